This design comes from an exercise in tuning for small area on the open sky130 flow, not from production work.
RTL that was checked went through simulation tests only; none was proved equivalent to the original.
Runs are listed by start time; runs that overlapped did not see each other's results, and the first one shown may already differ from the original design.
The series may have gaps, and a smaller design here may also do less where the tests do not look.
The RTL of runs 2 to 7, 9, 10, 14, 15, 18 to 20, 22, 23, 25, 26, 34, 36 to 39, 41 and 43 was laid out without a check of its function.
Power and IR drop assume default switching activity.

<file path="design/flow/config.mk">
export PLATFORM = sky130hd
export DESIGN_NAME = sqrt
export DESIGN_NICKNAME = sqrt
export VERILOG_FILES = /design/flow/design.v
export SDC_FILE = /design/flow/constraint.sdc
export NUM_CORES = 4
export LEC_CHECK = 0
export CAP_MARGIN = 20
export CORE_MARGIN = 2
export CORE_UTILIZATION = 40
export SLEW_MARGIN = 20
</file>
<file path="design/flow/constraint.sdc">
create_clock -name core_clock -period 5.0 [get_ports {clk}]
set_input_delay 1.0000 -clock core_clock [delete_from_list [all_inputs] [get_ports {clk}]]
set_output_delay 1.0000 -clock core_clock [all_outputs]
set_load 0.01 [all_outputs]
</file>
<file path="design/flow/design.v">
`timescale 1ps / 1ps
module sqrt
#(
    parameter integer D_W = 32
)
(
    input  wire                clk,
    input  wire                rst,
    input  wire                enable,
    input  wire                in_valid,
    input  wire [D_W-1:0]      qin,
    output wire                out_valid,
    output wire [(D_W>>1)-1:0] qout
);
localparam integer P = D_W >> 1;     
localparam integer W = D_W >> 1;     
integer p;
reg         [P-1:0]   in_v_r;
reg                   out_v_r;
reg         [W-1:0]   qout_r;
reg         [W-1:0]   root_r [P-1:0];
reg         [D_W+1:0] acc_r  [P-1:0];
reg         [D_W-1:0] x_r    [P-1:0];
reg  signed [D_W+1:0] test   [P-1:0];
assign out_valid = out_v_r;
assign qout      = qout_r;
always @(*) begin
    for (p = 0; p < P; p = p + 1) begin
        test[p] = acc_r[p] - {root_r[p], 2'b01};
    end
end
always @(posedge clk) begin
    if (rst) begin
        for (p = 0; p < P; p = p + 1) begin
            in_v_r[p] <= 0;
            acc_r[p]  <= 0;
            x_r[p]    <= 0;
            root_r[p] <= 0;
        end
        out_v_r <= 0;
        qout_r  <= 0;
    end else if (enable) begin
        in_v_r[0]          <= in_valid;
        {acc_r[0], x_r[0]} <= {{D_W{1'b0}}, qin, 2'b00};
        root_r[0]          <= 0;
        for (p = 1; p < P; p = p + 1) begin
            in_v_r[p]         <= in_v_r[p-1];
            acc_r[p][D_W+1:2] <= test[p-1][D_W+1] ? acc_r[p-1][D_W-1:0] : test[p-1][D_W-1:0];
            acc_r[p][1:0]     <= x_r[p-1][D_W-1:D_W-2];
            x_r[p]            <= x_r[p-1] << 2;
            root_r[p]         <= {root_r[p-1][W-2:0], ~test[p-1][D_W+1]};
        end
        out_v_r <= in_v_r[P-1];
        qout_r  <= {root_r[P-1][W-2:0], ~test[P-1][D_W+1]};
    end
end
endmodule
</file>
<file path="design/flow/run.sh">
#!/bin/bash
# synth_recipe.tcl (not shown) runs the flow's synth.tcl, then flattens the netlist and writes it again
# the make line also repeats each setting of config.mk as NAME=value (left out here)
make -C /OpenROAD-flow-scripts/flow DESIGN_CONFIG=/design/flow/config.mk WORK_HOME=/design/flow/orfs CLKGATE_MAP_FILE= SYNTH_SCRIPT=/design/flow/synth_recipe.tcl finish
</file>
==> results of run 1 <==
-- sequential cells by signal (all words and copies together), names as in the netlist --
name     flops
acc_r      455
root_r     120
out_v_r      1
qout_r      16
x_r        240
in_v_r      16
-- where the power goes --
group	switching (mW)	internal, mW
Clock	2.85	4.03
Sequential	0.436	7.18
Combinational	2.20	1.69
-- synthesized netlist by cell type (9+ instances only) --
library cell  instances
or2_2                20
nor4_1               65
a211oi_1            269
a21oi_1             127
buf_1                40
mux2i_1             483
nand2b_1             37
buf_2                10
xnor2_1             191
nand3_1              57
nand4_1              39
xor2_1              146
o21ai_0             139
nor2_1              906
a31oi_1               9
clkbuf_1            219
dfxtp_1             848
and2_1               13
nor2b_1              40
or3_1                65
o211ai_1             17
a21boi_0             10
a21o_1               27
nand3b_1             15
ha_1                135
or4_1                34
a311oi_1             42
nor3_1              108
nand4b_1             14
nand2_1             275
o21a_1               31
nor3b_1              11
inv_1               181
and3_1               16
-- final cells by class --
class                           count  area, µm²  area share
Clock inverter                     40      391.6    0.008451
Tap cell                         1380       1727     0.03726
Timing Repair Buffer               95      991.0     0.02138
Inverter                          181      679.4     0.01466
Multi-Input combinational cell   3471      22840      0.4929
Clock buffer                      132       2736     0.05905
Sequential cell                   848      16980      0.3663
-- logic make-up after synthesis --
kind of cell / Yosys count / share of synthesized area
multiplexers: 484 / 0.1168
XOR/XNOR: 340 / 0.07258
AO/OA/AOI/OAI: 764 / 0.1262
buffers and inverters: 452 / 0.04146
adder cells (fa/ha/maj): 135 / 0.04071
flip-flops: 848 / 0.4091
AND/OR/NAND/NOR: 1748 / 0.1932
-- worst min-delay path by stage --
| stage | from | end | slack (ps) | cells past startpoint |
|---|---|---|---|---|
| 3_3_place_gp | acc_r[14][32]$_SDFFE_PP0P_ | acc_r[14][32]$_SDFFE_PP0P_ | 440 | 2 |
| 4_1_cts | acc_r[11][32]$_SDFFE_PP0P_ | acc_r[11][32]$_SDFFE_PP0P_ | 460 | 2 |
| 2_1_floorplan | acc_r[15][28]$_SDFFE_PP0P_ | acc_r[15][28]$_SDFFE_PP0P_ | 430 | 2 |
| 6_report | qout_r[0]$_SDFFE_PP0P_ | qout_r[0]$_SDFFE_PP0P_ | 450 | 2 |
| 5_1_grt | acc_r[11][32]$_SDFFE_PP0P_ | acc_r[11][32]$_SDFFE_PP0P_ | 480 | 2 |
| 3_5_place_dp | acc_r[11][32]$_SDFFE_PP0P_ | acc_r[11][32]$_SDFFE_PP0P_ | 450 | 2 |
-- critical path: cells and delay by family, from the launching register on --
family          cells  cell delay, ps
xor+xnor            2             310
compound gates      1             210
flops               1             360
simple gates        6            2770
-- metrics by stage --
stage	worst slack, ps	cell area [µm²]	hold WS (ps)	utilization
after global routing	956.9	46340	476.6	0.4490
after detailed placement	1297	43210	445.3	0.4187
after CTS	1277	46340	460.3	0.4490
final	1272	46340	453.5	0.4490
after global placement	1355	43210	437.4	0.4187
after floorplan	1643	41490	425.9	-
-- metal layers --
layer  routed length [µm]  track usage
met1                43880       0.2197
met2                40950       0.2715
met3                 2532      0.02296
met4                 2383      0.05420
met5                    0            0
==> run_summary.xml, run 1 <==
<?xml version="1.0" encoding="UTF-8"?>
<metrics>
  <group name="run_status">
    <metric name="status" unit="">no timing/DRC/antenna violations</metric>
  </group>
  <group name="global_route">
    <metric name="grt_pass1_wl" unit="µm">149600</metric>
    <metric name="overflow" unit="">0</metric>
    <metric name="first_global_vias" unit="">29438</metric>
    <metric name="grt_antenna_before_repair" unit="">0</metric>
    <metric name="grt_start_max_net_pins" unit="">200</metric>
    <metric name="grt.total_usage" unit="">0.1642</metric>
  </group>
  <group name="route">
    <metric name="drt_pass1_iterations" unit="">5</metric>
    <metric name="detail_route.iter0.violations" unit="">1722</metric>
    <metric name="wl" unit="µm">89740</metric>
    <metric name="wire_per_inst" unit="µm">14.60</metric>
    <metric name="avg_vias_per_cell" unit="">5.120</metric>
    <metric name="drtAntennaViolNets" unit="">0</metric>
    <metric name="remaining_drc_errors" unit="">0</metric>
    <metric name="dr_total_vias" unit="">31475</metric>
  </group>
  <group name="synthesis">
    <metric name="synth_seq_area_share" unit="">0.4091</metric>
    <metric name="synth_enable_flop_cells" unit="">0</metric>
    <metric name="synth.top_cell.area_share" unit="">0.4091</metric>
    <metric name="ys_warn_count" unit="">5</metric>
    <metric name="synth_largest_area_cell" unit="">dfxtp_1</metric>
    <metric name="mappedNetlistNets" unit="">4942</metric>
    <metric name="synth.distinct_cells" unit="">86</metric>
    <metric name="post_synth_instance_area" unit="µm²">41490</metric>
    <metric name="synth_flop_cell" unit="">dfxtp_1</metric>
    <metric name="synth_area_per_cell" unit="µm²">8.697</metric>
    <metric name="postSynthRegisterBits" unit="">848</metric>
    <metric name="syn-instance-count" unit="">4771</metric>
    <metric name="async_reset_ff_frac" unit="">0</metric>
    <metric name="most_area_consuming_cells_after_synthesis" unit="">dfxtp_1 (41%), mux2i_1 (12%), nor2_1 (8.2%)</metric>
  </group>
  <group name="worst_setup_path">
    <metric name="timing.critical_path.arrival" unit="ps">4310</metric>
    <metric name="timing_worst_setup_path_type" unit="">reg2reg</metric>
    <metric name="critical-path-top-cell-by-count" unit="">or4_1</metric>
    <metric name="timing.critical_path.from" unit="">acc_r[4][13]$_SDFFE_PP0P_</metric>
    <metric name="worst_reg_to_reg_setup_slack" unit="ps">1270</metric>
    <metric name="startpoint_type" unit="">flop</metric>
    <metric name="worstPathCellList" unit="">or4_1 -&gt; nor4_2 -&gt; nand3b_1 -&gt; nor4_1 -&gt; xor2_1 -&gt; or4_1 -&gt; or4_1 -&gt; xor2_1 -&gt; a211oi_1</metric>
    <metric name="worstSetupEndpointType" unit="">flop</metric>
    <metric name="slowest_delay" unit="ps">690</metric>
    <metric name="worst_r2r_startpoint" unit="">acc_r[4][13]$_SDFFE_PP0P_</metric>
    <metric name="r2r_end" unit="">acc_r[5][31]$_SDFFE_PP0P_</metric>
    <metric name="r2r_cells" unit="">9</metric>
    <metric name="crit_slowest_cell" unit="">nor4_1</metric>
    <metric name="timing.critical_path.to" unit="">acc_r[5][31]$_SDFFE_PP0P_</metric>
    <metric name="critPathMaxFanout" unit="">6</metric>
    <metric name="timing.critical_path.required" unit="ps">5580</metric>
  </group>
  <group name="sta">
    <metric name="rsz0062_at_grt" unit="">false</metric>
    <metric name="hold_violations" unit="">0</metric>
    <metric name="period_minus_slack" unit="ps">3728</metric>
    <metric name="timing.clock.skew" unit="ps">21.03</metric>
    <metric name="setup_tns" unit="ps">0</metric>
    <metric name="post_route_clock_period_utilization" unit="">0.7455</metric>
    <metric name="maxSlewViolCount" unit="">0</metric>
    <metric name="max_slew.worst_pin.slew" unit="ps">1048</metric>
    <metric name="max_slew_margin" unit="">0.2831</metric>
    <metric name="setup_viol" unit="">0</metric>
    <metric name="fmaxAchievable" unit="GHz">0.2683</metric>
  </group>
  <group name="die">
    <metric name="fp.coreArea" unit="µm²">103200</metric>
    <metric name="top_level_ports" unit="">53</metric>
    <metric name="die_h" unit="µm">326.1</metric>
    <metric name="floorplan.die_area" unit="µm²">106300</metric>
    <metric name="start_util" unit="">0.4021</metric>
    <metric name="die_width" unit="µm">326.1</metric>
    <metric name="rows" unit="">118</metric>
  </group>
  <group name="cells_and_area">
    <metric name="antenna_cells" unit="">0</metric>
    <metric name="layout.filler_cells" unit="">10141</metric>
    <metric name="final_cell_mix" unit="">nor2_1 (904), dfxtp_1 (848), mux2i_1 (483), nand2_1 (275), a211oi_1 (269)</metric>
    <metric name="drive_gt1_frac" unit="">0.05265</metric>
    <metric name="final_non_filler_cell_total" unit="">6147</metric>
    <metric name="area.growth.synth_to_final" unit="%">11.68</metric>
    <metric name="most_common_cell_after_layout_fill_and_taps_aside" unit="">nor2_1</metric>
    <metric name="nNetsFinal" unit="">4861</metric>
  </group>
  <group name="cts">
    <metric name="cts-buffers-inserted" unit="">93</metric>
    <metric name="clock-sinks" unit="">848</metric>
    <metric name="post_cts_resized" unit="">0</metric>
    <metric name="tritoncts" unit="">built</metric>
    <metric name="path_clk_slew" unit="ps">60</metric>
    <metric name="post-cts-setup-buffer-count" unit="">0</metric>
    <metric name="cts_max_level" unit="">3</metric>
    <metric name="cts-hold-fix-buffers" unit="">0</metric>
    <metric name="clk_root_buffer_cell" unit="">clkbuf_16</metric>
    <metric name="worst_skew_late_latency" unit="ps">670</metric>
    <metric name="clock_tree.buffer_depth" unit="">3</metric>
  </group>
  <group name="placed_design">
    <metric name="gp_routability_congestion" unit="">0.8781</metric>
    <metric name="post-place-cells" unit="">5975</metric>
    <metric name="io_buffers" unit="">52</metric>
    <metric name="post-dp-hpwl" unit="µm">60650</metric>
  </group>
  <group name="power_and_ir_drop">
    <metric name="fin_total_pwr" unit="mW">18.39</metric>
    <metric name="total_leakage_power" unit="nW">18.37</metric>
    <metric name="ir_drop" unit="µV">305.8</metric>
    <metric name="power.density_cell_area" unit="nW/µm²">396.8</metric>
  </group>
  <group name="run">
    <metric name="max_cap_viol_count" unit="">0</metric>
  </group>
  <group name="worst_hold_path">
    <metric name="hold_path.class" unit="">reg2reg</metric>
  </group>
</metrics>
--- run 2: outline of the changes from run 1 ---
design/flow/design.v: 57 -> 214 lines; modules unchanged: 0
  sqrt: edited, 56 -> 213 lines, shown in part
==> module sqrt, changes in run 2, first 35 of 244 lines <==
@@ -13,44 +13,201 @@
 );
-localparam integer P = D_W >> 1;     
-localparam integer W = D_W >> 1;     
-integer p;
-reg         [P-1:0]   in_v_r;
-reg                   out_v_r;
-reg         [W-1:0]   qout_r;
-reg         [W-1:0]   root_r [P-1:0];
-reg         [D_W+1:0] acc_r  [P-1:0];
-reg         [D_W-1:0] x_r    [P-1:0];
-reg  signed [D_W+1:0] test   [P-1:0];
-assign out_valid = out_v_r;
-assign qout      = qout_r;
-always @(*) begin
-    for (p = 0; p < P; p = p + 1) begin
-        test[p] = acc_r[p] - {root_r[p], 2'b01};
-    end
-end
-always @(posedge clk) begin
-    if (rst) begin
-        for (p = 0; p < P; p = p + 1) begin
-            in_v_r[p] <= 0;
-            acc_r[p]  <= 0;
-            x_r[p]    <= 0;
-            root_r[p] <= 0;
-        end
-        out_v_r <= 0;
-        qout_r  <= 0;
-    end else if (enable) begin
-        in_v_r[0]          <= in_valid;
-        {acc_r[0], x_r[0]} <= {{D_W{1'b0}}, qin, 2'b00};
-        root_r[0]          <= 0;
-        for (p = 1; p < P; p = p + 1) begin
-            in_v_r[p]         <= in_v_r[p-1];
==> run 2 against run 1 <==
Compared with the run above:
- the layout now fails its checks (setup timing)
- clock skew is 8.3 ps lower
- largest cell class unchanged
- wire length is 70% lower
- register-to-register slack worse by 1100 ps
- cell count is 70% lower
- critical path type is now reg2out
- maximum frequency is 29% lower
- worst setup slack worse by 1600 ps
- design area is 67% lower
- clock-buffer cell count is 115 lower
- die area is 70% lower
- sequential cell count is 678 lower
==> run_summary.xml, run 2 <==
<?xml version="1.0" encoding="UTF-8"?>
<metrics>
  <group name="synthesis">
    <metric name="syn-instance-count" unit="">1217</metric>
    <metric name="yosys.area_share.xor_xnor" unit="">0.06764</metric>
    <metric name="synth_top_family_by_area" unit="">compound AO/OA/AOI/OAI gates</metric>
    <metric name="most_area_consuming_cells_after_synthesis" unit="">edfxtp_1 (40%), ha_1 (13%), a21oi_1 (4.6%)</metric>
    <metric name="synth.top_cell.area_share" unit="">0.4028</metric>
    <metric name="adder_cell_share_of_the_synthesized_area" unit="">0.1343</metric>
    <metric name="postSynthRegisterBits" unit="">170</metric>
    <metric name="post-synth-top-count-cell" unit="">edfxtp_1</metric>
    <metric name="post_synth_instance_area" unit="µm²">12300</metric>
    <metric name="ys_warn_count" unit="">1</metric>
    <metric name="post_synth_most_frequent_cells" unit="">edfxtp_1 (165), ha_1 (132), a21oi_1 (112), inv_1 (108), nor2_1 (94)</metric>
    <metric name="synth_area_per_cell" unit="µm²">10.11</metric>
    <metric name="synth.distinct_cells" unit="">86</metric>
    <metric name="mappedNetlistNets" unit="">1385</metric>
    <metric name="async_reset_ff_frac" unit="">0</metric>
    <metric name="synth_compound_gate_area_share" unit="">0.1798</metric>
    <metric name="synth_largest_area_cell" unit="">edfxtp_1</metric>
    <metric name="synth_flop_cell" unit="">edfxtp_1</metric>
    <metric name="yosys-mux-area-fraction" unit="">0.03814</metric>
    <metric name="synth_seq_area_share" unit="">0.4109</metric>
    <metric name="synth_enable_flop_cells" unit="">165</metric>
    <metric name="synth-simple-area-share" unit="">0.1264</metric>
  </group>
  <group name="worst_hold_path">
    <metric name="hold_path.class" unit="">reg2reg</metric>
  </group>
  <group name="die">
    <metric name="fp.coreArea" unit="µm²">30430</metric>
    <metric name="rows" unit="">64</metric>
    <metric name="start_util" unit="">0.4042</metric>
    <metric name="die_h" unit="µm">179.4</metric>
    <metric name="top_level_ports" unit="">53</metric>
    <metric name="floorplan.die_area" unit="µm²">32170</metric>
    <metric name="die_width" unit="µm">179.4</metric>
  </group>
  <group name="route">
    <metric name="drt_pass1_iterations" unit="">5</metric>
    <metric name="met2WireLength" unit="µm">13760</metric>
    <metric name="detail_route.iter0.violations" unit="">450</metric>
    <metric name="remaining_drc_errors" unit="">0</metric>
    <metric name="top_sig_layer" unit="">met4</metric>
    <metric name="routed_length_on_met1" unit="µm">12300</metric>
    <metric name="avg_vias_per_cell" unit="">5.156</metric>
    <metric name="met3_wirelength" unit="µm">616</metric>
    <metric name="dr_total_vias" unit="">9466</metric>
    <metric name="wl" unit="µm">27280</metric>
    <metric name="drtAntennaViolNets" unit="">0</metric>
    <metric name="wire_per_inst" unit="µm">14.86</metric>
  </group>
  <group name="sta">
    <metric name="maxSlewViolCount" unit="">0</metric>
    <metric name="fmaxAchievable" unit="GHz">0.1892</metric>
    <metric name="max_slew.worst_pin.slew" unit="ps">844.1</metric>
    <metric name="timing.clock.skew" unit="ps">12.69</metric>
    <metric name="hold_violations" unit="">0</metric>
    <metric name="setup_viol" unit="">1</metric>
    <metric name="post_route_clock_period_utilization" unit="">1.057</metric>
    <metric name="max_slew_margin" unit="">0.4373</metric>
    <metric name="finalWorstSetupSlack" unit="ps">-284.5</metric>
    <metric name="rsz0062_at_grt" unit="">true</metric>
    <metric name="period_minus_slack" unit="ps">5285</metric>
  </group>
  <group name="cells_and_area">
    <metric name="antenna_cells" unit="">0</metric>
    <metric name="area.growth.synth_to_final" unit="%">24.99</metric>
    <metric name="registers.top_by_ff_count" unit="">x_s0</metric>
    <metric name="most_common_cell_after_layout_fill_and_taps_aside" unit="">edfxtp_1</metric>
    <metric name="largest_registers" unit="">x_s0: 24 flops, x_s1: 18 flops, r_s4: 15 flops</metric>
    <metric name="largest_register_ff_count" unit="">24</metric>
    <metric name="final_non_filler_cell_total" unit="">1836</metric>
    <metric name="drive_gt1_frac" unit="">0.2194</metric>
    <metric name="nNetsFinal" unit="">1596</metric>
    <metric name="final_cell_mix" unit="">edfxtp_1 (165), buf_4 (156), ha_1 (123), inv_1 (100), a21oi_1 (97)</metric>
  </group>
  <group name="cts">
    <metric name="clk_root_buffer_cell" unit="">clkbuf_16</metric>
    <metric name="cts-hold-fix-buffers" unit="">0</metric>
    <metric name="cts-buffers-inserted" unit="">17</metric>
    <metric name="tritoncts" unit="">built</metric>
    <metric name="clock_tree.buffer_depth" unit="">2</metric>
    <metric name="worst_skew_late_latency" unit="ps">440</metric>
    <metric name="cts_max_level" unit="">4</metric>
    <metric name="path_clk_slew" unit="ps">70</metric>
    <metric name="clock-sinks" unit="">170</metric>
  </group>
  <group name="worst_setup_path">
    <metric name="crit_slowest_cell" unit="">edfxtp_1</metric>
    <metric name="timing.critical_path.arrival" unit="ps">4280</metric>
    <metric name="startpoint_type" unit="">flop</metric>
    <metric name="slowest_delay" unit="ps">410</metric>
    <metric name="worstPathCellList" unit="">inv_2 -&gt; ha_4 -&gt; o21a_1 -&gt; o21a_1 -&gt; o2111ai_2 -&gt; a21o_1 -&gt; nand3_1 -&gt; a31o_2 -&gt; a41oi_4 -&gt; a21oi_4 -&gt; buf_6 -&gt; nor2_4 -&gt; a21oi_2 -&gt; ha_1 -&gt; a21o_1 -&gt; a21o_1 -&gt; a21oi_1 -&gt; nor2b_1 -&gt; o21ai_1 -&gt; nand2b_1 -&gt; a221oi_2 -&gt; o211ai_1 -&gt; buf_2</metric>
    <metric name="timing.critical_path.required" unit="ps">4000</metric>
    <metric name="critPathTopFamily" unit="">compound AO/OA/AOI/OAI gates</metric>
    <metric name="critical-path-top-cell-by-count" unit="">a21o_1</metric>
    <metric name="timing_worst_setup_path_type" unit="">reg2out</metric>
    <metric name="critPathMaxFanout" unit="">6</metric>
    <metric name="worstSetupEndpointType" unit="">primary output</metric>
    <metric name="critPathBufInv" unit="">3</metric>
  </group>
  <group name="placed_design">
    <metric name="post-place-cells" unit="">1789</metric>
    <metric name="post-dp-hpwl" unit="µm">21680</metric>
    <metric name="io_buffers" unit="">52</metric>
    <metric name="gp_routability_congestion" unit="">0.8704</metric>
  </group>
  <group name="run_status">
    <metric name="checkFailReasons" unit="">setup timing</metric>
    <metric name="status" unit="">failed layout checks</metric>
  </group>
  <group name="global_route">
    <metric name="grt_antenna_before_repair" unit="">0</metric>
    <metric name="grt.total_usage" unit="">0.1739</metric>
    <metric name="first_global_vias" unit="">9172</metric>
    <metric name="grt_pass1_wl" unit="µm">44060</metric>
    <metric name="grt_start_max_net_pins" unit="">92</metric>
    <metric name="overflow" unit="">0</metric>
  </group>
  <group name="run">
    <metric name="max_cap_viol_count" unit="">0</metric>
  </group>
</metrics>
## run 2: path summary, 6_finish.rpt
| path | from | endpoint | slack [ps] | cells after the start |
|---|---|---|---|---|
| setup / recovery | q_s4[0]$_DFFE_PP_ | qout[0] | -280 | 23 |
| hold / removal | x_s0[2]$_DFFE_PP_ | x_s1[2]$_DFFE_PP_ | 420 | 0 |
| setup reg to reg | r_s0[0]$_DFFE_PP_ | r_s1[3]$_DFFE_PP_ | 210 | 21 |
| hold reg to reg | x_s0[2]$_DFFE_PP_ | x_s1[2]$_DFFE_PP_ | 420 | 0 |
## run 2: area by class of cell
cell class / instances / area (µm²)
inverter: 113 / 432.9
clock inverter: 14 / 132.6
clock buffer: 17 / 425.4
multi-input combinational: 913 / 7072
timing repair buffer: 213 / 1762
tap: 396 / 495.5
sequential: 170 / 5055
fill: 2795 / 15050
## run 2: timing repair
item,in CTS,in global routing
pin swaps,11,12
resized for setup,22,36
setup endpoints to repair,12,36
endpoints found under the hold margin,0,0
setup buffers,7,9
## run 2: logic make-up after synthesis
family                     count (synthesis)
AOI/OAI and AO/OA                        330
and+or+nand+nor                          316
DFF                                      170
buffers and inverters                    134
adders and majority gates                132
xor gates and xnor gates                  95
muxes                                     40
## run 2: stage by stage
stage	util	setup TNS [ps]	hold WS (ps)	instance area [µm²]	setup slack, ps
6_report	0.5053	-284.5	417.4	15370	-284.5
5_1_grt	0.5053	-846.1	425.0	15370	-654.9
3_5_place_dp	0.4755	-1405	404.5	14470	-542.9
4_1_cts	0.4978	-407.8	416.9	15150	-407.8
3_3_place_gp	0.4755	-1183	401.0	14470	-373.8
2_1_floorplan	-	0	400.3	12500	3.023
## run 2: routing by layer
metal | global-route usage | vias up
li1 | - | 4886
met1 | 0.2136 | 4415
met2 | 0.3111 | 128
met3 | 0.02236 | 37
met4 | 0.06452 | 0
met5 | 0 | -
Power of run 2 is not shown: default switching activity piles up to over one toggle a cycle in this logic, so the estimate is an artifact.
==> inputs of run 3 (changes only) <==
--- a/design/flow/design.v
+++ b/design/flow/design.v
@@ -93,14 +93,4 @@
 wire [17:0] xn6 = xn5[17:0];
-reg [6:0] q_s1;
-reg [7:0] r_s1;
-reg [17:0] x_s1;
-always @(posedge clk) begin
-    if (enable) begin
-        q_s1 <= qn6;
-        r_s1 <= rn6;
-        x_s1 <= xn6;
-    end
-end
-wire [9:0] rp7 = {r_s1, x_s1[17:16]};
-wire [9:0] m7 = {1'd0, q_s1, 2'b01};
+wire [9:0] rp7 = {rn6, xn6[17:16]};
+wire [9:0] m7 = {1'd0, qn6, 2'b01};
 wire [10:0] t7;
@@ -110,6 +100,16 @@
 wire [8:0] rn7 = ge7 ? d7[8:0] : rp7[8:0];
-wire [7:0] qn7 = {q_s1, ge7};
-wire [15:0] xn7 = x_s1[15:0];
-wire [10:0] rp8 = {rn7, xn7[15:14]};
-wire [10:0] m8 = {1'd0, qn7, 2'b01};
+wire [7:0] qn7 = {qn6, ge7};
+wire [15:0] xn7 = xn6[15:0];
+reg [7:0] q_s1;
+reg [8:0] r_s1;
+reg [15:0] x_s1;
+always @(posedge clk) begin
+    if (enable) begin
+        q_s1 <= qn7;
+        r_s1 <= rn7;
+        x_s1 <= xn7;
+    end
+end
+wire [10:0] rp8 = {r_s1, x_s1[15:14]};
+wire [10:0] m8 = {1'd0, q_s1, 2'b01};
 wire [11:0] t8;
@@ -119,4 +119,4 @@
 wire [9:0] rn8 = ge8 ? d8[9:0] : rp8[9:0];
-wire [8:0] qn8 = {qn7, ge8};
-wire [13:0] xn8 = xn7[13:0];
+wire [8:0] qn8 = {q_s1, ge8};
+wire [13:0] xn8 = x_s1[13:0];
 wire [11:0] rp9 = {rn8, xn8[13:12]};
@@ -130,14 +130,4 @@
 wire [11:0] xn9 = xn8[11:0];
-reg [9:0] q_s2;
-reg [10:0] r_s2;
-reg [11:0] x_s2;
-always @(posedge clk) begin
-    if (enable) begin
-        q_s2 <= qn9;
-        r_s2 <= rn9;
-        x_s2 <= xn9;
-    end
-end
-wire [12:0] rp10 = {r_s2, x_s2[11:10]};
-wire [12:0] m10 = {1'd0, q_s2, 2'b01};
+wire [12:0] rp10 = {rn9, xn9[11:10]};
+wire [12:0] m10 = {1'd0, qn9, 2'b01};
 wire [13:0] t10;
@@ -147,6 +137,16 @@
 wire [11:0] rn10 = ge10 ? d10[11:0] : rp10[11:0];
-wire [10:0] qn10 = {q_s2, ge10};
-wire [9:0] xn10 = x_s2[9:0];
-wire [13:0] rp11 = {rn10, xn10[9:8]};
-wire [13:0] m11 = {1'd0, qn10, 2'b01};
+wire [10:0] qn10 = {qn9, ge10};
+wire [9:0] xn10 = xn9[9:0];
+reg [10:0] q_s2;
+reg [11:0] r_s2;
+reg [9:0] x_s2;
+always @(posedge clk) begin
+    if (enable) begin
+        q_s2 <= qn10;
+        r_s2 <= rn10;
+        x_s2 <= xn10;
+    end
+end
+wire [13:0] rp11 = {r_s2, x_s2[9:8]};
+wire [13:0] m11 = {1'd0, q_s2, 2'b01};
 wire [14:0] t11;
@@ -156,16 +156,6 @@
 wire [12:0] rn11 = ge11 ? d11[12:0] : rp11[12:0];
-wire [11:0] qn11 = {qn10, ge11};
-wire [7:0] xn11 = xn10[7:0];
-reg [11:0] q_s3;
-reg [12:0] r_s3;
-reg [7:0] x_s3;
-always @(posedge clk) begin
-    if (enable) begin
-        q_s3 <= qn11;
-        r_s3 <= rn11;
-        x_s3 <= xn11;
-    end
-end
-wire [14:0] rp12 = {r_s3, x_s3[7:6]};
-wire [14:0] m12 = {1'd0, q_s3, 2'b01};
+wire [11:0] qn11 = {q_s2, ge11};
+wire [7:0] xn11 = x_s2[7:0];
+wire [14:0] rp12 = {rn11, xn11[7:6]};
+wire [14:0] m12 = {1'd0, qn11, 2'b01};
 wire [15:0] t12;
@@ -175,6 +165,16 @@
 wire [13:0] rn12 = ge12 ? d12[13:0] : rp12[13:0];
-wire [12:0] qn12 = {q_s3, ge12};
-wire [5:0] xn12 = x_s3[5:0];
-wire [15:0] rp13 = {rn12, xn12[5:4]};
-wire [15:0] m13 = {1'd0, qn12, 2'b01};
+wire [12:0] qn12 = {qn11, ge12};
+wire [5:0] xn12 = xn11[5:0];
+reg [12:0] q_s3;
+reg [13:0] r_s3;
+reg [5:0] x_s3;
+always @(posedge clk) begin
+    if (enable) begin
+        q_s3 <= qn12;
+        r_s3 <= rn12;
+        x_s3 <= xn12;
+    end
+end
+wire [15:0] rp13 = {r_s3, x_s3[5:4]};
+wire [15:0] m13 = {1'd0, q_s3, 2'b01};
 wire [16:0] t13;
@@ -184,16 +184,6 @@
 wire [14:0] rn13 = ge13 ? d13[14:0] : rp13[14:0];
-wire [13:0] qn13 = {qn12, ge13};
-wire [3:0] xn13 = xn12[3:0];
-reg [13:0] q_s4;
-reg [14:0] r_s4;
-reg [3:0] x_s4;
-always @(posedge clk) begin
-    if (enable) begin
-        q_s4 <= qn13;
-        r_s4 <= rn13;
-        x_s4 <= xn13;
-    end
-end
-wire [16:0] rp14 = {r_s4, x_s4[3:2]};
-wire [16:0] m14 = {1'd0, q_s4, 2'b01};
+wire [13:0] qn13 = {q_s3, ge13};
+wire [3:0] xn13 = x_s3[3:0];
+wire [16:0] rp14 = {rn13, xn13[3:2]};
+wire [16:0] m14 = {1'd0, qn13, 2'b01};
 wire [17:0] t14;
@@ -203,6 +193,16 @@
 wire [15:0] rn14 = ge14 ? d14[15:0] : rp14[15:0];
-wire [14:0] qn14 = {q_s4, ge14};
-wire [1:0] xn14 = x_s4[1:0];
-wire [17:0] rp15 = {rn14, xn14[1:0]};
-wire [17:0] m15 = {1'd0, qn14, 2'b01};
+wire [14:0] qn14 = {qn13, ge14};
+wire [1:0] xn14 = xn13[1:0];
+reg [14:0] q_s4;
+reg [15:0] r_s4;
+reg [1:0] x_s4;
+always @(posedge clk) begin
+    if (enable) begin
+        q_s4 <= qn14;
+        r_s4 <= rn14;
+        x_s4 <= xn14;
+    end
+end
+wire [17:0] rp15 = {r_s4, x_s4[1:0]};
+wire [17:0] m15 = {1'd0, q_s4, 2'b01};
 wire [18:0] t15;
@@ -211,3 +211,3 @@
 wire [17:0] d15 = t15[17:0];
-wire [15:0] qn15 = {qn14, ge15};
+wire [15:0] qn15 = {q_s4, ge15};
 assign qout = qn15;
==> run 3 against run 2 <==
Compared with the run above:
- sequential share of layout area down 3.2 points
- critical endpoint is now r_s1[7]$_DFFE_PP_
- highest routed layer unchanged
- worst setup slack lost 680 ps
- die area shrank 0.44%
- the layout still fails its checks (setup timing)
==> run_summary.xml, run 3 <==
<?xml version="1.0" encoding="UTF-8"?>
<metrics>
  <group name="run_status">
    <metric name="status" unit="">failed layout checks</metric>
    <metric name="checkFailReasons" unit="">setup timing</metric>
  </group>
  <group name="cts">
    <metric name="worst_skew_late_latency" unit="ps">450</metric>
    <metric name="path_clk_slew" unit="ps">70</metric>
    <metric name="cts_max_level" unit="">4</metric>
    <metric name="clock-sinks" unit="">170</metric>
    <metric name="clk_root_buffer_cell" unit="">clkbuf_16</metric>
    <metric name="cts-hold-fix-buffers" unit="">0</metric>
    <metric name="tritoncts" unit="">built</metric>
    <metric name="clock_tree.buffer_depth" unit="">2</metric>
    <metric name="cts-buffers-inserted" unit="">17</metric>
  </group>
  <group name="die">
    <metric name="rows" unit="">64</metric>
    <metric name="die_width" unit="µm">179.0</metric>
    <metric name="floorplan.die_area" unit="µm²">32030</metric>
    <metric name="top_level_ports" unit="">53</metric>
    <metric name="die_h" unit="µm">179.0</metric>
    <metric name="fp.coreArea" unit="µm²">30350</metric>
    <metric name="start_util" unit="">0.4035</metric>
  </group>
  <group name="cells_and_area">
    <metric name="registers.top_by_ff_count" unit="">x_s0</metric>
    <metric name="largest_register_ff_count" unit="">24</metric>
    <metric name="antenna_cells" unit="">0</metric>
    <metric name="layout.filler_cells" unit="">2580</metric>
    <metric name="largest_registers" unit="">x_s0: 24 flops, r_s4: 16 flops, x_s1: 16 flops</metric>
    <metric name="drive_gt1_frac" unit="">0.3226</metric>
    <metric name="most_common_cell_after_layout_fill_and_taps_aside" unit="">buf_4</metric>
    <metric name="area.growth.synth_to_final" unit="%">39.27</metric>
    <metric name="finish.utilization" unit="">0.5619</metric>
    <metric name="final_cell_mix" unit="">buf_4 (266), edfxtp_1 (165), inv_1 (113), ha_1 (108), nor2_1 (86)</metric>
    <metric name="nNetsFinal" unit="">1739</metric>
  </group>
  <group name="worst_hold_path">
    <metric name="hold_path.class" unit="">reg2reg</metric>
    <metric name="hold-path-cell-count" unit="">0</metric>
  </group>
  <group name="synthesis">
    <metric name="post_synth_most_frequent_cells" unit="">edfxtp_1 (165), ha_1 (132), inv_1 (122), nor2_1 (101), a21oi_1 (99)</metric>
    <metric name="async_reset_ff_frac" unit="">0</metric>
    <metric name="synth.distinct_cells" unit="">85</metric>
    <metric name="synth_seq_area_share" unit="">0.4128</metric>
    <metric name="most_area_consuming_cells_after_synthesis" unit="">edfxtp_1 (40%), ha_1 (13%), xnor2_1 (4.5%)</metric>
    <metric name="yosys-mux-area-fraction" unit="">0.03454</metric>
    <metric name="synth_top_family_by_area" unit="">compound AO/OA/AOI/OAI gates</metric>
    <metric name="ys_warn_count" unit="">1</metric>
    <metric name="post-synth-top-count-cell" unit="">edfxtp_1</metric>
    <metric name="adder_cell_share_of_the_synthesized_area" unit="">0.1349</metric>
    <metric name="synth_enable_flop_cells" unit="">165</metric>
    <metric name="synth_compound_gate_area_share" unit="">0.1816</metric>
    <metric name="yosys.area_share.xor_xnor" unit="">0.06795</metric>
    <metric name="postSynthRegisterBits" unit="">170</metric>
    <metric name="syn-instance-count" unit="">1228</metric>
    <metric name="mappedNetlistNets" unit="">1396</metric>
    <metric name="synth.top_cell.area_share" unit="">0.4046</metric>
    <metric name="post_synth_instance_area" unit="µm²">12250</metric>
    <metric name="synth_largest_area_cell" unit="">edfxtp_1</metric>
    <metric name="synth_flop_cell" unit="">edfxtp_1</metric>
    <metric name="synth_area_per_cell" unit="µm²">9.972</metric>
    <metric name="synth-simple-area-share" unit="">0.1240</metric>
  </group>
  <group name="worst_setup_path">
    <metric name="worst-path-stages" unit="">32</metric>
    <metric name="r2r_cells" unit="">32</metric>
    <metric name="crit_slowest_cell" unit="">edfxtp_1</metric>
    <metric name="critPathMaxFanout" unit="">7</metric>
    <metric name="slowest_delay" unit="ps">410</metric>
    <metric name="critPathTopFamily" unit="">compound AO/OA/AOI/OAI gates</metric>
    <metric name="startpoint_type" unit="">flop</metric>
    <metric name="worstSetupEndpointType" unit="">flop</metric>
    <metric name="timing.critical_path.arrival" unit="ps">6160</metric>
    <metric name="timing_worst_setup_path_type" unit="">reg2reg</metric>
    <metric name="critPathBufInv" unit="">6</metric>
    <metric name="timing.critical_path.required" unit="ps">5200</metric>
  </group>
  <group name="sta">
    <metric name="max_slew_margin" unit="">0.4278</metric>
    <metric name="maxSlewViolCount" unit="">0</metric>
    <metric name="fmaxAchievable" unit="GHz">0.1676</metric>
    <metric name="period_minus_slack" unit="ps">5967</metric>
    <metric name="rsz0062_at_grt" unit="">true</metric>
    <metric name="hold_violations" unit="">0</metric>
    <metric name="setup_viol" unit="">23</metric>
    <metric name="whs" unit="ps">415.1</metric>
    <metric name="max_slew.worst_pin.slew" unit="ps">836.6</metric>
    <metric name="finalWorstSetupSlack" unit="ps">-967.4</metric>
    <metric name="post_route_clock_period_utilization" unit="">1.193</metric>
    <metric name="timing.clock.skew" unit="ps">11.54</metric>
  </group>
  <group name="route">
    <metric name="drtAntennaViolNets" unit="">0</metric>
    <metric name="wire_per_inst" unit="µm">15.67</metric>
    <metric name="drt_pass1_iterations" unit="">5</metric>
    <metric name="dr_total_vias" unit="">10265</metric>
    <metric name="avg_vias_per_cell" unit="">5.184</metric>
    <metric name="detail_route.iter0.violations" unit="">509</metric>
    <metric name="wl" unit="µm">31020</metric>
    <metric name="remaining_drc_errors" unit="">0</metric>
  </group>
  <group name="global_route">
    <metric name="grt_antenna_before_repair" unit="">0</metric>
    <metric name="first_global_vias" unit="">10375</metric>
    <metric name="grt_start_max_net_pins" unit="">87</metric>
    <metric name="grt_pass1_wl" unit="µm">49930</metric>
    <metric name="overflow" unit="">0</metric>
    <metric name="grt.total_usage" unit="">0.1985</metric>
  </group>
  <group name="placed_design">
    <metric name="dp_worst_setup_slack" unit="ps">-1121</metric>
    <metric name="post-dp-hpwl" unit="µm">23140</metric>
    <metric name="io_buffers" unit="">52</metric>
    <metric name="gp_routability_congestion" unit="">0.8556</metric>
  </group>
  <group name="run">
    <metric name="max_cap_viol_count" unit="">0</metric>
  </group>
</metrics>
run 3: worst paths after layout:
path | slack, ps | end | start
worst min-delay path | 420 | x_s1[4]$_DFFE_PP_ | x_s0[4]$_DFFE_PP_
worst min register to register | 420 | x_s1[4]$_DFFE_PP_ | x_s0[4]$_DFFE_PP_
worst max-delay path | -970 | r_s1[7]$_DFFE_PP_ | q_s0[2]$_DFFE_PP_
worst max register to register | -970 | r_s1[7]$_DFFE_PP_ | q_s0[2]$_DFFE_PP_
run 3: cell type report:
cell class / count / area [µm²] / area share
sequential: 170 / 5055 / 0.2964
timing repair buffer: 341 / 2853 / 0.1673
inverter: 125 / 488.0 / 0.02861
clock inverter: 14 / 141.4 / 0.008291
clock buffer: 18 / 429.2 / 0.02517
multi-input combinational: 916 / 7592 / 0.4452
tap: 396 / 495.5 / 0.02905
run 3: cells by family after synthesis:
family                   count (synthesis)
AND/OR/NAND/NOR                        324
XOR/XNOR                                95
buffers and inverters                  142
flip-flops                             170
multiplexers                            37
AO/OA/AOI/OAI                          328
adder cells (fa/ha/maj)                132
run 3: metrics by stage:
stage / setup TNS (ps) / cell area [µm²] / std cells
after floorplan: -12140 / 12480 / 1228
after global placement: -17930 / 15170 / 1892
after detailed placement: -20210 / 15170 / 1892
after CTS: -14320 / 16560 / 1959
after global routing: -23640 / 17050 / 1980
final: -17070 / 17050 / 1980
run 3: repair_timing:
item | in CTS | in global routing
buffers inserted | 35 | 23
pin swaps | 50 | 46
resized for setup | 114 | 65
endpoints found under the setup margin | 31 | 40
gates cloned | 1 | 0
run 3: metal layers:
metal	GRT usage	vias up	wire length, µm
met2	0.3567	163	15740
li1	-	5187	-
met1	0.2446	4878	13920
met5	0	-	0
met3	0.02714	37	833
met4	0.06301	0	529
Power of run 3 is left out for the same reason.
--- run 4: outline of the changes from run 3 ---
design/flow/design.v: 214 -> 224 lines; modules unchanged: 0
  sqrt: edited, 213 -> 223 lines, shown in part
==> module sqrt, changes in run 4, first 46 of 197 lines <==
@@ -13,8 +13,8 @@
 );
-reg [4:0] v;
-always @(posedge clk) begin
-    if (rst) v <= 5'd0;
-    else if (enable) v <= {v[3:0], in_valid};
-end
-assign out_valid = v[4];
+reg [5:0] v;
+always @(posedge clk) begin
+    if (rst) v <= 6'd0;
+    else if (enable) v <= {v[4:0], in_valid};
+end
+assign out_valid = v[5];
 wire [1:0] rp0 = qin[31:30];
@@ -92,4 +92,14 @@
 wire [17:0] xn6 = xn5[17:0];
-wire [9:0] rp7 = {rn6, xn6[17:16]};
-wire [9:0] m7 = {1'd0, qn6, 2'b01};
+reg [6:0] q_s1;
+reg [7:0] r_s1;
+reg [17:0] x_s1;
+always @(posedge clk) begin
+    if (enable) begin
+        q_s1 <= qn6;
+        r_s1 <= rn6;
+        x_s1 <= xn6;
+    end
+end
+wire [9:0] rp7 = {r_s1, x_s1[17:16]};
+wire [9:0] m7 = {1'd0, q_s1, 2'b01};
 wire [10:0] t7;
@@ -99,16 +109,6 @@
 wire [8:0] rn7 = ge7 ? d7[8:0] : rp7[8:0];
-wire [7:0] qn7 = {qn6, ge7};
-wire [15:0] xn7 = xn6[15:0];
-reg [7:0] q_s1;
-reg [8:0] r_s1;
-reg [15:0] x_s1;
-always @(posedge clk) begin
-    if (enable) begin
-        q_s1 <= qn7;
-        r_s1 <= rn7;
-        x_s1 <= xn7;
-    end
-end
==> run 4 against run 3 <==
Compared with the run above:
- still fails the layout checks on setup timing
- design area is 2.6% lower
- sequential cell count is 34 higher
- area after synthesis is 8.4% higher
- critical path type unchanged
- register-to-register slack better by 210 ps
- critical path depth is 7 lower
==> run_summary.xml, run 4 <==
<?xml version="1.0" encoding="UTF-8"?>
<metrics>
  <group name="cells_and_area">
    <metric name="largest_register_ff_count" unit="">24</metric>
    <metric name="post_layout_instance_area" unit="µm²">16610</metric>
    <metric name="drive_gt1_frac" unit="">0.1915</metric>
    <metric name="final_cell_mix" unit="">edfxtp_1 (198), buf_4 (167), ha_1 (128), inv_1 (126), nor2_1 (111)</metric>
    <metric name="registers.top_by_ff_count" unit="">x_s0</metric>
    <metric name="largest_registers" unit="">x_s0: 24 flops, x_s1: 18 flops, r_s5: 16 flops</metric>
    <metric name="area.growth.synth_to_final" unit="%">25.13</metric>
    <metric name="nNetsFinal" unit="">1675</metric>
    <metric name="most_common_cell_after_layout_fill_and_taps_aside" unit="">edfxtp_1</metric>
    <metric name="antenna_cells" unit="">0</metric>
  </group>
  <group name="cts">
    <metric name="tritoncts" unit="">built</metric>
    <metric name="path_clk_slew" unit="ps">60</metric>
    <metric name="cts-buffers-inserted" unit="">24</metric>
    <metric name="clock-sinks" unit="">204</metric>
    <metric name="cts_max_level" unit="">1</metric>
    <metric name="cts-hold-fix-buffers" unit="">0</metric>
    <metric name="clk_root_buffer_cell" unit="">clkbuf_16</metric>
    <metric name="clock_tree.buffer_depth" unit="">3</metric>
    <metric name="worst_skew_late_latency" unit="ps">530</metric>
  </group>
  <group name="synthesis">
    <metric name="post_synth_most_frequent_cells" unit="">edfxtp_1 (198), ha_1 (132), inv_1 (129), nor2_1 (114), a21oi_1 (112)</metric>
    <metric name="syn-instance-count" unit="">1277</metric>
    <metric name="ys_warn_count" unit="">1</metric>
    <metric name="synth_enable_flop_cells" unit="">198</metric>
    <metric name="post_synth_instance_area" unit="µm²">13280</metric>
    <metric name="synth-simple-area-share" unit="">0.1130</metric>
    <metric name="post-synth-top-count-cell" unit="">edfxtp_1</metric>
    <metric name="synth_area_per_cell" unit="µm²">10.40</metric>
    <metric name="synth.top_cell.area_share" unit="">0.4478</metric>
    <metric name="yosys.area_share.xor_xnor" unit="">0.06333</metric>
    <metric name="most_area_consuming_cells_after_synthesis" unit="">edfxtp_1 (45%), ha_1 (12%), xnor2_1 (4.4%)</metric>
    <metric name="adder_cell_share_of_the_synthesized_area" unit="">0.1244</metric>
    <metric name="synth.distinct_cells" unit="">82</metric>
    <metric name="async_reset_ff_frac" unit="">0</metric>
    <metric name="yosys-mux-area-fraction" unit="">0.03280</metric>
    <metric name="mappedNetlistNets" unit="">1445</metric>
    <metric name="synth_seq_area_share" unit="">0.4569</metric>
    <metric name="synth_compound_gate_area_share" unit="">0.1650</metric>
    <metric name="synth_top_family_by_area" unit="">compound AO/OA/AOI/OAI gates</metric>
    <metric name="synth_largest_area_cell" unit="">edfxtp_1</metric>
    <metric name="synth_flop_cell" unit="">edfxtp_1</metric>
    <metric name="postSynthRegisterBits" unit="">204</metric>
  </group>
  <group name="route">
    <metric name="wire_per_inst" unit="µm">14.14</metric>
    <metric name="wl" unit="µm">27820</metric>
    <metric name="drt_pass1_iterations" unit="">5</metric>
    <metric name="avg_vias_per_cell" unit="">5.062</metric>
    <metric name="detail_route.iter0.violations" unit="">379</metric>
    <metric name="drtAntennaViolNets" unit="">0</metric>
    <metric name="dr_total_vias" unit="">9957</metric>
    <metric name="remaining_drc_errors" unit="">0</metric>
  </group>
  <group name="worst_setup_path">
    <metric name="critical-path-top-cell-by-count" unit="">ha_4</metric>
    <metric name="timing.critical_path.arrival" unit="ps">6020</metric>
    <metric name="critPathMaxFanout" unit="">7</metric>
    <metric name="timing.critical_path.required" unit="ps">5260</metric>
    <metric name="slowest_delay" unit="ps">430</metric>
    <metric name="crit_slowest_cell" unit="">edfxtp_1</metric>
    <metric name="startpoint_type" unit="">flop</metric>
    <metric name="timing_worst_setup_path_type" unit="">reg2reg</metric>
    <metric name="worstSetupEndpointType" unit="">flop</metric>
    <metric name="worst_reg_to_reg_setup_slack" unit="ps">-760</metric>
  </group>
  <group name="global_route">
    <metric name="first_global_vias" unit="">9628</metric>
    <metric name="grt.total_usage" unit="">0.1603</metric>
    <metric name="grt_antenna_before_repair" unit="">0</metric>
    <metric name="overflow" unit="">0</metric>
    <metric name="grt_pass1_wl" unit="µm">45150</metric>
    <metric name="grt_start_max_net_pins" unit="">124</metric>
  </group>
  <group name="sta">
    <metric name="fmaxAchievable" unit="GHz">0.1736</metric>
    <metric name="period_minus_slack" unit="ps">5760</metric>
    <metric name="post_route_clock_period_utilization" unit="">1.152</metric>
    <metric name="finalWorstSetupSlack" unit="ps">-760.3</metric>
    <metric name="max_slew_margin" unit="">0.3295</metric>
    <metric name="rsz0062_at_grt" unit="">true</metric>
    <metric name="max_slew.worst_pin.slew" unit="ps">1006</metric>
    <metric name="setup_tns" unit="ps">-8547</metric>
    <metric name="timing.clock.skew" unit="ps">27.13</metric>
    <metric name="setup_viol" unit="">12</metric>
    <metric name="maxSlewViolCount" unit="">0</metric>
    <metric name="hold_violations" unit="">0</metric>
  </group>
  <group name="placed_design">
    <metric name="dp_area" unit="µm²">15500</metric>
    <metric name="post-dp-hpwl" unit="µm">21820</metric>
    <metric name="io_buffers" unit="">52</metric>
    <metric name="gp_routability_congestion" unit="">0.8752</metric>
  </group>
  <group name="die">
    <metric name="top_level_ports" unit="">53</metric>
    <metric name="die_width" unit="µm">186.2</metric>
    <metric name="fp.coreArea" unit="µm²">32620</metric>
    <metric name="die_h" unit="µm">186.2</metric>
    <metric name="floorplan.die_area" unit="µm²">34660</metric>
    <metric name="start_util" unit="">0.4070</metric>
    <metric name="rows" unit="">66</metric>
  </group>
  <group name="run_status">
    <metric name="status" unit="">failed layout checks</metric>
    <metric name="checkFailReasons" unit="">setup timing</metric>
  </group>
  <group name="worst_hold_path">
    <metric name="hold_path.class" unit="">reg2reg</metric>
  </group>
  <group name="run">
    <metric name="max_cap_viol_count" unit="">0</metric>
  </group>
</metrics>
run 4: changes by cell type after synthesis, moves of 7 or more:
cell | before | now
o21ai_0 | 56 | 46
edfxtp_1 | 165 | 198
mux2_2 | 26 | 14
inv_1 | 122 | 129
o21ai_1 | 11 | 18
nand2_1 | 95 | 79
a21oi_1 | 99 | 112
nor2_1 | 101 | 114
run 4: layout make-up:
| type | instances | area, µm² |
|---|---|---|
| fillers | 2937 | 16010 |
| multi-input cells | 918 | 6819 |
| flip-flops and latches | 204 | 6066 |
| repair buffers | 223 | 1832 |
| clock buffers | 25 | 604.3 |
| well taps | 442 | 553.0 |
| inverters | 136 | 515.5 |
| clock inverters | 19 | 222.7 |
run 4: cells by family (layout without fill, tap and decap cells):
family,after synthesis,in the layout
buf+inv,155,403
flops,204,204
simple gates,319,319
xor+xnor,96,96
fa+ha+maj,132,132
compound gates,333,333
mux,38,38
run 4: path summary, 6_finish.rpt:
check	start	to	cells after the start
setup / recovery	r_s1[0]$_DFFE_PP_	r_s2[4]$_DFFE_PP_	25
setup reg to reg	r_s1[0]$_DFFE_PP_	r_s2[4]$_DFFE_PP_	25
hold / removal	x_s0[3]$_DFFE_PP_	x_s1[3]$_DFFE_PP_	0
hold reg to reg	x_s0[3]$_DFFE_PP_	x_s1[3]$_DFFE_PP_	0
run 4: routing by layer:
metal | routed length, µm | track usage | vias to the layer above
met5 | 0 | 0 | -
met4 | 1029 | 0.05701 | 0
met3 | 805 | 0.02044 | 50
met2 | 13710 | 0.2904 | 134
met1 | 12280 | 0.1956 | 4644
li1 | - | - | 5129
run 4: stage by stage:
stage,cells,util,hold slack [ps],setup slack (ps)
6_report,1967,0.5093,412.1,-760.3
5_1_grt,1967,0.5093,421.1,-1054
4_1_cts,1961,0.5054,416.2,-872.6
3_5_place_dp,1906,0.4753,404.5,-918.2
3_3_place_gp,1906,0.4753,401.3,-759.1
2_1_floorplan,1277,-,400.3,-841.7
run 4: worst max-delay path: cells and delay by family, from the launching register on:
kind	cells	cell delay, ps
flip-flops	1	430
buffers and inverters	1	70
multiplexers	2	660
AO/OA/AOI/OAI	11	2100
AND/OR/NAND/NOR	7	1290
adder cells (fa/ha/maj)	3	760
XOR/XNOR	1	200
run 4: timing repair:
| action | in CTS | in global routing |
|---|---|---|
| setup buffers | 11 | 6 |
| gates resized for setup | 17 | 17 |
| pin swaps | 21 | 10 |
| endpoints found under the setup margin | 14 | 21 |
Power of run 4 is left out for the same reason.
==> inputs of run 5 (changes only) <==
--- a/design/flow/design.v
+++ b/design/flow/design.v
@@ -14,8 +14,8 @@
 );
-reg [5:0] v;
-always @(posedge clk) begin
-    if (rst) v <= 6'd0;
-    else if (enable) v <= {v[4:0], in_valid};
-end
-assign out_valid = v[5];
+reg [4:0] v;
+always @(posedge clk) begin
+    if (rst) v <= 5'd0;
+    else if (enable) v <= {v[3:0], in_valid};
+end
+assign out_valid = v[4];
 wire [1:0] rp0 = qin[31:30];
@@ -158,14 +158,4 @@
 wire [7:0] xn11 = xn10[7:0];
-reg [11:0] q_s3;
-reg [12:0] r_s3;
-reg [7:0] x_s3;
-always @(posedge clk) begin
-    if (enable) begin
-        q_s3 <= qn11;
-        r_s3 <= rn11;
-        x_s3 <= xn11;
-    end
-end
-wire [14:0] rp12 = {r_s3, x_s3[7:6]};
-wire [14:0] m12 = {1'd0, q_s3, 2'b01};
+wire [14:0] rp12 = {rn11, xn11[7:6]};
+wire [14:0] m12 = {1'd0, qn11, 2'b01};
 wire [15:0] t12;
@@ -175,6 +165,16 @@
 wire [13:0] rn12 = ge12 ? d12[13:0] : rp12[13:0];
-wire [12:0] qn12 = {q_s3, ge12};
-wire [5:0] xn12 = x_s3[5:0];
-wire [15:0] rp13 = {rn12, xn12[5:4]};
-wire [15:0] m13 = {1'd0, qn12, 2'b01};
+wire [12:0] qn12 = {qn11, ge12};
+wire [5:0] xn12 = xn11[5:0];
+reg [12:0] q_s3;
+reg [13:0] r_s3;
+reg [5:0] x_s3;
+always @(posedge clk) begin
+    if (enable) begin
+        q_s3 <= qn12;
+        r_s3 <= rn12;
+        x_s3 <= xn12;
+    end
+end
+wire [15:0] rp13 = {r_s3, x_s3[5:4]};
+wire [15:0] m13 = {1'd0, q_s3, 2'b01};
 wire [16:0] t13;
@@ -184,16 +184,6 @@
 wire [14:0] rn13 = ge13 ? d13[14:0] : rp13[14:0];
-wire [13:0] qn13 = {qn12, ge13};
-wire [3:0] xn13 = xn12[3:0];
-reg [13:0] q_s4;
-reg [14:0] r_s4;
-reg [3:0] x_s4;
-always @(posedge clk) begin
-    if (enable) begin
-        q_s4 <= qn13;
-        r_s4 <= rn13;
-        x_s4 <= xn13;
-    end
-end
-wire [16:0] rp14 = {r_s4, x_s4[3:2]};
-wire [16:0] m14 = {1'd0, q_s4, 2'b01};
+wire [13:0] qn13 = {q_s3, ge13};
+wire [3:0] xn13 = x_s3[3:0];
+wire [16:0] rp14 = {rn13, xn13[3:2]};
+wire [16:0] m14 = {1'd0, qn13, 2'b01};
 wire [17:0] t14;
@@ -203,16 +193,16 @@
 wire [15:0] rn14 = ge14 ? d14[15:0] : rp14[15:0];
-wire [14:0] qn14 = {q_s4, ge14};
-wire [1:0] xn14 = x_s4[1:0];
-reg [14:0] q_s5;
-reg [15:0] r_s5;
-reg [1:0] x_s5;
-always @(posedge clk) begin
-    if (enable) begin
-        q_s5 <= qn14;
-        r_s5 <= rn14;
-        x_s5 <= xn14;
-    end
-end
-wire [17:0] rp15 = {r_s5, x_s5[1:0]};
-wire [17:0] m15 = {1'd0, q_s5, 2'b01};
+wire [14:0] qn14 = {qn13, ge14};
+wire [1:0] xn14 = xn13[1:0];
+reg [14:0] q_s4;
+reg [15:0] r_s4;
+reg [1:0] x_s4;
+always @(posedge clk) begin
+    if (enable) begin
+        q_s4 <= qn14;
+        r_s4 <= rn14;
+        x_s4 <= xn14;
+    end
+end
+wire [17:0] rp15 = {r_s4, x_s4[1:0]};
+wire [17:0] m15 = {1'd0, q_s4, 2'b01};
 wire [18:0] t15;
@@ -221,3 +211,3 @@
 wire [17:0] d15 = t15[17:0];
-wire [15:0] qn15 = {q_s5, ge15};
+wire [15:0] qn15 = {q_s4, ge15};
 assign qout = qn15;
==> run 5 against run 4 <==
Compared with the run above:
- the layout still fails its checks (setup timing)
- sequential cell count down 34
- cell count grew 5.1%
- sequential share of layout area fell by 7.8 points
- clock skew is 14 ps lower
==> run_summary.xml, run 5 <==
<?xml version="1.0" encoding="UTF-8"?>
<metrics>
  <group name="die">
    <metric name="start_util" unit="">0.4036</metric>
    <metric name="floorplan.die_area" unit="µm²">32120</metric>
    <metric name="rows" unit="">64</metric>
    <metric name="die_h" unit="µm">179.2</metric>
    <metric name="top_level_ports" unit="">53</metric>
    <metric name="die_width" unit="µm">179.2</metric>
    <metric name="fp.coreArea" unit="µm²">30430</metric>
  </group>
  <group name="sta">
    <metric name="rsz0062_at_grt" unit="">true</metric>
    <metric name="hold_violations" unit="">0</metric>
    <metric name="finalWorstSetupSlack" unit="ps">-834.4</metric>
    <metric name="setup_viol" unit="">24</metric>
    <metric name="fmaxAchievable" unit="GHz">0.1714</metric>
    <metric name="post_route_clock_period_utilization" unit="">1.167</metric>
    <metric name="timing.clock.skew" unit="ps">12.85</metric>
    <metric name="period_minus_slack" unit="ps">5834</metric>
    <metric name="max_slew_margin" unit="">0.4507</metric>
    <metric name="maxSlewViolCount" unit="">0</metric>
    <metric name="max_slew.worst_pin.slew" unit="ps">824.0</metric>
  </group>
  <group name="synthesis">
    <metric name="syn-instance-count" unit="">1233</metric>
    <metric name="post_synth_most_frequent_cells" unit="">edfxtp_1 (165), ha_1 (132), inv_1 (114), nor2_1 (99), a21oi_1 (97)</metric>
    <metric name="synth_seq_area_share" unit="">0.4116</metric>
    <metric name="synth_largest_area_cell" unit="">edfxtp_1</metric>
    <metric name="synth.top_cell.area_share" unit="">0.4034</metric>
    <metric name="mappedNetlistNets" unit="">1401</metric>
    <metric name="post_synth_instance_area" unit="µm²">12280</metric>
    <metric name="postSynthRegisterBits" unit="">170</metric>
    <metric name="ys_warn_count" unit="">1</metric>
    <metric name="synth.distinct_cells" unit="">78</metric>
    <metric name="synth_area_per_cell" unit="µm²">9.961</metric>
    <metric name="async_reset_ff_frac" unit="">0</metric>
    <metric name="synth_enable_flop_cells" unit="">165</metric>
    <metric name="post-synth-top-count-cell" unit="">edfxtp_1</metric>
    <metric name="most_area_consuming_cells_after_synthesis" unit="">edfxtp_1 (40%), ha_1 (13%), xnor2_1 (4.1%)</metric>
    <metric name="synth_flop_cell" unit="">edfxtp_1</metric>
  </group>
  <group name="cts">
    <metric name="tritoncts" unit="">built</metric>
    <metric name="clock-sinks" unit="">170</metric>
    <metric name="worst_skew_late_latency" unit="ps">450</metric>
    <metric name="path_clk_slew" unit="ps">80</metric>
    <metric name="clk_root_buffer_cell" unit="">clkbuf_16</metric>
    <metric name="cts-buffers-inserted" unit="">17</metric>
    <metric name="cts_max_level" unit="">4</metric>
    <metric name="clock_tree.buffer_depth" unit="">2</metric>
  </group>
  <group name="route">
    <metric name="drtAntennaViolNets" unit="">0</metric>
    <metric name="drt_pass1_iterations" unit="">5</metric>
    <metric name="dr_total_vias" unit="">10779</metric>
    <metric name="avg_vias_per_cell" unit="">5.215</metric>
    <metric name="wl" unit="µm">31950</metric>
    <metric name="wire_per_inst" unit="µm">15.46</metric>
    <metric name="remaining_drc_errors" unit="">0</metric>
    <metric name="detail_route.iter0.violations" unit="">584</metric>
  </group>
  <group name="cells_and_area">
    <metric name="final_cell_mix" unit="">buf_4 (360), edfxtp_1 (165), ha_1 (106), inv_1 (104), nor2_1 (92)</metric>
    <metric name="most_common_cell_after_layout_fill_and_taps_aside" unit="">buf_4</metric>
    <metric name="layout.filler_cells" unit="">2564</metric>
    <metric name="nNetsFinal" unit="">1826</metric>
    <metric name="registers.top_by_ff_count" unit="">x_s0</metric>
    <metric name="antenna_cells" unit="">0</metric>
    <metric name="largest_registers" unit="">x_s0: 24 flops, x_s1: 18 flops, r_s4: 16 flops</metric>
    <metric name="largest_register_ff_count" unit="">24</metric>
    <metric name="drive_gt1_frac" unit="">0.3591</metric>
    <metric name="area.growth.synth_to_final" unit="%">43.56</metric>
  </group>
  <group name="global_route">
    <metric name="grt.total_usage" unit="">0.1995</metric>
    <metric name="grt_antenna_before_repair" unit="">0</metric>
    <metric name="overflow" unit="">0</metric>
    <metric name="first_global_vias" unit="">10638</metric>
    <metric name="grt_pass1_wl" unit="µm">50630</metric>
    <metric name="grt_start_max_net_pins" unit="">89</metric>
  </group>
  <group name="worst_setup_path">
    <metric name="slowest_delay" unit="ps">410</metric>
    <metric name="critical-path-top-cell-by-count" unit="">ha_4</metric>
    <metric name="timing_worst_setup_path_type" unit="">reg2reg</metric>
    <metric name="worst_r2r_startpoint" unit="">q_s2[6]$_DFFE_PP_</metric>
    <metric name="critPathMaxFanout" unit="">7</metric>
    <metric name="timing.critical_path.arrival" unit="ps">6040</metric>
    <metric name="crit_slowest_cell" unit="">a221o_1</metric>
    <metric name="worst_reg_to_reg_setup_slack" unit="ps">-830</metric>
    <metric name="worstSetupEndpointType" unit="">flop</metric>
    <metric name="r2r_cells" unit="">28</metric>
    <metric name="startpoint_type" unit="">flop</metric>
    <metric name="r2r_end" unit="">r_s3[3]$_DFFE_PP_</metric>
    <metric name="timing.critical_path.required" unit="ps">5200</metric>
  </group>
  <group name="worst_hold_path">
    <metric name="hold_path_end" unit="">x_s1[9]$_DFFE_PP_</metric>
    <metric name="min-delay-start" unit="">x_s0[9]$_DFFE_PP_</metric>
    <metric name="hold-path-cell-count" unit="">0</metric>
    <metric name="hold_path.class" unit="">reg2reg</metric>
  </group>
  <group name="run_status">
    <metric name="checkFailReasons" unit="">setup timing</metric>
    <metric name="status" unit="">failed layout checks</metric>
  </group>
  <group name="placed_design">
    <metric name="gp_routability_congestion" unit="">0.8982</metric>
    <metric name="dp_worst_setup_slack" unit="ps">-883.6</metric>
    <metric name="post-dp-hpwl" unit="µm">23860</metric>
    <metric name="io_buffers" unit="">52</metric>
  </group>
  <group name="run">
    <metric name="max_cap_viol_count" unit="">0</metric>
  </group>
</metrics>
run 5: changes by cell type in the layout (fill, tap and decap cells not counted), sizes merged, moves of 8 or more:
cell / previous run / this run
nor2: 115 / 99
xnor2: 67 / 57
inv: 135 / 125
and3: 2 / 11
o21a: 21 / 31
buf: 171 / 376
nand3: 16 / 24
clkbuf: 26 / 17
edfxtp: 198 / 165
a21oi: 113 / 98
run 5: area by class of cell:
type / count / area [µm²] / share of cell area
clock buffers: 17 / 425.4 / 0.02413
inverters: 118 / 460.4 / 0.02611
clock inverters: 15 / 193.9 / 0.01100
flip-flops and latches: 170 / 5055 / 0.2867
multi-input cells: 924 / 7602 / 0.4312
repair buffers: 427 / 3400 / 0.1928
well taps: 396 / 495.5 / 0.02810
run 5: worst max-delay path by stage:
stage,from,to,slack (ps)
after floorplan,q_s2[6]$_DFFE_PP_,r_s3[3]$_DFFE_PP_,-960
after global placement,q_s2[6]$_DFFE_PP_,r_s3[3]$_DFFE_PP_,-810
after detailed placement,q_s2[6]$_DFFE_PP_,r_s3[3]$_DFFE_PP_,-880
after CTS,q_s2[6]$_DFFE_PP_,r_s3[3]$_DFFE_PP_,-790
after global routing,r_s2[2]$_DFFE_PP_,r_s3[3]$_DFFE_PP_,-1090
final,q_s2[6]$_DFFE_PP_,r_s3[3]$_DFFE_PP_,-830
run 5: worst max-delay path, delay by kind of cell (launching register included):
kind | cells | cell delay (ps)
adder cells (fa/ha/maj) | 3 | 640
AND/OR/NAND/NOR | 6 | 940
multiplexers | 1 | 290
flip-flops | 1 | 400
AO/OA/AOI/OAI | 14 | 2760
buffers and inverters | 4 | 560
run 5: cells by family after synthesis:
group,synth area share
buffers and inverters,0.04442
muxes,0.03240
DFF,0.4116
AOI/OAI and AO/OA,0.1818
and+or+nand+nor,0.1297
xor gates and xnor gates,0.06561
adders and majority gates,0.1345
run 5: what timing repair did:
| action | CTS | global route |
|---|---|---|
| pin swaps | 49 | 73 |
| endpoints found under the setup margin | 39 | 53 |
| hold buffers | 0 | 0 |
| setup buffers | 54 | 22 |
| resized for setup | 73 | 105 |
| cloned | 0 | 1 |
run 5: metrics by stage:
| step | instance area, µm² | util | hold slack (ps) | std cells | TNS (ps) |
|---|---|---|---|---|---|
| 6_report | 17630 | 0.5794 | 414.2 | 2067 | -12420 |
| 5_1_grt | 17630 | 0.5794 | 422.2 | 2067 | -19610 |
| 4_1_cts | 16980 | 0.5580 | 411.1 | 2046 | -10580 |
| 3_5_place_dp | 15640 | 0.5140 | 404.5 | 1961 | -16080 |
| 3_3_place_gp | 15640 | 0.5140 | 402.1 | 1961 | -14270 |
| 2_1_floorplan | 12510 | - | 400.3 | 1233 | -12710 |
run 5: per-layer routing:
metal	part of all wire	wire length, µm	vias up	global-route usage
li1	-	-	5388	-
met1	0.44	14130	5144	0.2471
met2	0.50	16080	180	0.3500
met3	0.023	729	67	0.02545
met4	0.032	1013	0	0.08199
met5	0	0	-	0
Power of run 5 is left out for the same reason.
==> inputs of run 6 (changes only) <==
--- a/design/flow/design.v
+++ b/design/flow/design.v
@@ -158,4 +158,14 @@
 wire [7:0] xn11 = xn10[7:0];
-wire [14:0] rp12 = {rn11, xn11[7:6]};
-wire [14:0] m12 = {1'd0, qn11, 2'b01};
+reg [11:0] q_s3;
+reg [12:0] r_s3;
+reg [7:0] x_s3;
+always @(posedge clk) begin
+    if (enable) begin
+        q_s3 <= qn11;
+        r_s3 <= rn11;
+        x_s3 <= xn11;
+    end
+end
+wire [14:0] rp12 = {r_s3, x_s3[7:6]};
+wire [14:0] m12 = {1'd0, q_s3, 2'b01};
 wire [15:0] t12;
@@ -165,16 +175,6 @@
 wire [13:0] rn12 = ge12 ? d12[13:0] : rp12[13:0];
-wire [12:0] qn12 = {qn11, ge12};
-wire [5:0] xn12 = xn11[5:0];
-reg [12:0] q_s3;
-reg [13:0] r_s3;
-reg [5:0] x_s3;
-always @(posedge clk) begin
-    if (enable) begin
-        q_s3 <= qn12;
-        r_s3 <= rn12;
-        x_s3 <= xn12;
-    end
-end
-wire [15:0] rp13 = {r_s3, x_s3[5:4]};
-wire [15:0] m13 = {1'd0, q_s3, 2'b01};
+wire [12:0] qn12 = {q_s3, ge12};
+wire [5:0] xn12 = x_s3[5:0];
+wire [15:0] rp13 = {rn12, xn12[5:4]};
+wire [15:0] m13 = {1'd0, qn12, 2'b01};
 wire [16:0] t13;
@@ -184,6 +184,16 @@
 wire [14:0] rn13 = ge13 ? d13[14:0] : rp13[14:0];
-wire [13:0] qn13 = {q_s3, ge13};
-wire [3:0] xn13 = x_s3[3:0];
-wire [16:0] rp14 = {rn13, xn13[3:2]};
-wire [16:0] m14 = {1'd0, qn13, 2'b01};
+wire [13:0] qn13 = {qn12, ge13};
+wire [3:0] xn13 = xn12[3:0];
+reg [13:0] q_s4;
+reg [14:0] r_s4;
+reg [3:0] x_s4;
+always @(posedge clk) begin
+    if (enable) begin
+        q_s4 <= qn13;
+        r_s4 <= rn13;
+        x_s4 <= xn13;
+    end
+end
+wire [16:0] rp14 = {r_s4, x_s4[3:2]};
+wire [16:0] m14 = {1'd0, q_s4, 2'b01};
 wire [17:0] t14;
@@ -193,16 +203,6 @@
 wire [15:0] rn14 = ge14 ? d14[15:0] : rp14[15:0];
-wire [14:0] qn14 = {qn13, ge14};
-wire [1:0] xn14 = xn13[1:0];
-reg [14:0] q_s4;
-reg [15:0] r_s4;
-reg [1:0] x_s4;
-always @(posedge clk) begin
-    if (enable) begin
-        q_s4 <= qn14;
-        r_s4 <= rn14;
-        x_s4 <= xn14;
-    end
-end
-wire [17:0] rp15 = {r_s4, x_s4[1:0]};
-wire [17:0] m15 = {1'd0, q_s4, 2'b01};
+wire [14:0] qn14 = {q_s4, ge14};
+wire [1:0] xn14 = x_s4[1:0];
+wire [17:0] rp15 = {rn14, xn14[1:0]};
+wire [17:0] m15 = {1'd0, qn14, 2'b01};
 wire [18:0] t15;
@@ -211,3 +211,3 @@
 wire [17:0] d15 = t15[17:0];
-wire [15:0] qn15 = {q_s4, ge15};
+wire [15:0] qn15 = {qn14, ge15};
 assign qout = qn15;
--- a/design/flow/config.mk
+++ b/design/flow/config.mk
@@ -7,2 +7,3 @@
 export LEC_CHECK = 0
+export ABC_CLOCK_PERIOD_IN_PS = 4000
 export CAP_MARGIN = 20
==> run 6 against run 5 <==
Compared with the run above:
- the layout still fails its checks (setup timing)
- sequential cell count did not move
- hold slack improved by 3.2 ps
- core utilization fell by 7.4 points
- area after synthesis rose by 0.15%
- wire length fell by 15%
- highest routed layer unchanged
- die area rose by 0.15%
- design area fell by 13%
- critical path depth fell by 5
- synthesized cell count fell by 1.3%
==> run_summary.xml, run 6 <==
<?xml version="1.0" encoding="UTF-8"?>
<metrics>
  <group name="run_status">
    <metric name="status" unit="">failed layout checks</metric>
    <metric name="checkFailReasons" unit="">setup timing</metric>
  </group>
  <group name="placed_design">
    <metric name="post-place-cells" unit="">1789</metric>
    <metric name="dp_worst_setup_slack" unit="ps">-542.9</metric>
    <metric name="io_buffers" unit="">52</metric>
    <metric name="gp_routability_congestion" unit="">0.8704</metric>
    <metric name="post-dp-hpwl" unit="µm">21680</metric>
  </group>
  <group name="worst_setup_path">
    <metric name="critical-path-top-cell-by-count" unit="">a21o_1</metric>
    <metric name="slowest_delay" unit="ps">410</metric>
    <metric name="timing.critical_path.required" unit="ps">4000</metric>
    <metric name="worstPathCellList" unit="">inv_2 -&gt; ha_4 -&gt; o21a_1 -&gt; o21a_1 -&gt; o2111ai_2 -&gt; a21o_1 -&gt; nand3_1 -&gt; a31o_2 -&gt; a41oi_4 -&gt; a21oi_4 -&gt; buf_6 -&gt; nor2_4 -&gt; a21oi_2 -&gt; ha_1 -&gt; a21o_1 -&gt; a21o_1 -&gt; a21oi_1 -&gt; nor2b_1 -&gt; o21ai_1 -&gt; nand2b_1 -&gt; a221oi_2 -&gt; o211ai_1 -&gt; buf_2</metric>
    <metric name="startpoint_type" unit="">flop</metric>
    <metric name="critPathMaxFanout" unit="">6</metric>
    <metric name="r2r_end" unit="">r_s1[3]$_DFFE_PP_</metric>
    <metric name="worst_r2r_startpoint" unit="">r_s0[0]$_DFFE_PP_</metric>
    <metric name="critPathTopFamily" unit="">compound AO/OA/AOI/OAI gates</metric>
    <metric name="worstSetupEndpointType" unit="">primary output</metric>
    <metric name="crit_slowest_cell" unit="">edfxtp_1</metric>
    <metric name="timing.critical_path.arrival" unit="ps">4280</metric>
    <metric name="timing_worst_setup_path_type" unit="">reg2out</metric>
    <metric name="worst_reg_to_reg_setup_slack" unit="ps">210</metric>
    <metric name="critPathBufInv" unit="">3</metric>
    <metric name="r2r_cells" unit="">21</metric>
  </group>
  <group name="sta">
    <metric name="fmaxAchievable" unit="GHz">0.1892</metric>
    <metric name="post_route_clock_period_utilization" unit="">1.057</metric>
    <metric name="finalWorstSetupSlack" unit="ps">-284.5</metric>
    <metric name="max_slew.worst_pin.slew" unit="ps">844.1</metric>
    <metric name="setup_viol" unit="">1</metric>
    <metric name="maxSlewViolCount" unit="">0</metric>
    <metric name="rsz0062_at_grt" unit="">true</metric>
    <metric name="max_slew_margin" unit="">0.4373</metric>
    <metric name="period_minus_slack" unit="ps">5285</metric>
    <metric name="hold_violations" unit="">0</metric>
    <metric name="timing.clock.skew" unit="ps">12.69</metric>
  </group>
  <group name="synthesis">
    <metric name="mappedNetlistNets" unit="">1385</metric>
    <metric name="synth_enable_flop_cells" unit="">165</metric>
    <metric name="synth_flop_cell" unit="">edfxtp_1</metric>
    <metric name="postSynthRegisterBits" unit="">170</metric>
    <metric name="ys_warn_count" unit="">1</metric>
    <metric name="most_area_consuming_cells_after_synthesis" unit="">edfxtp_1 (40%), ha_1 (13%), a21oi_1 (4.6%)</metric>
    <metric name="async_reset_ff_frac" unit="">0</metric>
    <metric name="synth.top_cell.area_share" unit="">0.4028</metric>
    <metric name="post_synth_instance_area" unit="µm²">12300</metric>
    <metric name="synth_seq_area_share" unit="">0.4109</metric>
    <metric name="post-synth-top-count-cell" unit="">edfxtp_1</metric>
    <metric name="post_synth_most_frequent_cells" unit="">edfxtp_1 (165), ha_1 (132), a21oi_1 (112), inv_1 (108), nor2_1 (94)</metric>
    <metric name="syn-instance-count" unit="">1217</metric>
    <metric name="synth_largest_area_cell" unit="">edfxtp_1</metric>
    <metric name="synth.distinct_cells" unit="">86</metric>
    <metric name="synth_area_per_cell" unit="µm²">10.11</metric>
  </group>
  <group name="run">
    <metric name="max_cap_viol_count" unit="">0</metric>
  </group>
  <group name="worst_hold_path">
    <metric name="min-delay-start" unit="">x_s0[2]$_DFFE_PP_</metric>
    <metric name="hold_path.class" unit="">reg2reg</metric>
    <metric name="hold-path-cell-count" unit="">0</metric>
    <metric name="hold_path_end" unit="">x_s1[2]$_DFFE_PP_</metric>
  </group>
  <group name="global_route">
    <metric name="grt_start_max_net_pins" unit="">92</metric>
    <metric name="overflow" unit="">0</metric>
    <metric name="grt.total_usage" unit="">0.1739</metric>
    <metric name="first_global_vias" unit="">9172</metric>
    <metric name="grt_antenna_before_repair" unit="">0</metric>
    <metric name="grt_pass1_wl" unit="µm">44060</metric>
  </group>
  <group name="cells_and_area">
    <metric name="layout.filler_cells" unit="">2795</metric>
    <metric name="drive_gt1_frac" unit="">0.2194</metric>
    <metric name="largest_registers" unit="">x_s0: 24 flops, x_s1: 18 flops, r_s4: 15 flops</metric>
    <metric name="antenna_cells" unit="">0</metric>
    <metric name="registers.top_by_ff_count" unit="">x_s0</metric>
    <metric name="most_common_cell_after_layout_fill_and_taps_aside" unit="">edfxtp_1</metric>
    <metric name="area.growth.synth_to_final" unit="%">24.99</metric>
    <metric name="final_non_filler_cell_total" unit="">1836</metric>
    <metric name="largest_register_ff_count" unit="">24</metric>
    <metric name="final_cell_mix" unit="">edfxtp_1 (165), buf_4 (156), ha_1 (123), inv_1 (100), a21oi_1 (97)</metric>
    <metric name="nNetsFinal" unit="">1596</metric>
  </group>
  <group name="die">
    <metric name="die_h" unit="µm">179.4</metric>
    <metric name="die_width" unit="µm">179.4</metric>
    <metric name="top_level_ports" unit="">53</metric>
    <metric name="floorplan.die_area" unit="µm²">32170</metric>
    <metric name="rows" unit="">64</metric>
    <metric name="fp.coreArea" unit="µm²">30430</metric>
    <metric name="start_util" unit="">0.4042</metric>
  </group>
  <group name="cts">
    <metric name="clock-sinks" unit="">170</metric>
    <metric name="clock_tree.buffer_depth" unit="">2</metric>
    <metric name="tritoncts" unit="">built</metric>
    <metric name="clk_root_buffer_cell" unit="">clkbuf_16</metric>
    <metric name="cts-buffers-inserted" unit="">17</metric>
    <metric name="cts-hold-fix-buffers" unit="">0</metric>
    <metric name="path_clk_slew" unit="ps">70</metric>
    <metric name="cts_max_level" unit="">4</metric>
    <metric name="worst_skew_late_latency" unit="ps">440</metric>
  </group>
  <group name="route">
    <metric name="wl" unit="µm">27280</metric>
    <metric name="remaining_drc_errors" unit="">0</metric>
    <metric name="detail_route.iter0.violations" unit="">450</metric>
    <metric name="drt_pass1_iterations" unit="">5</metric>
    <metric name="drtAntennaViolNets" unit="">0</metric>
    <metric name="wire_per_inst" unit="µm">14.86</metric>
    <metric name="dr_total_vias" unit="">9466</metric>
    <metric name="avg_vias_per_cell" unit="">5.156</metric>
  </group>
</metrics>
[run 6: layer usage]
metal / global-route usage / part of all wire / vias up / wire [µm]
met4: 0.06452 / 0.022 / 0 / 604
met2: 0.3111 / 0.50 / 128 / 13760
li1: - / - / 4886 / -
met3: 0.02236 / 0.023 / 37 / 616
met1: 0.2136 / 0.45 / 4415 / 12300
met5: 0 / 0 / - / 0
[run 6: metrics by stage]
step	TNS, ps	hold WS [ps]	instance area (µm²)	utilization
after global placement	-1183	401.0	14470	0.4755
final	-284.5	417.4	15370	0.5053
after floorplan	0	400.3	12500	-
after global routing	-846.1	425.0	15370	0.5053
after detailed placement	-1405	404.5	14470	0.4755
after CTS	-407.8	416.9	15150	0.4978
[run 6: worst max path at each step]
stage,endpoint,from,cells past startpoint
finish,qout[0],q_s4[0]$_DFFE_PP_,23
global route,qout[0],q_s4[0]$_DFFE_PP_,23
CTS,qout[0],r_s4[0]$_DFFE_PP_,20
detailed placement,qout[0],q_s4[0]$_DFFE_PP_,23
global placement,qout[0],q_s4[0]$_DFFE_PP_,23
floorplan,r_s2[3]$_DFFE_PP_,q_s1[5]$_DFFE_PP_,28
[run 6: timing repair]
action / 4_1_cts / 5_1_grt
pin swaps: 11 / 12
resized for setup: 22 / 36
endpoints found under the setup margin: 12 / 36
buffers inserted: 7 / 9
[run 6: area by class of cell]
class / count / area [µm²] / area share
Multi-Input combinational cell: 913 / 7072 / 0.4600
Timing Repair Buffer: 213 / 1762 / 0.1146
Sequential cell: 170 / 5055 / 0.3288
Tap cell: 396 / 495.5 / 0.03223
Clock buffer: 17 / 425.4 / 0.02767
Clock inverter: 14 / 132.6 / 0.008626
Inverter: 113 / 432.9 / 0.02816
[run 6: cells by family after synthesis]
family | count (synthesis) | share of synthesized area
adder cells (fa/ha/maj) | 132 | 0.1343
AND/OR/NAND/NOR | 316 | 0.1264
flip-flops | 170 | 0.4109
multiplexers | 40 | 0.03814
XOR/XNOR | 95 | 0.06764
AO/OA/AOI/OAI | 330 | 0.1798
buffers and inverters | 134 | 0.04272
Power of run 6 is left out for the same reason.
==> inputs of run 7 (changes only) <==
--- a/design/flow/design.v
+++ b/design/flow/design.v
@@ -14,8 +14,8 @@
 );
-reg [4:0] v;
-always @(posedge clk) begin
-    if (rst) v <= 5'd0;
-    else if (enable) v <= {v[3:0], in_valid};
-end
-assign out_valid = v[4];
+reg [5:0] v;
+always @(posedge clk) begin
+    if (rst) v <= 6'd0;
+    else if (enable) v <= {v[4:0], in_valid};
+end
+assign out_valid = v[5];
 wire [1:0] rp0 = qin[31:30];
@@ -205,4 +205,14 @@
 wire [1:0] xn14 = x_s4[1:0];
-wire [17:0] rp15 = {rn14, xn14[1:0]};
-wire [17:0] m15 = {1'd0, qn14, 2'b01};
+reg [14:0] q_s5;
+reg [15:0] r_s5;
+reg [1:0] x_s5;
+always @(posedge clk) begin
+    if (enable) begin
+        q_s5 <= qn14;
+        r_s5 <= rn14;
+        x_s5 <= xn14;
+    end
+end
+wire [17:0] rp15 = {r_s5, x_s5[1:0]};
+wire [17:0] m15 = {1'd0, q_s5, 2'b01};
 wire [18:0] t15;
@@ -211,3 +221,3 @@
 wire [17:0] d15 = t15[17:0];
-wire [15:0] qn15 = {qn14, ge15};
+wire [15:0] qn15 = {q_s5, ge15};
 assign qout = qn15;
==> run 7 against run 6 <==
Compared with the run above:
- the layout still fails its checks (setup timing)
- maximum frequency is 8.3% lower
- global-route usage is 1.4 points lower
- cell count is 7.1% higher
- non-clock buffer count is 10 higher
- wire length is 2.0% higher
==> run_summary.xml, run 7 <==
<?xml version="1.0" encoding="UTF-8"?>
<metrics>
  <group name="run_status">
    <metric name="status" unit="">failed layout checks</metric>
    <metric name="checkFailReasons" unit="">setup timing</metric>
  </group>
  <group name="sta">
    <metric name="hold_violations" unit="">0</metric>
    <metric name="setup_viol" unit="">12</metric>
    <metric name="finalWorstSetupSlack" unit="ps">-760.3</metric>
    <metric name="fmaxAchievable" unit="GHz">0.1736</metric>
    <metric name="timing.clock.skew" unit="ps">27.13</metric>
    <metric name="post_route_clock_period_utilization" unit="">1.152</metric>
    <metric name="maxSlewViolCount" unit="">0</metric>
    <metric name="rsz0062_at_grt" unit="">true</metric>
    <metric name="max_slew.worst_pin.slew" unit="ps">1006</metric>
    <metric name="whs" unit="ps">412.1</metric>
    <metric name="period_minus_slack" unit="ps">5760</metric>
    <metric name="max_slew_margin" unit="">0.3295</metric>
  </group>
  <group name="worst_setup_path">
    <metric name="worstSetupEndpointType" unit="">flop</metric>
    <metric name="timing_worst_setup_path_type" unit="">reg2reg</metric>
    <metric name="worst_r2r_startpoint" unit="">r_s1[0]$_DFFE_PP_</metric>
    <metric name="startpoint_type" unit="">flop</metric>
    <metric name="timing.critical_path.arrival" unit="ps">6020</metric>
    <metric name="crit_slowest_cell" unit="">edfxtp_1</metric>
    <metric name="worst_reg_to_reg_setup_slack" unit="ps">-760</metric>
    <metric name="r2r_cells" unit="">25</metric>
    <metric name="timing.critical_path.required" unit="ps">5260</metric>
    <metric name="r2r_end" unit="">r_s2[4]$_DFFE_PP_</metric>
    <metric name="slowest_delay" unit="ps">430</metric>
    <metric name="critPathMaxFanout" unit="">7</metric>
    <metric name="critical-path-top-cell-by-count" unit="">ha_4</metric>
  </group>
  <group name="cts">
    <metric name="cts-buffers-inserted" unit="">24</metric>
    <metric name="worst_skew_late_latency" unit="ps">530</metric>
    <metric name="path_clk_slew" unit="ps">60</metric>
    <metric name="clk_root_buffer_cell" unit="">clkbuf_16</metric>
    <metric name="clock_tree.buffer_depth" unit="">3</metric>
    <metric name="clock-sinks" unit="">204</metric>
    <metric name="cts_max_level" unit="">1</metric>
    <metric name="tritoncts" unit="">built</metric>
  </group>
  <group name="synthesis">
    <metric name="yosys-mux-area-fraction" unit="">0.03280</metric>
    <metric name="post_synth_instance_area" unit="µm²">13280</metric>
    <metric name="post-synth-top-count-cell" unit="">edfxtp_1</metric>
    <metric name="synth_compound_gate_area_share" unit="">0.1650</metric>
    <metric name="synth.top_cell.area_share" unit="">0.4478</metric>
    <metric name="synth_largest_area_cell" unit="">edfxtp_1</metric>
    <metric name="ys_warn_count" unit="">1</metric>
    <metric name="synth_seq_area_share" unit="">0.4569</metric>
    <metric name="synth_top_family_by_area" unit="">compound AO/OA/AOI/OAI gates</metric>
    <metric name="synth_enable_flop_cells" unit="">198</metric>
    <metric name="postSynthRegisterBits" unit="">204</metric>
    <metric name="yosys.area_share.xor_xnor" unit="">0.06333</metric>
    <metric name="async_reset_ff_frac" unit="">0</metric>
    <metric name="synth-simple-area-share" unit="">0.1130</metric>
    <metric name="synth_flop_cell" unit="">edfxtp_1</metric>
    <metric name="mappedNetlistNets" unit="">1445</metric>
    <metric name="syn-instance-count" unit="">1277</metric>
    <metric name="synth_area_per_cell" unit="µm²">10.40</metric>
    <metric name="post_synth_most_frequent_cells" unit="">edfxtp_1 (198), ha_1 (132), inv_1 (129), nor2_1 (114), a21oi_1 (112)</metric>
    <metric name="synth.distinct_cells" unit="">82</metric>
    <metric name="adder_cell_share_of_the_synthesized_area" unit="">0.1244</metric>
    <metric name="most_area_consuming_cells_after_synthesis" unit="">edfxtp_1 (45%), ha_1 (12%), xnor2_1 (4.4%)</metric>
  </group>
  <group name="worst_hold_path">
    <metric name="hold_path.class" unit="">reg2reg</metric>
    <metric name="hold-path-cell-count" unit="">0</metric>
    <metric name="hold_path_end" unit="">x_s1[3]$_DFFE_PP_</metric>
    <metric name="min-delay-start" unit="">x_s0[3]$_DFFE_PP_</metric>
  </group>
  <group name="cells_and_area">
    <metric name="largest_register_ff_count" unit="">24</metric>
    <metric name="largest_registers" unit="">x_s0: 24 flops, x_s1: 18 flops, r_s5: 16 flops</metric>
    <metric name="drive_gt1_frac" unit="">0.1915</metric>
    <metric name="antenna_cells" unit="">0</metric>
    <metric name="layout.filler_cells" unit="">2937</metric>
    <metric name="nNetsFinal" unit="">1675</metric>
    <metric name="area.growth.synth_to_final" unit="%">25.13</metric>
    <metric name="final_cell_mix" unit="">edfxtp_1 (198), buf_4 (167), ha_1 (128), inv_1 (126), nor2_1 (111)</metric>
    <metric name="post_layout_instance_area" unit="µm²">16610</metric>
    <metric name="registers.top_by_ff_count" unit="">x_s0</metric>
    <metric name="most_common_cell_after_layout_fill_and_taps_aside" unit="">edfxtp_1</metric>
  </group>
  <group name="route">
    <metric name="top_sig_layer" unit="">met4</metric>
    <metric name="wl" unit="µm">27820</metric>
    <metric name="drtAntennaViolNets" unit="">0</metric>
    <metric name="met3_wirelength" unit="µm">805</metric>
    <metric name="dr_total_vias" unit="">9957</metric>
    <metric name="met2WireLength" unit="µm">13710</metric>
    <metric name="drt_pass1_iterations" unit="">5</metric>
    <metric name="detail_route.iter0.violations" unit="">379</metric>
    <metric name="wire_per_inst" unit="µm">14.14</metric>
    <metric name="avg_vias_per_cell" unit="">5.062</metric>
    <metric name="remaining_drc_errors" unit="">0</metric>
    <metric name="routed_length_on_met1" unit="µm">12280</metric>
  </group>
  <group name="global_route">
    <metric name="overflow" unit="">0</metric>
    <metric name="grt_antenna_before_repair" unit="">0</metric>
    <metric name="first_global_vias" unit="">9628</metric>
    <metric name="grt.total_usage" unit="">0.1603</metric>
    <metric name="grt_start_max_net_pins" unit="">124</metric>
    <metric name="grt_pass1_wl" unit="µm">45150</metric>
  </group>
  <group name="die">
    <metric name="top_level_ports" unit="">53</metric>
    <metric name="start_util" unit="">0.4070</metric>
    <metric name="rows" unit="">66</metric>
    <metric name="die_width" unit="µm">186.2</metric>
    <metric name="fp.coreArea" unit="µm²">32620</metric>
    <metric name="die_h" unit="µm">186.2</metric>
    <metric name="floorplan.die_area" unit="µm²">34660</metric>
  </group>
  <group name="placed_design">
    <metric name="gp_routability_congestion" unit="">0.8752</metric>
    <metric name="dp_area" unit="µm²">15500</metric>
    <metric name="post-dp-hpwl" unit="µm">21820</metric>
    <metric name="io_buffers" unit="">52</metric>
    <metric name="dp_worst_setup_slack" unit="ps">-918.2</metric>
  </group>
  <group name="run">
    <metric name="max_cap_viol_count" unit="">0</metric>
  </group>
</metrics>
-- run 7: cell types whose count changed after synthesis, moves of 8 or more --
cell,previous run,this run
xnor2_1,59,67
o21ai_1,10,18
nor2_1,94,114
edfxtp_1,165,198
a21o_1,40,29
inv_1,108,129
o21ai_0,57,46
-- run 7: timing repair --
action | CTS | global route
pin swaps | 21 | 10
endpoints found under the setup margin | 14 | 21
hold buffers | 0 | 0
setup buffers | 11 | 6
gates resized for setup | 17 | 17
-- run 7: logic make-up (layout without fill, tap and decap cells) --
kind of cell | after synthesis | in the layout
compound gates | 333 | 333
simple gates | 319 | 319
flops | 204 | 204
buf+inv | 155 | 403
fa+ha+maj | 132 | 132
xor+xnor | 96 | 96
mux | 38 | 38
-- run 7: per-stage QoR --
step	setup TNS, ps	std cells	util
6_report	-8547	1967	0.5093
5_1_grt	-11930	1967	0.5093
4_1_cts	-9788	1961	0.5054
3_5_place_dp	-10270	1906	0.4753
3_3_place_gp	-8489	1906	0.4753
2_1_floorplan	-8629	1277	-
-- run 7: final cells by class --
class	instances	area (µm²)	share of cell area
clock buffer	25	604.3	0.03638
clock inverter	19	222.7	0.01341
inverter	136	515.5	0.03103
multi-input combinational	918	6819	0.4105
sequential	204	6066	0.3651
tap	442	553.0	0.03329
timing repair buffer	223	1832	0.1103
-- run 7: worst max-delay path by stage --
stage	to	start	cells past startpoint
after CTS	r_s2[4]$_DFFE_PP_	r_s1[0]$_DFFE_PP_	24
after floorplan	r_s2[3]$_DFFE_PP_	q_s1[0]$_DFFE_PP_	27
after detailed placement	r_s2[4]$_DFFE_PP_	q_s1[0]$_DFFE_PP_	26
after global placement	r_s2[6]$_DFFE_PP_	q_s1[0]$_DFFE_PP_	26
after global routing	r_s2[4]$_DFFE_PP_	q_s1[0]$_DFFE_PP_	26
final	r_s2[4]$_DFFE_PP_	r_s1[0]$_DFFE_PP_	25
-- run 7: layer usage --
| metal | track usage | vias to the layer above |
|---|---|---|
| li1 | - | 5129 |
| met1 | 0.1956 | 4644 |
| met2 | 0.2904 | 134 |
| met3 | 0.02044 | 50 |
| met4 | 0.05701 | 0 |
| met5 | 0 | - |
-- run 7: critical path: cells and delay by family, from the launching register on --
family	cells	cell delay [ps]
adders and majority gates	3	760
DFF	1	430
AOI/OAI and AO/OA	11	2100
muxes	2	660
xor gates and xnor gates	1	200
buffers and inverters	1	70
and+or+nand+nor	7	1290
Power of run 7 is left out for the same reason.
==> inputs of run 8 (changes only) <==
--- a/design/flow/design.v
+++ b/design/flow/design.v
@@ -121,4 +121,14 @@
 wire [13:0] xn8 = xn7[13:0];
-wire [11:0] rp9 = {rn8, xn8[13:12]};
-wire [11:0] m9 = {1'd0, qn8, 2'b01};
+reg [8:0] q_s2;
+reg [9:0] r_s2;
+reg [13:0] x_s2;
+always @(posedge clk) begin
+    if (enable) begin
+        q_s2 <= qn8;
+        r_s2 <= rn8;
+        x_s2 <= xn8;
+    end
+end
+wire [11:0] rp9 = {r_s2, x_s2[13:12]};
+wire [11:0] m9 = {1'd0, q_s2, 2'b01};
 wire [12:0] t9;
@@ -128,16 +138,6 @@
 wire [10:0] rn9 = ge9 ? d9[10:0] : rp9[10:0];
-wire [9:0] qn9 = {qn8, ge9};
-wire [11:0] xn9 = xn8[11:0];
-reg [9:0] q_s2;
-reg [10:0] r_s2;
-reg [11:0] x_s2;
-always @(posedge clk) begin
-    if (enable) begin
-        q_s2 <= qn9;
-        r_s2 <= rn9;
-        x_s2 <= xn9;
-    end
-end
-wire [12:0] rp10 = {r_s2, x_s2[11:10]};
-wire [12:0] m10 = {1'd0, q_s2, 2'b01};
+wire [9:0] qn9 = {q_s2, ge9};
+wire [11:0] xn9 = x_s2[11:0];
+wire [12:0] rp10 = {rn9, xn9[11:10]};
+wire [12:0] m10 = {1'd0, qn9, 2'b01};
 wire [13:0] t10;
@@ -147,6 +147,16 @@
 wire [11:0] rn10 = ge10 ? d10[11:0] : rp10[11:0];
-wire [10:0] qn10 = {q_s2, ge10};
-wire [9:0] xn10 = x_s2[9:0];
-wire [13:0] rp11 = {rn10, xn10[9:8]};
-wire [13:0] m11 = {1'd0, qn10, 2'b01};
+wire [10:0] qn10 = {qn9, ge10};
+wire [9:0] xn10 = xn9[9:0];
+reg [10:0] q_s3;
+reg [11:0] r_s3;
+reg [9:0] x_s3;
+always @(posedge clk) begin
+    if (enable) begin
+        q_s3 <= qn10;
+        r_s3 <= rn10;
+        x_s3 <= xn10;
+    end
+end
+wire [13:0] rp11 = {r_s3, x_s3[9:8]};
+wire [13:0] m11 = {1'd0, q_s3, 2'b01};
 wire [14:0] t11;
@@ -156,16 +166,6 @@
 wire [12:0] rn11 = ge11 ? d11[12:0] : rp11[12:0];
-wire [11:0] qn11 = {qn10, ge11};
-wire [7:0] xn11 = xn10[7:0];
-reg [11:0] q_s3;
-reg [12:0] r_s3;
-reg [7:0] x_s3;
-always @(posedge clk) begin
-    if (enable) begin
-        q_s3 <= qn11;
-        r_s3 <= rn11;
-        x_s3 <= xn11;
-    end
-end
-wire [14:0] rp12 = {r_s3, x_s3[7:6]};
-wire [14:0] m12 = {1'd0, q_s3, 2'b01};
+wire [11:0] qn11 = {q_s3, ge11};
+wire [7:0] xn11 = x_s3[7:0];
+wire [14:0] rp12 = {rn11, xn11[7:6]};
+wire [14:0] m12 = {1'd0, qn11, 2'b01};
 wire [15:0] t12;
@@ -175,6 +175,16 @@
 wire [13:0] rn12 = ge12 ? d12[13:0] : rp12[13:0];
-wire [12:0] qn12 = {q_s3, ge12};
-wire [5:0] xn12 = x_s3[5:0];
-wire [15:0] rp13 = {rn12, xn12[5:4]};
-wire [15:0] m13 = {1'd0, qn12, 2'b01};
+wire [12:0] qn12 = {qn11, ge12};
+wire [5:0] xn12 = xn11[5:0];
+reg [12:0] q_s4;
+reg [13:0] r_s4;
+reg [5:0] x_s4;
+always @(posedge clk) begin
+    if (enable) begin
+        q_s4 <= qn12;
+        r_s4 <= rn12;
+        x_s4 <= xn12;
+    end
+end
+wire [15:0] rp13 = {r_s4, x_s4[5:4]};
+wire [15:0] m13 = {1'd0, q_s4, 2'b01};
 wire [16:0] t13;
@@ -184,16 +194,6 @@
 wire [14:0] rn13 = ge13 ? d13[14:0] : rp13[14:0];
-wire [13:0] qn13 = {qn12, ge13};
-wire [3:0] xn13 = xn12[3:0];
-reg [13:0] q_s4;
-reg [14:0] r_s4;
-reg [3:0] x_s4;
-always @(posedge clk) begin
-    if (enable) begin
-        q_s4 <= qn13;
-        r_s4 <= rn13;
-        x_s4 <= xn13;
-    end
-end
-wire [16:0] rp14 = {r_s4, x_s4[3:2]};
-wire [16:0] m14 = {1'd0, q_s4, 2'b01};
+wire [13:0] qn13 = {q_s4, ge13};
+wire [3:0] xn13 = x_s4[3:0];
+wire [16:0] rp14 = {rn13, xn13[3:2]};
+wire [16:0] m14 = {1'd0, qn13, 2'b01};
 wire [17:0] t14;
@@ -203,4 +203,4 @@
 wire [15:0] rn14 = ge14 ? d14[15:0] : rp14[15:0];
-wire [14:0] qn14 = {q_s4, ge14};
-wire [1:0] xn14 = x_s4[1:0];
+wire [14:0] qn14 = {qn13, ge14};
+wire [1:0] xn14 = xn13[1:0];
 reg [14:0] q_s5;
--- a/design/flow/config.mk
+++ b/design/flow/config.mk
@@ -7,3 +7,2 @@
 export LEC_CHECK = 0
-export ABC_CLOCK_PERIOD_IN_PS = 4000
 export CAP_MARGIN = 20
==> run 8 against run 7 <==
Compared with the run above:
- now clean on timing, DRC and antenna
- critical endpoint is now r_s1[6]$_DFFE_PP_
- clock-buffer cell count is the same
- largest cell class unchanged
- via count is 4.5% lower
- synthesized cell count down 0.16%
- register-to-register slack improved by 1100 ps
- first-iteration DRC count grew 46%
==> run_summary.xml, run 8 <==
<?xml version="1.0" encoding="UTF-8"?>
<metrics>
  <group name="run_status">
    <metric name="status" unit="">no timing/DRC/antenna violations</metric>
  </group>
  <group name="synthesis">
    <metric name="async_reset_ff_frac" unit="">0</metric>
    <metric name="synth_largest_area_cell" unit="">edfxtp_1</metric>
    <metric name="post_synth_instance_area" unit="µm²">13440</metric>
    <metric name="ys_warn_count" unit="">1</metric>
    <metric name="synth.top_cell.area_share" unit="">0.4423</metric>
    <metric name="post-synth-top-count-cell" unit="">edfxtp_1</metric>
    <metric name="most_area_consuming_cells_after_synthesis" unit="">edfxtp_1 (44%), ha_1 (12%), xnor2_1 (3.6%)</metric>
    <metric name="synth.distinct_cells" unit="">88</metric>
    <metric name="synth_enable_flop_cells" unit="">198</metric>
    <metric name="postSynthRegisterBits" unit="">204</metric>
    <metric name="synth_flop_cell" unit="">edfxtp_1</metric>
    <metric name="post_synth_most_frequent_cells" unit="">edfxtp_1 (198), ha_1 (132), inv_1 (123), nor2_1 (99), a21oi_1 (94)</metric>
    <metric name="syn-instance-count" unit="">1275</metric>
    <metric name="mappedNetlistNets" unit="">1443</metric>
    <metric name="synth_area_per_cell" unit="µm²">10.54</metric>
    <metric name="synth_seq_area_share" unit="">0.4513</metric>
  </group>
  <group name="route">
    <metric name="detail_route.iter0.violations" unit="">552</metric>
    <metric name="dr_total_vias" unit="">9506</metric>
    <metric name="drt_pass1_iterations" unit="">5</metric>
    <metric name="drtAntennaViolNets" unit="">0</metric>
    <metric name="wl" unit="µm">27730</metric>
    <metric name="remaining_drc_errors" unit="">0</metric>
    <metric name="wire_per_inst" unit="µm">15.25</metric>
    <metric name="avg_vias_per_cell" unit="">5.226</metric>
  </group>
  <group name="cells_and_area">
    <metric name="largest_register_ff_count" unit="">24</metric>
    <metric name="final_cell_mix" unit="">edfxtp_1 (198), ha_1 (130), inv_1 (123), nor2_1 (99), a21oi_1 (93)</metric>
    <metric name="antenna_cells" unit="">0</metric>
    <metric name="most_common_cell_after_layout_fill_and_taps_aside" unit="">edfxtp_1</metric>
    <metric name="largest_registers" unit="">x_s0: 24 flops, x_s1: 18 flops, r_s5: 16 flops</metric>
    <metric name="finish.utilization" unit="">0.4664</metric>
    <metric name="nNetsFinal" unit="">1521</metric>
    <metric name="drive_gt1_frac" unit="">0.1007</metric>
    <metric name="area.growth.synth_to_final" unit="%">15.47</metric>
    <metric name="registers.top_by_ff_count" unit="">x_s0</metric>
  </group>
  <group name="placed_design">
    <metric name="dp_worst_setup_slack" unit="ps">-20.21</metric>
    <metric name="post-dp-hpwl" unit="µm">21580</metric>
    <metric name="gp_routability_congestion" unit="">0.8958</metric>
    <metric name="io_buffers" unit="">52</metric>
  </group>
  <group name="worst_setup_path">
    <metric name="r2r_cells" unit="">19</metric>
    <metric name="critPathMaxFanout" unit="">9</metric>
    <metric name="timing.critical_path.arrival" unit="ps">4980</metric>
    <metric name="worst_reg_to_reg_setup_slack" unit="ps">290</metric>
    <metric name="timing_worst_setup_path_type" unit="">reg2reg</metric>
    <metric name="worstSetupEndpointType" unit="">flop</metric>
    <metric name="startpoint_type" unit="">flop</metric>
    <metric name="worst_r2r_startpoint" unit="">q_s0[0]$_DFFE_PP_</metric>
    <metric name="timing.critical_path.required" unit="ps">5270</metric>
    <metric name="r2r_end" unit="">r_s1[6]$_DFFE_PP_</metric>
  </group>
  <group name="die">
    <metric name="floorplan.die_area" unit="µm²">35090</metric>
    <metric name="fp.coreArea" unit="µm²">33280</metric>
    <metric name="die_h" unit="µm">187.3</metric>
    <metric name="rows" unit="">67</metric>
    <metric name="die_width" unit="µm">187.3</metric>
    <metric name="top_level_ports" unit="">53</metric>
    <metric name="start_util" unit="">0.4039</metric>
  </group>
  <group name="worst_hold_path">
    <metric name="hold-path-cell-count" unit="">0</metric>
    <metric name="hold_path.class" unit="">reg2reg</metric>
    <metric name="min-delay-start" unit="">x_s3[5]$_DFFE_PP_</metric>
    <metric name="hold_path_end" unit="">x_s4[5]$_DFFE_PP_</metric>
  </group>
  <group name="sta">
    <metric name="period_minus_slack" unit="ps">4709</metric>
    <metric name="hold_violations" unit="">0</metric>
    <metric name="setup_viol" unit="">0</metric>
    <metric name="fmaxAchievable" unit="GHz">0.2123</metric>
    <metric name="finalWorstSetupSlack" unit="ps">290.7</metric>
    <metric name="post_route_clock_period_utilization" unit="">0.9419</metric>
    <metric name="max_slew_margin" unit="">0.3475</metric>
    <metric name="max_slew.worst_pin.slew" unit="ps">978.8</metric>
    <metric name="whs" unit="ps">414.7</metric>
    <metric name="timing.clock.skew" unit="ps">14.55</metric>
    <metric name="maxSlewViolCount" unit="">0</metric>
  </group>
  <group name="cts">
    <metric name="tritoncts" unit="">built</metric>
    <metric name="clk_root_buffer_cell" unit="">clkbuf_16</metric>
    <metric name="cts-buffers-inserted" unit="">24</metric>
    <metric name="cts-hold-fix-buffers" unit="">0</metric>
    <metric name="path_clk_slew" unit="ps">60</metric>
    <metric name="worst_skew_late_latency" unit="ps">520</metric>
    <metric name="clock_tree.buffer_depth" unit="">3</metric>
    <metric name="clock-sinks" unit="">204</metric>
    <metric name="cts_max_level" unit="">1</metric>
  </group>
  <group name="global_route">
    <metric name="overflow" unit="">0</metric>
    <metric name="grt_antenna_before_repair" unit="">0</metric>
    <metric name="grt.total_usage" unit="">0.1571</metric>
    <metric name="grt_pass1_wl" unit="µm">45660</metric>
    <metric name="grt_start_max_net_pins" unit="">122</metric>
    <metric name="first_global_vias" unit="">9434</metric>
  </group>
  <group name="run">
    <metric name="max_cap_viol_count" unit="">0</metric>
  </group>
</metrics>
-- run 8: cell types whose count changed after synthesis, sizes merged, moves of 10 or more --
cell and delta:
a21oi -15, a21o -10, a31oi +10, xnor2 -12, o21ai +11, nor2 -16
-- run 8: how the worst max path moves through the flow --
stage / to / from / slack, ps
floorplan: r_s1[3]$_DFFE_PP_ / q_s0[0]$_DFFE_PP_ / 290
global placement: r_s1[6]$_DFFE_PP_ / q_s0[0]$_DFFE_PP_ / 100
detailed placement: r_s1[4]$_DFFE_PP_ / q_s0[0]$_DFFE_PP_ / -20
CTS: r_s1[6]$_DFFE_PP_ / q_s0[0]$_DFFE_PP_ / 10
global route: r_s1[4]$_DFFE_PP_ / q_s0[2]$_DFFE_PP_ / -4
finish: r_s1[6]$_DFFE_PP_ / q_s0[0]$_DFFE_PP_ / 290
-- run 8: layout make-up --
type                            instances  area, µm²
Fill cell                            3114      17760
Multi-Input combinational cell        923       6820
Sequential cell                       204       6066
Timing Repair Buffer                   73      694.4
Clock buffer                           25      625.6
Tap cell                              448      560.5
Inverter                              127      491.7
Clock inverter                         19      262.8
-- run 8: what timing repair did --
item | CTS | global route
buffers inserted | 0 | 1
resized for setup | 1 | 10
endpoints found under the setup margin | 4 | 9
hold endpoints to repair | 0 | 0
pin swaps | 0 | 2
-- run 8: layer usage --
layer,up-vias,track usage,part of all wire
met4,0,0.03877,0.023
met5,-,0,0
met3,38,0.01820,0.028
li1,4866,-,-
met2,127,0.2912,0.50
met1,4475,0.1936,0.45
-- run 8: worst max-delay path, cell delays in order, from the launching register on --
cell      delay [ps]
edfxtp_1         390
inv_1            170
ha_2             340
o21ai_2          190
o21ai_2          110
nand2_2          170
o21ai_0          160
ha_1             400
nand2_1           70
a211o_1          290
a31oi_1          240
or2_4            200
nand2_1           80
xor2_2           160
ha_2             390
nand3_1           80
a211o_1          260
a31o_1           250
nand2_4          130
mux2_2           350
-- run 8: cells by family (layout without fill, tap and decap cells) --
family | Yosys count | count (layout) | share of synthesized area
muxes | 40 | 40 | 0.03649
buffers and inverters | 148 | 244 | 0.04468
xor gates and xnor gates | 89 | 89 | 0.05799
adders and majority gates | 132 | 132 | 0.1229
DFF | 204 | 204 | 0.4513
AOI/OAI and AO/OA | 334 | 334 | 0.1683
and+or+nand+nor | 328 | 328 | 0.1184
-- run 8: stage by stage --
stage | std cells | TNS, ps | cell area [µm²]
finish | 1819 | 0 | 15520
global route | 1819 | -6.043 | 15520
CTS | 1818 | 0 | 15470
detailed placement | 1774 | -44.91 | 14580
global placement | 1774 | 0 | 14580
floorplan | 1275 | 0 | 13440
Power of run 8 is left out for the same reason.
--- run 9: outline of the changes from run 8 ---
design/flow/design.v: 224 -> 141 lines; modules unchanged: 0
  sqrt: edited, 223 -> 140 lines, not shown
==> run 9 against run 8 <==
Compared with the run above:
- the layout now fails its checks (setup timing)
- global-route usage is 3.7 points higher
- worst setup slack worse by 310 ps
- register-to-register slack worse by 310 ps
- highest routed layer unchanged
==> run_summary.xml, run 9 <==
<?xml version="1.0" encoding="UTF-8"?>
<metrics>
  <group name="run_status">
    <metric name="status" unit="">failed layout checks</metric>
    <metric name="checkFailReasons" unit="">setup timing</metric>
  </group>
  <group name="global_route">
    <metric name="grt.total_usage" unit="">0.1944</metric>
    <metric name="grt_pass1_wl" unit="µm">56860</metric>
    <metric name="grt_start_max_net_pins" unit="">73</metric>
    <metric name="overflow" unit="">0</metric>
    <metric name="first_global_vias" unit="">11608</metric>
    <metric name="grt_antenna_before_repair" unit="">0</metric>
  </group>
  <group name="die">
    <metric name="rows" unit="">68</metric>
    <metric name="start_util" unit="">0.4074</metric>
    <metric name="fp.coreArea" unit="µm²">34630</metric>
    <metric name="die_width" unit="µm">191.8</metric>
    <metric name="top_level_ports" unit="">53</metric>
    <metric name="die_h" unit="µm">191.8</metric>
    <metric name="floorplan.die_area" unit="µm²">36790</metric>
  </group>
  <group name="worst_setup_path">
    <metric name="critPathMaxFanout" unit="">6</metric>
    <metric name="worst_reg_to_reg_setup_slack" unit="ps">-20</metric>
    <metric name="r2r_cells" unit="">21</metric>
    <metric name="timing.critical_path.arrival" unit="ps">5190</metric>
    <metric name="timing.critical_path.required" unit="ps">5180</metric>
    <metric name="timing.critical_path.from" unit="">q_s1[1]$_DFFE_PP_</metric>
    <metric name="worst_r2r_startpoint" unit="">q_s1[1]$_DFFE_PP_</metric>
    <metric name="timing_worst_setup_path_type" unit="">reg2reg</metric>
    <metric name="timing.critical_path.to" unit="">r_s2[4]$_DFFE_PP_</metric>
    <metric name="startpoint_type" unit="">flop</metric>
    <metric name="r2r_end" unit="">r_s2[4]$_DFFE_PP_</metric>
    <metric name="worstSetupEndpointType" unit="">flop</metric>
  </group>
  <group name="sta">
    <metric name="max_slew_margin" unit="">0.3096</metric>
    <metric name="finalWorstSetupSlack" unit="ps">-16.50</metric>
    <metric name="rsz0062_at_grt" unit="">true</metric>
    <metric name="period_minus_slack" unit="ps">5017</metric>
    <metric name="max_slew.worst_pin.slew" unit="ps">1026</metric>
    <metric name="hold_violations" unit="">0</metric>
    <metric name="maxSlewViolCount" unit="">0</metric>
    <metric name="fmaxAchievable" unit="GHz">0.1993</metric>
    <metric name="setup_viol" unit="">3</metric>
    <metric name="timing.clock.skew" unit="ps">12.72</metric>
    <metric name="post_route_clock_period_utilization" unit="">1.003</metric>
  </group>
  <group name="cts">
    <metric name="cts-buffers-inserted" unit="">17</metric>
    <metric name="clock_tree.buffer_depth" unit="">2</metric>
    <metric name="tritoncts" unit="">built</metric>
    <metric name="clk_root_buffer_cell" unit="">clkbuf_16</metric>
    <metric name="worst_skew_late_latency" unit="ps">440</metric>
    <metric name="clock-sinks" unit="">136</metric>
    <metric name="path_clk_slew" unit="ps">70</metric>
    <metric name="cts_max_level" unit="">4</metric>
  </group>
  <group name="route">
    <metric name="wl" unit="µm">35520</metric>
    <metric name="wire_per_inst" unit="µm">16.29</metric>
    <metric name="drtAntennaViolNets" unit="">0</metric>
    <metric name="remaining_drc_errors" unit="">0</metric>
    <metric name="detail_route.iter0.violations" unit="">531</metric>
    <metric name="dr_total_vias" unit="">11648</metric>
    <metric name="drt_pass1_iterations" unit="">5</metric>
    <metric name="avg_vias_per_cell" unit="">5.341</metric>
  </group>
  <group name="cells_and_area">
    <metric name="antenna_cells" unit="">0</metric>
    <metric name="registers.top_by_ff_count" unit="">x_s0</metric>
    <metric name="final_non_filler_cell_total" unit="">2181</metric>
    <metric name="most_common_cell_after_layout_fill_and_taps_aside" unit="">buf_4</metric>
    <metric name="drive_gt1_frac" unit="">0.2213</metric>
    <metric name="largest_registers" unit="">x_s0: 24 flops, x_s1: 16 flops, r_s3: 15 flops</metric>
    <metric name="area.growth.synth_to_final" unit="%">27.86</metric>
    <metric name="largest_register_ff_count" unit="">24</metric>
    <metric name="layout.filler_cells" unit="">3082</metric>
    <metric name="nNetsFinal" unit="">2007</metric>
    <metric name="final_cell_mix" unit="">buf_4 (199), ha_1 (195), inv_1 (150), edfxtp_1 (132), xnor2_1 (88)</metric>
  </group>
  <group name="synthesis">
    <metric name="synth_enable_flop_cells" unit="">132</metric>
    <metric name="synth_area_per_cell" unit="µm²">9.736</metric>
    <metric name="async_reset_ff_frac" unit="">0</metric>
    <metric name="post_synth_instance_area" unit="µm²">14110</metric>
    <metric name="synth.distinct_cells" unit="">93</metric>
    <metric name="postSynthRegisterBits" unit="">136</metric>
    <metric name="most_area_consuming_cells_after_synthesis" unit="">edfxtp_1 (28%), ha_1 (19%), fa_1 (6.8%)</metric>
    <metric name="synth_seq_area_share" unit="">0.2867</metric>
    <metric name="synth_largest_area_cell" unit="">edfxtp_1</metric>
    <metric name="mappedNetlistNets" unit="">1743</metric>
    <metric name="syn-instance-count" unit="">1449</metric>
    <metric name="synth.top_cell.area_share" unit="">0.2810</metric>
    <metric name="post-synth-top-count-cell" unit="">ha_1</metric>
    <metric name="synth_flop_cell" unit="">edfxtp_1</metric>
    <metric name="post_synth_most_frequent_cells" unit="">ha_1 (210), inv_1 (160), edfxtp_1 (132), a21oi_1 (105), xnor2_1 (88)</metric>
    <metric name="ys_warn_count" unit="">1</metric>
  </group>
  <group name="placed_design">
    <metric name="post-place-cells" unit="">2120</metric>
    <metric name="io_buffers" unit="">52</metric>
    <metric name="gp_routability_congestion" unit="">0.9449</metric>
    <metric name="post-dp-hpwl" unit="µm">27900</metric>
  </group>
  <group name="worst_hold_path">
    <metric name="hold_path.class" unit="">reg2reg</metric>
  </group>
  <group name="run">
    <metric name="max_cap_viol_count" unit="">0</metric>
  </group>
</metrics>
-- run 9: per-layer routing --
layer,share of wire,wire length [µm],GRT usage,vias to the layer above
met5,0,0,0,-
met4,0.027,965,0.06450,0
met3,0.027,966,0.02485,49
met2,0.50,17900,0.3516,187
met1,0.44,15690,0.2377,5591
li1,-,-,-,5821
-- run 9: worst min-delay path by stage --
stage / from / endpoint / slack [ps] / cells after the start
2_1_floorplan: x_s0[0]$_DFFE_PP_ / x_s1[0]$_DFFE_PP_ / 400 / 0
3_3_place_gp: x_s1[2]$_DFFE_PP_ / x_s2[2]$_DFFE_PP_ / 400 / 0
3_5_place_dp: x_s2[3]$_DFFE_PP_ / x_s3[3]$_DFFE_PP_ / 410 / 0
4_1_cts: x_s2[3]$_DFFE_PP_ / x_s3[3]$_DFFE_PP_ / 420 / 0
5_1_grt: x_s2[3]$_DFFE_PP_ / x_s3[3]$_DFFE_PP_ / 420 / 0
6_report: x_s2[3]$_DFFE_PP_ / x_s3[3]$_DFFE_PP_ / 420 / 0
-- run 9: critical path, stage by stage (launching register included) --
cell and delay (ps):
edfxtp_1 400, inv_2 140, fa_1 470, ha_4 270, o21ai_4 180, a21oi_4 60, o311ai_4 340, a21o_2 270
nand2b_4 90, mux2i_4 230, buf_4 170, ha_4 190, or2_4 240, a21oi_4 200, o31ai_4 100, a21o_1 190
a21o_1 190, and3_4 200, and4bb_4 430, buf_6 130, mux2i_1 170, o21ai_1 110
-- run 9: timing repair --
item	in CTS	in global routing
cloned	1	2
buffers inserted	7	21
pin swaps	20	46
setup endpoints to repair	13	24
resized for setup	32	102
endpoints found under the hold margin	0	0
hold buffers	0	0
-- run 9: final cells by class --
cell class / count / area, µm² / share of cell area
clock buffer: 17 / 425.4 / 0.02358
clock inverter: 15 / 220.2 / 0.01221
inverter: 165 / 619.3 / 0.03434
multi-input combinational: 1127 / 9963 / 0.5524
sequential: 136 / 4044 / 0.2242
tap: 455 / 569.3 / 0.03156
timing repair buffer: 266 / 2196 / 0.1217
-- run 9: cells by family after synthesis --
logic type,after synthesis,synth area share
simple gates,317,0.1127
flops,136,0.2867
buf+inv,187,0.05188
xor+xnor,115,0.07140
mux,39,0.02803
compound gates,397,0.1949
fa+ha+maj,258,0.2544
-- run 9: metrics by stage --
stage          hold slack, ps  TNS [ps]  setup WS, ps  cell area (µm²)    util
6_report                416.4    -33.67        -16.50            18040  0.5209
5_1_grt                 420.8     -2149        -164.1            18040  0.5209
4_1_cts                 419.6         0         4.049            17370  0.5015
3_5_place_dp            405.4     -2144        -252.7            16500  0.4764
3_3_place_gp            400.8    -968.6        -154.8            16500  0.4764
2_1_floorplan           400.3         0         7.849            14120       -
Power of run 9 is left out for the same reason.
--- run 10: outline of the changes from run 9 ---
design/flow/design.v: 141 -> 151 lines; modules unchanged: 0
  sqrt: edited, 140 -> 150 lines, not shown
==> run 10 against run 9 <==
Compared with the run above:
- now clean on timing, DRC and antenna
- critical path depth fell by 4
- non-clock buffer count fell by 171
- core utilization fell by 5.8 points
- critical path type unchanged
- register-to-register slack improved by 190 ps
- cell count fell by 11%
- area after synthesis rose by 1.6%
- clock-buffer cell count did not move
- global-route usage fell by 3.1 points
- die area rose by 1.5%
- wire length fell by 15%
- maximum frequency rose by 4.0%
- first-iteration DRC count fell by 24%
==> run_summary.xml, run 10 <==
<?xml version="1.0" encoding="UTF-8"?>
<metrics>
  <group name="synthesis">
    <metric name="mappedNetlistNets" unit="">1634</metric>
    <metric name="synth_seq_area_share" unit="">0.3528</metric>
    <metric name="postSynthRegisterBits" unit="">170</metric>
    <metric name="post_synth_instance_area" unit="µm²">14330</metric>
    <metric name="synth_flop_cell" unit="">edfxtp_1</metric>
    <metric name="most_area_consuming_cells_after_synthesis" unit="">edfxtp_1 (35%), ha_1 (17%), fa_1 (5.9%)</metric>
    <metric name="synth_largest_area_cell" unit="">edfxtp_1</metric>
    <metric name="synth_area_per_cell" unit="µm²">10.50</metric>
    <metric name="synth.distinct_cells" unit="">84</metric>
    <metric name="adder_cell_share_of_the_synthesized_area" unit="">0.2264</metric>
    <metric name="synth-simple-area-share" unit="">0.1025</metric>
    <metric name="post_synth_most_frequent_cells" unit="">ha_1 (192), edfxtp_1 (165), inv_1 (114), a21oi_1 (100), nor2_1 (77)</metric>
    <metric name="synth_enable_flop_cells" unit="">165</metric>
    <metric name="post-synth-top-count-cell" unit="">ha_1</metric>
    <metric name="syn-instance-count" unit="">1364</metric>
    <metric name="ys_warn_count" unit="">1</metric>
    <metric name="yosys.area_share.xor_xnor" unit="">0.06786</metric>
    <metric name="synth_top_family_by_area" unit="">adder cells</metric>
    <metric name="yosys-mux-area-fraction" unit="">0.04079</metric>
    <metric name="synth.top_cell.area_share" unit="">0.3459</metric>
    <metric name="synth_compound_gate_area_share" unit="">0.1716</metric>
    <metric name="async_reset_ff_frac" unit="">0</metric>
  </group>
  <group name="sta">
    <metric name="fmaxAchievable" unit="GHz">0.2073</metric>
    <metric name="max_slew_margin" unit="">0.4044</metric>
    <metric name="post_route_clock_period_utilization" unit="">0.9646</metric>
    <metric name="finalWorstSetupSlack" unit="ps">176.9</metric>
    <metric name="hold_violations" unit="">0</metric>
    <metric name="setup_viol" unit="">0</metric>
    <metric name="setup_tns" unit="ps">0</metric>
    <metric name="timing.clock.skew" unit="ps">17.35</metric>
    <metric name="period_minus_slack" unit="ps">4823</metric>
    <metric name="rsz0062_at_grt" unit="">false</metric>
    <metric name="max_slew.worst_pin.slew" unit="ps">890.5</metric>
    <metric name="maxSlewViolCount" unit="">0</metric>
  </group>
  <group name="route">
    <metric name="remaining_drc_errors" unit="">0</metric>
    <metric name="wl" unit="µm">30340</metric>
    <metric name="drt_pass1_iterations" unit="">5</metric>
    <metric name="avg_vias_per_cell" unit="">5.347</metric>
    <metric name="detail_route.iter0.violations" unit="">405</metric>
    <metric name="wire_per_inst" unit="µm">15.71</metric>
    <metric name="drtAntennaViolNets" unit="">0</metric>
    <metric name="dr_total_vias" unit="">10326</metric>
  </group>
  <group name="die">
    <metric name="die_width" unit="µm">193.3</metric>
    <metric name="top_level_ports" unit="">53</metric>
    <metric name="fp.coreArea" unit="µm²">35400</metric>
    <metric name="floorplan.die_area" unit="µm²">37350</metric>
    <metric name="die_h" unit="µm">193.3</metric>
    <metric name="start_util" unit="">0.4047</metric>
    <metric name="rows" unit="">69</metric>
  </group>
  <group name="worst_setup_path">
    <metric name="worst_reg_to_reg_setup_slack" unit="ps">180</metric>
    <metric name="worst_r2r_startpoint" unit="">r_s1[0]$_DFFE_PP_</metric>
    <metric name="timing.critical_path.to" unit="">r_s2[2]$_DFFE_PP_</metric>
    <metric name="r2r_end" unit="">r_s2[2]$_DFFE_PP_</metric>
    <metric name="timing_worst_setup_path_type" unit="">reg2reg</metric>
    <metric name="timing.critical_path.from" unit="">r_s1[0]$_DFFE_PP_</metric>
    <metric name="worstSetupEndpointType" unit="">flop</metric>
    <metric name="startpoint_type" unit="">flop</metric>
    <metric name="critPathMaxFanout" unit="">7</metric>
    <metric name="r2r_cells" unit="">17</metric>
    <metric name="timing.critical_path.arrival" unit="ps">5000</metric>
    <metric name="timing.critical_path.required" unit="ps">5180</metric>
  </group>
  <group name="cells_and_area">
    <metric name="drive_gt1_frac" unit="">0.1068</metric>
    <metric name="final_cell_mix" unit="">ha_1 (188), edfxtp_1 (165), inv_1 (110), a21oi_1 (99), nor2_1 (77)</metric>
    <metric name="largest_registers" unit="">x_s0: 24 flops, x_s1: 18 flops, r_s4: 15 flops</metric>
    <metric name="area.growth.synth_to_final" unit="%">14.31</metric>
    <metric name="nNetsFinal" unit="">1727</metric>
    <metric name="registers.top_by_ff_count" unit="">x_s0</metric>
    <metric name="antenna_cells" unit="">0</metric>
    <metric name="largest_register_ff_count" unit="">24</metric>
    <metric name="most_common_cell_after_layout_fill_and_taps_aside" unit="">ha_1</metric>
    <metric name="post_layout_instance_area" unit="µm²">16380</metric>
  </group>
  <group name="worst_hold_path">
    <metric name="hold_path.class" unit="">reg2reg</metric>
    <metric name="hold-path-cell-count" unit="">0</metric>
  </group>
  <group name="global_route">
    <metric name="grt_start_max_net_pins" unit="">89</metric>
    <metric name="first_global_vias" unit="">10380</metric>
    <metric name="grt_pass1_wl" unit="µm">50600</metric>
    <metric name="grt_antenna_before_repair" unit="">0</metric>
    <metric name="overflow" unit="">0</metric>
    <metric name="grt.total_usage" unit="">0.1631</metric>
  </group>
  <group name="cts">
    <metric name="clock-sinks" unit="">170</metric>
    <metric name="worst_skew_late_latency" unit="ps">440</metric>
    <metric name="cts-buffers-inserted" unit="">17</metric>
    <metric name="clk_root_buffer_cell" unit="">clkbuf_16</metric>
    <metric name="tritoncts" unit="">built</metric>
    <metric name="path_clk_slew" unit="ps">80</metric>
    <metric name="clock_tree.buffer_depth" unit="">2</metric>
    <metric name="cts_max_level" unit="">4</metric>
  </group>
  <group name="run">
    <metric name="max_cap_viol_count" unit="">0</metric>
  </group>
  <group name="placed_design">
    <metric name="gp_routability_congestion" unit="">0.8758</metric>
    <metric name="dp_worst_setup_slack" unit="ps">-88.40</metric>
    <metric name="post-dp-hpwl" unit="µm">24370</metric>
    <metric name="io_buffers" unit="">52</metric>
    <metric name="dp_area" unit="µm²">15530</metric>
  </group>
  <group name="run_status">
    <metric name="status" unit="">no timing/DRC/antenna violations</metric>
  </group>
</metrics>
==> run 10: area by class of cell <==
type / instances / area, µm²
repair buffers: 95 / 864.6
clock buffers: 17 / 425.4
multi-input cells: 1059 / 8820
fillers: 3326 / 19020
clock inverters: 15 / 206.4
flip-flops and latches: 170 / 5055
well taps: 461 / 576.8
inverters: 114 / 427.9
==> run 10: critical path: stages, from the launching register on <==
cell and delay [ps]:
edfxtp_1 470, fa_1 560, ha_4 310, nand3_1 110, o211ai_2 240, nor2b_1 100
o31ai_4 420, o21ai_0 160, xnor2_1 230, ha_1 300, o21ai_0 160, a21oi_1 90
o41ai_2 240, buf_4 180, o21ai_1 110, a221oi_2 350, buf_6 190, mux2_2 340
==> run 10: cells by family after synthesis <==
family	count (synthesis)
AOI/OAI and AO/OA	367
xor gates and xnor gates	111
adders and majority gates	234
buffers and inverters	135
DFF	170
muxes	53
and+or+nand+nor	294
==> run 10: worst min path at each step <==
stage | slack, ps | endpoint | from
floorplan | 400 | x_s1[0]$_DFFE_PP_ | x_s0[0]$_DFFE_PP_
finish | 410 | x_s1[10]$_DFFE_PP_ | x_s0[10]$_DFFE_PP_
detailed placement | 410 | x_s2[2]$_DFFE_PP_ | x_s1[2]$_DFFE_PP_
global placement | 400 | x_s4[2]$_DFFE_PP_ | x_s3[2]$_DFFE_PP_
CTS | 410 | x_s1[10]$_DFFE_PP_ | x_s0[10]$_DFFE_PP_
global route | 430 | x_s3[7]$_DFFE_PP_ | x_s2[7]$_DFFE_PP_
==> run 10: timing repair <==
action,CTS,global route
endpoints found under the setup margin,9,18
hold buffers,0,0
buffers inserted,2,14
resized for setup,0,22
pin swaps,1,10
gates cloned,0,1
==> run 10: metrics by stage <==
| stage | instances | utilization | hold slack, ps |
|---|---|---|---|
| detailed placement | 1882 | 0.4388 | 405.2 |
| finish | 1931 | 0.4626 | 414.7 |
| CTS | 1916 | 0.4571 | 413.2 |
| floorplan | 1364 | - | 400.3 |
| global route | 1931 | 0.4626 | 426.9 |
| global placement | 1882 | 0.4388 | 401.7 |
==> run 10: per-layer routing <==
metal	share of wire	track usage
met5	0	0
met2	0.52	0.3050
met4	0.016	0.04128
met1	0.44	0.1951
met3	0.027	0.02336
Power of run 10 is left out for the same reason.
==> inputs of run 11 (changes only) <==
==> design/flow/design.v: back to that of run 8 <==
--- a/design/flow/config.mk
+++ b/design/flow/config.mk
@@ -10,2 +10,3 @@
 export CORE_UTILIZATION = 40
+export CTS_BUF_LIST = sky130_fd_sc_hd__clkbuf_4
 export SLEW_MARGIN = 20
==> run 11 against run 10 <==
Compared with the run above:
- sequential cell count rose by 34
- global-route usage barely moved
- worst setup slack improved by 90 ps
- critical path type unchanged
- largest cell class unchanged
==> run_summary.xml, run 11 <==
<?xml version="1.0" encoding="UTF-8"?>
<metrics>
  <group name="run_status">
    <metric name="status" unit="">no timing/DRC/antenna violations</metric>
  </group>
  <group name="route">
    <metric name="drtAntennaViolNets" unit="">0</metric>
    <metric name="drt_pass1_iterations" unit="">5</metric>
    <metric name="wl" unit="µm">28170</metric>
    <metric name="remaining_drc_errors" unit="">0</metric>
    <metric name="avg_vias_per_cell" unit="">5.160</metric>
    <metric name="detail_route.iter0.violations" unit="">478</metric>
    <metric name="wire_per_inst" unit="µm">15.01</metric>
    <metric name="dr_total_vias" unit="">9686</metric>
  </group>
  <group name="synthesis">
    <metric name="synth.top_cell.area_share" unit="">0.4423</metric>
    <metric name="ys_warn_count" unit="">1</metric>
    <metric name="async_reset_ff_frac" unit="">0</metric>
    <metric name="synth.distinct_cells" unit="">88</metric>
    <metric name="post-synth-top-count-cell" unit="">edfxtp_1</metric>
    <metric name="synth_largest_area_cell" unit="">edfxtp_1</metric>
    <metric name="postSynthRegisterBits" unit="">204</metric>
    <metric name="synth_enable_flop_cells" unit="">198</metric>
    <metric name="mappedNetlistNets" unit="">1443</metric>
    <metric name="synth_seq_area_share" unit="">0.4513</metric>
    <metric name="synth_flop_cell" unit="">edfxtp_1</metric>
    <metric name="syn-instance-count" unit="">1275</metric>
    <metric name="post_synth_most_frequent_cells" unit="">edfxtp_1 (198), ha_1 (132), inv_1 (123), nor2_1 (99), a21oi_1 (94)</metric>
    <metric name="synth_area_per_cell" unit="µm²">10.54</metric>
    <metric name="most_area_consuming_cells_after_synthesis" unit="">edfxtp_1 (44%), ha_1 (12%), xnor2_1 (3.6%)</metric>
    <metric name="post_synth_instance_area" unit="µm²">13440</metric>
  </group>
  <group name="worst_setup_path">
    <metric name="critPathTopFamily" unit="">compound AO/OA/AOI/OAI gates</metric>
    <metric name="slowest_delay" unit="ps">400</metric>
    <metric name="worstSetupEndpointType" unit="">flop</metric>
    <metric name="startpoint_type" unit="">flop</metric>
    <metric name="critPathMaxFanout" unit="">9</metric>
    <metric name="timing_worst_setup_path_type" unit="">reg2reg</metric>
    <metric name="timing.critical_path.from" unit="">q_s0[0]$_DFFE_PP_</metric>
    <metric name="timing.critical_path.arrival" unit="ps">5200</metric>
    <metric name="worst_r2r_startpoint" unit="">q_s0[0]$_DFFE_PP_</metric>
    <metric name="worst_reg_to_reg_setup_slack" unit="ps">270</metric>
    <metric name="crit_slowest_cell" unit="">ha_1</metric>
    <metric name="critPathBufInv" unit="">1</metric>
    <metric name="timing.critical_path.required" unit="ps">5470</metric>
    <metric name="worstPathCellList" unit="">inv_1 -&gt; ha_2 -&gt; o21ai_2 -&gt; o21ai_2 -&gt; nand2_2 -&gt; o21ai_0 -&gt; ha_1 -&gt; nand2_1 -&gt; a211o_1 -&gt; a31oi_1 -&gt; or2_4 -&gt; nand2_1 -&gt; xor2_2 -&gt; ha_2 -&gt; nand3_1 -&gt; a211o_1 -&gt; a31o_1 -&gt; nand2_4 -&gt; mux2_2</metric>
  </group>
  <group name="sta">
    <metric name="setup_viol" unit="">0</metric>
    <metric name="max_slew_margin" unit="">0.3583</metric>
    <metric name="max_slew.worst_pin.slew" unit="ps">962.6</metric>
    <metric name="maxSlewViolCount" unit="">0</metric>
    <metric name="whs" unit="ps">407.3</metric>
    <metric name="timing.clock.skew" unit="ps">60.78</metric>
    <metric name="period_minus_slack" unit="ps">4733</metric>
    <metric name="post_route_clock_period_utilization" unit="">0.9467</metric>
    <metric name="fmaxAchievable" unit="GHz">0.2113</metric>
    <metric name="hold_violations" unit="">0</metric>
    <metric name="finalWorstSetupSlack" unit="ps">266.7</metric>
  </group>
  <group name="die">
    <metric name="top_level_ports" unit="">53</metric>
    <metric name="die_width" unit="µm">187.3</metric>
    <metric name="rows" unit="">67</metric>
    <metric name="die_h" unit="µm">187.3</metric>
    <metric name="start_util" unit="">0.4039</metric>
    <metric name="fp.coreArea" unit="µm²">33280</metric>
    <metric name="floorplan.die_area" unit="µm²">35090</metric>
  </group>
  <group name="cells_and_area">
    <metric name="most_common_cell_after_layout_fill_and_taps_aside" unit="">edfxtp_1</metric>
    <metric name="area.growth.synth_to_final" unit="%">14.38</metric>
    <metric name="nNetsFinal" unit="">1552</metric>
    <metric name="largest_register_ff_count" unit="">24</metric>
    <metric name="final_non_filler_cell_total" unit="">1877</metric>
    <metric name="drive_gt1_frac" unit="">0.1276</metric>
    <metric name="registers.top_by_ff_count" unit="">x_s0</metric>
    <metric name="final_cell_mix" unit="">edfxtp_1 (198), ha_1 (130), inv_1 (123), nor2_1 (99), a21oi_1 (93)</metric>
    <metric name="largest_registers" unit="">x_s0: 24 flops, x_s1: 18 flops, r_s5: 16 flops</metric>
    <metric name="finish.utilization" unit="">0.4620</metric>
  </group>
  <group name="global_route">
    <metric name="grt_pass1_wl" unit="µm">46350</metric>
    <metric name="overflow" unit="">0</metric>
    <metric name="grt.total_usage" unit="">0.1628</metric>
    <metric name="grt_antenna_before_repair" unit="">2</metric>
    <metric name="grt_start_max_net_pins" unit="">122</metric>
    <metric name="first_global_vias" unit="">9682</metric>
  </group>
  <group name="cts">
    <metric name="cts-hold-fix-buffers" unit="">0</metric>
    <metric name="worst_skew_late_latency" unit="ps">750</metric>
    <metric name="path_clk_slew" unit="ps">70</metric>
    <metric name="tritoncts" unit="">built</metric>
    <metric name="clk_root_buffer_cell" unit="">clkbuf_4</metric>
    <metric name="clock-sinks" unit="">204</metric>
    <metric name="clock_tree.buffer_depth" unit="">3</metric>
    <metric name="cts-buffers-inserted" unit="">55</metric>
    <metric name="cts_max_level" unit="">2</metric>
  </group>
  <group name="worst_hold_path">
    <metric name="hold_path.class" unit="">reg2reg</metric>
    <metric name="min-delay-start" unit="">x_s0[1]$_DFFE_PP_</metric>
  </group>
  <group name="placed_design">
    <metric name="post-dp-hpwl" unit="µm">21580</metric>
    <metric name="gp_routability_congestion" unit="">0.8958</metric>
    <metric name="post-place-cells" unit="">1774</metric>
    <metric name="dp_worst_setup_slack" unit="ps">-20.21</metric>
    <metric name="io_buffers" unit="">52</metric>
  </group>
  <group name="run">
    <metric name="max_cap_viol_count" unit="">0</metric>
  </group>
</metrics>
[run 11: worst register-to-register path, stage by stage, from the launching register on]
cell and delay [ps]:
edfxtp_1 390, inv_1 170, ha_2 340, o21ai_2 200, o21ai_2 110, nand2_2 180, o21ai_0 160, ha_1 400
nand2_1 70, a211o_1 290, a31oi_1 250, or2_4 200, nand2_1 90, xor2_2 160, ha_2 390, nand3_1 80
a211o_1 260, a31o_1 260, nand2_4 140, mux2_2 360
[run 11: final cells by class]
type / instances / area (µm²)
Antenna cell: 3 / 7.507
Fill cell: 3164 / 17910
Sequential cell: 204 / 6066
Tap cell: 448 / 560.5
Clock buffer: 80 / 600.6
Timing Repair Buffer: 73 / 694.4
Inverter: 127 / 491.7
Clock inverter: 19 / 132.6
Multi-Input combinational cell: 923 / 6822
[run 11: final timing paths]
path	to	cells after the start
max	r_s1[6]$_DFFE_PP_	19
min	x_s1[1]$_DFFE_PP_	0
max reg2reg	r_s1[6]$_DFFE_PP_	19
min reg2reg	x_s1[1]$_DFFE_PP_	0
[run 11: repair_timing]
action                                  in CTS  in global routing
setup buffers                                0                  1
gates cloned                                 0                  0
endpoints found under the setup margin       4                 10
resized for setup                            1                 11
pin swaps                                    0                  2
[run 11: routing by layer]
metal / wire [µm] / up-vias / share of wire / track usage
met3: 1037 / 42 / 0.037 / 0.03621
met5: 0 / - / 0 / 0
met4: 629 / 0 / 0.022 / 0.05464
li1: - / 4973 / - / -
met1: 12460 / 4528 / 0.44 / 0.1912
met2: 14050 / 143 / 0.50 / 0.2930
[run 11: kinds of logic after synthesis]
| logic type | count (synthesis) | synth area share |
|---|---|---|
| muxes | 40 | 0.03649 |
| buffers and inverters | 148 | 0.04468 |
| AOI/OAI and AO/OA | 334 | 0.1683 |
| adders and majority gates | 132 | 0.1229 |
| and+or+nand+nor | 328 | 0.1184 |
| DFF | 204 | 0.4513 |
| xor gates and xnor gates | 89 | 0.05799 |
[run 11: per-stage QoR]
stage / area [µm²] / TNS (ps)
finish: 15370 / 0
global route: 15370 / -69.57
CTS: 15320 / 0
detailed placement: 14580 / -44.91
global placement: 14580 / 0
floorplan: 13440 / 0
Power of run 11 is left out for the same reason.
==> inputs of run 12 (changes only) <==
--- a/design/flow/config.mk
+++ b/design/flow/config.mk
@@ -7,2 +7,3 @@
 export LEC_CHECK = 0
+export ABC_AREA = 1
 export CAP_MARGIN = 20
==> run 12 against run 11 <==
Compared with the run above:
- clock skew increased by 5.5 ps
- maximum frequency increased by 4.5%
- hold slack got worse by 13 ps
- critical path type unchanged
- design area about the same
- global-route usage increased by 0.49 points
==> run_summary.xml, run 12 <==
<?xml version="1.0" encoding="UTF-8"?>
<metrics>
  <group name="cells_and_area">
    <metric name="nNetsFinal" unit="">1789</metric>
    <metric name="final_non_filler_cell_total" unit="">2117</metric>
    <metric name="final_cell_mix" unit="">nand2_1 (358), edfxtp_1 (198), inv_1 (195), ha_1 (132), a21oi_1 (104)</metric>
    <metric name="finish.utilization" unit="">0.4588</metric>
    <metric name="area.growth.synth_to_final" unit="%">13.23</metric>
    <metric name="most_common_cell_after_layout_fill_and_taps_aside" unit="">nand2_1</metric>
    <metric name="registers.top_by_ff_count" unit="">x_s0</metric>
    <metric name="drive_gt1_frac" unit="">0.1110</metric>
    <metric name="largest_register_ff_count" unit="">24</metric>
    <metric name="largest_registers" unit="">x_s0: 24 flops, x_s1: 18 flops, r_s5: 16 flops</metric>
  </group>
  <group name="synthesis">
    <metric name="synth_enable_flop_cells" unit="">198</metric>
    <metric name="synth_flop_cell" unit="">edfxtp_1</metric>
    <metric name="mappedNetlistNets" unit="">1685</metric>
    <metric name="async_reset_ff_frac" unit="">0</metric>
    <metric name="syn-instance-count" unit="">1517</metric>
    <metric name="synth_seq_area_share" unit="">0.4464</metric>
    <metric name="synth.distinct_cells" unit="">50</metric>
    <metric name="synth_area_per_cell" unit="µm²">8.956</metric>
    <metric name="most_area_consuming_cells_after_synthesis" unit="">edfxtp_1 (44%), ha_1 (12%), nand2_1 (9.9%)</metric>
    <metric name="post_synth_instance_area" unit="µm²">13590</metric>
    <metric name="post_synth_most_frequent_cells" unit="">nand2_1 (358), edfxtp_1 (198), inv_1 (195), ha_1 (132), a21oi_1 (104)</metric>
    <metric name="postSynthRegisterBits" unit="">204</metric>
    <metric name="ys_warn_count" unit="">1</metric>
    <metric name="synth_largest_area_cell" unit="">edfxtp_1</metric>
    <metric name="synth.top_cell.area_share" unit="">0.4376</metric>
    <metric name="post-synth-top-count-cell" unit="">nand2_1</metric>
  </group>
  <group name="worst_setup_path">
    <metric name="worstSetupEndpointType" unit="">flop</metric>
    <metric name="timing.critical_path.required" unit="ps">5470</metric>
    <metric name="startpoint_type" unit="">flop</metric>
    <metric name="timing_worst_setup_path_type" unit="">reg2reg</metric>
    <metric name="critPathMaxFanout" unit="">11</metric>
    <metric name="critical-path-top-cell-by-count" unit="">nand2_1</metric>
    <metric name="worst_reg_to_reg_setup_slack" unit="ps">470</metric>
    <metric name="timing.critical_path.arrival" unit="ps">5000</metric>
    <metric name="crit_slowest_cell" unit="">and3_1</metric>
    <metric name="slowest_delay" unit="ps">450</metric>
  </group>
  <group name="sta">
    <metric name="setup_viol" unit="">0</metric>
    <metric name="timing.clock.skew" unit="ps">66.25</metric>
    <metric name="whs" unit="ps">393.9</metric>
    <metric name="post_route_clock_period_utilization" unit="">0.9063</metric>
    <metric name="setup_tns" unit="ps">0</metric>
    <metric name="fmaxAchievable" unit="GHz">0.2207</metric>
    <metric name="max_slew_margin" unit="">0.3983</metric>
    <metric name="max_slew.worst_pin.slew" unit="ps">902.5</metric>
    <metric name="hold_violations" unit="">0</metric>
    <metric name="maxSlewViolCount" unit="">0</metric>
    <metric name="period_minus_slack" unit="ps">4531</metric>
    <metric name="rsz0062_at_grt" unit="">false</metric>
  </group>
  <group name="cts">
    <metric name="path_clk_slew" unit="ps">70</metric>
    <metric name="cts-hold-fix-buffers" unit="">0</metric>
    <metric name="cts_max_level" unit="">2</metric>
    <metric name="clock_tree.buffer_depth" unit="">3</metric>
    <metric name="clock-sinks" unit="">204</metric>
    <metric name="cts-buffers-inserted" unit="">56</metric>
    <metric name="tritoncts" unit="">built</metric>
    <metric name="worst_skew_late_latency" unit="ps">760</metric>
    <metric name="clk_root_buffer_cell" unit="">clkbuf_4</metric>
    <metric name="post-cts-setup-buffer-count" unit="">0</metric>
    <metric name="post_cts_resized" unit="">0</metric>
  </group>
  <group name="route">
    <metric name="drt_pass1_iterations" unit="">5</metric>
    <metric name="drtAntennaViolNets" unit="">0</metric>
    <metric name="dr_total_vias" unit="">10436</metric>
    <metric name="avg_vias_per_cell" unit="">4.930</metric>
    <metric name="detail_route.iter0.violations" unit="">543</metric>
    <metric name="wire_per_inst" unit="µm">13.79</metric>
    <metric name="remaining_drc_errors" unit="">0</metric>
    <metric name="wl" unit="µm">29200</metric>
  </group>
  <group name="die">
    <metric name="rows" unit="">67</metric>
    <metric name="die_width" unit="µm">188.3</metric>
    <metric name="start_util" unit="">0.4052</metric>
    <metric name="fp.coreArea" unit="µm²">33530</metric>
    <metric name="die_h" unit="µm">188.3</metric>
    <metric name="top_level_ports" unit="">53</metric>
    <metric name="floorplan.die_area" unit="µm²">35460</metric>
  </group>
  <group name="run">
    <metric name="max_cap_viol_count" unit="">0</metric>
  </group>
  <group name="placed_design">
    <metric name="post-dp-hpwl" unit="µm">22790</metric>
    <metric name="gp_routability_congestion" unit="">0.8840</metric>
    <metric name="post-place-cells" unit="">2011</metric>
    <metric name="io_buffers" unit="">52</metric>
  </group>
  <group name="global_route">
    <metric name="overflow" unit="">0</metric>
    <metric name="grt_antenna_before_repair" unit="">2</metric>
    <metric name="grt_start_max_net_pins" unit="">116</metric>
    <metric name="grt_pass1_wl" unit="µm">48410</metric>
    <metric name="grt.total_usage" unit="">0.1676</metric>
    <metric name="first_global_vias" unit="">10061</metric>
  </group>
  <group name="run_status">
    <metric name="status" unit="">no timing/DRC/antenna violations</metric>
  </group>
  <group name="worst_hold_path">
    <metric name="hold_path.class" unit="">reg2reg</metric>
  </group>
</metrics>
-- run 12: cell count changes after synthesis, moves of 14 or more --
cell      before  now
o21ai_0       66   95
nand2b_1      21    0
nand3_1       25   77
nand2_2        3   28
nor2_1        99   85
o21a_1        23    2
nand3b_1       3   17
mux2_4        15    0
nand2_1       76  358
inv_1        123  195
xnor2_1       55   30
a31oi_1       20    3
nor3_1        32   12
-- run 12: metal layers --
layer  wire length [µm]  global-route usage  vias up
met4                647             0.05138        0
met1              12960              0.2105     4783
met5                  0                   0        -
met3               1269             0.03744       44
met2              14320              0.2880      173
li1                   -                   -     5436
-- run 12: worst max-delay path: cells and delay by family, from the launching register on --
family,cells,cell delay (ps)
AO/OA/AOI/OAI,5,840
adder cells (fa/ha/maj),3,1010
buffers and inverters,6,470
flip-flops,1,360
AND/OR/NAND/NOR,14,1620
-- run 12: through the flow --
| stage | setup WS [ps] | area (µm²) |
|---|---|---|
| floorplan | 1158 | 13590 |
| global placement | 401.3 | 14620 |
| detailed placement | 306.7 | 14620 |
| CTS | 475.1 | 15380 |
| global route | 70.69 | 15380 |
| finish | 468.5 | 15380 |
-- run 12: path summary, 6_finish.rpt --
check                         start                end  cells past startpoint
setup / recovery  q_s0[1]$_DFFE_PP_  r_s1[6]$_DFFE_PP_                     28
hold / removal    x_s2[4]$_DFFE_PP_  x_s3[4]$_DFFE_PP_                      0
setup reg to reg  q_s0[1]$_DFFE_PP_  r_s1[6]$_DFFE_PP_                     28
hold reg to reg   x_s2[4]$_DFFE_PP_  x_s3[4]$_DFFE_PP_                      0
-- run 12: cells by family after synthesis --
| kind of cell | after synthesis | synth area share |
|---|---|---|
| buf+inv | 220 | 0.06658 |
| xor+xnor | 71 | 0.04632 |
| compound gates | 273 | 0.1153 |
| flops | 204 | 0.4465 |
| simple gates | 617 | 0.2038 |
| fa+ha+maj | 132 | 0.1216 |
-- run 12: final cells by class --
cell class	count	area [µm²]
antenna	2	5.005
clock buffer	90	675.6
fill	3303	18150
multi-input combinational	1093	6616
tap	448	560.5
inverter	205	784.5
sequential	204	6066
timing repair buffer	61	591.8
clock inverter	14	85.08
Power of run 12 is left out for the same reason.
==> inputs of run 13 (changes only) <==
==> design/flow/design.v (replaced) <==
`timescale 1ps / 1ps
module sqrt
#(
    parameter integer D_W = 32
)
(
    input  wire                clk,
    input  wire                rst,
    input  wire                enable,
    input  wire                in_valid,
    input  wire [D_W-1:0]      qin,
    output wire                out_valid,
    output wire [(D_W>>1)-1:0] qout
);
reg [4:0] v;
always @(posedge clk) begin
    if (rst) v <= 5'd0;
    else if (enable) v <= {v[3:0], in_valid};
end
assign out_valid = v[4];
wire [1:0] a0 = qin[31:30];
wire [1:0] t0 = a0 - 2'd1;
wire ge0 = a0 != 2'd0;
wire [0:0] q1 = ge0;
wire [1:0] r1 = ge0 ? t0[1:0] : a0[1:0];
wire [3:0] a1 = {r1, qin[29:28]};
wire [4:0] t1 = {1'b0, a1} - {2'b00, q1, 2'b01};
wire ge1 = ~t1[4];
wire [1:0] q2 = {q1, ge1};
wire [2:0] r2 = ge1 ? t1[2:0] : a1[2:0];
wire [4:0] a2 = {r2, qin[27:26]};
wire [5:0] t2 = {1'b0, a2} - {2'b00, q2, 2'b01};
wire ge2 = ~t2[5];
wire [2:0] q3 = {q2, ge2};
wire [3:0] r3 = ge2 ? t2[3:0] : a2[3:0];
wire [5:0] a3 = {r3, qin[25:24]};
wire [6:0] t3 = {1'b0, a3} - {2'b00, q3, 2'b01};
wire ge3 = ~t3[6];
wire [3:0] q4 = {q3, ge3};
wire [4:0] r4 = ge3 ? t3[4:0] : a3[4:0];
reg [3:0] q_s0;
reg [4:0] r_s0;
reg [23:0] x_s0;
always @(posedge clk) begin
    if (enable) begin
        q_s0 <= q4;
        r_s0 <= r4;
        x_s0 <= qin[23:0];
    end
end
wire [6:0] a4 = {r_s0, x_s0[23:22]};
wire [7:0] t4 = {1'b0, a4} - {2'b00, q_s0, 2'b01};
wire ge4 = ~t4[7];
wire [4:0] q5 = {q_s0, ge4};
wire [5:0] r5 = ge4 ? t4[5:0] : a4[5:0];
wire [7:0] a5 = {r5, x_s0[21:20]};
wire [8:0] t5 = {1'b0, a5} - {2'b00, q5, 2'b01};
wire ge5 = ~t5[8];
wire [5:0] q6 = {q5, ge5};
wire [6:0] r6 = ge5 ? t5[6:0] : a5[6:0];
wire [8:0] a6 = {r6, x_s0[19:18]};
wire [9:0] t6 = {1'b0, a6} - {2'b00, q6, 2'b01};
wire ge6 = ~t6[9];
wire [6:0] q7 = {q6, ge6};
wire [7:0] r7 = ge6 ? t6[7:0] : a6[7:0];
reg [6:0] q_s1;
reg [7:0] r_s1;
reg [17:0] x_s1;
always @(posedge clk) begin
    if (enable) begin
        q_s1 <= q7;
        r_s1 <= r7;
        x_s1 <= x_s0[17:0];
    end
end
wire [9:0] a7 = {r_s1, x_s1[17:16]};
wire [10:0] t7 = {1'b0, a7} - {2'b00, q_s1, 2'b01};
wire ge7 = ~t7[10];
wire [7:0] q8 = {q_s1, ge7};
wire [8:0] r8 = ge7 ? t7[8:0] : a7[8:0];
wire [10:0] a8 = {r8, x_s1[15:14]};
wire [11:0] t8 = {1'b0, a8} - {2'b00, q8, 2'b01};
wire ge8 = ~t8[11];
wire [8:0] q9 = {q8, ge8};
wire [9:0] r9 = ge8 ? t8[9:0] : a8[9:0];
wire [11:0] a9 = {r9, x_s1[13:12]};
wire [12:0] t9 = {1'b0, a9} - {2'b00, q9, 2'b01};
wire ge9 = ~t9[12];
wire [9:0] q10 = {q9, ge9};
wire [10:0] r10 = ge9 ? t9[10:0] : a9[10:0];
reg [9:0] q_s2;
reg [10:0] r_s2;
reg [11:0] x_s2;
always @(posedge clk) begin
    if (enable) begin
        q_s2 <= q10;
        r_s2 <= r10;
        x_s2 <= x_s1[11:0];
    end
end
wire [12:0] a10 = {r_s2, x_s2[11:10]};
wire [13:0] t10 = {1'b0, a10} - {2'b00, q_s2, 2'b01};
wire ge10 = ~t10[13];
wire [10:0] q11 = {q_s2, ge10};
wire [11:0] r11 = ge10 ? t10[11:0] : a10[11:0];
wire [13:0] a11 = {r11, x_s2[9:8]};
wire [14:0] t11 = {1'b0, a11} - {2'b00, q11, 2'b01};
wire ge11 = ~t11[14];
wire [11:0] q12 = {q11, ge11};
wire [12:0] r12 = ge11 ? t11[12:0] : a11[12:0];
reg [11:0] q_s3;
reg [12:0] r_s3;
reg [7:0] x_s3;
always @(posedge clk) begin
    if (enable) begin
        q_s3 <= q12;
        r_s3 <= r12;
        x_s3 <= x_s2[7:0];
    end
end
wire [14:0] a12 = {r_s3, x_s3[7:6]};
wire [15:0] t12 = {1'b0, a12} - {2'b00, q_s3, 2'b01};
wire ge12 = ~t12[15];
wire [12:0] q13 = {q_s3, ge12};
wire [13:0] r13 = ge12 ? t12[13:0] : a12[13:0];
wire [15:0] a13 = {r13, x_s3[5:4]};
wire [16:0] t13 = {1'b0, a13} - {2'b00, q13, 2'b01};
wire ge13 = ~t13[16];
wire [13:0] q14 = {q13, ge13};
wire [14:0] r14 = ge13 ? t13[14:0] : a13[14:0];
reg [13:0] q_s4;
reg [14:0] r_s4;
reg [3:0] x_s4;
always @(posedge clk) begin
    if (enable) begin
        q_s4 <= q14;
        r_s4 <= r14;
        x_s4 <= x_s3[3:0];
    end
end
wire [18:0] a14 = {r_s4, x_s4[3:0]};
wire [19:0] u14_1 = {1'b0, a14} - {2'b00, q_s4, 3'b001};
wire [19:0] u14_2 = {1'b0, a14} - {1'b0, q_s4, 4'b0100};
wire [19:0] u14_3 = {1'b0, a14} - {1'b0, q_s4, 4'b1001} - {2'b00, q_s4, 3'b000};
wire c14_1 = ~u14_1[19];
wire c14_2 = ~u14_2[19];
wire c14_3 = ~u14_3[19];
wire [1:0] d14 = {c14_2, c14_3 | (c14_1 & ~c14_2)};
wire [15:0] q16 = {q_s4, d14};
assign qout = q16;
endmodule
--- a/design/flow/config.mk
+++ b/design/flow/config.mk
@@ -7,3 +7,2 @@
 export LEC_CHECK = 0
-export ABC_AREA = 1
 export CAP_MARGIN = 20
@@ -11,3 +10,2 @@
 export CORE_UTILIZATION = 40
-export CTS_BUF_LIST = sky130_fd_sc_hd__clkbuf_4
 export SLEW_MARGIN = 20
==> run 13 against run 12 <==
Compared with the run above:
- now fails the layout checks on setup timing
- via count is 7.1% lower
- non-clock buffer count is 174 higher
- sequential cell count is 34 lower
- register-to-register slack worse by 670 ps
- synthesized cell count is 21% lower
- clock-buffer cell count is 73 lower
- maximum frequency is 13% lower
- sequential share of layout area is 7.6 points lower
- cell count is 13% lower
- hold slack better by 27 ps
- clock skew is 48 ps lower
- critical path type unchanged
- largest cell class unchanged
==> run_summary.xml, run 13 <==
<?xml version="1.0" encoding="UTF-8"?>
<metrics>
  <group name="run_status">
    <metric name="status" unit="">failed layout checks</metric>
    <metric name="checkFailReasons" unit="">setup timing</metric>
  </group>
  <group name="synthesis">
    <metric name="synth_area_per_cell" unit="µm²">10.44</metric>
    <metric name="post_synth_instance_area" unit="µm²">12510</metric>
    <metric name="synth_largest_area_cell" unit="">edfxtp_1</metric>
    <metric name="synth.top_cell.area_share" unit="">0.3961</metric>
    <metric name="synth.distinct_cells" unit="">94</metric>
    <metric name="synth_flop_cell" unit="">edfxtp_1</metric>
    <metric name="mappedNetlistNets" unit="">1393</metric>
    <metric name="postSynthRegisterBits" unit="">170</metric>
    <metric name="post_synth_most_frequent_cells" unit="">edfxtp_1 (165), ha_1 (146), inv_1 (108), nor2_1 (97), a21oi_1 (93)</metric>
    <metric name="syn-instance-count" unit="">1198</metric>
    <metric name="synth_seq_area_share" unit="">0.4041</metric>
    <metric name="ys_warn_count" unit="">1</metric>
    <metric name="most_area_consuming_cells_after_synthesis" unit="">edfxtp_1 (40%), ha_1 (15%), a21oi_1 (3.7%)</metric>
    <metric name="synth_enable_flop_cells" unit="">165</metric>
    <metric name="post-synth-top-count-cell" unit="">edfxtp_1</metric>
    <metric name="async_reset_ff_frac" unit="">0</metric>
  </group>
  <group name="route">
    <metric name="remaining_drc_errors" unit="">0</metric>
    <metric name="drt_pass1_iterations" unit="">4</metric>
    <metric name="wl" unit="µm">28300</metric>
    <metric name="wire_per_inst" unit="µm">15.34</metric>
    <metric name="detail_route.iter0.violations" unit="">436</metric>
    <metric name="dr_total_vias" unit="">9694</metric>
    <metric name="avg_vias_per_cell" unit="">5.254</metric>
    <metric name="drtAntennaViolNets" unit="">0</metric>
  </group>
  <group name="cells_and_area">
    <metric name="registers.top_by_ff_count" unit="">x_s0</metric>
    <metric name="final_cell_mix" unit="">buf_4 (175), edfxtp_1 (165), ha_1 (135), inv_1 (104), nor2_1 (90)</metric>
    <metric name="layout.filler_cells" unit="">2740</metric>
    <metric name="area.growth.synth_to_final" unit="%">27.06</metric>
    <metric name="largest_register_ff_count" unit="">24</metric>
    <metric name="largest_registers" unit="">x_s0: 24 flops, x_s1: 18 flops, r_s4: 15 flops</metric>
    <metric name="most_common_cell_after_layout_fill_and_taps_aside" unit="">buf_4</metric>
    <metric name="antenna_cells" unit="">0</metric>
    <metric name="nNetsFinal" unit="">1631</metric>
    <metric name="drive_gt1_frac" unit="">0.2374</metric>
  </group>
  <group name="sta">
    <metric name="setup_tns" unit="ps">-1777</metric>
    <metric name="fmaxAchievable" unit="GHz">0.1924</metric>
    <metric name="period_minus_slack" unit="ps">5198</metric>
    <metric name="finalWorstSetupSlack" unit="ps">-198.5</metric>
    <metric name="max_slew_margin" unit="">0.4219</metric>
    <metric name="maxSlewViolCount" unit="">0</metric>
    <metric name="timing.clock.skew" unit="ps">18.66</metric>
    <metric name="setup_viol" unit="">12</metric>
    <metric name="rsz0062_at_grt" unit="">true</metric>
    <metric name="max_slew.worst_pin.slew" unit="ps">845.3</metric>
    <metric name="hold_violations" unit="">0</metric>
    <metric name="post_route_clock_period_utilization" unit="">1.040</metric>
  </group>
  <group name="global_route">
    <metric name="grt_antenna_before_repair" unit="">0</metric>
    <metric name="first_global_vias" unit="">9467</metric>
    <metric name="overflow" unit="">0</metric>
    <metric name="grt.total_usage" unit="">0.1740</metric>
    <metric name="grt_pass1_wl" unit="µm">46340</metric>
    <metric name="grt_start_max_net_pins" unit="">119</metric>
  </group>
  <group name="cts">
    <metric name="path_clk_slew" unit="ps">80</metric>
    <metric name="cts-hold-fix-buffers" unit="">0</metric>
    <metric name="clk_root_buffer_cell" unit="">clkbuf_16</metric>
    <metric name="clock-sinks" unit="">170</metric>
    <metric name="tritoncts" unit="">built</metric>
    <metric name="cts_max_level" unit="">4</metric>
    <metric name="worst_skew_late_latency" unit="ps">440</metric>
    <metric name="cts-buffers-inserted" unit="">17</metric>
    <metric name="clock_tree.buffer_depth" unit="">2</metric>
  </group>
  <group name="placed_design">
    <metric name="io_buffers" unit="">52</metric>
    <metric name="gp_routability_congestion" unit="">0.8926</metric>
    <metric name="dp_worst_setup_slack" unit="ps">-401.1</metric>
    <metric name="post-dp-hpwl" unit="µm">22670</metric>
  </group>
  <group name="run">
    <metric name="max_cap_viol_count" unit="">0</metric>
  </group>
  <group name="die">
    <metric name="top_level_ports" unit="">53</metric>
    <metric name="rows" unit="">64</metric>
    <metric name="die_width" unit="µm">180.8</metric>
    <metric name="start_util" unit="">0.4078</metric>
    <metric name="die_h" unit="µm">180.8</metric>
    <metric name="floorplan.die_area" unit="µm²">32700</metric>
    <metric name="fp.coreArea" unit="µm²">30670</metric>
  </group>
  <group name="worst_hold_path">
    <metric name="hold_path.class" unit="">reg2reg</metric>
  </group>
  <group name="worst_setup_path">
    <metric name="timing.critical_path.arrival" unit="ps">5380</metric>
    <metric name="critPathMaxFanout" unit="">8</metric>
    <metric name="timing.critical_path.required" unit="ps">5190</metric>
    <metric name="timing_worst_setup_path_type" unit="">reg2reg</metric>
    <metric name="startpoint_type" unit="">flop</metric>
    <metric name="worstSetupEndpointType" unit="">flop</metric>
  </group>
</metrics>
-- run 13: changes by cell type after synthesis, sizes merged, moves of 14 or more --
cell / delta
inv: -95
nand2: -309
or3: +14
ha: +14
nand2b: +14
a21oi: -16
mux2: +23
edfxtp: -33
nand3: -63
o21ai: -64
nand3b: -14
o21a: +27
nor2: +14
-- run 13: timing repair --
action / in CTS / in global routing
pin swaps: 14 / 17
buffers inserted: 15 / 16
endpoints found under the hold margin: 0 / 0
setup endpoints to repair: 12 / 35
gates resized for setup: 25 / 45
-- run 13: cells by family after synthesis --
logic type / Yosys count / share of synthesized area
AO/OA/AOI/OAI: 318 / 0.1799
AND/OR/NAND/NOR: 315 / 0.1226
flip-flops: 170 / 0.4041
adder cells (fa/ha/maj): 159 / 0.1668
buffers and inverters: 128 / 0.04061
XOR/XNOR: 76 / 0.05382
multiplexers: 32 / 0.03211
-- run 13: path summary, 6_finish.rpt --
kind                      start  slack (ps)                  to  cells after the start
max           q_s1[3]$_DFFE_PP_        -200   r_s2[5]$_DFFE_PP_                     25
min          x_s1[10]$_DFFE_PP_         420  x_s2[10]$_DFFE_PP_                      0
max reg2reg   q_s1[3]$_DFFE_PP_        -200   r_s2[5]$_DFFE_PP_                     25
min reg2reg  x_s1[10]$_DFFE_PP_         420  x_s2[10]$_DFFE_PP_                      0
-- run 13: stage by stage --
stage	cells	utilization	area (µm²)	hold WS, ps
final	1845	0.5182	15890	420.6
after global routing	1845	0.5182	15890	430.9
after CTS	1829	0.5069	15540	421.9
after detailed placement	1783	0.4791	14690	404.5
after global placement	1783	0.4791	14690	400.7
after floorplan	1198	-	12590	400.3
-- run 13: critical path, stage by stage, from the launching register on --
cell and delay [ps]:
edfxtp_1 400, inv_2 90, ha_4 200, a21o_1 160, or3_4 330, o211ai_1 240, nand2_2 200, buf_6 180
mux2_2 300, ha_4 280, o21ai_0 80, nand2b_1 100, and3_4 210, nand3_4 80, nand2_4 130, mux2_4 330
ha_4 280, o211ai_1 110, nand2_1 90, a21oi_2 60, nor2b_2 180, nor2_4 70, nor4_4 330, nor2_4 60
buf_12 150, mux2_4 300
-- run 13: metal layers --
| layer | GRT usage | up-vias | share of wire |
|---|---|---|---|
| li1 | - | 4935 | - |
| met1 | 0.2040 | 4569 | 0.43 |
| met2 | 0.3211 | 139 | 0.51 |
| met3 | 0.02439 | 51 | 0.021 |
| met4 | 0.06387 | 0 | 0.031 |
| met5 | 0 | - | 0 |
-- run 13: area by class of cell --
type | count | area (µm²) | share of cell area
Multi-Input combinational cell | 900 | 7308 | 0.4599
Sequential cell | 170 | 5055 | 0.3181
Timing Repair Buffer | 235 | 1977 | 0.1244
Tap cell | 396 | 495.5 | 0.03118
Clock buffer | 17 | 425.4 | 0.02677
Inverter | 112 | 425.4 | 0.02677
Clock inverter | 15 | 206.4 | 0.01299
Power of run 13 is left out for the same reason.
==> inputs of run 14 (changes only) <==
--- a/design/flow/design.v
+++ b/design/flow/design.v
@@ -26,3 +26,20 @@
 wire [3:0] a1 = {r1, qin[29:28]};
-wire [4:0] t1 = {1'b0, a1} - {2'b00, q1, 2'b01};
+wire [3:0] t1_y = {1'b0, q1, 2'b01};
+wire [3:0] t1_h = a1 ^ t1_y;
+wire [3:0] t1_g = ~a1 & t1_y;
+wire [3:0] t1_p = ~t1_h;
+wire t1_n1_G = t1_g[1] | (t1_p[1] & t1_g[0]);
+wire t1_n1_P = t1_p[1] & t1_p[0];
+wire t1_n2_G = t1_g[3] | (t1_p[3] & t1_g[2]);
+wire t1_n2_P = t1_p[3] & t1_p[2];
+wire t1_n3_G = t1_n2_G | (t1_n2_P & t1_n1_G);
+wire t1_n3_P = t1_n2_P & t1_n1_P;
+wire t1_n4_G = t1_g[2] | (t1_p[2] & t1_n1_G);
+wire t1_n4_P = t1_p[2] & t1_n1_P;
+wire [4:0] t1;
+assign t1[0] = t1_h[0];
+assign t1[1] = t1_h[1] ^ t1_g[0];
+assign t1[2] = t1_h[2] ^ t1_n1_G;
+assign t1[3] = t1_h[3] ^ t1_n4_G;
+assign t1[4] = t1_n3_G;
 wire ge1 = ~t1[4];
@@ -31,3 +48,23 @@
 wire [4:0] a2 = {r2, qin[27:26]};
-wire [5:0] t2 = {1'b0, a2} - {2'b00, q2, 2'b01};
+wire [4:0] t2_y = {1'b0, q2, 2'b01};
+wire [4:0] t2_h = a2 ^ t2_y;
+wire [4:0] t2_g = ~a2 & t2_y;
+wire [4:0] t2_p = ~t2_h;
+wire t2_n1_G = t2_g[1] | (t2_p[1] & t2_g[0]);
+wire t2_n1_P = t2_p[1] & t2_p[0];
+wire t2_n2_G = t2_g[3] | (t2_p[3] & t2_g[2]);
+wire t2_n2_P = t2_p[3] & t2_p[2];
+wire t2_n3_G = t2_n2_G | (t2_n2_P & t2_n1_G);
+wire t2_n3_P = t2_n2_P & t2_n1_P;
+wire t2_n4_G = t2_g[2] | (t2_p[2] & t2_n1_G);
+wire t2_n4_P = t2_p[2] & t2_n1_P;
+wire t2_n5_G = t2_g[4] | (t2_p[4] & t2_n3_G);
+wire t2_n5_P = t2_p[4] & t2_n3_P;
+wire [5:0] t2;
+assign t2[0] = t2_h[0];
+assign t2[1] = t2_h[1] ^ t2_g[0];
+assign t2[2] = t2_h[2] ^ t2_n1_G;
+assign t2[3] = t2_h[3] ^ t2_n4_G;
+assign t2[4] = t2_h[4] ^ t2_n3_G;
+assign t2[5] = t2_n5_G;
 wire ge2 = ~t2[5];
@@ -36,3 +73,28 @@
 wire [5:0] a3 = {r3, qin[25:24]};
-wire [6:0] t3 = {1'b0, a3} - {2'b00, q3, 2'b01};
+wire [5:0] t3_y = {1'b0, q3, 2'b01};
+wire [5:0] t3_h = a3 ^ t3_y;
+wire [5:0] t3_g = ~a3 & t3_y;
+wire [5:0] t3_p = ~t3_h;
+wire t3_n1_G = t3_g[1] | (t3_p[1] & t3_g[0]);
+wire t3_n1_P = t3_p[1] & t3_p[0];
+wire t3_n2_G = t3_g[3] | (t3_p[3] & t3_g[2]);
+wire t3_n2_P = t3_p[3] & t3_p[2];
+wire t3_n3_G = t3_g[5] | (t3_p[5] & t3_g[4]);
+wire t3_n3_P = t3_p[5] & t3_p[4];
+wire t3_n4_G = t3_n2_G | (t3_n2_P & t3_n1_G);
+wire t3_n4_P = t3_n2_P & t3_n1_P;
+wire t3_n5_G = t3_n3_G | (t3_n3_P & t3_n4_G);
+wire t3_n5_P = t3_n3_P & t3_n4_P;
+wire t3_n6_G = t3_g[2] | (t3_p[2] & t3_n1_G);
+wire t3_n6_P = t3_p[2] & t3_n1_P;
+wire t3_n7_G = t3_g[4] | (t3_p[4] & t3_n4_G);
+wire t3_n7_P = t3_p[4] & t3_n4_P;
+wire [6:0] t3;
+assign t3[0] = t3_h[0];
+assign t3[1] = t3_h[1] ^ t3_g[0];
+assign t3[2] = t3_h[2] ^ t3_n1_G;
+assign t3[3] = t3_h[3] ^ t3_n6_G;
+assign t3[4] = t3_h[4] ^ t3_n4_G;
+assign t3[5] = t3_h[5] ^ t3_n7_G;
+assign t3[6] = t3_n5_G;
 wire ge3 = ~t3[6];
@@ -51,3 +113,31 @@
 wire [6:0] a4 = {r_s0, x_s0[23:22]};
-wire [7:0] t4 = {1'b0, a4} - {2'b00, q_s0, 2'b01};
+wire [6:0] t4_y = {1'b0, q_s0, 2'b01};
+wire [6:0] t4_h = a4 ^ t4_y;
+wire [6:0] t4_g = ~a4 & t4_y;
+wire [6:0] t4_p = ~t4_h;
+wire t4_n1_G = t4_g[1] | (t4_p[1] & t4_g[0]);
+wire t4_n1_P = t4_p[1] & t4_p[0];
+wire t4_n2_G = t4_g[3] | (t4_p[3] & t4_g[2]);
+wire t4_n2_P = t4_p[3] & t4_p[2];
+wire t4_n3_G = t4_g[5] | (t4_p[5] & t4_g[4]);
+wire t4_n3_P = t4_p[5] & t4_p[4];
+wire t4_n4_G = t4_n2_G | (t4_n2_P & t4_n1_G);
+wire t4_n4_P = t4_n2_P & t4_n1_P;
+wire t4_n5_G = t4_n3_G | (t4_n3_P & t4_n4_G);
+wire t4_n5_P = t4_n3_P & t4_n4_P;
+wire t4_n6_G = t4_g[2] | (t4_p[2] & t4_n1_G);
+wire t4_n6_P = t4_p[2] & t4_n1_P;
+wire t4_n7_G = t4_g[4] | (t4_p[4] & t4_n4_G);
+wire t4_n7_P = t4_p[4] & t4_n4_P;
+wire t4_n8_G = t4_g[6] | (t4_p[6] & t4_n5_G);
+wire t4_n8_P = t4_p[6] & t4_n5_P;
+wire [7:0] t4;
+assign t4[0] = t4_h[0];
+assign t4[1] = t4_h[1] ^ t4_g[0];
+assign t4[2] = t4_h[2] ^ t4_n1_G;
+assign t4[3] = t4_h[3] ^ t4_n6_G;
+assign t4[4] = t4_h[4] ^ t4_n4_G;
+assign t4[5] = t4_h[5] ^ t4_n7_G;
+assign t4[6] = t4_h[6] ^ t4_n5_G;
+assign t4[7] = t4_n8_G;
 wire ge4 = ~t4[7];
@@ -56,3 +146,38 @@
 wire [7:0] a5 = {r5, x_s0[21:20]};
-wire [8:0] t5 = {1'b0, a5} - {2'b00, q5, 2'b01};
+wire [7:0] t5_y = {1'b0, q5, 2'b01};
+wire [7:0] t5_h = a5 ^ t5_y;
+wire [7:0] t5_g = ~a5 & t5_y;
+wire [7:0] t5_p = ~t5_h;
+wire t5_n1_G = t5_g[1] | (t5_p[1] & t5_g[0]);
+wire t5_n1_P = t5_p[1] & t5_p[0];
+wire t5_n2_G = t5_g[3] | (t5_p[3] & t5_g[2]);
+wire t5_n2_P = t5_p[3] & t5_p[2];
+wire t5_n3_G = t5_g[5] | (t5_p[5] & t5_g[4]);
+wire t5_n3_P = t5_p[5] & t5_p[4];
+wire t5_n4_G = t5_g[7] | (t5_p[7] & t5_g[6]);
+wire t5_n4_P = t5_p[7] & t5_p[6];
+wire t5_n5_G = t5_n2_G | (t5_n2_P & t5_n1_G);
+wire t5_n5_P = t5_n2_P & t5_n1_P;
+wire t5_n6_G = t5_n4_G | (t5_n4_P & t5_n3_G);
+wire t5_n6_P = t5_n4_P & t5_n3_P;
+wire t5_n7_G = t5_n6_G | (t5_n6_P & t5_n5_G);
+wire t5_n7_P = t5_n6_P & t5_n5_P;
+wire t5_n8_G = t5_n3_G | (t5_n3_P & t5_n5_G);
+wire t5_n8_P = t5_n3_P & t5_n5_P;
+wire t5_n9_G = t5_g[2] | (t5_p[2] & t5_n1_G);
+wire t5_n9_P = t5_p[2] & t5_n1_P;
+wire t5_n10_G = t5_g[4] | (t5_p[4] & t5_n5_G);
+wire t5_n10_P = t5_p[4] & t5_n5_P;
+wire t5_n11_G = t5_g[6] | (t5_p[6] & t5_n8_G);
+wire t5_n11_P = t5_p[6] & t5_n8_P;
+wire [8:0] t5;
+assign t5[0] = t5_h[0];
+assign t5[1] = t5_h[1] ^ t5_g[0];
+assign t5[2] = t5_h[2] ^ t5_n1_G;
+assign t5[3] = t5_h[3] ^ t5_n9_G;
+assign t5[4] = t5_h[4] ^ t5_n5_G;
+assign t5[5] = t5_h[5] ^ t5_n10_G;
+assign t5[6] = t5_h[6] ^ t5_n8_G;
+assign t5[7] = t5_h[7] ^ t5_n11_G;
+assign t5[8] = t5_n7_G;
 wire ge5 = ~t5[8];
@@ -61,3 +186,41 @@
 wire [8:0] a6 = {r6, x_s0[19:18]};
-wire [9:0] t6 = {1'b0, a6} - {2'b00, q6, 2'b01};
+wire [8:0] t6_y = {1'b0, q6, 2'b01};
+wire [8:0] t6_h = a6 ^ t6_y;
+wire [8:0] t6_g = ~a6 & t6_y;
+wire [8:0] t6_p = ~t6_h;
+wire t6_n1_G = t6_g[1] | (t6_p[1] & t6_g[0]);
+wire t6_n1_P = t6_p[1] & t6_p[0];
+wire t6_n2_G = t6_g[3] | (t6_p[3] & t6_g[2]);
+wire t6_n2_P = t6_p[3] & t6_p[2];
+wire t6_n3_G = t6_g[5] | (t6_p[5] & t6_g[4]);
+wire t6_n3_P = t6_p[5] & t6_p[4];
+wire t6_n4_G = t6_g[7] | (t6_p[7] & t6_g[6]);
+wire t6_n4_P = t6_p[7] & t6_p[6];
+wire t6_n5_G = t6_n2_G | (t6_n2_P & t6_n1_G);
+wire t6_n5_P = t6_n2_P & t6_n1_P;
+wire t6_n6_G = t6_n4_G | (t6_n4_P & t6_n3_G);
+wire t6_n6_P = t6_n4_P & t6_n3_P;
+wire t6_n7_G = t6_n6_G | (t6_n6_P & t6_n5_G);
+wire t6_n7_P = t6_n6_P & t6_n5_P;
+wire t6_n8_G = t6_n3_G | (t6_n3_P & t6_n5_G);
+wire t6_n8_P = t6_n3_P & t6_n5_P;
+wire t6_n9_G = t6_g[2] | (t6_p[2] & t6_n1_G);
+wire t6_n9_P = t6_p[2] & t6_n1_P;
+wire t6_n10_G = t6_g[4] | (t6_p[4] & t6_n5_G);
+wire t6_n10_P = t6_p[4] & t6_n5_P;
+wire t6_n11_G = t6_g[6] | (t6_p[6] & t6_n8_G);
+wire t6_n11_P = t6_p[6] & t6_n8_P;
+wire t6_n12_G = t6_g[8] | (t6_p[8] & t6_n7_G);
+wire t6_n12_P = t6_p[8] & t6_n7_P;
+wire [9:0] t6;
+assign t6[0] = t6_h[0];
+assign t6[1] = t6_h[1] ^ t6_g[0];
+assign t6[2] = t6_h[2] ^ t6_n1_G;
+assign t6[3] = t6_h[3] ^ t6_n9_G;
+assign t6[4] = t6_h[4] ^ t6_n5_G;
+assign t6[5] = t6_h[5] ^ t6_n10_G;
+assign t6[6] = t6_h[6] ^ t6_n8_G;
+assign t6[7] = t6_h[7] ^ t6_n11_G;
+assign t6[8] = t6_h[8] ^ t6_n7_G;
+assign t6[9] = t6_n12_G;
 wire ge6 = ~t6[9];
@@ -76,3 +239,46 @@
 wire [9:0] a7 = {r_s1, x_s1[17:16]};
-wire [10:0] t7 = {1'b0, a7} - {2'b00, q_s1, 2'b01};
+wire [9:0] t7_y = {1'b0, q_s1, 2'b01};
+wire [9:0] t7_h = a7 ^ t7_y;
+wire [9:0] t7_g = ~a7 & t7_y;
+wire [9:0] t7_p = ~t7_h;
+wire t7_n1_G = t7_g[1] | (t7_p[1] & t7_g[0]);
+wire t7_n1_P = t7_p[1] & t7_p[0];
+wire t7_n2_G = t7_g[3] | (t7_p[3] & t7_g[2]);
+wire t7_n2_P = t7_p[3] & t7_p[2];
+wire t7_n3_G = t7_g[5] | (t7_p[5] & t7_g[4]);
+wire t7_n3_P = t7_p[5] & t7_p[4];
+wire t7_n4_G = t7_g[7] | (t7_p[7] & t7_g[6]);
+wire t7_n4_P = t7_p[7] & t7_p[6];
+wire t7_n5_G = t7_g[9] | (t7_p[9] & t7_g[8]);
+wire t7_n5_P = t7_p[9] & t7_p[8];
+wire t7_n6_G = t7_n2_G | (t7_n2_P & t7_n1_G);
+wire t7_n6_P = t7_n2_P & t7_n1_P;
+wire t7_n7_G = t7_n4_G | (t7_n4_P & t7_n3_G);
+wire t7_n7_P = t7_n4_P & t7_n3_P;
+wire t7_n8_G = t7_n7_G | (t7_n7_P & t7_n6_G);
+wire t7_n8_P = t7_n7_P & t7_n6_P;
+wire t7_n9_G = t7_n3_G | (t7_n3_P & t7_n6_G);
+wire t7_n9_P = t7_n3_P & t7_n6_P;
+wire t7_n10_G = t7_n5_G | (t7_n5_P & t7_n8_G);
+wire t7_n10_P = t7_n5_P & t7_n8_P;
+wire t7_n11_G = t7_g[2] | (t7_p[2] & t7_n1_G);
+wire t7_n11_P = t7_p[2] & t7_n1_P;
+wire t7_n12_G = t7_g[4] | (t7_p[4] & t7_n6_G);
+wire t7_n12_P = t7_p[4] & t7_n6_P;
+wire t7_n13_G = t7_g[6] | (t7_p[6] & t7_n9_G);
+wire t7_n13_P = t7_p[6] & t7_n9_P;
+wire t7_n14_G = t7_g[8] | (t7_p[8] & t7_n8_G);
+wire t7_n14_P = t7_p[8] & t7_n8_P;
+wire [10:0] t7;
+assign t7[0] = t7_h[0];
+assign t7[1] = t7_h[1] ^ t7_g[0];
+assign t7[2] = t7_h[2] ^ t7_n1_G;
+assign t7[3] = t7_h[3] ^ t7_n11_G;
+assign t7[4] = t7_h[4] ^ t7_n6_G;
+assign t7[5] = t7_h[5] ^ t7_n12_G;
+assign t7[6] = t7_h[6] ^ t7_n9_G;
+assign t7[7] = t7_h[7] ^ t7_n13_G;
+assign t7[8] = t7_h[8] ^ t7_n8_G;
+assign t7[9] = t7_h[9] ^ t7_n14_G;
+assign t7[10] = t7_n10_G;
 wire ge7 = ~t7[10];
@@ -81,3 +287,49 @@
 wire [10:0] a8 = {r8, x_s1[15:14]};
-wire [11:0] t8 = {1'b0, a8} - {2'b00, q8, 2'b01};
+wire [10:0] t8_y = {1'b0, q8, 2'b01};
+wire [10:0] t8_h = a8 ^ t8_y;
+wire [10:0] t8_g = ~a8 & t8_y;
+wire [10:0] t8_p = ~t8_h;
+wire t8_n1_G = t8_g[1] | (t8_p[1] & t8_g[0]);
+wire t8_n1_P = t8_p[1] & t8_p[0];
+wire t8_n2_G = t8_g[3] | (t8_p[3] & t8_g[2]);
+wire t8_n2_P = t8_p[3] & t8_p[2];
+wire t8_n3_G = t8_g[5] | (t8_p[5] & t8_g[4]);
+wire t8_n3_P = t8_p[5] & t8_p[4];
+wire t8_n4_G = t8_g[7] | (t8_p[7] & t8_g[6]);
+wire t8_n4_P = t8_p[7] & t8_p[6];
+wire t8_n5_G = t8_g[9] | (t8_p[9] & t8_g[8]);
+wire t8_n5_P = t8_p[9] & t8_p[8];
+wire t8_n6_G = t8_n2_G | (t8_n2_P & t8_n1_G);
+wire t8_n6_P = t8_n2_P & t8_n1_P;
+wire t8_n7_G = t8_n4_G | (t8_n4_P & t8_n3_G);
+wire t8_n7_P = t8_n4_P & t8_n3_P;
+wire t8_n8_G = t8_n7_G | (t8_n7_P & t8_n6_G);
+wire t8_n8_P = t8_n7_P & t8_n6_P;
+wire t8_n9_G = t8_n3_G | (t8_n3_P & t8_n6_G);
+wire t8_n9_P = t8_n3_P & t8_n6_P;
+wire t8_n10_G = t8_n5_G | (t8_n5_P & t8_n8_G);
+wire t8_n10_P = t8_n5_P & t8_n8_P;
+wire t8_n11_G = t8_g[2] | (t8_p[2] & t8_n1_G);
+wire t8_n11_P = t8_p[2] & t8_n1_P;
+wire t8_n12_G = t8_g[4] | (t8_p[4] & t8_n6_G);
+wire t8_n12_P = t8_p[4] & t8_n6_P;
+wire t8_n13_G = t8_g[6] | (t8_p[6] & t8_n9_G);
+wire t8_n13_P = t8_p[6] & t8_n9_P;
+wire t8_n14_G = t8_g[8] | (t8_p[8] & t8_n8_G);
+wire t8_n14_P = t8_p[8] & t8_n8_P;
+wire t8_n15_G = t8_g[10] | (t8_p[10] & t8_n10_G);
+wire t8_n15_P = t8_p[10] & t8_n10_P;
+wire [11:0] t8;
+assign t8[0] = t8_h[0];
+assign t8[1] = t8_h[1] ^ t8_g[0];
+assign t8[2] = t8_h[2] ^ t8_n1_G;
+assign t8[3] = t8_h[3] ^ t8_n11_G;
+assign t8[4] = t8_h[4] ^ t8_n6_G;
+assign t8[5] = t8_h[5] ^ t8_n12_G;
+assign t8[6] = t8_h[6] ^ t8_n9_G;
+assign t8[7] = t8_h[7] ^ t8_n13_G;
+assign t8[8] = t8_h[8] ^ t8_n8_G;
+assign t8[9] = t8_h[9] ^ t8_n14_G;
+assign t8[10] = t8_h[10] ^ t8_n10_G;
+assign t8[11] = t8_n15_G;
 wire ge8 = ~t8[11];
@@ -86,3 +338,56 @@
 wire [11:0] a9 = {r9, x_s1[13:12]};
-wire [12:0] t9 = {1'b0, a9} - {2'b00, q9, 2'b01};
+wire [11:0] t9_y = {1'b0, q9, 2'b01};
+wire [11:0] t9_h = a9 ^ t9_y;
+wire [11:0] t9_g = ~a9 & t9_y;
+wire [11:0] t9_p = ~t9_h;
+wire t9_n1_G = t9_g[1] | (t9_p[1] & t9_g[0]);
+wire t9_n1_P = t9_p[1] & t9_p[0];
+wire t9_n2_G = t9_g[3] | (t9_p[3] & t9_g[2]);
+wire t9_n2_P = t9_p[3] & t9_p[2];
+wire t9_n3_G = t9_g[5] | (t9_p[5] & t9_g[4]);
+wire t9_n3_P = t9_p[5] & t9_p[4];
+wire t9_n4_G = t9_g[7] | (t9_p[7] & t9_g[6]);
+wire t9_n4_P = t9_p[7] & t9_p[6];
+wire t9_n5_G = t9_g[9] | (t9_p[9] & t9_g[8]);
+wire t9_n5_P = t9_p[9] & t9_p[8];
+wire t9_n6_G = t9_g[11] | (t9_p[11] & t9_g[10]);
+wire t9_n6_P = t9_p[11] & t9_p[10];
+wire t9_n7_G = t9_n2_G | (t9_n2_P & t9_n1_G);
+wire t9_n7_P = t9_n2_P & t9_n1_P;
+wire t9_n8_G = t9_n4_G | (t9_n4_P & t9_n3_G);
+wire t9_n8_P = t9_n4_P & t9_n3_P;
+wire t9_n9_G = t9_n6_G | (t9_n6_P & t9_n5_G);
+wire t9_n9_P = t9_n6_P & t9_n5_P;
+wire t9_n10_G = t9_n8_G | (t9_n8_P & t9_n7_G);
+wire t9_n10_P = t9_n8_P & t9_n7_P;
+wire t9_n11_G = t9_n9_G | (t9_n9_P & t9_n10_G);
+wire t9_n11_P = t9_n9_P & t9_n10_P;
+wire t9_n12_G = t9_n3_G | (t9_n3_P & t9_n7_G);
+wire t9_n12_P = t9_n3_P & t9_n7_P;
+wire t9_n13_G = t9_n5_G | (t9_n5_P & t9_n10_G);
+wire t9_n13_P = t9_n5_P & t9_n10_P;
+wire t9_n14_G = t9_g[2] | (t9_p[2] & t9_n1_G);
+wire t9_n14_P = t9_p[2] & t9_n1_P;
+wire t9_n15_G = t9_g[4] | (t9_p[4] & t9_n7_G);
+wire t9_n15_P = t9_p[4] & t9_n7_P;
+wire t9_n16_G = t9_g[6] | (t9_p[6] & t9_n12_G);
+wire t9_n16_P = t9_p[6] & t9_n12_P;
+wire t9_n17_G = t9_g[8] | (t9_p[8] & t9_n10_G);
+wire t9_n17_P = t9_p[8] & t9_n10_P;
+wire t9_n18_G = t9_g[10] | (t9_p[10] & t9_n13_G);
+wire t9_n18_P = t9_p[10] & t9_n13_P;
+wire [12:0] t9;
+assign t9[0] = t9_h[0];
+assign t9[1] = t9_h[1] ^ t9_g[0];
+assign t9[2] = t9_h[2] ^ t9_n1_G;
+assign t9[3] = t9_h[3] ^ t9_n14_G;
+assign t9[4] = t9_h[4] ^ t9_n7_G;
+assign t9[5] = t9_h[5] ^ t9_n15_G;
+assign t9[6] = t9_h[6] ^ t9_n12_G;
+assign t9[7] = t9_h[7] ^ t9_n16_G;
+assign t9[8] = t9_h[8] ^ t9_n10_G;
+assign t9[9] = t9_h[9] ^ t9_n17_G;
+assign t9[10] = t9_h[10] ^ t9_n13_G;
+assign t9[11] = t9_h[11] ^ t9_n18_G;
+assign t9[12] = t9_n11_G;
 wire ge9 = ~t9[12];
@@ -101,3 +406,59 @@
 wire [12:0] a10 = {r_s2, x_s2[11:10]};
-wire [13:0] t10 = {1'b0, a10} - {2'b00, q_s2, 2'b01};
+wire [12:0] t10_y = {1'b0, q_s2, 2'b01};
+wire [12:0] t10_h = a10 ^ t10_y;
+wire [12:0] t10_g = ~a10 & t10_y;
+wire [12:0] t10_p = ~t10_h;
+wire t10_n1_G = t10_g[1] | (t10_p[1] & t10_g[0]);
+wire t10_n1_P = t10_p[1] & t10_p[0];
+wire t10_n2_G = t10_g[3] | (t10_p[3] & t10_g[2]);
+wire t10_n2_P = t10_p[3] & t10_p[2];
+wire t10_n3_G = t10_g[5] | (t10_p[5] & t10_g[4]);
+wire t10_n3_P = t10_p[5] & t10_p[4];
+wire t10_n4_G = t10_g[7] | (t10_p[7] & t10_g[6]);
+wire t10_n4_P = t10_p[7] & t10_p[6];
+wire t10_n5_G = t10_g[9] | (t10_p[9] & t10_g[8]);
+wire t10_n5_P = t10_p[9] & t10_p[8];
+wire t10_n6_G = t10_g[11] | (t10_p[11] & t10_g[10]);
+wire t10_n6_P = t10_p[11] & t10_p[10];
+wire t10_n7_G = t10_n2_G | (t10_n2_P & t10_n1_G);
+wire t10_n7_P = t10_n2_P & t10_n1_P;
+wire t10_n8_G = t10_n4_G | (t10_n4_P & t10_n3_G);
+wire t10_n8_P = t10_n4_P & t10_n3_P;
+wire t10_n9_G = t10_n6_G | (t10_n6_P & t10_n5_G);
+wire t10_n9_P = t10_n6_P & t10_n5_P;
+wire t10_n10_G = t10_n8_G | (t10_n8_P & t10_n7_G);
+wire t10_n10_P = t10_n8_P & t10_n7_P;
+wire t10_n11_G = t10_n9_G | (t10_n9_P & t10_n10_G);
+wire t10_n11_P = t10_n9_P & t10_n10_P;
+wire t10_n12_G = t10_n3_G | (t10_n3_P & t10_n7_G);
+wire t10_n12_P = t10_n3_P & t10_n7_P;
+wire t10_n13_G = t10_n5_G | (t10_n5_P & t10_n10_G);
+wire t10_n13_P = t10_n5_P & t10_n10_P;
+wire t10_n14_G = t10_g[2] | (t10_p[2] & t10_n1_G);
+wire t10_n14_P = t10_p[2] & t10_n1_P;
+wire t10_n15_G = t10_g[4] | (t10_p[4] & t10_n7_G);
+wire t10_n15_P = t10_p[4] & t10_n7_P;
+wire t10_n16_G = t10_g[6] | (t10_p[6] & t10_n12_G);
+wire t10_n16_P = t10_p[6] & t10_n12_P;
+wire t10_n17_G = t10_g[8] | (t10_p[8] & t10_n10_G);
+wire t10_n17_P = t10_p[8] & t10_n10_P;
+wire t10_n18_G = t10_g[10] | (t10_p[10] & t10_n13_G);
+wire t10_n18_P = t10_p[10] & t10_n13_P;
+wire t10_n19_G = t10_g[12] | (t10_p[12] & t10_n11_G);
+wire t10_n19_P = t10_p[12] & t10_n11_P;
+wire [13:0] t10;
+assign t10[0] = t10_h[0];
+assign t10[1] = t10_h[1] ^ t10_g[0];
+assign t10[2] = t10_h[2] ^ t10_n1_G;
+assign t10[3] = t10_h[3] ^ t10_n14_G;
+assign t10[4] = t10_h[4] ^ t10_n7_G;
+assign t10[5] = t10_h[5] ^ t10_n15_G;
+assign t10[6] = t10_h[6] ^ t10_n12_G;
+assign t10[7] = t10_h[7] ^ t10_n16_G;
+assign t10[8] = t10_h[8] ^ t10_n10_G;
+assign t10[9] = t10_h[9] ^ t10_n17_G;
+assign t10[10] = t10_h[10] ^ t10_n13_G;
+assign t10[11] = t10_h[11] ^ t10_n18_G;
+assign t10[12] = t10_h[12] ^ t10_n11_G;
+assign t10[13] = t10_n19_G;
 wire ge10 = ~t10[13];
@@ -106,3 +467,64 @@
 wire [13:0] a11 = {r11, x_s2[9:8]};
-wire [14:0] t11 = {1'b0, a11} - {2'b00, q11, 2'b01};
+wire [13:0] t11_y = {1'b0, q11, 2'b01};
+wire [13:0] t11_h = a11 ^ t11_y;
+wire [13:0] t11_g = ~a11 & t11_y;
+wire [13:0] t11_p = ~t11_h;
+wire t11_n1_G = t11_g[1] | (t11_p[1] & t11_g[0]);
+wire t11_n1_P = t11_p[1] & t11_p[0];
+wire t11_n2_G = t11_g[3] | (t11_p[3] & t11_g[2]);
+wire t11_n2_P = t11_p[3] & t11_p[2];
+wire t11_n3_G = t11_g[5] | (t11_p[5] & t11_g[4]);
+wire t11_n3_P = t11_p[5] & t11_p[4];
+wire t11_n4_G = t11_g[7] | (t11_p[7] & t11_g[6]);
+wire t11_n4_P = t11_p[7] & t11_p[6];
+wire t11_n5_G = t11_g[9] | (t11_p[9] & t11_g[8]);
+wire t11_n5_P = t11_p[9] & t11_p[8];
+wire t11_n6_G = t11_g[11] | (t11_p[11] & t11_g[10]);
+wire t11_n6_P = t11_p[11] & t11_p[10];
+wire t11_n7_G = t11_g[13] | (t11_p[13] & t11_g[12]);
+wire t11_n7_P = t11_p[13] & t11_p[12];
+wire t11_n8_G = t11_n2_G | (t11_n2_P & t11_n1_G);
+wire t11_n8_P = t11_n2_P & t11_n1_P;
+wire t11_n9_G = t11_n4_G | (t11_n4_P & t11_n3_G);
+wire t11_n9_P = t11_n4_P & t11_n3_P;
+wire t11_n10_G = t11_n6_G | (t11_n6_P & t11_n5_G);
+wire t11_n10_P = t11_n6_P & t11_n5_P;
+wire t11_n11_G = t11_n9_G | (t11_n9_P & t11_n8_G);
+wire t11_n11_P = t11_n9_P & t11_n8_P;
+wire t11_n12_G = t11_n10_G | (t11_n10_P & t11_n11_G);
+wire t11_n12_P = t11_n10_P & t11_n11_P;
+wire t11_n13_G = t11_n3_G | (t11_n3_P & t11_n8_G);
+wire t11_n13_P = t11_n3_P & t11_n8_P;
+wire t11_n14_G = t11_n5_G | (t11_n5_P & t11_n11_G);
+wire t11_n14_P = t11_n5_P & t11_n11_P;
+wire t11_n15_G = t11_n7_G | (t11_n7_P & t11_n12_G);
+wire t11_n15_P = t11_n7_P & t11_n12_P;
+wire t11_n16_G = t11_g[2] | (t11_p[2] & t11_n1_G);
+wire t11_n16_P = t11_p[2] & t11_n1_P;
+wire t11_n17_G = t11_g[4] | (t11_p[4] & t11_n8_G);
+wire t11_n17_P = t11_p[4] & t11_n8_P;
+wire t11_n18_G = t11_g[6] | (t11_p[6] & t11_n13_G);
+wire t11_n18_P = t11_p[6] & t11_n13_P;
+wire t11_n19_G = t11_g[8] | (t11_p[8] & t11_n11_G);
+wire t11_n19_P = t11_p[8] & t11_n11_P;
+wire t11_n20_G = t11_g[10] | (t11_p[10] & t11_n14_G);
+wire t11_n20_P = t11_p[10] & t11_n14_P;
+wire t11_n21_G = t11_g[12] | (t11_p[12] & t11_n12_G);
+wire t11_n21_P = t11_p[12] & t11_n12_P;
+wire [14:0] t11;
+assign t11[0] = t11_h[0];
+assign t11[1] = t11_h[1] ^ t11_g[0];
+assign t11[2] = t11_h[2] ^ t11_n1_G;
+assign t11[3] = t11_h[3] ^ t11_n16_G;
+assign t11[4] = t11_h[4] ^ t11_n8_G;
+assign t11[5] = t11_h[5] ^ t11_n17_G;
+assign t11[6] = t11_h[6] ^ t11_n13_G;
+assign t11[7] = t11_h[7] ^ t11_n18_G;
+assign t11[8] = t11_h[8] ^ t11_n11_G;
+assign t11[9] = t11_h[9] ^ t11_n19_G;
+assign t11[10] = t11_h[10] ^ t11_n14_G;
+assign t11[11] = t11_h[11] ^ t11_n20_G;
+assign t11[12] = t11_h[12] ^ t11_n12_G;
+assign t11[13] = t11_h[13] ^ t11_n21_G;
+assign t11[14] = t11_n15_G;
 wire ge11 = ~t11[14];
@@ -121,3 +543,67 @@
 wire [14:0] a12 = {r_s3, x_s3[7:6]};
-wire [15:0] t12 = {1'b0, a12} - {2'b00, q_s3, 2'b01};
+wire [14:0] t12_y = {1'b0, q_s3, 2'b01};
+wire [14:0] t12_h = a12 ^ t12_y;
+wire [14:0] t12_g = ~a12 & t12_y;
+wire [14:0] t12_p = ~t12_h;
+wire t12_n1_G = t12_g[1] | (t12_p[1] & t12_g[0]);
+wire t12_n1_P = t12_p[1] & t12_p[0];
+wire t12_n2_G = t12_g[3] | (t12_p[3] & t12_g[2]);
+wire t12_n2_P = t12_p[3] & t12_p[2];
+wire t12_n3_G = t12_g[5] | (t12_p[5] & t12_g[4]);
+wire t12_n3_P = t12_p[5] & t12_p[4];
+wire t12_n4_G = t12_g[7] | (t12_p[7] & t12_g[6]);
+wire t12_n4_P = t12_p[7] & t12_p[6];
+wire t12_n5_G = t12_g[9] | (t12_p[9] & t12_g[8]);
+wire t12_n5_P = t12_p[9] & t12_p[8];
+wire t12_n6_G = t12_g[11] | (t12_p[11] & t12_g[10]);
+wire t12_n6_P = t12_p[11] & t12_p[10];
+wire t12_n7_G = t12_g[13] | (t12_p[13] & t12_g[12]);
+wire t12_n7_P = t12_p[13] & t12_p[12];
+wire t12_n8_G = t12_n2_G | (t12_n2_P & t12_n1_G);
+wire t12_n8_P = t12_n2_P & t12_n1_P;
+wire t12_n9_G = t12_n4_G | (t12_n4_P & t12_n3_G);
+wire t12_n9_P = t12_n4_P & t12_n3_P;
+wire t12_n10_G = t12_n6_G | (t12_n6_P & t12_n5_G);
+wire t12_n10_P = t12_n6_P & t12_n5_P;
+wire t12_n11_G = t12_n9_G | (t12_n9_P & t12_n8_G);
+wire t12_n11_P = t12_n9_P & t12_n8_P;
+wire t12_n12_G = t12_n10_G | (t12_n10_P & t12_n11_G);
+wire t12_n12_P = t12_n10_P & t12_n11_P;
+wire t12_n13_G = t12_n3_G | (t12_n3_P & t12_n8_G);
+wire t12_n13_P = t12_n3_P & t12_n8_P;
+wire t12_n14_G = t12_n5_G | (t12_n5_P & t12_n11_G);
+wire t12_n14_P = t12_n5_P & t12_n11_P;
+wire t12_n15_G = t12_n7_G | (t12_n7_P & t12_n12_G);
+wire t12_n15_P = t12_n7_P & t12_n12_P;
+wire t12_n16_G = t12_g[2] | (t12_p[2] & t12_n1_G);
+wire t12_n16_P = t12_p[2] & t12_n1_P;
+wire t12_n17_G = t12_g[4] | (t12_p[4] & t12_n8_G);
+wire t12_n17_P = t12_p[4] & t12_n8_P;
+wire t12_n18_G = t12_g[6] | (t12_p[6] & t12_n13_G);
+wire t12_n18_P = t12_p[6] & t12_n13_P;
+wire t12_n19_G = t12_g[8] | (t12_p[8] & t12_n11_G);
+wire t12_n19_P = t12_p[8] & t12_n11_P;
+wire t12_n20_G = t12_g[10] | (t12_p[10] & t12_n14_G);
+wire t12_n20_P = t12_p[10] & t12_n14_P;
+wire t12_n21_G = t12_g[12] | (t12_p[12] & t12_n12_G);
+wire t12_n21_P = t12_p[12] & t12_n12_P;
+wire t12_n22_G = t12_g[14] | (t12_p[14] & t12_n15_G);
+wire t12_n22_P = t12_p[14] & t12_n15_P;
+wire [15:0] t12;
+assign t12[0] = t12_h[0];
+assign t12[1] = t12_h[1] ^ t12_g[0];
+assign t12[2] = t12_h[2] ^ t12_n1_G;
+assign t12[3] = t12_h[3] ^ t12_n16_G;
+assign t12[4] = t12_h[4] ^ t12_n8_G;
+assign t12[5] = t12_h[5] ^ t12_n17_G;
+assign t12[6] = t12_h[6] ^ t12_n13_G;
+assign t12[7] = t12_h[7] ^ t12_n18_G;
+assign t12[8] = t12_h[8] ^ t12_n11_G;
+assign t12[9] = t12_h[9] ^ t12_n19_G;
+assign t12[10] = t12_h[10] ^ t12_n14_G;
+assign t12[11] = t12_h[11] ^ t12_n20_G;
+assign t12[12] = t12_h[12] ^ t12_n12_G;
+assign t12[13] = t12_h[13] ^ t12_n21_G;
+assign t12[14] = t12_h[14] ^ t12_n15_G;
+assign t12[15] = t12_n22_G;
 wire ge12 = ~t12[15];
@@ -126,3 +612,76 @@
 wire [15:0] a13 = {r13, x_s3[5:4]};
-wire [16:0] t13 = {1'b0, a13} - {2'b00, q13, 2'b01};
+wire [15:0] t13_y = {1'b0, q13, 2'b01};
+wire [15:0] t13_h = a13 ^ t13_y;
+wire [15:0] t13_g = ~a13 & t13_y;
+wire [15:0] t13_p = ~t13_h;
+wire t13_n1_G = t13_g[1] | (t13_p[1] & t13_g[0]);
+wire t13_n1_P = t13_p[1] & t13_p[0];
+wire t13_n2_G = t13_g[3] | (t13_p[3] & t13_g[2]);
+wire t13_n2_P = t13_p[3] & t13_p[2];
+wire t13_n3_G = t13_g[5] | (t13_p[5] & t13_g[4]);
+wire t13_n3_P = t13_p[5] & t13_p[4];
+wire t13_n4_G = t13_g[7] | (t13_p[7] & t13_g[6]);
+wire t13_n4_P = t13_p[7] & t13_p[6];
+wire t13_n5_G = t13_g[9] | (t13_p[9] & t13_g[8]);
+wire t13_n5_P = t13_p[9] & t13_p[8];
+wire t13_n6_G = t13_g[11] | (t13_p[11] & t13_g[10]);
+wire t13_n6_P = t13_p[11] & t13_p[10];
+wire t13_n7_G = t13_g[13] | (t13_p[13] & t13_g[12]);
+wire t13_n7_P = t13_p[13] & t13_p[12];
+wire t13_n8_G = t13_g[15] | (t13_p[15] & t13_g[14]);
+wire t13_n8_P = t13_p[15] & t13_p[14];
+wire t13_n9_G = t13_n2_G | (t13_n2_P & t13_n1_G);
+wire t13_n9_P = t13_n2_P & t13_n1_P;
+wire t13_n10_G = t13_n4_G | (t13_n4_P & t13_n3_G);
+wire t13_n10_P = t13_n4_P & t13_n3_P;
+wire t13_n11_G = t13_n6_G | (t13_n6_P & t13_n5_G);
+wire t13_n11_P = t13_n6_P & t13_n5_P;
+wire t13_n12_G = t13_n8_G | (t13_n8_P & t13_n7_G);
+wire t13_n12_P = t13_n8_P & t13_n7_P;
+wire t13_n13_G = t13_n10_G | (t13_n10_P & t13_n9_G);
+wire t13_n13_P = t13_n10_P & t13_n9_P;
+wire t13_n14_G = t13_n12_G | (t13_n12_P & t13_n11_G);
+wire t13_n14_P = t13_n12_P & t13_n11_P;
+wire t13_n15_G = t13_n14_G | (t13_n14_P & t13_n13_G);
+wire t13_n15_P = t13_n14_P & t13_n13_P;
+wire t13_n16_G = t13_n11_G | (t13_n11_P & t13_n13_G);
+wire t13_n16_P = t13_n11_P & t13_n13_P;
+wire t13_n17_G = t13_n3_G | (t13_n3_P & t13_n9_G);
+wire t13_n17_P = t13_n3_P & t13_n9_P;
+wire t13_n18_G = t13_n5_G | (t13_n5_P & t13_n13_G);
+wire t13_n18_P = t13_n5_P & t13_n13_P;
+wire t13_n19_G = t13_n7_G | (t13_n7_P & t13_n16_G);
+wire t13_n19_P = t13_n7_P & t13_n16_P;
+wire t13_n20_G = t13_g[2] | (t13_p[2] & t13_n1_G);
+wire t13_n20_P = t13_p[2] & t13_n1_P;
+wire t13_n21_G = t13_g[4] | (t13_p[4] & t13_n9_G);
+wire t13_n21_P = t13_p[4] & t13_n9_P;
+wire t13_n22_G = t13_g[6] | (t13_p[6] & t13_n17_G);
+wire t13_n22_P = t13_p[6] & t13_n17_P;
+wire t13_n23_G = t13_g[8] | (t13_p[8] & t13_n13_G);
+wire t13_n23_P = t13_p[8] & t13_n13_P;
+wire t13_n24_G = t13_g[10] | (t13_p[10] & t13_n18_G);
+wire t13_n24_P = t13_p[10] & t13_n18_P;
+wire t13_n25_G = t13_g[12] | (t13_p[12] & t13_n16_G);
+wire t13_n25_P = t13_p[12] & t13_n16_P;
+wire t13_n26_G = t13_g[14] | (t13_p[14] & t13_n19_G);
+wire t13_n26_P = t13_p[14] & t13_n19_P;
+wire [16:0] t13;
+assign t13[0] = t13_h[0];
+assign t13[1] = t13_h[1] ^ t13_g[0];
+assign t13[2] = t13_h[2] ^ t13_n1_G;
+assign t13[3] = t13_h[3] ^ t13_n20_G;
+assign t13[4] = t13_h[4] ^ t13_n9_G;
+assign t13[5] = t13_h[5] ^ t13_n21_G;
+assign t13[6] = t13_h[6] ^ t13_n17_G;
+assign t13[7] = t13_h[7] ^ t13_n22_G;
+assign t13[8] = t13_h[8] ^ t13_n13_G;
+assign t13[9] = t13_h[9] ^ t13_n23_G;
+assign t13[10] = t13_h[10] ^ t13_n18_G;
+assign t13[11] = t13_h[11] ^ t13_n24_G;
+assign t13[12] = t13_h[12] ^ t13_n16_G;
+assign t13[13] = t13_h[13] ^ t13_n25_G;
+assign t13[14] = t13_h[14] ^ t13_n19_G;
+assign t13[15] = t13_h[15] ^ t13_n26_G;
+assign t13[16] = t13_n15_G;
 wire ge13 = ~t13[16];
==> run 14 against run 13 <==
Compared with the run above:
- the layout still fails its checks (setup timing)
- register-to-register slack worse by 800 ps
- core utilization up 0.41 points
- clock skew down 6.7 ps
- cell count down 8.3%
- sequential share of layout area up 0.85 points
- critical endpoint is now r_s2[8]$_DFFE_PP_
- largest cell class unchanged
- wire length down 15%
- worst setup slack worse by 800 ps
- sequential cell count unchanged
- non-clock buffer count down 16
- synthesized cell count down 11%
- first-iteration DRC count down 21%
==> run_summary.xml, run 14 <==
<?xml version="1.0" encoding="UTF-8"?>
<metrics>
  <group name="sta">
    <metric name="finalWorstSetupSlack" unit="ps">-999.9</metric>
    <metric name="maxSlewViolCount" unit="">0</metric>
    <metric name="whs" unit="ps">416.6</metric>
    <metric name="post_route_clock_period_utilization" unit="">1.200</metric>
    <metric name="setup_viol" unit="">12</metric>
    <metric name="timing.clock.skew" unit="ps">11.96</metric>
    <metric name="max_slew.worst_pin.slew" unit="ps">1047</metric>
    <metric name="hold_violations" unit="">0</metric>
    <metric name="rsz0062_at_grt" unit="">true</metric>
    <metric name="max_slew_margin" unit="">0.3021</metric>
    <metric name="fmaxAchievable" unit="GHz">0.1667</metric>
    <metric name="period_minus_slack" unit="ps">6000</metric>
    <metric name="setup_tns" unit="ps">-10320</metric>
  </group>
  <group name="global_route">
    <metric name="grt.total_usage" unit="">0.1562</metric>
    <metric name="grt_pass1_wl" unit="µm">39610</metric>
    <metric name="overflow" unit="">0</metric>
    <metric name="grt_antenna_before_repair" unit="">0</metric>
    <metric name="grt_start_max_net_pins" unit="">114</metric>
    <metric name="first_global_vias" unit="">8609</metric>
  </group>
  <group name="cts">
    <metric name="clock_tree.buffer_depth" unit="">2</metric>
    <metric name="tritoncts" unit="">built</metric>
    <metric name="path_clk_slew" unit="ps">80</metric>
    <metric name="clk_root_buffer_cell" unit="">clkbuf_16</metric>
    <metric name="clock-sinks" unit="">170</metric>
    <metric name="cts_max_level" unit="">4</metric>
    <metric name="cts-buffers-inserted" unit="">17</metric>
    <metric name="worst_skew_late_latency" unit="ps">440</metric>
  </group>
  <group name="synthesis">
    <metric name="synth_enable_flop_cells" unit="">165</metric>
    <metric name="synth.distinct_cells" unit="">79</metric>
    <metric name="synth_seq_area_share" unit="">0.4209</metric>
    <metric name="syn-instance-count" unit="">1067</metric>
    <metric name="post_synth_instance_area" unit="µm²">12010</metric>
    <metric name="synth.top_cell.area_share" unit="">0.4126</metric>
    <metric name="ys_warn_count" unit="">1</metric>
    <metric name="synth_largest_area_cell" unit="">edfxtp_1</metric>
    <metric name="post-synth-top-count-cell" unit="">edfxtp_1</metric>
    <metric name="postSynthRegisterBits" unit="">170</metric>
    <metric name="most_area_consuming_cells_after_synthesis" unit="">edfxtp_1 (41%), ha_1 (15%), fa_1 (7.5%)</metric>
    <metric name="synth_area_per_cell" unit="µm²">11.25</metric>
    <metric name="post_synth_most_frequent_cells" unit="">edfxtp_1 (165), ha_1 (146), inv_1 (129), a21oi_1 (72), o21ai_0 (63)</metric>
    <metric name="mappedNetlistNets" unit="">1294</metric>
    <metric name="async_reset_ff_frac" unit="">0</metric>
    <metric name="synth_flop_cell" unit="">edfxtp_1</metric>
  </group>
  <group name="die">
    <metric name="die_h" unit="µm">177.3</metric>
    <metric name="floorplan.die_area" unit="µm²">31420</metric>
    <metric name="rows" unit="">63</metric>
    <metric name="start_util" unit="">0.4052</metric>
    <metric name="die_width" unit="µm">177.3</metric>
    <metric name="fp.coreArea" unit="µm²">29640</metric>
    <metric name="top_level_ports" unit="">53</metric>
  </group>
  <group name="run_status">
    <metric name="checkFailReasons" unit="">setup timing</metric>
    <metric name="status" unit="">failed layout checks</metric>
  </group>
  <group name="worst_setup_path">
    <metric name="timing.critical_path.required" unit="ps">5180</metric>
    <metric name="startpoint_type" unit="">flop</metric>
    <metric name="critPathMaxFanout" unit="">5</metric>
    <metric name="timing_worst_setup_path_type" unit="">reg2reg</metric>
    <metric name="timing.critical_path.arrival" unit="ps">6180</metric>
    <metric name="worstSetupEndpointType" unit="">flop</metric>
  </group>
  <group name="route">
    <metric name="wl" unit="µm">24180</metric>
    <metric name="wire_per_inst" unit="µm">14.29</metric>
    <metric name="drtAntennaViolNets" unit="">0</metric>
    <metric name="dr_total_vias" unit="">8566</metric>
    <metric name="detail_route.iter0.violations" unit="">346</metric>
    <metric name="remaining_drc_errors" unit="">0</metric>
    <metric name="drt_pass1_iterations" unit="">4</metric>
    <metric name="avg_vias_per_cell" unit="">5.063</metric>
  </group>
  <group name="cells_and_area">
    <metric name="multi_input_area" unit="µm²">7002</metric>
    <metric name="drive_gt1_frac" unit="">0.2465</metric>
    <metric name="ff_latch_area" unit="µm²">5055</metric>
    <metric name="most_common_cell_after_layout_fill_and_taps_aside" unit="">edfxtp_1</metric>
    <metric name="largest_register_ff_count" unit="">24</metric>
    <metric name="antenna_cells" unit="">0</metric>
    <metric name="area.growth.synth_to_final" unit="%">28.91</metric>
    <metric name="final_cell_mix" unit="">edfxtp_1 (165), buf_4 (160), ha_1 (129), inv_1 (123), a21oi_1 (54)</metric>
    <metric name="layout.filler_cells" unit="">2585</metric>
    <metric name="nNetsFinal" unit="">1516</metric>
    <metric name="registers.top_by_ff_count" unit="">x_s0</metric>
    <metric name="final_non_filler_cell_total" unit="">1692</metric>
    <metric name="largest_registers" unit="">x_s0: 24 flops, x_s1: 18 flops, r_s4: 15 flops</metric>
  </group>
  <group name="run">
    <metric name="max_cap_viol_count" unit="">0</metric>
  </group>
  <group name="placed_design">
    <metric name="gp_routability_congestion" unit="">0.8570</metric>
    <metric name="io_buffers" unit="">52</metric>
    <metric name="post-place-cells" unit="">1631</metric>
    <metric name="post-dp-hpwl" unit="µm">18670</metric>
    <metric name="dp_worst_setup_slack" unit="ps">-1076</metric>
  </group>
  <group name="worst_hold_path">
    <metric name="hold_path.class" unit="">reg2reg</metric>
  </group>
</metrics>
run 14: cell count changes in the layout (fill, tap and decap cells not counted), moves of 10 or more:
cell,delta
nor2_1,-40
fa_1,+32
a21oi_1,-26
nand2_1,-25
inv_1,+19
mux2i_1,+19
buf_4,-15
o21ai_0,+12
xor2_1,-11
mux2_4,-10
nand3_1,-10
nor3_1,-10
run 14: logic make-up after synthesis:
group / Yosys count / synth area share
XOR/XNOR: 64 / 0.04668
buffers and inverters: 149 / 0.04782
flip-flops: 170 / 0.4209
multiplexers: 41 / 0.03542
adder cells (fa/ha/maj): 193 / 0.2289
AO/OA/AOI/OAI: 264 / 0.1462
AND/OR/NAND/NOR: 186 / 0.07408
run 14: final timing paths:
kind | from | to | slack (ps) | cells after the start
min reg2reg | x_s0[7]$_DFFE_PP_ | x_s1[7]$_DFFE_PP_ | 420 | 0
max | q_s1[5]$_DFFE_PP_ | r_s2[8]$_DFFE_PP_ | -1000 | 26
max reg2reg | q_s1[5]$_DFFE_PP_ | r_s2[8]$_DFFE_PP_ | -1000 | 26
min | x_s0[7]$_DFFE_PP_ | x_s1[7]$_DFFE_PP_ | 420 | 0
run 14: area by class of cell:
class / count / area share
multi-input combinational: 749 / 0.4523
clock buffer: 17 / 0.02748
tap: 390 / 0.03152
inverter: 132 / 0.03225
sequential: 170 / 0.3265
timing repair buffer: 219 / 0.1163
clock inverter: 15 / 0.01366
run 14: what timing repair did:
| action | CTS | global route |
|---|---|---|
| pin swaps | 25 | 51 |
| cloned | 0 | 1 |
| setup endpoints to repair | 30 | 44 |
| hold endpoints to repair | 0 | 0 |
| hold buffers | 0 | 0 |
| gates resized for setup | 32 | 63 |
| buffers inserted | 7 | 22 |
run 14: routing by layer:
metal | part of all wire | track usage
met3 | 0.017 | 0.01933
met4 | 0.024 | 0.05772
met1 | 0.43 | 0.1819
met5 | 0 | 0
met2 | 0.53 | 0.2920
run 14: stage by stage:
stage,cell area [µm²],util
after floorplan,12270,-
after global placement,14180,0.4783
after detailed placement,14180,0.4783
after CTS,15000,0.5062
after global routing,15480,0.5223
final,15480,0.5223
run 14: critical path: stages, from the launching register on:
cell      delay [ps]
edfxtp_1         440
ha_4             330
a21oi_4           70
a21boi_2         220
a21oi_4           90
nor2_4           170
inv_4             50
ha_4             280
nor4bb_2          40
a311o_1          360
o31ai_2          250
o211ai_2         140
a211oi_2         250
nor2_2            90
mux2_4           320
ha_4             240
nand2_2           60
nor2_2            40
and4_1           180
a211o_1          230
a211o_1          250
maj3_2           310
a21o_1           180
maj3_2           300
a21oi_2          150
fa_1             430
mux2_4           270
Power of run 14 is left out for the same reason.
## Run 15: large edit since run 14, in outline
design/flow/design.v: 710 -> 877 lines; modules unchanged: 0
  sqrt: edited, 709 -> 876 lines, not shown
==> run 15 against run 14 <==
Compared with the run above:
- global-route usage shrank 0.44 points
- synthesized cell count grew 19%
- critical path depth shrank 4
- clock-buffer cell count grew 13
- via count grew 15%
- cell count grew 14%
- the run now finishes clean
- register-to-register slack gained 1200 ps
- largest cell class unchanged
- sequential cell count grew 34
==> run_summary.xml, run 15 <==
<?xml version="1.0" encoding="UTF-8"?>
<metrics>
  <group name="synthesis">
    <metric name="post_synth_instance_area" unit="µm²">13790</metric>
    <metric name="synth_largest_area_cell" unit="">edfxtp_1</metric>
    <metric name="async_reset_ff_frac" unit="">0</metric>
    <metric name="post-synth-top-count-cell" unit="">edfxtp_1</metric>
    <metric name="mappedNetlistNets" unit="">1482</metric>
    <metric name="postSynthRegisterBits" unit="">204</metric>
    <metric name="syn-instance-count" unit="">1273</metric>
    <metric name="most_area_consuming_cells_after_synthesis" unit="">edfxtp_1 (43%), ha_1 (12%), fa_1 (5.8%)</metric>
    <metric name="synth.top_cell.area_share" unit="">0.4311</metric>
    <metric name="synth_enable_flop_cells" unit="">198</metric>
    <metric name="synth_flop_cell" unit="">edfxtp_1</metric>
    <metric name="post_synth_most_frequent_cells" unit="">edfxtp_1 (198), inv_1 (159), ha_1 (133), a21oi_1 (87), nor2_1 (78)</metric>
    <metric name="ys_warn_count" unit="">1</metric>
    <metric name="synth.distinct_cells" unit="">75</metric>
    <metric name="synth_area_per_cell" unit="µm²">10.83</metric>
    <metric name="synth_seq_area_share" unit="">0.4398</metric>
  </group>
  <group name="route">
    <metric name="wire_per_inst" unit="µm">13.99</metric>
    <metric name="detail_route.iter0.violations" unit="">305</metric>
    <metric name="drtAntennaViolNets" unit="">0</metric>
    <metric name="remaining_drc_errors" unit="">0</metric>
    <metric name="wl" unit="µm">27000</metric>
    <metric name="dr_total_vias" unit="">9879</metric>
    <metric name="drt_pass1_iterations" unit="">4</metric>
    <metric name="avg_vias_per_cell" unit="">5.119</metric>
  </group>
  <group name="die">
    <metric name="start_util" unit="">0.4022</metric>
    <metric name="fp.coreArea" unit="µm²">34290</metric>
    <metric name="die_h" unit="µm">189.7</metric>
    <metric name="rows" unit="">68</metric>
    <metric name="die_width" unit="µm">189.7</metric>
    <metric name="floorplan.die_area" unit="µm²">35980</metric>
    <metric name="top_level_ports" unit="">53</metric>
  </group>
  <group name="cts">
    <metric name="worst_skew_late_latency" unit="ps">520</metric>
    <metric name="clock_tree.buffer_depth" unit="">3</metric>
    <metric name="tritoncts" unit="">built</metric>
    <metric name="cts_max_level" unit="">1</metric>
    <metric name="path_clk_slew" unit="ps">60</metric>
    <metric name="clk_root_buffer_cell" unit="">clkbuf_16</metric>
    <metric name="cts-hold-fix-buffers" unit="">0</metric>
    <metric name="cts-buffers-inserted" unit="">25</metric>
    <metric name="clock-sinks" unit="">204</metric>
  </group>
  <group name="worst_setup_path">
    <metric name="timing.critical_path.required" unit="ps">5270</metric>
    <metric name="worst_reg_to_reg_setup_slack" unit="ps">150</metric>
    <metric name="critPathMaxFanout" unit="">7</metric>
    <metric name="r2r_end" unit="">r_s1[7]$_DFFE_PP_</metric>
    <metric name="worstPathCellList" unit="">inv_1 -&gt; ha_2 -&gt; buf_4 -&gt; a211o_1 -&gt; o21ai_2 -&gt; fa_1 -&gt; xor2_1 -&gt; or3_1 -&gt; a211o_1 -&gt; a31o_4 -&gt; buf_4 -&gt; nor2_2 -&gt; a21oi_2 -&gt; ha_1 -&gt; o211a_1 -&gt; a21oi_2 -&gt; fa_2 -&gt; buf_4 -&gt; nand2b_1 -&gt; a2bb2oi_1 -&gt; a2111oi_2 -&gt; nand3_1</metric>
    <metric name="timing.critical_path.to" unit="">r_s1[7]$_DFFE_PP_</metric>
    <metric name="timing.critical_path.from" unit="">x_s0[22]$_DFFE_PP_</metric>
    <metric name="r2r_cells" unit="">22</metric>
    <metric name="startpoint_type" unit="">flop</metric>
    <metric name="critical-path-top-cell-by-count" unit="">buf_4</metric>
    <metric name="timing_worst_setup_path_type" unit="">reg2reg</metric>
    <metric name="worstSetupEndpointType" unit="">flop</metric>
    <metric name="slowest_delay" unit="ps">430</metric>
    <metric name="timing.critical_path.arrival" unit="ps">5120</metric>
    <metric name="crit_slowest_cell" unit="">fa_1</metric>
    <metric name="worst_r2r_startpoint" unit="">x_s0[22]$_DFFE_PP_</metric>
  </group>
  <group name="sta">
    <metric name="max_slew_margin" unit="">0.2891</metric>
    <metric name="hold_violations" unit="">0</metric>
    <metric name="rsz0062_at_grt" unit="">true</metric>
    <metric name="setup_viol" unit="">0</metric>
    <metric name="timing.clock.skew" unit="ps">12.06</metric>
    <metric name="period_minus_slack" unit="ps">4850</metric>
    <metric name="maxSlewViolCount" unit="">0</metric>
    <metric name="post_route_clock_period_utilization" unit="">0.9699</metric>
    <metric name="max_slew.worst_pin.slew" unit="ps">1066</metric>
    <metric name="fmaxAchievable" unit="GHz">0.2062</metric>
  </group>
  <group name="cells_and_area">
    <metric name="layout.filler_cells" unit="">3126</metric>
    <metric name="most_common_cell_after_layout_fill_and_taps_aside" unit="">edfxtp_1</metric>
    <metric name="nNetsFinal" unit="">1666</metric>
    <metric name="final_cell_mix" unit="">edfxtp_1 (198), inv_1 (156), buf_4 (135), ha_1 (125), a21oi_1 (81)</metric>
    <metric name="antenna_cells" unit="">0</metric>
    <metric name="largest_register_ff_count" unit="">24</metric>
    <metric name="multi_input_area" unit="µm²">7266</metric>
    <metric name="registers.top_by_ff_count" unit="">x_s0</metric>
    <metric name="post_layout_instance_area" unit="µm²">16870</metric>
    <metric name="ff_latch_area" unit="µm²">6066</metric>
    <metric name="largest_registers" unit="">x_s0: 24 flops, x_s1: 18 flops, r_s5: 16 flops</metric>
    <metric name="area.growth.synth_to_final" unit="%">22.32</metric>
    <metric name="drive_gt1_frac" unit="">0.1715</metric>
  </group>
  <group name="placed_design">
    <metric name="gp_routability_congestion" unit="">0.8652</metric>
    <metric name="post-dp-hpwl" unit="µm">21230</metric>
    <metric name="io_buffers" unit="">52</metric>
    <metric name="dp_area" unit="µm²">15910</metric>
  </group>
  <group name="global_route">
    <metric name="grt_pass1_wl" unit="µm">44870</metric>
    <metric name="grt.total_usage" unit="">0.1519</metric>
    <metric name="overflow" unit="">0</metric>
    <metric name="grt_start_max_net_pins" unit="">128</metric>
    <metric name="first_global_vias" unit="">9959</metric>
    <metric name="grt_antenna_before_repair" unit="">0</metric>
  </group>
  <group name="worst_hold_path">
    <metric name="hold_path.class" unit="">reg2reg</metric>
  </group>
  <group name="run_status">
    <metric name="status" unit="">no timing/DRC/antenna violations</metric>
  </group>
  <group name="run">
    <metric name="max_cap_viol_count" unit="">0</metric>
  </group>
</metrics>
==> run 15: kinds of logic after synthesis <==
family / share of synthesized area
compound gates: 0.1372
xor+xnor: 0.04509
fa+ha+maj: 0.1787
buf+inv: 0.05416
flops: 0.4398
mux: 0.03348
simple gates: 0.1116
==> run 15: critical path: cells and delay by family (launching register included) <==
kind	cells	cell delay (ps)
buffers and inverters	4	520
adder cells (fa/ha/maj)	4	1340
AO/OA/AOI/OAI	9	1480
flip-flops	1	400
AND/OR/NAND/NOR	4	680
XOR/XNOR	1	160
==> run 15: what timing repair did <==
item,in CTS,in global routing
setup endpoints to repair,4,27
gates resized for setup,10,26
pin swaps,1,20
buffers inserted,0,6
==> run 15: cell type report <==
| class | instances | area share |
|---|---|---|
| Clock buffer | 30 | 0.03820 |
| Clock inverter | 15 | 0.007046 |
| Inverter | 159 | 0.03538 |
| Multi-Input combinational cell | 876 | 0.4307 |
| Sequential cell | 204 | 0.3596 |
| Tap cell | 455 | 0.03375 |
| Timing Repair Buffer | 191 | 0.09538 |
==> run 15: worst min-delay path by stage <==
stage / end / slack, ps / cells after the start / start
detailed placement: x_s4[2]$_DFFE_PP_ / 400 / 0 / x_s3[2]$_DFFE_PP_
CTS: x_s1[6]$_DFFE_PP_ / 410 / 0 / x_s0[6]$_DFFE_PP_
global route: x_s1[7]$_DFFE_PP_ / 420 / 0 / x_s0[7]$_DFFE_PP_
floorplan: x_s1[0]$_DFFE_PP_ / 400 / 0 / x_s0[0]$_DFFE_PP_
finish: x_s1[7]$_DFFE_PP_ / 410 / 0 / x_s0[7]$_DFFE_PP_
global placement: x_s1[12]$_DFFE_PP_ / 400 / 0 / x_s0[12]$_DFFE_PP_
==> run 15: through the flow <==
stage | hold slack [ps] | util | std cells | TNS (ps) | worst slack (ps)
global route | 418.2 | 0.4920 | 1930 | -162.8 | -98.52
detailed placement | 404.5 | 0.4640 | 1879 | -1069 | -228.2
CTS | 413.2 | 0.4878 | 1924 | 0 | 3.067
finish | 413.8 | 0.4920 | 1930 | 0 | 150.3
global placement | 400.4 | 0.4640 | 1879 | -140.1 | -34.04
floorplan | 400.3 | - | 1273 | -648.2 | -393.7
==> run 15: routing by layer <==
metal  track usage  part of all wire
met5             0                 0
met1        0.1615              0.40
met2        0.2975              0.54
met3       0.02269             0.030
met4       0.06112             0.035
Power of run 15 is left out for the same reason.
==> inputs of run 16 (changes only) <==
==> design/flow/design.v: back to that of run 8 <==
--- a/design/flow/config.mk
+++ b/design/flow/config.mk
@@ -10,2 +10,3 @@
 export CORE_UTILIZATION = 40
+export GPL_TIMING_DRIVEN = 0
 export SLEW_MARGIN = 20
==> run 16 against run 15 <==
Compared with the run above:
- still clean on timing, DRC and antenna
- critical path depth is 2 lower
- register-to-register slack better by 60 ps
- clock skew hardly changed
- critical path type unchanged
==> run_summary.xml, run 16 <==
<?xml version="1.0" encoding="UTF-8"?>
<metrics>
  <group name="synthesis">
    <metric name="synth.top_cell.area_share" unit="">0.4423</metric>
    <metric name="synth_seq_area_share" unit="">0.4513</metric>
    <metric name="mappedNetlistNets" unit="">1443</metric>
    <metric name="postSynthRegisterBits" unit="">204</metric>
    <metric name="syn-instance-count" unit="">1275</metric>
    <metric name="post_synth_most_frequent_cells" unit="">edfxtp_1 (198), ha_1 (132), inv_1 (123), nor2_1 (99), a21oi_1 (94)</metric>
    <metric name="most_area_consuming_cells_after_synthesis" unit="">edfxtp_1 (44%), ha_1 (12%), xnor2_1 (3.6%)</metric>
    <metric name="synth_flop_cell" unit="">edfxtp_1</metric>
    <metric name="synth_largest_area_cell" unit="">edfxtp_1</metric>
    <metric name="synth_enable_flop_cells" unit="">198</metric>
    <metric name="synth_area_per_cell" unit="µm²">10.54</metric>
    <metric name="synth.distinct_cells" unit="">88</metric>
    <metric name="post_synth_instance_area" unit="µm²">13440</metric>
    <metric name="async_reset_ff_frac" unit="">0</metric>
    <metric name="ys_warn_count" unit="">1</metric>
    <metric name="post-synth-top-count-cell" unit="">edfxtp_1</metric>
  </group>
  <group name="sta">
    <metric name="max_slew.worst_pin.slew" unit="ps">733.7</metric>
    <metric name="maxSlewViolCount" unit="">0</metric>
    <metric name="post_route_clock_period_utilization" unit="">0.9577</metric>
    <metric name="timing.clock.skew" unit="ps">11.70</metric>
    <metric name="setup_tns" unit="ps">0</metric>
    <metric name="period_minus_slack" unit="ps">4788</metric>
    <metric name="hold_violations" unit="">0</metric>
    <metric name="max_slew_margin" unit="">0.5109</metric>
    <metric name="setup_viol" unit="">0</metric>
    <metric name="fmaxAchievable" unit="GHz">0.2088</metric>
  </group>
  <group name="route">
    <metric name="wire_per_inst" unit="µm">15.39</metric>
    <metric name="drt_pass1_iterations" unit="">5</metric>
    <metric name="detail_route.iter0.violations" unit="">517</metric>
    <metric name="drtAntennaViolNets" unit="">0</metric>
    <metric name="remaining_drc_errors" unit="">0</metric>
    <metric name="avg_vias_per_cell" unit="">5.227</metric>
    <metric name="dr_total_vias" unit="">9575</metric>
    <metric name="wl" unit="µm">28190</metric>
  </group>
  <group name="cts">
    <metric name="path_clk_slew" unit="ps">60</metric>
    <metric name="cts_max_level" unit="">1</metric>
    <metric name="clock_tree.buffer_depth" unit="">3</metric>
    <metric name="tritoncts" unit="">built</metric>
    <metric name="cts-buffers-inserted" unit="">24</metric>
    <metric name="worst_skew_late_latency" unit="ps">520</metric>
    <metric name="clk_root_buffer_cell" unit="">clkbuf_16</metric>
    <metric name="clock-sinks" unit="">204</metric>
    <metric name="cts-hold-fix-buffers" unit="">0</metric>
  </group>
  <group name="die">
    <metric name="rows" unit="">67</metric>
    <metric name="fp.coreArea" unit="µm²">33280</metric>
    <metric name="start_util" unit="">0.4039</metric>
    <metric name="floorplan.die_area" unit="µm²">35090</metric>
    <metric name="die_h" unit="µm">187.3</metric>
    <metric name="top_level_ports" unit="">53</metric>
    <metric name="die_width" unit="µm">187.3</metric>
  </group>
  <group name="worst_setup_path">
    <metric name="critical-path-top-cell-by-count" unit="">nor2_1</metric>
    <metric name="critPathMaxFanout" unit="">10</metric>
    <metric name="timing.critical_path.required" unit="ps">5260</metric>
    <metric name="slowest_delay" unit="ps">430</metric>
    <metric name="timing.critical_path.arrival" unit="ps">5050</metric>
    <metric name="timing_worst_setup_path_type" unit="">reg2reg</metric>
    <metric name="startpoint_type" unit="">flop</metric>
    <metric name="worstSetupEndpointType" unit="">flop</metric>
    <metric name="timing.critical_path.from" unit="">q_s4[3]$_DFFE_PP_</metric>
    <metric name="worstPathCellList" unit="">inv_1 -&gt; ha_1 -&gt; a21o_1 -&gt; or3_1 -&gt; o21a_2 -&gt; a21o_4 -&gt; inv_2 -&gt; clkbuf_1 -&gt; nor2_1 -&gt; nor2_1 -&gt; ha_1 -&gt; nor2_1 -&gt; nor2_1 -&gt; o2111ai_1 -&gt; a31oi_4 -&gt; o211ai_4 -&gt; and2_4 -&gt; buf_6 -&gt; inv_8 -&gt; mux2_4</metric>
    <metric name="worst_r2r_startpoint" unit="">q_s4[3]$_DFFE_PP_</metric>
    <metric name="crit_slowest_cell" unit="">edfxtp_1</metric>
  </group>
  <group name="cells_and_area">
    <metric name="largest_registers" unit="">x_s0: 24 flops, x_s1: 18 flops, r_s5: 16 flops</metric>
    <metric name="final_non_filler_cell_total" unit="">1832</metric>
    <metric name="antenna_cells" unit="">0</metric>
    <metric name="registers.top_by_ff_count" unit="">x_s0</metric>
    <metric name="layout.filler_cells" unit="">3098</metric>
    <metric name="most_common_cell_after_layout_fill_and_taps_aside" unit="">edfxtp_1</metric>
    <metric name="final_cell_mix" unit="">edfxtp_1 (198), ha_1 (123), inv_1 (119), nor2_1 (99), a21oi_1 (88)</metric>
    <metric name="largest_register_ff_count" unit="">24</metric>
    <metric name="finish.utilization" unit="">0.4703</metric>
    <metric name="area.growth.synth_to_final" unit="%">16.45</metric>
    <metric name="drive_gt1_frac" unit="">0.1156</metric>
    <metric name="nNetsFinal" unit="">1535</metric>
  </group>
  <group name="global_route">
    <metric name="use_met2" unit="">0.2901</metric>
    <metric name="grt.met3_usage" unit="">0.01932</metric>
    <metric name="grt.total_usage" unit="">0.1595</metric>
    <metric name="busiest_metal_layer_after_global_routing" unit="">met2</metric>
    <metric name="global_route.usage.met1" unit="">0.1948</metric>
    <metric name="first_global_vias" unit="">9525</metric>
    <metric name="grt_start_max_net_pins" unit="">105</metric>
    <metric name="grt_pass1_wl" unit="µm">46180</metric>
    <metric name="grt_antenna_before_repair" unit="">0</metric>
    <metric name="overflow" unit="">0</metric>
  </group>
  <group name="placed_design">
    <metric name="io_buffers" unit="">52</metric>
    <metric name="gp_routability_congestion" unit="">0.8838</metric>
    <metric name="post-dp-hpwl" unit="µm">21580</metric>
    <metric name="post-place-cells" unit="">1776</metric>
  </group>
  <group name="run_status">
    <metric name="status" unit="">no timing/DRC/antenna violations</metric>
  </group>
  <group name="worst_hold_path">
    <metric name="min-delay-start" unit="">x_s2[4]$_DFFE_PP_</metric>
    <metric name="hold_path.class" unit="">reg2reg</metric>
  </group>
  <group name="run">
    <metric name="max_cap_viol_count" unit="">0</metric>
  </group>
</metrics>
## run 16: worst paths after layout
kind                        endpoint  slack (ps)  depth (start not counted)
setup / recovery  r_s5[10]$_DFFE_PP_         210                         20
hold / removal     x_s3[4]$_DFFE_PP_         420                          0
setup reg to reg  r_s5[10]$_DFFE_PP_         210                         20
hold reg to reg    x_s3[4]$_DFFE_PP_         420                          0
## run 16: metrics by stage
step	setup slack, ps	hold slack, ps	area (µm²)
floorplan	292.9	400.3	13440
global placement	-3587	400.4	14520
detailed placement	-569.6	405.4	14560
CTS	4.739	419.3	15440
global route	-26.65	420.7	15650
finish	211.6	417.1	15650
## run 16: critical path: cells and delay by family, from the launching register on
family | cells | cell delay (ps)
buffers and inverters | 5 | 800
adders and majority gates | 2 | 600
and+or+nand+nor | 6 | 1010
DFF | 1 | 430
AOI/OAI and AO/OA | 6 | 1390
muxes | 1 | 290
## run 16: timing repair
action | CTS | global route
gates resized for setup | 24 | 36
pin swaps | 6 | 12
setup endpoints to repair | 28 | 52
buffers inserted | 4 | 13
## run 16: logic make-up (layout without fill, tap and decap cells)
family                   Yosys count  in the layout  share of synthesized area
AO/OA/AOI/OAI                    334            334                     0.1683
AND/OR/NAND/NOR                  328            328                     0.1184
flip-flops                       204            204                     0.4513
buffers and inverters            148            257                    0.04468
adder cells (fa/ha/maj)          132            132                     0.1229
XOR/XNOR                          89             89                    0.05799
multiplexers                      40             40                    0.03649
## run 16: final cells by class
cell class / instances / area [µm²] / area share
multi-input cells: 923 / 6963 / 0.4448
flip-flops and latches: 204 / 6066 / 0.3875
repair buffers: 70 / 680.7 / 0.04349
clock buffers: 30 / 644.4 / 0.04117
well taps: 448 / 560.5 / 0.03581
inverters: 127 / 495.5 / 0.03165
plain buffers: 17 / 122.6 / 0.007834
clock inverters: 13 / 120.1 / 0.007674
## run 16: per-layer routing
metal	vias to the layer above	part of all wire
met1	4488	0.44
met3	42	0.028
li1	4899	-
met4	0	0.027
met2	146	0.50
met5	-	0
Power of run 16 is left out for the same reason.
==> inputs of run 17 (changes only) <==
==> design/flow/design.v: back to that of run 13 <==
==> run 17 against run 16 <==
Compared with the run above:
- critical endpoint is now r_s2[8]$_DFFE_PP_
- synthesized cell count fell by 6.0%
- first-iteration DRC count fell by 7.9%
- core utilization rose by 3.0 points
- the layout now fails its checks (setup timing)
- global-route usage rose by 1.1 points
- register-to-register slack got worse by 880 ps
- sequential cell count fell by 34
- maximum frequency fell by 16%
==> run_summary.xml, run 17 <==
<?xml version="1.0" encoding="UTF-8"?>
<metrics>
  <group name="global_route">
    <metric name="first_global_vias" unit="">9405</metric>
    <metric name="grt.total_usage" unit="">0.1702</metric>
    <metric name="grt_start_max_net_pins" unit="">61</metric>
    <metric name="overflow" unit="">0</metric>
    <metric name="grt_pass1_wl" unit="µm">45260</metric>
    <metric name="grt_antenna_before_repair" unit="">0</metric>
  </group>
  <group name="route">
    <metric name="dr_total_vias" unit="">9421</metric>
    <metric name="drt_pass1_iterations" unit="">4</metric>
    <metric name="avg_vias_per_cell" unit="">5.380</metric>
    <metric name="wire_per_inst" unit="µm">15.93</metric>
    <metric name="detail_route.iter0.violations" unit="">476</metric>
    <metric name="drtAntennaViolNets" unit="">0</metric>
    <metric name="wl" unit="µm">27890</metric>
    <metric name="remaining_drc_errors" unit="">0</metric>
  </group>
  <group name="worst_setup_path">
    <metric name="critPathMaxFanout" unit="">8</metric>
    <metric name="crit_slowest_cell" unit="">edfxtp_1</metric>
    <metric name="slowest_delay" unit="ps">480</metric>
    <metric name="timing.critical_path.arrival" unit="ps">5860</metric>
    <metric name="timing.critical_path.required" unit="ps">5190</metric>
    <metric name="timing_worst_setup_path_type" unit="">reg2reg</metric>
    <metric name="startpoint_type" unit="">flop</metric>
    <metric name="worstSetupEndpointType" unit="">flop</metric>
  </group>
  <group name="cts">
    <metric name="clock_tree.buffer_depth" unit="">2</metric>
    <metric name="tritoncts" unit="">built</metric>
    <metric name="clk_root_buffer_cell" unit="">clkbuf_16</metric>
    <metric name="worst_skew_late_latency" unit="ps">440</metric>
    <metric name="path_clk_slew" unit="ps">80</metric>
    <metric name="clock-sinks" unit="">170</metric>
    <metric name="cts_max_level" unit="">4</metric>
    <metric name="cts-buffers-inserted" unit="">17</metric>
  </group>
  <group name="synthesis">
    <metric name="syn-instance-count" unit="">1198</metric>
    <metric name="async_reset_ff_frac" unit="">0</metric>
    <metric name="post_synth_instance_area" unit="µm²">12510</metric>
    <metric name="synth_seq_area_share" unit="">0.4041</metric>
    <metric name="synth_top_family_by_area" unit="">compound AO/OA/AOI/OAI gates</metric>
    <metric name="post-synth-top-count-cell" unit="">edfxtp_1</metric>
    <metric name="yosys-mux-area-fraction" unit="">0.03211</metric>
    <metric name="ys_warn_count" unit="">1</metric>
    <metric name="synth_flop_cell" unit="">edfxtp_1</metric>
    <metric name="most_area_consuming_cells_after_synthesis" unit="">edfxtp_1 (40%), ha_1 (15%), a21oi_1 (3.7%)</metric>
    <metric name="synth.top_cell.area_share" unit="">0.3961</metric>
    <metric name="post_synth_most_frequent_cells" unit="">edfxtp_1 (165), ha_1 (146), inv_1 (108), nor2_1 (97), a21oi_1 (93)</metric>
    <metric name="synth_compound_gate_area_share" unit="">0.1799</metric>
    <metric name="synth_enable_flop_cells" unit="">165</metric>
    <metric name="synth_area_per_cell" unit="µm²">10.44</metric>
    <metric name="synth.distinct_cells" unit="">94</metric>
    <metric name="postSynthRegisterBits" unit="">170</metric>
    <metric name="synth_largest_area_cell" unit="">edfxtp_1</metric>
    <metric name="adder_cell_share_of_the_synthesized_area" unit="">0.1669</metric>
    <metric name="synth-simple-area-share" unit="">0.1226</metric>
    <metric name="yosys.area_share.xor_xnor" unit="">0.05382</metric>
    <metric name="mappedNetlistNets" unit="">1393</metric>
  </group>
  <group name="die">
    <metric name="die_width" unit="µm">180.8</metric>
    <metric name="fp.coreArea" unit="µm²">30670</metric>
    <metric name="top_level_ports" unit="">53</metric>
    <metric name="die_h" unit="µm">180.8</metric>
    <metric name="floorplan.die_area" unit="µm²">32700</metric>
    <metric name="rows" unit="">64</metric>
    <metric name="start_util" unit="">0.4078</metric>
  </group>
  <group name="cells_and_area">
    <metric name="nNetsFinal" unit="">1537</metric>
    <metric name="antenna_cells" unit="">0</metric>
    <metric name="ff_latch_area" unit="µm²">5055</metric>
    <metric name="area.growth.synth_to_final" unit="%">22.56</metric>
    <metric name="most_common_cell_after_layout_fill_and_taps_aside" unit="">edfxtp_1</metric>
    <metric name="drive_gt1_frac" unit="">0.1934</metric>
    <metric name="post_layout_instance_area" unit="µm²">15330</metric>
    <metric name="largest_registers" unit="">x_s0: 24 flops, x_s1: 18 flops, r_s4: 15 flops</metric>
    <metric name="registers.top_by_ff_count" unit="">x_s0</metric>
    <metric name="layout.filler_cells" unit="">2750</metric>
    <metric name="multi_input_area" unit="µm²">7420</metric>
    <metric name="largest_register_ff_count" unit="">24</metric>
    <metric name="final_cell_mix" unit="">edfxtp_1 (165), ha_1 (129), inv_1 (100), nor2_1 (90), a21oi_1 (78)</metric>
  </group>
  <group name="placed_design">
    <metric name="post-dp-hpwl" unit="µm">21010</metric>
    <metric name="gp_routability_congestion" unit="">0.8922</metric>
    <metric name="dp_area" unit="µm²">13670</metric>
    <metric name="io_buffers" unit="">52</metric>
  </group>
  <group name="sta">
    <metric name="period_minus_slack" unit="ps">5673</metric>
    <metric name="setup_viol" unit="">12</metric>
    <metric name="fmaxAchievable" unit="GHz">0.1763</metric>
    <metric name="post_route_clock_period_utilization" unit="">1.135</metric>
    <metric name="rsz0062_at_grt" unit="">true</metric>
    <metric name="max_slew_margin" unit="">0.4440</metric>
    <metric name="setup_tns" unit="ps">-7505</metric>
    <metric name="hold_violations" unit="">0</metric>
    <metric name="max_slew.worst_pin.slew" unit="ps">829.0</metric>
    <metric name="timing.clock.skew" unit="ps">12.17</metric>
    <metric name="maxSlewViolCount" unit="">0</metric>
    <metric name="finalWorstSetupSlack" unit="ps">-673.2</metric>
  </group>
  <group name="run_status">
    <metric name="checkFailReasons" unit="">setup timing</metric>
    <metric name="status" unit="">failed layout checks</metric>
  </group>
  <group name="run">
    <metric name="max_cap_viol_count" unit="">0</metric>
  </group>
  <group name="worst_hold_path">
    <metric name="hold_path.class" unit="">reg2reg</metric>
  </group>
</metrics>
[run 17: cell types whose count changed after synthesis, moves of 7 or more]
| cell | previous run | this run |
|---|---|---|
| a31oi_1 | 20 | 6 |
| edfxtp_1 | 198 | 165 |
| fa_1 | 0 | 13 |
| ha_1 | 132 | 146 |
| inv_1 | 123 | 108 |
| nand2b_1 | 21 | 14 |
| nor3_1 | 32 | 20 |
| o21ai_0 | 66 | 45 |
| xnor2_1 | 55 | 42 |
[run 17: final cells by class]
class                   count  share of cell area
clock buffers              17             0.02775
flip-flops and latches    170              0.3297
multi-input cells         901              0.4840
plain buffers              13            0.007183
well taps                 396             0.03232
repair buffers            127             0.07648
clock inverters            15             0.01379
inverters                 112             0.02873
[run 17: stage by stage]
step	setup WS, ps	instances	hold slack [ps]	utilization
after CTS	-616.9	1726	421.1	0.4879
after floorplan	-375.7	1198	400.3	-
after global placement	-2396	1646	402.5	0.4437
final	-673.2	1751	417.3	0.4998
after detailed placement	-1624	1648	404.5	0.4457
after global routing	-893.1	1751	423.9	0.4998
[run 17: what timing repair did]
item	in CTS	in global routing
endpoints found under the hold margin	0	0
endpoints found under the setup margin	51	47
gates resized for setup	65	43
hold buffers	0	0
setup buffers	49	24
cloned	1	1
pin swaps	29	29
[run 17: kinds of logic (layout without fill, tap and decap cells)]
| family | Yosys count | in the layout |
|---|---|---|
| and+or+nand+nor | 315 | 316 |
| DFF | 170 | 170 |
| muxes | 32 | 32 |
| AOI/OAI and AO/OA | 318 | 318 |
| adders and majority gates | 159 | 159 |
| buffers and inverters | 128 | 284 |
| xor gates and xnor gates | 76 | 76 |
[run 17: layer usage]
| layer | part of all wire | GRT usage | vias up | wire length, µm |
|---|---|---|---|---|
| li1 | - | - | 4747 | - |
| met1 | 0.43 | 0.1971 | 4479 | 11990 |
| met2 | 0.52 | 0.3156 | 145 | 14410 |
| met3 | 0.023 | 0.02036 | 50 | 630 |
| met4 | 0.031 | 0.07097 | 0 | 865 |
| met5 | 0 | 0 | - | 0 |
[run 17: critical path: cells and delay by family (launching register included)]
| kind | cells | cell delay [ps] |
|---|---|---|
| buffers and inverters | 5 | 690 |
| and+or+nand+nor | 11 | 1700 |
| AOI/OAI and AO/OA | 6 | 1020 |
| DFF | 1 | 480 |
| adders and majority gates | 3 | 800 |
| muxes | 2 | 610 |
| xor gates and xnor gates | 1 | 100 |
[run 17: worst paths after layout]
kind / from / to / slack (ps) / cells after the start
worst min register to register: x_s0[7]$_DFFE_PP_ / x_s1[7]$_DFFE_PP_ / 420 / 0
worst max-delay path: q_s1[3]$_DFFE_PP_ / r_s2[8]$_DFFE_PP_ / -670 / 28
worst max register to register: q_s1[3]$_DFFE_PP_ / r_s2[8]$_DFFE_PP_ / -670 / 28
worst min-delay path: x_s0[7]$_DFFE_PP_ / x_s1[7]$_DFFE_PP_ / 420 / 0
Power of run 17 is left out for the same reason.
==> inputs of run 18 (changes only) <==
==> design/flow/design.v (replaced) <==
`timescale 1ps / 1ps
module sqrt
#(
    parameter integer D_W = 32
)
(
    input  wire                clk,
    input  wire                rst,
    input  wire                enable,
    input  wire                in_valid,
    input  wire [D_W-1:0]      qin,
    output wire                out_valid,
    output wire [(D_W>>1)-1:0] qout
);
reg [5:0] v;
always @(posedge clk) begin
    if (rst) v <= 6'd0;
    else if (enable) v <= {v[4:0], in_valid};
end
assign out_valid = v[5];
wire [2:0] t0 = {1'b0, qin[31:30]} - 3'd1;
wire [0:0] q1 = ~t0[2];
wire [2:0] r1 = t0[2:0];
wire [4:0] a1 = {r1, qin[29:28]};
wire p1 = ~r1[2];
wire [4:0] t1 = a1 + {{2{p1}}, q1 ^ {1{p1}}, 2'b11};
wire [1:0] q2 = {q1, ~t1[4]};
wire [3:0] r2 = t1[3:0];
wire [5:0] a2 = {r2, qin[27:26]};
wire p2 = ~r2[3];
wire [5:0] t2 = a2 + {{2{p2}}, q2 ^ {2{p2}}, 2'b11};
wire [2:0] q3 = {q2, ~t2[5]};
wire [4:0] r3 = t2[4:0];
wire [6:0] a3 = {r3, qin[25:24]};
wire p3 = ~r3[4];
wire [6:0] t3 = a3 + {{2{p3}}, q3 ^ {3{p3}}, 2'b11};
wire [3:0] q4 = {q3, ~t3[6]};
wire [5:0] r4 = t3[5:0];
reg [3:0] q_s0;
reg [5:0] r_s0;
reg [23:0] x_s0;
always @(posedge clk) begin
    if (enable) begin
        q_s0 <= q4;
        r_s0 <= r4;
        x_s0 <= qin[23:0];
    end
end
wire [7:0] a4 = {r_s0, x_s0[23:22]};
wire p4 = ~r_s0[5];
wire [7:0] t4 = a4 + {{2{p4}}, q_s0 ^ {4{p4}}, 2'b11};
wire [4:0] q5 = {q_s0, ~t4[7]};
wire [6:0] r5 = t4[6:0];
wire [8:0] a5 = {r5, x_s0[21:20]};
wire p5 = ~r5[6];
wire [8:0] t5 = a5 + {{2{p5}}, q5 ^ {5{p5}}, 2'b11};
wire [5:0] q6 = {q5, ~t5[8]};
wire [7:0] r6 = t5[7:0];
wire [9:0] a6 = {r6, x_s0[19:18]};
wire p6 = ~r6[7];
wire [9:0] t6 = a6 + {{2{p6}}, q6 ^ {6{p6}}, 2'b11};
wire [6:0] q7 = {q6, ~t6[9]};
wire [8:0] r7 = t6[8:0];
reg [6:0] q_s1;
reg [8:0] r_s1;
reg [17:0] x_s1;
always @(posedge clk) begin
    if (enable) begin
        q_s1 <= q7;
        r_s1 <= r7;
        x_s1 <= x_s0[17:0];
    end
end
wire [10:0] a7 = {r_s1, x_s1[17:16]};
wire p7 = ~r_s1[8];
wire [10:0] t7 = a7 + {{2{p7}}, q_s1 ^ {7{p7}}, 2'b11};
wire [7:0] q8 = {q_s1, ~t7[10]};
wire [9:0] r8 = t7[9:0];
wire [11:0] a8 = {r8, x_s1[15:14]};
wire p8 = ~r8[9];
wire [11:0] t8 = a8 + {{2{p8}}, q8 ^ {8{p8}}, 2'b11};
wire [8:0] q9 = {q8, ~t8[11]};
wire [10:0] r9 = t8[10:0];
reg [8:0] q_s2;
reg [10:0] r_s2;
reg [13:0] x_s2;
always @(posedge clk) begin
    if (enable) begin
        q_s2 <= q9;
        r_s2 <= r9;
        x_s2 <= x_s1[13:0];
    end
end
wire [12:0] a9 = {r_s2, x_s2[13:12]};
wire p9 = ~r_s2[10];
wire [12:0] t9 = a9 + {{2{p9}}, q_s2 ^ {9{p9}}, 2'b11};
wire [9:0] q10 = {q_s2, ~t9[12]};
wire [11:0] r10 = t9[11:0];
wire [13:0] a10 = {r10, x_s2[11:10]};
wire p10 = ~r10[11];
wire [13:0] t10 = a10 + {{2{p10}}, q10 ^ {10{p10}}, 2'b11};
wire [10:0] q11 = {q10, ~t10[13]};
wire [12:0] r11 = t10[12:0];
reg [10:0] q_s3;
reg [12:0] r_s3;
reg [9:0] x_s3;
always @(posedge clk) begin
    if (enable) begin
        q_s3 <= q11;
        r_s3 <= r11;
        x_s3 <= x_s2[9:0];
    end
end
wire [14:0] a11 = {r_s3, x_s3[9:8]};
wire p11 = ~r_s3[12];
wire [14:0] t11 = a11 + {{2{p11}}, q_s3 ^ {11{p11}}, 2'b11};
wire [11:0] q12 = {q_s3, ~t11[14]};
wire [13:0] r12 = t11[13:0];
wire [15:0] a12 = {r12, x_s3[7:6]};
wire p12 = ~r12[13];
wire [15:0] t12 = a12 + {{2{p12}}, q12 ^ {12{p12}}, 2'b11};
wire [12:0] q13 = {q12, ~t12[15]};
wire [14:0] r13 = t12[14:0];
reg [12:0] q_s4;
reg [14:0] r_s4;
reg [5:0] x_s4;
always @(posedge clk) begin
    if (enable) begin
        q_s4 <= q13;
        r_s4 <= r13;
        x_s4 <= x_s3[5:0];
    end
end
wire [16:0] a13 = {r_s4, x_s4[5:4]};
wire p13 = ~r_s4[14];
wire [16:0] t13 = a13 + {{2{p13}}, q_s4 ^ {13{p13}}, 2'b11};
wire [13:0] q14 = {q_s4, ~t13[16]};
wire [15:0] r14 = t13[15:0];
wire [17:0] a14 = {r14, x_s4[3:2]};
wire p14 = ~r14[15];
wire [17:0] t14 = a14 + {{2{p14}}, q14 ^ {14{p14}}, 2'b11};
wire [14:0] q15 = {q14, ~t14[17]};
wire [16:0] r15 = t14[16:0];
reg [14:0] q_s5;
reg [16:0] r_s5;
reg [1:0] x_s5;
always @(posedge clk) begin
    if (enable) begin
        q_s5 <= q15;
        r_s5 <= r15;
        x_s5 <= x_s4[1:0];
    end
end
wire [18:0] a15 = {r_s5, x_s5[1:0]};
wire p15 = ~r_s5[16];
wire [18:0] t15 = a15 + {{2{p15}}, q_s5 ^ {15{p15}}, 2'b11};
wire [15:0] q16 = {q_s5, ~t15[18]};
assign qout = q16;
endmodule
--- a/design/flow/config.mk
+++ b/design/flow/config.mk
@@ -10,3 +10,2 @@
 export CORE_UTILIZATION = 40
-export GPL_TIMING_DRIVEN = 0
 export SLEW_MARGIN = 20
==> run 18 against run 17 <==
Compared with the run above:
- now clean on timing, DRC and antenna
- critical path depth shrank 3
- hold slack worse by 4.1 ps
- maximum frequency increased by 17%
- clock skew shrank 1.0 ps
- sequential cell count rose by 40
- critical endpoint is now r_s1[7]$_DFFE_PP_
==> run_summary.xml, run 18 <==
<?xml version="1.0" encoding="UTF-8"?>
<metrics>
  <group name="cts">
    <metric name="cts-hold-fix-buffers" unit="">0</metric>
    <metric name="worst_skew_late_latency" unit="ps">530</metric>
    <metric name="clock_tree.buffer_depth" unit="">3</metric>
    <metric name="clk_root_buffer_cell" unit="">clkbuf_16</metric>
    <metric name="cts-buffers-inserted" unit="">25</metric>
    <metric name="tritoncts" unit="">built</metric>
    <metric name="cts_max_level" unit="">1</metric>
    <metric name="clock-sinks" unit="">210</metric>
    <metric name="path_clk_slew" unit="ps">60</metric>
  </group>
  <group name="worst_hold_path">
    <metric name="min-delay-start" unit="">x_s2[2]$_DFFE_PP_</metric>
    <metric name="hold_path_end" unit="">x_s3[2]$_DFFE_PP_</metric>
    <metric name="hold-path-cell-count" unit="">0</metric>
    <metric name="hold_path.class" unit="">reg2reg</metric>
  </group>
  <group name="route">
    <metric name="wire_per_inst" unit="µm">13.72</metric>
    <metric name="dr_total_vias" unit="">8468</metric>
    <metric name="drtAntennaViolNets" unit="">0</metric>
    <metric name="drt_pass1_iterations" unit="">4</metric>
    <metric name="detail_route.iter0.violations" unit="">314</metric>
    <metric name="wl" unit="µm">23630</metric>
    <metric name="remaining_drc_errors" unit="">0</metric>
    <metric name="avg_vias_per_cell" unit="">4.918</metric>
  </group>
  <group name="die">
    <metric name="rows" unit="">66</metric>
    <metric name="fp.coreArea" unit="µm²">32540</metric>
    <metric name="floorplan.die_area" unit="µm²">34450</metric>
    <metric name="start_util" unit="">0.4055</metric>
    <metric name="top_level_ports" unit="">53</metric>
    <metric name="die_h" unit="µm">185.6</metric>
    <metric name="die_width" unit="µm">185.6</metric>
  </group>
  <group name="synthesis">
    <metric name="post-synth-top-count-cell" unit="">edfxtp_1</metric>
    <metric name="synth_enable_flop_cells" unit="">204</metric>
    <metric name="postSynthRegisterBits" unit="">210</metric>
    <metric name="synth_flop_cell" unit="">edfxtp_1</metric>
    <metric name="syn-instance-count" unit="">1152</metric>
    <metric name="mappedNetlistNets" unit="">1335</metric>
    <metric name="synth_largest_area_cell" unit="">edfxtp_1</metric>
    <metric name="synth_seq_area_share" unit="">0.4734</metric>
    <metric name="synth_area_per_cell" unit="µm²">11.45</metric>
    <metric name="post_synth_most_frequent_cells" unit="">edfxtp_1 (204), xnor2_1 (156), ha_1 (147), inv_1 (86), nor2_1 (78)</metric>
    <metric name="synth.distinct_cells" unit="">66</metric>
    <metric name="synth.top_cell.area_share" unit="">0.4643</metric>
    <metric name="async_reset_ff_frac" unit="">0</metric>
    <metric name="post_synth_instance_area" unit="µm²">13190</metric>
    <metric name="ys_warn_count" unit="">1</metric>
    <metric name="most_area_consuming_cells_after_synthesis" unit="">edfxtp_1 (46%), ha_1 (14%), xnor2_1 (10%)</metric>
  </group>
  <group name="worst_setup_path">
    <metric name="critPathMaxFanout" unit="">3</metric>
    <metric name="worst_r2r_startpoint" unit="">q_s0[0]$_DFFE_PP_</metric>
    <metric name="r2r_cells" unit="">25</metric>
    <metric name="startpoint_type" unit="">flop</metric>
    <metric name="r2r_end" unit="">r_s1[7]$_DFFE_PP_</metric>
    <metric name="crit_slowest_cell" unit="">edfxtp_1</metric>
    <metric name="timing.critical_path.arrival" unit="ps">5140</metric>
    <metric name="worstSetupEndpointType" unit="">flop</metric>
    <metric name="slowest_delay" unit="ps">400</metric>
    <metric name="timing.critical_path.required" unit="ps">5280</metric>
    <metric name="worst_reg_to_reg_setup_slack" unit="ps">140</metric>
    <metric name="critPathBufInv" unit="">0</metric>
    <metric name="critical-path-top-cell-by-count" unit="">o21a_1</metric>
    <metric name="timing_worst_setup_path_type" unit="">reg2reg</metric>
    <metric name="critPathTopFamily" unit="">compound AO/OA/AOI/OAI gates</metric>
  </group>
  <group name="sta">
    <metric name="finalWorstSetupSlack" unit="ps">143.0</metric>
    <metric name="maxSlewViolCount" unit="">0</metric>
    <metric name="whs" unit="ps">413.3</metric>
    <metric name="timing.clock.skew" unit="ps">11.14</metric>
    <metric name="period_minus_slack" unit="ps">4857</metric>
    <metric name="rsz0062_at_grt" unit="">true</metric>
    <metric name="post_route_clock_period_utilization" unit="">0.9714</metric>
    <metric name="setup_viol" unit="">0</metric>
    <metric name="setup_tns" unit="ps">0</metric>
    <metric name="hold_violations" unit="">0</metric>
    <metric name="fmaxAchievable" unit="GHz">0.2059</metric>
    <metric name="max_slew_margin" unit="">0.4599</metric>
    <metric name="max_slew.worst_pin.slew" unit="ps">810.1</metric>
  </group>
  <group name="global_route">
    <metric name="overflow" unit="">0</metric>
    <metric name="grt.total_usage" unit="">0.1390</metric>
    <metric name="first_global_vias" unit="">8309</metric>
    <metric name="grt_antenna_before_repair" unit="">0</metric>
    <metric name="grt_pass1_wl" unit="µm">38720</metric>
    <metric name="grt_start_max_net_pins" unit="">100</metric>
  </group>
  <group name="cells_and_area">
    <metric name="ff_latch_area" unit="µm²">6246</metric>
    <metric name="nNetsFinal" unit="">1444</metric>
    <metric name="final_non_filler_cell_total" unit="">1722</metric>
    <metric name="final_cell_mix" unit="">edfxtp_1 (204), xnor2_1 (154), ha_1 (147), inv_1 (86), nor2_1 (78)</metric>
    <metric name="largest_registers" unit="">x_s0: 24 flops, x_s1: 18 flops, r_s5: 17 flops</metric>
    <metric name="area.growth.synth_to_final" unit="%">16.90</metric>
    <metric name="multi_input_area" unit="µm²">6616</metric>
    <metric name="most_common_cell_after_layout_fill_and_taps_aside" unit="">edfxtp_1</metric>
    <metric name="largest_register_ff_count" unit="">24</metric>
    <metric name="layout.filler_cells" unit="">3039</metric>
    <metric name="registers.top_by_ff_count" unit="">x_s0</metric>
    <metric name="drive_gt1_frac" unit="">0.08281</metric>
    <metric name="antenna_cells" unit="">0</metric>
  </group>
  <group name="placed_design">
    <metric name="post-dp-hpwl" unit="µm">18230</metric>
    <metric name="io_buffers" unit="">52</metric>
    <metric name="post-place-cells" unit="">1669</metric>
    <metric name="gp_routability_congestion" unit="">0.8490</metric>
    <metric name="dp_worst_setup_slack" unit="ps">-25.20</metric>
  </group>
  <group name="run_status">
    <metric name="status" unit="">no timing/DRC/antenna violations</metric>
  </group>
  <group name="run">
    <metric name="max_cap_viol_count" unit="">0</metric>
  </group>
</metrics>
run 18: kinds of logic after synthesis:
logic type	Yosys count	synth area share
AOI/OAI and AO/OA	254	0.1281
xor gates and xnor gates	211	0.1406
adders and majority gates	147	0.1394
buffers and inverters	99	0.02987
DFF	210	0.4734
muxes	7	0.005311
and+or+nand+nor	224	0.08326
run 18: worst max-delay path by stage:
stage | startpoint | end | slack [ps] | depth (start not counted)
6_report | q_s0[0]$_DFFE_PP_ | r_s1[7]$_DFFE_PP_ | 140 | 25
2_1_floorplan | r_s0[5]$_DFFE_PP_ | q_s1[0]$_DFFE_PP_ | 3 | 26
3_5_place_dp | r_s0[5]$_DFFE_PP_ | q_s1[0]$_DFFE_PP_ | -30 | 25
4_1_cts | r_s0[5]$_DFFE_PP_ | q_s1[0]$_DFFE_PP_ | 10 | 25
5_1_grt | r_s0[5]$_DFFE_PP_ | r_s1[7]$_DFFE_PP_ | -170 | 25
3_3_place_gp | r_s0[5]$_DFFE_PP_ | q_s1[0]$_DFFE_PP_ | 60 | 25
run 18: worst register-to-register path: stages, from the launching register on:
cell and delay [ps]:
edfxtp_1 400, xnor2_1 150, ha_1 330, o21a_1 130, o21a_1 180, o21ai_1 120
nand2b_1 80, a21o_1 180, a21o_1 190, xnor2_1 130, ha_1 320, o21a_1 160
o21a_1 160, o21ai_2 70, a21boi_2 190, mux2i_1 230, o2111ai_2 160, xnor2_1 160
ha_1 330, o21a_1 130, o21a_1 180, o21ai_1 110, nand2b_1 90, a21o_1 180
a21oi_2 160, xnor2_1 90
run 18: layout make-up:
type,instances,area share
inverter,86,0.02093
clock inverter,12,0.01030
sequential,210,0.4050
clock buffer,34,0.04275
timing repair buffer,95,0.05622
multi-input combinational,843,0.4290
tap,442,0.03586
run 18: per-layer routing:
layer  GRT usage  part of all wire  vias up
li1            -                 -     4389
met1      0.1588              0.43     3930
met2      0.2651              0.51      107
met3     0.02172             0.026       42
met4     0.04157             0.027        0
met5           0                 0        -
run 18: repair_timing:
action	in CTS	in global routing
endpoints found under the setup margin	1	11
pin swaps	0	22
resized for setup	2	17
buffers inserted	0	7
endpoints found under the hold margin	0	0
run 18: metrics by stage:
step | cell area [µm²] | util
2_1_floorplan | 13210 | -
3_3_place_gp | 14500 | 0.4458
3_5_place_dp | 14500 | 0.4458
4_1_cts | 15330 | 0.4710
5_1_grt | 15420 | 0.4740
6_report | 15420 | 0.4740
Power of run 18 is left out for the same reason.
==> inputs of run 19 (changes only) <==
==> design/flow/design.v (replaced) <==
`timescale 1ps / 1ps
module sqrt
#(
    parameter integer D_W = 32
)
(
    input  wire                clk,
    input  wire                rst,
    input  wire                enable,
    input  wire                in_valid,
    input  wire [D_W-1:0]      qin,
    output wire                out_valid,
    output wire [(D_W>>1)-1:0] qout
);
reg [4:0] v;
always @(posedge clk) begin
    if (rst) v <= 5'd0;
    else if (enable) v <= {v[3:0], in_valid};
end
assign out_valid = v[4];
wire [2:0] t0 = {1'b0, qin[31:30]} - 3'd1;
wire [0:0] q1 = ~t0[2];
wire [2:0] r1 = t0[2:0];
wire [4:0] a1 = {r1, qin[29:28]};
wire p1 = ~r1[2];
wire [4:0] t1 = a1 + {{2{p1}}, q1 ^ {1{p1}}, 2'b11};
wire [1:0] q2 = {q1, ~t1[4]};
wire [3:0] r2 = t1[3:0];
wire [5:0] a2 = {r2, qin[27:26]};
wire p2 = ~r2[3];
wire [5:0] t2 = a2 + {{2{p2}}, q2 ^ {2{p2}}, 2'b11};
wire [2:0] q3 = {q2, ~t2[5]};
wire [4:0] r3 = t2[4:0];
wire [6:0] a3 = {r3, qin[25:24]};
wire p3 = ~r3[4];
wire [6:0] t3 = a3 + {{2{p3}}, q3 ^ {3{p3}}, 2'b11};
wire [3:0] q4 = {q3, ~t3[6]};
wire [5:0] r4 = t3[5:0];
reg [3:0] q_s0;
reg [5:0] r_s0;
reg [23:0] x_s0;
always @(posedge clk) begin
    if (enable) begin
        q_s0 <= q4;
        r_s0 <= r4;
        x_s0 <= qin[23:0];
    end
end
wire [7:0] a4 = {r_s0, x_s0[23:22]};
wire p4 = ~r_s0[5];
wire [7:0] t4 = a4 + {{2{p4}}, q_s0 ^ {4{p4}}, 2'b11};
wire [4:0] q5 = {q_s0, ~t4[7]};
wire [6:0] r5 = t4[6:0];
wire [8:0] a5 = {r5, x_s0[21:20]};
wire p5 = ~r5[6];
wire [8:0] t5 = a5 + {{2{p5}}, q5 ^ {5{p5}}, 2'b11};
wire [5:0] q6 = {q5, ~t5[8]};
wire [7:0] r6 = t5[7:0];
wire [9:0] a6 = {r6, x_s0[19:18]};
wire p6 = ~r6[7];
wire [9:0] t6 = a6 + {{2{p6}}, q6 ^ {6{p6}}, 2'b11};
wire [6:0] q7 = {q6, ~t6[9]};
wire [8:0] r7 = t6[8:0];
reg [6:0] q_s1;
reg [8:0] r_s1;
reg [17:0] x_s1;
always @(posedge clk) begin
    if (enable) begin
        q_s1 <= q7;
        r_s1 <= r7;
        x_s1 <= x_s0[17:0];
    end
end
wire [10:0] a7 = {r_s1, x_s1[17:16]};
wire p7 = ~r_s1[8];
wire [10:0] t7 = a7 + {{2{p7}}, q_s1 ^ {7{p7}}, 2'b11};
wire [7:0] q8 = {q_s1, ~t7[10]};
wire [9:0] r8 = t7[9:0];
wire [11:0] a8 = {r8, x_s1[15:14]};
wire p8 = ~r8[9];
wire [11:0] t8 = a8 + {{2{p8}}, q8 ^ {8{p8}}, 2'b11};
wire [8:0] q9 = {q8, ~t8[11]};
wire [10:0] r9 = t8[10:0];
wire [12:0] a9 = {r9, x_s1[13:12]};
wire p9 = ~r9[10];
wire [12:0] t9 = a9 + {{2{p9}}, q9 ^ {9{p9}}, 2'b11};
wire [9:0] q10 = {q9, ~t9[12]};
wire [11:0] r10 = t9[11:0];
reg [9:0] q_s2;
reg [11:0] r_s2;
reg [11:0] x_s2;
always @(posedge clk) begin
    if (enable) begin
        q_s2 <= q10;
        r_s2 <= r10;
        x_s2 <= x_s1[11:0];
    end
end
wire [13:0] a10 = {r_s2, x_s2[11:10]};
wire p10 = ~r_s2[11];
wire [13:0] t10 = a10 + {{2{p10}}, q_s2 ^ {10{p10}}, 2'b11};
wire [10:0] q11 = {q_s2, ~t10[13]};
wire [12:0] r11 = t10[12:0];
wire [14:0] a11 = {r11, x_s2[9:8]};
wire p11 = ~r11[12];
wire [14:0] t11 = a11 + {{2{p11}}, q11 ^ {11{p11}}, 2'b11};
wire [11:0] q12 = {q11, ~t11[14]};
wire [13:0] r12 = t11[13:0];
reg [11:0] q_s3;
reg [13:0] r_s3;
reg [7:0] x_s3;
always @(posedge clk) begin
    if (enable) begin
        q_s3 <= q12;
        r_s3 <= r12;
        x_s3 <= x_s2[7:0];
    end
end
wire [15:0] a12 = {r_s3, x_s3[7:6]};
wire p12 = ~r_s3[13];
wire [15:0] t12 = a12 + {{2{p12}}, q_s3 ^ {12{p12}}, 2'b11};
wire [12:0] q13 = {q_s3, ~t12[15]};
wire [14:0] r13 = t12[14:0];
wire [16:0] a13 = {r13, x_s3[5:4]};
wire p13 = ~r13[14];
wire [16:0] t13 = a13 + {{2{p13}}, q13 ^ {13{p13}}, 2'b11};
wire [13:0] q14 = {q13, ~t13[16]};
wire [15:0] r14 = t13[15:0];
reg [13:0] q_s4;
reg [15:0] r_s4;
reg [3:0] x_s4;
always @(posedge clk) begin
    if (enable) begin
        q_s4 <= q14;
        r_s4 <= r14;
        x_s4 <= x_s3[3:0];
    end
end
wire [17:0] a14 = {r_s4, x_s4[3:2]};
wire p14 = ~r_s4[15];
wire [17:0] t14 = a14 + {{2{p14}}, q_s4 ^ {14{p14}}, 2'b11};
wire [14:0] q15 = {q_s4, ~t14[17]};
wire [16:0] r15 = t14[16:0];
wire [18:0] a15 = {r15, x_s4[1:0]};
wire p15 = ~r15[16];
wire [18:0] t15 = a15 + {{2{p15}}, q15 ^ {15{p15}}, 2'b11};
wire [15:0] q16 = {q15, ~t15[18]};
assign qout = q16;
endmodule
==> run 19 against run 18 <==
Compared with the run above:
- the layout now fails its checks (setup timing)
- sequential share of layout area down 8.0 points
- clock-buffer cell count down 17
- sequential cell count down 35
- global-route usage up 1.9 points
- design area up 3.7%
- wire length up 6.1%
- cell count up 3.6%
==> run_summary.xml, run 19 <==
<?xml version="1.0" encoding="UTF-8"?>
<metrics>
  <group name="synthesis">
    <metric name="postSynthRegisterBits" unit="">175</metric>
    <metric name="post_synth_most_frequent_cells" unit="">xnor2_1 (201), edfxtp_1 (170), ha_1 (148), inv_1 (81), nor2_1 (74)</metric>
    <metric name="post-synth-top-count-cell" unit="">xnor2_1</metric>
    <metric name="synth_enable_flop_cells" unit="">170</metric>
    <metric name="synth.distinct_cells" unit="">67</metric>
    <metric name="mappedNetlistNets" unit="">1314</metric>
    <metric name="async_reset_ff_frac" unit="">0</metric>
    <metric name="synth.top_cell.area_share" unit="">0.4153</metric>
    <metric name="post_synth_instance_area" unit="µm²">12290</metric>
    <metric name="synth_top_family_by_area" unit="">XOR/XNOR gates</metric>
    <metric name="synth_area_per_cell" unit="µm²">10.88</metric>
    <metric name="synth_compound_gate_area_share" unit="">0.1410</metric>
    <metric name="ys_warn_count" unit="">1</metric>
    <metric name="syn-instance-count" unit="">1130</metric>
    <metric name="yosys-mux-area-fraction" unit="">0.004885</metric>
    <metric name="synth_largest_area_cell" unit="">edfxtp_1</metric>
    <metric name="adder_cell_share_of_the_synthesized_area" unit="">0.1506</metric>
    <metric name="most_area_consuming_cells_after_synthesis" unit="">edfxtp_1 (42%), ha_1 (15%), xnor2_1 (14%)</metric>
    <metric name="synth_flop_cell" unit="">edfxtp_1</metric>
    <metric name="synth-simple-area-share" unit="">0.08427</metric>
    <metric name="synth_seq_area_share" unit="">0.4234</metric>
    <metric name="yosys.area_share.xor_xnor" unit="">0.1632</metric>
  </group>
  <group name="cells_and_area">
    <metric name="registers.top_by_ff_count" unit="">x_s0</metric>
    <metric name="post_layout_instance_area" unit="µm²">16000</metric>
    <metric name="area.growth.synth_to_final" unit="%">30.13</metric>
    <metric name="antenna_cells" unit="">0</metric>
    <metric name="most_common_cell_after_layout_fill_and_taps_aside" unit="">xnor2_1</metric>
    <metric name="final_non_filler_cell_total" unit="">1784</metric>
    <metric name="largest_register_ff_count" unit="">24</metric>
    <metric name="final_cell_mix" unit="">xnor2_1 (183), buf_4 (174), edfxtp_1 (170), ha_1 (138), inv_1 (81)</metric>
    <metric name="nNetsFinal" unit="">1559</metric>
    <metric name="drive_gt1_frac" unit="">0.2298</metric>
    <metric name="largest_registers" unit="">x_s0: 24 flops, x_s1: 18 flops, r_s4: 16 flops</metric>
  </group>
  <group name="worst_hold_path">
    <metric name="hold_path_end" unit="">x_s2[7]$_DFFE_PP_</metric>
    <metric name="min-delay-start" unit="">x_s1[7]$_DFFE_PP_</metric>
    <metric name="hold_path.class" unit="">reg2reg</metric>
    <metric name="hold-path-cell-count" unit="">0</metric>
  </group>
  <group name="worst_setup_path">
    <metric name="critical-path-top-cell-by-count" unit="">buf_4</metric>
    <metric name="r2r_end" unit="">r_s2[11]$_DFFE_PP_</metric>
    <metric name="worst_reg_to_reg_setup_slack" unit="ps">-260</metric>
    <metric name="timing.critical_path.arrival" unit="ps">5440</metric>
    <metric name="slowest_delay" unit="ps">560</metric>
    <metric name="worst_r2r_startpoint" unit="">r_s1[8]$_DFFE_PP_</metric>
    <metric name="timing.critical_path.required" unit="ps">5180</metric>
    <metric name="startpoint_type" unit="">flop</metric>
    <metric name="r2r_cells" unit="">28</metric>
    <metric name="critPathMaxFanout" unit="">7</metric>
    <metric name="critPathBufInv" unit="">8</metric>
    <metric name="worstSetupEndpointType" unit="">flop</metric>
    <metric name="crit_slowest_cell" unit="">edfxtp_1</metric>
    <metric name="timing_worst_setup_path_type" unit="">reg2reg</metric>
    <metric name="critPathTopFamily" unit="">compound AO/OA/AOI/OAI gates</metric>
  </group>
  <group name="cts">
    <metric name="cts-buffers-inserted" unit="">17</metric>
    <metric name="cts-hold-fix-buffers" unit="">0</metric>
    <metric name="path_clk_slew" unit="ps">80</metric>
    <metric name="worst_skew_late_latency" unit="ps">440</metric>
    <metric name="clock_tree.buffer_depth" unit="">2</metric>
    <metric name="cts_max_level" unit="">4</metric>
    <metric name="clk_root_buffer_cell" unit="">clkbuf_16</metric>
    <metric name="clock-sinks" unit="">175</metric>
    <metric name="tritoncts" unit="">built</metric>
  </group>
  <group name="sta">
    <metric name="setup_tns" unit="ps">-1141</metric>
    <metric name="hold_violations" unit="">0</metric>
    <metric name="rsz0062_at_grt" unit="">true</metric>
    <metric name="finalWorstSetupSlack" unit="ps">-259.5</metric>
    <metric name="fmaxAchievable" unit="GHz">0.1901</metric>
    <metric name="setup_viol" unit="">8</metric>
    <metric name="post_route_clock_period_utilization" unit="">1.052</metric>
    <metric name="max_slew_margin" unit="">0.4440</metric>
    <metric name="timing.clock.skew" unit="ps">12.48</metric>
    <metric name="maxSlewViolCount" unit="">0</metric>
    <metric name="max_slew.worst_pin.slew" unit="ps">834.0</metric>
    <metric name="period_minus_slack" unit="ps">5259</metric>
  </group>
  <group name="run">
    <metric name="max_cap_viol_count" unit="">0</metric>
  </group>
  <group name="global_route">
    <metric name="grt.total_usage" unit="">0.1577</metric>
    <metric name="grt_antenna_before_repair" unit="">0</metric>
    <metric name="overflow" unit="">0</metric>
    <metric name="grt_pass1_wl" unit="µm">40410</metric>
    <metric name="grt.met3_usage" unit="">0.02566</metric>
    <metric name="use_met2" unit="">0.2893</metric>
    <metric name="grt_start_max_net_pins" unit="">91</metric>
    <metric name="global_route.usage.met1" unit="">0.1871</metric>
    <metric name="busiest_metal_layer_after_global_routing" unit="">met2</metric>
    <metric name="first_global_vias" unit="">8819</metric>
  </group>
  <group name="placed_design">
    <metric name="post-dp-hpwl" unit="µm">18890</metric>
    <metric name="io_buffers" unit="">52</metric>
    <metric name="dp_worst_setup_slack" unit="ps">-517.8</metric>
    <metric name="dp_area" unit="µm²">14370</metric>
    <metric name="post-place-cells" unit="">1701</metric>
    <metric name="gp_routability_congestion" unit="">0.8390</metric>
  </group>
  <group name="route">
    <metric name="detail_route.iter0.violations" unit="">368</metric>
    <metric name="remaining_drc_errors" unit="">0</metric>
    <metric name="drt_pass1_iterations" unit="">4</metric>
    <metric name="drtAntennaViolNets" unit="">0</metric>
    <metric name="dr_total_vias" unit="">8849</metric>
    <metric name="wire_per_inst" unit="µm">14.06</metric>
    <metric name="avg_vias_per_cell" unit="">4.960</metric>
    <metric name="wl" unit="µm">25080</metric>
  </group>
  <group name="die">
    <metric name="rows" unit="">64</metric>
    <metric name="fp.coreArea" unit="µm²">30430</metric>
    <metric name="top_level_ports" unit="">53</metric>
    <metric name="die_h" unit="µm">179.3</metric>
    <metric name="start_util" unit="">0.4040</metric>
    <metric name="die_width" unit="µm">179.3</metric>
    <metric name="floorplan.die_area" unit="µm²">32150</metric>
  </group>
  <group name="run_status">
    <metric name="checkFailReasons" unit="">setup timing</metric>
    <metric name="status" unit="">failed layout checks</metric>
  </group>
</metrics>
[run 19: changes by cell type after synthesis, sizes merged, moves of 9 or more]
cell and delta:
a21oi +10, edfxtp -34, xnor2 +45, nand3 +9, xor2 -30, nand2 -15
[run 19: how the worst max path moves through the flow]
stage,start,endpoint,cells past startpoint
2_1_floorplan,r_s1[8]$_DFFE_PP_,r_s2[9]$_DFFE_PP_,27
3_3_place_gp,r_s1[8]$_DFFE_PP_,r_s2[11]$_DFFE_PP_,25
3_5_place_dp,r_s1[8]$_DFFE_PP_,r_s2[11]$_DFFE_PP_,25
4_1_cts,r_s4[15]$_DFFE_PP_,qout[0],20
5_1_grt,r_s1[8]$_DFFE_PP_,r_s2[11]$_DFFE_PP_,26
6_report,r_s1[8]$_DFFE_PP_,r_s2[11]$_DFFE_PP_,28
[run 19: routing by layer]
| metal | part of all wire | wire length, µm | up-vias |
|---|---|---|---|
| met3 | 0.019 | 466 | 29 |
| met4 | 0.019 | 469 | 0 |
| met1 | 0.44 | 11090 | 4161 |
| met2 | 0.52 | 13060 | 86 |
| li1 | - | - | 4573 |
| met5 | 0 | 0 | - |
[run 19: logic make-up after synthesis]
| family | Yosys count |
|---|---|
| simple gates | 212 |
| mux | 6 |
| flops | 175 |
| buf+inv | 99 |
| xor+xnor | 226 |
| fa+ha+maj | 148 |
| compound gates | 264 |
[run 19: cell type report]
cell class / count / area (µm²)
timing repair buffer: 244 / 2056
sequential: 175 / 5205
tap: 396 / 495.5
fill: 2654 / 14430
clock inverter: 15 / 216.5
multi-input combinational: 856 / 7295
inverter: 81 / 304.0
clock buffer: 17 / 425.4
[run 19: per-stage QoR]
step                utilization  hold WS [ps]
global route             0.5257         429.0
CTS                      0.5059         419.2
detailed placement       0.4723         405.2
global placement         0.4723         403.0
finish                   0.5257         414.2
floorplan                     -         400.3
[run 19: what timing repair did]
item | in CTS | in global routing
setup buffers | 31 | 22
endpoints found under the setup margin | 13 | 16
pin swaps | 56 | 75
resized for setup | 49 | 79
Power of run 19 is left out for the same reason.
==> inputs of run 20 (changes only) <==
==> design/flow/design.v (replaced) <==
`timescale 1ps / 1ps
module sqrt
#(
    parameter integer D_W = 32
)
(
    input  wire                clk,
    input  wire                rst,
    input  wire                enable,
    input  wire                in_valid,
    input  wire [D_W-1:0]      qin,
    output wire                out_valid,
    output wire [(D_W>>1)-1:0] qout
);
reg [4:0] v;
always @(posedge clk) begin
    if (rst) v <= 5'd0;
    else if (enable) v <= {v[3:0], in_valid};
end
assign out_valid = v[4];
wire [1:0] a0 = qin[31:30];
wire [1:0] t0 = a0 - 2'd1;
wire ge0 = a0 != 2'd0;
wire [0:0] q1 = ge0;
wire [1:0] r1 = ge0 ? t0[1:0] : a0[1:0];
wire [3:0] a1 = {r1, qin[29:28]};
wire [4:0] t1 = {1'b0, a1} - {2'b00, q1, 2'b01};
wire ge1 = ~t1[4];
wire [1:0] q2 = {q1, ge1};
wire [2:0] r2 = ge1 ? t1[2:0] : a1[2:0];
wire [4:0] a2 = {r2, qin[27:26]};
wire [5:0] t2 = {1'b0, a2} - {2'b00, q2, 2'b01};
wire ge2 = ~t2[5];
wire [2:0] q3 = {q2, ge2};
wire [3:0] r3 = ge2 ? t2[3:0] : a2[3:0];
wire [5:0] a3 = {r3, qin[25:24]};
wire [6:0] t3 = {1'b0, a3} - {2'b00, q3, 2'b01};
wire ge3 = ~t3[6];
wire [3:0] q4 = {q3, ge3};
wire [4:0] r4 = ge3 ? t3[4:0] : a3[4:0];
reg [3:0] q_s0;
reg [4:0] r_s0;
reg [23:0] x_s0;
always @(posedge clk) begin
    if (enable) begin
        q_s0 <= q4;
        r_s0 <= r4;
        x_s0 <= qin[23:0];
    end
end
wire [6:0] a4 = {r_s0, x_s0[23:22]};
wire [7:0] t4 = {1'b0, a4} - {2'b00, q_s0, 2'b01};
wire ge4 = ~t4[7];
wire [4:0] q5 = {q_s0, ge4};
wire [5:0] r5 = ge4 ? t4[5:0] : a4[5:0];
wire [7:0] a5 = {r5, x_s0[21:20]};
wire [8:0] t5 = {1'b0, a5} - {2'b00, q5, 2'b01};
wire ge5 = ~t5[8];
wire [5:0] q6 = {q5, ge5};
wire [6:0] r6 = ge5 ? t5[6:0] : a5[6:0];
wire [8:0] a6 = {r6, x_s0[19:18]};
wire [9:0] t6 = {1'b0, a6} - {2'b00, q6, 2'b01};
wire ge6 = ~t6[9];
wire [6:0] q7 = {q6, ge6};
wire [7:0] r7 = ge6 ? t6[7:0] : a6[7:0];
reg [6:0] q_s1;
reg [7:0] r_s1;
reg [17:0] x_s1;
always @(posedge clk) begin
    if (enable) begin
        q_s1 <= q7;
        r_s1 <= r7;
        x_s1 <= x_s0[17:0];
    end
end
wire [11:0] a7 = {r_s1, x_s1[17:14]};
wire [12:0] u7_1 = {1'b0, a7} - {2'b00, q_s1, 3'b001};
wire [12:0] u7_2 = {1'b0, a7} - {1'b0, q_s1, 4'b0100};
wire [12:0] u7_3 = {1'b0, a7} - {1'b0, q_s1, 4'b1001} - {2'b00, q_s1, 3'b000};
wire c7_1 = ~u7_1[12];
wire c7_2 = ~u7_2[12];
wire c7_3 = ~u7_3[12];
wire [1:0] d7 = {c7_2, c7_3 | (c7_1 & ~c7_2)};
wire [8:0] q9 = {q_s1, d7};
wire [9:0] r9 = c7_3 ? u7_3[9:0] : c7_2 ? u7_2[9:0] : c7_1 ? u7_1[9:0] : a7[9:0];
wire [11:0] a9 = {r9, x_s1[13:12]};
wire [12:0] t9 = {1'b0, a9} - {2'b00, q9, 2'b01};
wire ge9 = ~t9[12];
wire [9:0] q10 = {q9, ge9};
wire [10:0] r10 = ge9 ? t9[10:0] : a9[10:0];
reg [9:0] q_s2;
reg [10:0] r_s2;
reg [11:0] x_s2;
always @(posedge clk) begin
    if (enable) begin
        q_s2 <= q10;
        r_s2 <= r10;
        x_s2 <= x_s1[11:0];
    end
end
wire [12:0] a10 = {r_s2, x_s2[11:10]};
wire [13:0] t10 = {1'b0, a10} - {2'b00, q_s2, 2'b01};
wire ge10 = ~t10[13];
wire [10:0] q11 = {q_s2, ge10};
wire [11:0] r11 = ge10 ? t10[11:0] : a10[11:0];
wire [13:0] a11 = {r11, x_s2[9:8]};
wire [14:0] t11 = {1'b0, a11} - {2'b00, q11, 2'b01};
wire ge11 = ~t11[14];
wire [11:0] q12 = {q11, ge11};
wire [12:0] r12 = ge11 ? t11[12:0] : a11[12:0];
reg [11:0] q_s3;
reg [12:0] r_s3;
reg [7:0] x_s3;
always @(posedge clk) begin
    if (enable) begin
        q_s3 <= q12;
        r_s3 <= r12;
        x_s3 <= x_s2[7:0];
    end
end
wire [14:0] a12 = {r_s3, x_s3[7:6]};
wire [15:0] t12 = {1'b0, a12} - {2'b00, q_s3, 2'b01};
wire ge12 = ~t12[15];
wire [12:0] q13 = {q_s3, ge12};
wire [13:0] r13 = ge12 ? t12[13:0] : a12[13:0];
wire [15:0] a13 = {r13, x_s3[5:4]};
wire [16:0] t13 = {1'b0, a13} - {2'b00, q13, 2'b01};
wire ge13 = ~t13[16];
wire [13:0] q14 = {q13, ge13};
wire [14:0] r14 = ge13 ? t13[14:0] : a13[14:0];
reg [13:0] q_s4;
reg [14:0] r_s4;
reg [3:0] x_s4;
always @(posedge clk) begin
    if (enable) begin
        q_s4 <= q14;
        r_s4 <= r14;
        x_s4 <= x_s3[3:0];
    end
end
wire [18:0] a14 = {r_s4, x_s4[3:0]};
wire [19:0] u14_1 = {1'b0, a14} - {2'b00, q_s4, 3'b001};
wire [19:0] u14_2 = {1'b0, a14} - {1'b0, q_s4, 4'b0100};
wire [19:0] u14_3 = {1'b0, a14} - {1'b0, q_s4, 4'b1001} - {2'b00, q_s4, 3'b000};
wire c14_1 = ~u14_1[19];
wire c14_2 = ~u14_2[19];
wire c14_3 = ~u14_3[19];
wire [1:0] d14 = {c14_2, c14_3 | (c14_1 & ~c14_2)};
wire [15:0] q16 = {q_s4, d14};
assign qout = q16;
endmodule
==> run 20 against run 19 <==
Compared with the run above:
- maximum frequency is 11% higher
- critical endpoint is now r_s1[7]$_DFFE_PP_
- critical path depth down 7
- die area increased by 2.8%
- clock skew decreased by 1.1 ps
- clock-buffer cell count did not move
- worst setup slack better by 530 ps
- sequential share of layout area grew 2.0 points
- via count is 1.5% higher
- core utilization shrank 5.8 points
- now clean on timing, DRC and antenna
- critical path type unchanged
==> run_summary.xml, run 20 <==
<?xml version="1.0" encoding="UTF-8"?>
<metrics>
  <group name="sta">
    <metric name="period_minus_slack" unit="ps">4732</metric>
    <metric name="post_route_clock_period_utilization" unit="">0.9464</metric>
    <metric name="max_slew.worst_pin.slew" unit="ps">772.5</metric>
    <metric name="fmaxAchievable" unit="GHz">0.2113</metric>
    <metric name="max_slew_margin" unit="">0.4785</metric>
    <metric name="setup_viol" unit="">0</metric>
    <metric name="timing.clock.skew" unit="ps">11.35</metric>
    <metric name="hold_violations" unit="">0</metric>
    <metric name="maxSlewViolCount" unit="">0</metric>
  </group>
  <group name="synthesis">
    <metric name="adder_cell_share_of_the_synthesized_area" unit="">0.1845</metric>
    <metric name="synth_largest_area_cell" unit="">edfxtp_1</metric>
    <metric name="most_area_consuming_cells_after_synthesis" unit="">edfxtp_1 (39%), ha_1 (15%), xnor2_1 (4.5%)</metric>
    <metric name="yosys.area_share.xor_xnor" unit="">0.06166</metric>
    <metric name="synth_flop_cell" unit="">edfxtp_1</metric>
    <metric name="async_reset_ff_frac" unit="">0</metric>
    <metric name="synth.top_cell.area_share" unit="">0.3919</metric>
    <metric name="yosys-mux-area-fraction" unit="">0.03899</metric>
    <metric name="synth_top_family_by_area" unit="">adder cells</metric>
    <metric name="post_synth_instance_area" unit="µm²">12640</metric>
    <metric name="mappedNetlistNets" unit="">1403</metric>
    <metric name="synth_compound_gate_area_share" unit="">0.1709</metric>
    <metric name="synth_enable_flop_cells" unit="">165</metric>
    <metric name="synth.distinct_cells" unit="">79</metric>
    <metric name="post_synth_most_frequent_cells" unit="">edfxtp_1 (165), ha_1 (156), inv_1 (114), a21oi_1 (77), nor2_1 (71)</metric>
    <metric name="postSynthRegisterBits" unit="">170</metric>
    <metric name="ys_warn_count" unit="">1</metric>
    <metric name="synth-simple-area-share" unit="">0.1024</metric>
    <metric name="synth_seq_area_share" unit="">0.3998</metric>
    <metric name="syn-instance-count" unit="">1192</metric>
    <metric name="post-synth-top-count-cell" unit="">edfxtp_1</metric>
    <metric name="synth_area_per_cell" unit="µm²">10.61</metric>
  </group>
  <group name="worst_setup_path">
    <metric name="startpoint_type" unit="">flop</metric>
    <metric name="slowest_delay" unit="ps">400</metric>
    <metric name="worstPathCellList" unit="">inv_1 -&gt; ha_4 -&gt; o21a_1 -&gt; nor4_2 -&gt; o41ai_2 -&gt; buf_4 -&gt; inv_1 -&gt; ha_2 -&gt; or4_1 -&gt; o2111ai_1 -&gt; a311oi_2 -&gt; a211oi_2 -&gt; o21ai_4 -&gt; nand2_1 -&gt; xor2_1 -&gt; ha_1 -&gt; nor3_1 -&gt; nor2_1 -&gt; a31oi_1 -&gt; nor2b_1 -&gt; a211oi_2</metric>
    <metric name="worstSetupEndpointType" unit="">flop</metric>
    <metric name="timing_worst_setup_path_type" unit="">reg2reg</metric>
    <metric name="crit_slowest_cell" unit="">or4_1</metric>
    <metric name="critPathBufInv" unit="">3</metric>
    <metric name="timing.critical_path.required" unit="ps">5240</metric>
    <metric name="critPathTopFamily" unit="">compound AO/OA/AOI/OAI gates</metric>
    <metric name="critPathMaxFanout" unit="">8</metric>
    <metric name="timing.critical_path.arrival" unit="ps">4980</metric>
  </group>
  <group name="cells_and_area">
    <metric name="multi_input_area" unit="µm²">7164</metric>
    <metric name="layout.filler_cells" unit="">2889</metric>
    <metric name="antenna_cells" unit="">0</metric>
    <metric name="largest_registers" unit="">x_s0: 24 flops, x_s1: 18 flops, r_s4: 15 flops</metric>
    <metric name="registers.top_by_ff_count" unit="">x_s0</metric>
    <metric name="area.growth.synth_to_final" unit="%">15.92</metric>
    <metric name="largest_register_ff_count" unit="">24</metric>
    <metric name="ff_latch_area" unit="µm²">5055</metric>
    <metric name="final_cell_mix" unit="">edfxtp_1 (165), ha_1 (151), inv_1 (111), a21oi_1 (77), nor2_1 (71)</metric>
    <metric name="drive_gt1_frac" unit="">0.1176</metric>
    <metric name="nNetsFinal" unit="">1509</metric>
    <metric name="final_non_filler_cell_total" unit="">1712</metric>
    <metric name="most_common_cell_after_layout_fill_and_taps_aside" unit="">edfxtp_1</metric>
  </group>
  <group name="placed_design">
    <metric name="io_buffers" unit="">52</metric>
    <metric name="post-dp-hpwl" unit="µm">20860</metric>
    <metric name="gp_routability_congestion" unit="">0.8703</metric>
    <metric name="post-place-cells" unit="">1667</metric>
  </group>
  <group name="cts">
    <metric name="tritoncts" unit="">built</metric>
    <metric name="path_clk_slew" unit="ps">70</metric>
    <metric name="cts_max_level" unit="">4</metric>
    <metric name="clock-sinks" unit="">170</metric>
    <metric name="cts-buffers-inserted" unit="">17</metric>
    <metric name="clock_tree.buffer_depth" unit="">2</metric>
    <metric name="cts-hold-fix-buffers" unit="">0</metric>
    <metric name="worst_skew_late_latency" unit="ps">430</metric>
    <metric name="clk_root_buffer_cell" unit="">clkbuf_16</metric>
  </group>
  <group name="die">
    <metric name="die_width" unit="µm">181.8</metric>
    <metric name="start_util" unit="">0.4038</metric>
    <metric name="floorplan.die_area" unit="µm²">33040</metric>
    <metric name="top_level_ports" unit="">53</metric>
    <metric name="die_h" unit="µm">181.8</metric>
    <metric name="rows" unit="">65</metric>
    <metric name="fp.coreArea" unit="µm²">31310</metric>
  </group>
  <group name="route">
    <metric name="avg_vias_per_cell" unit="">5.248</metric>
    <metric name="wl" unit="µm">26750</metric>
    <metric name="drtAntennaViolNets" unit="">0</metric>
    <metric name="wire_per_inst" unit="µm">15.62</metric>
    <metric name="remaining_drc_errors" unit="">0</metric>
    <metric name="detail_route.iter0.violations" unit="">406</metric>
    <metric name="dr_total_vias" unit="">8984</metric>
    <metric name="drt_pass1_iterations" unit="">5</metric>
  </group>
  <group name="run_status">
    <metric name="status" unit="">no timing/DRC/antenna violations</metric>
  </group>
  <group name="global_route">
    <metric name="grt.total_usage" unit="">0.1662</metric>
    <metric name="grt_antenna_before_repair" unit="">0</metric>
    <metric name="grt_start_max_net_pins" unit="">76</metric>
    <metric name="overflow" unit="">0</metric>
    <metric name="first_global_vias" unit="">8963</metric>
    <metric name="grt_pass1_wl" unit="µm">44420</metric>
  </group>
  <group name="run">
    <metric name="max_cap_viol_count" unit="">0</metric>
  </group>
  <group name="worst_hold_path">
    <metric name="hold_path.class" unit="">reg2reg</metric>
  </group>
</metrics>
-- run 20: cell families after synthesis --
group | count (synthesis)
AOI/OAI and AO/OA | 316
and+or+nand+nor | 264
adders and majority gates | 175
DFF | 170
buffers and inverters | 134
xor gates and xnor gates | 89
muxes | 44
-- run 20: timing repair --
item / CTS / global route
resized for setup: 4 / 20
cloned: 0 / 1
pin swaps: 1 / 8
setup buffers: 2 / 11
endpoints found under the setup margin: 12 / 25
-- run 20: metrics by stage --
step	hold WS [ps]	area [µm²]	setup slack (ps)	setup TNS, ps	utilization
finish	419.8	14660	267.8	0	0.4681
CTS	417.2	14480	19.51	0	0.4625
floorplan	400.3	12640	56.09	0	-
global route	426.5	14660	-19.96	-168.8	0.4681
global placement	402.9	13870	34.96	0	0.4429
detailed placement	404.5	13870	-55.22	-377.0	0.4429
-- run 20: per-layer routing --
metal / GRT usage / vias to the layer above / part of all wire
li1: - / 4614 / -
met2: 0.2878 / 117 / 0.48
met4: 0.03967 / 0 / 0.014
met5: 0 / - / 0
met1: 0.2180 / 4234 / 0.48
met3: 0.02647 / 19 / 0.024
-- run 20: worst paths after layout --
kind | startpoint | end | slack [ps] | depth (start not counted)
worst max register to register | q_s0[0]$_DFFE_PP_ | r_s1[7]$_DFFE_PP_ | 270 | 21
worst min register to register | x_s1[8]$_DFFE_PP_ | x_s2[8]$_DFFE_PP_ | 420 | 0
worst min-delay path | x_s1[8]$_DFFE_PP_ | x_s2[8]$_DFFE_PP_ | 420 | 0
worst max-delay path | q_s0[0]$_DFFE_PP_ | r_s1[7]$_DFFE_PP_ | 270 | 21
-- run 20: worst reg2reg max path: cells and delay by family (launching register included) --
kind / cells / cell delay (ps)
DFF: 1 / 360
xor gates and xnor gates: 1 / 190
buffers and inverters: 3 / 350
AOI/OAI and AO/OA: 8 / 1720
adders and majority gates: 3 / 940
and+or+nand+nor: 6 / 970
-- run 20: final cells by class --
cell class	count	share of cell area
Sequential cell	170	0.3449
Timing Repair Buffer	102	0.06147
Multi-Input combinational cell	888	0.4889
Clock buffer	17	0.02903
Inverter	119	0.03065
Clock inverter	14	0.01076
Tap cell	402	0.03432
Power of run 20 is left out for the same reason.
==> inputs of run 21 (changes only) <==
--- a/design/flow/design.v
+++ b/design/flow/design.v
@@ -50,12 +50,12 @@
 end
-wire [6:0] a4 = {r_s0, x_s0[23:22]};
-wire [7:0] t4 = {1'b0, a4} - {2'b00, q_s0, 2'b01};
-wire ge4 = ~t4[7];
-wire [4:0] q5 = {q_s0, ge4};
-wire [5:0] r5 = ge4 ? t4[5:0] : a4[5:0];
-wire [7:0] a5 = {r5, x_s0[21:20]};
-wire [8:0] t5 = {1'b0, a5} - {2'b00, q5, 2'b01};
-wire ge5 = ~t5[8];
-wire [5:0] q6 = {q5, ge5};
-wire [6:0] r6 = ge5 ? t5[6:0] : a5[6:0];
+wire [8:0] a4 = {r_s0, x_s0[23:20]};
+wire [9:0] u4_1 = {1'b0, a4} - {2'b00, q_s0, 3'b001};
+wire [9:0] u4_2 = {1'b0, a4} - {1'b0, q_s0, 4'b0100};
+wire [9:0] u4_3 = {1'b0, a4} - {1'b0, q_s0, 4'b1001} - {2'b00, q_s0, 3'b000};
+wire c4_1 = ~u4_1[9];
+wire c4_2 = ~u4_2[9];
+wire c4_3 = ~u4_3[9];
+wire [1:0] d4 = {c4_2, c4_3 | (c4_1 & ~c4_2)};
+wire [5:0] q6 = {q_s0, d4};
+wire [6:0] r6 = c4_3 ? u4_3[6:0] : c4_2 ? u4_2[6:0] : c4_1 ? u4_1[6:0] : a4[6:0];
 wire [8:0] a6 = {r6, x_s0[19:18]};
==> run 21 against run 20 <==
Compared with the run above:
- sequential cell count stayed put
- sequential share of layout area is 0.31 points higher
- design area is 0.88% lower
- core utilization is 0.53 points lower
==> run_summary.xml, run 21 <==
<?xml version="1.0" encoding="UTF-8"?>
<metrics>
  <group name="synthesis">
    <metric name="synth.distinct_cells" unit="">71</metric>
    <metric name="async_reset_ff_frac" unit="">0</metric>
    <metric name="synth_largest_area_cell" unit="">edfxtp_1</metric>
    <metric name="syn-instance-count" unit="">1215</metric>
    <metric name="post-synth-top-count-cell" unit="">edfxtp_1</metric>
    <metric name="synth.top_cell.area_share" unit="">0.3914</metric>
    <metric name="synth_seq_area_share" unit="">0.3993</metric>
    <metric name="synth_enable_flop_cells" unit="">165</metric>
    <metric name="most_area_consuming_cells_after_synthesis" unit="">edfxtp_1 (39%), ha_1 (16%), a21oi_1 (3.6%)</metric>
    <metric name="synth_area_per_cell" unit="µm²">10.42</metric>
    <metric name="post_synth_most_frequent_cells" unit="">edfxtp_1 (165), ha_1 (163), inv_1 (112), a21oi_1 (91), nor2_1 (74)</metric>
    <metric name="mappedNetlistNets" unit="">1436</metric>
    <metric name="postSynthRegisterBits" unit="">170</metric>
    <metric name="synth_flop_cell" unit="">edfxtp_1</metric>
    <metric name="post_synth_instance_area" unit="µm²">12660</metric>
    <metric name="ys_warn_count" unit="">1</metric>
  </group>
  <group name="cells_and_area">
    <metric name="multi_input_area" unit="µm²">7091</metric>
    <metric name="drive_gt1_frac" unit="">0.07669</metric>
    <metric name="nNetsFinal" unit="">1525</metric>
    <metric name="final_non_filler_cell_total" unit="">1719</metric>
    <metric name="ff_latch_area" unit="µm²">5055</metric>
    <metric name="antenna_cells" unit="">0</metric>
    <metric name="area.growth.synth_to_final" unit="%">14.76</metric>
    <metric name="registers.top_by_ff_count" unit="">x_s0</metric>
    <metric name="final_cell_mix" unit="">edfxtp_1 (165), ha_1 (163), inv_1 (111), a21oi_1 (88), nor2_1 (73)</metric>
    <metric name="largest_register_ff_count" unit="">24</metric>
    <metric name="most_common_cell_after_layout_fill_and_taps_aside" unit="">edfxtp_1</metric>
    <metric name="largest_registers" unit="">x_s0: 24 flops, x_s1: 18 flops, r_s4: 15 flops</metric>
    <metric name="layout.filler_cells" unit="">2935</metric>
    <metric name="finish.utilization" unit="">0.4627</metric>
  </group>
  <group name="die">
    <metric name="die_width" unit="µm">181.9</metric>
    <metric name="top_level_ports" unit="">53</metric>
    <metric name="die_h" unit="µm">181.9</metric>
    <metric name="start_util" unit="">0.4032</metric>
    <metric name="fp.coreArea" unit="µm²">31390</metric>
    <metric name="rows" unit="">65</metric>
    <metric name="floorplan.die_area" unit="µm²">33090</metric>
  </group>
  <group name="sta">
    <metric name="maxSlewViolCount" unit="">0</metric>
    <metric name="timing.clock.skew" unit="ps">11.66</metric>
    <metric name="max_slew.worst_pin.slew" unit="ps">971.7</metric>
    <metric name="max_slew_margin" unit="">0.3522</metric>
    <metric name="hold_violations" unit="">0</metric>
    <metric name="setup_viol" unit="">0</metric>
    <metric name="period_minus_slack" unit="ps">4806</metric>
    <metric name="fmaxAchievable" unit="GHz">0.2081</metric>
    <metric name="post_route_clock_period_utilization" unit="">0.9611</metric>
    <metric name="setup_tns" unit="ps">0</metric>
  </group>
  <group name="global_route">
    <metric name="overflow" unit="">0</metric>
    <metric name="grt.total_usage" unit="">0.1615</metric>
    <metric name="grt_pass1_wl" unit="µm">43080</metric>
    <metric name="first_global_vias" unit="">8858</metric>
    <metric name="grt_start_max_net_pins" unit="">108</metric>
    <metric name="grt_antenna_before_repair" unit="">0</metric>
  </group>
  <group name="cts">
    <metric name="cts_max_level" unit="">4</metric>
    <metric name="clk_root_buffer_cell" unit="">clkbuf_16</metric>
    <metric name="path_clk_slew" unit="ps">70</metric>
    <metric name="tritoncts" unit="">built</metric>
    <metric name="cts-buffers-inserted" unit="">17</metric>
    <metric name="cts-hold-fix-buffers" unit="">0</metric>
    <metric name="worst_skew_late_latency" unit="ps">440</metric>
    <metric name="clock-sinks" unit="">170</metric>
    <metric name="clock_tree.buffer_depth" unit="">2</metric>
  </group>
  <group name="route">
    <metric name="avg_vias_per_cell" unit="">5.263</metric>
    <metric name="detail_route.iter0.violations" unit="">380</metric>
    <metric name="drt_pass1_iterations" unit="">4</metric>
    <metric name="wl" unit="µm">26050</metric>
    <metric name="dr_total_vias" unit="">9047</metric>
    <metric name="remaining_drc_errors" unit="">0</metric>
    <metric name="drtAntennaViolNets" unit="">0</metric>
    <metric name="wire_per_inst" unit="µm">15.15</metric>
  </group>
  <group name="worst_setup_path">
    <metric name="worstSetupEndpointType" unit="">flop</metric>
    <metric name="timing.critical_path.required" unit="ps">5180</metric>
    <metric name="r2r_cells" unit="">20</metric>
    <metric name="timing.critical_path.arrival" unit="ps">4990</metric>
    <metric name="critPathMaxFanout" unit="">5</metric>
    <metric name="startpoint_type" unit="">flop</metric>
    <metric name="timing_worst_setup_path_type" unit="">reg2reg</metric>
  </group>
  <group name="placed_design">
    <metric name="io_buffers" unit="">52</metric>
    <metric name="gp_routability_congestion" unit="">0.8928</metric>
    <metric name="post-place-cells" unit="">1680</metric>
    <metric name="post-dp-hpwl" unit="µm">20530</metric>
  </group>
  <group name="worst_hold_path">
    <metric name="hold-path-cell-count" unit="">0</metric>
    <metric name="hold_path.class" unit="">reg2reg</metric>
  </group>
  <group name="run">
    <metric name="max_cap_viol_count" unit="">0</metric>
  </group>
  <group name="run_status">
    <metric name="status" unit="">no timing/DRC/antenna violations</metric>
  </group>
</metrics>
-- run 21: cell count changes after synthesis, moves of 10 or more --
cell,previous run,this run
mux2_2,25,5
xor2_1,24,38
o21ai_1,4,35
a21oi_1,77,91
o21ai_0,61,43
xnor2_1,65,49
nor3_1,22,35
mux2_1,1,16
nor2b_1,20,10
-- run 21: cells by family after synthesis --
kind of cell | Yosys count | synth area share
xor+xnor | 87 | 0.06020
fa+ha+maj | 185 | 0.1959
mux | 37 | 0.03331
flops | 170 | 0.3993
simple gates | 284 | 0.1096
buf+inv | 135 | 0.04260
compound gates | 317 | 0.1590
-- run 21: worst paths after layout --
kind / startpoint / to / slack (ps)
worst max register to register: r_s1[3]$_DFFE_PP_ / r_s2[10]$_DFFE_PP_ / 190
worst min register to register: x_s2[6]$_DFFE_PP_ / x_s3[6]$_DFFE_PP_ / 420
worst min-delay path: x_s2[6]$_DFFE_PP_ / x_s3[6]$_DFFE_PP_ / 420
worst max-delay path: r_s1[3]$_DFFE_PP_ / r_s2[10]$_DFFE_PP_ / 190
-- run 21: per-layer routing --
layer | wire length [µm] | part of all wire | up-vias | global-route usage
met4 | 558 | 0.021 | 0 | 0.05290
met1 | 12400 | 0.48 | 4224 | 0.2109
met5 | 0 | 0 | - | 0
met3 | 756 | 0.029 | 34 | 0.02387
met2 | 12340 | 0.47 | 145 | 0.2759
li1 | - | - | 4644 | -
-- run 21: timing repair --
action                     in CTS  in global routing
setup endpoints to repair       0                 21
hold endpoints to repair        0                  0
buffers inserted                0                  6
gates resized for setup         0                 13
-- run 21: layout make-up --
cell class / instances / area share
Clock inverter: 13 / 0.01249
Clock buffer: 19 / 0.02980
Timing Repair Buffer: 89 / 0.05702
Inverter: 116 / 0.02997
Sequential cell: 170 / 0.3480
Multi-Input combinational cell: 910 / 0.4881
Tap cell: 402 / 0.03463
-- run 21: worst max-delay path: stages (launching register included) --
cell and delay (ps):
edfxtp_1 460, fa_1 520, ha_1 330, or2_1 240, a21oi_2 150, nand4b_1 170
o21a_1 160, o21ai_1 110, nor3_1 160, a21oi_1 90, ha_1 310, nor2b_1 130
o21ai_1 210, a21boi_1 140, o21ai_2 190, a21oi_2 90, nor2_2 130, o21ai_1 120
a311oi_2 290, buf_4 220, mux2_1 320
-- run 21: metrics by stage --
step | hold WS (ps) | instance area (µm²) | setup slack (ps)
3_5_place_dp | 404.5 | 13830 | 52.59
4_1_cts | 417.6 | 14440 | 35.94
2_1_floorplan | 400.3 | 12660 | 111.9
5_1_grt | 424.1 | 14530 | -129.5
6_report | 416.1 | 14530 | 194.4
3_3_place_gp | 400.7 | 13830 | 91.59
Power of run 21 is left out for the same reason.
==> inputs of run 22 (changes only) <==
==> design/flow/design.v (replaced) <==
`timescale 1ps / 1ps
module sqrt
#(
    parameter integer D_W = 32
)
(
    input  wire                clk,
    input  wire                rst,
    input  wire                enable,
    input  wire                in_valid,
    input  wire [D_W-1:0]      qin,
    output wire                out_valid,
    output wire [(D_W>>1)-1:0] qout
);
reg [3:0] v;
always @(posedge clk) begin
    if (rst) v <= 4'd0;
    else if (enable) v <= {v[2:0], in_valid};
end
assign out_valid = v[3];
wire [3:0] a0 = qin[31:28];
wire [4:0] u0_1 = {1'b0, a0} - 5'd1;
wire [4:0] u0_2 = {1'b0, a0} - 5'd4;
wire [4:0] u0_3 = {1'b0, a0} - 5'd9;
wire c0_1 = ~u0_1[4];
wire c0_2 = ~u0_2[4];
wire c0_3 = ~u0_3[4];
wire [1:0] d0 = {c0_2, c0_3 | (c0_1 & ~c0_2)};
wire [1:0] q2 = d0;
wire [2:0] r2 = c0_3 ? u0_3[2:0] : c0_2 ? u0_2[2:0] : c0_1 ? u0_1[2:0] : a0[2:0];
wire [6:0] a2 = {r2, qin[27:24]};
wire [7:0] u2_1 = {1'b0, a2} - {2'b00, q2, 3'b001};
wire [7:0] u2_2 = {1'b0, a2} - {1'b0, q2, 4'b0100};
wire [7:0] u2_3 = {1'b0, a2} - {1'b0, q2, 4'b1001} - {2'b00, q2, 3'b000};
wire c2_1 = ~u2_1[7];
wire c2_2 = ~u2_2[7];
wire c2_3 = ~u2_3[7];
wire [1:0] d2 = {c2_2, c2_3 | (c2_1 & ~c2_2)};
wire [3:0] q4 = {q2, d2};
wire [4:0] r4 = c2_3 ? u2_3[4:0] : c2_2 ? u2_2[4:0] : c2_1 ? u2_1[4:0] : a2[4:0];
wire [6:0] a4 = {r4, qin[23:22]};
wire [7:0] t4 = {1'b0, a4} - {2'b00, q4, 2'b01};
wire ge4 = ~t4[7];
wire [4:0] q5 = {q4, ge4};
wire [5:0] r5 = ge4 ? t4[5:0] : a4[5:0];
reg [4:0] q_s0;
reg [5:0] r_s0;
reg [21:0] x_s0;
always @(posedge clk) begin
    if (enable) begin
        q_s0 <= q5;
        r_s0 <= r5;
        x_s0 <= qin[21:0];
    end
end
wire [9:0] a5 = {r_s0, x_s0[21:18]};
wire [10:0] u5_1 = {1'b0, a5} - {2'b00, q_s0, 3'b001};
wire [10:0] u5_2 = {1'b0, a5} - {1'b0, q_s0, 4'b0100};
wire [10:0] u5_3 = {1'b0, a5} - {1'b0, q_s0, 4'b1001} - {2'b00, q_s0, 3'b000};
wire c5_1 = ~u5_1[10];
wire c5_2 = ~u5_2[10];
wire c5_3 = ~u5_3[10];
wire [1:0] d5 = {c5_2, c5_3 | (c5_1 & ~c5_2)};
wire [6:0] q7 = {q_s0, d5};
wire [7:0] r7 = c5_3 ? u5_3[7:0] : c5_2 ? u5_2[7:0] : c5_1 ? u5_1[7:0] : a5[7:0];
wire [9:0] a7 = {r7, x_s0[17:16]};
wire [10:0] t7 = {1'b0, a7} - {2'b00, q7, 2'b01};
wire ge7 = ~t7[10];
wire [7:0] q8 = {q7, ge7};
wire [8:0] r8 = ge7 ? t7[8:0] : a7[8:0];
reg [7:0] q_s1;
reg [8:0] r_s1;
reg [15:0] x_s1;
always @(posedge clk) begin
    if (enable) begin
        q_s1 <= q8;
        r_s1 <= r8;
        x_s1 <= x_s0[15:0];
    end
end
wire [12:0] a8 = {r_s1, x_s1[15:12]};
wire [13:0] u8_1 = {1'b0, a8} - {2'b00, q_s1, 3'b001};
wire [13:0] u8_2 = {1'b0, a8} - {1'b0, q_s1, 4'b0100};
wire [13:0] u8_3 = {1'b0, a8} - {1'b0, q_s1, 4'b1001} - {2'b00, q_s1, 3'b000};
wire c8_1 = ~u8_1[13];
wire c8_2 = ~u8_2[13];
wire c8_3 = ~u8_3[13];
wire [1:0] d8 = {c8_2, c8_3 | (c8_1 & ~c8_2)};
wire [9:0] q10 = {q_s1, d8};
wire [10:0] r10 = c8_3 ? u8_3[10:0] : c8_2 ? u8_2[10:0] : c8_1 ? u8_1[10:0] : a8[10:0];
wire [12:0] a10 = {r10, x_s1[11:10]};
wire [13:0] t10 = {1'b0, a10} - {2'b00, q10, 2'b01};
wire ge10 = ~t10[13];
wire [10:0] q11 = {q10, ge10};
wire [11:0] r11 = ge10 ? t10[11:0] : a10[11:0];
reg [10:0] q_s2;
reg [11:0] r_s2;
reg [9:0] x_s2;
always @(posedge clk) begin
    if (enable) begin
        q_s2 <= q11;
        r_s2 <= r11;
        x_s2 <= x_s1[9:0];
    end
end
wire [15:0] a11 = {r_s2, x_s2[9:6]};
wire [16:0] u11_1 = {1'b0, a11} - {2'b00, q_s2, 3'b001};
wire [16:0] u11_2 = {1'b0, a11} - {1'b0, q_s2, 4'b0100};
wire [16:0] u11_3 = {1'b0, a11} - {1'b0, q_s2, 4'b1001} - {2'b00, q_s2, 3'b000};
wire c11_1 = ~u11_1[16];
wire c11_2 = ~u11_2[16];
wire c11_3 = ~u11_3[16];
wire [1:0] d11 = {c11_2, c11_3 | (c11_1 & ~c11_2)};
wire [12:0] q13 = {q_s2, d11};
wire [13:0] r13 = c11_3 ? u11_3[13:0] : c11_2 ? u11_2[13:0] : c11_1 ? u11_1[13:0] : a11[13:0];
wire [15:0] a13 = {r13, x_s2[5:4]};
wire [16:0] t13 = {1'b0, a13} - {2'b00, q13, 2'b01};
wire ge13 = ~t13[16];
wire [13:0] q14 = {q13, ge13};
wire [14:0] r14 = ge13 ? t13[14:0] : a13[14:0];
reg [13:0] q_s3;
reg [14:0] r_s3;
reg [3:0] x_s3;
always @(posedge clk) begin
    if (enable) begin
        q_s3 <= q14;
        r_s3 <= r14;
        x_s3 <= x_s2[3:0];
    end
end
wire [18:0] a14 = {r_s3, x_s3[3:0]};
wire [19:0] u14_1 = {1'b0, a14} - {2'b00, q_s3, 3'b001};
wire [19:0] u14_2 = {1'b0, a14} - {1'b0, q_s3, 4'b0100};
wire [19:0] u14_3 = {1'b0, a14} - {1'b0, q_s3, 4'b1001} - {2'b00, q_s3, 3'b000};
wire c14_1 = ~u14_1[19];
wire c14_2 = ~u14_2[19];
wire c14_3 = ~u14_3[19];
wire [1:0] d14 = {c14_2, c14_3 | (c14_1 & ~c14_2)};
wire [15:0] q16 = {q_s3, d14};
assign qout = q16;
endmodule
==> run 22 against run 21 <==
Compared with the run above:
- the layout now fails its checks (setup timing)
- critical endpoint is now r_s3[8]$_DFFE_PP_
- critical path depth is 1 higher
- design area is 19% higher
- worst setup slack worse by 310 ps
- first-iteration DRC count up 29%
- global-route usage up 3.5 points
- non-clock buffer count grew 259
- core utilization rose by 8.2 points
- sequential cell count shrank 34
- maximum frequency is 6.0% lower
- hold slack better by 1.9 ps
==> run_summary.xml, run 22 <==
<?xml version="1.0" encoding="UTF-8"?>
<metrics>
  <group name="route">
    <metric name="detail_route.iter0.violations" unit="">489</metric>
    <metric name="drt_pass1_iterations" unit="">7</metric>
    <metric name="wire_per_inst" unit="µm">16.16</metric>
    <metric name="top_sig_layer" unit="">met4</metric>
    <metric name="met3_wirelength" unit="µm">963</metric>
    <metric name="remaining_drc_errors" unit="">0</metric>
    <metric name="dr_total_vias" unit="">10790</metric>
    <metric name="routed_length_on_met1" unit="µm">15100</metric>
    <metric name="met2WireLength" unit="µm">16440</metric>
    <metric name="avg_vias_per_cell" unit="">5.294</metric>
    <metric name="drtAntennaViolNets" unit="">0</metric>
    <metric name="wl" unit="µm">32940</metric>
  </group>
  <group name="cells_and_area">
    <metric name="largest_register_ff_count" unit="">22</metric>
    <metric name="final_cell_mix" unit="">buf_4 (286), ha_1 (169), edfxtp_1 (132), inv_1 (97), nor2_1 (74)</metric>
    <metric name="largest_registers" unit="">x_s0: 22 flops, x_s1: 16 flops, r_s3: 15 flops</metric>
    <metric name="most_common_cell_after_layout_fill_and_taps_aside" unit="">buf_4</metric>
    <metric name="antenna_cells" unit="">0</metric>
    <metric name="area.growth.synth_to_final" unit="%">33.42</metric>
    <metric name="final_non_filler_cell_total" unit="">2038</metric>
    <metric name="registers.top_by_ff_count" unit="">x_s0</metric>
    <metric name="nNetsFinal" unit="">1880</metric>
    <metric name="drive_gt1_frac" unit="">0.2903</metric>
  </group>
  <group name="sta">
    <metric name="max_slew_margin" unit="">0.3176</metric>
    <metric name="setup_viol" unit="">8</metric>
    <metric name="setup_tns" unit="ps">-566.3</metric>
    <metric name="rsz0062_at_grt" unit="">true</metric>
    <metric name="finalWorstSetupSlack" unit="ps">-113.1</metric>
    <metric name="period_minus_slack" unit="ps">5113</metric>
    <metric name="max_slew.worst_pin.slew" unit="ps">1024</metric>
    <metric name="post_route_clock_period_utilization" unit="">1.023</metric>
    <metric name="hold_violations" unit="">0</metric>
    <metric name="fmaxAchievable" unit="GHz">0.1956</metric>
    <metric name="maxSlewViolCount" unit="">0</metric>
    <metric name="timing.clock.skew" unit="ps">12.50</metric>
  </group>
  <group name="synthesis">
    <metric name="synth_area_per_cell" unit="µm²">10.09</metric>
    <metric name="synth-simple-area-share" unit="">0.1116</metric>
    <metric name="mappedNetlistNets" unit="">1540</metric>
    <metric name="postSynthRegisterBits" unit="">136</metric>
    <metric name="post_synth_instance_area" unit="µm²">12950</metric>
    <metric name="most_area_consuming_cells_after_synthesis" unit="">edfxtp_1 (31%), ha_1 (18%), fa_1 (5.3%)</metric>
    <metric name="post-synth-top-count-cell" unit="">ha_1</metric>
    <metric name="synth_largest_area_cell" unit="">edfxtp_1</metric>
    <metric name="async_reset_ff_frac" unit="">0</metric>
    <metric name="adder_cell_share_of_the_synthesized_area" unit="">0.2322</metric>
    <metric name="synth_seq_area_share" unit="">0.3121</metric>
    <metric name="synth_top_family_by_area" unit="">adder cells</metric>
    <metric name="synth_compound_gate_area_share" unit="">0.1754</metric>
    <metric name="syn-instance-count" unit="">1284</metric>
    <metric name="yosys-mux-area-fraction" unit="">0.05264</metric>
    <metric name="ys_warn_count" unit="">1</metric>
    <metric name="post_synth_most_frequent_cells" unit="">ha_1 (186), edfxtp_1 (132), inv_1 (117), a21oi_1 (81), nor2_1 (78)</metric>
    <metric name="synth_flop_cell" unit="">edfxtp_1</metric>
    <metric name="yosys.area_share.xor_xnor" unit="">0.07166</metric>
    <metric name="synth.top_cell.area_share" unit="">0.3060</metric>
    <metric name="synth.distinct_cells" unit="">82</metric>
    <metric name="synth_enable_flop_cells" unit="">132</metric>
  </group>
  <group name="run_status">
    <metric name="status" unit="">failed layout checks</metric>
    <metric name="checkFailReasons" unit="">setup timing</metric>
  </group>
  <group name="placed_design">
    <metric name="dp_worst_setup_slack" unit="ps">-493.8</metric>
    <metric name="post-place-cells" unit="">1962</metric>
    <metric name="gp_routability_congestion" unit="">0.9304</metric>
    <metric name="io_buffers" unit="">52</metric>
    <metric name="post-dp-hpwl" unit="µm">26200</metric>
  </group>
  <group name="global_route">
    <metric name="grt.total_usage" unit="">0.1967</metric>
    <metric name="overflow" unit="">0</metric>
    <metric name="grt_pass1_wl" unit="µm">53230</metric>
    <metric name="grt_antenna_before_repair" unit="">0</metric>
    <metric name="first_global_vias" unit="">10736</metric>
    <metric name="grt_start_max_net_pins" unit="">112</metric>
  </group>
  <group name="cts">
    <metric name="cts-buffers-inserted" unit="">17</metric>
    <metric name="cts_max_level" unit="">4</metric>
    <metric name="clock_tree.buffer_depth" unit="">2</metric>
    <metric name="clock-sinks" unit="">136</metric>
    <metric name="cts-hold-fix-buffers" unit="">0</metric>
    <metric name="clk_root_buffer_cell" unit="">clkbuf_16</metric>
    <metric name="path_clk_slew" unit="ps">60</metric>
    <metric name="worst_skew_late_latency" unit="ps">430</metric>
    <metric name="tritoncts" unit="">built</metric>
  </group>
  <group name="worst_setup_path">
    <metric name="critPathMaxFanout" unit="">7</metric>
    <metric name="startpoint_type" unit="">flop</metric>
    <metric name="timing.critical_path.required" unit="ps">5170</metric>
    <metric name="worstSetupEndpointType" unit="">flop</metric>
    <metric name="timing_worst_setup_path_type" unit="">reg2reg</metric>
    <metric name="timing.critical_path.arrival" unit="ps">5280</metric>
  </group>
  <group name="die">
    <metric name="fp.coreArea" unit="µm²">31720</metric>
    <metric name="die_width" unit="µm">184.0</metric>
    <metric name="floorplan.die_area" unit="µm²">33840</metric>
    <metric name="start_util" unit="">0.4084</metric>
    <metric name="die_h" unit="µm">184.0</metric>
    <metric name="top_level_ports" unit="">53</metric>
    <metric name="rows" unit="">65</metric>
  </group>
  <group name="run">
    <metric name="max_cap_viol_count" unit="">0</metric>
  </group>
  <group name="worst_hold_path">
    <metric name="hold_path.class" unit="">reg2reg</metric>
  </group>
</metrics>
[run 22: area by class of cell]
type                       instances  area, µm²
fill                            2774      14430
sequential                       136       4044
multi-input combinational       1004       8894
tap                              402      503.0
timing repair buffer             348       2818
inverter                         117      441.7
clock buffer                      19      432.9
clock inverter                    12      151.4
[run 22: repair_timing]
action                     in CTS  in global routing
pin swaps                      18                 31
setup endpoints to repair      32                 44
cloned                          1                  0
gates resized for setup        35                101
buffers inserted               15                 30
[run 22: routing by layer]
metal / global-route usage / vias up
li1: - / 5456
met1: 0.2559 / 5129
met2: 0.3503 / 179
met3: 0.02239 / 26
met4: 0.04352 / 0
met5: 0 / -
[run 22: critical path, cell delays in order, from the launching register on]
cell and delay [ps]:
edfxtp_1 470, inv_2 150, fa_1 440, ha_1 320, a21oi_1 230, o21ai_2 140
a31oi_4 180, o21a_4 190, a21boi_4 200, inv_2 70, mux2i_4 210, ha_4 230
or2_4 230, o311a_4 140, o21ai_4 170, a21oi_2 80, o21a_1 200, a41o_1 230
nor4b_4 340, buf_4 180, clkbuf_16 160, mux2_4 290
[run 22: path summary, 6_finish.rpt]
check	start	end	slack, ps	depth (start not counted)
worst min register to register	x_s2[2]$_DFFE_PP_	x_s3[2]$_DFFE_PP_	420	0
worst max register to register	q_s2[5]$_DFFE_PP_	r_s3[8]$_DFFE_PP_	-110	21
worst min-delay path	x_s2[2]$_DFFE_PP_	x_s3[2]$_DFFE_PP_	420	0
worst max-delay path	q_s2[5]$_DFFE_PP_	r_s3[8]$_DFFE_PP_	-110	21
[run 22: cells by family (layout without fill, tap and decap cells)]
family                   Yosys count  count (layout)
flip-flops                       136             136
adder cells (fa/ha/maj)          220             220
AND/OR/NAND/NOR                  281             281
multiplexers                      60              60
AO/OA/AOI/OAI                    337             337
XOR/XNOR                         106             106
buffers and inverters            144             496
[run 22: through the flow]
step | hold slack, ps | cell area [µm²] | util
finish | 418.0 | 17280 | 0.5449
global route | 421.1 | 17280 | 0.5449
CTS | 418.4 | 16640 | 0.5246
detailed placement | 404.5 | 15800 | 0.4982
global placement | 400.4 | 15800 | 0.4982
floorplan | 400.3 | 13020 | -
Power of run 22 is left out for the same reason.
==> inputs of run 23 (changes only) <==
--- a/design/flow/design.v
+++ b/design/flow/design.v
@@ -30,12 +30,12 @@
 wire [2:0] r2 = c0_3 ? u0_3[2:0] : c0_2 ? u0_2[2:0] : c0_1 ? u0_1[2:0] : a0[2:0];
-wire [6:0] a2 = {r2, qin[27:24]};
-wire [7:0] u2_1 = {1'b0, a2} - {2'b00, q2, 3'b001};
-wire [7:0] u2_2 = {1'b0, a2} - {1'b0, q2, 4'b0100};
-wire [7:0] u2_3 = {1'b0, a2} - {1'b0, q2, 4'b1001} - {2'b00, q2, 3'b000};
-wire c2_1 = ~u2_1[7];
-wire c2_2 = ~u2_2[7];
-wire c2_3 = ~u2_3[7];
-wire [1:0] d2 = {c2_2, c2_3 | (c2_1 & ~c2_2)};
-wire [3:0] q4 = {q2, d2};
-wire [4:0] r4 = c2_3 ? u2_3[4:0] : c2_2 ? u2_2[4:0] : c2_1 ? u2_1[4:0] : a2[4:0];
+wire [4:0] a2 = {r2, qin[27:26]};
+wire [5:0] t2 = {1'b0, a2} - {2'b00, q2, 2'b01};
+wire ge2 = ~t2[5];
+wire [2:0] q3 = {q2, ge2};
+wire [3:0] r3 = ge2 ? t2[3:0] : a2[3:0];
+wire [5:0] a3 = {r3, qin[25:24]};
+wire [6:0] t3 = {1'b0, a3} - {2'b00, q3, 2'b01};
+wire ge3 = ~t3[6];
+wire [3:0] q4 = {q3, ge3};
+wire [4:0] r4 = ge3 ? t3[4:0] : a3[4:0];
 wire [6:0] a4 = {r4, qin[23:22]};
==> run 23 against run 22 <==
Compared with the run above:
- still fails the layout checks on setup timing
- die area shrank 3.2%
- core utilization increased by 1.3 points
- maximum frequency down 2.9%
- via count down 2.2%
- cell count about the same
- clock skew down 1.5 ps
- sequential cell count unchanged
- worst setup slack lost 150 ps
- global-route usage shrank 0.66 points
- clock-buffer cell count decreased by 2
- non-clock buffer count up 37
==> run_summary.xml, run 23 <==
<?xml version="1.0" encoding="UTF-8"?>
<metrics>
  <group name="run_status">
    <metric name="status" unit="">failed layout checks</metric>
    <metric name="checkFailReasons" unit="">setup timing</metric>
  </group>
  <group name="sta">
    <metric name="period_minus_slack" unit="ps">5266</metric>
    <metric name="setup_viol" unit="">16</metric>
    <metric name="max_slew.worst_pin.slew" unit="ps">723.5</metric>
    <metric name="finalWorstSetupSlack" unit="ps">-266.4</metric>
    <metric name="max_slew_margin" unit="">0.5177</metric>
    <metric name="post_route_clock_period_utilization" unit="">1.053</metric>
    <metric name="rsz0062_at_grt" unit="">true</metric>
    <metric name="hold_violations" unit="">0</metric>
    <metric name="timing.clock.skew" unit="ps">11.03</metric>
    <metric name="setup_tns" unit="ps">-3937</metric>
    <metric name="maxSlewViolCount" unit="">0</metric>
    <metric name="fmaxAchievable" unit="GHz">0.1899</metric>
  </group>
  <group name="cells_and_area">
    <metric name="nNetsFinal" unit="">1881</metric>
    <metric name="largest_register_ff_count" unit="">22</metric>
    <metric name="antenna_cells" unit="">0</metric>
    <metric name="final_cell_mix" unit="">buf_4 (322), ha_1 (169), edfxtp_1 (132), inv_1 (91), nor2_1 (82)</metric>
    <metric name="ff_latch_area" unit="µm²">4044</metric>
    <metric name="layout.filler_cells" unit="">2699</metric>
    <metric name="registers.top_by_ff_count" unit="">x_s0</metric>
    <metric name="drive_gt1_frac" unit="">0.3108</metric>
    <metric name="multi_input_area" unit="µm²">8501</metric>
    <metric name="largest_registers" unit="">x_s0: 22 flops, x_s1: 16 flops, r_s3: 15 flops</metric>
    <metric name="area.growth.synth_to_final" unit="%">36.92</metric>
    <metric name="most_common_cell_after_layout_fill_and_taps_aside" unit="">buf_4</metric>
  </group>
  <group name="worst_setup_path">
    <metric name="startpoint_type" unit="">flop</metric>
    <metric name="worst_reg_to_reg_setup_slack" unit="ps">-270</metric>
    <metric name="timing_worst_setup_path_type" unit="">reg2reg</metric>
    <metric name="r2r_cells" unit="">23</metric>
    <metric name="crit_slowest_cell" unit="">fa_1</metric>
    <metric name="worstPathCellList" unit="">inv_2 -&gt; fa_1 -&gt; ha_4 -&gt; and3_4 -&gt; a221oi_4 -&gt; a21oi_2 -&gt; a41oi_2 -&gt; a31oi_4 -&gt; buf_6 -&gt; nor2_4 -&gt; a21oi_4 -&gt; xnor2_2 -&gt; ha_4 -&gt; or3_4 -&gt; o211ai_1 -&gt; buf_4 -&gt; a311oi_2 -&gt; o21ai_1 -&gt; nand2b_1 -&gt; a211oi_2 -&gt; o311ai_4 -&gt; clkbuf_16 -&gt; mux2_2</metric>
    <metric name="critPathBufInv" unit="">4</metric>
    <metric name="worstSetupEndpointType" unit="">flop</metric>
    <metric name="worst_r2r_startpoint" unit="">q_s2[3]$_DFFE_PP_</metric>
    <metric name="critPathMaxFanout" unit="">7</metric>
    <metric name="critPathTopFamily" unit="">compound AO/OA/AOI/OAI gates</metric>
    <metric name="critical-path-top-cell-by-count" unit="">ha_4</metric>
    <metric name="timing.critical_path.arrival" unit="ps">5440</metric>
    <metric name="timing.critical_path.required" unit="ps">5180</metric>
    <metric name="slowest_delay" unit="ps">590</metric>
    <metric name="r2r_end" unit="">r_s3[3]$_DFFE_PP_</metric>
  </group>
  <group name="synthesis">
    <metric name="post-synth-top-count-cell" unit="">ha_1</metric>
    <metric name="synth.distinct_cells" unit="">75</metric>
    <metric name="async_reset_ff_frac" unit="">0</metric>
    <metric name="postSynthRegisterBits" unit="">136</metric>
    <metric name="adder_cell_share_of_the_synthesized_area" unit="">0.2340</metric>
    <metric name="ys_warn_count" unit="">1</metric>
    <metric name="synth_seq_area_share" unit="">0.3226</metric>
    <metric name="yosys-mux-area-fraction" unit="">0.04093</metric>
    <metric name="synth_area_per_cell" unit="µm²">10.04</metric>
    <metric name="synth.top_cell.area_share" unit="">0.3162</metric>
    <metric name="post_synth_instance_area" unit="µm²">12530</metric>
    <metric name="most_area_consuming_cells_after_synthesis" unit="">edfxtp_1 (32%), ha_1 (18%), fa_1 (5.4%)</metric>
    <metric name="synth_top_family_by_area" unit="">adder cells</metric>
    <metric name="syn-instance-count" unit="">1249</metric>
    <metric name="synth_compound_gate_area_share" unit="">0.1792</metric>
    <metric name="synth_flop_cell" unit="">edfxtp_1</metric>
    <metric name="synth_largest_area_cell" unit="">edfxtp_1</metric>
    <metric name="synth-simple-area-share" unit="">0.1109</metric>
    <metric name="post_synth_most_frequent_cells" unit="">ha_1 (180), edfxtp_1 (132), inv_1 (106), a21oi_1 (86), nor2_1 (86)</metric>
    <metric name="synth_enable_flop_cells" unit="">132</metric>
    <metric name="yosys.area_share.xor_xnor" unit="">0.07057</metric>
    <metric name="mappedNetlistNets" unit="">1499</metric>
  </group>
  <group name="die">
    <metric name="top_level_ports" unit="">53</metric>
    <metric name="die_h" unit="µm">181.0</metric>
    <metric name="start_util" unit="">0.4076</metric>
    <metric name="rows" unit="">64</metric>
    <metric name="die_width" unit="µm">181.0</metric>
    <metric name="floorplan.die_area" unit="µm²">32770</metric>
    <metric name="fp.coreArea" unit="µm²">30750</metric>
  </group>
  <group name="worst_hold_path">
    <metric name="hold_path.class" unit="">reg2reg</metric>
    <metric name="hold-path-cell-count" unit="">0</metric>
    <metric name="min-delay-start" unit="">x_s0[3]$_DFFE_PP_</metric>
    <metric name="hold_path_end" unit="">x_s1[3]$_DFFE_PP_</metric>
  </group>
  <group name="global_route">
    <metric name="grt_antenna_before_repair" unit="">0</metric>
    <metric name="overflow" unit="">0</metric>
    <metric name="first_global_vias" unit="">10548</metric>
    <metric name="grt.total_usage" unit="">0.1901</metric>
    <metric name="grt_pass1_wl" unit="µm">50560</metric>
    <metric name="grt_start_max_net_pins" unit="">76</metric>
  </group>
  <group name="cts">
    <metric name="clock_tree.buffer_depth" unit="">2</metric>
    <metric name="worst_skew_late_latency" unit="ps">430</metric>
    <metric name="cts-buffers-inserted" unit="">17</metric>
    <metric name="clock-sinks" unit="">136</metric>
    <metric name="cts-hold-fix-buffers" unit="">0</metric>
    <metric name="cts_max_level" unit="">4</metric>
    <metric name="tritoncts" unit="">built</metric>
    <metric name="clk_root_buffer_cell" unit="">clkbuf_16</metric>
    <metric name="path_clk_slew" unit="ps">60</metric>
  </group>
  <group name="placed_design">
    <metric name="post-dp-hpwl" unit="µm">24810</metric>
    <metric name="gp_routability_congestion" unit="">0.9098</metric>
    <metric name="io_buffers" unit="">52</metric>
  </group>
  <group name="route">
    <metric name="remaining_drc_errors" unit="">0</metric>
    <metric name="dr_total_vias" unit="">10557</metric>
    <metric name="drt_pass1_iterations" unit="">4</metric>
    <metric name="avg_vias_per_cell" unit="">5.175</metric>
    <metric name="drtAntennaViolNets" unit="">0</metric>
    <metric name="wl" unit="µm">31240</metric>
    <metric name="wire_per_inst" unit="µm">15.31</metric>
    <metric name="detail_route.iter0.violations" unit="">413</metric>
  </group>
  <group name="run">
    <metric name="max_cap_viol_count" unit="">0</metric>
  </group>
</metrics>
==> run 23: logic make-up (layout without fill, tap and decap cells) <==
kind of cell    count (synthesis)  count (layout)
compound gates                335             335
xor+xnor                      101             101
fa+ha+maj                     214             214
buf+inv                       131             525
flops                         136             136
mux                            45              45
simple gates                  287             288
==> run 23: layer usage <==
layer / vias to the layer above / wire length, µm / part of all wire / track usage
met5: - / 0 / 0 / 0
met4: 0 / 745 / 0.024 / 0.06634
met3: 40 / 729 / 0.023 / 0.02499
met2: 150 / 15630 / 0.50 / 0.3354
met1: 4981 / 14140 / 0.45 / 0.2391
li1: 5386 / - / - / -
==> run 23: per-stage QoR <==
stage	hold slack (ps)	instance area, µm²	setup WS, ps	util	cells
after floorplan	400.3	12680	-18.72	-	1249
after global placement	400.9	15820	-531.6	0.5144	1974
after detailed placement	404.5	15820	-735.2	0.5144	1974
after CTS	417.7	16750	-394.7	0.5448	2020
after global routing	424.0	17160	-527.4	0.5581	2040
final	418.0	17160	-266.4	0.5581	2040
==> run 23: timing repair <==
item	CTS	global route
setup endpoints to repair	44	46
setup buffers	13	18
cloned	1	2
pin swaps	24	40
gates resized for setup	50	66
==> run 23: final cells by class <==
type                       instances  area share
clock buffer                      17     0.02479
timing repair buffer             385      0.1797
multi-input combinational        983      0.4953
clock inverter                    15     0.01108
tap                              396     0.02887
sequential                       136      0.2356
inverter                         108     0.02464
==> run 23: how the worst max path moves through the flow <==
| stage | start | end | depth (start not counted) |
|---|---|---|---|
| after floorplan | qin[29] | r_s0[2]$_DFFE_PP_ | 25 |
| after global placement | qin[29] | r_s0[2]$_DFFE_PP_ | 25 |
| after detailed placement | qin[29] | r_s0[3]$_DFFE_PP_ | 24 |
| after CTS | q_s2[2]$_DFFE_PP_ | r_s3[10]$_DFFE_PP_ | 24 |
| after global routing | r_s2[1]$_DFFE_PP_ | r_s3[3]$_DFFE_PP_ | 25 |
| final | q_s2[3]$_DFFE_PP_ | r_s3[3]$_DFFE_PP_ | 23 |
Power of run 23 is left out for the same reason.
==> inputs of run 24 (changes only) <==
==> design/flow/design.v: back to that of run 21 <==
--- a/design/flow/config.mk
+++ b/design/flow/config.mk
@@ -9,3 +9,3 @@
 export CORE_MARGIN = 2
-export CORE_UTILIZATION = 40
+export CORE_UTILIZATION = 60
 export SLEW_MARGIN = 20
==> run 24 against run 23 <==
Compared with the run above:
- clock skew up 6.5 ps
- design area is 15% lower
- the run now finishes clean
- highest routed layer unchanged
- sequential share of layout area is 11 points higher
- core utilization increased by 14 points
- wire length down 16%
- via count is 13% lower
- largest cell class unchanged
- clock-buffer cell count stayed put
- cell count down 21%
- critical path type unchanged
==> run_summary.xml, run 24 <==
<?xml version="1.0" encoding="UTF-8"?>
<metrics>
  <group name="synthesis">
    <metric name="post-synth-top-count-cell" unit="">edfxtp_1</metric>
    <metric name="ys_warn_count" unit="">1</metric>
    <metric name="synth.top_cell.area_share" unit="">0.3914</metric>
    <metric name="syn-instance-count" unit="">1215</metric>
    <metric name="async_reset_ff_frac" unit="">0</metric>
    <metric name="post_synth_most_frequent_cells" unit="">edfxtp_1 (165), ha_1 (163), inv_1 (112), a21oi_1 (91), nor2_1 (74)</metric>
    <metric name="synth_seq_area_share" unit="">0.3993</metric>
    <metric name="mappedNetlistNets" unit="">1436</metric>
    <metric name="synth.distinct_cells" unit="">71</metric>
    <metric name="postSynthRegisterBits" unit="">170</metric>
    <metric name="synth_area_per_cell" unit="µm²">10.42</metric>
    <metric name="synth_flop_cell" unit="">edfxtp_1</metric>
    <metric name="post_synth_instance_area" unit="µm²">12660</metric>
    <metric name="most_area_consuming_cells_after_synthesis" unit="">edfxtp_1 (39%), ha_1 (16%), a21oi_1 (3.6%)</metric>
    <metric name="synth_enable_flop_cells" unit="">165</metric>
    <metric name="synth_largest_area_cell" unit="">edfxtp_1</metric>
  </group>
  <group name="global_route">
    <metric name="grt_start_max_net_pins" unit="">88</metric>
    <metric name="first_global_vias" unit="">8914</metric>
    <metric name="overflow" unit="">0</metric>
    <metric name="grt_pass1_wl" unit="µm">42490</metric>
    <metric name="grt_antenna_before_repair" unit="">0</metric>
    <metric name="grt.total_usage" unit="">0.2420</metric>
  </group>
  <group name="route">
    <metric name="wl" unit="µm">26380</metric>
    <metric name="drtAntennaViolNets" unit="">0</metric>
    <metric name="avg_vias_per_cell" unit="">5.683</metric>
    <metric name="wire_per_inst" unit="µm">16.38</metric>
    <metric name="remaining_drc_errors" unit="">0</metric>
    <metric name="dr_total_vias" unit="">9155</metric>
    <metric name="detail_route.iter0.violations" unit="">409</metric>
    <metric name="drt_pass1_iterations" unit="">5</metric>
  </group>
  <group name="placed_design">
    <metric name="dp_area" unit="µm²">13840</metric>
    <metric name="post-dp-hpwl" unit="µm">20840</metric>
    <metric name="gp_routability_congestion" unit="">0.8658</metric>
    <metric name="io_buffers" unit="">52</metric>
    <metric name="dp_worst_setup_slack" unit="ps">80.72</metric>
  </group>
  <group name="cts">
    <metric name="cts_max_level" unit="">4</metric>
    <metric name="tritoncts" unit="">built</metric>
    <metric name="worst_skew_late_latency" unit="ps">440</metric>
    <metric name="clock_tree.buffer_depth" unit="">2</metric>
    <metric name="cts-hold-fix-buffers" unit="">0</metric>
    <metric name="clock-sinks" unit="">170</metric>
    <metric name="clk_root_buffer_cell" unit="">clkbuf_16</metric>
    <metric name="path_clk_slew" unit="ps">80</metric>
    <metric name="cts-buffers-inserted" unit="">17</metric>
  </group>
  <group name="die">
    <metric name="die_h" unit="µm">149.3</metric>
    <metric name="rows" unit="">53</metric>
    <metric name="fp.coreArea" unit="µm²">20890</metric>
    <metric name="die_width" unit="µm">149.3</metric>
    <metric name="start_util" unit="">0.6060</metric>
    <metric name="top_level_ports" unit="">53</metric>
    <metric name="floorplan.die_area" unit="µm²">22280</metric>
  </group>
  <group name="cells_and_area">
    <metric name="ff_latch_area" unit="µm²">5055</metric>
    <metric name="post_layout_instance_area" unit="µm²">14520</metric>
    <metric name="multi_input_area" unit="µm²">7098</metric>
    <metric name="registers.top_by_ff_count" unit="">x_s0</metric>
    <metric name="most_common_cell_after_layout_fill_and_taps_aside" unit="">edfxtp_1</metric>
    <metric name="area.growth.synth_to_final" unit="%">14.70</metric>
    <metric name="nNetsFinal" unit="">1544</metric>
    <metric name="largest_registers" unit="">x_s0: 24 flops, x_s1: 18 flops, r_s4: 15 flops</metric>
    <metric name="drive_gt1_frac" unit="">0.09281</metric>
    <metric name="final_cell_mix" unit="">edfxtp_1 (165), ha_1 (163), inv_1 (111), a21oi_1 (88), nor2_1 (73)</metric>
    <metric name="layout.filler_cells" unit="">1638</metric>
    <metric name="largest_register_ff_count" unit="">24</metric>
    <metric name="antenna_cells" unit="">0</metric>
  </group>
  <group name="worst_hold_path">
    <metric name="hold_path.class" unit="">reg2reg</metric>
  </group>
  <group name="worst_setup_path">
    <metric name="worstSetupEndpointType" unit="">flop</metric>
    <metric name="critical-path-top-cell-by-count" unit="">a21oi_2</metric>
    <metric name="timing.critical_path.required" unit="ps">5190</metric>
    <metric name="worstPathCellList" unit="">inv_1 -&gt; fa_1 -&gt; ha_1 -&gt; or2_1 -&gt; a21oi_2 -&gt; nand4b_1 -&gt; o21a_1 -&gt; o21a_1 -&gt; buf_4 -&gt; a21boi_1 -&gt; a21oi_2 -&gt; xnor2_2 -&gt; ha_1 -&gt; a21boi_1 -&gt; o21ai_1 -&gt; a21oi_2 -&gt; nor2_2 -&gt; o21ai_2 -&gt; a311oi_2 -&gt; buf_4 -&gt; mux2_1</metric>
    <metric name="slowest_delay" unit="ps">440</metric>
    <metric name="critPathMaxFanout" unit="">6</metric>
    <metric name="timing.critical_path.arrival" unit="ps">5010</metric>
    <metric name="crit_slowest_cell" unit="">fa_1</metric>
    <metric name="critPathTopFamily" unit="">compound AO/OA/AOI/OAI gates</metric>
    <metric name="startpoint_type" unit="">flop</metric>
    <metric name="timing_worst_setup_path_type" unit="">reg2reg</metric>
    <metric name="critPathBufInv" unit="">3</metric>
  </group>
  <group name="sta">
    <metric name="timing.clock.skew" unit="ps">17.56</metric>
    <metric name="setup_viol" unit="">0</metric>
    <metric name="maxSlewViolCount" unit="">0</metric>
    <metric name="period_minus_slack" unit="ps">4825</metric>
    <metric name="max_slew_margin" unit="">0.4363</metric>
    <metric name="max_slew.worst_pin.slew" unit="ps">845.6</metric>
    <metric name="finalWorstSetupSlack" unit="ps">174.7</metric>
    <metric name="fmaxAchievable" unit="GHz">0.2072</metric>
    <metric name="hold_violations" unit="">0</metric>
    <metric name="post_route_clock_period_utilization" unit="">0.9651</metric>
  </group>
  <group name="run">
    <metric name="max_cap_viol_count" unit="">0</metric>
  </group>
  <group name="run_status">
    <metric name="status" unit="">no timing/DRC/antenna violations</metric>
  </group>
</metrics>
-- run 24: changes by cell type in the layout (fill, tap and decap cells not counted), moves of 12 or more --
cell,before,now
buf_4,322,53
edfxtp_1,132,165
inv_1,91,111
o21ai_1,17,35
mux2_2,22,5
mux2_1,0,16
a21oi_1,73,88
xnor2_1,62,48
fa_1,34,22
-- run 24: through the flow --
stage | instances | utilization | setup TNS [ps] | hold WS, ps
2_1_floorplan | 1215 | - | 0 | 400.3
3_5_place_dp | 1575 | 0.6624 | 0 | 404.5
3_3_place_gp | 1575 | 0.6624 | 0 | 400.3
6_report | 1611 | 0.6951 | 0 | 410.6
5_1_grt | 1611 | 0.6951 | -350.6 | 423.6
4_1_cts | 1607 | 0.6918 | 0 | 411.1
-- run 24: what timing repair did --
item	4_1_cts	5_1_grt
resized for setup	0	14
endpoints found under the setup margin	0	21
setup buffers	0	3
-- run 24: worst paths after layout --
check                          from                  to  slack, ps  cells after the start
hold / removal    x_s1[4]$_DFFE_PP_   x_s2[4]$_DFFE_PP_        410                      0
setup / recovery  q_s1[2]$_DFFE_PP_  r_s2[10]$_DFFE_PP_        170                     21
hold reg to reg   x_s1[4]$_DFFE_PP_   x_s2[4]$_DFFE_PP_        410                      0
setup reg to reg  q_s1[2]$_DFFE_PP_  r_s2[10]$_DFFE_PP_        170                     21
-- run 24: logic make-up (layout without fill, tap and decap cells) --
logic type | after synthesis | after routing | share of synthesized area
fa+ha+maj | 185 | 185 | 0.1959
simple gates | 284 | 284 | 0.1096
xor+xnor | 87 | 87 | 0.06020
mux | 37 | 37 | 0.03331
buf+inv | 135 | 256 | 0.04260
compound gates | 317 | 317 | 0.1590
flops | 170 | 170 | 0.3993
-- run 24: cell type report --
type,count,share of cell area
inverter,116,0.02999
sequential,170,0.3482
clock inverter,15,0.01310
clock buffer,17,0.02930
tap,275,0.02370
multi-input combinational,910,0.4889
timing repair buffer,108,0.06687
-- run 24: worst register-to-register path, cell delays in order (launching register included) --
cell,delay (ps)
edfxtp_1,360
inv_1,160
fa_1,450
ha_1,310
or2_1,240
a21oi_2,160
nand4b_1,150
o21a_1,150
o21a_1,140
buf_4,150
a21boi_1,90
a21oi_2,160
xnor2_2,140
ha_1,280
a21boi_1,150
o21ai_1,210
a21oi_2,100
nor2_2,130
o21ai_2,90
a311oi_2,380
buf_4,230
mux2_1,330
-- run 24: per-layer routing --
layer	vias to the layer above	part of all wire	GRT usage	wire (µm)
met3	29	0.028	0.03609	726
met4	0	0.020	0.07143	536
met1	4315	0.42	0.2871	11150
met5	-	0	0	0
li1	4668	-	-	-
met2	143	0.53	0.4521	13970
Power of run 24 is left out for the same reason.
==> inputs of run 25 (changes only) <==
--- a/design/flow/design.v
+++ b/design/flow/design.v
@@ -100,46 +100,36 @@
 end
-wire [12:0] a10 = {r_s2, x_s2[11:10]};
-wire [13:0] t10 = {1'b0, a10} - {2'b00, q_s2, 2'b01};
-wire ge10 = ~t10[13];
-wire [10:0] q11 = {q_s2, ge10};
-wire [11:0] r11 = ge10 ? t10[11:0] : a10[11:0];
-wire [13:0] a11 = {r11, x_s2[9:8]};
-wire [14:0] t11 = {1'b0, a11} - {2'b00, q11, 2'b01};
-wire ge11 = ~t11[14];
-wire [11:0] q12 = {q11, ge11};
-wire [12:0] r12 = ge11 ? t11[12:0] : a11[12:0];
-reg [11:0] q_s3;
-reg [12:0] r_s3;
-reg [7:0] x_s3;
+wire [14:0] a10 = {r_s2, x_s2[11:8]};
+wire [15:0] u10_1 = {1'b0, a10} - {2'b00, q_s2, 3'b001};
+wire [15:0] u10_2 = {1'b0, a10} - {1'b0, q_s2, 4'b0100};
+wire [15:0] u10_3 = {1'b0, a10} - {1'b0, q_s2, 4'b1001} - {2'b00, q_s2, 3'b000};
+wire c10_1 = ~u10_1[15];
+wire c10_2 = ~u10_2[15];
+wire c10_3 = ~u10_3[15];
+wire [1:0] d10 = {c10_2, c10_3 | (c10_1 & ~c10_2)};
+wire [11:0] q12 = {q_s2, d10};
+wire [12:0] r12 = c10_3 ? u10_3[12:0] : c10_2 ? u10_2[12:0] : c10_1 ? u10_1[12:0] : a10[12:0];
+wire [14:0] a12 = {r12, x_s2[7:6]};
+wire [15:0] t12 = {1'b0, a12} - {2'b00, q12, 2'b01};
+wire ge12 = ~t12[15];
+wire [12:0] q13 = {q12, ge12};
+wire [13:0] r13 = ge12 ? t12[13:0] : a12[13:0];
+reg [12:0] q_s3;
+reg [13:0] r_s3;
+reg [5:0] x_s3;
 always @(posedge clk) begin
     if (enable) begin
-        q_s3 <= q12;
-        r_s3 <= r12;
-        x_s3 <= x_s2[7:0];
+        q_s3 <= q13;
+        r_s3 <= r13;
+        x_s3 <= x_s2[5:0];
     end
 end
-wire [14:0] a12 = {r_s3, x_s3[7:6]};
-wire [15:0] t12 = {1'b0, a12} - {2'b00, q_s3, 2'b01};
-wire ge12 = ~t12[15];
-wire [12:0] q13 = {q_s3, ge12};
-wire [13:0] r13 = ge12 ? t12[13:0] : a12[13:0];
-wire [15:0] a13 = {r13, x_s3[5:4]};
-wire [16:0] t13 = {1'b0, a13} - {2'b00, q13, 2'b01};
+wire [15:0] a13 = {r_s3, x_s3[5:4]};
+wire [16:0] t13 = {1'b0, a13} - {2'b00, q_s3, 2'b01};
 wire ge13 = ~t13[16];
-wire [13:0] q14 = {q13, ge13};
+wire [13:0] q14 = {q_s3, ge13};
 wire [14:0] r14 = ge13 ? t13[14:0] : a13[14:0];
-reg [13:0] q_s4;
-reg [14:0] r_s4;
-reg [3:0] x_s4;
-always @(posedge clk) begin
-    if (enable) begin
-        q_s4 <= q14;
-        r_s4 <= r14;
-        x_s4 <= x_s3[3:0];
-    end
-end
-wire [18:0] a14 = {r_s4, x_s4[3:0]};
-wire [19:0] u14_1 = {1'b0, a14} - {2'b00, q_s4, 3'b001};
-wire [19:0] u14_2 = {1'b0, a14} - {1'b0, q_s4, 4'b0100};
-wire [19:0] u14_3 = {1'b0, a14} - {1'b0, q_s4, 4'b1001} - {2'b00, q_s4, 3'b000};
+wire [18:0] a14 = {r14, x_s3[3:0]};
+wire [19:0] u14_1 = {1'b0, a14} - {2'b00, q14, 3'b001};
+wire [19:0] u14_2 = {1'b0, a14} - {1'b0, q14, 4'b0100};
+wire [19:0] u14_3 = {1'b0, a14} - {1'b0, q14, 4'b1001} - {2'b00, q14, 3'b000};
 wire c14_1 = ~u14_1[19];
@@ -148,4 +138,10 @@
 wire [1:0] d14 = {c14_2, c14_3 | (c14_1 & ~c14_2)};
-wire [15:0] q16 = {q_s4, d14};
-assign qout = q16;
+wire [15:0] q16 = {q14, d14};
+reg [15:0] q_s4;
+always @(posedge clk) begin
+    if (enable) begin
+        q_s4 <= q16;
+    end
+end
+assign qout = q_s4;
 endmodule
--- a/design/flow/config.mk
+++ b/design/flow/config.mk
@@ -9,3 +9,3 @@
 export CORE_MARGIN = 2
-export CORE_UTILIZATION = 60
+export CORE_UTILIZATION = 40
 export SLEW_MARGIN = 20
==> run 25 against run 24 <==
Compared with the run above:
- critical path depth is 1 lower
- clock skew shrank 6.5 ps
- sequential share of layout area shrank 6.5 points
- via count rose by 9.1%
- core utilization fell by 20 points
- design area grew 11%
- global-route usage is 6.0 points lower
==> run_summary.xml, run 25 <==
<?xml version="1.0" encoding="UTF-8"?>
<metrics>
  <group name="sta">
    <metric name="rsz0062_at_grt" unit="">true</metric>
    <metric name="maxSlewViolCount" unit="">0</metric>
    <metric name="max_slew_margin" unit="">0.4124</metric>
    <metric name="max_slew.worst_pin.slew" unit="ps">881.4</metric>
    <metric name="hold_violations" unit="">0</metric>
    <metric name="post_route_clock_period_utilization" unit="">0.9772</metric>
    <metric name="fmaxAchievable" unit="GHz">0.2047</metric>
    <metric name="timing.clock.skew" unit="ps">11.10</metric>
    <metric name="period_minus_slack" unit="ps">4886</metric>
    <metric name="setup_tns" unit="ps">0</metric>
    <metric name="setup_viol" unit="">0</metric>
  </group>
  <group name="worst_setup_path">
    <metric name="worst_reg_to_reg_setup_slack" unit="ps">110</metric>
    <metric name="worst_r2r_startpoint" unit="">r_s2[0]$_DFFE_PP_</metric>
    <metric name="worstSetupEndpointType" unit="">flop</metric>
    <metric name="crit_slowest_cell" unit="">fa_1</metric>
    <metric name="critPathMaxFanout" unit="">7</metric>
    <metric name="startpoint_type" unit="">flop</metric>
    <metric name="r2r_end" unit="">r_s3[5]$_DFFE_PP_</metric>
    <metric name="timing_worst_setup_path_type" unit="">reg2reg</metric>
    <metric name="timing.critical_path.arrival" unit="ps">5080</metric>
    <metric name="slowest_delay" unit="ps">510</metric>
    <metric name="r2r_cells" unit="">20</metric>
    <metric name="timing.critical_path.required" unit="ps">5190</metric>
    <metric name="worstPathCellList" unit="">fa_1 -&gt; ha_2 -&gt; o21a_1 -&gt; nor2_1 -&gt; or3_4 -&gt; and3_4 -&gt; buf_4 -&gt; o211ai_1 -&gt; a21boi_2 -&gt; xnor2_1 -&gt; ha_2 -&gt; nand3_1 -&gt; a21o_1 -&gt; a31oi_2 -&gt; nand4_1 -&gt; a21boi_2 -&gt; o21ai_2 -&gt; buf_4 -&gt; o211ai_4 -&gt; mux2_2</metric>
  </group>
  <group name="route">
    <metric name="remaining_drc_errors" unit="">0</metric>
    <metric name="met2WireLength" unit="µm">15010</metric>
    <metric name="wl" unit="µm">30530</metric>
    <metric name="top_sig_layer" unit="">met4</metric>
    <metric name="detail_route.iter0.violations" unit="">554</metric>
    <metric name="drt_pass1_iterations" unit="">5</metric>
    <metric name="dr_total_vias" unit="">9986</metric>
    <metric name="drtAntennaViolNets" unit="">0</metric>
    <metric name="wire_per_inst" unit="µm">15.83</metric>
    <metric name="routed_length_on_met1" unit="µm">13950</metric>
    <metric name="met3_wirelength" unit="µm">858</metric>
    <metric name="avg_vias_per_cell" unit="">5.179</metric>
  </group>
  <group name="synthesis">
    <metric name="post_synth_most_frequent_cells" unit="">ha_1 (175), edfxtp_1 (148), inv_1 (132), a21oi_1 (84), nor2_1 (80)</metric>
    <metric name="synth_seq_area_share" unit="">0.3463</metric>
    <metric name="synth.top_cell.area_share" unit="">0.3387</metric>
    <metric name="syn-instance-count" unit="">1270</metric>
    <metric name="most_area_consuming_cells_after_synthesis" unit="">edfxtp_1 (34%), ha_1 (17%), xnor2_1 (5.0%)</metric>
    <metric name="synth_flop_cell" unit="">edfxtp_1</metric>
    <metric name="post-synth-top-count-cell" unit="">ha_1</metric>
    <metric name="synth.distinct_cells" unit="">79</metric>
    <metric name="mappedNetlistNets" unit="">1511</metric>
    <metric name="async_reset_ff_frac" unit="">0</metric>
    <metric name="synth_area_per_cell" unit="µm²">10.33</metric>
    <metric name="postSynthRegisterBits" unit="">153</metric>
    <metric name="synth_enable_flop_cells" unit="">148</metric>
    <metric name="post_synth_instance_area" unit="µm²">13120</metric>
    <metric name="ys_warn_count" unit="">1</metric>
    <metric name="synth_largest_area_cell" unit="">edfxtp_1</metric>
  </group>
  <group name="cts">
    <metric name="cts-hold-fix-buffers" unit="">0</metric>
    <metric name="clock-sinks" unit="">153</metric>
    <metric name="cts_max_level" unit="">4</metric>
    <metric name="clk_root_buffer_cell" unit="">clkbuf_16</metric>
    <metric name="cts-buffers-inserted" unit="">17</metric>
    <metric name="path_clk_slew" unit="ps">70</metric>
    <metric name="clock_tree.buffer_depth" unit="">2</metric>
    <metric name="worst_skew_late_latency" unit="ps">450</metric>
    <metric name="tritoncts" unit="">built</metric>
  </group>
  <group name="cells_and_area">
    <metric name="registers.top_by_ff_count" unit="">x_s0</metric>
    <metric name="final_cell_mix" unit="">ha_1 (171), buf_4 (149), edfxtp_1 (148), inv_1 (123), a21oi_1 (83)</metric>
    <metric name="antenna_cells" unit="">0</metric>
    <metric name="largest_register_ff_count" unit="">24</metric>
    <metric name="final_non_filler_cell_total" unit="">1928</metric>
    <metric name="post_layout_instance_area" unit="µm²">16050</metric>
    <metric name="finish.utilization" unit="">0.4945</metric>
    <metric name="nNetsFinal" unit="">1714</metric>
    <metric name="drive_gt1_frac" unit="">0.1938</metric>
    <metric name="layout.filler_cells" unit="">2959</metric>
    <metric name="most_common_cell_after_layout_fill_and_taps_aside" unit="">ha_1</metric>
    <metric name="largest_registers" unit="">x_s0: 24 flops, x_s1: 18 flops, q_s4: 16 flops</metric>
    <metric name="area.growth.synth_to_final" unit="%">22.30</metric>
  </group>
  <group name="placed_design">
    <metric name="dp_area" unit="µm²">15100</metric>
    <metric name="gp_routability_congestion" unit="">0.8968</metric>
    <metric name="post-place-cells" unit="">1881</metric>
    <metric name="io_buffers" unit="">52</metric>
    <metric name="post-dp-hpwl" unit="µm">24250</metric>
  </group>
  <group name="die">
    <metric name="top_level_ports" unit="">53</metric>
    <metric name="rows" unit="">66</metric>
    <metric name="fp.coreArea" unit="µm²">32450</metric>
    <metric name="die_h" unit="µm">185.1</metric>
    <metric name="die_width" unit="µm">185.1</metric>
    <metric name="floorplan.die_area" unit="µm²">34270</metric>
    <metric name="start_util" unit="">0.4043</metric>
  </group>
  <group name="global_route">
    <metric name="first_global_vias" unit="">9888</metric>
    <metric name="overflow" unit="">0</metric>
    <metric name="grt.total_usage" unit="">0.1817</metric>
    <metric name="grt_start_max_net_pins" unit="">94</metric>
    <metric name="grt_antenna_before_repair" unit="">1</metric>
    <metric name="grt_pass1_wl" unit="µm">48770</metric>
  </group>
  <group name="worst_hold_path">
    <metric name="hold_path_end" unit="">x_s3[5]$_DFFE_PP_</metric>
    <metric name="min-delay-start" unit="">x_s2[5]$_DFFE_PP_</metric>
    <metric name="hold-path-cell-count" unit="">0</metric>
    <metric name="hold_path.class" unit="">reg2reg</metric>
  </group>
  <group name="run_status">
    <metric name="status" unit="">no timing/DRC/antenna violations</metric>
  </group>
  <group name="run">
    <metric name="max_cap_viol_count" unit="">0</metric>
  </group>
</metrics>
==> run 25: changes by cell type in the layout (fill, tap and decap cells not counted), moves of 10 or more <==
cell      before  now
buf_4         53  149
o21ai_1       35    8
xnor2_1       48   74
mux2_2         5   27
mux2i_1       11   30
edfxtp_1     165  148
o21ai_0       41   57
inv_1        111  123
mux2_1        16    4
nor3_1        35   24
xor2_1        38   28
==> run 25: worst max-delay path, delay by kind of cell (launching register included) <==
kind | cells | cell delay [ps]
compound gates | 8 | 1280
fa+ha+maj | 3 | 1190
simple gates | 5 | 850
flops | 1 | 490
mux | 1 | 390
buf+inv | 2 | 290
xor+xnor | 1 | 160
==> run 25: timing repair <==
item                       4_1_cts  5_1_grt
buffers inserted                 1       12
pin swaps                        2       12
gates cloned                     1        1
setup endpoints to repair       14       28
gates resized for setup         13       49
==> run 25: per-stage QoR <==
| step | hold slack (ps) | setup WS [ps] |
|---|---|---|
| final | 412.1 | 114.1 |
| after global routing | 414.2 | -59.15 |
| after CTS | 415.1 | 9.348 |
| after detailed placement | 404.5 | -132.3 |
| after global placement | 400.9 | -63.32 |
| after floorplan | 400.3 | 120.3 |
==> run 25: cell families after synthesis <==
| family | Yosys count | share of synthesized area |
|---|---|---|
| AND/OR/NAND/NOR | 269 | 0.1016 |
| flip-flops | 153 | 0.3463 |
| multiplexers | 73 | 0.06160 |
| buffers and inverters | 152 | 0.04692 |
| AO/OA/AOI/OAI | 315 | 0.1622 |
| XOR/XNOR | 103 | 0.06875 |
| adder cells (fa/ha/maj) | 205 | 0.2126 |
==> run 25: area by class of cell <==
type	count	area, µm²	share of cell area
tap	442	553.0	0.03446
multi-input combinational	967	8209	0.5115
clock buffer	17	425.4	0.02651
inverter	133	501.7	0.03126
timing repair buffer	201	1640	0.1022
sequential	153	4544	0.2832
clock inverter	15	173.9	0.01084
==> run 25: worst max path at each step <==
stage	startpoint	endpoint	slack, ps	cells past startpoint
2_1_floorplan	q_s2[1]$_DFFE_PP_	r_s3[10]$_DFFE_PP_	120	22
3_3_place_gp	q_s2[0]$_DFFE_PP_	r_s3[3]$_DFFE_PP_	-60	20
3_5_place_dp	q_s2[0]$_DFFE_PP_	r_s3[12]$_DFFE_PP_	-130	19
4_1_cts	q_s2[6]$_DFFE_PP_	r_s3[12]$_DFFE_PP_	9	17
5_1_grt	q_s3[3]$_DFFE_PP_	q_s4[0]$_DFFE_PP_	-60	21
6_report	r_s2[0]$_DFFE_PP_	r_s3[5]$_DFFE_PP_	110	20
==> run 25: metal layers <==
layer  vias up  global-route usage
li1       5062                   -
met5         -                   0
met3        35             0.03048
met4         0             0.05905
met1      4727              0.2306
met2       162              0.3146
Power of run 25 is left out for the same reason.
==> inputs of run 26 (changes only) <==
--- a/design/flow/config.mk
+++ b/design/flow/config.mk
@@ -10,2 +10,3 @@
 export CORE_UTILIZATION = 40
+export CTS_BUF_LIST = sky130_fd_sc_hd__clkbuf_8
 export SLEW_MARGIN = 20
==> run 26 against run 25 <==
Compared with the run above:
- synthesized cell count did not move
- non-clock buffer count fell by 1
- via count is 0.19% lower
- cell count about the same
- clock-buffer cell count is the same
- largest cell class unchanged
==> run_summary.xml, run 26 <==
<?xml version="1.0" encoding="UTF-8"?>
<metrics>
  <group name="worst_setup_path">
    <metric name="timing.critical_path.required" unit="ps">5240</metric>
    <metric name="worstSetupEndpointType" unit="">flop</metric>
    <metric name="startpoint_type" unit="">flop</metric>
    <metric name="timing.critical_path.arrival" unit="ps">5110</metric>
    <metric name="timing_worst_setup_path_type" unit="">reg2reg</metric>
    <metric name="slowest_delay" unit="ps">500</metric>
    <metric name="critical-path-top-cell-by-count" unit="">buf_4</metric>
    <metric name="crit_slowest_cell" unit="">edfxtp_1</metric>
    <metric name="worstPathCellList" unit="">fa_1 -&gt; ha_2 -&gt; o21a_1 -&gt; nor2_1 -&gt; or3_4 -&gt; and3_4 -&gt; buf_4 -&gt; o21a_2 -&gt; o21ai_0 -&gt; a2bb2oi_2 -&gt; ha_4 -&gt; nand3_1 -&gt; a21o_1 -&gt; a31oi_2 -&gt; nand4_1 -&gt; a21boi_2 -&gt; o21ai_2 -&gt; buf_4 -&gt; o211ai_4 -&gt; mux2_4</metric>
    <metric name="critPathMaxFanout" unit="">7</metric>
  </group>
  <group name="synthesis">
    <metric name="async_reset_ff_frac" unit="">0</metric>
    <metric name="mappedNetlistNets" unit="">1511</metric>
    <metric name="post_synth_instance_area" unit="µm²">13120</metric>
    <metric name="post_synth_most_frequent_cells" unit="">ha_1 (175), edfxtp_1 (148), inv_1 (132), a21oi_1 (84), nor2_1 (80)</metric>
    <metric name="synth_seq_area_share" unit="">0.3463</metric>
    <metric name="syn-instance-count" unit="">1270</metric>
    <metric name="synth_area_per_cell" unit="µm²">10.33</metric>
    <metric name="synth_flop_cell" unit="">edfxtp_1</metric>
    <metric name="synth.top_cell.area_share" unit="">0.3387</metric>
    <metric name="synth_largest_area_cell" unit="">edfxtp_1</metric>
    <metric name="postSynthRegisterBits" unit="">153</metric>
    <metric name="synth_enable_flop_cells" unit="">148</metric>
    <metric name="ys_warn_count" unit="">1</metric>
    <metric name="synth.distinct_cells" unit="">79</metric>
    <metric name="most_area_consuming_cells_after_synthesis" unit="">edfxtp_1 (34%), ha_1 (17%), xnor2_1 (5.0%)</metric>
    <metric name="post-synth-top-count-cell" unit="">ha_1</metric>
  </group>
  <group name="global_route">
    <metric name="grt.total_usage" unit="">0.1808</metric>
    <metric name="grt_antenna_before_repair" unit="">1</metric>
    <metric name="overflow" unit="">0</metric>
    <metric name="first_global_vias" unit="">9875</metric>
    <metric name="grt_start_max_net_pins" unit="">94</metric>
    <metric name="grt_pass1_wl" unit="µm">48620</metric>
  </group>
  <group name="sta">
    <metric name="hold_violations" unit="">0</metric>
    <metric name="max_slew_margin" unit="">0.4127</metric>
    <metric name="max_slew.worst_pin.slew" unit="ps">880.9</metric>
    <metric name="fmaxAchievable" unit="GHz">0.2051</metric>
    <metric name="maxSlewViolCount" unit="">0</metric>
    <metric name="period_minus_slack" unit="ps">4875</metric>
    <metric name="post_route_clock_period_utilization" unit="">0.9749</metric>
    <metric name="rsz0062_at_grt" unit="">true</metric>
    <metric name="setup_viol" unit="">0</metric>
    <metric name="whs" unit="ps">413.9</metric>
    <metric name="timing.clock.skew" unit="ps">15.36</metric>
  </group>
  <group name="die">
    <metric name="floorplan.die_area" unit="µm²">34270</metric>
    <metric name="rows" unit="">66</metric>
    <metric name="die_width" unit="µm">185.1</metric>
    <metric name="top_level_ports" unit="">53</metric>
    <metric name="start_util" unit="">0.4043</metric>
    <metric name="fp.coreArea" unit="µm²">32450</metric>
    <metric name="die_h" unit="µm">185.1</metric>
  </group>
  <group name="run_status">
    <metric name="status" unit="">no timing/DRC/antenna violations</metric>
  </group>
  <group name="cts">
    <metric name="clk_root_buffer_cell" unit="">clkbuf_8</metric>
    <metric name="cts-buffers-inserted" unit="">17</metric>
    <metric name="clock_tree.buffer_depth" unit="">2</metric>
    <metric name="cts-hold-fix-buffers" unit="">0</metric>
    <metric name="cts_max_level" unit="">4</metric>
    <metric name="tritoncts" unit="">built</metric>
    <metric name="clock-sinks" unit="">153</metric>
    <metric name="path_clk_slew" unit="ps">100</metric>
    <metric name="worst_skew_late_latency" unit="ps">490</metric>
  </group>
  <group name="route">
    <metric name="dr_total_vias" unit="">9967</metric>
    <metric name="drt_pass1_iterations" unit="">5</metric>
    <metric name="wl" unit="µm">30600</metric>
    <metric name="wire_per_inst" unit="µm">15.88</metric>
    <metric name="remaining_drc_errors" unit="">0</metric>
    <metric name="avg_vias_per_cell" unit="">5.172</metric>
    <metric name="detail_route.iter0.violations" unit="">568</metric>
    <metric name="drtAntennaViolNets" unit="">0</metric>
  </group>
  <group name="placed_design">
    <metric name="post-dp-hpwl" unit="µm">24250</metric>
    <metric name="gp_routability_congestion" unit="">0.8968</metric>
    <metric name="io_buffers" unit="">52</metric>
  </group>
  <group name="cells_and_area">
    <metric name="layout.filler_cells" unit="">2966</metric>
    <metric name="largest_register_ff_count" unit="">24</metric>
    <metric name="registers.top_by_ff_count" unit="">x_s0</metric>
    <metric name="drive_gt1_frac" unit="">0.1933</metric>
    <metric name="final_cell_mix" unit="">ha_1 (170), buf_4 (148), edfxtp_1 (148), inv_1 (123), a21oi_1 (84)</metric>
    <metric name="ff_latch_area" unit="µm²">4544</metric>
    <metric name="area.growth.synth_to_final" unit="%">21.10</metric>
    <metric name="most_common_cell_after_layout_fill_and_taps_aside" unit="">ha_1</metric>
    <metric name="nNetsFinal" unit="">1713</metric>
    <metric name="largest_registers" unit="">x_s0: 24 flops, x_s1: 18 flops, q_s4: 16 flops</metric>
    <metric name="antenna_cells" unit="">0</metric>
    <metric name="multi_input_area" unit="µm²">8243</metric>
  </group>
  <group name="worst_hold_path">
    <metric name="hold_path.class" unit="">reg2reg</metric>
  </group>
  <group name="run">
    <metric name="max_cap_viol_count" unit="">0</metric>
  </group>
</metrics>
-- run 26: area by class of cell --
cell class                 instances  share of cell area
tap                              442             0.03480
clock inverter                    15             0.01094
sequential                       153              0.2860
inverter                         133             0.03205
multi-input combinational        967              0.5187
timing repair buffer             200              0.1028
clock buffer                      17             0.01472
-- run 26: kinds of logic after synthesis --
family | Yosys count | share of synthesized area
adders and majority gates | 205 | 0.2126
and+or+nand+nor | 269 | 0.1016
muxes | 73 | 0.06160
xor gates and xnor gates | 103 | 0.06875
AOI/OAI and AO/OA | 315 | 0.1622
buffers and inverters | 152 | 0.04692
DFF | 153 | 0.3463
-- run 26: worst paths after layout --
check	start	to	slack [ps]	depth (start not counted)
setup reg to reg	r_s2[0]$_DFFE_PP_	r_s3[2]$_DFFE_PP_	130	20
hold reg to reg	x_s0[6]$_DFFE_PP_	x_s1[6]$_DFFE_PP_	410	0
hold / removal	x_s0[6]$_DFFE_PP_	x_s1[6]$_DFFE_PP_	410	0
setup / recovery	r_s2[0]$_DFFE_PP_	r_s3[2]$_DFFE_PP_	130	20
-- run 26: layer usage --
metal	routed length (µm)	GRT usage
met2	15130	0.3131
met5	0	0
met4	818	0.06571
met1	13900	0.2303
met3	759	0.02438
-- run 26: worst max-delay path: cells and delay by family, from the launching register on --
kind	cells	cell delay, ps
AO/OA/AOI/OAI	9	1620
adder cells (fa/ha/maj)	3	1020
buffers and inverters	2	290
flip-flops	1	500
multiplexers	1	340
AND/OR/NAND/NOR	5	850
-- run 26: repair_timing --
item                                    4_1_cts  5_1_grt
cloned                                        1        1
pin swaps                                     2       14
setup buffers                                 1       11
endpoints found under the setup margin       14       28
resized for setup                            13       60
-- run 26: per-stage QoR --
| step | setup TNS, ps | instances | util | worst slack, ps | area (µm²) |
|---|---|---|---|---|---|
| detailed placement | -1272 | 1881 | 0.4653 | -132.3 | 15100 |
| global placement | -616.7 | 1881 | 0.4653 | -63.32 | 15100 |
| CTS | 0 | 1915 | 0.4793 | 4.780 | 15550 |
| global route | -276.1 | 1927 | 0.4896 | -47.49 | 15890 |
| finish | 0 | 1927 | 0.4896 | 125.3 | 15890 |
| floorplan | 0 | 1270 | - | 120.3 | 13120 |
Power of run 26 is left out for the same reason.
==> inputs of run 27 (changes only) <==
==> design/flow/design.v: back to that of run 21 <==
==> run 27 against run 26 <==
Compared with the run above:
- still clean
- via count down 9.8%
- register-to-register slack gained 100 ps
- hold slack improved by 3.6 ps
- cell count down 11%
- area after synthesis fell by 3.5%
- critical endpoint is now r_s2[10]$_DFFE_PP_
==> run_summary.xml, run 27 <==
<?xml version="1.0" encoding="UTF-8"?>
<metrics>
  <group name="run_status">
    <metric name="status" unit="">no timing/DRC/antenna violations</metric>
  </group>
  <group name="sta">
    <metric name="max_slew_margin" unit="">0.3517</metric>
    <metric name="maxSlewViolCount" unit="">0</metric>
    <metric name="max_slew.worst_pin.slew" unit="ps">972.5</metric>
    <metric name="post_route_clock_period_utilization" unit="">0.9542</metric>
    <metric name="setup_viol" unit="">0</metric>
    <metric name="timing.clock.skew" unit="ps">16.53</metric>
    <metric name="period_minus_slack" unit="ps">4771</metric>
    <metric name="finalWorstSetupSlack" unit="ps">229.1</metric>
    <metric name="hold_violations" unit="">0</metric>
    <metric name="fmaxAchievable" unit="GHz">0.2096</metric>
  </group>
  <group name="cts">
    <metric name="clock-sinks" unit="">170</metric>
    <metric name="clock_tree.buffer_depth" unit="">2</metric>
    <metric name="cts-buffers-inserted" unit="">17</metric>
    <metric name="cts-hold-fix-buffers" unit="">0</metric>
    <metric name="tritoncts" unit="">built</metric>
    <metric name="cts_max_level" unit="">4</metric>
    <metric name="worst_skew_late_latency" unit="ps">480</metric>
    <metric name="clk_root_buffer_cell" unit="">clkbuf_8</metric>
    <metric name="path_clk_slew" unit="ps">90</metric>
  </group>
  <group name="synthesis">
    <metric name="synth.distinct_cells" unit="">71</metric>
    <metric name="synth.top_cell.area_share" unit="">0.3914</metric>
    <metric name="synth_seq_area_share" unit="">0.3993</metric>
    <metric name="synth_area_per_cell" unit="µm²">10.42</metric>
    <metric name="ys_warn_count" unit="">1</metric>
    <metric name="postSynthRegisterBits" unit="">170</metric>
    <metric name="synth_largest_area_cell" unit="">edfxtp_1</metric>
    <metric name="synth_flop_cell" unit="">edfxtp_1</metric>
    <metric name="mappedNetlistNets" unit="">1436</metric>
    <metric name="most_area_consuming_cells_after_synthesis" unit="">edfxtp_1 (39%), ha_1 (16%), a21oi_1 (3.6%)</metric>
    <metric name="post_synth_instance_area" unit="µm²">12660</metric>
    <metric name="syn-instance-count" unit="">1215</metric>
    <metric name="synth_enable_flop_cells" unit="">165</metric>
    <metric name="post-synth-top-count-cell" unit="">edfxtp_1</metric>
    <metric name="async_reset_ff_frac" unit="">0</metric>
    <metric name="post_synth_most_frequent_cells" unit="">edfxtp_1 (165), ha_1 (163), inv_1 (112), a21oi_1 (91), nor2_1 (74)</metric>
  </group>
  <group name="cells_and_area">
    <metric name="nNetsFinal" unit="">1525</metric>
    <metric name="largest_register_ff_count" unit="">24</metric>
    <metric name="final_cell_mix" unit="">edfxtp_1 (165), ha_1 (163), inv_1 (112), a21oi_1 (89), nor2_1 (74)</metric>
    <metric name="finish.utilization" unit="">0.4566</metric>
    <metric name="final_non_filler_cell_total" unit="">1719</metric>
    <metric name="area.growth.synth_to_final" unit="%">13.25</metric>
    <metric name="most_common_cell_after_layout_fill_and_taps_aside" unit="">edfxtp_1</metric>
    <metric name="registers.top_by_ff_count" unit="">x_s0</metric>
    <metric name="largest_registers" unit="">x_s0: 24 flops, x_s1: 18 flops, r_s4: 15 flops</metric>
    <metric name="drive_gt1_frac" unit="">0.07745</metric>
    <metric name="antenna_cells" unit="">0</metric>
  </group>
  <group name="global_route">
    <metric name="grt_start_max_net_pins" unit="">108</metric>
    <metric name="first_global_vias" unit="">8870</metric>
    <metric name="grt_antenna_before_repair" unit="">0</metric>
    <metric name="grt_pass1_wl" unit="µm">43230</metric>
    <metric name="overflow" unit="">0</metric>
    <metric name="grt.total_usage" unit="">0.1620</metric>
  </group>
  <group name="worst_hold_path">
    <metric name="hold-path-cell-count" unit="">0</metric>
    <metric name="hold_path.class" unit="">reg2reg</metric>
    <metric name="hold_path_end" unit="">x_s3[6]$_DFFE_PP_</metric>
    <metric name="min-delay-start" unit="">x_s2[6]$_DFFE_PP_</metric>
  </group>
  <group name="placed_design">
    <metric name="post-dp-hpwl" unit="µm">20530</metric>
    <metric name="io_buffers" unit="">52</metric>
    <metric name="dp_worst_setup_slack" unit="ps">52.59</metric>
    <metric name="gp_routability_congestion" unit="">0.8928</metric>
    <metric name="post-place-cells" unit="">1680</metric>
  </group>
  <group name="worst_setup_path">
    <metric name="startpoint_type" unit="">flop</metric>
    <metric name="r2r_cells" unit="">20</metric>
    <metric name="slowest_delay" unit="ps">520</metric>
    <metric name="critPathMaxFanout" unit="">5</metric>
    <metric name="worstSetupEndpointType" unit="">flop</metric>
    <metric name="crit_slowest_cell" unit="">fa_1</metric>
    <metric name="critPathTopFamily" unit="">compound AO/OA/AOI/OAI gates</metric>
    <metric name="r2r_end" unit="">r_s2[10]$_DFFE_PP_</metric>
    <metric name="critPathBufInv" unit="">1</metric>
    <metric name="timing.critical_path.arrival" unit="ps">5000</metric>
    <metric name="worst_reg_to_reg_setup_slack" unit="ps">230</metric>
    <metric name="worstPathCellList" unit="">fa_1 -&gt; ha_1 -&gt; or2_1 -&gt; a21oi_2 -&gt; nand4b_1 -&gt; o21a_1 -&gt; o21ai_1 -&gt; nor3_1 -&gt; a21oi_1 -&gt; ha_1 -&gt; nor2b_1 -&gt; o21ai_2 -&gt; a21boi_1 -&gt; o21ai_2 -&gt; a21oi_2 -&gt; nor2_1 -&gt; o21ai_1 -&gt; a311oi_2 -&gt; buf_4 -&gt; mux2_1</metric>
    <metric name="timing.critical_path.required" unit="ps">5230</metric>
    <metric name="worst_r2r_startpoint" unit="">r_s1[3]$_DFFE_PP_</metric>
    <metric name="timing_worst_setup_path_type" unit="">reg2reg</metric>
    <metric name="timing.critical_path.from" unit="">r_s1[3]$_DFFE_PP_</metric>
  </group>
  <group name="die">
    <metric name="start_util" unit="">0.4032</metric>
    <metric name="floorplan.die_area" unit="µm²">33090</metric>
    <metric name="die_h" unit="µm">181.9</metric>
    <metric name="rows" unit="">65</metric>
    <metric name="die_width" unit="µm">181.9</metric>
    <metric name="fp.coreArea" unit="µm²">31390</metric>
    <metric name="top_level_ports" unit="">53</metric>
  </group>
  <group name="route">
    <metric name="drt_pass1_iterations" unit="">5</metric>
    <metric name="wire_per_inst" unit="µm">15.15</metric>
    <metric name="dr_total_vias" unit="">8986</metric>
    <metric name="avg_vias_per_cell" unit="">5.227</metric>
    <metric name="remaining_drc_errors" unit="">0</metric>
    <metric name="wl" unit="µm">26050</metric>
    <metric name="detail_route.iter0.violations" unit="">377</metric>
    <metric name="drtAntennaViolNets" unit="">0</metric>
  </group>
  <group name="run">
    <metric name="max_cap_viol_count" unit="">0</metric>
  </group>
</metrics>
-- run 27: cell types whose count changed after synthesis, moves of 7 or more --
| cell | before | now |
|---|---|---|
| a21oi_1 | 84 | 91 |
| mux2i_1 | 32 | 11 |
| mux2_1 | 7 | 16 |
| inv_1 | 132 | 112 |
| ha_1 | 175 | 163 |
| mux2_2 | 27 | 5 |
| fa_1 | 30 | 22 |
| o21ai_1 | 3 | 35 |
| nor3_1 | 25 | 35 |
| xnor2_1 | 75 | 49 |
| o21ai_0 | 66 | 43 |
| edfxtp_1 | 148 | 165 |
| xor2_1 | 28 | 38 |
-- run 27: timing repair --
| action | in CTS | in global routing |
|---|---|---|
| setup endpoints to repair | 6 | 17 |
| gates resized for setup | 1 | 13 |
| setup buffers | 0 | 6 |
| gates cloned | 0 | 1 |
| pin swaps | 0 | 6 |
-- run 27: stage by stage --
step,TNS [ps],instance area (µm²),hold WS [ps]
CTS,0,14250,422.3
floorplan,0,12660,400.3
global route,-80.41,14340,429.4
global placement,0,13830,400.7
detailed placement,0,13830,404.5
finish,0,14340,417.5
-- run 27: cell type report --
type / instances / area [µm²]
clock buffer: 17 / 234.0
sequential: 170 / 5055
timing repair buffer: 89 / 828.3
tap: 402 / 503.0
clock inverter: 15 / 188.9
inverter: 116 / 435.4
fill: 2960 / 17060
multi-input combinational: 910 / 7091
-- run 27: worst max-delay path by stage --
stage | end | cells after the start
finish | r_s2[10]$_DFFE_PP_ | 20
CTS | r_s2[5]$_DFFE_PP_ | 19
detailed placement | r_s2[5]$_DFFE_PP_ | 20
global route | r_s2[10]$_DFFE_PP_ | 20
global placement | r_s0[3]$_DFFE_PP_ | 18
floorplan | r_s2[3]$_DFFE_PP_ | 22
-- run 27: worst reg2reg max path: stages, from the launching register on --
cell and delay (ps):
edfxtp_1 480, fa_1 520, ha_1 330, or2_1 240, a21oi_2 150, nand4b_1 170
o21a_1 160, o21ai_1 110, nor3_1 160, a21oi_1 80, ha_1 310, nor2b_1 140
o21ai_2 160, a21boi_1 130, o21ai_2 180, a21oi_2 80, nor2_1 160, o21ai_1 130
a311oi_2 280, buf_4 220, mux2_1 330
-- run 27: per-layer routing --
metal,track usage,up-vias,part of all wire
met5,0,-,0
met4,0.05323,0,0.019
met3,0.02306,26,0.030
met2,0.2771,144,0.48
met1,0.2117,4181,0.47
li1,-,4635,-
-- run 27: cell families after synthesis --
family / after synthesis / synth area share
adder cells (fa/ha/maj): 185 / 0.1959
multiplexers: 37 / 0.03331
AO/OA/AOI/OAI: 317 / 0.1590
flip-flops: 170 / 0.3993
AND/OR/NAND/NOR: 284 / 0.1096
buffers and inverters: 135 / 0.04260
XOR/XNOR: 87 / 0.06020
Power of run 27 is left out for the same reason.
==> inputs of run 28 (changes only) <==
==> design/flow/flow/run.sh (new file) <==
#!/bin/bash
# Own layout flow: the standard ORFS flow (standard synthesis unchanged),
# with the port buffers made of the smallest buffer cell (buf_1) instead of
# the cell buffer_ports picks by default.  Every tool's output goes to
# run.log here; ORFS's per-step logs stay under orfs/logs/.
set -euo pipefail
cd "$(dirname "$0")/.."
bash standard.sh BUFFER_PORTS_ARGS="-buffer_cell sky130_fd_sc_hd__buf_1" finish > run.log 2>&1
==> design/flow/standard.sh (new file) <==
#!/bin/bash
# synth_recipe.tcl (not shown) runs the flow's synth.tcl, then flattens the netlist and writes it again
# the make line also repeats each setting of config.mk as NAME=value (left out here)
make -C /OpenROAD-flow-scripts/flow DESIGN_CONFIG=/design/flow/config.mk WORK_HOME=/design/flow/orfs CLKGATE_MAP_FILE= SYNTH_SCRIPT=/design/flow/synth_recipe.tcl "${@:-finish}"
removed: design/flow/run.sh
==> run 28 against run 27 <==
Compared with the run above:
- still clean on timing, DRC and antenna
- critical path depth up 3
- hold slack worse by 4.9 ps
- core utilization down 0.85 points
- worst setup slack worse by 59 ps
- synthesized cell count unchanged
- global-route usage up 0.13 points
- register-to-register slack worse by 60 ps
- maximum frequency down 1.2%
- non-clock buffer count up 6
- highest routed layer unchanged
==> run_summary.xml, run 28 <==
<?xml version="1.0" encoding="UTF-8"?>
<metrics>
  <group name="cts">
    <metric name="tritoncts" unit="">built</metric>
    <metric name="clock_tree.buffer_depth" unit="">2</metric>
    <metric name="cts-buffers-inserted" unit="">17</metric>
    <metric name="path_clk_slew" unit="ps">100</metric>
    <metric name="clock-sinks" unit="">170</metric>
    <metric name="clk_root_buffer_cell" unit="">clkbuf_8</metric>
    <metric name="worst_skew_late_latency" unit="ps">480</metric>
    <metric name="cts-hold-fix-buffers" unit="">0</metric>
    <metric name="cts_max_level" unit="">4</metric>
  </group>
  <group name="route">
    <metric name="wire_per_inst" unit="µm">15.43</metric>
    <metric name="met2WireLength" unit="µm">12630</metric>
    <metric name="drt_pass1_iterations" unit="">5</metric>
    <metric name="wl" unit="µm">26610</metric>
    <metric name="met3_wirelength" unit="µm">871</metric>
    <metric name="drtAntennaViolNets" unit="">0</metric>
    <metric name="dr_total_vias" unit="">9111</metric>
    <metric name="detail_route.iter0.violations" unit="">448</metric>
    <metric name="avg_vias_per_cell" unit="">5.285</metric>
    <metric name="routed_length_on_met1" unit="µm">12490</metric>
    <metric name="remaining_drc_errors" unit="">0</metric>
    <metric name="top_sig_layer" unit="">met4</metric>
  </group>
  <group name="synthesis">
    <metric name="yosys.area_share.xor_xnor" unit="">0.06020</metric>
    <metric name="post_synth_instance_area" unit="µm²">12660</metric>
    <metric name="synth_compound_gate_area_share" unit="">0.1590</metric>
    <metric name="synth_area_per_cell" unit="µm²">10.42</metric>
    <metric name="post-synth-top-count-cell" unit="">edfxtp_1</metric>
    <metric name="synth_largest_area_cell" unit="">edfxtp_1</metric>
    <metric name="synth.distinct_cells" unit="">71</metric>
    <metric name="synth_enable_flop_cells" unit="">165</metric>
    <metric name="yosys-mux-area-fraction" unit="">0.03331</metric>
    <metric name="synth_seq_area_share" unit="">0.3993</metric>
    <metric name="mappedNetlistNets" unit="">1436</metric>
    <metric name="synth_flop_cell" unit="">edfxtp_1</metric>
    <metric name="syn-instance-count" unit="">1215</metric>
    <metric name="synth-simple-area-share" unit="">0.1096</metric>
    <metric name="most_area_consuming_cells_after_synthesis" unit="">edfxtp_1 (39%), ha_1 (16%), a21oi_1 (3.6%)</metric>
    <metric name="ys_warn_count" unit="">1</metric>
    <metric name="post_synth_most_frequent_cells" unit="">edfxtp_1 (165), ha_1 (163), inv_1 (112), a21oi_1 (91), nor2_1 (74)</metric>
    <metric name="adder_cell_share_of_the_synthesized_area" unit="">0.1959</metric>
    <metric name="async_reset_ff_frac" unit="">0</metric>
    <metric name="synth.top_cell.area_share" unit="">0.3914</metric>
    <metric name="synth_top_family_by_area" unit="">adder cells</metric>
    <metric name="postSynthRegisterBits" unit="">170</metric>
  </group>
  <group name="worst_setup_path">
    <metric name="startpoint_type" unit="">flop</metric>
    <metric name="critPathBufInv" unit="">4</metric>
    <metric name="critPathTopFamily" unit="">compound AO/OA/AOI/OAI gates</metric>
    <metric name="critical-path-top-cell-by-count" unit="">o21ai_2</metric>
    <metric name="timing_worst_setup_path_type" unit="">reg2reg</metric>
    <metric name="worstPathCellList" unit="">inv_2 -&gt; buf_4 -&gt; fa_1 -&gt; ha_1 -&gt; or2_1 -&gt; a21oi_2 -&gt; nand4b_1 -&gt; o21a_1 -&gt; o21ai_2 -&gt; nor3_1 -&gt; a21oi_1 -&gt; ha_1 -&gt; nor2b_1 -&gt; o21ai_1 -&gt; a21boi_2 -&gt; o21ai_2 -&gt; a21oi_2 -&gt; nor2_2 -&gt; o21ai_2 -&gt; a311oi_2 -&gt; clkbuf_16 -&gt; clkbuf_4 -&gt; mux2_1</metric>
    <metric name="timing.critical_path.required" unit="ps">5220</metric>
    <metric name="timing.critical_path.arrival" unit="ps">5050</metric>
    <metric name="worstSetupEndpointType" unit="">flop</metric>
    <metric name="critPathMaxFanout" unit="">5</metric>
    <metric name="crit_slowest_cell" unit="">edfxtp_1</metric>
    <metric name="slowest_delay" unit="ps">370</metric>
  </group>
  <group name="sta">
    <metric name="period_minus_slack" unit="ps">4830</metric>
    <metric name="max_slew.worst_pin.slew" unit="ps">832.7</metric>
    <metric name="max_slew_margin" unit="">0.4449</metric>
    <metric name="post_route_clock_period_utilization" unit="">0.9660</metric>
    <metric name="fmaxAchievable" unit="GHz">0.2070</metric>
    <metric name="timing.clock.skew" unit="ps">14.06</metric>
    <metric name="setup_viol" unit="">0</metric>
    <metric name="hold_violations" unit="">0</metric>
    <metric name="finalWorstSetupSlack" unit="ps">170.1</metric>
    <metric name="maxSlewViolCount" unit="">0</metric>
  </group>
  <group name="placed_design">
    <metric name="gp_routability_congestion" unit="">0.9174</metric>
    <metric name="post-dp-hpwl" unit="µm">21020</metric>
    <metric name="dp_worst_setup_slack" unit="ps">70.73</metric>
    <metric name="io_buffers" unit="">52</metric>
  </group>
  <group name="die">
    <metric name="top_level_ports" unit="">53</metric>
    <metric name="rows" unit="">65</metric>
    <metric name="start_util" unit="">0.4032</metric>
    <metric name="die_width" unit="µm">181.9</metric>
    <metric name="fp.coreArea" unit="µm²">31390</metric>
    <metric name="floorplan.die_area" unit="µm²">33090</metric>
    <metric name="die_h" unit="µm">181.9</metric>
  </group>
  <group name="cells_and_area">
    <metric name="final_cell_mix" unit="">edfxtp_1 (165), ha_1 (163), inv_1 (109), a21oi_1 (86), nor2_1 (73)</metric>
    <metric name="largest_register_ff_count" unit="">24</metric>
    <metric name="registers.top_by_ff_count" unit="">x_s0</metric>
    <metric name="most_common_cell_after_layout_fill_and_taps_aside" unit="">edfxtp_1</metric>
    <metric name="nNetsFinal" unit="">1531</metric>
    <metric name="drive_gt1_frac" unit="">0.09077</metric>
    <metric name="antenna_cells" unit="">0</metric>
    <metric name="area.growth.synth_to_final" unit="%">11.14</metric>
    <metric name="largest_registers" unit="">x_s0: 24 flops, x_s1: 18 flops, r_s4: 15 flops</metric>
  </group>
  <group name="global_route">
    <metric name="grt_pass1_wl" unit="µm">43350</metric>
    <metric name="grt_start_max_net_pins" unit="">88</metric>
    <metric name="grt_antenna_before_repair" unit="">0</metric>
    <metric name="grt.total_usage" unit="">0.1632</metric>
    <metric name="overflow" unit="">0</metric>
    <metric name="first_global_vias" unit="">8780</metric>
  </group>
  <group name="run_status">
    <metric name="status" unit="">no timing/DRC/antenna violations</metric>
  </group>
  <group name="worst_hold_path">
    <metric name="hold_path.class" unit="">reg2reg</metric>
  </group>
  <group name="run">
    <metric name="max_cap_viol_count" unit="">0</metric>
  </group>
</metrics>
-- run 28: cell counts after synthesis --
No cell type changed its count.
-- run 28: kinds of logic (layout without fill, tap and decap cells) --
kind of cell	count (synthesis)	after routing
AO/OA/AOI/OAI	317	317
AND/OR/NAND/NOR	284	284
adder cells (fa/ha/maj)	185	185
flip-flops	170	170
buffers and inverters	135	242
XOR/XNOR	87	87
multiplexers	37	37
-- run 28: worst reg2reg max path, delay by kind of cell, from the launching register on --
| kind | cells | cell delay, ps |
|---|---|---|
| AOI/OAI and AO/OA | 10 | 1440 |
| adders and majority gates | 3 | 990 |
| and+or+nand+nor | 5 | 920 |
| buffers and inverters | 4 | 570 |
| DFF | 1 | 370 |
| muxes | 1 | 330 |
-- run 28: path summary, 6_finish.rpt --
path | startpoint | end | slack (ps) | cells past startpoint
worst max register to register | q_s1[3]$_DFFE_PP_ | r_s2[3]$_DFFE_PP_ | 170 | 23
worst min register to register | x_s2[7]$_DFFE_PP_ | x_s3[7]$_DFFE_PP_ | 410 | 0
worst min-delay path | x_s2[7]$_DFFE_PP_ | x_s3[7]$_DFFE_PP_ | 410 | 0
worst max-delay path | q_s1[3]$_DFFE_PP_ | r_s2[3]$_DFFE_PP_ | 170 | 23
-- run 28: final cells by class --
| type | count | area, µm² |
|---|---|---|
| Clock buffer | 17 | 234.0 |
| Clock inverter | 14 | 141.4 |
| Fill cell | 2984 | 17320 |
| Inverter | 116 | 435.4 |
| Multi-Input combinational cell | 910 | 7136 |
| Sequential cell | 170 | 5055 |
| Tap cell | 402 | 503.0 |
| Timing Repair Buffer | 95 | 564.3 |
-- run 28: per-stage QoR --
step / setup TNS [ps] / hold slack (ps) / instance area, µm² / std cells / util
after floorplan: 0 / 400.3 / 12660 / 1215 / -
after CTS: 0 / 414.3 / 13920 / 1715 / 0.4436
after global routing: -620.5 / 421.5 / 14070 / 1724 / 0.4481
after detailed placement: 0 / 404.5 / 13550 / 1684 / 0.4316
final: 0 / 412.6 / 14070 / 1724 / 0.4481
after global placement: 0 / 400.3 / 13550 / 1684 / 0.4316
-- run 28: repair_timing --
action                                  in CTS  in global routing
setup buffers                                0                  9
endpoints found under the setup margin       0                 26
resized for setup                            0                 27
-- run 28: layer usage --
metal / vias to the layer above / global-route usage
met4: 0 / 0.05968
met2: 151 / 0.2752
met5: - / 0
met3: 33 / 0.02647
li1: 4641 / -
met1: 4286 / 0.2122
Power of run 28 is left out for the same reason.
==> inputs of run 29 (changes only) <==
--- a/design/flow/flow/run.sh
+++ b/design/flow/flow/run.sh
@@ -7,2 +7,2 @@
 cd "$(dirname "$0")/.."
-bash standard.sh BUFFER_PORTS_ARGS="-buffer_cell sky130_fd_sc_hd__buf_1" finish > run.log 2>&1
+bash standard.sh BUFFER_PORTS_ARGS="-buffer_cell sky130_fd_sc_hd__buf_1" RECOVER_POWER=100 finish > run.log 2>&1
==> run 29 against run 28 <==
Compared with the run above:
- still clean on timing, DRC and antenna
- area after synthesis is the same
- first-iteration DRC count is the same
- design area is the same
- core utilization is the same
- cell count is the same
- clock-buffer cell count is the same
- sequential share of layout area is the same
- maximum frequency is the same
- worst setup slack is the same
- global-route usage is the same
- register-to-register slack is essentially flat
- critical endpoint unchanged
- largest cell class unchanged
==> run_summary.xml, run 29 <==
<?xml version="1.0" encoding="UTF-8"?>
<metrics>
  <group name="worst_setup_path">
    <metric name="timing.critical_path.required" unit="ps">5220</metric>
    <metric name="slowest_delay" unit="ps">370</metric>
    <metric name="worstPathCellList" unit="">inv_2 -&gt; buf_4 -&gt; fa_1 -&gt; ha_1 -&gt; or2_1 -&gt; a21oi_2 -&gt; nand4b_1 -&gt; o21a_1 -&gt; o21ai_2 -&gt; nor3_1 -&gt; a21oi_1 -&gt; ha_1 -&gt; nor2b_1 -&gt; o21ai_1 -&gt; a21boi_2 -&gt; o21ai_2 -&gt; a21oi_2 -&gt; nor2_2 -&gt; o21ai_2 -&gt; a311oi_2 -&gt; clkbuf_16 -&gt; clkbuf_4 -&gt; mux2_1</metric>
    <metric name="worstSetupEndpointType" unit="">flop</metric>
    <metric name="crit_slowest_cell" unit="">edfxtp_1</metric>
    <metric name="critPathBufInv" unit="">4</metric>
    <metric name="startpoint_type" unit="">flop</metric>
    <metric name="critPathMaxFanout" unit="">5</metric>
    <metric name="critical-path-top-cell-by-count" unit="">o21ai_2</metric>
    <metric name="critPathTopFamily" unit="">compound AO/OA/AOI/OAI gates</metric>
    <metric name="timing.critical_path.arrival" unit="ps">5050</metric>
    <metric name="timing_worst_setup_path_type" unit="">reg2reg</metric>
  </group>
  <group name="cells_and_area">
    <metric name="most_common_cell_after_layout_fill_and_taps_aside" unit="">edfxtp_1</metric>
    <metric name="antenna_cells" unit="">0</metric>
    <metric name="drive_gt1_frac" unit="">0.09077</metric>
    <metric name="ff_latch_area" unit="µm²">5055</metric>
    <metric name="registers.top_by_ff_count" unit="">x_s0</metric>
    <metric name="nNetsFinal" unit="">1531</metric>
    <metric name="multi_input_area" unit="µm²">7136</metric>
    <metric name="area.growth.synth_to_final" unit="%">11.14</metric>
    <metric name="largest_register_ff_count" unit="">24</metric>
    <metric name="largest_registers" unit="">x_s0: 24 flops, x_s1: 18 flops, r_s4: 15 flops</metric>
    <metric name="layout.filler_cells" unit="">2984</metric>
    <metric name="post_layout_instance_area" unit="µm²">14070</metric>
    <metric name="final_cell_mix" unit="">edfxtp_1 (165), ha_1 (163), inv_1 (109), a21oi_1 (86), nor2_1 (73)</metric>
  </group>
  <group name="synthesis">
    <metric name="syn-instance-count" unit="">1215</metric>
    <metric name="postSynthRegisterBits" unit="">170</metric>
    <metric name="async_reset_ff_frac" unit="">0</metric>
    <metric name="synth_seq_area_share" unit="">0.3993</metric>
    <metric name="synth_largest_area_cell" unit="">edfxtp_1</metric>
    <metric name="synth_flop_cell" unit="">edfxtp_1</metric>
    <metric name="post-synth-top-count-cell" unit="">edfxtp_1</metric>
    <metric name="synth.top_cell.area_share" unit="">0.3914</metric>
    <metric name="synth.distinct_cells" unit="">71</metric>
    <metric name="mappedNetlistNets" unit="">1436</metric>
    <metric name="post_synth_most_frequent_cells" unit="">edfxtp_1 (165), ha_1 (163), inv_1 (112), a21oi_1 (91), nor2_1 (74)</metric>
    <metric name="synth_enable_flop_cells" unit="">165</metric>
    <metric name="ys_warn_count" unit="">1</metric>
    <metric name="most_area_consuming_cells_after_synthesis" unit="">edfxtp_1 (39%), ha_1 (16%), a21oi_1 (3.6%)</metric>
    <metric name="synth_area_per_cell" unit="µm²">10.42</metric>
    <metric name="post_synth_instance_area" unit="µm²">12660</metric>
  </group>
  <group name="sta">
    <metric name="maxSlewViolCount" unit="">0</metric>
    <metric name="max_slew_margin" unit="">0.4449</metric>
    <metric name="post_route_clock_period_utilization" unit="">0.9660</metric>
    <metric name="timing.clock.skew" unit="ps">14.06</metric>
    <metric name="fmaxAchievable" unit="GHz">0.2070</metric>
    <metric name="setup_viol" unit="">0</metric>
    <metric name="period_minus_slack" unit="ps">4830</metric>
    <metric name="max_slew.worst_pin.slew" unit="ps">832.7</metric>
    <metric name="hold_violations" unit="">0</metric>
  </group>
  <group name="run_status">
    <metric name="status" unit="">no timing/DRC/antenna violations</metric>
  </group>
  <group name="route">
    <metric name="wl" unit="µm">26610</metric>
    <metric name="dr_total_vias" unit="">9111</metric>
    <metric name="detail_route.iter0.violations" unit="">448</metric>
    <metric name="avg_vias_per_cell" unit="">5.285</metric>
    <metric name="remaining_drc_errors" unit="">0</metric>
    <metric name="wire_per_inst" unit="µm">15.43</metric>
    <metric name="drt_pass1_iterations" unit="">5</metric>
    <metric name="drtAntennaViolNets" unit="">0</metric>
  </group>
  <group name="global_route">
    <metric name="grt_start_max_net_pins" unit="">88</metric>
    <metric name="grt_pass1_wl" unit="µm">43350</metric>
    <metric name="grt.total_usage" unit="">0.1632</metric>
    <metric name="grt_antenna_before_repair" unit="">0</metric>
    <metric name="first_global_vias" unit="">8780</metric>
    <metric name="overflow" unit="">0</metric>
  </group>
  <group name="placed_design">
    <metric name="gp_routability_congestion" unit="">0.9174</metric>
    <metric name="io_buffers" unit="">52</metric>
    <metric name="dp_area" unit="µm²">13550</metric>
    <metric name="post-dp-hpwl" unit="µm">21020</metric>
  </group>
  <group name="cts">
    <metric name="clock-sinks" unit="">170</metric>
    <metric name="cts-buffers-inserted" unit="">17</metric>
    <metric name="cts_max_level" unit="">4</metric>
    <metric name="path_clk_slew" unit="ps">100</metric>
    <metric name="clk_root_buffer_cell" unit="">clkbuf_8</metric>
    <metric name="tritoncts" unit="">built</metric>
    <metric name="clock_tree.buffer_depth" unit="">2</metric>
    <metric name="worst_skew_late_latency" unit="ps">480</metric>
    <metric name="cts-hold-fix-buffers" unit="">0</metric>
  </group>
  <group name="die">
    <metric name="die_h" unit="µm">181.9</metric>
    <metric name="die_width" unit="µm">181.9</metric>
    <metric name="start_util" unit="">0.4032</metric>
    <metric name="fp.coreArea" unit="µm²">31390</metric>
    <metric name="rows" unit="">65</metric>
    <metric name="top_level_ports" unit="">53</metric>
    <metric name="floorplan.die_area" unit="µm²">33090</metric>
  </group>
  <group name="worst_hold_path">
    <metric name="hold_path.class" unit="">reg2reg</metric>
  </group>
  <group name="run">
    <metric name="max_cap_viol_count" unit="">0</metric>
  </group>
</metrics>
## run 29: area by class of cell
cell class / count / area share
Tap cell: 402 / 0.03575
Sequential cell: 170 / 0.3593
Inverter: 116 / 0.03095
Clock inverter: 14 / 0.01005
Multi-Input combinational cell: 910 / 0.5072
Clock buffer: 17 / 0.01663
Timing Repair Buffer: 95 / 0.04011
## run 29: kinds of logic (layout without fill, tap and decap cells)
logic type	after synthesis	in the layout	synth area share
AOI/OAI and AO/OA	317	317	0.1590
and+or+nand+nor	284	284	0.1096
adders and majority gates	185	185	0.1959
DFF	170	170	0.3993
buffers and inverters	135	242	0.04260
xor gates and xnor gates	87	87	0.06020
muxes	37	37	0.03331
## run 29: layer usage
layer  share of wire  up-vias  global-route usage
met4           0.023        0             0.05968
li1                -     4641                   -
met2            0.47      151              0.2752
met5               0        -                   0
met3           0.033       33             0.02647
met1            0.47     4286              0.2122
## run 29: per-stage QoR
stage	worst slack, ps	hold WS [ps]	cells	TNS, ps	util
2_1_floorplan	111.9	400.3	1215	0	-
3_3_place_gp	250.5	400.3	1684	0	0.4316
3_5_place_dp	70.73	404.5	1684	0	0.4316
4_1_cts	54.77	414.3	1715	0	0.4436
5_1_grt	-100.4	421.5	1724	-620.5	0.4481
6_report	170.1	412.6	1724	0	0.4481
## run 29: what timing repair did
| item | in CTS | in global routing |
|---|---|---|
| setup endpoints to repair | 0 | 26 |
| buffers inserted | 0 | 9 |
| gates resized for setup | 0 | 27 |
## run 29: worst paths after layout
kind	start	end	slack (ps)	cells after the start
max	q_s1[3]$_DFFE_PP_	r_s2[3]$_DFFE_PP_	170	23
min	x_s2[7]$_DFFE_PP_	x_s3[7]$_DFFE_PP_	410	0
min reg2reg	x_s2[7]$_DFFE_PP_	x_s3[7]$_DFFE_PP_	410	0
max reg2reg	q_s1[3]$_DFFE_PP_	r_s2[3]$_DFFE_PP_	170	23
Power of run 29 is left out for the same reason.
==> inputs of run 30 (changes only) <==
--- a/design/flow/flow/run.sh
+++ b/design/flow/flow/run.sh
@@ -7,2 +7,2 @@
 cd "$(dirname "$0")/.."
-bash standard.sh BUFFER_PORTS_ARGS="-buffer_cell sky130_fd_sc_hd__buf_1" RECOVER_POWER=100 finish > run.log 2>&1
+bash standard.sh BUFFER_PORTS_ARGS="-buffer_cell sky130_fd_sc_hd__buf_1" finish > run.log 2>&1
--- a/design/flow/config.mk
+++ b/design/flow/config.mk
@@ -11,2 +11,3 @@
 export CTS_BUF_LIST = sky130_fd_sc_hd__clkbuf_8
+export CTS_CLUSTER_SIZE = 30
 export SLEW_MARGIN = 20
==> run 30 against run 29 <==
Compared with the run above:
- sequential share of layout area unchanged
- critical path type unchanged
- global-route usage unchanged
- non-clock buffer count did not move
- first-iteration DRC count stayed put
- worst setup slack is the same
- design area unchanged
- clock-buffer cell count is the same
- hold slack is the same
- core utilization unchanged
==> run_summary.xml, run 30 <==
<?xml version="1.0" encoding="UTF-8"?>
<metrics>
  <group name="worst_setup_path">
    <metric name="worst-path-stages" unit="">23</metric>
    <metric name="worstPathCellList" unit="">inv_2 -&gt; buf_4 -&gt; fa_1 -&gt; ha_1 -&gt; or2_1 -&gt; a21oi_2 -&gt; nand4b_1 -&gt; o21a_1 -&gt; o21ai_2 -&gt; nor3_1 -&gt; a21oi_1 -&gt; ha_1 -&gt; nor2b_1 -&gt; o21ai_1 -&gt; a21boi_2 -&gt; o21ai_2 -&gt; a21oi_2 -&gt; nor2_2 -&gt; o21ai_2 -&gt; a311oi_2 -&gt; clkbuf_16 -&gt; clkbuf_4 -&gt; mux2_1</metric>
    <metric name="timing.critical_path.from" unit="">q_s1[3]$_DFFE_PP_</metric>
    <metric name="timing.critical_path.arrival" unit="ps">5050</metric>
    <metric name="critPathMaxFanout" unit="">5</metric>
    <metric name="timing.critical_path.required" unit="ps">5220</metric>
    <metric name="r2r_cells" unit="">23</metric>
    <metric name="worst_reg_to_reg_setup_slack" unit="ps">170</metric>
    <metric name="startpoint_type" unit="">flop</metric>
    <metric name="crit_slowest_cell" unit="">edfxtp_1</metric>
    <metric name="critPathBufInv" unit="">4</metric>
    <metric name="slowest_delay" unit="ps">370</metric>
    <metric name="critical-path-top-cell-by-count" unit="">o21ai_2</metric>
    <metric name="worst_r2r_startpoint" unit="">q_s1[3]$_DFFE_PP_</metric>
    <metric name="timing.critical_path.to" unit="">r_s2[3]$_DFFE_PP_</metric>
    <metric name="r2r_end" unit="">r_s2[3]$_DFFE_PP_</metric>
    <metric name="worstSetupEndpointType" unit="">flop</metric>
    <metric name="critPathTopFamily" unit="">compound AO/OA/AOI/OAI gates</metric>
    <metric name="timing_worst_setup_path_type" unit="">reg2reg</metric>
  </group>
  <group name="cts">
    <metric name="worst_skew_late_latency" unit="ps">480</metric>
    <metric name="cts-buffers-inserted" unit="">17</metric>
    <metric name="cts_max_level" unit="">4</metric>
    <metric name="cts-hold-fix-buffers" unit="">0</metric>
    <metric name="tritoncts" unit="">built</metric>
    <metric name="clock-sinks" unit="">170</metric>
    <metric name="path_clk_slew" unit="ps">100</metric>
    <metric name="clock_tree.buffer_depth" unit="">2</metric>
    <metric name="clk_root_buffer_cell" unit="">clkbuf_8</metric>
  </group>
  <group name="run_status">
    <metric name="status" unit="">no timing/DRC/antenna violations</metric>
  </group>
  <group name="sta">
    <metric name="hold_violations" unit="">0</metric>
    <metric name="period_minus_slack" unit="ps">4830</metric>
    <metric name="whs" unit="ps">412.6</metric>
    <metric name="setup_viol" unit="">0</metric>
    <metric name="fmaxAchievable" unit="GHz">0.2070</metric>
    <metric name="maxSlewViolCount" unit="">0</metric>
    <metric name="timing.clock.skew" unit="ps">14.06</metric>
    <metric name="max_slew_margin" unit="">0.4449</metric>
    <metric name="post_route_clock_period_utilization" unit="">0.9660</metric>
    <metric name="max_slew.worst_pin.slew" unit="ps">832.7</metric>
  </group>
  <group name="placed_design">
    <metric name="post-dp-hpwl" unit="µm">21020</metric>
    <metric name="io_buffers" unit="">52</metric>
    <metric name="dp_area" unit="µm²">13550</metric>
    <metric name="gp_routability_congestion" unit="">0.9174</metric>
  </group>
  <group name="worst_hold_path">
    <metric name="min-delay-start" unit="">x_s2[7]$_DFFE_PP_</metric>
    <metric name="hold_path.class" unit="">reg2reg</metric>
  </group>
  <group name="route">
    <metric name="wire_per_inst" unit="µm">15.43</metric>
    <metric name="remaining_drc_errors" unit="">0</metric>
    <metric name="wl" unit="µm">26610</metric>
    <metric name="drt_pass1_iterations" unit="">5</metric>
    <metric name="detail_route.iter0.violations" unit="">448</metric>
    <metric name="drtAntennaViolNets" unit="">0</metric>
    <metric name="avg_vias_per_cell" unit="">5.285</metric>
    <metric name="dr_total_vias" unit="">9111</metric>
  </group>
  <group name="synthesis">
    <metric name="most_area_consuming_cells_after_synthesis" unit="">edfxtp_1 (39%), ha_1 (16%), a21oi_1 (3.6%)</metric>
    <metric name="post_synth_most_frequent_cells" unit="">edfxtp_1 (165), ha_1 (163), inv_1 (112), a21oi_1 (91), nor2_1 (74)</metric>
    <metric name="syn-instance-count" unit="">1215</metric>
    <metric name="synth.top_cell.area_share" unit="">0.3914</metric>
    <metric name="async_reset_ff_frac" unit="">0</metric>
    <metric name="ys_warn_count" unit="">1</metric>
    <metric name="synth_area_per_cell" unit="µm²">10.42</metric>
    <metric name="postSynthRegisterBits" unit="">170</metric>
    <metric name="synth_enable_flop_cells" unit="">165</metric>
    <metric name="post-synth-top-count-cell" unit="">edfxtp_1</metric>
    <metric name="mappedNetlistNets" unit="">1436</metric>
    <metric name="synth_flop_cell" unit="">edfxtp_1</metric>
    <metric name="synth_largest_area_cell" unit="">edfxtp_1</metric>
    <metric name="synth_seq_area_share" unit="">0.3993</metric>
    <metric name="post_synth_instance_area" unit="µm²">12660</metric>
    <metric name="synth.distinct_cells" unit="">71</metric>
  </group>
  <group name="cells_and_area">
    <metric name="post_layout_instance_area" unit="µm²">14070</metric>
    <metric name="largest_registers" unit="">x_s0: 24 flops, x_s1: 18 flops, r_s4: 15 flops</metric>
    <metric name="largest_register_ff_count" unit="">24</metric>
    <metric name="nNetsFinal" unit="">1531</metric>
    <metric name="most_common_cell_after_layout_fill_and_taps_aside" unit="">edfxtp_1</metric>
    <metric name="drive_gt1_frac" unit="">0.09077</metric>
    <metric name="final_cell_mix" unit="">edfxtp_1 (165), ha_1 (163), inv_1 (109), a21oi_1 (86), nor2_1 (73)</metric>
    <metric name="antenna_cells" unit="">0</metric>
    <metric name="registers.top_by_ff_count" unit="">x_s0</metric>
    <metric name="area.growth.synth_to_final" unit="%">11.14</metric>
    <metric name="layout.filler_cells" unit="">2984</metric>
  </group>
  <group name="global_route">
    <metric name="first_global_vias" unit="">8780</metric>
    <metric name="grt_pass1_wl" unit="µm">43350</metric>
    <metric name="grt_start_max_net_pins" unit="">88</metric>
    <metric name="overflow" unit="">0</metric>
    <metric name="grt_antenna_before_repair" unit="">0</metric>
    <metric name="grt.total_usage" unit="">0.1632</metric>
  </group>
  <group name="die">
    <metric name="floorplan.die_area" unit="µm²">33090</metric>
    <metric name="top_level_ports" unit="">53</metric>
    <metric name="die_h" unit="µm">181.9</metric>
    <metric name="rows" unit="">65</metric>
    <metric name="die_width" unit="µm">181.9</metric>
    <metric name="fp.coreArea" unit="µm²">31390</metric>
    <metric name="start_util" unit="">0.4032</metric>
  </group>
  <group name="run">
    <metric name="max_cap_viol_count" unit="">0</metric>
  </group>
</metrics>
[run 30: cell counts in the layout (fill, tap and decap cells not counted)]
No cell type changed its count.
[run 30: area by class of cell]
| class | instances | area (µm²) | share of cell area |
|---|---|---|---|
| clock inverters | 14 | 141.4 | 0.01005 |
| clock buffers | 17 | 234.0 | 0.01663 |
| inverters | 116 | 435.4 | 0.03095 |
| repair buffers | 95 | 564.3 | 0.04011 |
| well taps | 402 | 503.0 | 0.03575 |
| flip-flops and latches | 170 | 5055 | 0.3593 |
| multi-input cells | 910 | 7136 | 0.5072 |
[run 30: worst min path at each step]
stage                                   end  cells past startpoint
after global placement    x_s3[0]$_DFFE_PP_                      0
after CTS                 x_s3[7]$_DFFE_PP_                      0
final                     x_s3[7]$_DFFE_PP_                      0
after detailed placement  x_s2[6]$_DFFE_PP_                      0
after floorplan           x_s1[0]$_DFFE_PP_                      0
after global routing      x_s3[7]$_DFFE_PP_                      0
[run 30: metrics by stage]
| step | setup TNS [ps] | utilization | worst slack [ps] | instances |
|---|---|---|---|---|
| after global placement | 0 | 0.4316 | 250.5 | 1684 |
| after floorplan | 0 | - | 111.9 | 1215 |
| after CTS | 0 | 0.4436 | 54.77 | 1715 |
| after global routing | -620.5 | 0.4481 | -100.4 | 1724 |
| final | 0 | 0.4481 | 170.1 | 1724 |
| after detailed placement | 0 | 0.4316 | 70.73 | 1684 |
[run 30: logic make-up (layout without fill, tap and decap cells)]
family                     after synthesis  count (layout)  share of synthesized area
AOI/OAI and AO/OA                      317             317                     0.1590
and+or+nand+nor                        284             284                     0.1096
adders and majority gates              185             185                     0.1959
DFF                                    170             170                     0.3993
buffers and inverters                  135             242                    0.04260
xor gates and xnor gates                87              87                    0.06020
muxes                                   37              37                    0.03331
[run 30: repair_timing]
| action | CTS | global route |
|---|---|---|
| gates resized for setup | 0 | 27 |
| setup endpoints to repair | 0 | 26 |
| buffers inserted | 0 | 9 |
[run 30: routing by layer]
| layer | GRT usage | share of wire | up-vias |
|---|---|---|---|
| met5 | 0 | 0 | - |
| met4 | 0.05968 | 0.023 | 0 |
| met3 | 0.02647 | 0.033 | 33 |
| met2 | 0.2752 | 0.47 | 151 |
| met1 | 0.2122 | 0.47 | 4286 |
| li1 | - | - | 4641 |
Power of run 30 is left out for the same reason.
==> inputs of run 31 (changes only) <==
--- a/design/flow/config.mk
+++ b/design/flow/config.mk
@@ -7,3 +7,3 @@
 export LEC_CHECK = 0
-export CAP_MARGIN = 20
+export CAP_MARGIN = 0
 export CORE_MARGIN = 2
@@ -11,3 +11,2 @@
 export CTS_BUF_LIST = sky130_fd_sc_hd__clkbuf_8
-export CTS_CLUSTER_SIZE = 30
-export SLEW_MARGIN = 20
+export SLEW_MARGIN = 0
==> run 31 against run 30 <==
Compared with the run above:
- core utilization did not move
- clock-buffer cell count did not move
- die area did not move
- sequential cell count did not move
- hold slack did not move
==> run_summary.xml, run 31 <==
<?xml version="1.0" encoding="UTF-8"?>
<metrics>
  <group name="synthesis">
    <metric name="synth-simple-area-share" unit="">0.1096</metric>
    <metric name="mappedNetlistNets" unit="">1436</metric>
    <metric name="synth_top_family_by_area" unit="">adder cells</metric>
    <metric name="synth.distinct_cells" unit="">71</metric>
    <metric name="ys_warn_count" unit="">1</metric>
    <metric name="syn-instance-count" unit="">1215</metric>
    <metric name="post_synth_most_frequent_cells" unit="">edfxtp_1 (165), ha_1 (163), inv_1 (112), a21oi_1 (91), nor2_1 (74)</metric>
    <metric name="yosys-mux-area-fraction" unit="">0.03331</metric>
    <metric name="synth_compound_gate_area_share" unit="">0.1590</metric>
    <metric name="post-synth-top-count-cell" unit="">edfxtp_1</metric>
    <metric name="async_reset_ff_frac" unit="">0</metric>
    <metric name="yosys.area_share.xor_xnor" unit="">0.06020</metric>
    <metric name="synth_seq_area_share" unit="">0.3993</metric>
    <metric name="adder_cell_share_of_the_synthesized_area" unit="">0.1959</metric>
    <metric name="synth_flop_cell" unit="">edfxtp_1</metric>
    <metric name="synth_enable_flop_cells" unit="">165</metric>
    <metric name="synth.top_cell.area_share" unit="">0.3914</metric>
    <metric name="postSynthRegisterBits" unit="">170</metric>
    <metric name="post_synth_instance_area" unit="µm²">12660</metric>
    <metric name="synth_largest_area_cell" unit="">edfxtp_1</metric>
    <metric name="synth_area_per_cell" unit="µm²">10.42</metric>
    <metric name="most_area_consuming_cells_after_synthesis" unit="">edfxtp_1 (39%), ha_1 (16%), a21oi_1 (3.6%)</metric>
  </group>
  <group name="global_route">
    <metric name="grt_pass1_wl" unit="µm">43350</metric>
    <metric name="grt_start_max_net_pins" unit="">88</metric>
    <metric name="grt_antenna_before_repair" unit="">0</metric>
    <metric name="overflow" unit="">0</metric>
    <metric name="grt.total_usage" unit="">0.1632</metric>
    <metric name="first_global_vias" unit="">8780</metric>
  </group>
  <group name="cells_and_area">
    <metric name="most_common_cell_after_layout_fill_and_taps_aside" unit="">edfxtp_1</metric>
    <metric name="final_cell_mix" unit="">edfxtp_1 (165), ha_1 (163), inv_1 (109), a21oi_1 (86), nor2_1 (73)</metric>
    <metric name="largest_registers" unit="">x_s0: 24 flops, x_s1: 18 flops, r_s4: 15 flops</metric>
    <metric name="final_non_filler_cell_total" unit="">1724</metric>
    <metric name="drive_gt1_frac" unit="">0.09077</metric>
    <metric name="area.growth.synth_to_final" unit="%">11.14</metric>
    <metric name="largest_register_ff_count" unit="">24</metric>
    <metric name="antenna_cells" unit="">0</metric>
    <metric name="nNetsFinal" unit="">1531</metric>
    <metric name="registers.top_by_ff_count" unit="">x_s0</metric>
  </group>
  <group name="cts">
    <metric name="cts_max_level" unit="">4</metric>
    <metric name="clk_root_buffer_cell" unit="">clkbuf_8</metric>
    <metric name="clock-sinks" unit="">170</metric>
    <metric name="cts-buffers-inserted" unit="">17</metric>
    <metric name="worst_skew_late_latency" unit="ps">480</metric>
    <metric name="clock_tree.buffer_depth" unit="">2</metric>
    <metric name="path_clk_slew" unit="ps">100</metric>
    <metric name="tritoncts" unit="">built</metric>
  </group>
  <group name="sta">
    <metric name="setup_tns" unit="ps">0</metric>
    <metric name="hold_violations" unit="">0</metric>
    <metric name="max_slew_margin" unit="">0.4449</metric>
    <metric name="post_route_clock_period_utilization" unit="">0.9660</metric>
    <metric name="timing.clock.skew" unit="ps">14.06</metric>
    <metric name="fmaxAchievable" unit="GHz">0.2070</metric>
    <metric name="period_minus_slack" unit="ps">4830</metric>
    <metric name="maxSlewViolCount" unit="">0</metric>
    <metric name="max_slew.worst_pin.slew" unit="ps">832.7</metric>
    <metric name="setup_viol" unit="">0</metric>
  </group>
  <group name="placed_design">
    <metric name="post-dp-hpwl" unit="µm">21020</metric>
    <metric name="post-place-cells" unit="">1684</metric>
    <metric name="io_buffers" unit="">52</metric>
    <metric name="gp_routability_congestion" unit="">0.9174</metric>
  </group>
  <group name="run_status">
    <metric name="status" unit="">no timing/DRC/antenna violations</metric>
  </group>
  <group name="route">
    <metric name="drtAntennaViolNets" unit="">0</metric>
    <metric name="remaining_drc_errors" unit="">0</metric>
    <metric name="met2WireLength" unit="µm">12630</metric>
    <metric name="drt_pass1_iterations" unit="">5</metric>
    <metric name="dr_total_vias" unit="">9111</metric>
    <metric name="top_sig_layer" unit="">met4</metric>
    <metric name="detail_route.iter0.violations" unit="">448</metric>
    <metric name="met3_wirelength" unit="µm">871</metric>
    <metric name="avg_vias_per_cell" unit="">5.285</metric>
    <metric name="wl" unit="µm">26610</metric>
    <metric name="wire_per_inst" unit="µm">15.43</metric>
    <metric name="routed_length_on_met1" unit="µm">12490</metric>
  </group>
  <group name="worst_setup_path">
    <metric name="worstSetupEndpointType" unit="">flop</metric>
    <metric name="timing.critical_path.arrival" unit="ps">5050</metric>
    <metric name="timing.critical_path.required" unit="ps">5220</metric>
    <metric name="worst_reg_to_reg_setup_slack" unit="ps">170</metric>
    <metric name="critPathMaxFanout" unit="">5</metric>
    <metric name="timing_worst_setup_path_type" unit="">reg2reg</metric>
    <metric name="startpoint_type" unit="">flop</metric>
  </group>
  <group name="die">
    <metric name="fp.coreArea" unit="µm²">31390</metric>
    <metric name="die_width" unit="µm">181.9</metric>
    <metric name="start_util" unit="">0.4032</metric>
    <metric name="floorplan.die_area" unit="µm²">33090</metric>
    <metric name="die_h" unit="µm">181.9</metric>
    <metric name="rows" unit="">65</metric>
    <metric name="top_level_ports" unit="">53</metric>
  </group>
  <group name="run">
    <metric name="max_cap_viol_count" unit="">0</metric>
  </group>
  <group name="worst_hold_path">
    <metric name="hold_path.class" unit="">reg2reg</metric>
  </group>
</metrics>
run 31: cell counts after synthesis:
No cell type changed its count.
run 31: worst max-delay path: stages (launching register included):
cell       delay, ps
edfxtp_1         370
inv_2             60
buf_4            150
fa_1             360
ha_1             330
or2_1            270
a21oi_2          150
nand4b_1         200
o21a_1           170
o21ai_2           80
nor3_1           190
a21oi_1           80
ha_1             300
nor2b_1          130
o21ai_1          230
a21boi_2         110
o21ai_2          170
a21oi_2           90
nor2_2           130
o21ai_2          100
a311oi_2         260
clkbuf_16        190
clkbuf_4         170
mux2_1           330
run 31: cell families (layout without fill, tap and decap cells):
kind of cell    count (synthesis)  in the layout
simple gates                  284            284
mux                            37             37
fa+ha+maj                     185            185
compound gates                317            317
xor+xnor                       87             87
flops                         170            170
buf+inv                       135            242
run 31: routing by layer:
| metal | track usage | up-vias |
|---|---|---|
| li1 | - | 4641 |
| met1 | 0.2122 | 4286 |
| met2 | 0.2752 | 151 |
| met3 | 0.02647 | 33 |
| met4 | 0.05968 | 0 |
| met5 | 0 | - |
run 31: final timing paths:
path / from / cells past startpoint / end
min reg2reg: x_s2[7]$_DFFE_PP_ / 0 / x_s3[7]$_DFFE_PP_
max reg2reg: q_s1[3]$_DFFE_PP_ / 23 / r_s2[3]$_DFFE_PP_
max: q_s1[3]$_DFFE_PP_ / 23 / r_s2[3]$_DFFE_PP_
min: x_s2[7]$_DFFE_PP_ / 0 / x_s3[7]$_DFFE_PP_
run 31: stage by stage:
| stage | instance area [µm²] | setup WS, ps | hold WS (ps) | util |
|---|---|---|---|---|
| after floorplan | 12660 | 111.9 | 400.3 | - |
| final | 14070 | 170.1 | 412.6 | 0.4481 |
| after global placement | 13550 | 250.5 | 400.3 | 0.4316 |
| after detailed placement | 13550 | 70.73 | 404.5 | 0.4316 |
| after global routing | 14070 | -100.4 | 421.5 | 0.4481 |
| after CTS | 13920 | 54.77 | 414.3 | 0.4436 |
run 31: cell type report:
cell class | count | area (µm²)
Inverter | 116 | 435.4
Tap cell | 402 | 503.0
Multi-Input combinational cell | 910 | 7136
Clock inverter | 14 | 141.4
Fill cell | 2984 | 17320
Sequential cell | 170 | 5055
Clock buffer | 17 | 234.0
Timing Repair Buffer | 95 | 564.3
run 31: timing repair:
item / in CTS / in global routing
hold buffers: 0 / 0
gates resized for setup: 0 / 27
setup buffers: 0 / 9
setup endpoints to repair: 0 / 26
Power of run 31 is left out for the same reason.
==> inputs of run 32 (changes only) <==
==> design/flow/flow/run.sh (replaced) <==
#!/bin/bash
# Own layout flow: the standard ORFS flow with two changes.
#  1. Synthesis is synth_recipe.tcl (the standard synthesis) except that its
#     ABC pass uses flow/area.abc, an area-oriented mapping script (dch +
#     amap, then ABC's usual timing-driven buffering and sizing), instead of
#     ORFS's abc_speed.script.  Registers are not touched by ABC.
#  2. The port buffers are the smallest buffer cell (buf_1).
# Every tool's output goes to run.log here; ORFS's per-step logs stay under
# orfs/logs/.
set -euo pipefail
cd "$(dirname "$0")/.."
work=$(pwd)
cat > my_synth.tcl <<EOT
proc abc {args} {
  set i [lsearch -exact \$args -script]
  if {\$i >= 0} { lset args [expr {\$i + 1}] $work/flow/area.abc }
  yosys abc {*}\$args
}
source $work/synth_recipe.tcl
EOT
bash standard.sh SYNTH_SCRIPT=$work/my_synth.tcl \
  BUFFER_PORTS_ARGS="-buffer_cell sky130_fd_sc_hd__buf_1" finish > run.log 2>&1
==> design/flow/flow/area.abc (new file) <==
strash
dch
amap
topo
stime -c
buffer -c
upsize -c
dnsize -c
--- a/design/flow/config.mk
+++ b/design/flow/config.mk
@@ -7,3 +7,3 @@
 export LEC_CHECK = 0
-export CAP_MARGIN = 0
+export CAP_MARGIN = 20
 export CORE_MARGIN = 2
@@ -11,2 +11,2 @@
 export CTS_BUF_LIST = sky130_fd_sc_hd__clkbuf_8
-export SLEW_MARGIN = 0
+export SLEW_MARGIN = 20
==> run 32 against run 31 <==
Compared with the run above:
- the layout now fails its checks (setup timing)
- cell count is 3.1% higher
- clock skew is 6.3 ps higher
- via count is 0.22% higher
- clock-buffer cell count stayed put
- wire length is 3.0% lower
- critical path type unchanged
- critical endpoint is now r_s2[7]$_DFFE_PP_
==> run_summary.xml, run 32 <==
<?xml version="1.0" encoding="UTF-8"?>
<metrics>
  <group name="run_status">
    <metric name="status" unit="">failed layout checks</metric>
    <metric name="checkFailReasons" unit="">setup timing</metric>
  </group>
  <group name="route">
    <metric name="wire_per_inst" unit="µm">14.52</metric>
    <metric name="drtAntennaViolNets" unit="">0</metric>
    <metric name="detail_route.iter0.violations" unit="">429</metric>
    <metric name="avg_vias_per_cell" unit="">5.138</metric>
    <metric name="remaining_drc_errors" unit="">0</metric>
    <metric name="wl" unit="µm">25810</metric>
    <metric name="drt_pass1_iterations" unit="">6</metric>
    <metric name="dr_total_vias" unit="">9131</metric>
  </group>
  <group name="sta">
    <metric name="setup_tns" unit="ps">-2090</metric>
    <metric name="timing.clock.skew" unit="ps">20.40</metric>
    <metric name="period_minus_slack" unit="ps">5198</metric>
    <metric name="setup_viol" unit="">12</metric>
    <metric name="hold_violations" unit="">0</metric>
    <metric name="fmaxAchievable" unit="GHz">0.1924</metric>
    <metric name="max_slew.worst_pin.slew" unit="ps">921.0</metric>
    <metric name="maxSlewViolCount" unit="">0</metric>
    <metric name="finalWorstSetupSlack" unit="ps">-197.8</metric>
    <metric name="post_route_clock_period_utilization" unit="">1.040</metric>
    <metric name="max_slew_margin" unit="">0.3860</metric>
    <metric name="rsz0062_at_grt" unit="">true</metric>
  </group>
  <group name="cts">
    <metric name="clk_root_buffer_cell" unit="">clkbuf_8</metric>
    <metric name="worst_skew_late_latency" unit="ps">470</metric>
    <metric name="tritoncts" unit="">built</metric>
    <metric name="clock_tree.buffer_depth" unit="">2</metric>
    <metric name="cts_max_level" unit="">4</metric>
    <metric name="clock-sinks" unit="">170</metric>
    <metric name="cts-buffers-inserted" unit="">17</metric>
    <metric name="path_clk_slew" unit="ps">110</metric>
    <metric name="cts-hold-fix-buffers" unit="">0</metric>
  </group>
  <group name="die">
    <metric name="die_h" unit="µm">178.1</metric>
    <metric name="floorplan.die_area" unit="µm²">31710</metric>
    <metric name="fp.coreArea" unit="µm²">29720</metric>
    <metric name="rows" unit="">63</metric>
    <metric name="die_width" unit="µm">178.1</metric>
    <metric name="top_level_ports" unit="">53</metric>
    <metric name="start_util" unit="">0.4079</metric>
  </group>
  <group name="worst_setup_path">
    <metric name="timing.critical_path.from" unit="">q_s1[0]$_DFFE_PP_</metric>
    <metric name="critPathMaxFanout" unit="">5</metric>
    <metric name="timing.critical_path.arrival" unit="ps">5420</metric>
    <metric name="timing.critical_path.required" unit="ps">5220</metric>
    <metric name="startpoint_type" unit="">flop</metric>
    <metric name="worst_r2r_startpoint" unit="">q_s1[0]$_DFFE_PP_</metric>
    <metric name="slowest_delay" unit="ps">610</metric>
    <metric name="worstSetupEndpointType" unit="">flop</metric>
    <metric name="crit_slowest_cell" unit="">fa_1</metric>
    <metric name="timing_worst_setup_path_type" unit="">reg2reg</metric>
  </group>
  <group name="synthesis">
    <metric name="post_synth_most_frequent_cells" unit="">inv_1 (196), edfxtp_1 (165), ha_1 (163), nor2_1 (130), a21oi_1 (115)</metric>
    <metric name="post-synth-top-count-cell" unit="">inv_1</metric>
    <metric name="synth_seq_area_share" unit="">0.4171</metric>
    <metric name="synth.distinct_cells" unit="">63</metric>
    <metric name="async_reset_ff_frac" unit="">0</metric>
    <metric name="synth_flop_cell" unit="">edfxtp_1</metric>
    <metric name="ys_warn_count" unit="">1</metric>
    <metric name="most_area_consuming_cells_after_synthesis" unit="">edfxtp_1 (41%), ha_1 (17%), inv_1 (6.1%)</metric>
    <metric name="postSynthRegisterBits" unit="">170</metric>
    <metric name="syn-instance-count" unit="">1238</metric>
    <metric name="synth_enable_flop_cells" unit="">165</metric>
    <metric name="synth.top_cell.area_share" unit="">0.4088</metric>
    <metric name="post_synth_instance_area" unit="µm²">12120</metric>
    <metric name="synth_area_per_cell" unit="µm²">9.790</metric>
    <metric name="mappedNetlistNets" unit="">1459</metric>
    <metric name="synth_largest_area_cell" unit="">edfxtp_1</metric>
  </group>
  <group name="placed_design">
    <metric name="dp_area" unit="µm²">13130</metric>
    <metric name="post-place-cells" unit="">1715</metric>
    <metric name="gp_routability_congestion" unit="">0.9044</metric>
    <metric name="post-dp-hpwl" unit="µm">19850</metric>
    <metric name="io_buffers" unit="">52</metric>
  </group>
  <group name="cells_and_area">
    <metric name="final_non_filler_cell_total" unit="">1777</metric>
    <metric name="final_cell_mix" unit="">inv_1 (184), edfxtp_1 (165), ha_1 (157), nor2_1 (125), a21oi_1 (109)</metric>
    <metric name="registers.top_by_ff_count" unit="">x_s0</metric>
    <metric name="largest_registers" unit="">x_s0: 24 flops, x_s1: 18 flops, r_s4: 15 flops</metric>
    <metric name="finish.utilization" unit="">0.4723</metric>
    <metric name="post_layout_instance_area" unit="µm²">14030</metric>
    <metric name="largest_register_ff_count" unit="">24</metric>
    <metric name="drive_gt1_frac" unit="">0.1356</metric>
    <metric name="area.growth.synth_to_final" unit="%">15.79</metric>
    <metric name="nNetsFinal" unit="">1595</metric>
    <metric name="most_common_cell_after_layout_fill_and_taps_aside" unit="">inv_1</metric>
  </group>
  <group name="global_route">
    <metric name="first_global_vias" unit="">8877</metric>
    <metric name="grt.total_usage" unit="">0.1637</metric>
    <metric name="grt_pass1_wl" unit="µm">41450</metric>
    <metric name="grt_start_max_net_pins" unit="">68</metric>
    <metric name="grt_antenna_before_repair" unit="">1</metric>
    <metric name="overflow" unit="">0</metric>
  </group>
  <group name="run">
    <metric name="max_cap_viol_count" unit="">0</metric>
  </group>
  <group name="worst_hold_path">
    <metric name="hold_path.class" unit="">reg2reg</metric>
    <metric name="min-delay-start" unit="">x_s2[5]$_DFFE_PP_</metric>
  </group>
</metrics>
==> run 32: cell count changes in the layout (fill, tap and decap cells not counted), sizes merged, moves of 21 or more <==
cell	before	now
inv	123	214
xnor2	49	2
mux2	26	0
buf	92	127
nand2	67	95
o22ai	1	73
nor2	74	131
xor2	38	0
a21o	30	9
a21oi	91	116
==> run 32: kinds of logic after synthesis <==
group | synth area share
and+or+nand+nor | 0.09136
buffers and inverters | 0.06927
AOI/OAI and AO/OA | 0.2163
adders and majority gates | 0.2046
xor gates and xnor gates | 0.001445
DFF | 0.4171
==> run 32: final timing paths <==
kind	end	slack, ps	depth (start not counted)
min reg2reg	x_s3[5]$_DFFE_PP_	420	0
max	r_s2[7]$_DFFE_PP_	-200	28
max reg2reg	r_s2[7]$_DFFE_PP_	-200	28
min	x_s3[5]$_DFFE_PP_	420	0
==> run 32: per-stage QoR <==
stage | setup WS, ps | hold slack (ps)
after floorplan | 1.730 | 400.3
after global placement | 48.61 | 401.1
after detailed placement | -107.4 | 404.5
after CTS | 11.85 | 424.1
after global routing | -524.6 | 428.7
final | -197.8 | 422.0
==> run 32: area by class of cell <==
| class | count | area (µm²) |
|---|---|---|
| Multi-Input combinational cell | 850 | 6507 |
| Clock buffer | 17 | 234.0 |
| Tap cell | 390 | 488.0 |
| Antenna cell | 1 | 2.502 |
| Timing Repair inverter | 2 | 12.51 |
| Fill cell | 2762 | 15680 |
| Sequential cell | 170 | 5055 |
| Clock inverter | 14 | 148.9 |
| Timing Repair Buffer | 128 | 812.0 |
| Inverter | 205 | 774.5 |
==> run 32: what timing repair did <==
action | in CTS | in global routing
pin swaps | 4 | 47
setup buffers | 6 | 22
setup endpoints to repair | 12 | 22
resized for setup | 5 | 69
cloned | 0 | 2
==> run 32: metal layers <==
layer  global-route usage  share of wire
met1               0.2011           0.45
met2               0.2926           0.50
met3              0.02430          0.025
met4              0.05567          0.021
met5                    0              0
==> run 32: critical path, delay by kind of cell, from the launching register on <==
| family | cells | cell delay [ps] |
|---|---|---|
| compound gates | 13 | 2240 |
| buf+inv | 6 | 620 |
| simple gates | 6 | 500 |
| flops | 1 | 380 |
| fa+ha+maj | 3 | 1200 |
Power of run 32 is left out for the same reason.
==> inputs of run 33 (changes only) <==
--- a/design/flow/flow/run.sh
+++ b/design/flow/flow/run.sh
@@ -4,3 +4,3 @@
 #     ABC pass uses flow/area.abc, an area-oriented mapping script (dch +
-#     amap, then ABC's usual timing-driven buffering and sizing), instead of
+#     map -a, then ABC's usual timing-driven buffering and sizing), instead of
 #     ORFS's abc_speed.script.  Registers are not touched by ABC.
==> design/flow/flow/area.abc (replaced) <==
strash
dch
map -a
topo
stime -c
buffer -c
upsize -c
dnsize -c
==> run 33 against run 32 <==
Compared with the run above:
- critical path type unchanged
- die area grew 3.2%
- now clean on timing, DRC and antenna
- wire length grew 0.25%
- global-route usage shrank 0.16 points
- largest cell class unchanged
- sequential cell count is the same
- design area shrank 1.4%
==> run_summary.xml, run 33 <==
<?xml version="1.0" encoding="UTF-8"?>
<metrics>
  <group name="route">
    <metric name="drt_pass1_iterations" unit="">4</metric>
    <metric name="remaining_drc_errors" unit="">0</metric>
    <metric name="drtAntennaViolNets" unit="">0</metric>
    <metric name="wl" unit="µm">25870</metric>
    <metric name="dr_total_vias" unit="">9246</metric>
    <metric name="avg_vias_per_cell" unit="">5.006</metric>
    <metric name="detail_route.iter0.violations" unit="">442</metric>
    <metric name="wire_per_inst" unit="µm">14.01</metric>
  </group>
  <group name="worst_setup_path">
    <metric name="r2r_end" unit="">r_s1[1]$_DFFE_PP_</metric>
    <metric name="timing.critical_path.required" unit="ps">5350</metric>
    <metric name="r2r_cells" unit="">24</metric>
    <metric name="critPathMaxFanout" unit="">11</metric>
    <metric name="timing.critical_path.arrival" unit="ps">4950</metric>
    <metric name="timing_worst_setup_path_type" unit="">reg2reg</metric>
    <metric name="worstSetupEndpointType" unit="">flop</metric>
    <metric name="startpoint_type" unit="">flop</metric>
    <metric name="worst_reg_to_reg_setup_slack" unit="ps">400</metric>
    <metric name="worst_r2r_startpoint" unit="">q_s0[3]$_DFFE_PP_</metric>
  </group>
  <group name="synthesis">
    <metric name="synth_area_per_cell" unit="µm²">9.256</metric>
    <metric name="adder_cell_share_of_the_synthesized_area" unit="">0.1982</metric>
    <metric name="synth_top_family_by_area" unit="">adder cells</metric>
    <metric name="most_area_consuming_cells_after_synthesis" unit="">edfxtp_1 (40%), ha_1 (16%), inv_1 (6.7%)</metric>
    <metric name="async_reset_ff_frac" unit="">0</metric>
    <metric name="syn-instance-count" unit="">1352</metric>
    <metric name="mappedNetlistNets" unit="">1573</metric>
    <metric name="synth.top_cell.area_share" unit="">0.3959</metric>
    <metric name="synth_compound_gate_area_share" unit="">0.1467</metric>
    <metric name="ys_warn_count" unit="">1</metric>
    <metric name="yosys-mux-area-fraction" unit="">0.001600</metric>
    <metric name="synth_seq_area_share" unit="">0.4039</metric>
    <metric name="synth-simple-area-share" unit="">0.1172</metric>
    <metric name="yosys.area_share.xor_xnor" unit="">0.05729</metric>
    <metric name="postSynthRegisterBits" unit="">170</metric>
    <metric name="synth.distinct_cells" unit="">56</metric>
    <metric name="synth_flop_cell" unit="">edfxtp_1</metric>
    <metric name="post_synth_most_frequent_cells" unit="">inv_1 (224), edfxtp_1 (165), ha_1 (163), a21oi_1 (156), nor2_1 (146)</metric>
    <metric name="post-synth-top-count-cell" unit="">inv_1</metric>
    <metric name="post_synth_instance_area" unit="µm²">12510</metric>
    <metric name="synth_largest_area_cell" unit="">edfxtp_1</metric>
    <metric name="synth_enable_flop_cells" unit="">165</metric>
  </group>
  <group name="worst_hold_path">
    <metric name="min-delay-start" unit="">x_s0[11]$_DFFE_PP_</metric>
    <metric name="hold_path.class" unit="">reg2reg</metric>
    <metric name="hold_path_end" unit="">x_s1[11]$_DFFE_PP_</metric>
    <metric name="hold-path-cell-count" unit="">0</metric>
  </group>
  <group name="sta">
    <metric name="max_slew_margin" unit="">0.5032</metric>
    <metric name="maxSlewViolCount" unit="">0</metric>
    <metric name="timing.clock.skew" unit="ps">16.14</metric>
    <metric name="period_minus_slack" unit="ps">4600</metric>
    <metric name="hold_violations" unit="">0</metric>
    <metric name="post_route_clock_period_utilization" unit="">0.9201</metric>
    <metric name="finalWorstSetupSlack" unit="ps">399.7</metric>
    <metric name="max_slew.worst_pin.slew" unit="ps">745.1</metric>
    <metric name="fmaxAchievable" unit="GHz">0.2174</metric>
    <metric name="setup_viol" unit="">0</metric>
  </group>
  <group name="global_route">
    <metric name="grt.total_usage" unit="">0.1622</metric>
    <metric name="grt_antenna_before_repair" unit="">0</metric>
    <metric name="grt_start_max_net_pins" unit="">98</metric>
    <metric name="overflow" unit="">0</metric>
    <metric name="grt_pass1_wl" unit="µm">43210</metric>
    <metric name="first_global_vias" unit="">9129</metric>
  </group>
  <group name="cells_and_area">
    <metric name="area.growth.synth_to_final" unit="%">10.63</metric>
    <metric name="registers.top_by_ff_count" unit="">x_s0</metric>
    <metric name="final_cell_mix" unit="">inv_1 (217), edfxtp_1 (165), ha_1 (163), a21oi_1 (155), nor2_1 (146)</metric>
    <metric name="drive_gt1_frac" unit="">0.07236</metric>
    <metric name="ff_latch_area" unit="µm²">5055</metric>
    <metric name="most_common_cell_after_layout_fill_and_taps_aside" unit="">inv_1</metric>
    <metric name="largest_registers" unit="">x_s0: 24 flops, x_s1: 18 flops, r_s4: 15 flops</metric>
    <metric name="largest_register_ff_count" unit="">24</metric>
    <metric name="multi_input_area" unit="µm²">6549</metric>
    <metric name="nNetsFinal" unit="">1659</metric>
    <metric name="antenna_cells" unit="">0</metric>
    <metric name="finish.utilization" unit="">0.4514</metric>
    <metric name="layout.filler_cells" unit="">2947</metric>
  </group>
  <group name="cts">
    <metric name="worst_skew_late_latency" unit="ps">470</metric>
    <metric name="clock-sinks" unit="">170</metric>
    <metric name="clk_root_buffer_cell" unit="">clkbuf_8</metric>
    <metric name="path_clk_slew" unit="ps">110</metric>
    <metric name="tritoncts" unit="">built</metric>
    <metric name="post-cts-setup-buffer-count" unit="">0</metric>
    <metric name="clock_tree.buffer_depth" unit="">2</metric>
    <metric name="post_cts_resized" unit="">1</metric>
    <metric name="cts-buffers-inserted" unit="">17</metric>
    <metric name="cts_max_level" unit="">4</metric>
    <metric name="cts-hold-fix-buffers" unit="">0</metric>
  </group>
  <group name="die">
    <metric name="die_width" unit="µm">180.9</metric>
    <metric name="fp.coreArea" unit="µm²">30670</metric>
    <metric name="rows" unit="">64</metric>
    <metric name="top_level_ports" unit="">53</metric>
    <metric name="start_util" unit="">0.4080</metric>
    <metric name="floorplan.die_area" unit="µm²">32720</metric>
    <metric name="die_h" unit="µm">180.9</metric>
  </group>
  <group name="placed_design">
    <metric name="post-dp-hpwl" unit="µm">20880</metric>
    <metric name="io_buffers" unit="">52</metric>
    <metric name="dp_worst_setup_slack" unit="ps">15.93</metric>
    <metric name="gp_routability_congestion" unit="">0.9392</metric>
  </group>
  <group name="run">
    <metric name="max_cap_viol_count" unit="">0</metric>
  </group>
  <group name="run_status">
    <metric name="status" unit="">no timing/DRC/antenna violations</metric>
  </group>
</metrics>
## run 33: cell count changes after synthesis, sizes merged, moves of 9 or more
cell,delta
xnor2,+15
o21ai,+20
o22a,-19
o21bai,-9
nand2,+41
xor2,+64
a21oi,+43
o22ai,-73
inv,+24
nand3,+28
nor2,+15
o32ai,-12
## run 33: area by class of cell
class                   instances  share of cell area
multi-input cells             938              0.4730
flip-flops and latches        170              0.3651
inverters                     228             0.06218
well taps                     396             0.03579
repair buffers                 83             0.03208
clock buffers                  17             0.01690
clock inverters                15             0.01491
## run 33: cells by family after synthesis
family	after synthesis
AND/OR/NAND/NOR	350
AO/OA/AOI/OAI	320
buffers and inverters	244
adder cells (fa/ha/maj)	185
flip-flops	170
XOR/XNOR	81
multiplexers	2
## run 33: how the worst max path moves through the flow
| stage | start | to |
|---|---|---|
| after floorplan | q_s1[3]$_DFFE_PP_ | r_s2[5]$_DFFE_PP_ |
| after global placement | q_s1[2]$_DFFE_PP_ | r_s2[9]$_DFFE_PP_ |
| after detailed placement | q_s1[2]$_DFFE_PP_ | r_s2[5]$_DFFE_PP_ |
| after CTS | q_s1[4]$_DFFE_PP_ | r_s2[5]$_DFFE_PP_ |
| after global routing | q_s0[3]$_DFFE_PP_ | r_s1[1]$_DFFE_PP_ |
| final | q_s0[3]$_DFFE_PP_ | r_s1[1]$_DFFE_PP_ |
## run 33: per-stage QoR
stage	hold WS, ps	setup TNS [ps]	cells	area (µm²)
after floorplan	400.3	0	1352	12510
after global placement	400.4	0	1815	13370
after detailed placement	404.5	0	1815	13370
after CTS	425.8	0	1847	13810
after global routing	428.0	-9.833	1847	13840
final	422.4	0	1847	13840
## run 33: worst max-delay path: stages (launching register included)
cell	delay (ps)
edfxtp_1	500
inv_1	200
fa_1	460
ha_1	350
a21oi_1	170
o31a_1	150
nand3_1	150
inv_1	230
nor2_1	90
a31oi_2	220
ha_1	280
o21ai_0	80
nand2_1	90
a21oi_1	140
inv_1	60
a21oi_1	190
o21ai_0	130
a21oi_1	150
inv_1	70
nand2_1	70
nand3_1	90
buf_4	190
buf_4	140
a21oi_1	150
buf_4	130
## run 33: metal layers
metal | up-vias | wire length (µm) | track usage
met4 | 0 | 520 | 0.04710
met2 | 125 | 12820 | 0.2856
met5 | - | 0 | 0
li1 | 4806 | - | -
met3 | 33 | 755 | 0.02701
met1 | 4282 | 11770 | 0.2041
Power of run 33 is left out for the same reason.
==> inputs of run 34 (changes only) <==
==> design/flow/design.v: back to that of run 22 <==
==> run 34 against run 33 <==
Compared with the run above:
- the layout now fails its checks (setup timing)
- clock skew rose by 5.9 ps
- die area rose by 0.20%
- clock-buffer cell count did not move
- design area rose by 12%
- non-clock buffer count rose by 178
- synthesized cell count rose by 4.5%
- wire length rose by 14%
- area after synthesis rose by 0.21%
- critical path type unchanged
==> run_summary.xml, run 34 <==
<?xml version="1.0" encoding="UTF-8"?>
<metrics>
  <group name="global_route">
    <metric name="grt_antenna_before_repair" unit="">0</metric>
    <metric name="grt.total_usage" unit="">0.1823</metric>
    <metric name="overflow" unit="">0</metric>
    <metric name="grt_start_max_net_pins" unit="">73</metric>
    <metric name="first_global_vias" unit="">10414</metric>
    <metric name="grt_pass1_wl" unit="µm">48730</metric>
  </group>
  <group name="route">
    <metric name="drt_pass1_iterations" unit="">5</metric>
    <metric name="met3_wirelength" unit="µm">732</metric>
    <metric name="avg_vias_per_cell" unit="">5.066</metric>
    <metric name="top_sig_layer" unit="">met4</metric>
    <metric name="drtAntennaViolNets" unit="">0</metric>
    <metric name="wl" unit="µm">29580</metric>
    <metric name="routed_length_on_met1" unit="µm">13300</metric>
    <metric name="detail_route.iter0.violations" unit="">424</metric>
    <metric name="remaining_drc_errors" unit="">0</metric>
    <metric name="met2WireLength" unit="µm">14760</metric>
    <metric name="wire_per_inst" unit="µm">14.17</metric>
    <metric name="dr_total_vias" unit="">10578</metric>
  </group>
  <group name="cells_and_area">
    <metric name="ff_latch_area" unit="µm²">4044</metric>
    <metric name="multi_input_area" unit="µm²">7850</metric>
    <metric name="largest_registers" unit="">x_s0: 22 flops, x_s1: 16 flops, r_s3: 15 flops</metric>
    <metric name="most_common_cell_after_layout_fill_and_taps_aside" unit="">buf_4</metric>
    <metric name="final_cell_mix" unit="">buf_4 (203), inv_1 (200), ha_1 (183), a21oi_1 (145), nand2_1 (140)</metric>
    <metric name="area.growth.synth_to_final" unit="%">23.69</metric>
    <metric name="antenna_cells" unit="">0</metric>
    <metric name="drive_gt1_frac" unit="">0.2175</metric>
    <metric name="post_layout_instance_area" unit="µm²">15510</metric>
    <metric name="nNetsFinal" unit="">1935</metric>
    <metric name="registers.top_by_ff_count" unit="">x_s0</metric>
    <metric name="layout.filler_cells" unit="">2921</metric>
    <metric name="largest_register_ff_count" unit="">22</metric>
  </group>
  <group name="sta">
    <metric name="max_slew_margin" unit="">0.3553</metric>
    <metric name="finalWorstSetupSlack" unit="ps">-233.7</metric>
    <metric name="timing.clock.skew" unit="ps">21.99</metric>
    <metric name="period_minus_slack" unit="ps">5234</metric>
    <metric name="setup_viol" unit="">16</metric>
    <metric name="rsz0062_at_grt" unit="">true</metric>
    <metric name="maxSlewViolCount" unit="">0</metric>
    <metric name="post_route_clock_period_utilization" unit="">1.047</metric>
    <metric name="hold_violations" unit="">0</metric>
    <metric name="fmaxAchievable" unit="GHz">0.1911</metric>
    <metric name="max_slew.worst_pin.slew" unit="ps">967.1</metric>
  </group>
  <group name="placed_design">
    <metric name="dp_area" unit="µm²">14520</metric>
    <metric name="post-dp-hpwl" unit="µm">23790</metric>
    <metric name="gp_routability_congestion" unit="">0.9429</metric>
    <metric name="io_buffers" unit="">52</metric>
  </group>
  <group name="worst_setup_path">
    <metric name="timing.critical_path.from" unit="">q_s2[1]$_DFFE_PP_</metric>
    <metric name="crit_slowest_cell" unit="">edfxtp_1</metric>
    <metric name="slowest_delay" unit="ps">450</metric>
    <metric name="worstSetupEndpointType" unit="">flop</metric>
    <metric name="timing.critical_path.required" unit="ps">5220</metric>
    <metric name="startpoint_type" unit="">flop</metric>
    <metric name="critPathMaxFanout" unit="">7</metric>
    <metric name="worst_r2r_startpoint" unit="">q_s2[1]$_DFFE_PP_</metric>
    <metric name="timing.critical_path.arrival" unit="ps">5450</metric>
    <metric name="timing_worst_setup_path_type" unit="">reg2reg</metric>
  </group>
  <group name="synthesis">
    <metric name="synth_enable_flop_cells" unit="">132</metric>
    <metric name="post_synth_most_frequent_cells" unit="">inv_1 (215), ha_1 (186), a21oi_1 (159), nand2_1 (147), nor2_1 (135)</metric>
    <metric name="async_reset_ff_frac" unit="">0</metric>
    <metric name="ys_warn_count" unit="">1</metric>
    <metric name="synth_seq_area_share" unit="">0.3225</metric>
    <metric name="post_synth_instance_area" unit="µm²">12540</metric>
    <metric name="synth.top_cell.area_share" unit="">0.3161</metric>
    <metric name="synth_area_per_cell" unit="µm²">8.875</metric>
    <metric name="synth.distinct_cells" unit="">68</metric>
    <metric name="most_area_consuming_cells_after_synthesis" unit="">edfxtp_1 (32%), ha_1 (19%), inv_1 (6.4%)</metric>
    <metric name="post-synth-top-count-cell" unit="">inv_1</metric>
    <metric name="synth_flop_cell" unit="">edfxtp_1</metric>
    <metric name="mappedNetlistNets" unit="">1669</metric>
    <metric name="postSynthRegisterBits" unit="">136</metric>
    <metric name="synth_largest_area_cell" unit="">edfxtp_1</metric>
    <metric name="syn-instance-count" unit="">1413</metric>
  </group>
  <group name="run_status">
    <metric name="status" unit="">failed layout checks</metric>
    <metric name="checkFailReasons" unit="">setup timing</metric>
  </group>
  <group name="die">
    <metric name="die_h" unit="µm">181.1</metric>
    <metric name="floorplan.die_area" unit="µm²">32780</metric>
    <metric name="start_util" unit="">0.4078</metric>
    <metric name="die_width" unit="µm">181.1</metric>
    <metric name="rows" unit="">64</metric>
    <metric name="fp.coreArea" unit="µm²">30750</metric>
    <metric name="top_level_ports" unit="">53</metric>
  </group>
  <group name="cts">
    <metric name="clock_tree.buffer_depth" unit="">2</metric>
    <metric name="cts-buffers-inserted" unit="">17</metric>
    <metric name="clock-sinks" unit="">136</metric>
    <metric name="worst_skew_late_latency" unit="ps">460</metric>
    <metric name="path_clk_slew" unit="ps">100</metric>
    <metric name="cts_max_level" unit="">4</metric>
    <metric name="clk_root_buffer_cell" unit="">clkbuf_8</metric>
    <metric name="tritoncts" unit="">built</metric>
  </group>
  <group name="worst_hold_path">
    <metric name="hold_path.class" unit="">reg2reg</metric>
    <metric name="min-delay-start" unit="">x_s0[2]$_DFFE_PP_</metric>
  </group>
  <group name="run">
    <metric name="max_cap_viol_count" unit="">0</metric>
  </group>
</metrics>
run 34: final timing paths:
kind	cells past startpoint	slack (ps)	endpoint
max	31	-230	r_s3[9]$_DFFE_PP_
min	0	420	x_s1[2]$_DFFE_PP_
max reg2reg	31	-230	r_s3[9]$_DFFE_PP_
min reg2reg	0	420	x_s1[2]$_DFFE_PP_
run 34: area by class of cell:
| type | count | area share |
|---|---|---|
| inverters | 228 | 0.05655 |
| repair inverters | 1 | 0.0004033 |
| well taps | 396 | 0.03194 |
| repair buffers | 261 | 0.1166 |
| clock inverters | 15 | 0.01266 |
| clock buffers | 17 | 0.01508 |
| multi-input cells | 1034 | 0.5061 |
| flip-flops and latches | 136 | 0.2607 |
run 34: metrics by stage:
| step | TNS [ps] | cells | setup slack (ps) | hold WS, ps | utilization |
|---|---|---|---|---|---|
| floorplan | -849.3 | 1413 | -127.4 | 400.3 | - |
| global placement | -2019 | 2024 | -168.7 | 400.7 | 0.4721 |
| detailed placement | -5028 | 2024 | -314.0 | 404.5 | 0.4721 |
| CTS | -2608 | 2077 | -192.4 | 416.7 | 0.4947 |
| global route | -9367 | 2088 | -610.7 | 427.6 | 0.5044 |
| finish | -3423 | 2088 | -233.7 | 419.0 | 0.5044 |
run 34: layer usage:
metal,GRT usage,vias to the layer above
li1,-,5446
met1,0.2250,4942
met2,0.3282,146
met3,0.02237,44
met4,0.06341,0
met5,0,-
run 34: logic make-up (layout without fill, tap and decap cells):
| kind of cell | count (synthesis) | in the layout | share of synthesized area |
|---|---|---|---|
| AO/OA/AOI/OAI | 354 | 354 | 0.1710 |
| XOR/XNOR | 86 | 86 | 0.06006 |
| adder cells (fa/ha/maj) | 220 | 220 | 0.2398 |
| buffers and inverters | 245 | 522 | 0.07732 |
| flip-flops | 136 | 136 | 0.3225 |
| AND/OR/NAND/NOR | 372 | 374 | 0.1293 |
run 34: critical path, delay by kind of cell, from the launching register on:
kind	cells	cell delay (ps)
compound gates	9	1520
fa+ha+maj	3	1070
buf+inv	6	760
flops	1	450
simple gates	13	1190
run 34: what timing repair did:
action	in CTS	in global routing
endpoints found under the setup margin	27	45
gates cloned	3	1
pin swaps	8	18
setup buffers	18	11
resized for setup	25	60
hold buffers	0	0
Power of run 34 is left out for the same reason.
==> inputs of run 35 (changes only) <==
==> design/flow/design.v: back to that of run 13 <==
==> run 35 against run 34 <==
Compared with the run above:
- the run now finishes clean
- largest cell class unchanged
- design area is 12% lower
- highest routed layer unchanged
- via count decreased by 21%
- first-iteration DRC count fell by 6.6%
- hold slack worse by 1.1 ps
- critical endpoint is now r_s2[9]$_DFFE_PP_
- clock-buffer cell count unchanged
- wire length is 24% lower
- global-route usage decreased by 3.6 points
- cell count fell by 18%
- sequential cell count increased by 34
- maximum frequency increased by 10%
- clock skew fell by 1.9 ps
- synthesized cell count down 16%
==> run_summary.xml, run 35 <==
<?xml version="1.0" encoding="UTF-8"?>
<metrics>
  <group name="route">
    <metric name="avg_vias_per_cell" unit="">4.870</metric>
    <metric name="remaining_drc_errors" unit="">0</metric>
    <metric name="wire_per_inst" unit="µm">13.14</metric>
    <metric name="drt_pass1_iterations" unit="">4</metric>
    <metric name="dr_total_vias" unit="">8327</metric>
    <metric name="wl" unit="µm">22470</metric>
    <metric name="drtAntennaViolNets" unit="">0</metric>
    <metric name="met2WireLength" unit="µm">11050</metric>
    <metric name="detail_route.iter0.violations" unit="">396</metric>
    <metric name="routed_length_on_met1" unit="µm">10380</metric>
    <metric name="met3_wirelength" unit="µm">610</metric>
    <metric name="top_sig_layer" unit="">met4</metric>
  </group>
  <group name="die">
    <metric name="start_util" unit="">0.4081</metric>
    <metric name="die_h" unit="µm">175.6</metric>
    <metric name="top_level_ports" unit="">53</metric>
    <metric name="floorplan.die_area" unit="µm²">30830</metric>
    <metric name="fp.coreArea" unit="µm²">28860</metric>
    <metric name="rows" unit="">62</metric>
    <metric name="die_width" unit="µm">175.6</metric>
  </group>
  <group name="cells_and_area">
    <metric name="finish.utilization" unit="">0.4709</metric>
    <metric name="drive_gt1_frac" unit="">0.1561</metric>
    <metric name="largest_register_ff_count" unit="">24</metric>
    <metric name="largest_registers" unit="">x_s0: 24 flops, x_s1: 18 flops, r_s4: 15 flops</metric>
    <metric name="nNetsFinal" unit="">1508</metric>
    <metric name="layout.filler_cells" unit="">2722</metric>
    <metric name="area.growth.synth_to_final" unit="%">15.38</metric>
    <metric name="registers.top_by_ff_count" unit="">x_s0</metric>
    <metric name="post_layout_instance_area" unit="µm²">13590</metric>
    <metric name="most_common_cell_after_layout_fill_and_taps_aside" unit="">inv_1</metric>
    <metric name="ff_latch_area" unit="µm²">5055</metric>
    <metric name="final_cell_mix" unit="">inv_1 (168), edfxtp_1 (165), ha_1 (139), nand2_1 (112), a21oi_1 (109)</metric>
    <metric name="antenna_cells" unit="">0</metric>
    <metric name="multi_input_area" unit="µm²">6176</metric>
  </group>
  <group name="worst_setup_path">
    <metric name="startpoint_type" unit="">flop</metric>
    <metric name="crit_slowest_cell" unit="">edfxtp_1</metric>
    <metric name="timing.critical_path.required" unit="ps">5320</metric>
    <metric name="worstSetupEndpointType" unit="">flop</metric>
    <metric name="critical-path-top-cell-by-count" unit="">inv_2</metric>
    <metric name="timing.critical_path.arrival" unit="ps">5060</metric>
    <metric name="slowest_delay" unit="ps">450</metric>
    <metric name="critPathMaxFanout" unit="">8</metric>
    <metric name="timing_worst_setup_path_type" unit="">reg2reg</metric>
  </group>
  <group name="global_route">
    <metric name="grt_start_max_net_pins" unit="">73</metric>
    <metric name="grt_antenna_before_repair" unit="">0</metric>
    <metric name="overflow" unit="">0</metric>
    <metric name="first_global_vias" unit="">8116</metric>
    <metric name="grt.total_usage" unit="">0.1465</metric>
    <metric name="grt_pass1_wl" unit="µm">36750</metric>
  </group>
  <group name="synthesis">
    <metric name="synth_area_per_cell" unit="µm²">9.897</metric>
    <metric name="ys_warn_count" unit="">1</metric>
    <metric name="post-synth-top-count-cell" unit="">inv_1</metric>
    <metric name="mappedNetlistNets" unit="">1385</metric>
    <metric name="synth_enable_flop_cells" unit="">165</metric>
    <metric name="synth_seq_area_share" unit="">0.4292</metric>
    <metric name="synth.distinct_cells" unit="">63</metric>
    <metric name="synth.top_cell.area_share" unit="">0.4207</metric>
    <metric name="async_reset_ff_frac" unit="">0</metric>
    <metric name="syn-instance-count" unit="">1190</metric>
    <metric name="synth_flop_cell" unit="">edfxtp_1</metric>
    <metric name="synth_largest_area_cell" unit="">edfxtp_1</metric>
    <metric name="postSynthRegisterBits" unit="">170</metric>
    <metric name="post_synth_instance_area" unit="µm²">11780</metric>
    <metric name="most_area_consuming_cells_after_synthesis" unit="">edfxtp_1 (42%), ha_1 (16%), inv_1 (5.6%)</metric>
    <metric name="post_synth_most_frequent_cells" unit="">inv_1 (175), edfxtp_1 (165), ha_1 (146), a21oi_1 (120), nand2_1 (113)</metric>
  </group>
  <group name="placed_design">
    <metric name="gp_routability_congestion" unit="">0.8408</metric>
    <metric name="io_buffers" unit="">52</metric>
    <metric name="dp_area" unit="µm²">12740</metric>
    <metric name="post-dp-hpwl" unit="µm">17620</metric>
  </group>
  <group name="cts">
    <metric name="cts_max_level" unit="">4</metric>
    <metric name="path_clk_slew" unit="ps">120</metric>
    <metric name="tritoncts" unit="">built</metric>
    <metric name="cts-hold-fix-buffers" unit="">0</metric>
    <metric name="clock_tree.buffer_depth" unit="">2</metric>
    <metric name="clock-sinks" unit="">170</metric>
    <metric name="cts-buffers-inserted" unit="">17</metric>
    <metric name="worst_skew_late_latency" unit="ps">480</metric>
    <metric name="clk_root_buffer_cell" unit="">clkbuf_8</metric>
  </group>
  <group name="sta">
    <metric name="period_minus_slack" unit="ps">4739</metric>
    <metric name="max_slew_margin" unit="">0.3679</metric>
    <metric name="setup_tns" unit="ps">0</metric>
    <metric name="post_route_clock_period_utilization" unit="">0.9478</metric>
    <metric name="max_slew.worst_pin.slew" unit="ps">948.1</metric>
    <metric name="maxSlewViolCount" unit="">0</metric>
    <metric name="fmaxAchievable" unit="GHz">0.2110</metric>
    <metric name="hold_violations" unit="">0</metric>
    <metric name="timing.clock.skew" unit="ps">20.12</metric>
    <metric name="setup_viol" unit="">0</metric>
  </group>
  <group name="run_status">
    <metric name="status" unit="">no timing/DRC/antenna violations</metric>
  </group>
  <group name="worst_hold_path">
    <metric name="hold_path.class" unit="">reg2reg</metric>
  </group>
  <group name="run">
    <metric name="max_cap_viol_count" unit="">0</metric>
  </group>
</metrics>
[run 35: area by class of cell]
class                      count  area share
tap                          384     0.03536
multi-input combinational    820      0.4545
timing repair buffer         116     0.05294
clock buffer                  17     0.01722
inverter                     188     0.05267
clock inverter                15     0.01538
sequential                   170      0.3720
[run 35: logic make-up after synthesis]
logic type	Yosys count	share of synthesized area
simple gates	285	0.1066
compound gates	282	0.1476
buf+inv	202	0.06810
flops	170	0.4292
fa+ha+maj	159	0.1772
xor+xnor	88	0.06799
mux	4	0.003400
[run 35: timing repair]
item                       4_1_cts  5_1_grt
cloned                           0        3
pin swaps                        1       25
setup endpoints to repair       11       20
buffers inserted                 2       14
resized for setup                4       69
[run 35: path summary, 6_finish.rpt]
check	start	end	slack, ps	cells past startpoint
worst max-delay path	q_s1[3]$_DFFE_PP_	r_s2[9]$_DFFE_PP_	260	31
worst min-delay path	x_s1[4]$_DFFE_PP_	x_s2[4]$_DFFE_PP_	420	0
worst max register to register	q_s1[3]$_DFFE_PP_	r_s2[9]$_DFFE_PP_	260	31
worst min register to register	x_s1[4]$_DFFE_PP_	x_s2[4]$_DFFE_PP_	420	0
[run 35: critical path: cells and delay by family, from the launching register on]
kind	cells	cell delay, ps
buffers and inverters	8	820
AO/OA/AOI/OAI	9	1360
AND/OR/NAND/NOR	10	1000
XOR/XNOR	1	170
adder cells (fa/ha/maj)	3	750
flip-flops	1	450
[run 35: stage by stage]
step                      cells  setup slack [ps]  hold slack (ps)
after CTS                  1693             18.39            422.1
after global placement     1659            0.2656            401.1
after global routing       1710            -28.61            428.6
after floorplan            1190             269.9            400.3
final                      1710             260.8            417.8
after detailed placement   1659            -83.14            405.4
[run 35: metal layers]
metal | up-vias | track usage
met4 | 0 | 0.04993
met2 | 107 | 0.2566
met1 | 3801 | 0.1823
li1 | 4388 | -
met5 | - | 0
met3 | 31 | 0.02597
Power of run 35 is left out for the same reason.
==> inputs of run 36 (changes only) <==
--- a/design/flow/design.v
+++ b/design/flow/design.v
@@ -140,11 +140,11 @@
 end
-wire [18:0] a14 = {r_s4, x_s4[3:0]};
-wire [19:0] u14_1 = {1'b0, a14} - {2'b00, q_s4, 3'b001};
-wire [19:0] u14_2 = {1'b0, a14} - {1'b0, q_s4, 4'b0100};
-wire [19:0] u14_3 = {1'b0, a14} - {1'b0, q_s4, 4'b1001} - {2'b00, q_s4, 3'b000};
-wire c14_1 = ~u14_1[19];
-wire c14_2 = ~u14_2[19];
-wire c14_3 = ~u14_3[19];
-wire [1:0] d14 = {c14_2, c14_3 | (c14_1 & ~c14_2)};
-wire [15:0] q16 = {q_s4, d14};
+wire [16:0] a14 = {r_s4, x_s4[3:2]};
+wire [17:0] t14 = {1'b0, a14} - {2'b00, q_s4, 2'b01};
+wire ge14 = ~t14[17];
+wire [14:0] q15 = {q_s4, ge14};
+wire [15:0] r15 = ge14 ? t14[15:0] : a14[15:0];
+wire [17:0] a15 = {r15, x_s4[1:0]};
+wire [18:0] t15 = {1'b0, a15} - {2'b00, q15, 2'b01};
+wire ge15 = ~t15[18];
+wire [15:0] q16 = {q15, ge15};
 assign qout = q16;
==> run 36 against run 35 <==
Compared with the run above:
- hold slack got worse by 4.5 ps
- global-route usage increased by 0.99 points
- cell count rose by 4.4%
- wire length up 6.7%
- maximum frequency shrank 5.7%
- via count grew 5.0%
- sequential share of layout area down 0.93 points
- clock skew grew 7.0 ps
- now fails the layout checks on setup timing
- highest routed layer unchanged
- core utilization is 1.6 points higher
==> run_summary.xml, run 36 <==
<?xml version="1.0" encoding="UTF-8"?>
<metrics>
  <group name="run_status">
    <metric name="status" unit="">failed layout checks</metric>
    <metric name="checkFailReasons" unit="">setup timing</metric>
  </group>
  <group name="placed_design">
    <metric name="post-dp-hpwl" unit="µm">17770</metric>
    <metric name="gp_routability_congestion" unit="">0.8673</metric>
    <metric name="dp_worst_setup_slack" unit="ps">87.58</metric>
    <metric name="dp_area" unit="µm²">12720</metric>
    <metric name="io_buffers" unit="">52</metric>
  </group>
  <group name="worst_hold_path">
    <metric name="hold_path.class" unit="">reg2reg</metric>
    <metric name="hold_path_end" unit="">x_s1[1]$_DFFE_PP_</metric>
    <metric name="min-delay-start" unit="">x_s0[1]$_DFFE_PP_</metric>
    <metric name="hold-path-cell-count" unit="">0</metric>
  </group>
  <group name="die">
    <metric name="top_level_ports" unit="">53</metric>
    <metric name="floorplan.die_area" unit="µm²">30450</metric>
    <metric name="die_width" unit="µm">174.5</metric>
    <metric name="die_h" unit="µm">174.5</metric>
    <metric name="start_util" unit="">0.4062</metric>
    <metric name="rows" unit="">62</metric>
    <metric name="fp.coreArea" unit="µm²">28630</metric>
  </group>
  <group name="sta">
    <metric name="finalWorstSetupSlack" unit="ps">-23.90</metric>
    <metric name="timing.clock.skew" unit="ps">27.13</metric>
    <metric name="max_slew_margin" unit="">0.3556</metric>
    <metric name="rsz0062_at_grt" unit="">true</metric>
    <metric name="max_slew.worst_pin.slew" unit="ps">966.6</metric>
    <metric name="hold_violations" unit="">0</metric>
    <metric name="post_route_clock_period_utilization" unit="">1.005</metric>
    <metric name="fmaxAchievable" unit="GHz">0.1990</metric>
    <metric name="maxSlewViolCount" unit="">0</metric>
    <metric name="setup_viol" unit="">1</metric>
    <metric name="period_minus_slack" unit="ps">5024</metric>
  </group>
  <group name="synthesis">
    <metric name="mappedNetlistNets" unit="">1387</metric>
    <metric name="synth_flop_cell" unit="">edfxtp_1</metric>
    <metric name="post-synth-top-count-cell" unit="">inv_1</metric>
    <metric name="most_area_consuming_cells_after_synthesis" unit="">edfxtp_1 (43%), ha_1 (14%), xor2_1 (6.0%)</metric>
    <metric name="synth_enable_flop_cells" unit="">165</metric>
    <metric name="synth_area_per_cell" unit="µm²">9.537</metric>
    <metric name="synth_seq_area_share" unit="">0.4348</metric>
    <metric name="ys_warn_count" unit="">1</metric>
    <metric name="syn-instance-count" unit="">1219</metric>
    <metric name="postSynthRegisterBits" unit="">170</metric>
    <metric name="post_synth_instance_area" unit="µm²">11630</metric>
    <metric name="async_reset_ff_frac" unit="">0</metric>
    <metric name="synth_largest_area_cell" unit="">edfxtp_1</metric>
    <metric name="synth.distinct_cells" unit="">63</metric>
    <metric name="synth.top_cell.area_share" unit="">0.4262</metric>
    <metric name="post_synth_most_frequent_cells" unit="">inv_1 (171), edfxtp_1 (165), ha_1 (132), a21oi_1 (130), nor2_1 (123)</metric>
  </group>
  <group name="worst_setup_path">
    <metric name="timing_worst_setup_path_type" unit="">reg2out</metric>
    <metric name="worst_r2r_startpoint" unit="">q_s1[1]$_DFFE_PP_</metric>
    <metric name="timing.critical_path.arrival" unit="ps">4020</metric>
    <metric name="critical-path-top-cell-by-count" unit="">nand2_2</metric>
    <metric name="timing.critical_path.required" unit="ps">4000</metric>
    <metric name="critPathMaxFanout" unit="">5</metric>
    <metric name="timing.critical_path.from" unit="">q_s4[2]$_DFFE_PP_</metric>
    <metric name="critPathTopFamily" unit="">compound AO/OA/AOI/OAI gates</metric>
    <metric name="slowest_delay" unit="ps">420</metric>
    <metric name="startpoint_type" unit="">flop</metric>
    <metric name="critPathBufInv" unit="">6</metric>
    <metric name="worst_reg_to_reg_setup_slack" unit="ps">180</metric>
    <metric name="crit_slowest_cell" unit="">edfxtp_1</metric>
    <metric name="worstSetupEndpointType" unit="">primary output</metric>
    <metric name="r2r_end" unit="">r_s2[0]$_DFFE_PP_</metric>
    <metric name="r2r_cells" unit="">26</metric>
  </group>
  <group name="cells_and_area">
    <metric name="layout.filler_cells" unit="">2609</metric>
    <metric name="nNetsFinal" unit="">1556</metric>
    <metric name="antenna_cells" unit="">0</metric>
    <metric name="final_cell_mix" unit="">edfxtp_1 (165), inv_1 (160), ha_1 (125), nor2_1 (119), nand2_1 (113)</metric>
    <metric name="largest_register_ff_count" unit="">24</metric>
    <metric name="registers.top_by_ff_count" unit="">x_s0</metric>
    <metric name="multi_input_area" unit="µm²">6128</metric>
    <metric name="most_common_cell_after_layout_fill_and_taps_aside" unit="">edfxtp_1</metric>
    <metric name="ff_latch_area" unit="µm²">5055</metric>
    <metric name="area.growth.synth_to_final" unit="%">19.90</metric>
    <metric name="drive_gt1_frac" unit="">0.2006</metric>
    <metric name="largest_registers" unit="">x_s0: 24 flops, x_s1: 18 flops, r_s4: 15 flops</metric>
    <metric name="post_layout_instance_area" unit="µm²">13940</metric>
  </group>
  <group name="route">
    <metric name="drtAntennaViolNets" unit="">0</metric>
    <metric name="drt_pass1_iterations" unit="">4</metric>
    <metric name="dr_total_vias" unit="">8742</metric>
    <metric name="wl" unit="µm">23980</metric>
    <metric name="detail_route.iter0.violations" unit="">396</metric>
    <metric name="wire_per_inst" unit="µm">13.43</metric>
    <metric name="remaining_drc_errors" unit="">0</metric>
    <metric name="avg_vias_per_cell" unit="">4.897</metric>
  </group>
  <group name="cts">
    <metric name="cts-hold-fix-buffers" unit="">0</metric>
    <metric name="tritoncts" unit="">built</metric>
    <metric name="clock_tree.buffer_depth" unit="">2</metric>
    <metric name="cts_max_level" unit="">4</metric>
    <metric name="worst_skew_late_latency" unit="ps">480</metric>
    <metric name="clock-sinks" unit="">170</metric>
    <metric name="cts-buffers-inserted" unit="">17</metric>
    <metric name="path_clk_slew" unit="ps">120</metric>
    <metric name="clk_root_buffer_cell" unit="">clkbuf_8</metric>
  </group>
  <group name="global_route">
    <metric name="global_route.usage.met1" unit="">0.1958</metric>
    <metric name="use_met2" unit="">0.2798</metric>
    <metric name="grt.total_usage" unit="">0.1564</metric>
    <metric name="overflow" unit="">0</metric>
    <metric name="busiest_metal_layer_after_global_routing" unit="">met2</metric>
    <metric name="grt_antenna_before_repair" unit="">0</metric>
    <metric name="grt.met3_usage" unit="">0.02581</metric>
    <metric name="first_global_vias" unit="">8444</metric>
    <metric name="grt_start_max_net_pins" unit="">176</metric>
    <metric name="grt_pass1_wl" unit="µm">39020</metric>
  </group>
  <group name="run">
    <metric name="max_cap_viol_count" unit="">0</metric>
  </group>
</metrics>
==> run 36: cell count changes after synthesis, sizes merged, moves of 3 or more <==
cell,previous run,this run
a21boi,5,2
o21ai,95,103
nor2,113,126
nand2,120,128
inv,187,184
a21oi,126,139
a2111oi,5,2
fa,13,0
xor2,77,82
nand3,16,24
xnor2,11,19
nand4,7,0
ha,146,132
==> run 36: area by class of cell <==
type                       count  share of cell area
inverter                     184             0.04973
clock inverter                15             0.01499
timing repair buffer         166             0.08177
tap                          384             0.03447
sequential                   170              0.3626
clock buffer                  17             0.01678
multi-input combinational    849              0.4396
==> run 36: kinds of logic (layout without fill, tap and decap cells) <==
| logic type | after synthesis | count (layout) | share of synthesized area |
|---|---|---|---|
| and+or+nand+nor | 308 | 308 | 0.1128 |
| AOI/OAI and AO/OA | 305 | 305 | 0.1618 |
| buffers and inverters | 200 | 382 | 0.06866 |
| DFF | 170 | 170 | 0.4348 |
| adders and majority gates | 132 | 132 | 0.1421 |
| xor gates and xnor gates | 101 | 101 | 0.07738 |
| muxes | 3 | 3 | 0.002583 |
==> run 36: worst register-to-register path, stage by stage (launching register included) <==
cell and delay (ps):
edfxtp_1 430, inv_2 110, ha_1 270, a21oi_2 170, o21ai_1 90, a21oi_2 190, inv_2 70, a21oi_4 230
buf_12 170, o21ai_0 150, ha_1 390, nand3_2 90, nand2_2 80, a21boi_2 70, nor3_2 190, nor2_4 80
inv_2 150, nor2_1 80, a21oi_2 190, ha_1 280, a21oi_1 200, inv_1 90, a211oi_2 260, nand2_2 140
buf_4 160, buf_4 130, xor2_1 140
==> run 36: how the worst max path moves through the flow <==
stage | cells past startpoint | endpoint | slack [ps]
floorplan | 23 | qout[0] | 270
global placement | 26 | r_s2[1]$_DFFE_PP_ | 140
detailed placement | 25 | qout[0] | 90
CTS | 25 | qout[0] | -60
global route | 25 | qout[0] | -290
finish | 25 | qout[0] | -20
==> run 36: repair_timing <==
item	CTS	global route
endpoints found under the setup margin	1	22
pin swaps	17	44
gates cloned	3	1
buffers inserted	17	30
gates resized for setup	37	72
==> run 36: layer usage <==
metal  up-vias  share of wire
met3        24          0.024
met4         0          0.012
met1      4030           0.46
li1       4576              -
met5         -              0
met2       112           0.50
==> run 36: per-stage QoR <==
stage	TNS, ps	cells	hold WS [ps]	utilization
after floorplan	0	1219	400.3	-
after global placement	0	1702	401.7	0.4445
after detailed placement	0	1702	404.5	0.4445
after CTS	-61.79	1754	420.8	0.4698
after global routing	-892.0	1785	430.3	0.4870
final	-23.90	1785	413.3	0.4870
Power of run 36 is left out for the same reason.
==> inputs of run 37 (changes only) <==
==> design/flow/design.v (replaced) <==
`timescale 1ps / 1ps
module sqrt
#(
    parameter integer D_W = 32
)
(
    input  wire                clk,
    input  wire                rst,
    input  wire                enable,
    input  wire                in_valid,
    input  wire [D_W-1:0]      qin,
    output wire                out_valid,
    output wire [(D_W>>1)-1:0] qout
);
reg [3:0] v;
always @(posedge clk) begin
    if (rst) v <= 4'd0;
    else if (enable) v <= {v[2:0], in_valid};
end
assign out_valid = v[3];
wire [1:0] a0 = qin[31:30];
wire [1:0] t0 = a0 - 2'd1;
wire ge0 = a0 != 2'd0;
wire [0:0] q1 = ge0;
wire [1:0] r1 = ge0 ? t0[1:0] : a0[1:0];
wire [3:0] a1 = {r1, qin[29:28]};
wire [4:0] t1 = {1'b0, a1} - {2'b00, q1, 2'b01};
wire ge1 = ~t1[4];
wire [1:0] q2 = {q1, ge1};
wire [2:0] r2 = ge1 ? t1[2:0] : a1[2:0];
wire [4:0] a2 = {r2, qin[27:26]};
wire [5:0] t2 = {1'b0, a2} - {2'b00, q2, 2'b01};
wire ge2 = ~t2[5];
wire [2:0] q3 = {q2, ge2};
wire [3:0] r3 = ge2 ? t2[3:0] : a2[3:0];
wire [5:0] a3 = {r3, qin[25:24]};
wire [6:0] t3 = {1'b0, a3} - {2'b00, q3, 2'b01};
wire ge3 = ~t3[6];
wire [3:0] q4 = {q3, ge3};
wire [4:0] r4 = ge3 ? t3[4:0] : a3[4:0];
wire [6:0] a4 = {r4, qin[23:22]};
wire [7:0] t4 = {1'b0, a4} - {2'b00, q4, 2'b01};
wire ge4 = ~t4[7];
wire [4:0] q5 = {q4, ge4};
wire [5:0] r5 = ge4 ? t4[5:0] : a4[5:0];
reg [4:0] q_s0;
reg [5:0] r_s0;
reg [21:0] x_s0;
always @(posedge clk) begin
    if (enable) begin
        q_s0 <= q5;
        r_s0 <= r5;
        x_s0 <= qin[21:0];
    end
end
wire [7:0] a5 = {r_s0, x_s0[21:20]};
wire [8:0] t5 = {1'b0, a5} - {2'b00, q_s0, 2'b01};
wire ge5 = ~t5[8];
wire [5:0] q6 = {q_s0, ge5};
wire [6:0] r6 = ge5 ? t5[6:0] : a5[6:0];
wire [8:0] a6 = {r6, x_s0[19:18]};
wire [9:0] t6 = {1'b0, a6} - {2'b00, q6, 2'b01};
wire ge6 = ~t6[9];
wire [6:0] q7 = {q6, ge6};
wire [7:0] r7 = ge6 ? t6[7:0] : a6[7:0];
wire [9:0] a7 = {r7, x_s0[17:16]};
wire [10:0] t7 = {1'b0, a7} - {2'b00, q7, 2'b01};
wire ge7 = ~t7[10];
wire [7:0] q8 = {q7, ge7};
wire [8:0] r8 = ge7 ? t7[8:0] : a7[8:0];
reg [7:0] q_s1;
reg [8:0] r_s1;
reg [15:0] x_s1;
always @(posedge clk) begin
    if (enable) begin
        q_s1 <= q8;
        r_s1 <= r8;
        x_s1 <= x_s0[15:0];
    end
end
wire [10:0] a8 = {r_s1, x_s1[15:14]};
wire [11:0] t8 = {1'b0, a8} - {2'b00, q_s1, 2'b01};
wire ge8 = ~t8[11];
wire [8:0] q9 = {q_s1, ge8};
wire [9:0] r9 = ge8 ? t8[9:0] : a8[9:0];
wire [11:0] a9 = {r9, x_s1[13:12]};
wire [12:0] t9 = {1'b0, a9} - {2'b00, q9, 2'b01};
wire ge9 = ~t9[12];
wire [9:0] q10 = {q9, ge9};
wire [10:0] r10 = ge9 ? t9[10:0] : a9[10:0];
wire [12:0] a10 = {r10, x_s1[11:10]};
wire [13:0] t10 = {1'b0, a10} - {2'b00, q10, 2'b01};
wire ge10 = ~t10[13];
wire [10:0] q11 = {q10, ge10};
wire [11:0] r11 = ge10 ? t10[11:0] : a10[11:0];
reg [10:0] q_s2;
reg [11:0] r_s2;
reg [9:0] x_s2;
always @(posedge clk) begin
    if (enable) begin
        q_s2 <= q11;
        r_s2 <= r11;
        x_s2 <= x_s1[9:0];
    end
end
wire [13:0] a11 = {r_s2, x_s2[9:8]};
wire [14:0] t11 = {1'b0, a11} - {2'b00, q_s2, 2'b01};
wire ge11 = ~t11[14];
wire [11:0] q12 = {q_s2, ge11};
wire [12:0] r12 = ge11 ? t11[12:0] : a11[12:0];
wire [14:0] a12 = {r12, x_s2[7:6]};
wire [15:0] t12 = {1'b0, a12} - {2'b00, q12, 2'b01};
wire ge12 = ~t12[15];
wire [12:0] q13 = {q12, ge12};
wire [13:0] r13 = ge12 ? t12[13:0] : a12[13:0];
reg [12:0] q_s3;
reg [13:0] r_s3;
reg [5:0] x_s3;
always @(posedge clk) begin
    if (enable) begin
        q_s3 <= q13;
        r_s3 <= r13;
        x_s3 <= x_s2[5:0];
    end
end
wire [17:0] a13 = {r_s3, x_s3[5:2]};
wire [18:0] u13_1 = {1'b0, a13} - {2'b00, q_s3, 3'b001};
wire [18:0] u13_2 = {1'b0, a13} - {1'b0, q_s3, 4'b0100};
wire [18:0] u13_3 = {1'b0, a13} - {1'b0, q_s3, 4'b1001} - {2'b00, q_s3, 3'b000};
wire c13_1 = ~u13_1[18];
wire c13_2 = ~u13_2[18];
wire c13_3 = ~u13_3[18];
wire [1:0] d13 = {c13_2, c13_3 | (c13_1 & ~c13_2)};
wire [14:0] q15 = {q_s3, d13};
wire [15:0] r15 = c13_3 ? u13_3[15:0] : c13_2 ? u13_2[15:0] : c13_1 ? u13_1[15:0] : a13[15:0];
wire [17:0] a15 = {r15, x_s3[1:0]};
wire [18:0] t15 = {1'b0, a15} - {2'b00, q15, 2'b01};
wire ge15 = ~t15[18];
wire [15:0] q16 = {q15, ge15};
assign qout = q16;
endmodule
==> run 37 against run 36 <==
Compared with the run above:
- clock skew decreased by 13 ps
- the layout still fails its checks (setup timing)
- hold slack worse by 1.0 ps
- maximum frequency decreased by 9.7%
- worst setup slack got worse by 540 ps
- area after synthesis shrank 0.93%
- global-route usage grew 2.1 points
- wire length grew 11%
- core utilization grew 1.1 points
- via count increased by 9.7%
- sequential cell count shrank 34
- die area decreased by 0.90%
==> run_summary.xml, run 37 <==
<?xml version="1.0" encoding="UTF-8"?>
<metrics>
  <group name="run_status">
    <metric name="status" unit="">failed layout checks</metric>
    <metric name="checkFailReasons" unit="">setup timing</metric>
  </group>
  <group name="worst_setup_path">
    <metric name="r2r_cells" unit="">24</metric>
    <metric name="worst-path-stages" unit="">24</metric>
    <metric name="worstPathCellList" unit="">buf_4 -&gt; buf_4 -&gt; fa_1 -&gt; ha_1 -&gt; a21oi_1 -&gt; o21ai_0 -&gt; nand2_1 -&gt; o211ai_1 -&gt; nand2_1 -&gt; nand3_1 -&gt; buf_4 -&gt; o21ai_0 -&gt; nand2_1 -&gt; xor2_1 -&gt; ha_1 -&gt; nand3_1 -&gt; nor2_1 -&gt; a21oi_2 -&gt; o221ai_2 -&gt; nand4_1 -&gt; a21oi_2 -&gt; o21ai_1 -&gt; nand3b_1 -&gt; buf_2</metric>
    <metric name="timing.critical_path.arrival" unit="ps">4560</metric>
    <metric name="slowest_delay" unit="ps">450</metric>
    <metric name="crit_slowest_cell" unit="">edfxtp_1</metric>
    <metric name="critPathMaxFanout" unit="">4</metric>
    <metric name="critPathBufInv" unit="">4</metric>
    <metric name="worstSetupEndpointType" unit="">primary output</metric>
    <metric name="critPathTopFamily" unit="">adder cells</metric>
    <metric name="timing.critical_path.required" unit="ps">4000</metric>
    <metric name="startpoint_type" unit="">flop</metric>
    <metric name="timing_worst_setup_path_type" unit="">reg2out</metric>
  </group>
  <group name="placed_design">
    <metric name="gp_routability_congestion" unit="">0.8719</metric>
    <metric name="post-place-cells" unit="">1901</metric>
    <metric name="post-dp-hpwl" unit="µm">21510</metric>
    <metric name="dp_worst_setup_slack" unit="ps">-372.1</metric>
    <metric name="io_buffers" unit="">52</metric>
  </group>
  <group name="global_route">
    <metric name="use_met2" unit="">0.3253</metric>
    <metric name="grt_pass1_wl" unit="µm">43670</metric>
    <metric name="overflow" unit="">0</metric>
    <metric name="busiest_metal_layer_after_global_routing" unit="">met2</metric>
    <metric name="grt_antenna_before_repair" unit="">0</metric>
    <metric name="global_route.usage.met1" unit="">0.2133</metric>
    <metric name="first_global_vias" unit="">9476</metric>
    <metric name="grt_start_max_net_pins" unit="">83</metric>
    <metric name="grt.met3_usage" unit="">0.02434</metric>
    <metric name="grt.total_usage" unit="">0.1776</metric>
  </group>
  <group name="synthesis">
    <metric name="synth_enable_flop_cells" unit="">132</metric>
    <metric name="post_synth_most_frequent_cells" unit="">inv_1 (192), a21oi_1 (162), ha_1 (148), nand2_1 (145), edfxtp_1 (132)</metric>
    <metric name="synth_flop_cell" unit="">edfxtp_1</metric>
    <metric name="mappedNetlistNets" unit="">1520</metric>
    <metric name="synth.distinct_cells" unit="">64</metric>
    <metric name="post-synth-top-count-cell" unit="">inv_1</metric>
    <metric name="most_area_consuming_cells_after_synthesis" unit="">edfxtp_1 (34%), ha_1 (16%), xor2_1 (7.1%)</metric>
    <metric name="synth_largest_area_cell" unit="">edfxtp_1</metric>
    <metric name="syn-instance-count" unit="">1324</metric>
    <metric name="async_reset_ff_frac" unit="">0</metric>
    <metric name="synth.top_cell.area_share" unit="">0.3441</metric>
    <metric name="ys_warn_count" unit="">1</metric>
    <metric name="synth_area_per_cell" unit="µm²">8.700</metric>
    <metric name="synth_seq_area_share" unit="">0.3511</metric>
    <metric name="post_synth_instance_area" unit="µm²">11520</metric>
    <metric name="postSynthRegisterBits" unit="">136</metric>
  </group>
  <group name="sta">
    <metric name="post_route_clock_period_utilization" unit="">1.112</metric>
    <metric name="max_slew_margin" unit="">0.4419</metric>
    <metric name="rsz0062_at_grt" unit="">true</metric>
    <metric name="hold_violations" unit="">0</metric>
    <metric name="maxSlewViolCount" unit="">0</metric>
    <metric name="whs" unit="ps">412.3</metric>
    <metric name="timing.clock.skew" unit="ps">14.20</metric>
    <metric name="max_slew.worst_pin.slew" unit="ps">837.2</metric>
    <metric name="period_minus_slack" unit="ps">5561</metric>
    <metric name="setup_viol" unit="">1</metric>
    <metric name="finalWorstSetupSlack" unit="ps">-561.2</metric>
    <metric name="setup_tns" unit="ps">-561.2</metric>
    <metric name="fmaxAchievable" unit="GHz">0.1798</metric>
  </group>
  <group name="cts">
    <metric name="clock_tree.buffer_depth" unit="">2</metric>
    <metric name="clk_root_buffer_cell" unit="">clkbuf_8</metric>
    <metric name="clock-sinks" unit="">136</metric>
    <metric name="tritoncts" unit="">built</metric>
    <metric name="cts-buffers-inserted" unit="">17</metric>
    <metric name="worst_skew_late_latency" unit="ps">460</metric>
    <metric name="cts-hold-fix-buffers" unit="">0</metric>
    <metric name="path_clk_slew" unit="ps">80</metric>
    <metric name="cts_max_level" unit="">4</metric>
  </group>
  <group name="route">
    <metric name="drt_pass1_iterations" unit="">5</metric>
    <metric name="wl" unit="µm">26720</metric>
    <metric name="dr_total_vias" unit="">9592</metric>
    <metric name="detail_route.iter0.violations" unit="">526</metric>
    <metric name="remaining_drc_errors" unit="">0</metric>
    <metric name="drtAntennaViolNets" unit="">0</metric>
    <metric name="wire_per_inst" unit="µm">13.73</metric>
    <metric name="avg_vias_per_cell" unit="">4.929</metric>
  </group>
  <group name="cells_and_area">
    <metric name="final_non_filler_cell_total" unit="">1946</metric>
    <metric name="largest_register_ff_count" unit="">22</metric>
    <metric name="layout.filler_cells" unit="">2741</metric>
    <metric name="antenna_cells" unit="">0</metric>
    <metric name="registers.top_by_ff_count" unit="">x_s0</metric>
    <metric name="largest_registers" unit="">x_s0: 22 flops, x_s1: 16 flops, r_s3: 14 flops</metric>
    <metric name="final_cell_mix" unit="">inv_1 (188), buf_4 (171), nand2_1 (142), ha_1 (139), a21oi_1 (136)</metric>
    <metric name="nNetsFinal" unit="">1745</metric>
    <metric name="ff_latch_area" unit="µm²">4044</metric>
    <metric name="multi_input_area" unit="µm²">6992</metric>
    <metric name="drive_gt1_frac" unit="">0.2081</metric>
    <metric name="area.growth.synth_to_final" unit="%">23.46</metric>
    <metric name="most_common_cell_after_layout_fill_and_taps_aside" unit="">inv_1</metric>
  </group>
  <group name="die">
    <metric name="start_util" unit="">0.4035</metric>
    <metric name="rows" unit="">62</metric>
    <metric name="top_level_ports" unit="">53</metric>
    <metric name="die_h" unit="µm">173.7</metric>
    <metric name="fp.coreArea" unit="µm²">28550</metric>
    <metric name="die_width" unit="µm">173.7</metric>
    <metric name="floorplan.die_area" unit="µm²">30170</metric>
  </group>
  <group name="worst_hold_path">
    <metric name="hold-path-cell-count" unit="">0</metric>
    <metric name="hold_path.class" unit="">reg2reg</metric>
  </group>
  <group name="run">
    <metric name="max_cap_viol_count" unit="">0</metric>
  </group>
</metrics>
## run 37: cell count changes in the layout (fill, tap and decap cells not counted), sizes merged, moves of 6 or more
cell	delta
xnor2	-6
nand2	+25
nor2	+8
inv	+12
a21oi	+29
o21ai	+8
edfxtp	-33
nand4	+8
ha	+16
xor2	+12
buf	+62
fa	+12
## run 37: stage by stage
| stage | instance area (µm²) | util |
|---|---|---|
| 3_5_place_dp | 13330 | 0.4671 |
| 3_3_place_gp | 13330 | 0.4671 |
| 6_report | 14220 | 0.4982 |
| 4_1_cts | 13800 | 0.4836 |
| 2_1_floorplan | 11520 | - |
| 5_1_grt | 14220 | 0.4982 |
## run 37: timing repair
item	CTS	global route
endpoints found under the setup margin	13	35
cloned	0	1
pin swaps	5	33
buffers inserted	2	10
gates resized for setup	19	73
## run 37: cells by family (layout without fill, tap and decap cells)
kind of cell | count (synthesis) | count (layout) | share of synthesized area
AOI/OAI and AO/OA | 346 | 346 | 0.1734
xor gates and xnor gates | 107 | 107 | 0.08266
adders and majority gates | 160 | 160 | 0.1816
buffers and inverters | 222 | 460 | 0.07473
DFF | 136 | 136 | 0.3511
muxes | 5 | 5 | 0.004345
and+or+nand+nor | 348 | 348 | 0.1322
## run 37: final timing paths
check	start	end	slack (ps)
hold / removal	x_s0[8]$_DFFE_PP_	x_s1[8]$_DFFE_PP_	410
setup / recovery	r_s3[1]$_DFFE_PP_	qout[0]	-560
setup reg to reg	r_s1[0]$_DFFE_PP_	r_s2[0]$_DFFE_PP_	260
hold reg to reg	x_s0[8]$_DFFE_PP_	x_s1[8]$_DFFE_PP_	410
## run 37: cell type report
cell class	instances	share of cell area
multi-input cells	966	0.4916
flip-flops and latches	136	0.2844
inverters	201	0.05384
clock buffers	18	0.01742
well taps	384	0.03379
repair buffers	226	0.1080
repair inverters	1	0.0005279
clock inverters	14	0.01047
## run 37: routing by layer
layer | wire [µm] | up-vias
li1 | - | 5013
met1 | 11800 | 4402
met2 | 13820 | 144
met3 | 607 | 33
met4 | 497 | 0
met5 | 0 | -
Power of run 37 is left out for the same reason.
==> inputs of run 38 (changes only) <==
--- a/design/flow/design.v
+++ b/design/flow/design.v
@@ -115,26 +115,26 @@
 wire [13:0] r13 = ge12 ? t12[13:0] : a12[13:0];
-reg [12:0] q_s3;
-reg [13:0] r_s3;
-reg [5:0] x_s3;
+wire [15:0] a13 = {r13, x_s2[5:4]};
+wire [16:0] t13 = {1'b0, a13} - {2'b00, q13, 2'b01};
+wire ge13 = ~t13[16];
+wire [13:0] q14 = {q13, ge13};
+wire [14:0] r14 = ge13 ? t13[14:0] : a13[14:0];
+reg [13:0] q_s3;
+reg [14:0] r_s3;
+reg [3:0] x_s3;
 always @(posedge clk) begin
     if (enable) begin
-        q_s3 <= q13;
-        r_s3 <= r13;
-        x_s3 <= x_s2[5:0];
+        q_s3 <= q14;
+        r_s3 <= r14;
+        x_s3 <= x_s2[3:0];
     end
 end
-wire [17:0] a13 = {r_s3, x_s3[5:2]};
-wire [18:0] u13_1 = {1'b0, a13} - {2'b00, q_s3, 3'b001};
-wire [18:0] u13_2 = {1'b0, a13} - {1'b0, q_s3, 4'b0100};
-wire [18:0] u13_3 = {1'b0, a13} - {1'b0, q_s3, 4'b1001} - {2'b00, q_s3, 3'b000};
-wire c13_1 = ~u13_1[18];
-wire c13_2 = ~u13_2[18];
-wire c13_3 = ~u13_3[18];
-wire [1:0] d13 = {c13_2, c13_3 | (c13_1 & ~c13_2)};
-wire [14:0] q15 = {q_s3, d13};
-wire [15:0] r15 = c13_3 ? u13_3[15:0] : c13_2 ? u13_2[15:0] : c13_1 ? u13_1[15:0] : a13[15:0];
-wire [17:0] a15 = {r15, x_s3[1:0]};
-wire [18:0] t15 = {1'b0, a15} - {2'b00, q15, 2'b01};
-wire ge15 = ~t15[18];
-wire [15:0] q16 = {q15, ge15};
+wire [18:0] a14 = {r_s3, x_s3[3:0]};
+wire [19:0] u14_1 = {1'b0, a14} - {2'b00, q_s3, 3'b001};
+wire [19:0] u14_2 = {1'b0, a14} - {1'b0, q_s3, 4'b0100};
+wire [19:0] u14_3 = {1'b0, a14} - {1'b0, q_s3, 4'b1001} - {2'b00, q_s3, 3'b000};
+wire c14_1 = ~u14_1[19];
+wire c14_2 = ~u14_2[19];
+wire c14_3 = ~u14_3[19];
+wire [1:0] d14 = {c14_2, c14_3 | (c14_1 & ~c14_2)};
+wire [15:0] q16 = {q_s3, d14};
 assign qout = q16;
==> run 38 against run 37 <==
Compared with the run above:
- the layout still fails its checks (setup timing)
- global-route usage increased by 1.2 points
- synthesized cell count decreased by 11%
- clock-buffer cell count decreased by 1
- core utilization increased by 4.7 points
- design area increased by 0.39%
- critical path depth increased by 6
- highest routed layer unchanged
==> run_summary.xml, run 38 <==
<?xml version="1.0" encoding="UTF-8"?>
<metrics>
  <group name="run_status">
    <metric name="status" unit="">failed layout checks</metric>
    <metric name="checkFailReasons" unit="">setup timing</metric>
  </group>
  <group name="sta">
    <metric name="fmaxAchievable" unit="GHz">0.1942</metric>
    <metric name="setup_viol" unit="">15</metric>
    <metric name="hold_violations" unit="">0</metric>
    <metric name="period_minus_slack" unit="ps">5149</metric>
    <metric name="post_route_clock_period_utilization" unit="">1.030</metric>
    <metric name="timing.clock.skew" unit="ps">23.64</metric>
    <metric name="whs" unit="ps">422.0</metric>
    <metric name="finalWorstSetupSlack" unit="ps">-149.3</metric>
    <metric name="maxSlewViolCount" unit="">0</metric>
    <metric name="rsz0062_at_grt" unit="">true</metric>
    <metric name="max_slew_margin" unit="">0.3092</metric>
    <metric name="max_slew.worst_pin.slew" unit="ps">1036</metric>
  </group>
  <group name="synthesis">
    <metric name="mappedNetlistNets" unit="">1378</metric>
    <metric name="synth_enable_flop_cells" unit="">132</metric>
    <metric name="post_synth_most_frequent_cells" unit="">inv_1 (171), ha_1 (146), a21oi_1 (133), edfxtp_1 (132), nand2_1 (123)</metric>
    <metric name="post_synth_instance_area" unit="µm²">10730</metric>
    <metric name="synth_flop_cell" unit="">edfxtp_1</metric>
    <metric name="syn-instance-count" unit="">1183</metric>
    <metric name="synth_seq_area_share" unit="">0.3768</metric>
    <metric name="async_reset_ff_frac" unit="">0</metric>
    <metric name="ys_warn_count" unit="">1</metric>
    <metric name="synth_area_per_cell" unit="µm²">9.073</metric>
    <metric name="post-synth-top-count-cell" unit="">inv_1</metric>
    <metric name="synth_largest_area_cell" unit="">edfxtp_1</metric>
    <metric name="synth.distinct_cells" unit="">62</metric>
    <metric name="most_area_consuming_cells_after_synthesis" unit="">edfxtp_1 (37%), ha_1 (17%), a21oi_1 (6.2%)</metric>
    <metric name="synth.top_cell.area_share" unit="">0.3693</metric>
    <metric name="postSynthRegisterBits" unit="">136</metric>
  </group>
  <group name="global_route">
    <metric name="grt_antenna_before_repair" unit="">0</metric>
    <metric name="grt_start_max_net_pins" unit="">74</metric>
    <metric name="grt_pass1_wl" unit="µm">42710</metric>
    <metric name="grt.total_usage" unit="">0.1891</metric>
    <metric name="first_global_vias" unit="">8855</metric>
    <metric name="overflow" unit="">0</metric>
  </group>
  <group name="worst_setup_path">
    <metric name="worst_r2r_startpoint" unit="">r_s2[1]$_DFFE_PP_</metric>
    <metric name="timing_worst_setup_path_type" unit="">reg2reg</metric>
    <metric name="worst_reg_to_reg_setup_slack" unit="ps">-150</metric>
    <metric name="crit_slowest_cell" unit="">or4_4</metric>
    <metric name="critical-path-top-cell-by-count" unit="">a21oi_2</metric>
    <metric name="r2r_end" unit="">r_s3[12]$_DFFE_PP_</metric>
    <metric name="critPathBufInv" unit="">5</metric>
    <metric name="r2r_cells" unit="">30</metric>
    <metric name="critPathTopFamily" unit="">simple AND/OR/NAND/NOR gates</metric>
    <metric name="timing.critical_path.required" unit="ps">5230</metric>
    <metric name="startpoint_type" unit="">flop</metric>
    <metric name="critPathMaxFanout" unit="">7</metric>
    <metric name="worstSetupEndpointType" unit="">flop</metric>
    <metric name="timing.critical_path.arrival" unit="ps">5380</metric>
    <metric name="slowest_delay" unit="ps">460</metric>
  </group>
  <group name="route">
    <metric name="drt_pass1_iterations" unit="">5</metric>
    <metric name="dr_total_vias" unit="">9137</metric>
    <metric name="detail_route.iter0.violations" unit="">571</metric>
    <metric name="drtAntennaViolNets" unit="">0</metric>
    <metric name="wire_per_inst" unit="µm">14.64</metric>
    <metric name="remaining_drc_errors" unit="">0</metric>
    <metric name="wl" unit="µm">26720</metric>
    <metric name="avg_vias_per_cell" unit="">5.007</metric>
  </group>
  <group name="cts">
    <metric name="cts-buffers-inserted" unit="">17</metric>
    <metric name="tritoncts" unit="">built</metric>
    <metric name="worst_skew_late_latency" unit="ps">460</metric>
    <metric name="cts_max_level" unit="">4</metric>
    <metric name="path_clk_slew" unit="ps">100</metric>
    <metric name="clock-sinks" unit="">136</metric>
    <metric name="cts-hold-fix-buffers" unit="">0</metric>
    <metric name="clk_root_buffer_cell" unit="">clkbuf_8</metric>
    <metric name="clock_tree.buffer_depth" unit="">2</metric>
  </group>
  <group name="die">
    <metric name="rows" unit="">59</metric>
    <metric name="fp.coreArea" unit="µm²">26210</metric>
    <metric name="floorplan.die_area" unit="µm²">28160</metric>
    <metric name="die_h" unit="µm">167.8</metric>
    <metric name="top_level_ports" unit="">53</metric>
    <metric name="start_util" unit="">0.4095</metric>
    <metric name="die_width" unit="µm">167.8</metric>
  </group>
  <group name="cells_and_area">
    <metric name="ff_latch_area" unit="µm²">4044</metric>
    <metric name="most_common_cell_after_layout_fill_and_taps_aside" unit="">buf_4</metric>
    <metric name="largest_registers" unit="">x_s0: 22 flops, x_s1: 16 flops, r_s3: 15 flops</metric>
    <metric name="nNetsFinal" unit="">1672</metric>
    <metric name="drive_gt1_frac" unit="">0.2973</metric>
    <metric name="post_layout_instance_area" unit="µm²">14280</metric>
    <metric name="registers.top_by_ff_count" unit="">x_s0</metric>
    <metric name="layout.filler_cells" unit="">2365</metric>
    <metric name="multi_input_area" unit="µm²">6644</metric>
    <metric name="area.growth.synth_to_final" unit="%">33.01</metric>
    <metric name="final_cell_mix" unit="">buf_4 (229), inv_1 (154), edfxtp_1 (132), ha_1 (127), nand2_1 (119)</metric>
    <metric name="largest_register_ff_count" unit="">22</metric>
    <metric name="antenna_cells" unit="">0</metric>
  </group>
  <group name="placed_design">
    <metric name="gp_routability_congestion" unit="">0.8889</metric>
    <metric name="post-dp-hpwl" unit="µm">20520</metric>
    <metric name="io_buffers" unit="">52</metric>
    <metric name="dp_worst_setup_slack" unit="ps">-281.8</metric>
    <metric name="dp_area" unit="µm²">12730</metric>
  </group>
  <group name="run">
    <metric name="max_cap_viol_count" unit="">0</metric>
  </group>
  <group name="worst_hold_path">
    <metric name="min-delay-start" unit="">x_s1[6]$_DFFE_PP_</metric>
    <metric name="hold-path-cell-count" unit="">0</metric>
    <metric name="hold_path_end" unit="">x_s2[6]$_DFFE_PP_</metric>
    <metric name="hold_path.class" unit="">reg2reg</metric>
  </group>
</metrics>
[run 38: layout make-up]
cell class / instances / area share
inverters: 176 / 0.04750
multi-input cells: 855 / 0.4654
clock inverters: 15 / 0.01341
clock buffers: 17 / 0.01639
flip-flops and latches: 136 / 0.2833
well taps: 335 / 0.02936
repair buffers: 291 / 0.1447
[run 38: stage by stage]
step	std cells	TNS [ps]	util
6_report	1825	-1291	0.5448
5_1_grt	1825	-7065	0.5448
4_1_cts	1791	-454.8	0.5175
3_5_place_dp	1743	-5972	0.4859
3_3_place_gp	1743	-1966	0.4859
2_1_floorplan	1183	0	-
[run 38: worst max-delay path by stage]
stage | cells past startpoint | slack (ps) | end | start
6_report | 30 | -150 | r_s3[12]$_DFFE_PP_ | r_s2[1]$_DFFE_PP_
5_1_grt | 30 | -450 | r_s3[0]$_DFFE_PP_ | q_s2[2]$_DFFE_PP_
4_1_cts | 30 | -100 | r_s3[12]$_DFFE_PP_ | r_s2[2]$_DFFE_PP_
3_5_place_dp | 26 | -280 | r_s2[7]$_DFFE_PP_ | q_s1[6]$_DFFE_PP_
3_3_place_gp | 26 | -250 | r_s2[7]$_DFFE_PP_ | q_s1[6]$_DFFE_PP_
2_1_floorplan | 33 | 1 | r_s3[12]$_DFFE_PP_ | q_s2[0]$_DFFE_PP_
[run 38: per-layer routing]
layer / global-route usage / part of all wire / vias up
li1: - / - / 4692
met1: 0.2403 / 0.45 / 4271
met2: 0.3392 / 0.50 / 147
met3: 0.02351 / 0.028 / 27
met4: 0.05180 / 0.016 / 0
met5: 0 / 0 / -
[run 38: repair_timing]
action	CTS	global route
pin swaps	24	42
cloned	1	1
resized for setup	64	126
endpoints found under the setup margin	34	45
setup buffers	16	34
endpoints found under the hold margin	0	0
[run 38: cells by family after synthesis]
family                     Yosys count  synth area share
and+or+nand+nor                    308            0.1251
muxes                                3          0.002798
DFF                                136            0.3768
adders and majority gates          159            0.1945
buffers and inverters              192           0.06983
xor gates and xnor gates            88           0.07181
AOI/OAI and AO/OA                  297            0.1592
Power of run 38 is left out for the same reason.
==> inputs of run 39 (changes only) <==
==> design/flow/design.v (replaced) <==
`timescale 1ps / 1ps
module sqrt
#(
    parameter integer D_W = 32
)
(
    input  wire                clk,
    input  wire                rst,
    input  wire                enable,
    input  wire                in_valid,
    input  wire [D_W-1:0]      qin,
    output wire                out_valid,
    output wire [(D_W>>1)-1:0] qout
);
reg [4:0] v;
always @(posedge clk) begin
    if (rst) v <= 5'd0;
    else if (enable) v <= {v[3:0], in_valid};
end
assign out_valid = v[4];
wire [1:0] a0 = qin[31:30];
wire [1:0] t0 = a0 - 2'd1;
wire ge0 = a0 != 2'd0;
wire [0:0] q1 = ge0;
wire [1:0] r1 = ge0 ? t0[1:0] : a0[1:0];
wire [3:0] a1 = {r1, qin[29:28]};
wire [4:0] t1 = {1'b0, a1} - {2'b00, q1, 2'b01};
wire ge1 = ~t1[4];
wire [1:0] q2 = {q1, ge1};
wire [2:0] r2 = ge1 ? t1[2:0] : a1[2:0];
wire [4:0] a2 = {r2, qin[27:26]};
wire [5:0] t2 = {1'b0, a2} - {2'b00, q2, 2'b01};
wire ge2 = ~t2[5];
wire [2:0] q3 = {q2, ge2};
wire [3:0] r3 = ge2 ? t2[3:0] : a2[3:0];
wire [5:0] a3 = {r3, qin[25:24]};
wire [6:0] t3 = {1'b0, a3} - {2'b00, q3, 2'b01};
wire ge3 = ~t3[6];
wire [3:0] q4 = {q3, ge3};
wire [4:0] r4 = ge3 ? t3[4:0] : a3[4:0];
reg [3:0] nq_s0;   
reg [4:0] r_s0;
reg [23:0] x_s0;
always @(posedge clk) begin
    if (enable) begin
        nq_s0 <= ~q4;
        r_s0 <= r4;
        x_s0 <= qin[23:0];
    end
end
wire [3:0] q_s0 = ~nq_s0;
wire [6:0] a4 = {r_s0, x_s0[23:22]};
wire [7:0] t4 = {1'b0, a4} - {2'b00, q_s0, 2'b01};
wire ge4 = ~t4[7];
wire [4:0] q5 = {q_s0, ge4};
wire [5:0] r5 = ge4 ? t4[5:0] : a4[5:0];
wire [7:0] a5 = {r5, x_s0[21:20]};
wire [8:0] t5 = {1'b0, a5} - {2'b00, q5, 2'b01};
wire ge5 = ~t5[8];
wire [5:0] q6 = {q5, ge5};
wire [6:0] r6 = ge5 ? t5[6:0] : a5[6:0];
wire [8:0] a6 = {r6, x_s0[19:18]};
wire [9:0] t6 = {1'b0, a6} - {2'b00, q6, 2'b01};
wire ge6 = ~t6[9];
wire [6:0] q7 = {q6, ge6};
wire [7:0] r7 = ge6 ? t6[7:0] : a6[7:0];
reg [6:0] nq_s1;   
reg [7:0] r_s1;
reg [17:0] x_s1;
always @(posedge clk) begin
    if (enable) begin
        nq_s1 <= ~q7;
        r_s1 <= r7;
        x_s1 <= x_s0[17:0];
    end
end
wire [6:0] q_s1 = ~nq_s1;
wire [9:0] a7 = {r_s1, x_s1[17:16]};
wire [10:0] t7 = {1'b0, a7} - {2'b00, q_s1, 2'b01};
wire ge7 = ~t7[10];
wire [7:0] q8 = {q_s1, ge7};
wire [8:0] r8 = ge7 ? t7[8:0] : a7[8:0];
wire [10:0] a8 = {r8, x_s1[15:14]};
wire [11:0] t8 = {1'b0, a8} - {2'b00, q8, 2'b01};
wire ge8 = ~t8[11];
wire [8:0] q9 = {q8, ge8};
wire [9:0] r9 = ge8 ? t8[9:0] : a8[9:0];
wire [11:0] a9 = {r9, x_s1[13:12]};
wire [12:0] t9 = {1'b0, a9} - {2'b00, q9, 2'b01};
wire ge9 = ~t9[12];
wire [9:0] q10 = {q9, ge9};
wire [10:0] r10 = ge9 ? t9[10:0] : a9[10:0];
reg [9:0] nq_s2;   
reg [10:0] r_s2;
reg [11:0] x_s2;
always @(posedge clk) begin
    if (enable) begin
        nq_s2 <= ~q10;
        r_s2 <= r10;
        x_s2 <= x_s1[11:0];
    end
end
wire [9:0] q_s2 = ~nq_s2;
wire [12:0] a10 = {r_s2, x_s2[11:10]};
wire [13:0] t10 = {1'b0, a10} - {2'b00, q_s2, 2'b01};
wire ge10 = ~t10[13];
wire [10:0] q11 = {q_s2, ge10};
wire [11:0] r11 = ge10 ? t10[11:0] : a10[11:0];
wire [13:0] a11 = {r11, x_s2[9:8]};
wire [14:0] t11 = {1'b0, a11} - {2'b00, q11, 2'b01};
wire ge11 = ~t11[14];
wire [11:0] q12 = {q11, ge11};
wire [12:0] r12 = ge11 ? t11[12:0] : a11[12:0];
reg [11:0] nq_s3;   
reg [12:0] r_s3;
reg [7:0] x_s3;
always @(posedge clk) begin
    if (enable) begin
        nq_s3 <= ~q12;
        r_s3 <= r12;
        x_s3 <= x_s2[7:0];
    end
end
wire [11:0] q_s3 = ~nq_s3;
wire [14:0] a12 = {r_s3, x_s3[7:6]};
wire [15:0] t12 = {1'b0, a12} - {2'b00, q_s3, 2'b01};
wire ge12 = ~t12[15];
wire [12:0] q13 = {q_s3, ge12};
wire [13:0] r13 = ge12 ? t12[13:0] : a12[13:0];
wire [15:0] a13 = {r13, x_s3[5:4]};
wire [16:0] t13 = {1'b0, a13} - {2'b00, q13, 2'b01};
wire ge13 = ~t13[16];
wire [13:0] q14 = {q13, ge13};
wire [14:0] r14 = ge13 ? t13[14:0] : a13[14:0];
reg [13:0] nq_s4;   
reg [14:0] r_s4;
reg [3:0] x_s4;
always @(posedge clk) begin
    if (enable) begin
        nq_s4 <= ~q14;
        r_s4 <= r14;
        x_s4 <= x_s3[3:0];
    end
end
wire [13:0] q_s4 = ~nq_s4;
wire [18:0] a14 = {r_s4, x_s4[3:0]};
wire [19:0] u14_1 = {1'b0, a14} - {2'b00, q_s4, 3'b001};
wire [19:0] u14_2 = {1'b0, a14} - {1'b0, q_s4, 4'b0100};
wire [19:0] u14_3 = {1'b0, a14} - {1'b0, q_s4, 4'b1001} - {2'b00, q_s4, 3'b000};
wire c14_1 = ~u14_1[19];
wire c14_2 = ~u14_2[19];
wire c14_3 = ~u14_3[19];
wire [1:0] d14 = {c14_2, c14_3 | (c14_1 & ~c14_2)};
wire [15:0] q16 = {q_s4, d14};
assign qout = q16;
endmodule
--- a/design/flow/config.mk
+++ b/design/flow/config.mk
@@ -11,2 +11,3 @@
 export CTS_BUF_LIST = sky130_fd_sc_hd__clkbuf_8
+export GPL_TIMING_DRIVEN = 0
 export SLEW_MARGIN = 20
==> run 39 against run 38 <==
Compared with the run above:
- the layout still fails its checks (setup timing)
- via count decreased by 7.1%
- non-clock buffer count is 143 lower
- clock-buffer cell count unchanged
- largest cell class unchanged
- wire length is 9.8% lower
- first-iteration DRC count decreased by 25%
- maximum frequency rose by 2.2%
- hold slack better by 2.4 ps
- area after synthesis grew 8.5%
==> run_summary.xml, run 39 <==
<?xml version="1.0" encoding="UTF-8"?>
<metrics>
  <group name="sta">
    <metric name="max_slew_margin" unit="">0.6022</metric>
    <metric name="setup_viol" unit="">4</metric>
    <metric name="maxSlewViolCount" unit="">0</metric>
    <metric name="timing.clock.skew" unit="ps">16.95</metric>
    <metric name="fmaxAchievable" unit="GHz">0.1985</metric>
    <metric name="post_route_clock_period_utilization" unit="">1.007</metric>
    <metric name="rsz0062_at_grt" unit="">true</metric>
    <metric name="period_minus_slack" unit="ps">5037</metric>
    <metric name="max_slew.worst_pin.slew" unit="ps">581.6</metric>
    <metric name="finalWorstSetupSlack" unit="ps">-36.92</metric>
    <metric name="hold_violations" unit="">0</metric>
  </group>
  <group name="worst_setup_path">
    <metric name="slowest_delay" unit="ps">480</metric>
    <metric name="timing.critical_path.arrival" unit="ps">5240</metric>
    <metric name="critPathMaxFanout" unit="">6</metric>
    <metric name="startpoint_type" unit="">flop</metric>
    <metric name="worstSetupEndpointType" unit="">flop</metric>
    <metric name="crit_slowest_cell" unit="">edfxtp_1</metric>
    <metric name="critical-path-top-cell-by-count" unit="">nor2_1</metric>
    <metric name="timing_worst_setup_path_type" unit="">reg2reg</metric>
    <metric name="timing.critical_path.required" unit="ps">5210</metric>
  </group>
  <group name="die">
    <metric name="floorplan.die_area" unit="µm²">30500</metric>
    <metric name="die_h" unit="µm">174.7</metric>
    <metric name="fp.coreArea" unit="µm²">28700</metric>
    <metric name="rows" unit="">62</metric>
    <metric name="top_level_ports" unit="">53</metric>
    <metric name="start_util" unit="">0.4058</metric>
    <metric name="die_width" unit="µm">174.7</metric>
  </group>
  <group name="cells_and_area">
    <metric name="final_cell_mix" unit="">edfxtp_1 (165), ha_1 (126), nor2_1 (122), inv_1 (114), a21oi_1 (100)</metric>
    <metric name="finish.utilization" unit="">0.4991</metric>
    <metric name="most_common_cell_after_layout_fill_and_taps_aside" unit="">edfxtp_1</metric>
    <metric name="area.growth.synth_to_final" unit="%">22.99</metric>
    <metric name="nNetsFinal" unit="">1484</metric>
    <metric name="largest_registers" unit="">x_s0: 24 flops, x_s1: 18 flops, r_s4: 15 flops</metric>
    <metric name="largest_register_ff_count" unit="">24</metric>
    <metric name="registers.top_by_ff_count" unit="">x_s0</metric>
    <metric name="antenna_cells" unit="">0</metric>
    <metric name="layout.filler_cells" unit="">2599</metric>
    <metric name="drive_gt1_frac" unit="">0.2419</metric>
  </group>
  <group name="synthesis">
    <metric name="post_synth_most_frequent_cells" unit="">edfxtp_1 (165), ha_1 (146), nor2_1 (139), a21oi_1 (138), inv_1 (132)</metric>
    <metric name="synth.distinct_cells" unit="">68</metric>
    <metric name="synth.top_cell.area_share" unit="">0.4253</metric>
    <metric name="mappedNetlistNets" unit="">1332</metric>
    <metric name="synth_enable_flop_cells" unit="">165</metric>
    <metric name="synth_seq_area_share" unit="">0.4339</metric>
    <metric name="synth_largest_area_cell" unit="">edfxtp_1</metric>
    <metric name="post-synth-top-count-cell" unit="">edfxtp_1</metric>
    <metric name="post_synth_instance_area" unit="µm²">11650</metric>
    <metric name="synth_area_per_cell" unit="µm²">10.25</metric>
    <metric name="syn-instance-count" unit="">1137</metric>
    <metric name="postSynthRegisterBits" unit="">170</metric>
    <metric name="ys_warn_count" unit="">1</metric>
    <metric name="most_area_consuming_cells_after_synthesis" unit="">edfxtp_1 (43%), ha_1 (16%), a21oi_1 (5.9%)</metric>
    <metric name="synth_flop_cell" unit="">edfxtp_1</metric>
    <metric name="async_reset_ff_frac" unit="">0</metric>
  </group>
  <group name="cts">
    <metric name="tritoncts" unit="">built</metric>
    <metric name="cts_max_level" unit="">4</metric>
    <metric name="path_clk_slew" unit="ps">100</metric>
    <metric name="worst_skew_late_latency" unit="ps">460</metric>
    <metric name="clk_root_buffer_cell" unit="">clkbuf_8</metric>
    <metric name="clock-sinks" unit="">170</metric>
    <metric name="cts-buffers-inserted" unit="">17</metric>
    <metric name="clock_tree.buffer_depth" unit="">2</metric>
    <metric name="cts-hold-fix-buffers" unit="">0</metric>
  </group>
  <group name="placed_design">
    <metric name="io_buffers" unit="">52</metric>
    <metric name="gp_routability_congestion" unit="">0.8272</metric>
    <metric name="post-dp-hpwl" unit="µm">17050</metric>
  </group>
  <group name="global_route">
    <metric name="first_global_vias" unit="">8097</metric>
    <metric name="overflow" unit="">0</metric>
    <metric name="grt_antenna_before_repair" unit="">0</metric>
    <metric name="grt.total_usage" unit="">0.1499</metric>
    <metric name="grt_pass1_wl" unit="µm">37560</metric>
    <metric name="grt_start_max_net_pins" unit="">36</metric>
  </group>
  <group name="route">
    <metric name="wl" unit="µm">24110</metric>
    <metric name="detail_route.iter0.violations" unit="">428</metric>
    <metric name="drt_pass1_iterations" unit="">5</metric>
    <metric name="wire_per_inst" unit="µm">14.30</metric>
    <metric name="dr_total_vias" unit="">8489</metric>
    <metric name="drtAntennaViolNets" unit="">0</metric>
    <metric name="avg_vias_per_cell" unit="">5.035</metric>
    <metric name="remaining_drc_errors" unit="">0</metric>
  </group>
  <group name="run_status">
    <metric name="status" unit="">failed layout checks</metric>
    <metric name="checkFailReasons" unit="">setup timing</metric>
  </group>
  <group name="run">
    <metric name="max_cap_viol_count" unit="">0</metric>
  </group>
  <group name="worst_hold_path">
    <metric name="hold_path.class" unit="">reg2reg</metric>
  </group>
</metrics>
==> run 39: cell count changes in the layout (fill, tap and decap cells not counted), moves of 12 or more <==
cell      before  now
buf_4        229   64
nand2_1      119   76
inv_1        154  114
edfxtp_1     132  165
o21ai_0       59   38
nor2_1       104  122
o21ai_1       29   12
nand2_2        4   18
a21oi_2       44   32
==> run 39: path summary, 6_finish.rpt <==
path,cells after the start,slack [ps],endpoint,startpoint
worst max register to register,31,-40,r_s2[9]$_DFFE_PP_,r_s1[2]$_DFFE_PP_
worst min-delay path,0,420,x_s1[17]$_DFFE_PP_,x_s0[17]$_DFFE_PP_
worst min register to register,0,420,x_s1[17]$_DFFE_PP_,x_s0[17]$_DFFE_PP_
worst max-delay path,31,-40,r_s2[9]$_DFFE_PP_,r_s1[2]$_DFFE_PP_
==> run 39: layout make-up <==
class                           instances  area (µm²)  share of cell area
Multi-Input combinational cell        812        6685              0.4666
Sequential cell                       170        5055              0.3528
Inverter                              140       550.5             0.03843
Clock buffer                           17       234.0             0.01633
Timing Repair Buffer                  134       968.4             0.06760
Buffer                                 14       172.7             0.01205
Tap cell                              384       480.5             0.03354
Clock inverter                         15       180.2             0.01258
==> run 39: worst max-delay path: cells and delay by family (launching register included) <==
family	cells	cell delay (ps)
AOI/OAI and AO/OA	9	1540
xor gates and xnor gates	1	170
adders and majority gates	3	770
buffers and inverters	8	780
DFF	1	480
and+or+nand+nor	10	1030
==> run 39: repair_timing <==
action / 4_1_cts / 5_1_grt
setup endpoints to repair: 23 / 37
gates resized for setup: 44 / 149
buffers inserted: 23 / 51
gates cloned: 2 / 1
pin swaps: 12 / 42
==> run 39: through the flow <==
step / setup TNS [ps] / hold slack (ps) / cells / worst slack, ps / area, µm²
finish: -59.59 / 424.4 / 1686 / -36.92 / 14330
global route: -2676 / 431.9 / 1686 / -302.1 / 14330
CTS: -32.08 / 422.1 / 1634 / -32.08 / 13200
detailed placement: -10600 / 404.5 / 1578 / -821.4 / 12430
global placement: -484400 / 401.0 / 1573 / -2959 / 12320
floorplan: 0 / 400.3 / 1137 / 88.36 / 11650
==> run 39: kinds of logic (layout without fill, tap and decap cells) <==
family / Yosys count / count (layout) / share of synthesized area
multiplexers: 3 / 3 / 0.002578
buffers and inverters: 155 / 320 / 0.05639
adder cells (fa/ha/maj): 159 / 159 / 0.1792
flip-flops: 170 / 170 / 0.4339
AO/OA/AOI/OAI: 285 / 285 / 0.1582
XOR/XNOR: 86 / 86 / 0.06660
AND/OR/NAND/NOR: 279 / 279 / 0.1031
==> run 39: layer usage <==
metal	vias to the layer above	part of all wire	wire length, µm	GRT usage
met4	0	0.020	473	0.03854
met1	3991	0.41	9977	0.1724
met5	-	0	0	0
met3	41	0.022	541	0.02089
li1	4312	-	-	-
met2	145	0.54	13120	0.2892
Power of run 39 is left out for the same reason.
==> inputs of run 40 (changes only) <==
--- a/design/flow/design.v
+++ b/design/flow/design.v
@@ -40,3 +40,3 @@
 wire [4:0] r4 = ge3 ? t3[4:0] : a3[4:0];
-reg [3:0] nq_s0;   
+reg [3:0] q_s0;
 reg [4:0] r_s0;
@@ -45,3 +45,3 @@
     if (enable) begin
-        nq_s0 <= ~q4;
+        q_s0 <= q4;
         r_s0 <= r4;
@@ -50,3 +50,2 @@
 end
-wire [3:0] q_s0 = ~nq_s0;
 wire [6:0] a4 = {r_s0, x_s0[23:22]};
@@ -66,3 +65,3 @@
 wire [7:0] r7 = ge6 ? t6[7:0] : a6[7:0];
-reg [6:0] nq_s1;   
+reg [6:0] q_s1;
 reg [7:0] r_s1;
@@ -71,3 +70,3 @@
     if (enable) begin
-        nq_s1 <= ~q7;
+        q_s1 <= q7;
         r_s1 <= r7;
@@ -76,3 +75,2 @@
 end
-wire [6:0] q_s1 = ~nq_s1;
 wire [9:0] a7 = {r_s1, x_s1[17:16]};
@@ -92,3 +90,3 @@
 wire [10:0] r10 = ge9 ? t9[10:0] : a9[10:0];
-reg [9:0] nq_s2;   
+reg [9:0] q_s2;
 reg [10:0] r_s2;
@@ -97,3 +95,3 @@
     if (enable) begin
-        nq_s2 <= ~q10;
+        q_s2 <= q10;
         r_s2 <= r10;
@@ -102,3 +100,2 @@
 end
-wire [9:0] q_s2 = ~nq_s2;
 wire [12:0] a10 = {r_s2, x_s2[11:10]};
@@ -113,3 +110,3 @@
 wire [12:0] r12 = ge11 ? t11[12:0] : a11[12:0];
-reg [11:0] nq_s3;   
+reg [11:0] q_s3;
 reg [12:0] r_s3;
@@ -118,3 +115,3 @@
     if (enable) begin
-        nq_s3 <= ~q12;
+        q_s3 <= q12;
         r_s3 <= r12;
@@ -123,3 +120,2 @@
 end
-wire [11:0] q_s3 = ~nq_s3;
 wire [14:0] a12 = {r_s3, x_s3[7:6]};
@@ -134,3 +130,3 @@
 wire [14:0] r14 = ge13 ? t13[14:0] : a13[14:0];
-reg [13:0] nq_s4;   
+reg [13:0] q_s4;
 reg [14:0] r_s4;
@@ -139,3 +135,3 @@
     if (enable) begin
-        nq_s4 <= ~q14;
+        q_s4 <= q14;
         r_s4 <= r14;
@@ -144,3 +140,2 @@
 end
-wire [13:0] q_s4 = ~nq_s4;
 wire [18:0] a14 = {r_s4, x_s4[3:0]};
--- a/design/flow/flow/run.sh
+++ b/design/flow/flow/run.sh
@@ -3,3 +3,3 @@
 #  1. Synthesis is synth_recipe.tcl (the standard synthesis) except that its
-#     ABC pass uses flow/area.abc, an area-oriented mapping script (dch +
+#     ABC pass uses flow/area.abc, an area-oriented mapping script (&nf, then dch +
 #     map -a, then ABC's usual timing-driven buffering and sizing), instead of
==> design/flow/flow/area.abc (replaced) <==
strash
&get -n
&st
&dch
&nf -p
&put
strash
dch
map -a
topo
stime -c
buffer -c
upsize -c
dnsize -c
==> run 40 against run 39 <==
Compared with the run above:
- the layout still fails its checks (setup timing)
- critical path depth decreased by 4
- register-to-register slack got worse by 110 ps
- design area decreased by 5.2%
- largest cell class unchanged
==> run_summary.xml, run 40 <==
<?xml version="1.0" encoding="UTF-8"?>
<metrics>
  <group name="sta">
    <metric name="setup_viol" unit="">12</metric>
    <metric name="finalWorstSetupSlack" unit="ps">-142.5</metric>
    <metric name="post_route_clock_period_utilization" unit="">1.028</metric>
    <metric name="rsz0062_at_grt" unit="">true</metric>
    <metric name="max_slew_margin" unit="">0.5729</metric>
    <metric name="setup_tns" unit="ps">-872.9</metric>
    <metric name="hold_violations" unit="">0</metric>
    <metric name="fmaxAchievable" unit="GHz">0.1945</metric>
    <metric name="period_minus_slack" unit="ps">5142</metric>
    <metric name="timing.clock.skew" unit="ps">18.58</metric>
    <metric name="max_slew.worst_pin.slew" unit="ps">638.4</metric>
    <metric name="maxSlewViolCount" unit="">0</metric>
  </group>
  <group name="cells_and_area">
    <metric name="antenna_cells" unit="">0</metric>
    <metric name="largest_registers" unit="">x_s0: 24 flops, x_s1: 18 flops, r_s4: 15 flops</metric>
    <metric name="drive_gt1_frac" unit="">0.1630</metric>
    <metric name="ff_latch_area" unit="µm²">5055</metric>
    <metric name="most_common_cell_after_layout_fill_and_taps_aside" unit="">edfxtp_1</metric>
    <metric name="registers.top_by_ff_count" unit="">x_s0</metric>
    <metric name="nNetsFinal" unit="">1495</metric>
    <metric name="multi_input_area" unit="µm²">6105</metric>
    <metric name="finish.utilization" unit="">0.4759</metric>
    <metric name="area.growth.synth_to_final" unit="%">17.70</metric>
    <metric name="post_layout_instance_area" unit="µm²">13590</metric>
    <metric name="layout.filler_cells" unit="">2662</metric>
    <metric name="largest_register_ff_count" unit="">24</metric>
    <metric name="final_cell_mix" unit="">edfxtp_1 (165), inv_1 (157), ha_1 (138), nor2_1 (127), a21oi_1 (112)</metric>
  </group>
  <group name="synthesis">
    <metric name="most_area_consuming_cells_after_synthesis" unit="">edfxtp_1 (43%), ha_1 (16%), a21oi_1 (5.9%)</metric>
    <metric name="synth_flop_cell" unit="">edfxtp_1</metric>
    <metric name="synth_largest_area_cell" unit="">edfxtp_1</metric>
    <metric name="synth_enable_flop_cells" unit="">165</metric>
    <metric name="ys_warn_count" unit="">1</metric>
    <metric name="synth_seq_area_share" unit="">0.4379</metric>
    <metric name="postSynthRegisterBits" unit="">170</metric>
    <metric name="synth_area_per_cell" unit="µm²">9.808</metric>
    <metric name="post_synth_instance_area" unit="µm²">11540</metric>
    <metric name="synth.distinct_cells" unit="">55</metric>
    <metric name="syn-instance-count" unit="">1177</metric>
    <metric name="post-synth-top-count-cell" unit="">inv_1</metric>
    <metric name="post_synth_most_frequent_cells" unit="">inv_1 (169), edfxtp_1 (165), ha_1 (146), a21oi_1 (136), nor2_1 (136)</metric>
    <metric name="synth.top_cell.area_share" unit="">0.4292</metric>
    <metric name="mappedNetlistNets" unit="">1372</metric>
    <metric name="async_reset_ff_frac" unit="">0</metric>
  </group>
  <group name="worst_setup_path">
    <metric name="critPathBufInv" unit="">6</metric>
    <metric name="critPathMaxFanout" unit="">6</metric>
    <metric name="timing_worst_setup_path_type" unit="">reg2reg</metric>
    <metric name="timing.critical_path.required" unit="ps">5230</metric>
    <metric name="timing.critical_path.arrival" unit="ps">5370</metric>
    <metric name="slowest_delay" unit="ps">510</metric>
    <metric name="crit_slowest_cell" unit="">edfxtp_1</metric>
    <metric name="critPathTopFamily" unit="">compound AO/OA/AOI/OAI gates</metric>
    <metric name="worstSetupEndpointType" unit="">flop</metric>
    <metric name="startpoint_type" unit="">flop</metric>
  </group>
  <group name="route">
    <metric name="dr_total_vias" unit="">8301</metric>
    <metric name="avg_vias_per_cell" unit="">4.892</metric>
    <metric name="wire_per_inst" unit="µm">13.22</metric>
    <metric name="detail_route.iter0.violations" unit="">348</metric>
    <metric name="remaining_drc_errors" unit="">0</metric>
    <metric name="drtAntennaViolNets" unit="">0</metric>
    <metric name="wl" unit="µm">22430</metric>
    <metric name="drt_pass1_iterations" unit="">6</metric>
  </group>
  <group name="cts">
    <metric name="cts-buffers-inserted" unit="">17</metric>
    <metric name="cts_max_level" unit="">4</metric>
    <metric name="clock-sinks" unit="">170</metric>
    <metric name="tritoncts" unit="">built</metric>
    <metric name="clock_tree.buffer_depth" unit="">2</metric>
    <metric name="clk_root_buffer_cell" unit="">clkbuf_8</metric>
    <metric name="worst_skew_late_latency" unit="ps">480</metric>
    <metric name="path_clk_slew" unit="ps">110</metric>
    <metric name="cts-hold-fix-buffers" unit="">0</metric>
  </group>
  <group name="die">
    <metric name="die_width" unit="µm">173.9</metric>
    <metric name="floorplan.die_area" unit="µm²">30230</metric>
    <metric name="start_util" unit="">0.4044</metric>
    <metric name="top_level_ports" unit="">53</metric>
    <metric name="fp.coreArea" unit="µm²">28550</metric>
    <metric name="rows" unit="">62</metric>
    <metric name="die_h" unit="µm">173.9</metric>
  </group>
  <group name="global_route">
    <metric name="grt_start_max_net_pins" unit="">38</metric>
    <metric name="grt_pass1_wl" unit="µm">36060</metric>
    <metric name="busiest_metal_layer_after_global_routing" unit="">met2</metric>
    <metric name="grt_antenna_before_repair" unit="">0</metric>
    <metric name="global_route.usage.met1" unit="">0.1732</metric>
    <metric name="grt.met3_usage" unit="">0.02741</metric>
    <metric name="grt.total_usage" unit="">0.1442</metric>
    <metric name="use_met2" unit="">0.2611</metric>
    <metric name="overflow" unit="">0</metric>
    <metric name="first_global_vias" unit="">7979</metric>
  </group>
  <group name="placed_design">
    <metric name="gp_routability_congestion" unit="">0.8613</metric>
    <metric name="post-dp-hpwl" unit="µm">16710</metric>
    <metric name="io_buffers" unit="">52</metric>
    <metric name="dp_area" unit="µm²">12320</metric>
  </group>
  <group name="run">
    <metric name="max_cap_viol_count" unit="">0</metric>
  </group>
  <group name="worst_hold_path">
    <metric name="hold_path.class" unit="">reg2reg</metric>
  </group>
  <group name="run_status">
    <metric name="status" unit="">failed layout checks</metric>
    <metric name="checkFailReasons" unit="">setup timing</metric>
  </group>
</metrics>
[run 40: routing by layer]
metal | up-vias | routed length, µm
met5 | - | 0
li1 | 4322 | -
met3 | 43 | 621
met4 | 0 | 547
met2 | 129 | 11540
met1 | 3807 | 9726
[run 40: final cells by class]
cell class                      instances  area share
Multi-Input combinational cell        815      0.4493
Tap cell                              384     0.03536
Clock inverter                         15     0.01409
Inverter                              176     0.04927
Timing Repair Buffer                  104     0.05166
Buffer                                 16     0.01105
Clock buffer                           17     0.01722
Sequential cell                       170      0.3720
[run 40: kinds of logic (layout without fill, tap and decap cells)]
group | after synthesis | count (layout) | synth area share
xor gates and xnor gates | 88 | 88 | 0.06742
DFF | 170 | 170 | 0.4379
and+or+nand+nor | 302 | 302 | 0.1114
buffers and inverters | 192 | 328 | 0.06482
AOI/OAI and AO/OA | 264 | 264 | 0.1359
adders and majority gates | 159 | 159 | 0.1808
muxes | 2 | 2 | 0.001734
[run 40: through the flow]
step	hold WS, ps	cells	setup slack [ps]
3_3_place_gp	401.6	1613	-3538
3_5_place_dp	404.5	1618	-949.3
5_1_grt	428.4	1697	-317.9
2_1_floorplan	400.3	1177	2.710
6_report	423.8	1697	-142.5
4_1_cts	424.7	1662	4.021
[run 40: path summary, 6_finish.rpt]
check | to | slack (ps) | cells past startpoint | from
setup reg to reg | r_s2[0]$_DFFE_PP_ | -140 | 27 | q_s1[5]$_DFFE_PP_
hold reg to reg | x_s3[6]$_DFFE_PP_ | 420 | 0 | x_s2[6]$_DFFE_PP_
hold / removal | x_s3[6]$_DFFE_PP_ | 420 | 0 | x_s2[6]$_DFFE_PP_
setup / recovery | r_s2[0]$_DFFE_PP_ | -140 | 27 | q_s1[5]$_DFFE_PP_
[run 40: what timing repair did]
action                                  4_1_cts  5_1_grt
cloned                                        1        3
pin swaps                                    10       30
endpoints found under the setup margin       20       50
resized for setup                            41       80
endpoints found under the hold margin         0        0
setup buffers                                11       32
Power of run 40 is left out for the same reason.
--- run 41: outline of the changes from run 40 ---
design/flow/design.v: 151 -> 405 lines; modules unchanged: 0
  sqrt: edited, 150 -> 404 lines, not shown
--- a/design/flow/flow/run.sh
+++ b/design/flow/flow/run.sh
@@ -3,3 +3,3 @@
 #  1. Synthesis is synth_recipe.tcl (the standard synthesis) except that its
-#     ABC pass uses flow/area.abc, an area-oriented mapping script (&nf, then dch +
+#     ABC pass uses flow/area.abc, an area-oriented mapping script (dch +
 #     map -a, then ABC's usual timing-driven buffering and sizing), instead of
==> design/flow/flow/area.abc (replaced) <==
strash
dch
map -a
topo
stime -c
buffer -c
upsize -c
dnsize -c
==> run 41 against run 40 <==
Compared with the run above:
- the run now finishes clean
- non-clock buffer count shrank 12
- register-to-register slack gained 350 ps
- via count shrank 4.8%
- sequential share of layout area grew 0.27 points
- worst setup slack gained 350 ps
- sequential cell count is the same
- critical path type unchanged
==> run_summary.xml, run 41 <==
<?xml version="1.0" encoding="UTF-8"?>
<metrics>
  <group name="cells_and_area">
    <metric name="drive_gt1_frac" unit="">0.1431</metric>
    <metric name="multi_input_area" unit="µm²">6065</metric>
    <metric name="largest_register_ff_count" unit="">24</metric>
    <metric name="largest_registers" unit="">x_s0: 24 flops, x_s1: 18 flops, r_s4: 15 flops</metric>
    <metric name="most_common_cell_after_layout_fill_and_taps_aside" unit="">inv_1</metric>
    <metric name="registers.top_by_ff_count" unit="">x_s0</metric>
    <metric name="finish.utilization" unit="">0.4712</metric>
    <metric name="area.growth.synth_to_final" unit="%">16.04</metric>
    <metric name="ff_latch_area" unit="µm²">5055</metric>
    <metric name="antenna_cells" unit="">0</metric>
    <metric name="nNetsFinal" unit="">1453</metric>
    <metric name="layout.filler_cells" unit="">2649</metric>
    <metric name="final_cell_mix" unit="">inv_1 (172), edfxtp_1 (165), ha_1 (140), nor2_1 (95), a21oi_1 (93)</metric>
  </group>
  <group name="synthesis">
    <metric name="ys_warn_count" unit="">1</metric>
    <metric name="post_synth_instance_area" unit="µm²">11620</metric>
    <metric name="synth_largest_area_cell" unit="">edfxtp_1</metric>
    <metric name="mappedNetlistNets" unit="">1342</metric>
    <metric name="most_area_consuming_cells_after_synthesis" unit="">edfxtp_1 (43%), ha_1 (16%), inv_1 (5.9%)</metric>
    <metric name="post_synth_most_frequent_cells" unit="">inv_1 (182), edfxtp_1 (165), ha_1 (146), a21oi_1 (109), nor2_1 (98)</metric>
    <metric name="synth_seq_area_share" unit="">0.4348</metric>
    <metric name="async_reset_ff_frac" unit="">0</metric>
    <metric name="synth.distinct_cells" unit="">58</metric>
    <metric name="synth_enable_flop_cells" unit="">165</metric>
    <metric name="synth_flop_cell" unit="">edfxtp_1</metric>
    <metric name="postSynthRegisterBits" unit="">170</metric>
    <metric name="synth_area_per_cell" unit="µm²">10.31</metric>
    <metric name="synth.top_cell.area_share" unit="">0.4262</metric>
    <metric name="syn-instance-count" unit="">1127</metric>
    <metric name="post-synth-top-count-cell" unit="">inv_1</metric>
  </group>
  <group name="sta">
    <metric name="finalWorstSetupSlack" unit="ps">204.1</metric>
    <metric name="rsz0062_at_grt" unit="">true</metric>
    <metric name="post_route_clock_period_utilization" unit="">0.9592</metric>
    <metric name="period_minus_slack" unit="ps">4796</metric>
    <metric name="fmaxAchievable" unit="GHz">0.2085</metric>
    <metric name="maxSlewViolCount" unit="">0</metric>
    <metric name="timing.clock.skew" unit="ps">20.73</metric>
    <metric name="max_slew.worst_pin.slew" unit="ps">535.4</metric>
    <metric name="max_slew_margin" unit="">0.6338</metric>
    <metric name="hold_violations" unit="">0</metric>
    <metric name="whs" unit="ps">416.6</metric>
    <metric name="setup_viol" unit="">0</metric>
  </group>
  <group name="worst_setup_path">
    <metric name="worst_r2r_startpoint" unit="">q_s1[3]$_DFFE_PP_</metric>
    <metric name="crit_slowest_cell" unit="">edfxtp_1</metric>
    <metric name="timing_worst_setup_path_type" unit="">reg2reg</metric>
    <metric name="r2r_cells" unit="">35</metric>
    <metric name="slowest_delay" unit="ps">420</metric>
    <metric name="r2r_end" unit="">r_s2[8]$_DFFE_PP_</metric>
    <metric name="worstSetupEndpointType" unit="">flop</metric>
    <metric name="worst_reg_to_reg_setup_slack" unit="ps">200</metric>
    <metric name="timing.critical_path.required" unit="ps">5220</metric>
    <metric name="timing.critical_path.arrival" unit="ps">5020</metric>
    <metric name="critical-path-top-cell-by-count" unit="">inv_2</metric>
    <metric name="startpoint_type" unit="">flop</metric>
    <metric name="critPathMaxFanout" unit="">10</metric>
  </group>
  <group name="global_route">
    <metric name="grt_start_max_net_pins" unit="">35</metric>
    <metric name="grt_antenna_before_repair" unit="">0</metric>
    <metric name="first_global_vias" unit="">7811</metric>
    <metric name="grt.total_usage" unit="">0.1414</metric>
    <metric name="overflow" unit="">0</metric>
    <metric name="grt_pass1_wl" unit="µm">35340</metric>
  </group>
  <group name="die">
    <metric name="start_util" unit="">0.4061</metric>
    <metric name="rows" unit="">62</metric>
    <metric name="top_level_ports" unit="">53</metric>
    <metric name="die_h" unit="µm">174.5</metric>
    <metric name="die_width" unit="µm">174.5</metric>
    <metric name="fp.coreArea" unit="µm²">28630</metric>
    <metric name="floorplan.die_area" unit="µm²">30440</metric>
  </group>
  <group name="worst_hold_path">
    <metric name="hold_path_end" unit="">x_s2[10]$_DFFE_PP_</metric>
    <metric name="hold_path.class" unit="">reg2reg</metric>
    <metric name="hold-path-cell-count" unit="">0</metric>
    <metric name="min-delay-start" unit="">x_s1[10]$_DFFE_PP_</metric>
  </group>
  <group name="cts">
    <metric name="clk_root_buffer_cell" unit="">clkbuf_8</metric>
    <metric name="worst_skew_late_latency" unit="ps">480</metric>
    <metric name="path_clk_slew" unit="ps">110</metric>
    <metric name="tritoncts" unit="">built</metric>
    <metric name="clock-sinks" unit="">170</metric>
    <metric name="clock_tree.buffer_depth" unit="">2</metric>
    <metric name="cts_max_level" unit="">4</metric>
    <metric name="cts-buffers-inserted" unit="">17</metric>
    <metric name="cts-hold-fix-buffers" unit="">0</metric>
  </group>
  <group name="placed_design">
    <metric name="dp_worst_setup_slack" unit="ps">-1102</metric>
    <metric name="gp_routability_congestion" unit="">0.8776</metric>
    <metric name="post-dp-hpwl" unit="µm">16110</metric>
    <metric name="io_buffers" unit="">52</metric>
  </group>
  <group name="run_status">
    <metric name="status" unit="">no timing/DRC/antenna violations</metric>
  </group>
  <group name="route">
    <metric name="detail_route.iter0.violations" unit="">287</metric>
    <metric name="drt_pass1_iterations" unit="">4</metric>
    <metric name="avg_vias_per_cell" unit="">4.835</metric>
    <metric name="remaining_drc_errors" unit="">0</metric>
    <metric name="wire_per_inst" unit="µm">12.85</metric>
    <metric name="wl" unit="µm">21010</metric>
    <metric name="drtAntennaViolNets" unit="">0</metric>
    <metric name="dr_total_vias" unit="">7906</metric>
  </group>
  <group name="run">
    <metric name="max_cap_viol_count" unit="">0</metric>
  </group>
</metrics>
-- run 41: worst max path at each step --
stage	from	end	slack [ps]	cells after the start
after floorplan	r_s1[3]$_DFFE_PP_	r_s2[5]$_DFFE_PP_	110	31
after global placement	enable	v[3]$_SDFFE_PP0P_	-2910	5
after detailed placement	q_s1[3]$_DFFE_PP_	r_s2[8]$_DFFE_PP_	-1100	32
after CTS	q_s1[3]$_DFFE_PP_	r_s2[2]$_DFFE_PP_	-2	34
after global routing	q_s1[0]$_DFFE_PP_	r_s2[2]$_DFFE_PP_	-100	31
final	q_s1[3]$_DFFE_PP_	r_s2[8]$_DFFE_PP_	200	35
-- run 41: routing by layer --
layer / global-route usage / up-vias / part of all wire
li1: - / 4111 / -
met1: 0.1707 / 3683 / 0.44
met2: 0.2545 / 92 / 0.52
met3: 0.02581 / 20 / 0.028
met4: 0.04517 / 0 / 0.015
met5: 0 / - / 0
-- run 41: kinds of logic after synthesis --
kind of cell	share of synthesized area
buffers and inverters	0.06910
muxes	0.001722
AOI/OAI and AO/OA	0.1365
adders and majority gates	0.2140
DFF	0.4348
xor gates and xnor gates	0.05651
and+or+nand+nor	0.08740
-- run 41: layout make-up --
class                           instances  share of cell area
Tap cell                              384             0.03562
Multi-Input combinational cell        750              0.4496
Buffer                                 15             0.01048
Clock inverter                         15             0.01568
Timing Repair Buffer                   93             0.04322
Sequential cell                       170              0.3747
Clock buffer                           17             0.01735
Inverter                              191             0.05333
-- run 41: worst max-delay path: cells and delay by family (launching register included) --
family / cells / cell delay [ps]
AND/OR/NAND/NOR: 14 / 1280
buffers and inverters: 11 / 1000
AO/OA/AOI/OAI: 6 / 850
adder cells (fa/ha/maj): 3 / 770
flip-flops: 1 / 420
XOR/XNOR: 1 / 190
-- run 41: timing repair --
item                                    CTS  global route
setup buffers                            13            23
endpoints found under the setup margin   37            57
resized for setup                        44            61
pin swaps                                 6            16
-- run 41: stage by stage --
stage | setup TNS, ps | std cells | instance area (µm²)
CTS | -1.585 | 1613 | 13100
detailed placement | -25400 | 1568 | 12400
global placement | -490780 | 1563 | 12300
floorplan | 0 | 1127 | 11620
finish | 0 | 1635 | 13490
global route | -903.0 | 1635 | 13490
Power of run 41 is left out for the same reason.
==> inputs of run 42 (changes only) <==
==> design/flow/design.v: back to that of run 13 <==
==> run 42 against run 41 <==
Compared with the run above:
- critical path depth decreased by 4
- worst setup slack improved by 35 ps
- sequential cell count unchanged
- sequential share of layout area decreased by 0.083 points
- register-to-register slack improved by 40 ps
- first-iteration DRC count increased by 1.4%
- maximum frequency increased by 0.74%
- wire length increased by 4.3%
- cell count increased by 4.0%
- largest cell class unchanged
- design area increased by 0.22%
- via count increased by 5.1%
- hold slack improved by 6.3 ps
==> run_summary.xml, run 42 <==
<?xml version="1.0" encoding="UTF-8"?>
<metrics>
  <group name="sta">
    <metric name="rsz0062_at_grt" unit="">true</metric>
    <metric name="period_minus_slack" unit="ps">4761</metric>
    <metric name="max_slew.worst_pin.slew" unit="ps">601.0</metric>
    <metric name="max_slew_margin" unit="">0.5983</metric>
    <metric name="post_route_clock_period_utilization" unit="">0.9522</metric>
    <metric name="hold_violations" unit="">0</metric>
    <metric name="maxSlewViolCount" unit="">0</metric>
    <metric name="fmaxAchievable" unit="GHz">0.2100</metric>
    <metric name="timing.clock.skew" unit="ps">16.12</metric>
    <metric name="setup_viol" unit="">0</metric>
  </group>
  <group name="cells_and_area">
    <metric name="final_cell_mix" unit="">inv_1 (166), edfxtp_1 (165), ha_1 (142), nand2_1 (113), a21oi_1 (107)</metric>
    <metric name="area.growth.synth_to_final" unit="%">14.79</metric>
    <metric name="post_layout_instance_area" unit="µm²">13520</metric>
    <metric name="antenna_cells" unit="">0</metric>
    <metric name="largest_registers" unit="">x_s0: 24 flops, x_s1: 18 flops, r_s4: 15 flops</metric>
    <metric name="most_common_cell_after_layout_fill_and_taps_aside" unit="">inv_1</metric>
    <metric name="largest_register_ff_count" unit="">24</metric>
    <metric name="registers.top_by_ff_count" unit="">x_s0</metric>
    <metric name="drive_gt1_frac" unit="">0.1465</metric>
    <metric name="nNetsFinal" unit="">1499</metric>
  </group>
  <group name="route">
    <metric name="drtAntennaViolNets" unit="">0</metric>
    <metric name="wire_per_inst" unit="µm">12.88</metric>
    <metric name="dr_total_vias" unit="">8308</metric>
    <metric name="avg_vias_per_cell" unit="">4.884</metric>
    <metric name="drt_pass1_iterations" unit="">7</metric>
    <metric name="remaining_drc_errors" unit="">0</metric>
    <metric name="wl" unit="µm">21900</metric>
    <metric name="detail_route.iter0.violations" unit="">291</metric>
  </group>
  <group name="synthesis">
    <metric name="synth.distinct_cells" unit="">63</metric>
    <metric name="synth_largest_area_cell" unit="">edfxtp_1</metric>
    <metric name="async_reset_ff_frac" unit="">0</metric>
    <metric name="ys_warn_count" unit="">1</metric>
    <metric name="synth_flop_cell" unit="">edfxtp_1</metric>
    <metric name="most_area_consuming_cells_after_synthesis" unit="">edfxtp_1 (42%), ha_1 (16%), inv_1 (5.6%)</metric>
    <metric name="post-synth-top-count-cell" unit="">inv_1</metric>
    <metric name="mappedNetlistNets" unit="">1385</metric>
    <metric name="postSynthRegisterBits" unit="">170</metric>
    <metric name="synth_enable_flop_cells" unit="">165</metric>
    <metric name="post_synth_most_frequent_cells" unit="">inv_1 (175), edfxtp_1 (165), ha_1 (146), a21oi_1 (120), nand2_1 (113)</metric>
    <metric name="synth.top_cell.area_share" unit="">0.4207</metric>
    <metric name="syn-instance-count" unit="">1190</metric>
    <metric name="synth_seq_area_share" unit="">0.4292</metric>
    <metric name="synth_area_per_cell" unit="µm²">9.897</metric>
    <metric name="post_synth_instance_area" unit="µm²">11780</metric>
  </group>
  <group name="worst_setup_path">
    <metric name="timing.critical_path.arrival" unit="ps">5050</metric>
    <metric name="crit_slowest_cell" unit="">edfxtp_1</metric>
    <metric name="critical-path-top-cell-by-count" unit="">inv_2</metric>
    <metric name="worstSetupEndpointType" unit="">flop</metric>
    <metric name="slowest_delay" unit="ps">430</metric>
    <metric name="timing.critical_path.required" unit="ps">5290</metric>
    <metric name="critPathBufInv" unit="">8</metric>
    <metric name="critPathMaxFanout" unit="">10</metric>
    <metric name="startpoint_type" unit="">flop</metric>
    <metric name="critPathTopFamily" unit="">compound AO/OA/AOI/OAI gates</metric>
    <metric name="timing_worst_setup_path_type" unit="">reg2reg</metric>
  </group>
  <group name="worst_hold_path">
    <metric name="hold_path.class" unit="">reg2reg</metric>
  </group>
  <group name="cts">
    <metric name="path_clk_slew" unit="ps">100</metric>
    <metric name="clk_root_buffer_cell" unit="">clkbuf_8</metric>
    <metric name="cts-hold-fix-buffers" unit="">0</metric>
    <metric name="clock-sinks" unit="">170</metric>
    <metric name="clock_tree.buffer_depth" unit="">2</metric>
    <metric name="tritoncts" unit="">built</metric>
    <metric name="cts-buffers-inserted" unit="">17</metric>
    <metric name="cts_max_level" unit="">4</metric>
    <metric name="worst_skew_late_latency" unit="ps">470</metric>
  </group>
  <group name="placed_design">
    <metric name="gp_routability_congestion" unit="">0.8651</metric>
    <metric name="post-dp-hpwl" unit="µm">17370</metric>
    <metric name="dp_area" unit="µm²">12550</metric>
    <metric name="io_buffers" unit="">52</metric>
  </group>
  <group name="die">
    <metric name="start_util" unit="">0.4081</metric>
    <metric name="fp.coreArea" unit="µm²">28860</metric>
    <metric name="rows" unit="">62</metric>
    <metric name="die_width" unit="µm">175.6</metric>
    <metric name="top_level_ports" unit="">53</metric>
    <metric name="floorplan.die_area" unit="µm²">30830</metric>
    <metric name="die_h" unit="µm">175.6</metric>
  </group>
  <group name="run">
    <metric name="max_cap_viol_count" unit="">0</metric>
  </group>
  <group name="run_status">
    <metric name="status" unit="">no timing/DRC/antenna violations</metric>
  </group>
  <group name="global_route">
    <metric name="first_global_vias" unit="">7975</metric>
    <metric name="grt_pass1_wl" unit="µm">36740</metric>
    <metric name="grt_antenna_before_repair" unit="">0</metric>
    <metric name="grt_start_max_net_pins" unit="">36</metric>
    <metric name="grt.total_usage" unit="">0.1466</metric>
    <metric name="overflow" unit="">0</metric>
  </group>
</metrics>
-- run 42: cell type report --
class	count	area [µm²]
fillers	2739	15340
inverters	188	713.2
clock buffers	17	234.0
clock inverters	15	136.4
well taps	384	480.5
multi-input cells	819	6166
flip-flops and latches	170	5055
plain buffers	13	127.6
repair buffers	95	606.8
-- run 42: worst paths after layout --
path / start / endpoint / slack (ps) / cells after the start
min reg2reg: x_s0[14]$_DFFE_PP_ / x_s1[14]$_DFFE_PP_ / 420 / 0
max reg2reg: q_s1[3]$_DFFE_PP_ / r_s2[1]$_DFFE_PP_ / 240 / 31
max: q_s1[3]$_DFFE_PP_ / r_s2[1]$_DFFE_PP_ / 240 / 31
min: x_s0[14]$_DFFE_PP_ / x_s1[14]$_DFFE_PP_ / 420 / 0
-- run 42: timing repair --
action	4_1_cts	5_1_grt
buffers inserted	8	29
setup endpoints to repair	21	28
pin swaps	6	30
cloned	0	2
gates resized for setup	29	57
-- run 42: metal layers --
metal | global-route usage | routed length (µm) | up-vias
li1 | - | - | 4352
met1 | 0.1785 | 9813 | 3828
met2 | 0.2630 | 11200 | 102
met3 | 0.02554 | 485 | 26
met4 | 0.04718 | 401 | 0
met5 | 0 | 0 | -
-- run 42: cell families (layout without fill, tap and decap cells) --
logic type / Yosys count / in the layout / synth area share
AOI/OAI and AO/OA: 282 / 282 / 0.1476
xor gates and xnor gates: 88 / 88 / 0.06799
adders and majority gates: 159 / 159 / 0.1772
buffers and inverters: 202 / 328 / 0.06810
DFF: 170 / 170 / 0.4292
muxes: 4 / 4 / 0.003400
and+or+nand+nor: 285 / 286 / 0.1066
-- run 42: stage by stage --
stage | hold slack, ps | util | setup TNS [ps] | std cells | worst slack (ps)
floorplan | 400.3 | - | 0 | 1190 | 269.9
global placement | 400.7 | 0.4315 | -487890 | 1626 | -2936
detailed placement | 404.5 | 0.4351 | -14530 | 1631 | -941.5
CTS | 421.1 | 0.4528 | 0 | 1671 | 23.11
global route | 429.7 | 0.4685 | -241.3 | 1701 | -40.53
finish | 422.9 | 0.4685 | 0 | 1701 | 239.2
Power of run 42 is left out for the same reason.
==> inputs of run 43 (changes only) <==
--- a/design/flow/design.v
+++ b/design/flow/design.v
@@ -40,21 +40,21 @@
 wire [4:0] r4 = ge3 ? t3[4:0] : a3[4:0];
-reg [3:0] q_s0;
-reg [4:0] r_s0;
-reg [23:0] x_s0;
+wire [6:0] a4 = {r4, qin[23:22]};
+wire [7:0] t4 = {1'b0, a4} - {2'b00, q4, 2'b01};
+wire ge4 = ~t4[7];
+wire [4:0] q5 = {q4, ge4};
+wire [5:0] r5 = ge4 ? t4[5:0] : a4[5:0];
+reg [4:0] q_s0;
+reg [5:0] r_s0;
+reg [21:0] x_s0;
 always @(posedge clk) begin
     if (enable) begin
-        q_s0 <= q4;
-        r_s0 <= r4;
-        x_s0 <= qin[23:0];
+        q_s0 <= q5;
+        r_s0 <= r5;
+        x_s0 <= qin[21:0];
     end
 end
-wire [6:0] a4 = {r_s0, x_s0[23:22]};
-wire [7:0] t4 = {1'b0, a4} - {2'b00, q_s0, 2'b01};
-wire ge4 = ~t4[7];
-wire [4:0] q5 = {q_s0, ge4};
-wire [5:0] r5 = ge4 ? t4[5:0] : a4[5:0];
-wire [7:0] a5 = {r5, x_s0[21:20]};
-wire [8:0] t5 = {1'b0, a5} - {2'b00, q5, 2'b01};
+wire [7:0] a5 = {r_s0, x_s0[21:20]};
+wire [8:0] t5 = {1'b0, a5} - {2'b00, q_s0, 2'b01};
 wire ge5 = ~t5[8];
-wire [5:0] q6 = {q5, ge5};
+wire [5:0] q6 = {q_s0, ge5};
 wire [6:0] r6 = ge5 ? t5[6:0] : a5[6:0];
==> run 43 against run 42 <==
Compared with the run above:
- cell count decreased by 0.29%
- via count decreased by 0.77%
- sequential cell count unchanged
- hold slack about the same
- design area increased by 0.31%
- clock-buffer cell count did not move
- global-route usage fell by 0.11 points
- area after synthesis unchanged
- die area is the same
- critical endpoint is now r_s2[0]$_DFFE_PP_
- highest routed layer unchanged
==> run_summary.xml, run 43 <==
<?xml version="1.0" encoding="UTF-8"?>
<metrics>
  <group name="run_status">
    <metric name="status" unit="">no timing/DRC/antenna violations</metric>
  </group>
  <group name="global_route">
    <metric name="overflow" unit="">0</metric>
    <metric name="grt.total_usage" unit="">0.1455</metric>
    <metric name="grt_antenna_before_repair" unit="">0</metric>
  </group>
  <group name="worst_setup_path">
    <metric name="crit_slowest_cell" unit="">edfxtp_1</metric>
    <metric name="critPathTopFamily" unit="">simple AND/OR/NAND/NOR gates</metric>
    <metric name="timing.critical_path.required" unit="ps">5310</metric>
    <metric name="r2r_end" unit="">r_s2[0]$_DFFE_PP_</metric>
    <metric name="critPathBufInv" unit="">8</metric>
    <metric name="worst-path-stages" unit="">29</metric>
    <metric name="slowest_delay" unit="ps">430</metric>
    <metric name="worstSetupEndpointType" unit="">flop</metric>
    <metric name="worst_reg_to_reg_setup_slack" unit="ps">140</metric>
    <metric name="timing.critical_path.from" unit="">q_s1[3]$_DFFE_PP_</metric>
    <metric name="r2r_cells" unit="">29</metric>
    <metric name="timing.critical_path.arrival" unit="ps">5170</metric>
    <metric name="startpoint_type" unit="">flop</metric>
  </group>
  <group name="synthesis">
    <metric name="mappedNetlistNets" unit="">1381</metric>
    <metric name="post_synth_most_frequent_cells" unit="">inv_1 (182), edfxtp_1 (165), ha_1 (146), a21oi_1 (128), nor2_1 (114)</metric>
    <metric name="synth_flop_cell" unit="">edfxtp_1</metric>
    <metric name="post-synth-top-count-cell" unit="">inv_1</metric>
  </group>
  <group name="cts">
    <metric name="tritoncts" unit="">built</metric>
    <metric name="clock_tree.buffer_depth" unit="">2</metric>
    <metric name="clk_root_buffer_cell" unit="">clkbuf_8</metric>
    <metric name="cts-hold-fix-buffers" unit="">0</metric>
    <metric name="worst_skew_late_latency" unit="ps">470</metric>
  </group>
  <group name="placed_design">
    <metric name="dp_worst_setup_slack" unit="ps">-858.5</metric>
    <metric name="gp_routability_congestion" unit="">0.9042</metric>
    <metric name="io_buffers" unit="">52</metric>
  </group>
  <group name="die">
    <metric name="die_h" unit="µm">175.6</metric>
    <metric name="top_level_ports" unit="">53</metric>
    <metric name="rows" unit="">62</metric>
  </group>
  <group name="cells_and_area">
    <metric name="registers.top_by_ff_count" unit="">x_s0</metric>
    <metric name="multi_input_area" unit="µm²">6187</metric>
    <metric name="area.growth.synth_to_final" unit="%">15.14</metric>
    <metric name="final_cell_mix" unit="">inv_1 (171), edfxtp_1 (165), ha_1 (143), a21oi_1 (111), nor2_1 (107)</metric>
  </group>
  <group name="sta">
    <metric name="timing.clock.skew" unit="ps">15.08</metric>
    <metric name="post_route_clock_period_utilization" unit="">0.9719</metric>
    <metric name="hold_violations" unit="">0</metric>
    <metric name="fmaxAchievable" unit="GHz">0.2058</metric>
    <metric name="max_slew_margin" unit="">0.5089</metric>
    <metric name="setup_viol" unit="">0</metric>
    <metric name="rsz0062_at_grt" unit="">true</metric>
    <metric name="maxSlewViolCount" unit="">0</metric>
  </group>
  <group name="route">
    <metric name="remaining_drc_errors" unit="">0</metric>
    <metric name="avg_vias_per_cell" unit="">4.861</metric>
    <metric name="detail_route.iter0.violations" unit="">277</metric>
  </group>
  <group name="worst_hold_path">
    <metric name="hold_path.class" unit="">reg2reg</metric>
  </group>
  <group name="run">
    <metric name="max_cap_viol_count" unit="">0</metric>
  </group>
</metrics>
==> run 43: worst reg2reg max path: cells and delay by family, from the launching register on <==
kind                       cells  cell delay (ps)
DFF                            1              430
and+or+nand+nor               10             1030
xor gates and xnor gates       2              420
AOI/OAI and AO/OA              6             1030
adders and majority gates      3              840
buffers and inverters          8              950
==> run 43: worst min-delay path by stage <==
stage                                  start                  to  slack (ps)  depth (start not counted)
after floorplan            x_s0[0]$_DFFE_PP_   x_s1[0]$_DFFE_PP_         400                          0
after global placement     x_s2[2]$_DFFE_PP_   x_s3[2]$_DFFE_PP_         400                          0
after detailed placement  x_s0[13]$_DFFE_PP_  x_s1[13]$_DFFE_PP_         400                          0
after CTS                  x_s1[8]$_DFFE_PP_   x_s2[8]$_DFFE_PP_         420                          0
after global routing      x_s0[14]$_DFFE_PP_  x_s1[14]$_DFFE_PP_         420                          0
final                     x_s0[14]$_DFFE_PP_  x_s1[14]$_DFFE_PP_         420                          0
==> run 43: logic make-up (layout without fill, tap and decap cells) <==
group                    count (synthesis)  in the layout  synth area share
buffers and inverters                  204            329           0.06842
AND/OR/NAND/NOR                        279            280            0.1061
XOR/XNOR                                90             90           0.06820
AO/OA/AOI/OAI                          279            279            0.1466
multiplexers                             5              5          0.004250
adder cells (fa/ha/maj)                159            159            0.1772
flip-flops                             170            170            0.4292
==> run 43: final cells by class <==
cell class	instances	area share
Multi-Input combinational cell	813	0.4563
Sequential cell	170	0.3728
Clock inverter	14	0.01190
Timing Repair Buffer	94	0.04420
Inverter	190	0.05333
Tap cell	384	0.03543
Clock buffer	17	0.01725
Buffer	14	0.008858
==> run 43: through the flow <==
step	cell area [µm²]	hold slack, ps	cells
3_3_place_gp	12450	400.5	1622
3_5_place_dp	12550	404.5	1627
6_report	13560	422.6	1696
2_1_floorplan	11780	400.3	1186
5_1_grt	13560	424.8	1696
4_1_cts	13060	424.5	1664
==> run 43: what timing repair did <==
item / 4_1_cts / 5_1_grt
endpoints found under the setup margin: 12 / 40
setup buffers: 6 / 30
resized for setup: 21 / 69
cloned: 0 / 2
pin swaps: 6 / 23
==> run 43: metal layers <==
metal | global-route usage | share of wire | up-vias
met4 | 0.05510 | 0.029 | 0
met5 | 0 | 0 | -
li1 | - | - | 4339
met2 | 0.2546 | 0.50 | 102
met3 | 0.02554 | 0.025 | 42
met1 | 0.1793 | 0.45 | 3761
Power of run 43 is left out for the same reason.

[afterwards: timing with drivers on the ports]
Ports are ideal in the flow. The routed layouts listed here were re-timed in OpenROAD.
Step 1 assumes that a clkbuf_16 drives the clock port and a buf_2 every other input.
Step 2 adds t to the input delays and takes it off the output delays; t is the mean of the earliest and latest rising clock arrival at the registers after step 1. Input paths then give back, and output paths get back, about the clock's delay inside the block.
Three values: ideal, step 1, step 2; two values: the first two.
| run | shift t [ns] | setup slack, ns | latest minus earliest clock arrival (ns) | worst slew at a driven data input, ns | cell pins on the clock port's net |
|---|---|---|---|---|---|
| run 1 | 0.718 | 1.272 / 1.272 / 1.272 | 0.027 / 0.027 | 0.05 | 1 |
| run 2 | 0.487 | -0.285 / -0.336 / 0.151 | 0.012 / 0.013 | 0.04 | 1 |
| run 3 | 0.488 | -0.967 / -0.967 / -0.967 | 0.014 / 0.014 | 0.04 | 1 |
| run 4 | 0.565 | -0.760 / -0.760 / -0.760 | 0.029 / 0.028 | 0.04 | 1 |
| run 5 | 0.492 | -0.834 / -0.834 / -0.834 | 0.014 / 0.014 | 0.04 | 1 |
| run 6 | 0.487 | -0.285 / -0.336 / 0.151 | 0.012 / 0.013 | 0.04 | 1 |
| run 7 | 0.565 | -0.760 / -0.760 / -0.760 | 0.029 / 0.028 | 0.04 | 1 |
| run 8 | 0.556 | 0.291 / 0.291 / 0.231 | 0.020 / 0.019 | 0.03 | 1 |
| run 9 | 0.479 | -0.017 / -0.017 / -0.017 | 0.014 / 0.013 | 0.04 | 1 |
| run 10 | 0.482 | 0.177 / 0.177 / 0.081 | 0.018 / 0.018 | 0.04 | 1 |
| run 11 | 0.760 | 0.267 / 0.267 / 0.223 | 0.063 / 0.063 | 0.04 | 1 |
| run 12 | 0.770 | 0.469 / 0.469 / 0.240 | 0.069 / 0.069 | 0.04 | 1 |
| run 13 | 0.479 | -0.198 / -0.198 / -0.198 | 0.022 / 0.022 | 0.04 | 1 |
| run 14 | 0.476 | -1.000 / -1.000 / -1.000 | 0.012 / 0.012 | 0.04 | 1 |
| run 15 | 0.568 | 0.150 / 0.150 / -0.197 | 0.013 / 0.013 | 0.04 | 1 |
| run 16 | 0.563 | 0.212 / 0.212 / 0.035 | 0.012 / 0.012 | 0.05 | 1 |
| run 17 | 0.480 | -0.673 / -0.673 / -0.673 | 0.015 / 0.014 | 0.05 | 1 |
| run 18 | 0.571 | 0.143 / 0.143 / 0.143 | 0.014 / 0.013 | 0.04 | 1 |
| run 19 | 0.478 | -0.259 / -0.259 / -0.259 | 0.014 / 0.013 | 0.04 | 1 |
| run 20 | 0.476 | 0.268 / 0.268 / 0.221 | 0.011 / 0.012 | 0.04 | 1 |
| run 21 | 0.475 | 0.194 / 0.194 / 0.092 | 0.013 / 0.013 | 0.04 | 1 |
| run 22 | 0.466 | -0.113 / -0.113 / -0.113 | 0.013 / 0.013 | 0.04 | 1 |
| run 23 | 0.474 | -0.266 / -0.266 / -0.266 | 0.013 / 0.012 | 0.04 | 1 |
| run 24 | 0.484 | 0.175 / 0.175 / 0.090 | 0.018 / 0.018 | 0.04 | 1 |
| run 25 | 0.490 | 0.114 / 0.114 / 0.114 | 0.012 / 0.012 | 0.04 | 1 |
| run 26 | 0.530 | 0.125 / 0.125 / 0.125 | 0.018 / 0.017 | 0.04 | 1 |
| run 27 | 0.521 | 0.229 / 0.229 / 0.123 | 0.021 / 0.020 | 0.04 | 1 |
| run 28 | 0.512 | 0.170 / 0.170 / 0.170 | 0.017 / 0.018 | 0.03 | 1 |
| run 29 | 0.512 | 0.170 / 0.170 / 0.170 | 0.017 / 0.018 | 0.03 | 1 |
| run 30 | 0.512 | 0.170 / 0.170 / 0.170 | 0.017 / 0.018 | 0.03 | 1 |
| run 31 | 0.512 | 0.170 / 0.170 / 0.170 | 0.017 / 0.018 | 0.03 | 1 |
| run 32 | 0.506 | -0.198 / -0.198 / -0.198 | 0.020 / 0.021 | 0.04 | 1 |
| run 33 | 0.506 | 0.400 / 0.400 / 0.400 | 0.017 / 0.017 | 0.06 | 1 |
| run 34 | 0.489 | -0.234 / -0.234 / -0.234 | 0.022 / 0.022 | 0.04 | 1 |
| run 35 | 0.509 | 0.261 / 0.261 / 0.261 | 0.021 / 0.022 | 0.04 | 1 |
| run 36 | 0.505 | -0.024 / -0.065 / 0.180 | 0.027 / 0.028 | 0.04 | 1 |
| run 37 | 0.497 | -0.561 / -0.605 / -0.108 | 0.015 / 0.015 | 0.04 | 1 |
| run 38 | 0.492 | -0.149 / -0.149 / -0.149 | 0.024 / 0.024 | 0.05 | 1 |
| run 39 | 0.493 | -0.037 / -0.037 / -0.037 | 0.018 / 0.018 | 0.05 | 1 |
| run 40 | 0.504 | -0.142 / -0.142 / -0.142 | 0.019 / 0.019 | 0.04 | 1 |
| run 41 | 0.506 | 0.204 / 0.204 / 0.196 | 0.021 / 0.021 | 0.03 | 1 |
| run 42 | 0.502 | 0.239 / 0.239 / 0.239 | 0.017 / 0.016 | 0.03 | 1 |
| run 43 | 0.502 | 0.140 / 0.140 / -0.124 | 0.016 / 0.015 | 0.05 | 1 |
With both steps, setup timing fails in run 15 and run 43, where it was met with ideal ports. For run 15, which loses most, drivers alone change the setup slack by 0.000 ns; drivers and shift together by -0.347 ns.
